Context: an optimization exercise on an open-source flow, tuned for small area and a short achievable clock period. The choices shown serve that exercise and are no tape-out recipe.
RTL that was checked went through simulation tests only; none was proved equivalent to the original.
Order is by start time. A run may have started before the one above it ended, and the first run may already hold edits.
The series may have gaps, and a smaller design here may also do less where the tests do not look.
Function not checked in runs 1 to 5, 10, 30 and 31: the RTL went through the layout flow alone.
No activity file was given, so power comes from the tool's default toggle rates. The flow treats the clock pin as an ideal source, which a real chip does not have.

==> design.v <==
module memory_in(
    input [7:0] data,
    input [5:0] addr,
    input wr,
    input clk,
    output [7:0] out
);
  (* mem2reg *) reg [7:0] mem [63:0];
  reg [5:0] addr_reg;
  always @ (posedge clk)
    begin
      if (wr) begin
         mem[addr] <= data;  
      end
      addr_reg <= addr;   
    end
  assign out = mem[addr_reg];  
endmodule
module memory_out(
    input [7:0] data,
    input [3:0] addr,
    input wr,
    input clk,
    output [7:0] out
);
  (* mem2reg *) reg [7:0] mem [15:0];
  reg [5:0] addr_reg;
  always @ (posedge clk)
    begin
      if (wr) begin
         mem[addr] <= data;  
      end
      addr_reg <= addr;   
    end
  assign out = mem[addr_reg];  
endmodule
module memory_weight(
    input [7:0] data,
    input [3:0] addr,
    input wr,
    input clk,
    output [7:0] out
);
  (* mem2reg *) reg [7:0] mem [15:0];
  reg [5:0] addr_reg;
  always @ (posedge clk)
    begin
      if (wr) begin
         mem[addr] <= data;  
      end
      addr_reg <= addr;   
    end
  assign out = mem[addr_reg];  
endmodule
module lr_memories(
    input        clk,
    input  [7:0] in_data,
    input  [5:0] in_addr,
    input        in_wr,
    output [7:0] in_q,
    input  [7:0] out_data,
    input  [3:0] out_addr,
    input        out_wr,
    output [7:0] out_q,
    input  [7:0] w_data,
    input  [3:0] w_addr,
    input        w_wr,
    output [7:0] w_q
);
  memory_in u_in (
    .data(in_data), .addr(in_addr), .wr(in_wr), .clk(clk), .out(in_q)
  );
  memory_out u_out (
    .data(out_data), .addr(out_addr), .wr(out_wr), .clk(clk), .out(out_q)
  );
  memory_weight u_w (
    .data(w_data), .addr(w_addr), .wr(w_wr), .clk(clk), .out(w_q)
  );
endmodule
==> run.sh <==
#!/bin/bash
# synth_recipe.tcl (not shown) runs the flow's synth.tcl, then flattens the netlist and writes it again
# the make line also repeats each setting of config.mk as NAME=value (left out here)
make -C /OpenROAD-flow-scripts/flow DESIGN_CONFIG=/design/flow/config.mk WORK_HOME=/design/flow/orfs CLKGATE_MAP_FILE= SYNTH_SCRIPT=/design/flow/synth_recipe.tcl finish
==> config.mk <==
export PLATFORM = sky130hd
export DESIGN_NAME = lr_memories
export DESIGN_NICKNAME = lr_memories
export VERILOG_FILES = /design/flow/design.v
export SDC_FILE = /design/flow/constraint.sdc
export NUM_CORES = 4
export LEC_CHECK = 0
export CAP_MARGIN = 20
export CORE_MARGIN = 2
export CORE_UTILIZATION = 40
export PLACE_DENSITY = 0.6
export SETUP_SLACK_MARGIN = 0.3
export SLEW_MARGIN = 20
==> constraint.sdc <==
create_clock -name core_clock -period 5.0 [get_ports {clk}]
set_input_delay 1.0000 -clock core_clock [delete_from_list [all_inputs] [get_ports {clk}]]
set_output_delay 1.0000 -clock core_clock [all_outputs]
set_load 0.01 [all_outputs]
==> run summary, run 1 <==
- For this run, the leading register cell type out of synthesis is edfxtp_1.
- The startpoint type of the worst setup path is a flop.
- The post-layout utilization of the core is 0.475.
- The design draws 14.0 mW.
- The number of unique standard cell types used by synthesis is 61.
- The final setup violation count is 0.
- The proportion of register bits with asynchronous set or reset after synthesis is 0.
- The type of the worst setup path is reg -> out.
- The accumulated negative setup slack is 0 ns.
- Setup repair after global routing could not meet its margin everywhere.
- The cell with the largest stage delay on the worst path is clkdlybuf4s50_1.
- The arrival time at the worst endpoint is 3.65 ns.
- The filler cells instantiated in the layout total 6545.
- The type of destination of the critical path is a primary output.
- Buffers inserted during clock tree synthesis total 82.
- For this design the static power due to leakage is 11.4 nW.
- The first detailed-routing pass took 5 iterations.
- The register name with the most flops is u_in.mem.
- The initial antenna violation count is 1.
- The DRC violation count after routing is 0.
- The number of sinks driven by the clock tree is 782.
- The maximum vdd ir drop is 0.276 mV.
- The multi-input combinational cell area is 7040 um^2.
- For the pin with the worst max-slew slack, the measured transition is 1.21 ns.
- Counting flops with a built-in enable in the synthesized netlist gives 768.
- From synthesis to final layout, the design area changed by 17.2%.
- The net count reported at finish is 2280.
- Across the run, the number of max-cap violations was 0.
- The count of pins over their slew limit is 0.
- The clock-pin slew on the worst setup and hold paths is 0.06 ns.
- In this design, the stage delay of the slowest critical-path cell is 0.55 ns.
- The initial utilization of the core area, before any placement, comes to 0.405.
- Once detail routing completed, the nets flagged for antenna violations numbered 0.
- The post-route standard cell area excluding fillers is 36100 um^2.
- The register with the most flip-flops in the layout has 512 of them.
- The most frequent cell on the critical path is nand4_1.
- The wire length of the first global-routing pass is 133000 um.
- The largest buffer count on any clock path is 3.
- The cell sitting at the root of the clock tree is a clkbuf_16.
- The largest registers in the layout are u_in.mem: 512 flops, u_out.mem: 128 flops, u_w.mem: 128 flops.
- The via total after detailed routing is 20.3k.
- Of all nets on the critical path, the largest fanout is 99.
- The critical path required time is 4.00 ns.
- In this run the horizontal extent of the chip is 282 um.
- Measured against its own limit, the worst slew margin works out to 0.188.
- The register area is 23300 um^2.
- In this run the number of H-tree levels came out at 3.
- The number of flip-flops and latches in the synthesized netlist is 782.
- Among cell families on the critical path, the largest total delay comes from simple AND/OR/NAND/NOR gates.
- The share of the Yosys chip area taken by registers is 0.757.
- The core region is 76100 um^2.
- The final-layout worst hold slack is 0.778 ns.
- Counting every net in the synthesized netlist gives 2150.
- The number of standard cells in the layout, taps in and fillers out is 3330.
- The count of hold buffers inserted by post-cts repair is 0.
- Each instance of the synthesized netlist takes up on average 14.6 um^2.
- By area the synthesized netlist is led by edfxtp_1 75%, nand3_1 8.1%, nand4_1 2.6%.
- Routability-driven placement finished with a final weighted congestion of 0.937.
- The number of diodes is 0.
- The global-route usage over all layers is 0.230.
- Summing every instance area after synthesis gives 30800 um^2.
- The number of global-route vias before repair is 19.8k.
- After legalization and detailed placement, the total HPWL measured 57000 um.
- In the final layout, the share of cells above drive strength 1 is 0.145.
- The remaining global-route overflow is 0.
- Timing analysis after detailed placement gives a worst setup slack of 0.355 ns.
- Derived from the worst setup path, the maximum achievable clock frequency is 215 MHz.
- The critical path contains buffers and inverters numbering 3 combined.
- Entering global routing, the biggest net connects 100 pins.
- The signal on the critical path passes through nor2b_4, buf_12, buf_4, nand3_1, nand4_1, nor4_2, nand4_1, clkdlybuf4s50_1.
- In this run the cell area measured after placement is 33400 um^2.
- The count of input and output buffers is 65.
- 66 I/O pins were placed.
- The die height is 282 um.
- After detailed routing, the total wire length is 92000 um.
- The count of synthesis-stage warnings from yosys is 3.
- The portion of synthesized cell area occupied by the leading cell type is 0.748.
- TritonCTS built the clock tree.
- edfxtp_1 takes more of the synthesized area than any other cell.
- The site row count is 101.
- The flow ran to the end and the layout has no timing, DRC or antenna violations.
- The first-iteration detailed-routing DRC count is 2915.
- The ratio of final minimum period to clock period is 0.930.
- The setup slack after layout is 0.348 ns.
- Dividing the detail-routed wire length by the instance count gives 27.6 um.
- Counting tap cells, the placed design contains a total of 3179 instances.
- The count of mapped cells out of synthesis is 2108.
- The final critical delay including setup and external delays is 4.65 ns.
- The number of hold-slack violations in the final timing report came to 0.
- Dividing the detail-routed via count by the number of cells gives 6.11.
- Dividing total power by cell area gives a power density of 389 nW/um^2.
- The full die area is 79300 um^2.
- In this run the worst hold path is classified as in -> reg.
-- final cells by class --
cell class	instances	area share
well taps	1030	0.0357
repair buffers	204	0.0497
flip-flops and latches	782	0.647
multi-input cells	1157	0.195
clock buffers	105	0.0618
inverters	11	0.00114
clock inverters	41	0.0103
-- per-layer routing --
| layer | GRT usage | routed length (um) |
|---|---|---|
| met1 | 0.319 | 37100 |
| met2 | 0.358 | 42200 |
| met3 | 0.0458 | 9240 |
| met4 | 0.0922 | 3520 |
| met5 | 0 | 0 |
-- kinds of logic after synthesis --
kind of cell,count (synthesis),share of synthesized area
DFF,782,0.757
AOI/OAI and AO/OA,176,0.0427
buffers and inverters,169,0.0224
muxes,51,0.0198
and+or+nand+nor,930,0.158
-- Yosys cell counts, drive strengths merged, types with 8 or more instances --
| library cell | instances |
|---|---|
| mux2i | 24 |
| clkbuf | 99 |
| nand3 | 496 |
| a22oi | 17 |
| a32o | 10 |
| a32oi | 16 |
| nand4 | 128 |
| a21oi | 27 |
| o21ai | 21 |
| a221oi | 12 |
| and3 | 8 |
| a22o | 9 |
| nand2 | 48 |
| nor3 | 13 |
| o2bb2ai | 8 |
| buf | 59 |
| nor4 | 33 |
| nor2 | 124 |
| dfxtp | 14 |
| nand2b | 9 |
| mux2 | 21 |
| inv | 9 |
| nand3b | 13 |
| a31oi | 9 |
| edfxtp | 768 |
| nor2b | 25 |
-- cell usage in the layout, fill, tap and decap left out, types with 23 or more instances in the layout --
master / synthesis / final
nor2_1: 124 / 112
clkdlybuf4s50_1: 0 / 57
edfxtp_1: 768 / 768
nor4_1: 32 / 23
clkbuf_16: 0 / 85
buf_4: 2 / 127
nand2_1: 48 / 48
mux2i_1: 24 / 24
nand3_1: 496 / 496
nand4_1: 128 / 128
nor2b_1: 25 / 23
a21oi_1: 27 / 27
-- worst paths after layout --
check / cells after the start / slack [ns] / end / start
setup / recovery: 8 / 0.35 / in_q[2] / u_in.addr_reg[4]
hold / removal: 1 / 0.78 / u_in.mem[7][5] / in_data[5]
-- what timing repair did --
item	in CTS	in global routing
pin swaps	1	1
buffers inserted	0	3
endpoints found under the hold margin	0	0
endpoints found under the setup margin	8	8
resized for setup	14	6
-- power by group --
| part | total [mW] | switching [mW] | internal, mW |
|---|---|---|---|
| logic | 0.753 | 0.507 | 0.246 |
| clock network | 5.97 | 2.47 | 3.50 |
| registers | 7.32 | 0.0448 | 7.28 |
| total | 14.0 | 3.02 | 11.0 |
==> inputs of run 2 (changes only) <==
--- a/design.v
+++ b/design.v
@@ -8,3 +8,3 @@
   (* mem2reg *) reg [7:0] mem [63:0];
-  reg [5:0] addr_reg;
+  reg [7:0] q;
   always @ (posedge clk)
@@ -14,5 +14,5 @@
       end
-      addr_reg <= addr;   
+      q <= wr ? data : mem[addr];  
     end
-  assign out = mem[addr_reg];  
+  assign out = q;
 endmodule
@@ -26,3 +26,3 @@
   (* mem2reg *) reg [7:0] mem [15:0];
-  reg [5:0] addr_reg;
+  reg [7:0] q;
   always @ (posedge clk)
@@ -32,5 +32,5 @@
       end
-      addr_reg <= addr;   
+      q <= wr ? data : mem[addr];  
     end
-  assign out = mem[addr_reg];  
+  assign out = q;
 endmodule
@@ -44,3 +44,3 @@
   (* mem2reg *) reg [7:0] mem [15:0];
-  reg [5:0] addr_reg;
+  reg [7:0] q;
   always @ (posedge clk)
@@ -50,5 +50,5 @@
       end
-      addr_reg <= addr;   
+      q <= wr ? data : mem[addr];  
     end
-  assign out = mem[addr_reg];  
+  assign out = q;
 endmodule
==> run summary, run 2 <==
- The die height is 282 um (about the same).
- Leading registers by flop count: u_in.mem: 512 flops, u_out.mem: 128 flops, u_w.mem: 128 flops (unchanged).
- The initial antenna violation count came to 3 (was 1).
- The proportion of layout cells with a drive suffix above 1 is 0.159 (was 0.145).
- For the final database, setup skew stands at 0.0305 ns.
- The number of flip-flops and latches in the synthesized netlist came to 792 (was 782).
- The type of the tightest min-delay check is reg -> reg (was in -> reg).
- The global-route usage over all layers is 0.273 (was 0.230).
- The number of flops mapped to enable cells by yosys came to 768 (unchanged).
- The multi-input combinational cell area is 6730 um^2 (was 7040 um^2).
- The first-iteration detailed-routing DRC count is 3931 (was 2915).
- The most common cell in the synthesized netlist is edfxtp_1 (unchanged).
- The switching power is 3.26 mW (was 3.02 mW).
- The arrival time at the worst endpoint is 4.31 ns (was 3.65 ns).
- The DRC violation count after routing came to 0 (unchanged).
- The top cell type by total area after synthesis is edfxtp_1 (unchanged).
- The ratio of final minimum period to clock period is 0.766 (was 0.930).
- Most frequent cells after synthesis: 768 x edfxtp_1, 170 x nor2_1, 101 x a22oi_1 (was 768 x edfxtp_1, 496 x nand3_1, 128 x nand4_1).
- The register name with the most flops is u_in.mem (unchanged).
- The maximum vdd ir drop was 0.264 mV (was 0.276 mV).
- The TritonCTS clock tree is yes (unchanged).
- The critical path required time was 5.48 ns (was 4.00 ns).
- The proportion of register bits with asynchronous set or reset after synthesis is 0 (unchanged).
- The maximum number of pins on one net before global-route repair came to 45 (was 100).
- The total CTS buffers is 83 (was 82).
- The site row count was 101 (unchanged).
- The slew of the pin with the lowest slew margin came to 1.17 ns (was 1.21 ns).
- The wire length of the first global-routing pass is 152000 um (was 133000 um).
- The final setup violation count was 0 (unchanged).
- The remaining global-route overflow is 0 (unchanged).
- Unrepaired setup endpoints after global routing: no (was yes).
- The cell area after synthesis is 30800 um^2 (about the same).
- The placed wire-length estimate is 71300 um (was 57000 um).
- The floorplan die width is 282 um (about the same).
- Most frequent cells in the layout: 768 x edfxtp_1, 168 x nor2_1, 157 x buf_4, 101 x a22oi_1, 99 x nand3_1 (was 768 x edfxtp_1, 496 x nand3_1, 128 x nand4_1, 127 x buf_4, 112 x nor2_1).
- The end point of the worst hold path is u_w.q[6] (was u_in.mem[7][5]).
- The maximum clock rate is 261 MHz (was 215 MHz).
- The largest driver fanout on the critical path was 25 (was 99).
- The number of setup buffers added after CTS is 0 (unchanged).
- The cell with the largest stage delay on the worst path is nor4_1 (was clkdlybuf4s50_1).
- The portion of synthesized cell area occupied by the leading cell type is 0.748 (about the same).
- The number of standard cells in the layout, taps in and fillers out is 3221 (was 3330).
- The final critical delay including setup and external delays was 3.83 ns (was 4.65 ns).
- The weighted congestion at the end of routability-driven global placement is 1.11 (was 0.937).
- The count of placed standard cells including taps was 3065 (was 3179).
- The startpoint identified for the worst register-to-register timing path is u_in.mem[58][4].
- The cell chosen for the clock root was clkbuf_16 (unchanged).
- The hold path startpoint was u_w.mem[0][6] (was in_data[5]).
- Setup slack on the worst reg-to-reg path comes out at 2.59 ns.
- The number of sinks driven by the clock tree was 792 (was 782).
- The detailed-route wire length is 109000 um (was 92000 um).
- The type of destination of the critical path is a flop (was primary output).
- The commonest register cell after synthesis is edfxtp_1 (unchanged).
- The synthesized net count came to 1979 (was 2150).
- The clock-pin slew on the worst setup and hold paths is 0.06 ns (about the same).
- The net count reported at finish was 2163 (was 2280).
- Chain of cells forming the critical path: clkdlybuf4s50_1, buf_4, buf_4, nor4b_4, buf_4, a22o_1, a221oi_1, o21ai_0, nor4_1, a31oi_1 (was nor2b_4, buf_12, buf_4, nand3_1, nand4_1, nor4_2, nand4_1, clkdlybuf4s50_1).
- Run status: no timing/DRC/antenna violations (unchanged).
- The final antenna-violating net count is 0 (unchanged).
- The sequential fraction of design power came to 0.514 (was 0.521).
- The number of unique standard cell types used by synthesis came to 77 (was 61).
- The count of hold buffers inserted by post-cts repair is 0 (unchanged).
- The leakage power is 11.6 nW (was 11.4 nW).
- The count of mapped cells out of synthesis was 1937 (was 2108).
- The type of the worst setup path is in -> reg (was reg -> out).
- The sequential fraction of the synthesis area came to 0.763 (was 0.757).
- The number of fillers in the final layout is 6552 (was 6545).
- The register area came to 23500 um^2 (was 23300 um^2).
- The most frequent cell on the critical path is buf_4 (was nand4_1).
- The growth of design area from synthesis to finish is 17.1% (was 17.2%).
- The vias per cell is 6.41 (was 6.11).
- The largest buffer count on any clock path was 3 (unchanged).
- The delay of the slowest cell on the worst path came to 0.77 ns (was 0.55 ns).
- The I/O pin count is 66 (unchanged).
- The number of gates resized after CTS is 0 (was 14).
- The count of input and output buffers came to 65 (unchanged).
- The via total after detailed routing was 20.7k (was 20.3k).
- The max-cap violation count is 0 (unchanged).
- Top area cells in the synthesized netlist: edfxtp_1 75%, a22oi_1 2.5%, nor2_1 2.1% (was edfxtp_1 75%, nand3_1 8.1%, nand4_1 2.6%).
- The worst hold path cell count was 2 (was 1).
- The accumulated negative setup slack is 0 ns (unchanged).
- The clock network fraction of total power is 0.430 (was 0.425).
- The count of synthesis-stage warnings from yosys is 3 (unchanged).
- The flip-flop count of the largest register, all copies and words added is 512 (unchanged).
- The number of global-route vias before repair is 19.7k (was 19.8k).
- The effective utilization at floorplan is 0.405 (about the same).
- The iteration count of the initial detailed-routing pass was 7 (was 5).
- The share of total power consumed by net switching is 0.226 (was 0.215).
- The mean post-synth cell area came to 15.9 um^2 (was 14.6 um^2).
- The count of pins over their slew limit came to 0 (unchanged).
- The area of placed instances came to 33400 um^2 (about the same).
- The most common cell after layout, fill and taps aside is edfxtp_1 (unchanged).
- The headroom to the max-slew limit is 0.217 (was 0.188).
- The number of levels in the clock H-tree came to 3 (unchanged).
- The clock insertion delay at the later pin of the skew report is 0.66 ns.
- The share of total power in combinational logic came to 0.056 (was 0.054).
- The routed wire length per instance came to 33.7 um (was 27.6 um).
- The number of hold-slack violations in the final timing report is 0 (unchanged).
- The post-route standard cell area excluding fillers was 36100 um^2 (about the same).
- The power per unit of standard cell area is 399 nW/um^2 (was 389 nW/um^2).
- The final-layout worst hold slack came to 0.535 ns (was 0.778 ns).
- The internal power is 11.2 mW (was 11.0 mW).
- The depth of the worst register-to-register path is 5.
- The full die area is 79300 um^2 (about the same).
- The startpoint type of the worst setup path is an input pin (was flop).
- The area of the core is 76100 um^2 (unchanged).
- The end of the worst register-to-register path is u_in.q[4].
-- run 2: area by class of cell --
cell class,count,area share
Timing Repair Buffer,224,0.0498
Sequential cell,792,0.652
Tap cell,1030,0.0357
Multi-Input combinational cell,1007,0.186
Antenna cell,1,0.0000693
Clock inverter,50,0.0148
Clock buffer,104,0.0603
Inverter,13,0.00135
-- run 2: worst max path at each step --
stage / cells after the start / slack [ns] / start / end
after floorplan: 7 / 1.95 / in_addr[4] / u_in.mem[23][0]
after global placement: 10 / 0.67 / in_addr[0] / u_in.q[4]
after detailed placement: 10 / 0.73 / in_addr[0] / u_in.q[4]
after CTS: 10 / 1.43 / in_addr[0] / u_in.q[4]
after global routing: 10 / 1.27 / in_addr[0] / u_in.q[4]
final: 10 / 1.17 / in_addr[0] / u_in.q[4]
-- run 2: cells by family (layout without fill, tap and decap cells) --
logic type             Yosys count  after routing  synth area share
multiplexers                    63             63            0.0235
other                            0              1                 0
buffers and inverters          138            391            0.0214
AO/OA/AOI/OAI                  424            424             0.104
flip-flops                     792            792             0.763
AND/OR/NAND/NOR                520            520            0.0878
-- run 2: through the flow --
stage                     power (mW)  setup WS, ns   util
after floorplan                 7.88          1.95      -
after global placement          8.32         0.670  0.439
after global routing            14.8          1.27  0.475
after detailed placement        8.32         0.729  0.439
final                           14.4          1.17  0.475
after CTS                       14.4          1.43  0.475
-- run 2: metal layers --
metal	share of wire	GRT usage
met1	0.36	0.358
met2	0.44	0.410
met3	0.13	0.0839
met4	0.063	0.140
met5	0.00025	0
-- run 2: power by group through the flow --
| stage | combinational [mW] | clock (mW) | sequential, mW |
|---|---|---|---|
| 2_1_floorplan | 0.333 | 0 | 7.54 |
| 3_3_place_gp | 0.770 | 0 | 7.55 |
| 3_5_place_dp | 0.774 | 0 | 7.55 |
| 4_1_cts | 0.776 | 6.23 | 7.41 |
| 5_1_grt | 0.827 | 6.51 | 7.41 |
| 6_report | 0.801 | 6.20 | 7.41 |
-- run 2: critical path: cells and delay by family --
| family | cells | cell delay [ns] |
|---|---|---|
| buffers and inverters | 4 | 1.29 |
| AOI/OAI and AO/OA | 4 | 1.15 |
| and+or+nand+nor | 2 | 0.83 |
==> inputs of run 3 (changes only) <==
--- a/config.mk
+++ b/config.mk
@@ -11,3 +11,3 @@
 export PLACE_DENSITY = 0.6
-export SETUP_SLACK_MARGIN = 0.3
+export SETUP_SLACK_MARGIN = 3.3
 export SLEW_MARGIN = 20
==> run summary, run 3 <==
- The cell chosen for the clock root is clkbuf_16 (unchanged).
- The cell area after synthesis is 30800 um^2 (unchanged).
- The type of destination of the critical path was a flop (unchanged).
- The ratio of final minimum period to clock period is 0.494 (was 0.766).
- The power consumption was 14.9 mW (was 14.4 mW).
- The DRC violation count after routing came to 0 (unchanged).
- The detailed-route wire length is 125000 um (was 109000 um).
- The net count reported at finish is 2484 (was 2163).
- The register area was 23600 um^2 (was 23500 um^2).
- The count of pins over their slew limit is 0 (unchanged).
- The post-route standard cell area excluding fillers is 43600 um^2 (was 36100 um^2).
- The worst slack after detailed placement was 0.670 ns (was 0.729 ns).
- The proportion of register bits with asynchronous set or reset after synthesis is 0 (unchanged).
- The mean post-synth cell area came to 15.9 um^2 (unchanged).
- The leakage power came to 14.6 nW (was 11.6 nW).
- The area of the core is 76100 um^2 (unchanged).
- The startpoint type of the worst setup path was an input pin (unchanged).
- The flip-flop count of the largest register, all copies and words added is 512 (unchanged).
- Unrepaired setup endpoints after global routing: yes (was no).
- The setup slack after layout is 2.53 ns (was 1.17 ns).
- The sequential fraction of the synthesis area is 0.763 (unchanged).
- The first-iteration detailed-routing DRC count is 3929 (was 3931).
- The vias per cell was 6.51 (was 6.41).
- Most frequent cells in the layout: 768 x edfxtp_1, 221 x buf_4, 121 x buf_6, 116 x buf_12, 114 x nor2_4 (was 768 x edfxtp_1, 168 x nor2_1, 157 x buf_4, 101 x a22oi_1, 99 x nand3_1).
- The total buffers and inverters traversed by the critical path is 3 (was 4).
- Most frequent cells after synthesis: 768 x edfxtp_1, 170 x nor2_1, 101 x a22oi_1 (unchanged).
- The effective utilization at floorplan is 0.405 (unchanged).
- The area of placed instances is 33900 um^2 (was 33400 um^2).
- The count of input and output buffers is 65 (unchanged).
- The delay of the slowest cell on the worst path came to 0.39 ns (was 0.77 ns).
- The largest driver fanout on the critical path came to 13 (was 25).
- The number of hold-slack violations in the final timing report is 0 (unchanged).
- The critical path required time is 5.52 ns (was 5.48 ns).
- The number of sinks driven by the clock tree is 792 (unchanged).
- The I/O pin count is 66 (unchanged).
- The synthesized net count is 1979 (unchanged).
- The type of the worst setup path is in -> reg (unchanged).
- The global-route usage over all layers is 0.307 (was 0.273).
- The growth of design area from synthesis to finish was 41.5% (was 17.1%).
- The wire length of the first global-routing pass was 169000 um (was 152000 um).
- The final antenna-violating net count is 0 (unchanged).
- The clock insertion delay at the later pin of the skew report is 0.65 ns (was 0.66 ns).
- Leading registers by flop count: u_in.mem: 512 flops, u_out.mem: 128 flops, u_w.mem: 128 flops (unchanged).
- The floorplan die width is 282 um (unchanged).
- The final critical delay including setup and external delays came to 2.47 ns (was 3.83 ns).
- The most common cell after layout, fill and taps aside is edfxtp_1 (unchanged).
- The number of global-route vias before repair is 21.8k (was 19.7k).
- The proportion of layout cells with a drive suffix above 1 came to 0.420 (was 0.159).
- The cell class contributing the biggest share of worst-path delay is compound AO/OA/AOI/OAI gates (was buffers and inverters).
- The clock-pin slew on the worst setup and hold paths is 0.06 ns (about the same).
- The power per unit of standard cell area is 341 nW/um^2 (was 399 nW/um^2).
- The iteration count of the initial detailed-routing pass is 6 (was 7).
- The worst-case clock skew is 0.0335 ns (was 0.0305 ns).
- The initial antenna violation count came to 3 (unchanged).
- The commonest register cell after synthesis is edfxtp_1 (unchanged).
- The remaining global-route overflow was 0 (unchanged).
- The cell with the largest stage delay on the worst path was nor4_4 (was nor4_1).
- The multi-input combinational cell area was 9240 um^2 (was 6730 um^2).
- The maximum clock rate is 405 MHz (was 261 MHz).
- The site row count is 101 (unchanged).
- The type of the tightest min-delay check was reg -> reg (unchanged).
- The number of levels in the clock H-tree was 3 (unchanged).
- The slew of the pin with the lowest slew margin is 0.914 ns (was 1.17 ns).
- The post-layout utilization of the core is 0.574 (was 0.475).
- The weighted congestion at the end of routability-driven global placement is 0.986 (was 1.11).
- The count of mapped cells out of synthesis is 1937 (unchanged).
- The number of flip-flops and latches in the synthesized netlist is 792 (unchanged).
- The register name with the most flops is u_in.mem (unchanged).
- The placed wire-length estimate is 70200 um (was 71300 um).
- The routed wire length per instance is 35.3 um (was 33.7 um).
- The maximum number of pins on one net before global-route repair is 53 (was 45).
- The TritonCTS clock tree is yes (unchanged).
- The accumulated negative setup slack is 0 ns (unchanged).
- The via total after detailed routing came to 23.1k (was 20.7k).
- The arrival time at the worst endpoint is 2.99 ns (was 4.31 ns).
- The die height is 282 um (unchanged).
- The final setup violation count came to 0 (unchanged).
- The top cell type by total area after synthesis is edfxtp_1 (unchanged).
- The maximum vdd ir drop is 0.263 mV (was 0.264 mV).
- Run status: no timing/DRC/antenna violations (unchanged).
- The portion of synthesized cell area occupied by the leading cell type is 0.748 (unchanged).
- Chain of cells forming the critical path: buf_12, buf_4, and4b_4, buf_8, a22o_1, a221oi_2, o22ai_2, nor4_4, a31oi_1 (was clkdlybuf4s50_1, buf_4, buf_4, nor4b_4, buf_4, a22o_1, a221oi_1, o21ai_0, nor4_1, a31oi_1).
- The max-cap violation count is 0 (unchanged).
- The headroom to the max-slew limit came to 0.390 (was 0.217).
- The most common cell in the synthesized netlist is edfxtp_1 (unchanged).
- The number of fillers in the final layout was 5640 (was 6552).
- The number of unique standard cell types used by synthesis is 77 (unchanged).
- The full die area is 79300 um^2 (unchanged).
- The largest buffer count on any clock path came to 3 (unchanged).
- The count of synthesis-stage warnings from yosys came to 3 (unchanged).
- The total CTS buffers is 85 (was 83).
- Top area cells in the synthesized netlist: edfxtp_1 75%, a22oi_1 2.5%, nor2_1 2.1% (unchanged).
- The number of flops mapped to enable cells by yosys came to 768 (unchanged).
run 3: cell counts after synthesis:
No cell type changed its count.
run 3: worst paths after layout:
check | cells after the start | to | startpoint | slack (ns)
setup / recovery | 9 | u_in.q[0] | in_addr[2] | 2.53
hold / removal | 2 | u_w.q[6] | u_w.mem[0][6] | 0.54
setup reg to reg | 5 | u_in.q[1] | u_in.mem[23][1] | 3.14
hold reg to reg | 2 | u_w.q[6] | u_w.mem[0][6] | 0.54
run 3: kinds of logic (layout without fill, tap and decap cells):
kind of cell           Yosys count  after routing  share of synthesized area
DFF                            792            792                      0.763
and+or+nand+nor                520            526                     0.0878
buffers and inverters          138            703                     0.0214
AOI/OAI and AO/OA              424            424                      0.104
other                            0              3                          0
muxes                           63             63                     0.0235
run 3: worst register-to-register path, cell delays in order (launching register included):
cell and delay, ns:
edfxtp_1 0.35, mux2i_1 0.45, o32ai_1 0.15, or3_4 0.42
nor4_4 0.29, a21oi_1 0.11
run 3: cell type report:
cell class                      count  share of cell area
Antenna cell                        3            0.000172
Clock buffer                      114              0.0524
Clock inverter                     39             0.00900
Inverter                           13             0.00175
Multi-Input combinational cell   1013               0.212
Sequential cell                   792               0.540
Tap cell                         1030              0.0295
Timing Repair Buffer              537               0.156
run 3: through the flow:
stage,std cells,hold WS (ns)
2_1_floorplan,1937,0.477
3_3_place_gp,2983,0.527
3_5_place_dp,2983,0.526
4_1_cts,3472,0.535
5_1_grt,3538,0.566
6_report,3541,0.540
run 3: what timing repair did:
item / in CTS / in global routing
buffers inserted: 306 / 63
pin swaps: 196 / 123
cloned: 30 / 3
hold buffers: 0 / 0
endpoints found under the setup margin: 983 / 672
resized for setup: 529 / 147
run 3: where the power goes:
| part | total [mW] | internal (mW) | switching [mW] | leakage, nW |
|---|---|---|---|---|
| registers | 7.41 | 7.38 | 0.0367 | 7.12 |
| clock network | 6.13 | 3.49 | 2.65 | 1.31 |
| logic | 1.35 | 0.562 | 0.785 | 6.19 |
run 3: metal layers:
layer / up-vias / share of wire / GRT usage
met5: - / 0.00018 / 0
met4: 4 / 0.076 / 0.173
met3: 498 / 0.13 / 0.0849
met2: 2022 / 0.45 / 0.469
met1: 11600 / 0.35 / 0.395
li1: 8960 / - / -
==> inputs of run 4 (changes only) <==
--- a/design.v
+++ b/design.v
@@ -7,12 +7,5 @@
 );
-  (* mem2reg *) reg [7:0] mem [63:0];
-  reg [7:0] q;
-  always @ (posedge clk)
-    begin
-      if (wr) begin
-         mem[addr] <= data;  
-      end
-      q <= wr ? data : mem[addr];  
-    end
-  assign out = q;
+  mem_core #(.A(6), .LO(3)) u_core (
+    .data(data), .addr(addr), .wr(wr), .clk(clk), .out(out)
+  );
 endmodule
@@ -25,12 +18,5 @@
 );
-  (* mem2reg *) reg [7:0] mem [15:0];
-  reg [7:0] q;
-  always @ (posedge clk)
-    begin
-      if (wr) begin
-         mem[addr] <= data;  
-      end
-      q <= wr ? data : mem[addr];  
-    end
-  assign out = q;
+  mem_core #(.A(4), .LO(2)) u_core (
+    .data(data), .addr(addr), .wr(wr), .clk(clk), .out(out)
+  );
 endmodule
@@ -43,12 +29,5 @@
 );
-  (* mem2reg *) reg [7:0] mem [15:0];
-  reg [7:0] q;
-  always @ (posedge clk)
-    begin
-      if (wr) begin
-         mem[addr] <= data;  
-      end
-      q <= wr ? data : mem[addr];  
-    end
-  assign out = q;
+  mem_core #(.A(4), .LO(2)) u_core (
+    .data(data), .addr(addr), .wr(wr), .clk(clk), .out(out)
+  );
 endmodule
@@ -79 +58,117 @@
 endmodule
+module mem_core #(
+    parameter A  = 6,
+    parameter LO = 3
+) (
+    input  [7:0]   data,
+    input  [A-1:0] addr,
+    input          wr,
+    input          clk,
+    output [7:0]   out
+);
+  localparam N  = 1 << A;
+  localparam HI = A - LO;
+  localparam NA = 1 << LO;
+  localparam NB = 1 << HI;
+  genvar i, b, m;
+  wire [A-1:0]  addr_n;
+  wire          wr_n;
+  wire [NA-1:0] pa_n;
+  wire [NB-1:0] pb_n;
+  generate
+    for (i = 0; i < A; i = i + 1) begin : g_lit
+      c_inv u_inv (.a(addr[i]), .y(addr_n[i]));
+    end
+    for (i = 0; i < NA; i = i + 1) begin : g_pa
+      if (LO == 3) begin : g3
+        c_nand3 u_pd (.a(i[0] ? addr[0] : addr_n[0]),
+                      .b(i[1] ? addr[1] : addr_n[1]),
+                      .c(i[2] ? addr[2] : addr_n[2]), .y(pa_n[i]));
+      end else begin : g2
+        c_nand2 u_pd (.a(i[0] ? addr[0] : addr_n[0]),
+                      .b(i[1] ? addr[1] : addr_n[1]), .y(pa_n[i]));
+      end
+    end
+    for (i = 0; i < NB; i = i + 1) begin : g_pb
+      if (HI == 3) begin : g3
+        c_nand3 u_pd (.a(i[0] ? addr[LO] : addr_n[LO]),
+                      .b(i[1] ? addr[LO+1] : addr_n[LO+1]),
+                      .c(i[2] ? addr[LO+2] : addr_n[LO+2]), .y(pb_n[i]));
+      end else begin : g2
+        c_nand2 u_pd (.a(i[0] ? addr[LO] : addr_n[LO]),
+                      .b(i[1] ? addr[LO+1] : addr_n[LO+1]), .y(pb_n[i]));
+      end
+    end
+  endgenerate
+  c_inv u_wr_n (.a(wr), .y(wr_n));
+  wire [N-1:0] wl;
+  wire [N-1:0] we;
+  wire [7:0]   word_q [N-1:0];
+  generate
+    for (i = 0; i < N; i = i + 1) begin : g_word
+      reg [7:0] word;
+      c_nor2 u_wl (.a(pa_n[i % NA]), .b(pb_n[i / NA]), .y(wl[i]));
+      c_nor3 u_we (.a(pa_n[i % NA]), .b(pb_n[i / NA]), .c(wr_n), .y(we[i]));
+      always @ (posedge clk)
+        if (we[i])
+          word <= data;  
+      assign word_q[i] = word;
+    end
+  endgenerate
+  wire [7:0] q_d;
+  reg  [7:0] q;
+  generate
+    for (b = 0; b < 8; b = b + 1) begin : g_bit
+      wire [N/8-1:0] p;
+      for (m = 0; m < N/8; m = m + 1) begin : g_grp
+        c_ao8 u_p (.w(wl[8*m+7:8*m]),
+                   .d({word_q[8*m+7][b], word_q[8*m+6][b], word_q[8*m+5][b],
+                       word_q[8*m+4][b], word_q[8*m+3][b], word_q[8*m+2][b],
+                       word_q[8*m+1][b], word_q[8*m][b]}),
+                   .y(p[m]));
+      end
+      if (N == 64) begin : g64
+        wire [3:0] r_n;
+        for (m = 0; m < 4; m = m + 1) begin : g_or
+          c_nor2 u_r (.a(p[2*m]), .b(p[2*m+1]), .y(r_n[m]));
+        end
+        c_wt4 u_wt (.n(r_n), .wr(wr), .d(data[b]), .y(q_d[b]));
+      end else begin : g16
+        c_wt2 u_wt (.p(p), .wr(wr), .d(data[b]), .y(q_d[b]));
+      end
+    end
+  endgenerate
+  always @ (posedge clk)
+    q <= q_d;  
+  assign out = q;
+endmodule
+module c_inv (input a, output y);
+  assign y = ~a;
+endmodule
+module c_nand2 (input a, input b, output y);
+  assign y = ~(a & b);
+endmodule
+module c_nand3 (input a, input b, input c, output y);
+  assign y = ~(a & b & c);
+endmodule
+module c_nand4 (input a, input b, input c, input d, output y);
+  assign y = ~(a & b & c & d);
+endmodule
+module c_nor2 (input a, input b, output y);
+  assign y = ~(a | b);
+endmodule
+module c_nor3 (input a, input b, input c, output y);
+  assign y = ~(a | b | c);
+endmodule
+module c_a22oi (input a1, input a2, input b1, input b2, output y);
+  assign y = ~((a1 & a2) | (b1 & b2));
+endmodule
+module c_wt4 (input [3:0] n, input wr, input d, output y);
+  assign y = wr ? d : ~(&n);
+endmodule
+module c_wt2 (input [1:0] p, input wr, input d, output y);
+  assign y = wr ? d : (|p);
+endmodule
+module c_ao8 (input [7:0] w, input [7:0] d, output y);
+  assign y = |(w & d);
+endmodule
--- a/config.mk
+++ b/config.mk
@@ -11,3 +11,5 @@
 export PLACE_DENSITY = 0.6
-export SETUP_SLACK_MARGIN = 3.3
+export SETUP_SLACK_MARGIN = 3.0
 export SLEW_MARGIN = 20
+export SYNTH_HIERARCHICAL = 1
+export SYNTH_MINIMUM_KEEP_SIZE = 0
==> run summary, run 4 <==
- The area of placed instances was 31300 um^2 (was 33900 um^2).
- The share of total power consumed by net switching came to 0.212 (was 0.233).
- The TritonCTS clock tree was yes (unchanged).
- The count of mapped cells out of synthesis is 1609 (was 1937).
- The number of global-route vias before repair is 17.7k (was 21.8k).
- The leakage power is 12.4 nW (was 14.6 nW).
- The startpoint type of the worst setup path is an input pin (unchanged).
- The launch point of the worst reg-to-reg path was u_in.u_core.g_word[2].word[7] (was u_in.mem[23][1]).
- The number of hold-slack violations in the final timing report came to 0 (unchanged).
- The final antenna-violating net count is 0 (unchanged).
- The total CTS buffers is 82 (was 85).
- The proportion of register bits with asynchronous set or reset after synthesis is 0 (unchanged).
- The commonest register cell after synthesis is edfxtp_1 (unchanged).
- The remaining global-route overflow is 0 (unchanged).
- The cell area after synthesis is 29000 um^2 (was 30800 um^2).
- The delay of the slowest cell on the worst path is 0.29 ns (was 0.39 ns).
- The site row count came to 98 (was 101).
- The post-route standard cell area excluding fillers was 38600 um^2 (was 43600 um^2).
- The final setup violation count is 0 (unchanged).
- The routed wire length per instance came to 25.6 um (was 35.3 um).
- The number of sinks driven by the clock tree came to 792 (unchanged).
- The power per unit of standard cell area came to 371 nW/um^2 (was 341 nW/um^2).
- The headroom to the max-slew limit is 0.319 (was 0.390).
- The die height is 273 um (was 282 um).
- The max-cap violation count was 0 (unchanged).
- The detailed-route wire length is 77600 um (was 125000 um).
- The weighted congestion at the end of routability-driven global placement is 0.850 (was 0.986).
- The largest buffer count on any clock path came to 3 (unchanged).
- The number of diodes came to 0 (was 3).
- The sequential fraction of the synthesis area is 0.811 (was 0.763).
- The net count reported at finish is 2059 (was 2484).
- The type of the tightest min-delay check is reg -> reg (unchanged).
- The first-iteration detailed-routing DRC count came to 2006 (was 3929).
- The portion of synthesized cell area occupied by the leading cell type came to 0.795 (was 0.748).
- The arrival time at the worst endpoint came to 2.87 ns (was 2.99 ns).
- The growth of design area from synthesis to finish is 33.2% (was 41.5%).
- The proportion of layout cells with a drive suffix above 1 is 0.393 (was 0.420).
- The DRC violation count after routing came to 0 (unchanged).
- The iteration count of the initial detailed-routing pass came to 7 (was 6).
- The global-route usage over all layers is 0.204 (was 0.307).
- Leading registers by flop count: u_in.u_core.g_word.word: 512 flops, u_out.u_core.g_word.word: 128 flops, u_w.u_core.g_word.word: 128 flops (was u_in.mem: 512 flops, u_out.mem: 128 flops, u_w.mem: 128 flops).
- The critical path required time is 5.51 ns (was 5.52 ns).
- The wire length of the first global-routing pass is 113000 um (was 169000 um).
- The count of hold buffers inserted by post-cts repair was 0 (unchanged).
- The count of synthesis-stage warnings from yosys is 8 (was 3).
- The full die area was 74700 um^2 (was 79300 um^2).
- The count of input and output buffers is 65 (unchanged).
- The clock insertion delay at the later pin of the skew report is 0.62 ns (was 0.65 ns).
- The end of the worst register-to-register path is u_in.u_core.q[7] (was u_in.q[1]).
- The worst hold path cell count is 4 (was 2).
- The largest driver fanout on the critical path is 8 (was 13).
- The power consumption is 14.3 mW (was 14.9 mW).
- The count of pins over their slew limit is 0 (unchanged).
- The count of placed standard cells including taps is 2635 (was 2983).
- The flip-flop count of the largest register, all copies and words added is 512 (unchanged).
- The maximum vdd ir drop is 0.283 mV (was 0.263 mV).
- The placed wire-length estimate was 43500 um (was 70200 um).
- The final-layout worst hold slack came to 0.649 ns (was 0.540 ns).
- The maximum clock rate is 423 MHz (was 405 MHz).
- The number of unique standard cell types used by synthesis is 11 (was 77).
- The type of destination of the critical path is a flop (unchanged).
- The worst reg-to-reg setup slack is 3.36 ns (was 3.14 ns).
- The I/O pin count is 66 (unchanged).
- The clock-pin slew on the worst setup and hold paths came to 0.06 ns (about the same).
- The via total after detailed routing came to 17.8k (was 23.1k).
- The synthesized net count came to 1651 (was 1979).
- Top area cells in the synthesized netlist: edfxtp_1 79%, a22oi_1 9.9%, nor3_2 3.3% (was edfxtp_1 75%, a22oi_1 2.5%, nor2_1 2.1%).
- The number of standard cells in the layout, taps in and fillers out is 3030 (was 3541).
- Run status: no timing/DRC/antenna violations (unchanged).
- The initial antenna violation count was 0 (was 3).
- The switching power is 3.03 mW (was 3.47 mW).
- The type of the worst setup path is in -> reg (unchanged).
- The accumulated negative setup slack is 0 ns (unchanged).
- The cell with the largest stage delay on the worst path is nand4_1 (was nor4_4).
- The sequential fraction of design power is 0.518 (was 0.498).
- The depth of the worst register-to-register path was 5 (unchanged).
- The cell chosen for the clock root is clkbuf_16 (unchanged).
- The register name with the most flops was u_in.u_core.g_word.word (was u_in.mem).
- The maximum number of pins on one net before global-route repair was 66 (was 53).
- The share of total power in combinational logic was 0.055 (was 0.090).
- The clock network fraction of total power is 0.427 (was 0.412).
- Unrepaired setup endpoints after global routing: yes (unchanged).
- The internal power came to 11.3 mW (was 11.4 mW).
- Most frequent cells in the layout: 768 x edfxtp_1, 275 x a22oi_1, 142 x buf_4, 109 x a22oi_2, 104 x nand4_1 (was 768 x edfxtp_1, 221 x buf_4, 121 x buf_6, 116 x buf_12, 114 x nor2_4).
- The top cell type by total area after synthesis is edfxtp_1 (unchanged).
- The end point of the worst hold path was u_w.u_core.q[0] (was u_w.q[6]).
- The number of fillers in the final layout is 5436 (was 5640).
- The area of the core is 71600 um^2 (was 76100 um^2).
- The floorplan die width was 273 um (was 282 um).
- The vias per cell is 5.87 (was 6.51).
- The number of flip-flops and latches in the synthesized netlist is 792 (unchanged).
- The number of levels in the clock H-tree is 3 (unchanged).
- The hold path startpoint is u_w.u_core.g_word[4].word[0] (was u_w.mem[0][6]).
- The worst setup path startpoint is in_addr[1] (was in_addr[2]).
- The most common cell in the synthesized netlist is edfxtp_1 (unchanged).
- Chain of cells forming the critical path: buf_12, clkinvlp_4, buf_6, nand3_4, buf_8, nor2_2, a22oi_1, nand4_1, nor2_2, nand4_1, mux2_2 (was buf_12, buf_4, and4b_4, buf_8, a22o_1, a221oi_2, o22ai_2, nor4_4, a31oi_1).
- The ratio of final minimum period to clock period is 0.473 (was 0.494).
- The final critical delay including setup and external delays came to 2.36 ns (was 2.47 ns).
- Most frequent cells after synthesis: 768 x edfxtp_1, 384 x a22oi_1, 144 x nor2_1 (was 768 x edfxtp_1, 170 x nor2_1, 101 x a22oi_1).
- The mean post-synth cell area is 18.0 um^2 (was 15.9 um^2).
- The effective utilization at floorplan is 0.405 (about the same).
- The number of flops mapped to enable cells by yosys was 768 (unchanged).
- The worst-case clock skew is 0.0283 ns (was 0.0335 ns).
- The most common cell after layout, fill and taps aside is edfxtp_1 (unchanged).
- The slew of the pin with the lowest slew margin is 1.02 ns (was 0.914 ns).
-- run 4: cell types whose count changed in the layout (fill, tap and decap cells not counted), sizes merged, moves of 34 or more --
cell	previous run	this run
a22oi	101	384
buf	505	293
nand3	100	18
nor3	17	96
nand4	35	104
a32oi	62	0
nand2	74	32
a21oi	38	0
mux2i	34	0
-- run 4: power groups by stage --
stage	registers, mW	logic [mW]	clock network, mW
global placement	7.54	0.549	0
floorplan	7.55	0.222	0
detailed placement	7.54	0.560	0
global route	7.42	0.837	6.46
CTS	7.41	0.744	6.20
finish	7.41	0.794	6.11
-- run 4: through the flow --
stage               worst slack, ns   util
finish                         2.64  0.540
global route                   2.60  0.540
CTS                            2.67  0.531
detailed placement            0.868  0.437
global placement              0.977  0.437
floorplan                      1.97      -
-- run 4: per-layer routing --
metal / global-route usage / share of wire / vias up
li1: - / - / 7692
met3: 0.0417 / 0.082 / 183
met5: 0 / 0 / -
met2: 0.336 / 0.49 / 886
met1: 0.269 / 0.39 / 9011
met4: 0.0741 / 0.036 / 0
-- run 4: worst max path at each step --
stage / to / cells past startpoint
6_report: u_in.u_core.q[7] / 11
5_1_grt: u_in.u_core.q[1] / 12
4_1_cts: u_in.u_core.q[7] / 9
3_5_place_dp: u_in.u_core.q[7] / 9
3_3_place_gp: u_in.u_core.q[7] / 9
2_1_floorplan: u_in.u_core.g_word[0].word[0] / 2
-- run 4: logic make-up after synthesis --
family / after synthesis / synth area share
multiplexers: 8 / 0.00311
AO/OA/AOI/OAI: 400 / 0.102
buffers and inverters: 17 / 0.00220
flip-flops: 792 / 0.811
AND/OR/NAND/NOR: 392 / 0.0811
-- run 4: worst max-delay path: cells and delay by family --
family | cells | cell delay [ns]
compound gates | 1 | 0.23
buf+inv | 4 | 0.58
mux | 1 | 0.27
simple gates | 5 | 0.77
-- run 4: final cells by class --
type / instances / area [um^2] / area share
clock buffer: 101 / 2200 / 0.0568
clock inverter: 46 / 495 / 0.0128
inverter: 17 / 98.8 / 0.00256
multi-input combinational: 802 / 7440 / 0.193
sequential: 792 / 23600 / 0.610
tap: 950 / 1190 / 0.0308
timing repair buffer: 322 / 3660 / 0.0948
-- run 4: repair_timing --
action / 4_1_cts / 5_1_grt
setup buffers: 204 / 37
gates resized for setup: 543 / 68
pin swaps: 188 / 44
cloned: 4 / 2
endpoints found under the setup margin: 816 / 580
-- run 4: Yosys stat by module, one instance, submodules excluded, excerpt --
module	copies in the design	cell area [um^2]	flops+latches
c_ao8	96	36.3	0
c_inv	17	3.75	0
c_nand2	16	3.75	0
c_nand3	16	5.00	0
c_nor2	128	3.75	0
c_nor3	96	10.0	0
c_wt2	16	12.5	0
c_wt4	8	17.5	0
==> inputs of run 5 (changes only) <==
--- a/config.mk
+++ b/config.mk
@@ -9,4 +9,6 @@
 export CORE_MARGIN = 2
-export CORE_UTILIZATION = 40
-export PLACE_DENSITY = 0.6
+export CORE_UTILIZATION = 60
+export CTS_CLUSTER_DIAMETER = 60
+export CTS_CLUSTER_SIZE = 30
+export PLACE_DENSITY = 0.7
 export SETUP_SLACK_MARGIN = 3.0
==> run summary, run 5 <==
- The DRC violation count after routing came to 0 (unchanged).
- The startpoint type of the worst setup path is an input pin (unchanged).
- The most common cell after layout, fill and taps aside is edfxtp_1 (unchanged).
- The number of hold-slack violations in the final timing report is 0 (unchanged).
- The sum of met2 wire segment lengths after detailed routing is 38200 um (was 38000 um).
- The slew of the pin with the lowest slew margin is 0.986 ns (was 1.02 ns).
- The arrival time at the worst endpoint is 2.97 ns (was 2.87 ns).
- The number of flip-flops and latches in the synthesized netlist is 792 (unchanged).
- The accumulated negative setup slack came to 0 ns (unchanged).
- The leakage power is 11.8 nW (was 12.4 nW).
- The most common cell in the synthesized netlist is edfxtp_1 (unchanged).
- The number of unique standard cell types used by synthesis came to 11 (unchanged).
- The via total after detailed routing came to 18.0k (was 17.8k).
- The ratio of final minimum period to clock period is 0.490 (was 0.473).
- The site row count is 80 (was 98).
- The maximum vdd ir drop is 0.367 mV (was 0.283 mV).
- The number of global-route vias before repair came to 17.1k (was 17.7k).
- The critical path required time is 5.52 ns (was 5.51 ns).
- The type of the tightest min-delay check was reg -> reg (unchanged).
- The vias per cell came to 6.79 (was 5.87).
- The effective utilization at floorplan is 0.608 (was 0.405).
- The top layer used by detailed routing is met4 (unchanged).
- The worst-case clock skew is 0.0344 ns (was 0.0283 ns).
- The cell chosen for the clock root is clkbuf_16 (unchanged).
- The number of flops mapped to enable cells by yosys is 768 (unchanged).
- The headroom to the max-slew limit is 0.343 (was 0.319).
- The routed length on met1 is 27400 um (was 30400 um).
- The count of pins over their slew limit is 0 (unchanged).
- The count of placed standard cells including taps is 2303 (was 2635).
- The clock-pin slew on the worst setup and hold paths came to 0.10 ns (was 0.06 ns).
- The maximum number of pins on one net before global-route repair was 66 (unchanged).
- The die height came to 224 um (was 273 um).
- The largest buffer count on any clock path is 3 (unchanged).
- The synthesized net count is 1651 (unchanged).
- The total CTS buffers is 43 (was 82).
- The clock insertion delay at the later pin of the skew report came to 0.62 ns (about the same).
- The proportion of layout cells with a drive suffix above 1 is 0.376 (was 0.393).
- The top cell type by total area after synthesis is edfxtp_1 (unchanged).
- The portion of synthesized cell area occupied by the leading cell type is 0.795 (unchanged).
- The floorplan die width was 224 um (was 273 um).
- The proportion of register bits with asynchronous set or reset after synthesis is 0 (unchanged).
- The net count reported at finish is 2037 (was 2059).
- The post-layout utilization of the core came to 0.774 (was 0.540).
- The type of destination of the critical path is a flop (unchanged).
- The flip-flop count of the largest register, all copies and words added was 512 (unchanged).
- The placed wire-length estimate is 41800 um (was 43500 um).
- The I/O pin count came to 66 (unchanged).
- The worst reg-to-reg setup slack was 3.30 ns (was 3.36 ns).
- The TritonCTS clock tree is yes (unchanged).
- The sequential fraction of the synthesis area was 0.811 (unchanged).
- The global-route usage over all layers came to 0.293 (was 0.204).
- Leading registers by flop count: u_in.u_core.g_word.word: 512 flops, u_out.u_core.g_word.word: 128 flops, u_w.u_core.g_word.word: 128 flops (unchanged).
- The number of levels in the clock H-tree came to 2 (was 3).
- The number of standard cells in the layout, taps in and fillers out is 2644 (was 3030).
- The commonest register cell after synthesis was edfxtp_1 (unchanged).
- The remaining global-route overflow is 0 (unchanged).
- Run status: no timing/DRC/antenna violations (unchanged).
- The cell area after synthesis is 29000 um^2 (unchanged).
- Unrepaired setup endpoints after global routing: yes (unchanged).
- The final antenna-violating net count is 0 (unchanged).
- The count of synthesis-stage warnings from yosys was 8 (unchanged).
- The maximum clock rate is 408 MHz (was 423 MHz).
- The count of mapped cells out of synthesis is 1609 (unchanged).
- Top area cells in the synthesized netlist: edfxtp_1 79%, a22oi_1 9.9%, nor3_2 3.3% (unchanged).
- The area of the core was 47700 um^2 (was 71600 um^2).
- The routed wire length per instance is 28.7 um (was 25.6 um).
- The initial antenna violation count is 0 (unchanged).
- The type of the worst setup path is in -> reg (unchanged).
- The weighted congestion at the end of routability-driven global placement is 0.915 (was 0.850).
- The power per unit of standard cell area is 334 nW/um^2 (was 371 nW/um^2).
- The count of input and output buffers is 65 (unchanged).
- The number of sinks driven by the clock tree came to 792 (unchanged).
- The full die area came to 50100 um^2 (was 74700 um^2).
- The max-cap violation count is 0 (unchanged).
- The number of diodes is 0 (unchanged).
- The wire length of the first global-routing pass is 108000 um (was 113000 um).
- Most frequent cells in the layout: 768 x edfxtp_1, 295 x a22oi_1, 182 x buf_4, 104 x nand4_1, 94 x nor3_4 (was 768 x edfxtp_1, 275 x a22oi_1, 142 x buf_4, 109 x a22oi_2, 104 x nand4_1).
- The first-iteration detailed-routing DRC count is 2442 (was 2006).
- The final critical delay including setup and external delays is 2.45 ns (was 2.36 ns).
- The largest driver fanout on the critical path is 8 (unchanged).
- The iteration count of the initial detailed-routing pass is 6 (was 7).
- The final-layout worst hold slack came to 0.660 ns (was 0.649 ns).
- The detailed-route wire length was 75800 um (was 77600 um).
- The sum of met3 wire segment lengths after detailed routing is 6940 um (was 6400 um).
- The register name with the most flops is u_in.u_core.g_word.word (unchanged).
- Most frequent cells after synthesis: 768 x edfxtp_1, 384 x a22oi_1, 144 x nor2_1 (unchanged).
- The growth of design area from synthesis to finish is 27.3% (was 33.2%).
- The final setup violation count was 0 (unchanged).
- The mean post-synth cell area was 18.0 um^2 (unchanged).
==> run 5: cell count changes in the layout (fill, tap and decap cells not counted), sizes merged <==
cell,previous run,this run
inv,13,27
clkbuf,110,53
clkinv,30,12
clkinvlp,10,11
bufbuf,1,0
dlygate4sd2,0,1
bufinv,10,0
buf,293,309
nand3,18,21
==> run 5: repair_timing <==
action,in CTS,in global routing
pin swaps,139,86
endpoints found under the setup margin,816,512
resized for setup,481,87
setup buffers,177,78
hold buffers,0,0
gates cloned,6,1
==> run 5: cell type report <==
type | count | area (um^2)
Clock buffer | 46 | 1130
Inverter | 17 | 96.3
Timing Repair Buffer | 336 | 3640
Sequential cell | 792 | 23600
Clock inverter | 33 | 417
Fill cell | 2417 | 10800
Multi-Input combinational cell | 805 | 7310
Tap cell | 615 | 769
==> run 5: path summary, 6_finish.rpt <==
kind                                        start                end  depth (start not counted)
hold / removal    u_out.u_core.g_word[14].word[2]  u_out.u_core.q[2]                          4
setup reg to reg   u_in.u_core.g_word[48].word[2]   u_in.u_core.q[2]                          5
setup / recovery                       in_addr[3]   u_in.u_core.q[2]                         10
hold reg to reg   u_out.u_core.g_word[14].word[2]  u_out.u_core.q[2]                          4
==> run 5: critical path: stages <==
cell and delay (ns):
buf_12 0.09, clkinvlp_4 0.21, buf_4 0.22, nand3_2 0.16
nor2_2 0.14, a22oi_2 0.27, nand4_1 0.22, nor2_4 0.23
nand4_1 0.14, mux2_4 0.29
==> run 5: logic make-up after synthesis <==
logic type             after synthesis  share of synthesized area
and+or+nand+nor                    392                     0.0811
DFF                                792                      0.811
AOI/OAI and AO/OA                  400                      0.102
buffers and inverters               17                    0.00220
muxes                                8                    0.00311
==> run 5: per-module statistics from Yosys (local to each module, per instance), excerpt <==
| module | cells inside | times used |
|---|---|---|
| c_wt2 | 3 | 16 |
| c_inv | 1 | 17 |
| c_nor2 | 1 | 128 |
| c_ao8 | 5 | 96 |
| c_nand2 | 1 | 16 |
| c_wt4 | 2 | 8 |
==> run 5: power by group <==
group | switching, mW | internal [mW] | total [mW]
logic | 0.516 | 0.276 | 0.792
clock network | 2.32 | 1.81 | 4.14
registers | 0.0379 | 7.37 | 7.41
total | 2.88 | 9.46 | 12.3
==> run 5: metrics by stage <==
stage,total power [mW],instance area (um^2),worst slack (ns)
finish,12.3,36900,2.55
global route,12.6,36900,2.53
CTS,12.3,35700,2.74
detailed placement,8.10,30900,0.912
global placement,8.09,30900,0.963
floorplan,7.77,29400,1.97
==> run 5: metal layers <==
layer | up-vias | track usage
met2 | 1165 | 0.490
li1 | 7623 | -
met5 | - | 0
met1 | 8963 | 0.394
met3 | 208 | 0.0480
met4 | 0 | 0.105
==> inputs of run 6 (changes only) <==
--- a/design.v
+++ b/design.v
@@ -109,3 +109,3 @@
       reg [7:0] word;
-      c_nor2 u_wl (.a(pa_n[i % NA]), .b(pb_n[i / NA]), .y(wl[i]));
+      c_nor3 u_wl (.a(pa_n[i % NA]), .b(pb_n[i / NA]), .c(wr), .y(wl[i]));
       c_nor3 u_we (.a(pa_n[i % NA]), .b(pb_n[i / NA]), .c(wr_n), .y(we[i]));
@@ -129,10 +129,13 @@
       end
+      wire wd;
+      c_and2 u_wd (.a(wr), .b(data[b]), .y(wd));
       if (N == 64) begin : g64
         wire [3:0] r_n;
-        for (m = 0; m < 4; m = m + 1) begin : g_or
+        for (m = 0; m < 3; m = m + 1) begin : g_or
           c_nor2 u_r (.a(p[2*m]), .b(p[2*m+1]), .y(r_n[m]));
         end
-        c_wt4 u_wt (.n(r_n), .wr(wr), .d(data[b]), .y(q_d[b]));
+        c_nor3 u_r3 (.a(p[6]), .b(p[7]), .c(wd), .y(r_n[3]));
+        c_nand4 u_q (.a(r_n[0]), .b(r_n[1]), .c(r_n[2]), .d(r_n[3]), .y(q_d[b]));
       end else begin : g16
-        c_wt2 u_wt (.p(p), .wr(wr), .d(data[b]), .y(q_d[b]));
+        c_or3 u_q (.a(p[0]), .b(p[1]), .c(wd), .y(q_d[b]));
       end
@@ -162,10 +165,7 @@
 endmodule
-module c_a22oi (input a1, input a2, input b1, input b2, output y);
-  assign y = ~((a1 & a2) | (b1 & b2));
+module c_and2 (input a, input b, output y);
+  assign y = a & b;
 endmodule
-module c_wt4 (input [3:0] n, input wr, input d, output y);
-  assign y = wr ? d : ~(&n);
-endmodule
-module c_wt2 (input [1:0] p, input wr, input d, output y);
-  assign y = wr ? d : (|p);
+module c_or3 (input a, input b, input c, output y);
+  assign y = a | b | c;
 endmodule
==> run summary, run 6 <==
- Run status: no timing/DRC/antenna violations (unchanged).
- The total CTS buffers is 48 (was 43).
- The count of input and output buffers is 65 (unchanged).
- The global-route usage over all layers was 0.302 (was 0.293).
- The area of placed instances is 32200 um^2 (was 30900 um^2).
- The number of hold-slack violations in the final timing report was 0 (unchanged).
- The cell chosen for the clock root is clkbuf_16 (unchanged).
- The ratio of final minimum period to clock period is 0.452 (was 0.490).
- Leading registers by flop count: u_in.u_core.g_word.word: 512 flops, u_out.u_core.g_word.word: 128 flops, u_w.u_core.g_word.word: 128 flops (unchanged).
- The register name with the most flops is u_in.u_core.g_word.word (unchanged).
- The number of diodes was 0 (unchanged).
- The maximum clock rate came to 443 MHz (was 408 MHz).
- The number of levels in the clock H-tree is 2 (unchanged).
- The detailed-route wire length is 76800 um (was 75800 um).
- The register area was 23600 um^2 (about the same).
- The startpoint type of the worst setup path is an input pin (unchanged).
- The number of fillers in the final layout is 2496 (was 2417).
- The clock-pin slew on the worst setup and hold paths is 0.11 ns (was 0.10 ns).
- The wire length of the first global-routing pass is 113000 um (was 108000 um).
- The weighted congestion at the end of routability-driven global placement is 0.896 (was 0.915).
- The vias per cell is 6.70 (was 6.79).
- The largest driver fanout on the critical path is 8 (unchanged).
- The number of flops mapped to enable cells by yosys is 768 (unchanged).
- The most common cell in the synthesized netlist is edfxtp_1 (unchanged).
- The full die area is 51200 um^2 (was 50100 um^2).
- Chain of cells forming the critical path: buf_12, clkinvlp_4, nand3_4, buf_12, buf_12, nor3_4, a22oi_1, nand4_1, nor3_4, nand4_1 (was buf_12, clkinvlp_4, buf_4, nand3_2, nor2_2, a22oi_2, nand4_1, nor2_4, nand4_1, mux2_4).
- The count of synthesis-stage warnings from yosys came to 8 (unchanged).
- The portion of synthesized cell area occupied by the leading cell type is 0.779 (was 0.795).
- The accumulated negative setup slack is 0 ns (unchanged).
- Most frequent cells in the layout: 768 x edfxtp_1, 271 x a22oi_1, 193 x nor3_4, 151 x buf_4, 113 x a22oi_2 (was 768 x edfxtp_1, 295 x a22oi_1, 182 x buf_4, 104 x nand4_1, 94 x nor3_4).
- The type of the tightest min-delay check is reg -> reg (unchanged).
- The top cell type by total area after synthesis is edfxtp_1 (unchanged).
- The die height is 226 um (was 224 um).
- The maximum vdd ir drop is 0.395 mV (was 0.367 mV).
- The site row count came to 81 (was 80).
- The mean post-synth cell area is 18.6 um^2 (was 18.0 um^2).
- The arrival time at the worst endpoint is 2.74 ns (was 2.97 ns).
- The type of the worst setup path is in -> reg (unchanged).
- The routed wire length per instance is 28.7 um (about the same).
- The count of mapped cells out of synthesis is 1593 (was 1609).
- The growth of design area from synthesis to finish is 29.7% (was 27.3%).
- The delay of the slowest cell on the worst path came to 0.38 ns (was 0.29 ns).
- The largest buffer count on any clock path was 3 (unchanged).
- The type of destination of the critical path is a flop (unchanged).
- The power per unit of standard cell area is 333 nW/um^2 (was 334 nW/um^2).
- The DRC violation count after routing was 0 (unchanged).
- The flip-flop count of the largest register, all copies and words added is 512 (unchanged).
- The post-route standard cell area excluding fillers is 38400 um^2 (was 36900 um^2).
- Top area cells in the synthesized netlist: edfxtp_1 78%, a22oi_1 9.7%, nor3_2 6.8% (was edfxtp_1 79%, a22oi_1 9.9%, nor3_2 3.3%).
- The critical path required time was 5.48 ns (was 5.52 ns).
- The floorplan die width came to 226 um (was 224 um).
- The number of sinks driven by the clock tree is 792 (unchanged).
- The worst-case clock skew is 0.0483 ns (was 0.0344 ns).
- The final critical delay including setup and external delays came to 2.26 ns (was 2.45 ns).
- The most common cell after layout, fill and taps aside is edfxtp_1 (unchanged).
- The TritonCTS clock tree is yes (unchanged).
- The clock insertion delay at the later pin of the skew report came to 0.65 ns (was 0.62 ns).
- The leakage power is 12.5 nW (was 11.8 nW).
- The final antenna-violating net count came to 0 (unchanged).
- The number of global-route vias before repair is 17.7k (was 17.1k).
- The via total after detailed routing was 18.0k (about the same).
- The proportion of layout cells with a drive suffix above 1 is 0.396 (was 0.376).
- The iteration count of the initial detailed-routing pass was 6 (unchanged).
- The headroom to the max-slew limit is 0.339 (was 0.343).
- The first-iteration detailed-routing DRC count came to 2248 (was 2442).
- The cell area after synthesis was 29600 um^2 (was 29000 um^2).
- Most frequent cells after synthesis: 768 x edfxtp_1, 384 x a22oi_1, 200 x nor3_2 (was 768 x edfxtp_1, 384 x a22oi_1, 144 x nor2_1).
- The count of hold buffers inserted by post-cts repair is 0 (unchanged).
- The number of flip-flops and latches in the synthesized netlist was 792 (unchanged).
- The number of unique standard cell types used by synthesis is 11 (unchanged).
- The multi-input combinational cell area was 8280 um^2 (was 7310 um^2).
- The placed wire-length estimate is 42800 um (was 41800 um).
- The max-cap violation count was 0 (unchanged).
- The count of pins over their slew limit is 0 (unchanged).
- The proportion of register bits with asynchronous set or reset after synthesis is 0 (unchanged).
- The cell with the largest stage delay on the worst path was nor3_4 (was mux2_4).
- The final setup violation count came to 0 (unchanged).
- The commonest register cell after synthesis is edfxtp_1 (unchanged).
- Unrepaired setup endpoints after global routing: yes (unchanged).
- The area of the core is 48800 um^2 (was 47700 um^2).
- The sequential fraction of the synthesis area is 0.795 (was 0.811).
- The net count reported at finish is 2016 (was 2037).
- The remaining global-route overflow is 0 (unchanged).
- The synthesized net count is 1635 (was 1651).
- The I/O pin count was 66 (unchanged).
- The slew of the pin with the lowest slew margin is 0.992 ns (was 0.986 ns).
- The maximum number of pins on one net before global-route repair is 66 (unchanged).
- The effective utilization at floorplan is 0.606 (was 0.608).
- The initial antenna violation count is 1 (was 0).
- The most frequent cell on the critical path is buf_12 (was nand4_1).
## run 6: cell count changes after synthesis
| cell | delta |
|---|---|
| mux2_2 | -8 |
| nor2_1 | -120 |
| nand2_1 | -16 |
| and2_1 | +24 |
| o21ai_1 | -16 |
| nor3_2 | +104 |
| or3_1 | +16 |
## run 6: routing by layer
metal	wire length, um	GRT usage	share of wire
met5	0	0	0
met1	28200	0.389	0.37
met2	39100	0.511	0.51
met4	4040	0.145	0.053
met3	5500	0.0453	0.072
## run 6: kinds of logic after synthesis
family,share of synthesized area
AO/OA/AOI/OAI,0.0973
flip-flops,0.795
AND/OR/NAND/NOR,0.106
buffers and inverters,0.00215
## run 6: power by group
group	internal (mW)	switching [mW]	total, mW
clock network	2.10	2.48	4.58
registers	7.37	0.0407	7.41
logic	0.284	0.523	0.807
## run 6: modules after synthesis (local to each module, per instance), a selection
module | area (um^2) | flip-flops and latches | times used
c_ao8 | 36.3 | 0 | 96
c_nor3 | 10.0 | 0 | 200
c_and2 | 6.26 | 0 | 24
c_nand4 | 6.26 | 0 | 8
c_or3 | 6.26 | 0 | 16
c_nand3 | 5.00 | 0 | 16
c_inv | 3.75 | 0 | 17
c_nand2 | 3.75 | 0 | 16
c_nor2 | 3.75 | 0 | 24
## run 6: final timing paths
kind / start / to / slack, ns / depth (start not counted)
max: in_addr[2] / u_in.u_core.q[2] / 2.74 / 10
min: u_w.u_core.g_word[12].word[5] / u_w.u_core.q[5] / 0.57 / 3
max reg2reg: u_in.u_core.g_word[53].word[2] / u_in.u_core.q[2] / 3.39 / 4
min reg2reg: u_w.u_core.g_word[12].word[5] / u_w.u_core.q[5] / 0.57 / 3
## run 6: worst max-delay path: cells and delay by family
kind | cells | cell delay [ns]
buf+inv | 4 | 0.53
compound gates | 1 | 0.18
simple gates | 5 | 1.04
## run 6: timing repair
action                                  CTS  global route
resized for setup                       427           103
setup buffers                           210            32
endpoints found under the setup margin  816           166
pin swaps                               164            86
gates cloned                              4             1
## run 6: area by class of cell
cell class | count | share of cell area
Sequential cell | 792 | 0.613
Multi-Input combinational cell | 785 | 0.215
Timing Repair Buffer | 330 | 0.101
Clock buffer | 50 | 0.0320
Tap cell | 664 | 0.0216
Clock inverter | 40 | 0.0144
Inverter | 17 | 0.00254
## run 6: through the flow
stage,hold WS (ns),worst slack (ns),instances,utilization,total power [mW]
finish,0.568,2.74,2678,0.787,12.8
CTS,0.573,2.83,2645,0.770,12.8
global route,0.627,2.77,2678,0.787,13.1
detailed placement,0.561,0.905,2341,0.658,8.12
global placement,0.565,0.978,2341,0.658,8.11
floorplan,0.522,1.97,1593,-,7.77
==> inputs of run 7 (changes only) <==
--- a/config.mk
+++ b/config.mk
@@ -9,6 +9,4 @@
 export CORE_MARGIN = 2
-export CORE_UTILIZATION = 60
-export CTS_CLUSTER_DIAMETER = 60
-export CTS_CLUSTER_SIZE = 30
-export PLACE_DENSITY = 0.7
+export CORE_UTILIZATION = 40
+export PLACE_DENSITY = 0.6
 export SETUP_SLACK_MARGIN = 3.0
==> run summary, run 7 <==
- The initial antenna violation count is 0 (was 1).
- The synthesized net count is 1635 (unchanged).
- The accumulated negative setup slack was 0 ns (unchanged).
- The wire length of the first global-routing pass is 113000 um (about the same).
- The type of destination of the critical path is a flop (unchanged).
- The area of the core is 73100 um^2 (was 48800 um^2).
- The area of placed instances came to 32500 um^2 (was 32200 um^2).
- The headroom to the max-slew limit is 0.292 (was 0.339).
- The register name with the most flops is u_in.u_core.g_word.word (unchanged).
- The met3 demand-to-capacity share in global routing is 0.0352 (was 0.0453).
- The xor-xnor portion of the synthesized cell area is 0 (unchanged).
- The number of diodes is 0 (unchanged).
- The slew of the pin with the lowest slew margin is 1.06 ns (was 0.992 ns).
- The sequential fraction of the synthesis area is 0.795 (unchanged).
- The mux contribution to synthesized area is 0 (unchanged).
- Most frequent cells in the layout: 768 x edfxtp_1, 276 x a22oi_1, 190 x nor3_4, 138 x buf_4, 108 x a22oi_2 (was 768 x edfxtp_1, 271 x a22oi_1, 193 x nor3_4, 151 x buf_4, 113 x a22oi_2).
- The most frequent cell on the critical path is buf_12 (unchanged).
- Unrepaired setup endpoints after global routing: yes (unchanged).
- The max-cap violation count is 0 (unchanged).
- The most common cell after layout, fill and taps aside is edfxtp_1 (unchanged).
- The number of sinks driven by the clock tree was 792 (unchanged).
- The total CTS buffers came to 82 (was 48).
- The maximum number of pins on one net before global-route repair is 48 (was 66).
- The die height is 276 um (was 226 um).
- The arrival time at the worst endpoint is 2.76 ns (was 2.74 ns).
- The simple logic cell fraction of the synthesized area is 0.106 (unchanged).
- The clock-pin slew on the worst setup and hold paths is 0.06 ns (was 0.11 ns).
- The via total after detailed routing was 17.7k (was 18.0k).
- The placed wire-length estimate is 45300 um (was 42800 um).
- Top area cells in the synthesized netlist: edfxtp_1 78%, a22oi_1 9.7%, nor3_2 6.8% (unchanged).
- The iteration count of the initial detailed-routing pass is 6 (unchanged).
- The full die area is 76200 um^2 (was 51200 um^2).
- The TritonCTS clock tree is yes (unchanged).
- The count of hold buffers inserted by post-cts repair is 0 (unchanged).
- The cell class contributing the biggest share of worst-path delay is simple AND/OR/NAND/NOR gates (unchanged).
- The most common cell in the synthesized netlist is edfxtp_1 (unchanged).
- Most frequent cells after synthesis: 768 x edfxtp_1, 384 x a22oi_1, 200 x nor3_2 (unchanged).
- The proportion of register bits with asynchronous set or reset after synthesis is 0 (unchanged).
- The worst-case clock skew was 0.0209 ns (was 0.0483 ns).
- The DRC violation count after routing is 0 (unchanged).
- The met2 track utilization from global routing is 0.327 (was 0.511).
- The site row count is 99 (was 81).
- The met1 usage in global routing is 0.267 (was 0.389).
- The effective utilization at floorplan is 0.405 (was 0.606).
- The count of synthesis-stage warnings from yosys is 8 (unchanged).
- The type of the worst setup path is in -> reg (unchanged).
- The mean post-synth cell area is 18.6 um^2 (unchanged).
- The number of unique standard cell types used by synthesis is 11 (unchanged).
- The proportion of layout cells with a drive suffix above 1 is 0.388 (was 0.396).
- The power consumption came to 14.2 mW (was 12.8 mW).
- The largest driver fanout on the critical path is 7 (was 8).
- The critical path required time was 5.49 ns (was 5.48 ns).
- The fraction of the mapped netlist area in compound gates was 0.0973 (unchanged).
- The count of mapped cells out of synthesis was 1593 (unchanged).
- The count of input and output buffers was 65 (unchanged).
- The floorplan die width is 276 um (was 226 um).
- The type of the tightest min-delay check is reg -> reg (unchanged).
- The delay of the slowest cell on the worst path was 0.24 ns (was 0.38 ns).
- The remaining global-route overflow is 0 (unchanged).
- The cell with the largest stage delay on the worst path is a22oi_2 (was nor3_4).
- The final setup violation count is 0 (unchanged).
- The number of flip-flops and latches in the synthesized netlist was 792 (unchanged).
- The first-iteration detailed-routing DRC count is 2119 (was 2248).
- The post-route standard cell area excluding fillers is 39400 um^2 (was 38400 um^2).
- The net count reported at finish came to 2023 (was 2016).
- The power per unit of standard cell area is 362 nW/um^2 (was 333 nW/um^2).
- The worst slack after detailed placement came to 0.922 ns (was 0.905 ns).
- The number of flops mapped to enable cells by yosys is 768 (unchanged).
- The cell area after synthesis is 29600 um^2 (unchanged).
- The ratio of final minimum period to clock period is 0.453 (was 0.452).
- The detailed-route wire length is 77800 um (was 76800 um).
- The number of global-route vias before repair is 17.3k (was 17.7k).
- The number of hold-slack violations in the final timing report is 0 (unchanged).
- The maximum clock rate is 441 MHz (was 443 MHz).
- The final critical delay including setup and external delays is 2.27 ns (was 2.26 ns).
- The most used routing layer in global routing is met2 (unchanged).
- The portion of synthesized cell area occupied by the leading cell type is 0.779 (unchanged).
- The clock insertion delay at the later pin of the skew report is 0.62 ns (was 0.65 ns).
- The commonest register cell after synthesis is edfxtp_1 (unchanged).
- The vias per cell is 5.89 (was 6.70).
- The number of levels in the clock H-tree is 3 (was 2).
- The flip-flop count of the largest register, all copies and words added is 512 (unchanged).
- The top cell type by total area after synthesis is edfxtp_1 (unchanged).
- The setup slack after layout was 2.73 ns (was 2.74 ns).
- The startpoint type of the worst setup path is an input pin (unchanged).
- The total buffers and inverters traversed by the critical path is 5 (was 4).
- The weighted congestion at the end of routability-driven global placement is 0.853 (was 0.896).
- The I/O pin count is 66 (unchanged).
- The leakage power is 12.8 nW (was 12.5 nW).
- The dominant combinational cell family by area after synthesis was simple AND/OR/NAND/NOR gates (unchanged).
- Run status: no timing/DRC/antenna violations (unchanged).
- Chain of cells forming the critical path: buf_6, buf_12, clkinvlp_4, nand3_4, buf_12, nor3_4, buf_12, a22oi_2, nand4_1, nor2_1, nand4_1 (was buf_12, clkinvlp_4, nand3_4, buf_12, buf_12, nor3_4, a22oi_1, nand4_1, nor3_4, nand4_1).
- The cell chosen for the clock root is clkbuf_16 (unchanged).
- The growth of design area from synthesis to finish is 32.8% (was 29.7%).
- The routed wire length per instance is 25.8 um (was 28.7 um).
- The maximum vdd ir drop is 0.244 mV (was 0.395 mV).
- The area share of fa/ha/maj cells after synthesis came to 0 (unchanged).
- The final antenna-violating net count is 0 (unchanged).
- The largest buffer count on any clock path is 3 (unchanged).
- The global-route usage over all layers is 0.199 (was 0.302).
- Leading registers by flop count: u_in.u_core.g_word.word: 512 flops, u_out.u_core.g_word.word: 128 flops, u_w.u_core.g_word.word: 128 flops (unchanged).
- The count of pins over their slew limit is 0 (unchanged).
run 7: per-layer routing:
| layer | up-vias | part of all wire |
|---|---|---|
| met4 | 0 | 0.033 |
| li1 | 7700 | - |
| met3 | 158 | 0.069 |
| met1 | 9124 | 0.40 |
| met5 | - | 0 |
| met2 | 745 | 0.49 |
run 7: kinds of logic after synthesis:
family / count (synthesis)
buf+inv: 17
compound gates: 384
flops: 792
simple gates: 400
run 7: final cells by class:
cell class / count / area, um^2
inverters: 17 / 103
well taps: 959 / 1200
clock buffers: 110 / 2270
repair buffers: 303 / 3580
fillers: 5611 / 33700
flip-flops and latches: 792 / 23600
multi-input cells: 785 / 8220
clock inverters: 43 / 412
run 7: what timing repair did:
action	in CTS	in global routing
cloned	6	0
endpoints found under the setup margin	816	406
buffers inserted	148	64
resized for setup	411	96
pin swaps	102	99
run 7: worst min-delay path, delay by kind of cell, from the launching register on:
| family | cells | cell delay [ns] |
|---|---|---|
| simple gates | 2 | 0.17 |
| compound gates | 1 | 0.07 |
| flops | 1 | 0.32 |
run 7: per-module statistics from Yosys, one instance, submodules excluded, excerpt:
module / cells / flops+latches
c_and2: 1 / 0
c_ao8: 5 / 0
c_inv: 1 / 0
c_nand2: 1 / 0
c_nand3: 1 / 0
c_nand4: 1 / 0
c_nor2: 1 / 0
c_nor3: 1 / 0
c_or3: 1 / 0
run 7: per-stage QoR:
step / instances / utilization / hold slack, ns
after floorplan: 1593 / - / 0.522
after global placement: 2638 / 0.445 / 0.564
after detailed placement: 2638 / 0.445 / 0.585
after CTS: 2945 / 0.522 / 0.600
after global routing: 3009 / 0.538 / 0.634
final: 3009 / 0.538 / 0.587
run 7: path summary, 6_finish.rpt:
check                                  from                to  slack, ns  depth (start not counted)
max                              in_addr[5]  u_in.u_core.q[1]       2.73                         11
min           u_w.u_core.g_word[14].word[7]   u_w.u_core.q[7]       0.59                          3
max reg2reg  u_in.u_core.g_word[50].word[0]  u_in.u_core.q[0]       3.52                          4
min reg2reg   u_w.u_core.g_word[14].word[7]   u_w.u_core.q[7]       0.59                          3
run 7: power breakdown:
| part | internal (mW) | leakage [nW] | switching (mW) |
|---|---|---|---|
| clock network | 3.52 | 1.30 | 2.50 |
| registers | 7.38 | 7.12 | 0.0385 |
| logic | 0.288 | 4.42 | 0.526 |
| total | 11.2 | 12.8 | 3.06 |
==> inputs of run 8 (changes only) <==
--- a/config.mk
+++ b/config.mk
@@ -9,5 +9,7 @@
 export CORE_MARGIN = 2
-export CORE_UTILIZATION = 40
-export PLACE_DENSITY = 0.6
-export SETUP_SLACK_MARGIN = 3.0
+export CORE_UTILIZATION = 60
+export CTS_CLUSTER_DIAMETER = 60
+export CTS_CLUSTER_SIZE = 30
+export PLACE_DENSITY = 0.7
+export SETUP_SLACK_MARGIN = 2.6
 export SLEW_MARGIN = 20
==> run summary, run 8 <==
- Run status: no timing/DRC/antenna violations (unchanged).
- The number of diodes is 0 (unchanged).
- The total buffers and inverters traversed by the critical path came to 4 (was 5).
- Chain of cells forming the critical path: clkdlybuf4s15_2, inv_2, nand3_2, buf_12, buf_4, nor3_4, a22oi_1, nand4_1, nor2_1, nand4_1 (was buf_6, buf_12, clkinvlp_4, nand3_4, buf_12, nor3_4, buf_12, a22oi_2, nand4_1, nor2_1, nand4_1).
- The top cell type by total area after synthesis is edfxtp_1 (unchanged).
- The most frequent cell on the critical path is nand4_1 (was buf_12).
- The number of fillers in the final layout was 2991 (was 5611).
- The share of total power in combinational logic is 0.053 (was 0.057).
- The I/O pin count is 66 (unchanged).
- The iteration count of the initial detailed-routing pass is 5 (was 6).
- The most used routing layer in global routing is met2 (unchanged).
- The sequential fraction of design power came to 0.600 (was 0.521).
- The type of the worst setup path is in -> reg (unchanged).
- The number of global-route vias before repair is 16.4k (was 17.3k).
- The number of standard cells in the layout, taps in and fillers out is 2521 (was 3009).
- The count of synthesis-stage warnings from yosys is 8 (unchanged).
- The weighted congestion at the end of routability-driven global placement came to 0.880 (was 0.853).
- The routed wire length per instance was 27.0 um (was 25.8 um).
- The count of input and output buffers is 65 (unchanged).
- The clock network fraction of total power came to 0.347 (was 0.422).
- The arrival time at the worst endpoint is 2.96 ns (was 2.76 ns).
- The maximum clock rate was 405 MHz (was 441 MHz).
- The clock insertion delay at the later pin of the skew report is 0.62 ns (about the same).
- The worst-case clock skew is 0.0264 ns (was 0.0209 ns).
- The net count reported at finish was 1865 (was 2023).
- The final antenna-violating net count is 0 (unchanged).
- The critical path required time is 5.49 ns (about the same).
- The fraction of the mapped netlist area in compound gates is 0.0973 (unchanged).
- The maximum vdd ir drop is 0.304 mV (was 0.244 mV).
- The most common cell in the synthesized netlist is edfxtp_1 (unchanged).
- The commonest register cell after synthesis is edfxtp_1 (unchanged).
- The ratio of final minimum period to clock period is 0.493 (was 0.453).
- The type of the tightest min-delay check was reg -> reg (unchanged).
- The largest buffer count on any clock path is 3 (unchanged).
- The cell area after synthesis is 29600 um^2 (unchanged).
- The count of mapped cells out of synthesis came to 1593 (unchanged).
- The floorplan die width is 226 um (was 276 um).
- The area of the core is 48800 um^2 (was 73100 um^2).
- The die height is 226 um (was 276 um).
- The initial antenna violation count was 0 (unchanged).
- The type of destination of the critical path is a flop (unchanged).
- The via total after detailed routing is 16.8k (was 17.7k).
- The count of pins over their slew limit came to 0 (unchanged).
- The delay of the slowest cell on the worst path is 0.33 ns (was 0.24 ns).
- The mux contribution to synthesized area is 0 (unchanged).
- Most frequent cells in the layout: 768 x edfxtp_1, 372 x a22oi_1, 133 x nor3_4, 104 x nand4_1, 87 x buf_4 (was 768 x edfxtp_1, 276 x a22oi_1, 190 x nor3_4, 138 x buf_4, 108 x a22oi_2).
- The sequential fraction of the synthesis area is 0.795 (unchanged).
- The xor-xnor portion of the synthesized cell area came to 0 (unchanged).
- The number of sinks driven by the clock tree came to 792 (unchanged).
- The headroom to the max-slew limit is 0.358 (was 0.292).
- The flip-flop count of the largest register, all copies and words added is 512 (unchanged).
- The most common cell after layout, fill and taps aside is edfxtp_1 (unchanged).
- The share of total power consumed by net switching is 0.228 (was 0.215).
- The max-cap violation count came to 0 (unchanged).
- The proportion of layout cells with a drive suffix above 1 is 0.256 (was 0.388).
- The largest driver fanout on the critical path is 16 (was 7).
- The number of flops mapped to enable cells by yosys came to 768 (unchanged).
- The proportion of register bits with asynchronous set or reset after synthesis was 0 (unchanged).
- The met1 usage in global routing came to 0.377 (was 0.267).
- The synthesized net count is 1635 (unchanged).
- The remaining global-route overflow came to 0 (unchanged).
- The number of unique standard cell types used by synthesis is 11 (unchanged).
- The met3 demand-to-capacity share in global routing is 0.0394 (was 0.0352).
- The startpoint type of the worst setup path is an input pin (unchanged).
- The wire length of the first global-routing pass was 102000 um (was 113000 um).
- The number of flip-flops and latches in the synthesized netlist came to 792 (unchanged).
- The detailed-route wire length came to 68200 um (was 77800 um).
- The area share of fa/ha/maj cells after synthesis is 0 (unchanged).
- The global-route usage over all layers is 0.272 (was 0.199).
- The TritonCTS clock tree is yes (unchanged).
- The count of placed standard cells including taps is 2339 (was 2638).
- The cell class contributing the biggest share of worst-path delay is buffers and inverters (was simple AND/OR/NAND/NOR gates).
- Unrepaired setup endpoints after global routing: yes (unchanged).
- The power per unit of standard cell area is 351 nW/um^2 (was 362 nW/um^2).
- The site row count was 81 (was 99).
- Top area cells in the synthesized netlist: edfxtp_1 78%, a22oi_1 9.7%, nor3_2 6.8% (unchanged).
- The full die area is 51200 um^2 (was 76200 um^2).
- The met2 track utilization from global routing is 0.458 (was 0.327).
- The register name with the most flops is u_in.u_core.g_word.word (unchanged).
- The first-iteration detailed-routing DRC count is 2087 (was 2119).
- Most frequent cells after synthesis: 768 x edfxtp_1, 384 x a22oi_1, 200 x nor3_2 (unchanged).
- The number of levels in the clock H-tree is 2 (was 3).
- The effective utilization at floorplan is 0.606 (was 0.405).
- The placed wire-length estimate is 42600 um (was 45300 um).
- The final critical delay including setup and external delays came to 2.47 ns (was 2.27 ns).
- The total CTS buffers is 43 (was 82).
- The portion of synthesized cell area occupied by the leading cell type was 0.779 (unchanged).
- The mean post-synth cell area was 18.6 um^2 (unchanged).
- The vias per cell is 6.65 (was 5.89).
- The leakage power is 11.2 nW (was 12.8 nW).
- The growth of design area from synthesis to finish is 18.7% (was 32.8%).
- The simple logic cell fraction of the synthesized area is 0.106 (unchanged).
- The accumulated negative setup slack was 0 ns (unchanged).
- The number of hold-slack violations in the final timing report came to 0 (unchanged).
- The switching power is 2.81 mW (was 3.06 mW).
- The DRC violation count after routing came to 0 (unchanged).
- The maximum number of pins on one net before global-route repair is 52 (was 48).
- The clock-pin slew on the worst setup and hold paths came to 0.10 ns (was 0.06 ns).
- The internal power is 9.52 mW (was 11.2 mW).
- The cell chosen for the clock root is clkbuf_16 (unchanged).
- The final setup violation count is 0 (unchanged).
- The dominant combinational cell family by area after synthesis is simple AND/OR/NAND/NOR gates (unchanged).
- The power consumption was 12.3 mW (was 14.2 mW).
- Leading registers by flop count: u_in.u_core.g_word.word: 512 flops, u_out.u_core.g_word.word: 128 flops, u_w.u_core.g_word.word: 128 flops (unchanged).
- The slew of the pin with the lowest slew margin came to 0.963 ns (was 1.06 ns).
- The cell with the largest stage delay on the worst path is clkdlybuf4s15_2 (was a22oi_2).
## run 8: cell count changes in the layout (fill, tap and decap cells not counted), sizes merged
cell,before,now
clkinv,29,7
inv,11,31
dlygate4sd2,0,28
bufbuf,3,0
clkinvlp,14,10
bufinv,6,3
nand3,17,16
dlymetal6s2s,0,3
clkdlybuf4s50,16,17
clkbuf,111,48
buf,281,130
clkdlybuf4s15,2,4
## run 8: power groups by stage
stage	clock (mW)	sequential [mW]	combinational, mW
after floorplan	0	7.55	0.173
after global placement	0	7.54	0.495
after detailed placement	0	7.55	0.506
after CTS	4.32	7.39	0.622
after global routing	4.55	7.40	0.688
final	4.28	7.39	0.653
## run 8: metal layers
metal / routed length [um] / vias up / part of all wire
met5: 0 / - / 0
met4: 1830 / 0 / 0.027
met3: 4710 / 112 / 0.069
met2: 34800 / 717 / 0.51
met1: 26900 / 8588 / 0.39
li1: - / 7347 / -
## run 8: through the flow
stage,hold slack (ns),area [um^2],utilization,setup slack (ns)
after floorplan,0.522,29700,-,1.97
after global routing,0.637,35200,0.720,2.59
after CTS,0.592,34700,0.711,2.46
after detailed placement,0.579,31300,0.640,1.16
final,0.589,35200,0.720,2.53
after global placement,0.578,31300,0.640,1.22
## run 8: per-module statistics from Yosys, one instance, submodules excluded, excerpt
module	flip-flops and latches	copies in the design	cells inside	cell area, um^2
c_nor2	0	24	1	3.75
c_or3	0	16	1	6.26
c_nand2	0	16	1	3.75
c_inv	0	17	1	3.75
c_and2	0	24	1	6.26
c_ao8	0	96	5	36.3
c_nor3	0	200	1	10.0
c_nand4	0	8	1	6.26
c_nand3	0	16	1	5.00
## run 8: worst min-delay path: stages (launching register included)
cell	delay, ns
edfxtp_1	0.33
a22oi_1	0.06
nand4_1	0.07
nor2_1	0.05
nand4_1	0.06
## run 8: what timing repair did
item,in CTS,in global routing
pin swaps,20,16
hold buffers,0,0
resized for setup,249,34
setup buffers,73,30
endpoints found under the setup margin,816,157
## run 8: cell type report
class / count / area (um^2) / area share
Sequential cell: 792 / 23500 / 0.670
Multi-Input combinational cell: 784 / 7210 / 0.205
Timing Repair Buffer: 185 / 1880 / 0.0535
Clock buffer: 45 / 1130 / 0.0320
Tap cell: 664 / 831 / 0.0236
Clock inverter: 34 / 475 / 0.0135
Inverter: 17 / 90.1 / 0.00256
## run 8: cell families after synthesis
logic type | count (synthesis)
buf+inv | 17
simple gates | 400
flops | 792
compound gates | 384
## run 8: final timing paths
kind | from | to | slack, ns | depth (start not counted)
hold reg to reg | u_in.u_core.g_word[22].word[7] | u_in.u_core.q[7] | 0.59 | 4
setup reg to reg | u_in.u_core.g_word[53].word[7] | u_in.u_core.q[7] | 3.53 | 4
hold / removal | u_in.u_core.g_word[22].word[7] | u_in.u_core.q[7] | 0.59 | 4
setup / recovery | in_addr[1] | u_in.u_core.q[1] | 2.53 | 10
==> inputs of run 9 (changes only) <==
--- a/config.mk
+++ b/config.mk
@@ -13,3 +13,3 @@
 export PLACE_DENSITY = 0.7
-export SETUP_SLACK_MARGIN = 2.6
+export SETUP_SLACK_MARGIN = 3.0
 export SLEW_MARGIN = 20
@@ -17 +17,2 @@
 export SYNTH_MINIMUM_KEEP_SIZE = 0
+export TNS_END_PERCENT = 0
==> run summary, run 9 <==
- The placed wire-length estimate is 42700 um (was 42600 um).
- The cell area after synthesis is 29600 um^2 (unchanged).
- The iteration count of the initial detailed-routing pass came to 5 (unchanged).
- The initial antenna violation count is 0 (unchanged).
- The vias per cell came to 6.72 (was 6.65).
- The flip-flop count of the largest register, all copies and words added is 512 (unchanged).
- The critical path required time was 5.49 ns (about the same).
- The final antenna-violating net count came to 0 (unchanged).
- The synthesized net count is 1635 (unchanged).
- The maximum clock rate is 456 MHz (was 405 MHz).
- The accumulated negative setup slack was 0 ns (unchanged).
- The max-cap violation count is 0 (unchanged).
- The number of fillers in the final layout is 2775 (was 2991).
- Run status: no timing/DRC/antenna violations (unchanged).
- The depth of the worst register-to-register path is 4 (unchanged).
- The type of the tightest min-delay check is reg -> reg (unchanged).
- The total CTS buffers is 44 (was 43).
- The net count reported at finish came to 1963 (was 1865).
- The weighted congestion at the end of routability-driven global placement is 0.903 (was 0.880).
- Leading registers by flop count: u_in.u_core.g_word.word: 512 flops, u_out.u_core.g_word.word: 128 flops, u_w.u_core.g_word.word: 128 flops (unchanged).
- The worst reg-to-reg setup slack came to 3.51 ns (was 3.53 ns).
- The post-route standard cell area excluding fillers is 36600 um^2 (was 35200 um^2).
- The end of the worst register-to-register path is u_in.u_core.q[5] (was u_in.u_core.q[7]).
- The count of synthesis-stage warnings from yosys is 8 (unchanged).
- The proportion of layout cells with a drive suffix above 1 is 0.337 (was 0.256).
- The power per unit of standard cell area is 341 nW/um^2 (was 351 nW/um^2).
- The count of mapped cells out of synthesis is 1593 (unchanged).
- The cell with the largest stage delay on the worst path was nor2_4 (was clkdlybuf4s15_2).
- The site row count came to 81 (unchanged).
- The remaining global-route overflow is 0 (unchanged).
- The number of flops mapped to enable cells by yosys is 768 (unchanged).
- The count of placed standard cells including taps is 2353 (was 2339).
- The worst slack after detailed placement was 1.09 ns (was 1.16 ns).
- The number of diodes was 0 (unchanged).
- The maximum vdd ir drop is 0.337 mV (was 0.304 mV).
- The mean post-synth cell area is 18.6 um^2 (unchanged).
- The clock-pin slew on the worst setup and hold paths is 0.10 ns (about the same).
- The wire length of the first global-routing pass is 111000 um (was 102000 um).
- The worst hold path cell count was 4 (unchanged).
- The register name with the most flops is u_in.u_core.g_word.word (unchanged).
- The multi-input combinational cell area is 7630 um^2 (was 7210 um^2).
- The delay of the slowest cell on the worst path was 0.26 ns (was 0.33 ns).
- The type of destination of the critical path is a flop (unchanged).
- Top area cells in the synthesized netlist: edfxtp_1 78%, a22oi_1 9.7%, nor3_2 6.8% (unchanged).
- The area of the core is 48800 um^2 (unchanged).
- The final setup violation count was 0 (unchanged).
- The slew of the pin with the lowest slew margin is 1.05 ns (was 0.963 ns).
- The number of sinks driven by the clock tree came to 792 (unchanged).
- The clock insertion delay at the later pin of the skew report was 0.61 ns (was 0.62 ns).
- The final-layout worst hold slack is 0.598 ns (was 0.589 ns).
- Most frequent cells after synthesis: 768 x edfxtp_1, 384 x a22oi_1, 200 x nor3_2 (unchanged).
- The DRC violation count after routing is 0 (unchanged).
- The count of input and output buffers is 65 (unchanged).
- The proportion of register bits with asynchronous set or reset after synthesis is 0 (unchanged).
- The first-iteration detailed-routing DRC count is 2187 (was 2087).
- The count of pins over their slew limit is 0 (unchanged).
- The most common cell after layout, fill and taps aside is edfxtp_1 (unchanged).
- The detailed-route wire length is 74900 um (was 68200 um).
- The hold path startpoint is u_in.u_core.g_word[38].word[7] (was u_in.u_core.g_word[22].word[7]).
- Unrepaired setup endpoints after global routing: yes (unchanged).
- The startpoint type of the worst setup path is an input pin (unchanged).
- The count of hold buffers inserted by post-cts repair was 0 (unchanged).
- The commonest register cell after synthesis is edfxtp_1 (unchanged).
- The total buffers and inverters traversed by the critical path is 5 (was 4).
- The cell chosen for the clock root was clkbuf_16 (unchanged).
- The top cell type by total area after synthesis is edfxtp_1 (unchanged).
- The end point of the worst hold path is u_in.u_core.q[7] (unchanged).
- The maximum number of pins on one net before global-route repair was 47 (was 52).
- The launch point of the worst reg-to-reg path is u_in.u_core.g_word[51].word[5] (was u_in.u_core.g_word[53].word[7]).
- The die height came to 226 um (unchanged).
- The growth of design area from synthesis to finish was 23.7% (was 18.7%).
- The post-layout utilization of the core was 0.750 (was 0.720).
- The leakage power was 12.0 nW (was 11.2 nW).
- The setup slack after layout came to 2.81 ns (was 2.53 ns).
- The number of standard cells in the layout, taps in and fillers out is 2619 (was 2521).
- The type of the worst setup path is in -> reg (unchanged).
- The sequential fraction of the synthesis area is 0.795 (unchanged).
- The register area is 23600 um^2 (was 23500 um^2).
- The cell class contributing the biggest share of worst-path delay is simple AND/OR/NAND/NOR gates (was buffers and inverters).
- The area of placed instances is 31300 um^2 (about the same).
- The via total after detailed routing was 17.6k (was 16.8k).
- The number of unique standard cell types used by synthesis is 11 (unchanged).
- The I/O pin count is 66 (unchanged).
- The largest buffer count on any clock path is 3 (unchanged).
- The largest driver fanout on the critical path was 8 (was 16).
- The number of levels in the clock H-tree is 2 (unchanged).
- The global-route usage over all layers is 0.298 (was 0.272).
- The final critical delay including setup and external delays is 2.19 ns (was 2.47 ns).
- The full die area is 51200 um^2 (unchanged).
- The TritonCTS clock tree was yes (unchanged).
- The power consumption was 12.5 mW (was 12.3 mW).
- The number of global-route vias before repair is 17.0k (was 16.4k).
- The arrival time at the worst endpoint is 2.68 ns (was 2.96 ns).
- Most frequent cells in the layout: 768 x edfxtp_1, 331 x a22oi_1, 162 x buf_4, 159 x nor3_4, 104 x nand4_1 (was 768 x edfxtp_1, 372 x a22oi_1, 133 x nor3_4, 104 x nand4_1, 87 x buf_4).
- The routed wire length per instance is 28.6 um (was 27.0 um).
- The most common cell in the synthesized netlist is edfxtp_1 (unchanged).
- The effective utilization at floorplan is 0.606 (unchanged).
- The number of hold-slack violations in the final timing report is 0 (unchanged).
- The number of flip-flops and latches in the synthesized netlist is 792 (unchanged).
- The worst-case clock skew is 0.0253 ns (was 0.0264 ns).
- The ratio of final minimum period to clock period is 0.438 (was 0.493).
- The portion of synthesized cell area occupied by the leading cell type was 0.779 (unchanged).
- Chain of cells forming the critical path: buf_6, inv_4, nand3_4, buf_12, buf_4, nor3_4, buf_12, a22oi_1, nand4_1, nor2_4, nand4_1 (was clkdlybuf4s15_2, inv_2, nand3_2, buf_12, buf_4, nor3_4, a22oi_1, nand4_1, nor2_1, nand4_1).
- The floorplan die width came to 226 um (unchanged).
- The headroom to the max-slew limit is 0.298 (was 0.358).
## run 9: per-module statistics from Yosys (local to each module, per instance), a selection
module	area [um^2]	times used	cells inside	flip-flops and latches
c_and2	6.26	24	1	0
c_nor3	10.0	200	1	0
c_or3	6.26	16	1	0
c_nor2	3.75	24	1	0
c_nand4	6.26	8	1	0
c_nand2	3.75	16	1	0
c_ao8	36.3	96	5	0
c_inv	3.75	17	1	0
c_nand3	5.00	16	1	0
## run 9: worst register-to-register path, stage by stage, from the launching register on
cell	delay, ns
edfxtp_1	0.38
a22oi_1	0.30
nand4_1	0.24
nor3_4	0.33
nand4_1	0.11
## run 9: worst max-delay path by stage
stage	startpoint	end	depth (start not counted)	slack, ns
after global placement	in_addr[2]	u_in.u_core.q[1]	9	1.14
final	in_addr[5]	u_in.u_core.q[1]	11	2.81
after global routing	in_addr[0]	u_in.u_core.q[3]	9	2.80
after floorplan	in_wr	u_in.u_core.g_word[0].word[0]	2	1.97
after detailed placement	in_addr[3]	u_in.u_core.q[1]	9	1.09
after CTS	u_in.u_core.q[3]	in_q[3]	1	2.87
## run 9: layout make-up
class	instances	share of cell area
flip-flops and latches	792	0.643
multi-input cells	785	0.208
repair buffers	281	0.0783
clock buffers	45	0.0307
well taps	664	0.0227
clock inverters	35	0.0144
inverters	17	0.00239
## run 9: metal layers
metal  wire length, um  global-route usage
met1             27900               0.398
met2             37400               0.494
met3              5980              0.0440
met4              3620               0.131
met5                 0                   0
## run 9: power by group
group	internal, mW	switching (mW)	total [mW]
Sequential	7.37	0.0346	7.40
Clock	2.06	2.31	4.37
Combinational	0.223	0.490	0.712
Total	9.65	2.83	12.5
## run 9: kinds of logic after synthesis
family / after synthesis / share of synthesized area
DFF: 792 / 0.795
AOI/OAI and AO/OA: 384 / 0.0973
and+or+nand+nor: 400 / 0.106
buffers and inverters: 17 / 0.00215
## run 9: timing repair
item / in CTS / in global routing
gates resized for setup: 480 / 39
endpoints found under the hold margin: 0 / 0
pin swaps: 100 / 25
endpoints found under the setup margin: 816 / 673
setup buffers: 152 / 26
cloned: 8 / 0
==> inputs of run 10 (changes only) <==
--- a/design.v
+++ b/design.v
@@ -75,4 +75,5 @@
   wire          wr_n;
-  wire [NA-1:0] pa_n;
-  wire [NB-1:0] pb_n;
+  wire [NA-1:0] pa_n [1:0];
+  wire [NB-1:0] pb_n [1:0];
+  genvar s;
   generate
@@ -81,20 +82,22 @@
     end
-    for (i = 0; i < NA; i = i + 1) begin : g_pa
-      if (LO == 3) begin : g3
-        c_nand3 u_pd (.a(i[0] ? addr[0] : addr_n[0]),
-                      .b(i[1] ? addr[1] : addr_n[1]),
-                      .c(i[2] ? addr[2] : addr_n[2]), .y(pa_n[i]));
-      end else begin : g2
-        c_nand2 u_pd (.a(i[0] ? addr[0] : addr_n[0]),
-                      .b(i[1] ? addr[1] : addr_n[1]), .y(pa_n[i]));
+    for (s = 0; s < 2; s = s + 1) begin : g_set
+      for (i = 0; i < NA; i = i + 1) begin : g_pa
+        if (LO == 3) begin : g3
+          c_nand3 u_pd (.a(i[0] ? addr[0] : addr_n[0]),
+                        .b(i[1] ? addr[1] : addr_n[1]),
+                        .c(i[2] ? addr[2] : addr_n[2]), .y(pa_n[s][i]));
+        end else begin : g2
+          c_nand2 u_pd (.a(i[0] ? addr[0] : addr_n[0]),
+                        .b(i[1] ? addr[1] : addr_n[1]), .y(pa_n[s][i]));
+        end
       end
-    end
-    for (i = 0; i < NB; i = i + 1) begin : g_pb
-      if (HI == 3) begin : g3
-        c_nand3 u_pd (.a(i[0] ? addr[LO] : addr_n[LO]),
-                      .b(i[1] ? addr[LO+1] : addr_n[LO+1]),
-                      .c(i[2] ? addr[LO+2] : addr_n[LO+2]), .y(pb_n[i]));
-      end else begin : g2
-        c_nand2 u_pd (.a(i[0] ? addr[LO] : addr_n[LO]),
-                      .b(i[1] ? addr[LO+1] : addr_n[LO+1]), .y(pb_n[i]));
+      for (i = 0; i < NB; i = i + 1) begin : g_pb
+        if (HI == 3) begin : g3
+          c_nand3 u_pd (.a(i[0] ? addr[LO] : addr_n[LO]),
+                        .b(i[1] ? addr[LO+1] : addr_n[LO+1]),
+                        .c(i[2] ? addr[LO+2] : addr_n[LO+2]), .y(pb_n[s][i]));
+        end else begin : g2
+          c_nand2 u_pd (.a(i[0] ? addr[LO] : addr_n[LO]),
+                        .b(i[1] ? addr[LO+1] : addr_n[LO+1]), .y(pb_n[s][i]));
+        end
       end
@@ -109,4 +112,4 @@
       reg [7:0] word;
-      c_nor3 u_wl (.a(pa_n[i % NA]), .b(pb_n[i / NA]), .c(wr), .y(wl[i]));
-      c_nor3 u_we (.a(pa_n[i % NA]), .b(pb_n[i / NA]), .c(wr_n), .y(we[i]));
+      c_nor3 u_wl (.a(pa_n[0][i % NA]), .b(pb_n[0][i / NA]), .c(wr), .y(wl[i]));
+      c_nor3 u_we (.a(pa_n[1][i % NA]), .b(pb_n[1][i / NA]), .c(wr_n), .y(we[i]));
       always @ (posedge clk)
==> run summary, run 10 <==
- Run status: no timing/DRC/antenna violations (unchanged).
- The max-cap violation count is 0 (unchanged).
- The count of mapped cells out of synthesis was 1625 (was 1593).
- The area of the core is 49000 um^2 (was 48800 um^2).
- The cell with the largest stage delay on the worst path was a22oi_1 (was nor2_4).
- The delay of the slowest cell on the worst path came to 0.34 ns (was 0.26 ns).
- The number of unique standard cell types used by synthesis was 11 (unchanged).
- The ratio of final minimum period to clock period is 0.490 (was 0.438).
- The cell chosen for the clock root is clkbuf_16 (unchanged).
- The share of total power consumed by net switching is 0.231 (was 0.227).
- The most common cell in the synthesized netlist is edfxtp_1 (unchanged).
- The launch point of the worst reg-to-reg path is u_in.u_core.g_word[48].word[7] (was u_in.u_core.g_word[51].word[5]).
- The area of placed instances is 31300 um^2 (about the same).
- The count of synthesis-stage warnings from yosys was 8 (unchanged).
- The headroom to the max-slew limit was 0.341 (was 0.298).
- The I/O pin count is 66 (unchanged).
- The number of diodes came to 0 (unchanged).
- The DRC violation count after routing is 0 (unchanged).
- The TritonCTS clock tree is yes (unchanged).
- The iteration count of the initial detailed-routing pass is 9 (was 5).
- The mean post-synth cell area is 18.3 um^2 (was 18.6 um^2).
- The cell class contributing the biggest share of worst-path delay is simple AND/OR/NAND/NOR gates (unchanged).
- The die height is 227 um (was 226 um).
- The largest driver fanout on the critical path came to 8 (unchanged).
- The internal power is 9.40 mW (was 9.65 mW).
- The accumulated negative setup slack came to 0 ns (unchanged).
- The post-route standard cell area excluding fillers came to 35800 um^2 (was 36600 um^2).
- The sequential fraction of design power is 0.605 (was 0.593).
- The clock network fraction of total power is 0.340 (was 0.350).
- The number of flops mapped to enable cells by yosys came to 768 (unchanged).
- The worst setup path startpoint is in_addr[3] (was in_addr[5]).
- The count of pins over their slew limit is 0 (unchanged).
- Top area cells in the synthesized netlist: edfxtp_1 77%, a22oi_1 9.7%, nor3_2 6.7% (was edfxtp_1 78%, a22oi_1 9.7%, nor3_2 6.8%).
- The switching power was 2.83 mW (about the same).
- Unrepaired setup endpoints after global routing: yes (unchanged).
- The sequential fraction of the synthesis area is 0.791 (was 0.795).
- The share of total power in combinational logic is 0.056 (was 0.057).
- The maximum number of pins on one net before global-route repair is 52 (was 47).
- The most common cell after layout, fill and taps aside is edfxtp_1 (unchanged).
- The routed wire length per instance is 28.9 um (was 28.6 um).
- The critical path required time is 5.49 ns (about the same).
- The startpoint type of the worst setup path is an input pin (unchanged).
- The leakage power is 11.5 nW (was 12.0 nW).
- The clock insertion delay at the later pin of the skew report is 0.62 ns (was 0.61 ns).
- The type of the worst setup path is in -> reg (unchanged).
- The vias per cell is 6.85 (was 6.72).
- The maximum clock rate came to 408 MHz (was 456 MHz).
- The number of sinks driven by the clock tree was 792 (unchanged).
- The type of destination of the critical path is a flop (unchanged).
- The flip-flop count of the largest register, all copies and words added is 512 (unchanged).
- The number of global-route vias before repair was 17.3k (was 17.0k).
- The commonest register cell after synthesis is edfxtp_1 (unchanged).
- The count of input and output buffers is 65 (unchanged).
- The total buffers and inverters traversed by the critical path is 4 (was 5).
- The register name with the most flops is u_in.u_core.g_word.word (unchanged).
- The proportion of layout cells with a drive suffix above 1 came to 0.288 (was 0.337).
- The number of hold-slack violations in the final timing report came to 0 (unchanged).
- The number of levels in the clock H-tree is 2 (unchanged).
- The arrival time at the worst endpoint was 2.94 ns (was 2.68 ns).
- The largest buffer count on any clock path came to 3 (unchanged).
- The net count reported at finish was 1909 (was 1963).
- Chain of cells forming the critical path: buf_6, buf_8, clkinvlp_4, nand3_4, buf_12, nor3_4, a22oi_1, nand4_1, nor3_4, nand4_1 (was buf_6, inv_4, nand3_4, buf_12, buf_4, nor3_4, buf_12, a22oi_1, nand4_1, nor2_4, nand4_1).
- The final antenna-violating net count is 0 (unchanged).
- The final setup violation count was 0 (unchanged).
- The setup slack after layout is 2.55 ns (was 2.81 ns).
- The final critical delay including setup and external delays came to 2.45 ns (was 2.19 ns).
- The total CTS buffers is 43 (was 44).
- The remaining global-route overflow was 0 (unchanged).
- The maximum vdd ir drop is 0.280 mV (was 0.337 mV).
- The global-route usage over all layers was 0.294 (was 0.298).
- The top cell type by total area after synthesis is edfxtp_1 (unchanged).
- The proportion of register bits with asynchronous set or reset after synthesis was 0 (unchanged).
- The worst-case clock skew is 0.0329 ns (was 0.0253 ns).
- The cell area after synthesis is 29800 um^2 (was 29600 um^2).
- The full die area was 51400 um^2 (was 51200 um^2).
- Most frequent cells after synthesis: 768 x edfxtp_1, 384 x a22oi_1, 200 x nor3_2 (unchanged).
- The site row count is 81 (unchanged).
- The first-iteration detailed-routing DRC count came to 2192 (was 2187).
- The growth of design area from synthesis to finish is 20.4% (was 23.7%).
- The effective utilization at floorplan is 0.608 (was 0.606).
- The number of flip-flops and latches in the synthesized netlist came to 792 (unchanged).
- The floorplan die width is 227 um (was 226 um).
- The wire length of the first global-routing pass was 110000 um (was 111000 um).
- Leading registers by flop count: u_in.u_core.g_word.word: 512 flops, u_out.u_core.g_word.word: 128 flops, u_w.u_core.g_word.word: 128 flops (unchanged).
- The detailed-route wire length is 74100 um (was 74900 um).
- The hold path startpoint is u_w.u_core.g_word[12].word[1] (was u_in.u_core.g_word[38].word[7]).
- The placed wire-length estimate came to 45500 um (was 42700 um).
- The via total after detailed routing is 17.6k (about the same).
- The weighted congestion at the end of routability-driven global placement is 0.845 (was 0.903).
- The slew of the pin with the lowest slew margin is 0.989 ns (was 1.05 ns).
- The synthesized net count is 1667 (was 1635).
- The worst slack after detailed placement was 0.998 ns (was 1.09 ns).
- The initial antenna violation count came to 1 (was 0).
- The type of the tightest min-delay check is reg -> reg (unchanged).
- The power consumption came to 12.2 mW (was 12.5 mW).
- The power per unit of standard cell area is 341 nW/um^2 (about the same).
- The count of hold buffers inserted by post-cts repair is 0 (unchanged).
- The clock-pin slew on the worst setup and hold paths is 0.10 ns (about the same).
- The portion of synthesized cell area occupied by the leading cell type came to 0.775 (was 0.779).
- Most frequent cells in the layout: 768 x edfxtp_1, 346 x a22oi_1, 166 x nor3_4, 104 x nand4_1, 94 x buf_4 (was 768 x edfxtp_1, 331 x a22oi_1, 162 x buf_4, 159 x nor3_4, 104 x nand4_1).
## run 10: modules after synthesis (local to each module, per instance), excerpt
module / cell area, um^2 / copies in the design / flip-flops and latches
c_ao8: 36.3 / 96 / 0
c_nor3: 10.0 / 200 / 0
c_and2: 6.26 / 24 / 0
c_nand4: 6.26 / 8 / 0
c_or3: 6.26 / 16 / 0
c_nand3: 5.00 / 32 / 0
c_inv: 3.75 / 17 / 0
c_nand2: 3.75 / 32 / 0
c_nor2: 3.75 / 24 / 0
## run 10: tightest hold or removal path, stage by stage, from the launching register on
cell	delay (ns)
edfxtp_1	0.34
a22oi_1	0.06
nand4_1	0.08
or3_1	0.10
## run 10: cell families (layout without fill, tap and decap cells)
family                 count (synthesis)  count (layout)  synth area share
buffers and inverters                 17             293           0.00214
flip-flops                           792             792             0.791
AND/OR/NAND/NOR                      432             432             0.110
AO/OA/AOI/OAI                        384             384            0.0969
## run 10: metal layers
layer  share of wire  vias to the layer above  GRT usage
met1            0.37                     8857      0.391
met3           0.086                      240     0.0527
met5               0                        -          0
met4           0.053                        0      0.133
met2            0.49                     1006      0.481
li1                -                     7464          -
## run 10: through the flow
step                cells  utilization  hold slack (ns)
floorplan            1625            -            0.522
global placement     2372        0.640            0.557
detailed placement   2372        0.640            0.573
CTS                  2561        0.730            0.596
global route         2565        0.732            0.622
finish               2565        0.732            0.590
## run 10: area by class of cell
| class | count | area [um^2] |
|---|---|---|
| clock inverters | 33 | 415 |
| repair buffers | 197 | 2050 |
| fillers | 2869 | 13100 |
| well taps | 664 | 831 |
| flip-flops and latches | 792 | 23500 |
| clock buffers | 46 | 1130 |
| inverters | 17 | 97.6 |
| multi-input cells | 816 | 7750 |
## run 10: power groups by stage
stage	logic [mW]	registers (mW)	clock network, mW
4_1_cts	0.656	7.40	4.19
6_report	0.679	7.40	4.15
5_1_grt	0.712	7.41	4.41
2_1_floorplan	0.176	7.55	0
3_3_place_gp	0.506	7.54	0
3_5_place_dp	0.519	7.55	0
## run 10: path summary, 6_finish.rpt
check	to	slack [ns]	cells after the start
setup reg to reg	u_in.u_core.q[7]	3.40	4
setup / recovery	u_in.u_core.q[7]	2.55	10
hold / removal	u_w.u_core.q[1]	0.59	3
hold reg to reg	u_w.u_core.q[1]	0.59	3
## run 10: repair_timing
item | CTS | global route
setup buffers | 109 | 4
cloned | 1 | 0
gates resized for setup | 436 | 16
pin swaps | 90 | 12
setup endpoints to repair | 816 | 750
==> inputs of run 11 (changes only) <==
--- a/design.v
+++ b/design.v
@@ -78,2 +78,3 @@
   genvar s;
+  c_inv u_wr_n (.a(wr), .y(wr_n));
   generate
@@ -85,8 +86,10 @@
         if (LO == 3) begin : g3
+          c_nand4 u_pd (.a(i[0] ? addr[0] : addr_n[0]),
+                        .b(i[1] ? addr[1] : addr_n[1]),
+                        .c(i[2] ? addr[2] : addr_n[2]),
+                        .d(s ? wr : wr_n), .y(pa_n[s][i]));
+        end else begin : g2
           c_nand3 u_pd (.a(i[0] ? addr[0] : addr_n[0]),
                         .b(i[1] ? addr[1] : addr_n[1]),
-                        .c(i[2] ? addr[2] : addr_n[2]), .y(pa_n[s][i]));
-        end else begin : g2
-          c_nand2 u_pd (.a(i[0] ? addr[0] : addr_n[0]),
-                        .b(i[1] ? addr[1] : addr_n[1]), .y(pa_n[s][i]));
+                        .c(s ? wr : wr_n), .y(pa_n[s][i]));
         end
@@ -105,3 +108,2 @@
   endgenerate
-  c_inv u_wr_n (.a(wr), .y(wr_n));
   wire [N-1:0] wl;
@@ -112,4 +114,4 @@
       reg [7:0] word;
-      c_nor3 u_wl (.a(pa_n[0][i % NA]), .b(pb_n[0][i / NA]), .c(wr), .y(wl[i]));
-      c_nor3 u_we (.a(pa_n[1][i % NA]), .b(pb_n[1][i / NA]), .c(wr_n), .y(we[i]));
+      c_nor2 u_wl (.a(pa_n[0][i % NA]), .b(pb_n[0][i / NA]), .y(wl[i]));
+      c_nor2 u_we (.a(pa_n[1][i % NA]), .b(pb_n[1][i / NA]), .y(we[i]));
       always @ (posedge clk)
==> flow/run.sh (new file) <==
#!/bin/bash
# Layout flow: the standard ORFS flow (standard.sh), synthesis unchanged,
# with these changes to the later steps:
#  - the port buffers are plain buffers, not the delay cells buffer_ports
#    otherwise picks;
#  - clock tree synthesis without dummy loads and with larger sink clusters.
# Each step's full log stays under orfs/logs; make's own output goes to
# flow_synth.log and flow_layout.log here.
set -euo pipefail
here=$(pwd)

bash standard.sh synth > "$here/flow_synth.log" 2>&1

cts_args="-sink_clustering_enable -repair_clock_nets -dont_use_dummy_load"
cts_args="$cts_args -sink_clustering_size 30 -sink_clustering_max_diameter 60"

bash standard.sh \
  BUFFER_PORTS_ARGS="-buffer_cell sky130_fd_sc_hd__buf_4" \
  CTS_ARGS="$cts_args" \
  finish > "$here/flow_layout.log" 2>&1
==> standard.sh (new file) <==
#!/bin/bash
# synth_recipe.tcl (not shown) runs the flow's synth.tcl, then flattens the netlist and writes it again
# the make line also repeats each setting of config.mk as NAME=value (left out here)
make -C /OpenROAD-flow-scripts/flow DESIGN_CONFIG=/design/flow/config.mk WORK_HOME=/design/flow/orfs CLKGATE_MAP_FILE= SYNTH_SCRIPT=/design/flow/synth_recipe.tcl "${@:-finish}"
removed: run.sh
==> run summary, run 11 <==
- Most frequent cells in the layout: 768 x edfxtp_1, 320 x a22oi_1, 125 x buf_4, 120 x nand4_1, 82 x nor2_2 (was 768 x edfxtp_1, 346 x a22oi_1, 166 x nor3_4, 104 x nand4_1, 94 x buf_4).
- The share of total power in combinational logic was 0.045 (was 0.056).
- The wire length of the first global-routing pass was 98200 um (was 110000 um).
- Top area cells in the synthesized netlist: edfxtp_1 81%, a22oi_1 10%, nor2_1 2.8% (was edfxtp_1 77%, a22oi_1 9.7%, nor3_2 6.7%).
- The net count reported at finish is 1857 (was 1909).
- The number of sinks driven by the clock tree is 792 (unchanged).
- The arrival time at the worst endpoint is 2.79 ns (was 2.94 ns).
- The most common cell after layout, fill and taps aside was edfxtp_1 (unchanged).
- The growth of design area from synthesis to finish is 15.0% (was 20.4%).
- The sequential fraction of design power came to 0.656 (was 0.605).
- The number of unique standard cell types used by synthesis was 11 (unchanged).
- The most common cell in the synthesized netlist is edfxtp_1 (unchanged).
- The final setup violation count came to 0 (unchanged).
- The DRC violation count after routing is 0 (unchanged).
- Unrepaired setup endpoints after global routing: yes (unchanged).
- The number of hold-slack violations in the final timing report came to 0 (unchanged).
- Leading registers by flop count: u_in.u_core.g_word.word: 512 flops, u_out.u_core.g_word.word: 128 flops, u_w.u_core.g_word.word: 128 flops (unchanged).
- The number of diodes is 0 (unchanged).
- The commonest register cell after synthesis is edfxtp_1 (unchanged).
- The leakage power is 9.74 nW (was 11.5 nW).
- The critical path required time came to 5.48 ns (was 5.49 ns).
- The count of hold buffers inserted by post-cts repair is 0 (unchanged).
- The type of the worst setup path is in -> reg (unchanged).
- The switching power is 2.25 mW (was 2.83 mW).
- The flip-flop count of the largest register, all copies and words added is 512 (unchanged).
- The power per unit of standard cell area came to 343 nW/um^2 (was 341 nW/um^2).
- The synthesized net count is 1667 (unchanged).
- The placed wire-length estimate was 41500 um (was 45500 um).
- The mean post-synth cell area is 17.6 um^2 (was 18.3 um^2).
- The maximum vdd ir drop is 0.357 mV (was 0.280 mV).
- The power consumption was 11.3 mW (was 12.2 mW).
- The detailed-route wire length is 66900 um (was 74100 um).
- The headroom to the max-slew limit is 0.453 (was 0.341).
- The maximum number of pins on one net before global-route repair came to 66 (was 52).
- The ratio of final minimum period to clock period is 0.463 (was 0.490).
- The sequential fraction of the synthesis area was 0.823 (was 0.791).
- The cell chosen for the clock root was clkbuf_16 (unchanged).
- The worst slack after detailed placement is 1.43 ns (was 0.998 ns).
- The largest buffer count on any clock path was 3 (unchanged).
- The site row count is 80 (was 81).
- The number of flops mapped to enable cells by yosys is 768 (unchanged).
- The remaining global-route overflow is 0 (unchanged).
- The number of global-route vias before repair is 16.0k (was 17.3k).
- The setup slack after layout is 2.69 ns (was 2.55 ns).
- The I/O pin count is 66 (unchanged).
- The total CTS buffers is 42 (was 43).
- The global-route usage over all layers came to 0.266 (was 0.294).
- The count of pins over their slew limit is 0 (unchanged).
- The vias per cell is 6.81 (was 6.85).
- The die height is 222 um (was 227 um).
- The final critical delay including setup and external delays is 2.31 ns (was 2.45 ns).
- The count of mapped cells out of synthesis is 1625 (unchanged).
- The full die area came to 49400 um^2 (was 51400 um^2).
- The clock-pin slew on the worst setup and hold paths is 0.11 ns (was 0.10 ns).
- The worst-case clock skew is 0.0613 ns (was 0.0329 ns).
- The max-cap violation count is 0 (unchanged).
- The maximum clock rate came to 432 MHz (was 408 MHz).
- The largest driver fanout on the critical path was 9 (was 8).
- The count of input and output buffers is 65 (unchanged).
- The register name with the most flops is u_in.u_core.g_word.word (unchanged).
- The proportion of layout cells with a drive suffix above 1 was 0.237 (was 0.288).
- The startpoint type of the worst setup path is an input pin (unchanged).
- The portion of synthesized cell area occupied by the leading cell type came to 0.806 (was 0.775).
- Most frequent cells after synthesis: 768 x edfxtp_1, 384 x a22oi_1, 216 x nor2_1 (was 768 x edfxtp_1, 384 x a22oi_1, 200 x nor3_2).
- The final-layout worst hold slack was 0.559 ns (was 0.590 ns).
- The top cell type by total area after synthesis was edfxtp_1 (unchanged).
- The final antenna-violating net count came to 0 (unchanged).
- The internal power is 9.02 mW (was 9.40 mW).
- The slew of the pin with the lowest slew margin is 0.818 ns (was 0.989 ns).
- Run status: no timing/DRC/antenna violations (unchanged).
- The count of synthesis-stage warnings from yosys came to 8 (unchanged).
- The number of levels in the clock H-tree came to 2 (unchanged).
- The type of the tightest min-delay check is reg -> reg (unchanged).
- The area of the core came to 47300 um^2 (was 49000 um^2).
- The effective utilization at floorplan was 0.604 (was 0.608).
- The proportion of register bits with asynchronous set or reset after synthesis is 0 (unchanged).
- The clock insertion delay at the later pin of the skew report came to 0.60 ns (was 0.62 ns).
- The number of flip-flops and latches in the synthesized netlist came to 792 (unchanged).
- The routed wire length per instance came to 27.6 um (was 28.9 um).
- The first-iteration detailed-routing DRC count is 2165 (was 2192).
- The share of total power consumed by net switching is 0.200 (was 0.231).
- The weighted congestion at the end of routability-driven global placement came to 0.893 (was 0.845).
- The floorplan die width is 222 um (was 227 um).
- The iteration count of the initial detailed-routing pass is 6 (was 9).
- The clock network fraction of total power is 0.299 (was 0.340).
- The TritonCTS clock tree is yes (unchanged).
- The initial antenna violation count is 0 (was 1).
- The accumulated negative setup slack is 0 ns (unchanged).
- The type of destination of the critical path is a flop (unchanged).
- The cell area after synthesis was 28600 um^2 (was 29800 um^2).
- The via total after detailed routing is 16.5k (was 17.6k).
==> run 11: cell count changes after synthesis, sizes merged <==
cell / before / now
nand4: 104 / 120
nand2: 32 / 16
nor2: 24 / 216
nor3: 200 / 8
==> run 11: power by group through the flow <==
stage	Clock [mW]	Sequential [mW]	Combinational, mW
after CTS	3.42	7.40	0.462
after global routing	3.65	7.40	0.538
final	3.37	7.40	0.508
after floorplan	0	7.55	0.128
after global placement	0	7.54	0.396
after detailed placement	0	7.55	0.407
==> run 11: path summary, 6_finish.rpt <==
path	startpoint	to	slack, ns	cells after the start
max	in_addr[1]	u_in.u_core.q[3]	2.69	9
max reg2reg	u_in.u_core.g_word[53].word[7]	u_in.u_core.q[7]	3.56	4
min reg2reg	u_out.u_core.g_word[4].word[7]	u_out.u_core.q[7]	0.56	3
min	u_out.u_core.g_word[4].word[7]	u_out.u_core.q[7]	0.56	3
==> run 11: routing by layer <==
layer / part of all wire / global-route usage / vias to the layer above
met5: 0 / 0 / -
met4: 0.045 / 0.103 / 0
met3: 0.077 / 0.0458 / 181
met2: 0.50 / 0.443 / 846
met1: 0.38 / 0.356 / 8377
li1: - / - / 7121
==> run 11: cells by family (layout without fill, tap and decap cells) <==
| group | after synthesis | after routing | synth area share |
|---|---|---|---|
| flops | 792 | 792 | 0.823 |
| simple gates | 432 | 432 | 0.0738 |
| compound gates | 384 | 384 | 0.101 |
| buf+inv | 17 | 205 | 0.00223 |
==> run 11: area by class of cell <==
type | count | area, um^2
Multi-Input combinational cell | 816 | 6140
Inverter | 17 | 90.1
Sequential cell | 792 | 23500
Fill cell | 2927 | 14500
Clock buffer | 42 | 1050
Timing Repair Buffer | 146 | 1290
Tap cell | 615 | 769
==> run 11: critical path, cell delays in order <==
cell and delay, ns:
buf_6 0.13, clkinvlp_4 0.19, nand4_1 0.19, buf_4 0.22, nor2_2 0.12, a22oi_1 0.28, nand4_1 0.20, nor3_2 0.33
nand4_1 0.13
==> run 11: through the flow <==
stage          utilization  std cells  instance area, um^2
6_report             0.695       2428                32900
5_1_grt              0.695       2428                32900
4_1_cts              0.677       2398                32100
3_5_place_dp         0.631       2305                29900
3_3_place_gp         0.631       2305                29900
2_1_floorplan            -       1625                28600
==> run 11: Yosys stat by module, one instance, submodules excluded, a selection <==
module	times used	flip-flops and latches
c_nor2	216	0
c_nand2	16	0
c_nor3	8	0
c_inv	17	0
c_nand4	24	0
c_ao8	96	0
c_nand3	32	0
c_and2	24	0
c_or3	16	0
==> run 11: what timing repair did <==
action / 4_1_cts / 5_1_grt
gates resized for setup: 216 / 116
endpoints found under the setup margin: 545 / 378
setup buffers: 51 / 29
pin swaps: 32 / 47
cloned: 0 / 1
==> inputs of run 12 (changes only) <==
--- a/config.mk
+++ b/config.mk
@@ -17,2 +17,2 @@
 export SYNTH_MINIMUM_KEEP_SIZE = 0
-export TNS_END_PERCENT = 0
+export TNS_END_PERCENT = 5
==> run summary, run 12 <==
- Run status: no timing/DRC/antenna violations (unchanged).
- The number of sinks driven by the clock tree was 792 (unchanged).
- The type of destination of the critical path is a flop (unchanged).
- The via total after detailed routing is 16.3k (was 16.5k).
- The sequential fraction of design power came to 0.652 (was 0.656).
- The number of unique standard cell types used by synthesis is 11 (unchanged).
- The DRC violation count after routing came to 0 (unchanged).
- The top cell type by total area after synthesis is edfxtp_1 (unchanged).
- The setup slack after layout is 2.19 ns (was 2.69 ns).
- The final-layout worst hold slack is 0.580 ns (was 0.559 ns).
- The site row count is 80 (unchanged).
- The number of diodes came to 0 (unchanged).
- The flip-flop count of the largest register, all copies and words added is 512 (unchanged).
- The count of hold buffers inserted by post-cts repair is 0 (unchanged).
- The accumulated negative setup slack is 0 ns (unchanged).
- The floorplan die width was 222 um (unchanged).
- Top area cells in the synthesized netlist: edfxtp_1 81%, a22oi_1 10%, nor2_1 2.8% (unchanged).
- The power per unit of standard cell area was 350 nW/um^2 (was 343 nW/um^2).
- The count of synthesis-stage warnings from yosys is 8 (unchanged).
- The count of mapped cells out of synthesis was 1625 (unchanged).
- The routed wire length per instance came to 27.4 um (was 27.6 um).
- The critical path required time is 5.18 ns (was 5.48 ns).
- The remaining global-route overflow was 0 (unchanged).
- The maximum clock rate is 356 MHz (was 432 MHz).
- Most frequent cells in the layout: 768 x edfxtp_1, 341 x a22oi_1, 120 x nand4_1, 103 x nor2_1, 100 x buf_4 (was 768 x edfxtp_1, 320 x a22oi_1, 125 x buf_4, 120 x nand4_1, 82 x nor2_2).
- The effective utilization at floorplan was 0.604 (unchanged).
- The post-layout utilization of the core is 0.684 (was 0.695).
- The most common cell after layout, fill and taps aside is edfxtp_1 (unchanged).
- The net count reported at finish came to 1836 (was 1857).
- The headroom to the max-slew limit was 0.294 (was 0.453).
- The die height is 222 um (unchanged).
- The full die area is 49400 um^2 (unchanged).
- The arrival time at the worst endpoint is 2.99 ns (was 2.79 ns).
- The cell chosen for the clock root is clkbuf_16 (unchanged).
- The leakage power was 9.65 nW (was 9.74 nW).
- The depth of the worst register-to-register path is 3 (was 4).
- Unrepaired setup endpoints after global routing: yes (unchanged).
- The share of total power consumed by net switching is 0.200 (about the same).
- The placed wire-length estimate is 41100 um (was 41500 um).
- The register name with the most flops is u_in.u_core.g_word.word (unchanged).
- The number of global-route vias before repair came to 16.0k (about the same).
- The count of pins over their slew limit is 0 (unchanged).
- The worst slack after detailed placement is 1.43 ns (about the same).
- The cell area after synthesis is 28600 um^2 (unchanged).
- The largest buffer count on any clock path was 3 (unchanged).
- The switching power is 2.27 mW (was 2.25 mW).
- Leading registers by flop count: u_in.u_core.g_word.word: 512 flops, u_out.u_core.g_word.word: 128 flops, u_w.u_core.g_word.word: 128 flops (unchanged).
- The maximum number of pins on one net before global-route repair is 66 (unchanged).
- The TritonCTS clock tree is yes (unchanged).
- The iteration count of the initial detailed-routing pass is 6 (unchanged).
- The number of flip-flops and latches in the synthesized netlist is 792 (unchanged).
- The post-route standard cell area excluding fillers came to 32400 um^2 (was 32900 um^2).
- The mean post-synth cell area is 17.6 um^2 (unchanged).
- The synthesized net count is 1667 (unchanged).
- The weighted congestion at the end of routability-driven global placement came to 0.885 (was 0.893).
- The final setup violation count is 0 (unchanged).
- The count of input and output buffers is 65 (unchanged).
- The share of total power in combinational logic came to 0.043 (was 0.045).
- The clock insertion delay at the later pin of the skew report was 0.61 ns (was 0.60 ns).
- The largest driver fanout on the critical path was 9 (unchanged).
- The type of the worst setup path is in -> reg (unchanged).
- The ratio of final minimum period to clock period is 0.562 (was 0.463).
- The first-iteration detailed-routing DRC count is 2427 (was 2165).
- The sequential fraction of the synthesis area is 0.823 (unchanged).
- The vias per cell was 6.79 (was 6.81).
- The final critical delay including setup and external delays is 2.81 ns (was 2.31 ns).
- The clock network fraction of total power is 0.306 (was 0.299).
- The proportion of layout cells with a drive suffix above 1 was 0.192 (was 0.237).
- The initial antenna violation count came to 0 (unchanged).
- The growth of design area from synthesis to finish is 13.2% (was 15.0%).
- The power consumption is 11.3 mW (about the same).
- The proportion of register bits with asynchronous set or reset after synthesis is 0 (unchanged).
- The final antenna-violating net count was 0 (unchanged).
- The most common cell in the synthesized netlist is edfxtp_1 (unchanged).
- The global-route usage over all layers is 0.267 (was 0.266).
- The internal power came to 9.08 mW (was 9.02 mW).
- The number of flops mapped to enable cells by yosys is 768 (unchanged).
- The clock-pin slew on the worst setup and hold paths came to 0.09 ns (was 0.11 ns).
- The I/O pin count is 66 (unchanged).
- The worst-case clock skew is 0.0680 ns (was 0.0613 ns).
- Most frequent cells after synthesis: 768 x edfxtp_1, 384 x a22oi_1, 216 x nor2_1 (unchanged).
- The area of the core was 47300 um^2 (unchanged).
- The worst hold path cell count is 3 (unchanged).
- The commonest register cell after synthesis is edfxtp_1 (unchanged).
- The max-cap violation count is 0 (unchanged).
- The area of placed instances is 29900 um^2 (unchanged).
- The portion of synthesized cell area occupied by the leading cell type is 0.806 (unchanged).
- The startpoint type of the worst setup path is an input pin (unchanged).
- The number of hold-slack violations in the final timing report is 0 (unchanged).
- The wire length of the first global-routing pass is 98000 um (was 98200 um).
- The number of levels in the clock H-tree is 2 (unchanged).
- The number of standard cells in the layout, taps in and fillers out came to 2407 (was 2428).
- The slew of the pin with the lowest slew margin is 1.06 ns (was 0.818 ns).
- The count of placed standard cells including taps is 2305 (unchanged).
- The maximum vdd ir drop is 0.265 mV (was 0.357 mV).
- The type of the tightest min-delay check is reg -> reg (unchanged).
- The detailed-route wire length came to 65900 um (was 66900 um).
- The number of fillers in the final layout is 3077 (was 2927).
- The total CTS buffers is 44 (was 42).
## run 12: cell counts after synthesis
Identical to the previous run, type by type.
## run 12: cell families (layout without fill, tap and decap cells)
| group | count (synthesis) | in the layout | synth area share |
|---|---|---|---|
| simple gates | 432 | 432 | 0.0738 |
| compound gates | 384 | 384 | 0.101 |
| buf+inv | 17 | 184 | 0.00223 |
| flops | 792 | 792 | 0.823 |
## run 12: worst max-delay path: stages
cell     delay (ns)
buf_4          0.14
inv_1          0.23
nand4_1        0.88
nor2_2         0.73
## run 12: timing repair
action,CTS,global route
gates resized for setup,221,19
pin swaps,79,1
endpoints found under the hold margin,0,0
setup buffers,57,1
endpoints found under the setup margin,549,447
## run 12: modules after synthesis (local to each module, per instance), excerpt
module | copies in the design | cells inside
c_ao8 | 96 | 5
c_nor3 | 8 | 1
c_and2 | 24 | 1
c_or3 | 16 | 1
c_nand4 | 24 | 1
c_nand3 | 32 | 1
c_inv | 17 | 1
c_nand2 | 16 | 1
## run 12: power groups by stage
stage / clock (mW) / sequential, mW / combinational, mW
2_1_floorplan: 0 / 7.55 / 0.128
3_3_place_gp: 0 / 7.54 / 0.399
3_5_place_dp: 0 / 7.54 / 0.411
4_1_cts: 3.53 / 7.39 / 0.478
5_1_grt: 3.76 / 7.40 / 0.515
6_report: 3.47 / 7.39 / 0.484
## run 12: layout make-up
class,instances,area (um^2),share of cell area
flip-flops and latches,792,23500,0.727
multi-input cells,816,5790,0.179
clock buffers,44,1100,0.0340
repair buffers,123,1100,0.0340
well taps,615,769,0.0238
inverters,17,78.8,0.00243
## run 12: worst paths after layout
check / from / endpoint / slack, ns
setup / recovery: in_addr[0] / u_in.u_core.g_word[46].word[2] / 2.19
hold / removal: u_w.u_core.g_word[4].word[1] / u_w.u_core.q[1] / 0.58
setup reg to reg: u_out.u_core.g_word[10].word[4] / u_out.u_core.q[4] / 3.60
hold reg to reg: u_w.u_core.g_word[4].word[1] / u_w.u_core.q[1] / 0.58
## run 12: routing by layer
| layer | vias up | track usage | part of all wire |
|---|---|---|---|
| met5 | - | 0 | 0 |
| met4 | 0 | 0.105 | 0.043 |
| met3 | 179 | 0.0501 | 0.082 |
| met2 | 876 | 0.436 | 0.49 |
| met1 | 8205 | 0.363 | 0.39 |
| li1 | 7076 | - | - |
==> inputs of run 13 (changes only) <==
--- a/config.mk
+++ b/config.mk
@@ -17,2 +17,2 @@
 export SYNTH_MINIMUM_KEEP_SIZE = 0
-export TNS_END_PERCENT = 5
+export TNS_END_PERCENT = 20
==> run summary, run 13 <==
- The cell with the largest stage delay on the worst path was nor3_2 (was nand4_1).
- The remaining global-route overflow came to 0 (unchanged).
- Unrepaired setup endpoints after global routing: yes (unchanged).
- The synthesized net count is 1667 (unchanged).
- Most frequent cells after synthesis: 768 x edfxtp_1, 384 x a22oi_1, 216 x nor2_1 (unchanged).
- The iteration count of the initial detailed-routing pass came to 7 (was 6).
- The site row count was 80 (unchanged).
- The mean post-synth cell area is 17.6 um^2 (unchanged).
- The DRC violation count after routing was 0 (unchanged).
- The initial antenna violation count is 0 (unchanged).
- The final critical delay including setup and external delays is 2.35 ns (was 2.81 ns).
- The max-cap violation count is 0 (unchanged).
- The power per unit of standard cell area is 346 nW/um^2 (was 350 nW/um^2).
- The largest buffer count on any clock path is 3 (unchanged).
- The maximum number of pins on one net before global-route repair is 66 (unchanged).
- The I/O pin count was 66 (unchanged).
- The setup slack after layout came to 2.65 ns (was 2.19 ns).
- The maximum vdd ir drop is 0.371 mV (was 0.265 mV).
- The full die area is 49400 um^2 (unchanged).
- The global-route usage over all layers is 0.271 (was 0.267).
- The proportion of layout cells with a drive suffix above 1 is 0.223 (was 0.192).
- The ratio of final minimum period to clock period is 0.470 (was 0.562).
- The worst-case clock skew is 0.0562 ns (was 0.0680 ns).
- The number of flops mapped to enable cells by yosys is 768 (unchanged).
- The number of global-route vias before repair is 15.9k (was 16.0k).
- The arrival time at the worst endpoint is 2.82 ns (was 2.99 ns).
- The count of input and output buffers is 65 (unchanged).
- The endpoint of the worst setup timing path was u_in.u_core.q[1] (was u_in.u_core.g_word[46].word[2]).
- The slew of the pin with the lowest slew margin is 0.815 ns (was 1.06 ns).
- The register name with the most flops is u_in.u_core.g_word.word (unchanged).
- The sequential fraction of the synthesis area came to 0.823 (unchanged).
- The commonest register cell after synthesis was edfxtp_1 (unchanged).
- The detailed-route wire length is 67900 um (was 65900 um).
- The mux contribution to synthesized area is 0 (unchanged).
- The number of standard cells in the layout, taps in and fillers out is 2412 (was 2407).
- The fraction of the mapped netlist area in compound gates is 0.101 (unchanged).
- The count of synthesis-stage warnings from yosys came to 8 (unchanged).
- The TritonCTS clock tree is yes (unchanged).
- The number of levels in the clock H-tree is 2 (unchanged).
- The dominant combinational cell family by area after synthesis is compound AO/OA/AOI/OAI gates (unchanged).
- The depth of the worst register-to-register path is 4 (was 3).
- Leading registers by flop count: u_in.u_core.g_word.word: 512 flops, u_out.u_core.g_word.word: 128 flops, u_w.u_core.g_word.word: 128 flops (unchanged).
- The type of destination of the critical path is a flop (unchanged).
- The placed wire-length estimate is 42800 um (was 41100 um).
- The share of total power in combinational logic is 0.043 (about the same).
- The internal power came to 9.04 mW (was 9.08 mW).
- The proportion of register bits with asynchronous set or reset after synthesis came to 0 (unchanged).
- The most common cell in the synthesized netlist is edfxtp_1 (unchanged).
- The xor-xnor portion of the synthesized cell area was 0 (unchanged).
- The share of total power consumed by net switching is 0.200 (about the same).
- The largest driver fanout on the critical path is 9 (unchanged).
- The die height is 222 um (unchanged).
- The top cell type by total area after synthesis is edfxtp_1 (unchanged).
- The final setup violation count is 0 (unchanged).
- The count of mapped cells out of synthesis is 1625 (unchanged).
- The worst slack after detailed placement was 1.58 ns (was 1.43 ns).
- The type of the worst setup path is in -> reg (unchanged).
- The flip-flop count of the largest register, all copies and words added is 512 (unchanged).
- Chain of cells forming the critical path: buf_6, clkinvlp_4, nand4_1, buf_6, nor2_2, a22oi_1, nand4_1, nor3_2, nand4_1 (was buf_4, inv_1, nand4_1, nor2_2).
- The delay of the slowest cell on the worst path is 0.37 ns (was 0.88 ns).
- The cell that appears most often on the critical path is nand4_1.
- The area share of fa/ha/maj cells after synthesis is 0 (unchanged).
- The cell chosen for the clock root was clkbuf_16 (unchanged).
- The end of the worst register-to-register path is u_in.u_core.q[1] (was u_out.u_core.q[4]).
- The startpoint type of the worst setup path is an input pin (unchanged).
- The number of hold-slack violations in the final timing report is 0 (unchanged).
- The area of the core is 47300 um^2 (unchanged).
- The growth of design area from synthesis to finish is 14.3% (was 13.2%).
- The first-iteration detailed-routing DRC count is 2492 (was 2427).
- Run status: no timing/DRC/antenna violations (unchanged).
- The number of sinks driven by the clock tree is 792 (unchanged).
- The count of pins over their slew limit is 0 (unchanged).
- The accumulated negative setup slack was 0 ns (unchanged).
- The total CTS buffers is 43 (was 44).
- The maximum clock rate was 425 MHz (was 356 MHz).
- The post-layout utilization of the core came to 0.690 (was 0.684).
- The vias per cell is 6.89 (was 6.79).
- The area of placed instances is 29900 um^2 (unchanged).
- The simple logic cell fraction of the synthesized area is 0.0738 (unchanged).
- The final antenna-violating net count was 0 (unchanged).
- The net count reported at finish came to 1841 (was 1836).
- Most frequent cells in the layout: 768 x edfxtp_1, 321 x a22oi_1, 120 x nand4_1, 98 x buf_4, 80 x nor2_2 (was 768 x edfxtp_1, 341 x a22oi_1, 120 x nand4_1, 103 x nor2_1, 100 x buf_4).
- The via total after detailed routing is 16.6k (was 16.3k).
- The worst reg-to-reg setup slack is 3.53 ns (was 3.60 ns).
- The most common cell after layout, fill and taps aside is edfxtp_1 (unchanged).
- The number of diodes is 0 (unchanged).
- The cell area after synthesis was 28600 um^2 (unchanged).
- The count of placed standard cells including taps came to 2305 (unchanged).
- The portion of synthesized cell area occupied by the leading cell type is 0.806 (unchanged).
- The post-route standard cell area excluding fillers is 32700 um^2 (was 32400 um^2).
- The launch point of the worst reg-to-reg path is u_in.u_core.g_word[55].word[1] (was u_out.u_core.g_word[10].word[4]).
- The floorplan die width is 222 um (unchanged).
- The clock network fraction of total power is 0.302 (was 0.306).
- The leakage power is 9.67 nW (was 9.65 nW).
- The clock-pin slew on the worst setup and hold paths is 0.10 ns (was 0.09 ns).
- The sequential fraction of design power was 0.655 (was 0.652).
- The wire length of the first global-routing pass came to 99500 um (was 98000 um).
- The worst setup path startpoint is in_addr[2] (was in_addr[0]).
- The number of unique standard cell types used by synthesis was 11 (unchanged).
- The headroom to the max-slew limit is 0.454 (was 0.294).
- The switching power came to 2.26 mW (was 2.27 mW).
- Top area cells in the synthesized netlist: edfxtp_1 81%, a22oi_1 10%, nor2_1 2.8% (unchanged).
- The number of flip-flops and latches in the synthesized netlist is 792 (unchanged).
- The critical path required time is 5.47 ns (was 5.18 ns).
- The routed wire length per instance is 28.1 um (was 27.4 um).
- The type of the tightest min-delay check is reg -> reg (unchanged).
- The weighted congestion at the end of routability-driven global placement was 0.956 (was 0.885).
- The effective utilization at floorplan is 0.604 (unchanged).
- The clock insertion delay at the later pin of the skew report is 0.60 ns (was 0.61 ns).
## run 13: how the worst min path moves through the flow
stage                                        start           endpoint  slack [ns]  cells after the start
floorplan           u_out.u_core.g_word[6].word[0]  u_out.u_core.q[0]        0.52                      3
global placement    u_in.u_core.g_word[22].word[3]   u_in.u_core.q[3]        0.54                      4
detailed placement  u_in.u_core.g_word[22].word[4]   u_in.u_core.q[4]        0.56                      4
CTS                 u_in.u_core.g_word[22].word[3]   u_in.u_core.q[3]        0.58                      4
global route          u_w.u_core.g_word[4].word[3]    u_w.u_core.q[3]        0.61                      3
finish              u_in.u_core.g_word[22].word[3]   u_in.u_core.q[3]        0.58                      4
## run 13: cell type report
cell class | count | area, um^2
Fill cell | 3019 | 14700
Clock buffer | 43 | 1080
Tap cell | 615 | 769
Inverter | 17 | 86.3
Timing Repair Buffer | 129 | 1150
Sequential cell | 792 | 23500
Multi-Input combinational cell | 816 | 6060
## run 13: power groups by stage
stage                     logic, mW  registers, mW  clock network (mW)
after detailed placement      0.400           7.55                   0
after global placement        0.388           7.55                   0
after floorplan               0.128           7.55                   0
final                         0.488           7.40                3.42
after global routing          0.515           7.41                3.68
after CTS                     0.456           7.40                3.47
## run 13: modules after synthesis (local to each module, per instance), a selection
module / cell area [um^2] / times used / cells inside
c_ao8: 36.3 / 96 / 5
c_nor2: 3.75 / 216 / 1
c_inv: 3.75 / 17 / 1
c_nand3: 5.00 / 32 / 1
c_nand2: 3.75 / 16 / 1
c_and2: 6.26 / 24 / 1
c_nor3: 10.0 / 8 / 1
c_nand4: 6.26 / 24 / 1
c_or3: 6.26 / 16 / 1
## run 13: kinds of logic after synthesis
group	after synthesis
compound gates	384
simple gates	432
buf+inv	17
flops	792
## run 13: layer usage
metal,share of wire,GRT usage
met5,0,0
met4,0.043,0.0933
met3,0.095,0.0517
met2,0.47,0.436
met1,0.39,0.379
## run 13: worst max-delay path: cells and delay by family
kind | cells | cell delay [ns]
simple gates | 5 | 1.06
compound gates | 1 | 0.25
buf+inv | 3 | 0.49
## run 13: per-stage QoR
stage / power (mW) / hold WS, ns
global placement: 7.93 / 0.540
CTS: 11.3 / 0.582
global route: 11.6 / 0.608
finish: 11.3 / 0.584
detailed placement: 7.95 / 0.558
floorplan: 7.68 / 0.522
## run 13: repair_timing
| action | CTS | global route |
|---|---|---|
| hold buffers | 0 | 0 |
| setup buffers | 54 | 10 |
| resized for setup | 214 | 108 |
| endpoints found under the setup margin | 545 | 495 |
| pin swaps | 67 | 42 |
==> inputs of run 14 (changes only) <==
--- a/flow/run.sh
+++ b/flow/run.sh
@@ -5,3 +5,5 @@
 #    otherwise picks;
-#  - clock tree synthesis without dummy loads and with larger sink clusters.
+#  - clock tree synthesis without dummy loads and with larger sink clusters;
+#  - the address decoder and read-tree gates start at drive strengths that
+#    fit their fanout (flow/presize.tcl, after floorplanning).
 # Each step's full log stays under orfs/logs; make's own output goes to
@@ -19,2 +21,3 @@
   CTS_ARGS="$cts_args" \
+  POST_FLOORPLAN_TCL="$here/flow/presize.tcl" \
   finish > "$here/flow_layout.log" 2>&1
==> flow/presize.tcl (new file) <==
# Starting drive strengths for the decoder and read-tree gates of mem_core,
# set after floorplanning so that placement and timing repair start from
# gates that can drive their known fanout. Each gate is found by the name of
# the net it drives and keeps its function; only the drive strength changes.
set presize_rules {
  {*.g_lit\[*\].u_inv.y}   4
  {*.addr_n\[*\]}          4
  {*.u_wr_n.y}             4
  {*.u_pd.y}               4
  {*.u_wl.y}               2
  {*.u_we.y}               2
  {*.u_r.y}                2
  {*.u_r3.y}               2
}
set presize_count 0
set presize_db [ord::get_db]
foreach net [[ord::get_db_block] getNets] {
  set name [$net getName]
  set size ""
  foreach {pattern strength} $presize_rules {
    if {[string match $pattern $name]} { set size $strength; break }
  }
  if {$size eq ""} { continue }
  foreach iterm [$net getITerms] {
    if {![$iterm isOutputSignal]} { continue }
    set inst [$iterm getInst]
    set master [[$inst getMaster] getName]
    if {![regexp {^(.*_)[0-9]+$} $master -> stem]} { continue }
    set target [$presize_db findMaster "${stem}${size}"]
    if {$target eq "NULL" || [$target getName] eq $master} { continue }
    replace_cell [$inst getName] [$target getName]
    incr presize_count
  }
}
puts "presize: resized $presize_count gates"
==> run summary, run 14 <==
- The initial antenna violation count is 0 (unchanged).
- The multi-input combinational cell area was 7540 um^2 (was 6060 um^2).
- The die height was 222 um (unchanged).
- The register name with the most flops is u_in.u_core.g_word.word (unchanged).
- The number of global-route vias before repair was 16.2k (was 15.9k).
- The number of hold-slack violations in the final timing report is 0 (unchanged).
- The number of fillers in the final layout came to 2787 (was 3019).
- The clock-pin slew on the worst setup and hold paths is 0.09 ns (was 0.10 ns).
- The slew of the pin with the lowest slew margin is 0.859 ns (was 0.815 ns).
- The floorplan die width came to 222 um (unchanged).
- The maximum clock rate is 465 MHz (was 425 MHz).
- The worst reg-to-reg setup slack came to 3.57 ns (was 3.53 ns).
- The growth of design area from synthesis to finish is 21.0% (was 14.3%).
- The launch point of the worst reg-to-reg path was u_in.u_core.g_word[58].word[5] (was u_in.u_core.g_word[55].word[1]).
- The DRC violation count after routing is 0 (unchanged).
- The depth of the worst register-to-register path is 4 (unchanged).
- The final critical delay including setup and external delays came to 2.15 ns (was 2.35 ns).
- The register area came to 23600 um^2 (was 23500 um^2).
- The net count reported at finish came to 1852 (was 1841).
- Run status: no timing/DRC/antenna violations (unchanged).
- The type of destination of the critical path is a flop (unchanged).
- The number of diodes is 0 (unchanged).
- The number of flip-flops and latches in the synthesized netlist is 792 (unchanged).
- The first-iteration detailed-routing DRC count is 2222 (was 2492).
- The count of mapped cells out of synthesis was 1625 (unchanged).
- The arrival time at the worst endpoint is 2.37 ns (was 2.82 ns).
- The maximum vdd ir drop came to 0.323 mV (was 0.371 mV).
- The end point of the worst hold path was u_out.u_core.q[3] (was u_in.u_core.q[3]).
- The headroom to the max-slew limit is 0.427 (was 0.454).
- The max-cap violation count is 0 (unchanged).
- The most common cell in the synthesized netlist is edfxtp_1 (unchanged).
- The number of unique standard cell types used by synthesis was 11 (unchanged).
- The maximum number of pins on one net before global-route repair is 66 (unchanged).
- Top area cells in the synthesized netlist: edfxtp_1 81%, a22oi_1 10%, nor2_1 2.8% (unchanged).
- The startpoint type of the worst setup path was an input pin (unchanged).
- The flip-flop count of the largest register, all copies and words added came to 512 (unchanged).
- The proportion of register bits with asynchronous set or reset after synthesis was 0 (unchanged).
- The clock insertion delay at the later pin of the skew report came to 0.62 ns (was 0.60 ns).
- The wire length of the first global-routing pass is 104000 um (was 99500 um).
- The full die area is 49400 um^2 (unchanged).
- The hold path startpoint was u_out.u_core.g_word[8].word[3] (was u_in.u_core.g_word[22].word[3]).
- The placed wire-length estimate came to 45000 um (was 42800 um).
- The critical path required time is 5.22 ns (was 5.47 ns).
- The worst-case clock skew came to 0.0532 ns (was 0.0562 ns).
- The area of the core is 47300 um^2 (unchanged).
- The effective utilization at floorplan was 0.604 (unchanged).
- The final setup violation count is 0 (unchanged).
- The remaining global-route overflow came to 0 (unchanged).
- The end of the worst register-to-register path is u_in.u_core.q[5] (was u_in.u_core.q[1]).
- The largest driver fanout on the critical path was 16 (was 9).
- The leakage power is 10.0 nW (was 9.67 nW).
- Most frequent cells in the layout: 768 x edfxtp_1, 235 x a22oi_1, 149 x a22oi_2, 123 x nor2_2, 104 x nand4_1 (was 768 x edfxtp_1, 321 x a22oi_1, 120 x nand4_1, 98 x buf_4, 80 x nor2_2).
- The number of sinks driven by the clock tree is 792 (unchanged).
- The iteration count of the initial detailed-routing pass is 6 (was 7).
- Leading registers by flop count: u_in.u_core.g_word.word: 512 flops, u_out.u_core.g_word.word: 128 flops, u_w.u_core.g_word.word: 128 flops (unchanged).
- The cell area after synthesis is 28600 um^2 (unchanged).
- The global-route usage over all layers is 0.286 (was 0.271).
- The accumulated negative setup slack is 0 ns (unchanged).
- The type of the tightest min-delay check is reg -> reg (unchanged).
- The commonest register cell after synthesis is edfxtp_1 (unchanged).
- The top cell type by total area after synthesis is edfxtp_1 (unchanged).
- The site row count is 80 (unchanged).
- The worst hold path cell count was 3 (was 4).
- The final antenna-violating net count came to 0 (unchanged).
- The routed wire length per instance is 29.4 um (was 28.1 um).
- The weighted congestion at the end of routability-driven global placement is 1.00 (was 0.956).
- The sequential fraction of the synthesis area is 0.823 (unchanged).
- The via total after detailed routing is 16.6k (about the same).
- The ratio of final minimum period to clock period came to 0.430 (was 0.470).
- The cell chosen for the clock root is clkbuf_16 (unchanged).
- Unrepaired setup endpoints after global routing: yes (unchanged).
- The proportion of layout cells with a drive suffix above 1 is 0.359 (was 0.223).
- The number of flops mapped to enable cells by yosys is 768 (unchanged).
- The power consumption is 11.5 mW (was 11.3 mW).
- Most frequent cells after synthesis: 768 x edfxtp_1, 384 x a22oi_1, 216 x nor2_1 (unchanged).
- The number of levels in the clock H-tree is 2 (unchanged).
- The count of pins over their slew limit is 0 (unchanged).
- The I/O pin count is 66 (unchanged).
- The synthesized net count is 1667 (unchanged).
- The TritonCTS clock tree is yes (unchanged).
- The detailed-route wire length is 71100 um (was 67900 um).
- The type of the worst setup path is in -> reg (unchanged).
- The count of synthesis-stage warnings from yosys is 8 (unchanged).
- The vias per cell is 6.85 (was 6.89).
- The total CTS buffers came to 45 (was 43).
- The portion of synthesized cell area occupied by the leading cell type came to 0.806 (unchanged).
- The most common cell after layout, fill and taps aside is edfxtp_1 (unchanged).
- The count of input and output buffers is 65 (unchanged).
- The largest buffer count on any clock path is 3 (unchanged).
- The power per unit of standard cell area is 333 nW/um^2 (was 346 nW/um^2).
- The mean post-synth cell area is 17.6 um^2 (unchanged).
==> run 14: cell count changes in the layout (fill, tap and decap cells not counted), sizes merged <==
cell	previous run	this run
clkinvlp	6	15
inv	11	2
buf	129	138
clkbuf	43	45
==> run 14: what timing repair did <==
| item | in CTS | in global routing |
|---|---|---|
| hold buffers | 0 | 0 |
| gates resized for setup | 194 | 145 |
| setup buffers | 60 | 13 |
| setup endpoints to repair | 552 | 290 |
| pin swaps | 80 | 76 |
==> run 14: area by class of cell <==
type | count | area share
clock buffer | 45 | 0.0325
inverter | 17 | 0.00347
multi-input combinational | 816 | 0.218
sequential | 792 | 0.681
tap | 615 | 0.0222
timing repair buffer | 138 | 0.0427
==> run 14: cells by family after synthesis <==
group / Yosys count / synth area share
compound gates: 384 / 0.101
buf+inv: 17 / 0.00223
flops: 792 / 0.823
simple gates: 432 / 0.0738
==> run 14: worst max-delay path by stage <==
stage          slack (ns)                             end  depth (start not counted)       start
2_1_floorplan        2.81   u_in.u_core.g_word[0].word[0]                          3  in_addr[0]
3_3_place_gp         1.71                u_in.u_core.q[1]                          8       in_wr
3_5_place_dp         1.65                u_in.u_core.q[1]                          8       in_wr
4_1_cts              2.85               u_out.u_core.q[4]                          7      out_wr
5_1_grt              2.84                u_in.u_core.q[7]                          9  in_addr[4]
6_report             2.85  u_in.u_core.g_word[31].word[0]                          4       in_wr
==> run 14: metrics by stage <==
stage / setup WS (ns) / hold WS, ns / utilization / instance area [um^2] / std cells
after floorplan: 2.81 / 0.522 / - / 28600 / 1625
after global placement: 1.71 / 0.554 / 0.658 / 31200 / 2305
after detailed placement: 1.65 / 0.581 / 0.658 / 31200 / 2305
after CTS: 2.85 / 0.565 / 0.714 / 33800 / 2410
after global routing: 2.84 / 0.601 / 0.731 / 34600 / 2423
final: 2.85 / 0.574 / 0.731 / 34600 / 2423
==> run 14: report_power, final <==
part           internal, mW  total [mW]  switching [mW]
Sequential             7.37        7.42          0.0471
Clock                  1.60        3.50            1.90
Combinational         0.199       0.606           0.407
Total                  9.17        11.5            2.36
==> run 14: modules after synthesis, one instance, submodules excluded, excerpt <==
module | flops+latches | times used | cells inside | cell area (um^2)
c_or3 | 0 | 16 | 1 | 6.26
c_nand4 | 0 | 24 | 1 | 6.26
c_nand3 | 0 | 32 | 1 | 5.00
c_and2 | 0 | 24 | 1 | 6.26
c_nor2 | 0 | 216 | 1 | 3.75
c_nor3 | 0 | 8 | 1 | 10.0
c_inv | 0 | 17 | 1 | 3.75
c_ao8 | 0 | 96 | 5 | 36.3
c_nand2 | 0 | 16 | 1 | 3.75
==> run 14: worst max-delay path, stage by stage <==
cell     delay (ns)
buf_16         0.09
buf_4          0.28
nand4_4        0.40
nor2_2         0.60
==> run 14: layer usage <==
metal,wire length (um),GRT usage
met2,34300,0.451
met5,0,0
met4,2950,0.111
met3,5570,0.0554
met1,28300,0.402
==> inputs of run 15 (changes only) <==
--- a/config.mk
+++ b/config.mk
@@ -17,2 +17,2 @@
 export SYNTH_MINIMUM_KEEP_SIZE = 0
-export TNS_END_PERCENT = 20
+export TNS_END_PERCENT = 0
==> run summary, run 15 <==
- The site row count is 80 (unchanged).
- The synthesized net count is 1667 (unchanged).
- The share of total power consumed by net switching is 0.203 (was 0.204).
- The max-cap violation count is 0 (unchanged).
- The critical path required time is 5.45 ns (was 5.22 ns).
- The most common cell after layout, fill and taps aside is edfxtp_1 (unchanged).
- The count of pins over their slew limit is 0 (unchanged).
- Run status: no timing/DRC/antenna violations (unchanged).
- The die height is 222 um (unchanged).
- The sequential fraction of design power is 0.653 (was 0.644).
- The number of levels in the clock H-tree is 2 (unchanged).
- The startpoint type of the worst setup path is an input pin (unchanged).
- The final critical delay including setup and external delays is 2.19 ns (was 2.15 ns).
- Top area cells in the synthesized netlist: edfxtp_1 81%, a22oi_1 10%, nor2_1 2.8% (unchanged).
- The mean post-synth cell area was 17.6 um^2 (unchanged).
- The via total after detailed routing is 16.3k (was 16.6k).
- The largest buffer count on any clock path is 3 (unchanged).
- The register name with the most flops is u_in.u_core.g_word.word (unchanged).
- The count of hold buffers inserted by post-cts repair is 0 (unchanged).
- The ratio of final minimum period to clock period is 0.438 (was 0.430).
- The area of placed instances is 31200 um^2 (unchanged).
- The clock-pin slew on the worst setup and hold paths is 0.09 ns (about the same).
- The power per unit of standard cell area came to 339 nW/um^2 (was 333 nW/um^2).
- The leakage power is 9.85 nW (was 10.0 nW).
- The initial antenna violation count is 0 (unchanged).
- The proportion of layout cells with a drive suffix above 1 is 0.291 (was 0.359).
- The placed wire-length estimate is 43300 um (was 45000 um).
- The top cell type by total area after synthesis was edfxtp_1 (unchanged).
- The largest driver fanout on the critical path is 9 (was 16).
- The floorplan die width is 222 um (unchanged).
- The portion of synthesized cell area occupied by the leading cell type is 0.806 (unchanged).
- Unrepaired setup endpoints after global routing: yes (unchanged).
- The vias per cell came to 6.77 (was 6.85).
- The first-iteration detailed-routing DRC count is 1913 (was 2222).
- Most frequent cells after synthesis: 768 x edfxtp_1, 384 x a22oi_1, 216 x nor2_1 (unchanged).
- The total CTS buffers is 42 (was 45).
- The clock insertion delay at the later pin of the skew report is 0.61 ns (was 0.62 ns).
- The worst-case clock skew is 0.0427 ns (was 0.0532 ns).
- The routed length on met1 is 27000 um (was 28300 um).
- The I/O pin count was 66 (unchanged).
- The type of the tightest min-delay check is reg -> reg (unchanged).
- The net count reported at finish is 1844 (was 1852).
- The flip-flop count of the largest register, all copies and words added is 512 (unchanged).
- The switching power is 2.30 mW (was 2.36 mW).
- The number of diodes is 0 (unchanged).
- The maximum number of pins on one net before global-route repair is 66 (unchanged).
- Leading registers by flop count: u_in.u_core.g_word.word: 512 flops, u_out.u_core.g_word.word: 128 flops, u_w.u_core.g_word.word: 128 flops (unchanged).
- The weighted congestion at the end of routability-driven global placement was 0.869 (was 1.00).
- Most frequent cells in the layout: 768 x edfxtp_1, 340 x a22oi_1, 164 x nor2_2, 111 x buf_4, 104 x nand4_1 (was 768 x edfxtp_1, 235 x a22oi_1, 149 x a22oi_2, 123 x nor2_2, 104 x nand4_1).
- The cell chosen for the clock root is clkbuf_16 (unchanged).
- The growth of design area from synthesis to finish was 17.1% (was 21.0%).
- The arrival time at the worst endpoint is 2.63 ns (was 2.37 ns).
- The remaining global-route overflow is 0 (unchanged).
- The post-route standard cell area excluding fillers is 33500 um^2 (was 34600 um^2).
- The number of flops mapped to enable cells by yosys was 768 (unchanged).
- The count of input and output buffers was 65 (unchanged).
- The commonest register cell after synthesis is edfxtp_1 (unchanged).
- The accumulated negative setup slack came to 0 ns (unchanged).
- The internal power is 9.04 mW (was 9.17 mW).
- The headroom to the max-slew limit is 0.464 (was 0.427).
- The count of mapped cells out of synthesis is 1625 (unchanged).
- The type of the worst setup path is in -> reg (unchanged).
- The detailed-route wire length is 67600 um (was 71100 um).
- The most common cell in the synthesized netlist is edfxtp_1 (unchanged).
- The DRC violation count after routing is 0 (unchanged).
- The final setup violation count is 0 (unchanged).
- The maximum clock rate is 457 MHz (was 465 MHz).
- The count of synthesis-stage warnings from yosys came to 8 (unchanged).
- The number of sinks driven by the clock tree is 792 (unchanged).
- The number of unique standard cell types used by synthesis is 11 (unchanged).
- The number of hold-slack violations in the final timing report is 0 (unchanged).
- The effective utilization at floorplan is 0.604 (unchanged).
- The number of flip-flops and latches in the synthesized netlist came to 792 (unchanged).
- The global-route usage over all layers came to 0.275 (was 0.286).
- The full die area came to 49400 um^2 (unchanged).
- The sequential fraction of the synthesis area is 0.823 (unchanged).
- The slew of the pin with the lowest slew margin is 0.805 ns (was 0.859 ns).
- The share of total power in combinational logic is 0.050 (was 0.053).
- The sum of met2 wire segment lengths after detailed routing is 33400 um (was 34300 um).
- The wire length of the first global-routing pass came to 101000 um (was 104000 um).
- The routed wire length per instance is 28.0 um (was 29.4 um).
- The sum of met3 wire segment lengths after detailed routing is 4790 um (was 5570 um).
- The number of global-route vias before repair came to 15.8k (was 16.2k).
- The TritonCTS clock tree is yes (unchanged).
- The maximum vdd ir drop is 0.353 mV (was 0.323 mV).
- The proportion of register bits with asynchronous set or reset after synthesis was 0 (unchanged).
- The clock network fraction of total power came to 0.297 (was 0.304).
- The top layer used by detailed routing is met4 (unchanged).
- The area of the core came to 47300 um^2 (unchanged).
- The final antenna-violating net count came to 0 (unchanged).
- The iteration count of the initial detailed-routing pass is 5 (was 6).
- The type of destination of the critical path is a flop (unchanged).
- The cell area after synthesis is 28600 um^2 (unchanged).
==> run 15: changes by cell type in the layout (fill, tap and decap cells not counted), sizes merged <==
cell,previous run,this run
buf,138,133
clkbuf,45,42
clkinvlp,15,8
inv,2,9
==> run 15: kinds of logic (layout without fill, tap and decap cells) <==
family / after synthesis / in the layout / synth area share
and+or+nand+nor: 432 / 432 / 0.0738
DFF: 792 / 792 / 0.823
AOI/OAI and AO/OA: 384 / 384 / 0.101
buffers and inverters: 17 / 192 / 0.00223
==> run 15: repair_timing <==
item,in CTS,in global routing
hold endpoints to repair,0,0
resized for setup,141,15
buffers inserted,48,20
pin swaps,37,21
setup endpoints to repair,549,459
==> run 15: final cells by class <==
| type | count | area (um^2) |
|---|---|---|
| flip-flops and latches | 792 | 23600 |
| fillers | 2914 | 13900 |
| multi-input cells | 816 | 6810 |
| repair buffers | 133 | 1200 |
| clock buffers | 42 | 1050 |
| well taps | 615 | 769 |
| inverters | 17 | 93.8 |
==> run 15: critical path: stages <==
cell and delay [ns]:
buf_8 0.16, clkinvlp_4 0.18, buf_4 0.18, nand3_4 0.14, nor2_2 0.15, a22oi_1 0.24
nand4_1 0.23, nor2_4 0.21, nand4_1 0.11
==> run 15: final timing paths <==
check,from,end,slack (ns),depth (start not counted)
worst max-delay path,in_addr[4],u_in.u_core.q[5],2.81,9
worst min-delay path,u_w.u_core.g_word[12].word[6],u_w.u_core.q[6],0.59,3
worst max register to register,u_in.u_core.g_word[56].word[3],u_in.u_core.q[3],3.46,4
worst min register to register,u_w.u_core.g_word[12].word[6],u_w.u_core.q[6],0.59,3
==> run 15: routing by layer <==
layer | vias up | global-route usage
met5 | - | 0
met4 | 0 | 0.0916
met3 | 129 | 0.0424
met2 | 753 | 0.451
met1 | 8353 | 0.385
li1 | 7105 | -
==> run 15: per-stage QoR <==
stage	power, mW	instances	util	setup slack, ns	hold WS [ns]
after detailed placement	8.05	2305	0.658	1.51	0.572
after global placement	8.04	2305	0.658	1.58	0.562
after global routing	11.7	2415	0.707	2.77	0.607
after CTS	11.4	2395	0.703	2.87	0.596
final	11.3	2415	0.707	2.81	0.586
after floorplan	7.68	1625	-	2.81	0.522
==> run 15: modules after synthesis, one instance, submodules excluded, excerpt <==
module	cell area, um^2	cells inside
c_nor2	3.75	1
c_or3	6.26	1
c_and2	6.26	1
c_nand4	6.26	1
c_nand3	5.00	1
c_nand2	3.75	1
c_ao8	36.3	5
c_inv	3.75	1
c_nor3	10.0	1
==> run 15: power by group through the flow <==
stage | sequential, mW | clock (mW) | combinational (mW)
after floorplan | 7.55 | 0 | 0.128
after global placement | 7.55 | 0 | 0.486
after detailed placement | 7.55 | 0 | 0.498
after CTS | 7.41 | 3.42 | 0.556
after global routing | 7.42 | 3.65 | 0.605
final | 7.41 | 3.37 | 0.568
==> inputs of run 16 (changes only) <==
--- a/design.v
+++ b/design.v
@@ -75,4 +75,4 @@
   wire          wr_n;
-  wire [NA-1:0] pa_n [1:0];
-  wire [NB-1:0] pb_n [1:0];
+  wire [NA-1:0] pa [1:0];
+  wire [NB-1:0] pb [1:0];
   genvar s;
@@ -86,10 +86,10 @@
         if (LO == 3) begin : g3
-          c_nand4 u_pd (.a(i[0] ? addr[0] : addr_n[0]),
-                        .b(i[1] ? addr[1] : addr_n[1]),
-                        .c(i[2] ? addr[2] : addr_n[2]),
-                        .d(s ? wr : wr_n), .y(pa_n[s][i]));
+          c_and4 u_pd (.a(i[0] ? addr[0] : addr_n[0]),
+                       .b(i[1] ? addr[1] : addr_n[1]),
+                       .c(i[2] ? addr[2] : addr_n[2]),
+                       .d(s ? wr : wr_n), .y(pa[s][i]));
         end else begin : g2
-          c_nand3 u_pd (.a(i[0] ? addr[0] : addr_n[0]),
-                        .b(i[1] ? addr[1] : addr_n[1]),
-                        .c(s ? wr : wr_n), .y(pa_n[s][i]));
+          c_and3 u_pd (.a(i[0] ? addr[0] : addr_n[0]),
+                       .b(i[1] ? addr[1] : addr_n[1]),
+                       .c(s ? wr : wr_n), .y(pa[s][i]));
         end
@@ -98,8 +98,8 @@
         if (HI == 3) begin : g3
-          c_nand3 u_pd (.a(i[0] ? addr[LO] : addr_n[LO]),
-                        .b(i[1] ? addr[LO+1] : addr_n[LO+1]),
-                        .c(i[2] ? addr[LO+2] : addr_n[LO+2]), .y(pb_n[s][i]));
+          c_and3 u_pd (.a(i[0] ? addr[LO] : addr_n[LO]),
+                       .b(i[1] ? addr[LO+1] : addr_n[LO+1]),
+                       .c(i[2] ? addr[LO+2] : addr_n[LO+2]), .y(pb[s][i]));
         end else begin : g2
-          c_nand2 u_pd (.a(i[0] ? addr[LO] : addr_n[LO]),
-                        .b(i[1] ? addr[LO+1] : addr_n[LO+1]), .y(pb_n[s][i]));
+          c_and2 u_pd (.a(i[0] ? addr[LO] : addr_n[LO]),
+                       .b(i[1] ? addr[LO+1] : addr_n[LO+1]), .y(pb[s][i]));
         end
@@ -114,4 +114,4 @@
       reg [7:0] word;
-      c_nor2 u_wl (.a(pa_n[0][i % NA]), .b(pb_n[0][i / NA]), .y(wl[i]));
-      c_nor2 u_we (.a(pa_n[1][i % NA]), .b(pb_n[1][i / NA]), .y(we[i]));
+      c_and2 u_wl (.a(pa[0][i % NA]), .b(pb[0][i / NA]), .y(wl[i]));
+      c_and2 u_we (.a(pa[1][i % NA]), .b(pb[1][i / NA]), .y(we[i]));
       always @ (posedge clk)
@@ -173,2 +173,8 @@
 endmodule
+module c_and3 (input a, input b, input c, output y);
+  assign y = a & b & c;
+endmodule
+module c_and4 (input a, input b, input c, input d, output y);
+  assign y = a & b & c & d;
+endmodule
 module c_or3 (input a, input b, input c, output y);
--- a/flow/run.sh
+++ b/flow/run.sh
@@ -6,2 +6,4 @@
 #  - clock tree synthesis without dummy loads and with larger sink clusters;
+#  - slow low-power inverters and delay cells are kept out of the layout
+#    steps (the platform's own don't-use list plus these);
 #  - the address decoder and read-tree gates start at drive strengths that
@@ -18,3 +20,13 @@
 
+platform_dont_use=$(make -s -C "$FLOW_HOME" -f - print <<'MK'
+include platforms/sky130hd/config.mk
+print:
+	@echo $(DONT_USE_CELLS)
+MK
+)
+dont_use="$platform_dont_use sky130_fd_sc_hd__clkinvlp_* sky130_fd_sc_hd__dlygate4sd*"
+dont_use="$dont_use sky130_fd_sc_hd__clkdlybuf4s* sky130_fd_sc_hd__dlymetal6s*"
+
 bash standard.sh \
+  DONT_USE_CELLS="$dont_use" \
   BUFFER_PORTS_ARGS="-buffer_cell sky130_fd_sc_hd__buf_4" \
--- a/flow/presize.tcl
+++ b/flow/presize.tcl
@@ -8,3 +8,5 @@
   {*.u_wr_n.y}             4
-  {*.u_pd.y}               4
+  {*.u_pd.y}               2
+  {u_in.*.u_wl.y}          4
+  {u_in.*.u_we.y}          4
   {*.u_wl.y}               2
@@ -13,2 +15,3 @@
   {*.u_r3.y}               2
+  {u_in.*.g64.u_q.y}       2
 }
==> run summary, run 16 <==
- The net count reported at finish is 1779 (was 1844).
- The synthesized net count came to 1667 (unchanged).
- The maximum clock rate is 469 MHz (was 457 MHz).
- The number of levels in the clock H-tree is 2 (unchanged).
- Leading registers by flop count: u_in.u_core.g_word.word: 512 flops, u_out.u_core.g_word.word: 128 flops, u_w.u_core.g_word.word: 128 flops (unchanged).
- The clock-pin slew on the worst setup and hold paths is 0.09 ns (about the same).
- The first-iteration detailed-routing DRC count is 1921 (was 1913).
- The launch point of the worst reg-to-reg path was u_in.u_core.g_word[50].word[3] (was u_in.u_core.g_word[56].word[3]).
- The cell area after synthesis came to 29200 um^2 (was 28600 um^2).
- The count of pins over their slew limit is 0 (unchanged).
- The growth of design area from synthesis to finish was 11.6% (was 17.1%).
- The area of placed instances was 31300 um^2 (was 31200 um^2).
- The delay of the slowest cell on the worst path was 0.30 ns (was 0.24 ns).
- The leakage power is 10.1 nW (was 9.85 nW).
- The number of hold-slack violations in the final timing report is 0 (unchanged).
- The die height is 225 um (was 222 um).
- The via total after detailed routing is 15.8k (was 16.3k).
- The worst setup path startpoint is in_addr[5] (was in_addr[4]).
- The accumulated negative setup slack is 0 ns (unchanged).
- Top area cells in the synthesized netlist: edfxtp_1 79%, a22oi_1 9.9%, and2_1 5.0% (was edfxtp_1 81%, a22oi_1 10%, nor2_1 2.8%).
- The TritonCTS clock tree is yes (unchanged).
- The sequential fraction of the synthesis area is 0.806 (was 0.823).
- The worst slack after detailed placement came to 2.09 ns (was 1.51 ns).
- The power per unit of standard cell area was 347 nW/um^2 (was 339 nW/um^2).
- The number of global-route vias before repair is 15.6k (was 15.8k).
- The number of flip-flops and latches in the synthesized netlist is 792 (unchanged).
- The clock insertion delay at the later pin of the skew report is 0.61 ns (about the same).
- The arrival time at the worst endpoint is 2.62 ns (was 2.63 ns).
- The largest driver fanout on the critical path was 9 (unchanged).
- The floorplan die width is 225 um (was 222 um).
- The startpoint type of the worst setup path is an input pin (unchanged).
- Most frequent cells after synthesis: 768 x edfxtp_1, 384 x a22oi_1, 232 x and2_1 (was 768 x edfxtp_1, 384 x a22oi_1, 216 x nor2_1).
- The number of diodes is 0 (unchanged).
- Run status: no timing/DRC/antenna violations (unchanged).
- The final critical delay including setup and external delays came to 2.13 ns (was 2.19 ns).
- The maximum vdd ir drop is 0.284 mV (was 0.353 mV).
- The weighted congestion at the end of routability-driven global placement was 0.892 (was 0.869).
- The full die area is 50400 um^2 (was 49400 um^2).
- The headroom to the max-slew limit is 0.475 (was 0.464).
- The mean post-synth cell area is 18.0 um^2 (was 17.6 um^2).
- The most common cell in the synthesized netlist is edfxtp_1 (unchanged).
- The worst reg-to-reg setup slack was 3.59 ns (was 3.46 ns).
- The proportion of layout cells with a drive suffix above 1 is 0.281 (was 0.291).
- The detailed-route wire length came to 67400 um (was 67600 um).
- The cell chosen for the clock root is clkbuf_16 (unchanged).
- The area of the core is 47800 um^2 (was 47300 um^2).
- The maximum number of pins on one net before global-route repair is 66 (unchanged).
- The remaining global-route overflow is 0 (unchanged).
- The global-route usage over all layers came to 0.271 (was 0.275).
- The type of destination of the critical path is a flop (unchanged).
- The count of synthesis-stage warnings from yosys was 8 (unchanged).
- The hold path startpoint is u_out.u_core.g_word[1].word[6] (was u_w.u_core.g_word[12].word[6]).
- The max-cap violation count is 0 (unchanged).
- The number of sinks driven by the clock tree was 792 (unchanged).
- The register name with the most flops is u_in.u_core.g_word.word (unchanged).
- The DRC violation count after routing is 0 (unchanged).
- The initial antenna violation count is 2 (was 0).
- The final antenna-violating net count was 0 (unchanged).
- The multi-input combinational cell area is 6540 um^2 (was 6810 um^2).
- Unrepaired setup endpoints after global routing: yes (unchanged).
- The flip-flop count of the largest register, all copies and words added is 512 (unchanged).
- The slew of the pin with the lowest slew margin is 0.788 ns (was 0.805 ns).
- The number of unique standard cell types used by synthesis was 11 (unchanged).
- The post-layout utilization of the core came to 0.681 (was 0.707).
- The most common cell after layout, fill and taps aside is edfxtp_1 (unchanged).
- The commonest register cell after synthesis was edfxtp_1 (unchanged).
- The portion of synthesized cell area occupied by the leading cell type is 0.790 (was 0.806).
- Chain of cells forming the critical path: buf_4, inv_1, and3_2, and2_4, a22oi_1, nand4_1, nor2_2, nand4_2 (was buf_8, clkinvlp_4, buf_4, nand3_4, nor2_2, a22oi_1, nand4_1, nor2_4, nand4_1).
- The largest buffer count on any clock path is 3 (unchanged).
- The count of mapped cells out of synthesis is 1625 (unchanged).
- The effective utilization at floorplan is 0.610 (was 0.604).
- The post-route standard cell area excluding fillers was 32600 um^2 (was 33500 um^2).
- The top cell type by total area after synthesis is edfxtp_1 (unchanged).
- The vias per cell is 6.74 (was 6.77).
- The final setup violation count is 0 (unchanged).
- The iteration count of the initial detailed-routing pass is 7 (was 5).
- The cell with the largest stage delay on the worst path is and3_2 (was a22oi_1).
- The setup slack after layout is 2.87 ns (was 2.81 ns).
- The register area came to 23600 um^2 (about the same).
- The routed wire length per instance was 28.7 um (was 28.0 um).
- The placed wire-length estimate was 43500 um (was 43300 um).
- The count of input and output buffers was 65 (unchanged).
- The worst-case clock skew is 0.0525 ns (was 0.0427 ns).
- The I/O pin count came to 66 (unchanged).
- The number of fillers in the final layout is 3154 (was 2914).
- The site row count was 80 (unchanged).
- The type of the worst setup path is in -> reg (unchanged).
- The type of the tightest min-delay check is reg -> reg (unchanged).
- Most frequent cells in the layout: 768 x edfxtp_1, 322 x a22oi_1, 128 x and2_4, 96 x nand4_1, 80 x and2_2 (was 768 x edfxtp_1, 340 x a22oi_1, 164 x nor2_2, 111 x buf_4, 104 x nand4_1).
- The ratio of final minimum period to clock period came to 0.426 (was 0.438).
- The wire length of the first global-routing pass is 100000 um (was 101000 um).
- The total CTS buffers is 44 (was 42).
- The number of flops mapped to enable cells by yosys is 768 (unchanged).
- The critical path required time is 5.49 ns (was 5.45 ns).
- The proportion of register bits with asynchronous set or reset after synthesis came to 0 (unchanged).
-- run 16: changes by cell type after synthesis, sizes merged --
| cell | delta |
|---|---|
| nand3 | -32 |
| and2 | +208 |
| nand4 | -16 |
| nor2 | -192 |
| and3 | +32 |
| nand2 | -16 |
| and4 | +16 |
-- run 16: per-layer routing --
metal | vias up | routed length (um) | part of all wire | track usage
met1 | 8122 | 28900 | 0.43 | 0.398
met3 | 102 | 4490 | 0.067 | 0.0351
li1 | 6961 | - | - | -
met5 | - | 28 | 0.00042 | 0
met4 | 4 | 1510 | 0.022 | 0.0652
met2 | 659 | 32500 | 0.48 | 0.439
-- run 16: through the flow --
step	total power, mW	hold WS [ns]	std cells
after floorplan	7.70	0.517	1625
after global placement	7.98	0.560	2305
after detailed placement	7.99	0.551	2305
after CTS	11.4	0.565	2349
after global routing	11.6	0.603	2350
final	11.3	0.568	2350
-- run 16: Yosys stat by module (local to each module, per instance), excerpt --
module   copies in the design  flip-flops and latches  cell area [um^2]  cells inside
c_and2                    232                       0              6.26             1
c_and3                     32                       0              6.26             1
c_and4                     16                       0              8.76             1
c_ao8                      96                       0              36.3             5
c_inv                      17                       0              3.75             1
c_nand4                     8                       0              6.26             1
c_nor2                     24                       0              3.75             1
c_nor3                      8                       0              10.0             1
c_or3                      16                       0              6.26             1
-- run 16: worst paths after layout --
path / to / depth (start not counted)
worst max-delay path: u_in.u_core.q[5] / 8
worst max register to register: u_in.u_core.q[3] / 4
worst min-delay path: u_out.u_core.q[6] / 3
worst min register to register: u_out.u_core.q[6] / 3
-- run 16: layout make-up --
cell class                 instances  area share
clock buffer                      44      0.0338
multi-input combinational        816       0.201
inverter                          17     0.00288
tap                              615      0.0236
timing repair buffer              66      0.0157
sequential                       792       0.723
-- run 16: where the power goes --
group / internal [mW] / leakage (nW) / switching [mW] / total (mW)
Combinational: 0.140 / 2.48 / 0.302 / 0.442
Sequential: 7.37 / 7.12 / 0.0391 / 7.41
Clock: 1.57 / 0.542 / 1.89 / 3.45
Total: 9.08 / 10.1 / 2.23 / 11.3
-- run 16: worst max-delay path, delay by kind of cell --
kind | cells | cell delay, ns
buffers and inverters | 2 | 0.26
AOI/OAI and AO/OA | 1 | 0.26
and+or+nand+nor | 5 | 1.08
-- run 16: timing repair --
item                                    4_1_cts  5_1_grt
setup buffers                                 0        1
endpoints found under the setup margin       38       47
hold buffers                                  0        0
pin swaps                                     6       22
gates resized for setup                      24       28
-- run 16: cells by family (layout without fill, tap and decap cells) --
family	Yosys count	after routing	share of synthesized area
and+or+nand+nor	432	432	0.0929
buffers and inverters	17	127	0.00219
AOI/OAI and AO/OA	384	384	0.0987
DFF	792	792	0.806
==> inputs of run 17 (changes only) <==
--- a/design.v
+++ b/design.v
@@ -75,4 +75,4 @@
   wire          wr_n;
-  wire [NA-1:0] pa [1:0];
-  wire [NB-1:0] pb [1:0];
+  wire [NA-1:0] pa_n [1:0];
+  wire [NB-1:0] pb_n [1:0];
   genvar s;
@@ -86,10 +86,10 @@
         if (LO == 3) begin : g3
-          c_and4 u_pd (.a(i[0] ? addr[0] : addr_n[0]),
-                       .b(i[1] ? addr[1] : addr_n[1]),
-                       .c(i[2] ? addr[2] : addr_n[2]),
-                       .d(s ? wr : wr_n), .y(pa[s][i]));
+          c_nand4 u_pd (.a(i[0] ? addr[0] : addr_n[0]),
+                        .b(i[1] ? addr[1] : addr_n[1]),
+                        .c(i[2] ? addr[2] : addr_n[2]),
+                        .d(s ? wr : wr_n), .y(pa_n[s][i]));
         end else begin : g2
-          c_and3 u_pd (.a(i[0] ? addr[0] : addr_n[0]),
-                       .b(i[1] ? addr[1] : addr_n[1]),
-                       .c(s ? wr : wr_n), .y(pa[s][i]));
+          c_nand3 u_pd (.a(i[0] ? addr[0] : addr_n[0]),
+                        .b(i[1] ? addr[1] : addr_n[1]),
+                        .c(s ? wr : wr_n), .y(pa_n[s][i]));
         end
@@ -98,8 +98,8 @@
         if (HI == 3) begin : g3
-          c_and3 u_pd (.a(i[0] ? addr[LO] : addr_n[LO]),
-                       .b(i[1] ? addr[LO+1] : addr_n[LO+1]),
-                       .c(i[2] ? addr[LO+2] : addr_n[LO+2]), .y(pb[s][i]));
+          c_nand3 u_pd (.a(i[0] ? addr[LO] : addr_n[LO]),
+                        .b(i[1] ? addr[LO+1] : addr_n[LO+1]),
+                        .c(i[2] ? addr[LO+2] : addr_n[LO+2]), .y(pb_n[s][i]));
         end else begin : g2
-          c_and2 u_pd (.a(i[0] ? addr[LO] : addr_n[LO]),
-                       .b(i[1] ? addr[LO+1] : addr_n[LO+1]), .y(pb[s][i]));
+          c_nand2 u_pd (.a(i[0] ? addr[LO] : addr_n[LO]),
+                        .b(i[1] ? addr[LO+1] : addr_n[LO+1]), .y(pb_n[s][i]));
         end
@@ -114,4 +114,4 @@
       reg [7:0] word;
-      c_and2 u_wl (.a(pa[0][i % NA]), .b(pb[0][i / NA]), .y(wl[i]));
-      c_and2 u_we (.a(pa[1][i % NA]), .b(pb[1][i / NA]), .y(we[i]));
+      c_nor2 u_wl (.a(pa_n[0][i % NA]), .b(pb_n[0][i / NA]), .y(wl[i]));
+      c_nor2 u_we (.a(pa_n[1][i % NA]), .b(pb_n[1][i / NA]), .y(we[i]));
       always @ (posedge clk)
@@ -173,8 +173,2 @@
 endmodule
-module c_and3 (input a, input b, input c, output y);
-  assign y = a & b & c;
-endmodule
-module c_and4 (input a, input b, input c, input d, output y);
-  assign y = a & b & c & d;
-endmodule
 module c_or3 (input a, input b, input c, output y);
--- a/flow/presize.tcl
+++ b/flow/presize.tcl
@@ -8,5 +8,3 @@
   {*.u_wr_n.y}             4
-  {*.u_pd.y}               2
-  {u_in.*.u_wl.y}          4
-  {u_in.*.u_we.y}          4
+  {*.u_pd.y}               4
   {*.u_wl.y}               2
==> run summary, run 17 <==
- The type of destination of the critical path is a flop (unchanged).
- The clock network fraction of total power is 0.296 (was 0.306).
- The power per unit of standard cell area is 343 nW/um^2 (was 347 nW/um^2).
- The I/O pin count is 66 (unchanged).
- The growth of design area from synthesis to finish is 14.9% (was 11.6%).
- The type of the tightest min-delay check is reg -> reg (unchanged).
- The sequential fraction of design power is 0.657 (was 0.655).
- The TritonCTS clock tree is yes (unchanged).
- The count of hold buffers inserted by post-cts repair is 0 (unchanged).
- Run status: no timing/DRC/antenna violations (unchanged).
- The die height is 222 um (was 225 um).
- The most common cell in the synthesized netlist is edfxtp_1 (unchanged).
- The via total after detailed routing is 16.2k (was 15.8k).
- The commonest register cell after synthesis is edfxtp_1 (unchanged).
- The final critical delay including setup and external delays is 2.14 ns (was 2.13 ns).
- The area of the core is 47300 um^2 (was 47800 um^2).
- The placed wire-length estimate is 44300 um (was 43500 um).
- The top cell type by total area after synthesis is edfxtp_1 (unchanged).
- Most frequent cells after synthesis: 768 x edfxtp_1, 384 x a22oi_1, 216 x nor2_1 (was 768 x edfxtp_1, 384 x a22oi_1, 232 x and2_1).
- The most frequent cell on the critical path is nor2_2.
- The critical path required time was 5.50 ns (was 5.49 ns).
- The switching power came to 2.29 mW (was 2.23 mW).
- The number of diodes is 0 (unchanged).
- The count of synthesis-stage warnings from yosys is 8 (unchanged).
- The number of unique standard cell types used by synthesis is 11 (unchanged).
- The leakage power was 9.57 nW (was 10.1 nW).
- The wire length of the first global-routing pass is 102000 um (was 100000 um).
- The detailed-route wire length is 69000 um (was 67400 um).
- The clock insertion delay at the later pin of the skew report came to 0.61 ns (about the same).
- The cell chosen for the clock root is clkbuf_16 (unchanged).
- The floorplan die width is 222 um (was 225 um).
- The flip-flop count of the largest register, all copies and words added is 512 (unchanged).
- The startpoint type of the worst setup path is an input pin (unchanged).
- The worst slack after detailed placement is 1.71 ns (was 2.09 ns).
- The slew of the pin with the lowest slew margin is 0.826 ns (was 0.788 ns).
- The proportion of layout cells with a drive suffix above 1 is 0.272 (was 0.281).
- The global-route usage over all layers is 0.280 (was 0.271).
- Leading registers by flop count: u_in.u_core.g_word.word: 512 flops, u_out.u_core.g_word.word: 128 flops, u_w.u_core.g_word.word: 128 flops (unchanged).
- The ratio of final minimum period to clock period is 0.428 (was 0.426).
- The arrival time at the worst endpoint came to 2.64 ns (was 2.62 ns).
- The setup slack after layout is 2.86 ns (was 2.87 ns).
- The maximum number of pins on one net before global-route repair came to 66 (unchanged).
- The count of mapped cells out of synthesis is 1625 (unchanged).
- The number of sinks driven by the clock tree is 792 (unchanged).
- The proportion of register bits with asynchronous set or reset after synthesis is 0 (unchanged).
- The maximum clock rate is 468 MHz (was 469 MHz).
- The post-route standard cell area excluding fillers is 32900 um^2 (was 32600 um^2).
- The sequential fraction of the synthesis area is 0.823 (was 0.806).
- The vias per cell is 6.84 (was 6.74).
- The maximum vdd ir drop is 0.281 mV (was 0.284 mV).
- The power consumption was 11.3 mW (about the same).
- The share of total power in combinational logic is 0.047 (was 0.039).
- The number of global-route vias before repair was 15.7k (was 15.6k).
- The number of hold-slack violations in the final timing report is 0 (unchanged).
- The largest buffer count on any clock path is 3 (unchanged).
- The cell with the largest stage delay on the worst path is nor2_2 (was and3_2).
- The count of pins over their slew limit came to 0 (unchanged).
- The area of placed instances is 31200 um^2 (was 31300 um^2).
- The largest driver fanout on the critical path is 9 (unchanged).
- The final setup violation count is 0 (unchanged).
- The remaining global-route overflow was 0 (unchanged).
- The full die area is 49400 um^2 (was 50400 um^2).
- Most frequent cells in the layout: 768 x edfxtp_1, 343 x a22oi_1, 200 x nor2_2, 96 x nand4_1, 55 x buf_4 (was 768 x edfxtp_1, 322 x a22oi_1, 128 x and2_4, 96 x nand4_1, 80 x and2_2).
- The final antenna-violating net count is 0 (unchanged).
- The final-layout worst hold slack is 0.604 ns (was 0.568 ns).
- Chain of cells forming the critical path: buf_6, inv_4, nand4_4, buf_1, nor2_2, a22oi_1, nand4_1, nor2_2, nand4_2 (was buf_4, inv_1, and3_2, and2_4, a22oi_1, nand4_1, nor2_2, nand4_2).
- The DRC violation count after routing is 0 (unchanged).
- The register name with the most flops is u_in.u_core.g_word.word (unchanged).
- The worst-case clock skew is 0.0527 ns (was 0.0525 ns).
- The total CTS buffers was 41 (was 44).
- Unrepaired setup endpoints after global routing: yes (unchanged).
- The headroom to the max-slew limit is 0.450 (was 0.475).
- The number of flip-flops and latches in the synthesized netlist is 792 (unchanged).
- The internal power is 8.98 mW (was 9.08 mW).
- The delay of the slowest cell on the worst path is 0.34 ns (was 0.30 ns).
- The share of total power consumed by net switching was 0.203 (was 0.197).
- The mean post-synth cell area is 17.6 um^2 (was 18.0 um^2).
- The most common cell after layout, fill and taps aside was edfxtp_1 (unchanged).
- The number of levels in the clock H-tree is 2 (unchanged).
- The effective utilization at floorplan is 0.604 (was 0.610).
- The clock-pin slew on the worst setup and hold paths is 0.08 ns (was 0.09 ns).
- The count of input and output buffers is 65 (unchanged).
- The max-cap violation count is 0 (unchanged).
- The number of flops mapped to enable cells by yosys came to 768 (unchanged).
- The cell area after synthesis came to 28600 um^2 (was 29200 um^2).
- The portion of synthesized cell area occupied by the leading cell type came to 0.806 (was 0.790).
- The site row count is 80 (unchanged).
- The routed wire length per instance is 29.1 um (was 28.7 um).
- The net count reported at finish is 1800 (was 1779).
- The weighted congestion at the end of routability-driven global placement was 0.972 (was 0.892).
- Top area cells in the synthesized netlist: edfxtp_1 81%, a22oi_1 10%, nor2_1 2.8% (was edfxtp_1 79%, a22oi_1 9.9%, and2_1 5.0%).
- The initial antenna violation count is 0 (was 2).
- The first-iteration detailed-routing DRC count was 2230 (was 1921).
- The iteration count of the initial detailed-routing pass is 5 (was 7).
- The accumulated negative setup slack is 0 ns (unchanged).
- The synthesized net count came to 1667 (unchanged).
- The type of the worst setup path is in -> reg (unchanged).
[run 17: cell count changes after synthesis]
cell and change:
and2_1 -208, nor2_1 +192, and3_1 -32, nand3_1 +32
and4_1 -16, nand2_1 +16, nand4_1 +16
[run 17: timing repair]
| action | 4_1_cts | 5_1_grt |
|---|---|---|
| pin swaps | 20 | 25 |
| endpoints found under the setup margin | 550 | 324 |
| buffers inserted | 17 | 8 |
| gates resized for setup | 56 | 61 |
[run 17: modules after synthesis, one instance, submodules excluded, excerpt]
module	cell area, um^2	times used
c_or3	6.26	16
c_nor3	10.0	8
c_inv	3.75	17
c_nand4	6.26	24
c_nand3	5.00	32
c_nand2	3.75	16
[run 17: cell type report]
cell class | instances | area (um^2)
sequential | 792 | 23600
fill | 2989 | 14500
multi-input combinational | 816 | 6660
clock buffer | 41 | 1030
tap | 615 | 769
timing repair buffer | 90 | 751
inverter | 17 | 83.8
[run 17: worst max-delay path: cells and delay by family]
| family | cells | cell delay, ns |
|---|---|---|
| and+or+nand+nor | 5 | 0.93 |
| buffers and inverters | 3 | 0.51 |
| AOI/OAI and AO/OA | 1 | 0.19 |
[run 17: metal layers]
layer  vias to the layer above  track usage  routed length (um)
met1                      8276        0.399               27300
met4                         0       0.0821                1960
met3                       110       0.0499                5750
met5                         -            0                   0
li1                       7017            -                   -
met2                       810        0.452               34000
[run 17: cells by family (layout without fill, tap and decap cells)]
| family | Yosys count | after routing | share of synthesized area |
|---|---|---|---|
| AO/OA/AOI/OAI | 384 | 384 | 0.101 |
| buffers and inverters | 17 | 148 | 0.00223 |
| flip-flops | 792 | 792 | 0.823 |
| AND/OR/NAND/NOR | 432 | 432 | 0.0738 |
[run 17: path summary, 6_finish.rpt]
check,startpoint,to,slack (ns),cells past startpoint
setup reg to reg,u_out.u_core.g_word[8].word[4],u_out.u_core.q[4],3.57,3
setup / recovery,in_addr[0],u_in.u_core.q[7],2.86,9
hold reg to reg,u_out.u_core.g_word[6].word[7],u_out.u_core.q[7],0.60,3
hold / removal,u_out.u_core.g_word[6].word[7],u_out.u_core.q[7],0.60,3
[run 17: power by group through the flow]
stage / combinational [mW] / clock (mW) / sequential [mW]
detailed placement: 0.500 / 0 / 7.55
CTS: 0.521 / 3.39 / 7.41
finish: 0.528 / 3.34 / 7.41
global placement: 0.488 / 0 / 7.55
global route: 0.560 / 3.61 / 7.41
floorplan: 0.128 / 0 / 7.55
[run 17: stage by stage]
step	instances	util
3_3_place_gp	2305	0.659
5_1_grt	2371	0.694
2_1_floorplan	1625	-
6_report	2371	0.694
3_5_place_dp	2305	0.659
4_1_cts	2363	0.688
==> inputs of run 18 (changes only) <==
--- a/design.v
+++ b/design.v
@@ -75,4 +75,4 @@
   wire          wr_n;
-  wire [NA-1:0] pa_n [1:0];
-  wire [NB-1:0] pb_n [1:0];
+  wire [NA-1:0] pa [1:0];
+  wire [NB-1:0] pb [1:0];
   genvar s;
@@ -86,10 +86,10 @@
         if (LO == 3) begin : g3
-          c_nand4 u_pd (.a(i[0] ? addr[0] : addr_n[0]),
-                        .b(i[1] ? addr[1] : addr_n[1]),
-                        .c(i[2] ? addr[2] : addr_n[2]),
-                        .d(s ? wr : wr_n), .y(pa_n[s][i]));
+          c_and4 u_pd (.a(i[0] ? addr[0] : addr_n[0]),
+                       .b(i[1] ? addr[1] : addr_n[1]),
+                       .c(i[2] ? addr[2] : addr_n[2]),
+                       .d(s ? wr : wr_n), .y(pa[s][i]));
         end else begin : g2
-          c_nand3 u_pd (.a(i[0] ? addr[0] : addr_n[0]),
-                        .b(i[1] ? addr[1] : addr_n[1]),
-                        .c(s ? wr : wr_n), .y(pa_n[s][i]));
+          c_and3 u_pd (.a(i[0] ? addr[0] : addr_n[0]),
+                       .b(i[1] ? addr[1] : addr_n[1]),
+                       .c(s ? wr : wr_n), .y(pa[s][i]));
         end
@@ -98,8 +98,8 @@
         if (HI == 3) begin : g3
-          c_nand3 u_pd (.a(i[0] ? addr[LO] : addr_n[LO]),
-                        .b(i[1] ? addr[LO+1] : addr_n[LO+1]),
-                        .c(i[2] ? addr[LO+2] : addr_n[LO+2]), .y(pb_n[s][i]));
+          c_and3 u_pd (.a(i[0] ? addr[LO] : addr_n[LO]),
+                       .b(i[1] ? addr[LO+1] : addr_n[LO+1]),
+                       .c(i[2] ? addr[LO+2] : addr_n[LO+2]), .y(pb[s][i]));
         end else begin : g2
-          c_nand2 u_pd (.a(i[0] ? addr[LO] : addr_n[LO]),
-                        .b(i[1] ? addr[LO+1] : addr_n[LO+1]), .y(pb_n[s][i]));
+          c_and2 u_pd (.a(i[0] ? addr[LO] : addr_n[LO]),
+                       .b(i[1] ? addr[LO+1] : addr_n[LO+1]), .y(pb[s][i]));
         end
@@ -114,4 +114,4 @@
       reg [7:0] word;
-      c_nor2 u_wl (.a(pa_n[0][i % NA]), .b(pb_n[0][i / NA]), .y(wl[i]));
-      c_nor2 u_we (.a(pa_n[1][i % NA]), .b(pb_n[1][i / NA]), .y(we[i]));
+      c_and2 u_wl (.a(pa[0][i % NA]), .b(pb[0][i / NA]), .y(wl[i]));
+      c_and2 u_we (.a(pa[1][i % NA]), .b(pb[1][i / NA]), .y(we[i]));
       always @ (posedge clk)
@@ -173,2 +173,8 @@
 endmodule
+module c_and3 (input a, input b, input c, output y);
+  assign y = a & b & c;
+endmodule
+module c_and4 (input a, input b, input c, input d, output y);
+  assign y = a & b & c & d;
+endmodule
 module c_or3 (input a, input b, input c, output y);
--- a/flow/presize.tcl
+++ b/flow/presize.tcl
@@ -5,8 +5,13 @@
 set presize_rules {
-  {*.g_lit\[*\].u_inv.y}   4
-  {*.addr_n\[*\]}          4
-  {*.u_wr_n.y}             4
-  {*.u_pd.y}               4
+  {*.addr_n*}              4
+  {*.wr_n}                 4
+  {*.u_pd.y}               2
+  {u_in.*.u_wl.y}          4
+  {u_in.*.u_we.y}          4
   {*.u_wl.y}               2
   {*.u_we.y}               2
+  {u_in.*.u_r.a}           2
+  {u_in.*.u_r.b}           2
+  {u_in.*.u_r3.a}          2
+  {u_in.*.u_r3.b}          2
   {*.u_r.y}                2
@@ -15,2 +20,4 @@
 }
+# the read-result flip-flops drive the output ports: start them strong
+set presize_flops {*.u_core.q*$_DFF_P_}
 set presize_count 0
@@ -35,2 +42,9 @@
 }
+foreach inst [[ord::get_db_block] getInsts] {
+  if {![string match $presize_flops [$inst getName]]} { continue }
+  set target [$presize_db findMaster sky130_fd_sc_hd__dfxtp_4]
+  if {[[$inst getMaster] getName] eq [$target getName]} { continue }
+  replace_cell [$inst getName] [$target getName]
+  incr presize_count
+}
 puts "presize: resized $presize_count gates"
==> run summary, run 18 <==
- The final critical delay including setup and external delays was 2.14 ns (about the same).
- Leading registers by flop count: u_in.u_core.g_word.word: 512 flops, u_out.u_core.g_word.word: 128 flops, u_w.u_core.g_word.word: 128 flops (unchanged).
- The initial antenna violation count is 1 (was 0).
- The number of flip-flops and latches in the synthesized netlist is 792 (unchanged).
- The number of fillers in the final layout is 3119 (was 2989).
- The wire length of the first global-routing pass came to 97600 um (was 102000 um).
- The count of hold buffers inserted by post-cts repair came to 0 (unchanged).
- The number of global-route vias before repair is 15.3k (was 15.7k).
- The final antenna-violating net count is 0 (unchanged).
- The most frequent cell on the critical path is nand4_2 (was nor2_2).
- The most used routing layer in global routing is met2 (unchanged).
- The number of unique standard cell types used by synthesis was 11 (unchanged).
- The via total after detailed routing was 15.5k (was 16.2k).
- The most common cell after layout, fill and taps aside is edfxtp_1 (unchanged).
- The iteration count of the initial detailed-routing pass is 5 (unchanged).
- The vias per cell is 6.58 (was 6.84).
- The flip-flop count of the largest register, all copies and words added came to 512 (unchanged).
- The accumulated negative setup slack is 0 ns (unchanged).
- The type of destination of the critical path is a flop (unchanged).
- The maximum vdd ir drop came to 0.281 mV (about the same).
- The register name with the most flops was u_in.u_core.g_word.word (unchanged).
- The worst reg-to-reg setup slack was 3.56 ns (was 3.57 ns).
- The area of placed instances is 31800 um^2 (was 31200 um^2).
- The effective utilization at floorplan is 0.610 (was 0.604).
- The type of the tightest min-delay check is reg -> reg (unchanged).
- The maximum clock rate came to 467 MHz (was 468 MHz).
- The detailed-route wire length is 65500 um (was 69000 um).
- The mean post-synth cell area is 18.0 um^2 (was 17.6 um^2).
- The placed wire-length estimate was 42600 um (was 44300 um).
- The clock insertion delay at the later pin of the skew report is 0.61 ns (about the same).
- The number of sinks driven by the clock tree is 792 (unchanged).
- The final-layout worst hold slack is 0.565 ns (was 0.604 ns).
- The number of flops mapped to enable cells by yosys is 768 (unchanged).
- The max-cap violation count was 0 (unchanged).
- The clock-pin slew on the worst setup and hold paths is 0.08 ns (about the same).
- The global-route usage over all layers is 0.265 (was 0.280).
- The floorplan die width is 225 um (was 222 um).
- The maximum number of pins on one net before global-route repair was 66 (unchanged).
- The met3 demand-to-capacity share in global routing is 0.0396 (was 0.0499).
- The DRC violation count after routing is 0 (unchanged).
- The remaining global-route overflow is 0 (unchanged).
- The delay of the slowest cell on the worst path is 0.28 ns (was 0.34 ns).
- The site row count is 80 (unchanged).
- The count of synthesis-stage warnings from yosys is 8 (unchanged).
- The net count reported at finish came to 1779 (was 1800).
- The growth of design area from synthesis to finish came to 13.2% (was 14.9%).
- The depth of the worst register-to-register path came to 4 (was 3).
- The die height is 225 um (was 222 um).
- The proportion of layout cells with a drive suffix above 1 is 0.326 (was 0.272).
- Most frequent cells after synthesis: 768 x edfxtp_1, 384 x a22oi_1, 232 x and2_1 (was 768 x edfxtp_1, 384 x a22oi_1, 216 x nor2_1).
- The count of input and output buffers was 65 (unchanged).
- The arrival time at the worst endpoint is 2.60 ns (was 2.64 ns).
- The leakage power is 10.2 nW (was 9.57 nW).
- The met2 track utilization from global routing is 0.424 (was 0.452).
- The met1 usage in global routing is 0.379 (was 0.399).
- Unrepaired setup endpoints after global routing: yes (unchanged).
- The cell chosen for the clock root is clkbuf_16 (unchanged).
- The full die area is 50400 um^2 (was 49400 um^2).
- The count of mapped cells out of synthesis came to 1625 (unchanged).
- The portion of synthesized cell area occupied by the leading cell type was 0.790 (was 0.806).
- The endpoint of the worst setup timing path is u_in.u_core.q[0] (was u_in.u_core.q[7]).
- The setup slack after layout is 2.86 ns (about the same).
- The largest buffer count on any clock path is 3 (unchanged).
- The ratio of final minimum period to clock period is 0.428 (about the same).
- The cell area after synthesis is 29200 um^2 (was 28600 um^2).
- The startpoint type of the worst setup path is an input pin (unchanged).
- The post-route standard cell area excluding fillers was 33100 um^2 (was 32900 um^2).
- The total buffers and inverters traversed by the critical path was 2 (was 3).
- The I/O pin count is 66 (unchanged).
- The proportion of register bits with asynchronous set or reset after synthesis is 0 (unchanged).
- The cell class contributing the biggest share of worst-path delay was simple AND/OR/NAND/NOR gates (unchanged).
- The top cell type by total area after synthesis was edfxtp_1 (unchanged).
- The most common cell in the synthesized netlist was edfxtp_1 (unchanged).
- The final setup violation count is 0 (unchanged).
- The end of the worst register-to-register path is u_in.u_core.q[1] (was u_out.u_core.q[4]).
- Top area cells in the synthesized netlist: edfxtp_1 79%, a22oi_1 9.9%, and2_1 5.0% (was edfxtp_1 81%, a22oi_1 10%, nor2_1 2.8%).
- The worst setup path startpoint is in_wr (was in_addr[0]).
- The cell with the largest stage delay on the worst path is nor3_4 (was nor2_2).
- The type of the worst setup path was in -> reg (unchanged).
- The critical path required time is 5.46 ns (was 5.50 ns).
- The worst-case clock skew is 0.0877 ns (was 0.0527 ns).
- The first-iteration detailed-routing DRC count was 1506 (was 2230).
- Most frequent cells in the layout: 768 x edfxtp_1, 329 x a22oi_1, 128 x and2_4, 80 x and2_2, 72 x nand4_2 (was 768 x edfxtp_1, 343 x a22oi_1, 200 x nor2_2, 96 x nand4_1, 55 x buf_4).
- Run status: no timing/DRC/antenna violations (unchanged).
- The worst slack after detailed placement is 1.99 ns (was 1.71 ns).
- The weighted congestion at the end of routability-driven global placement is 0.839 (was 0.972).
- The routed wire length per instance came to 27.9 um (was 29.1 um).
- The number of cells on the critical path was 8 (was 9).
- The launch point of the worst reg-to-reg path is u_in.u_core.g_word[50].word[1] (was u_out.u_core.g_word[8].word[4]).
- The sequential fraction of the synthesis area is 0.806 (was 0.823).
- The largest driver fanout on the critical path was 17 (was 9).
- The number of hold-slack violations in the final timing report is 0 (unchanged).
- The commonest register cell after synthesis is edfxtp_1 (unchanged).
- The total CTS buffers came to 45 (was 41).
- The TritonCTS clock tree is yes (unchanged).
- The headroom to the max-slew limit came to 0.475 (was 0.450).
- The synthesized net count came to 1667 (unchanged).
- The worst hold path cell count is 3 (unchanged).
- The number of levels in the clock H-tree is 2 (unchanged).
- The power per unit of standard cell area was 343 nW/um^2 (about the same).
- The slew of the pin with the lowest slew margin was 0.788 ns (was 0.826 ns).
- The area of the core was 47800 um^2 (was 47300 um^2).
- The count of pins over their slew limit is 0 (unchanged).
- Chain of cells forming the critical path: buf_4, inv_2, and4_4, and2_4, a22oi_2, nand4_2, nor3_4, nand4_2 (was buf_6, inv_4, nand4_4, buf_1, nor2_2, a22oi_1, nand4_1, nor2_2, nand4_2).
[run 18: changes by cell type after synthesis, sizes merged]
| cell | previous run | this run |
|---|---|---|
| and2 | 24 | 232 |
| and3 | 0 | 32 |
| and4 | 0 | 16 |
| nand2 | 16 | 0 |
| nand3 | 32 | 0 |
| nand4 | 120 | 104 |
| nor2 | 216 | 24 |
[run 18: what timing repair did]
action	in CTS	in global routing
endpoints found under the setup margin	35	48
setup buffers	0	0
cloned	0	0
pin swaps	7	11
gates resized for setup	26	7
[run 18: per-module statistics from Yosys, one instance, submodules excluded, excerpt]
module	times used	cells inside	cell area [um^2]	flops+latches
c_and2	232	1	6.26	0
c_and3	32	1	6.26	0
c_and4	16	1	8.76	0
c_ao8	96	5	36.3	0
c_inv	17	1	3.75	0
c_nand4	8	1	6.26	0
c_nor2	24	1	3.75	0
c_nor3	8	1	10.0	0
c_or3	16	1	6.26	0
[run 18: worst min-delay path by stage]
stage,from,end
after floorplan,u_out.u_core.g_word[9].word[0],u_out.u_core.q[0]
after global placement,u_out.u_core.g_word[15].word[5],u_out.u_core.q[5]
after detailed placement,u_w.u_core.g_word[1].word[6],u_w.u_core.q[6]
after CTS,u_out.u_core.g_word[15].word[0],u_out.u_core.q[0]
after global routing,u_out.u_core.g_word[15].word[0],u_out.u_core.q[0]
final,u_out.u_core.g_word[15].word[0],u_out.u_core.q[0]
[run 18: cells by family (layout without fill, tap and decap cells)]
logic type	count (synthesis)	count (layout)	synth area share
AOI/OAI and AO/OA	384	384	0.0987
buffers and inverters	17	127	0.00219
DFF	792	792	0.806
other	0	2	0
and+or+nand+nor	432	432	0.0929
[run 18: report_power, final]
part / switching (mW) / internal [mW]
Clock: 1.86 / 1.60
Sequential: 0.0377 / 7.37
Combinational: 0.305 / 0.144
[run 18: routing by layer]
| metal | vias up | share of wire |
|---|---|---|
| met5 | - | 0 |
| li1 | 6961 | - |
| met4 | 0 | 0.032 |
| met3 | 104 | 0.061 |
| met1 | 7874 | 0.43 |
| met2 | 543 | 0.48 |
[run 18: area by class of cell]
| class | instances | area [um^2] | share of cell area |
|---|---|---|---|
| clock buffers | 45 | 1130 | 0.0341 |
| inverters | 17 | 104 | 0.00314 |
| repair buffers | 65 | 492 | 0.0149 |
| multi-input cells | 816 | 6930 | 0.210 |
| diodes | 2 | 5.00 | 0.000151 |
| well taps | 615 | 769 | 0.0233 |
| flip-flops and latches | 792 | 23600 | 0.715 |
[run 18: through the flow]
stage	cells	total power [mW]	util
2_1_floorplan	1625	7.70	-
3_3_place_gp	2305	7.99	0.664
3_5_place_dp	2305	8.00	0.664
4_1_cts	2350	11.4	0.690
5_1_grt	2351	11.6	0.691
6_report	2352	11.3	0.691
[run 18: tightest hold or removal path: cells and delay by family (launching register included)]
kind / cells / cell delay (ns)
flip-flops: 1 / 0.33
AND/OR/NAND/NOR: 2 / 0.17
AO/OA/AOI/OAI: 1 / 0.06
==> inputs of run 19 (changes only) <==
--- a/flow/presize.tcl
+++ b/flow/presize.tcl
@@ -5,4 +5,5 @@
 set presize_rules {
-  {*.addr_n*}              4
-  {*.wr_n}                 4
+  {*.g_lit\[*\].u_inv.y}   4
+  {*.addr_n\[*\]}          4
+  {*.u_wr_n.y}             4
   {*.u_pd.y}               2
@@ -12,6 +13,2 @@
   {*.u_we.y}               2
-  {u_in.*.u_r.a}           2
-  {u_in.*.u_r.b}           2
-  {u_in.*.u_r3.a}          2
-  {u_in.*.u_r3.b}          2
   {*.u_r.y}                2
@@ -20,4 +17,2 @@
 }
-# the read-result flip-flops drive the output ports: start them strong
-set presize_flops {*.u_core.q*$_DFF_P_}
 set presize_count 0
@@ -42,9 +37,2 @@
 }
-foreach inst [[ord::get_db_block] getInsts] {
-  if {![string match $presize_flops [$inst getName]]} { continue }
-  set target [$presize_db findMaster sky130_fd_sc_hd__dfxtp_4]
-  if {[[$inst getMaster] getName] eq [$target getName]} { continue }
-  replace_cell [$inst getName] [$target getName]
-  incr presize_count
-}
 puts "presize: resized $presize_count gates"
--- a/config.mk
+++ b/config.mk
@@ -9,6 +9,6 @@
 export CORE_MARGIN = 2
-export CORE_UTILIZATION = 60
+export CORE_UTILIZATION = 80
 export CTS_CLUSTER_DIAMETER = 60
 export CTS_CLUSTER_SIZE = 30
-export PLACE_DENSITY = 0.7
+export PLACE_DENSITY = 0.9
 export SETUP_SLACK_MARGIN = 3.0
==> run summary, run 19 <==
- The count of mapped cells out of synthesis came to 1625 (unchanged).
- The final-layout worst hold slack is 0.594 ns (was 0.565 ns).
- The final critical delay including setup and external delays is 2.22 ns (was 2.14 ns).
- The commonest register cell after synthesis is edfxtp_1 (unchanged).
- The power consumption came to 11.1 mW (was 11.3 mW).
- The wire length of the first global-routing pass is 111000 um (was 97600 um).
- The effective utilization at floorplan was 0.817 (was 0.610).
- The worst slack after detailed placement is 2.04 ns (was 1.99 ns).
- The cell class contributing the biggest share of worst-path delay was simple AND/OR/NAND/NOR gates (unchanged).
- The count of hold buffers inserted by post-cts repair is 0 (unchanged).
- Top area cells in the synthesized netlist: edfxtp_1 79%, a22oi_1 9.9%, and2_1 5.0% (unchanged).
- The mean post-synth cell area is 18.0 um^2 (unchanged).
- The clock network fraction of total power is 0.287 (was 0.306).
- The largest driver fanout on the critical path is 8 (was 17).
- The portion of synthesized cell area occupied by the leading cell type is 0.790 (unchanged).
- The TritonCTS clock tree is yes (unchanged).
- The vias per cell is 8.09 (was 6.58).
- The DRC violation count after routing is 0 (unchanged).
- The I/O pin count came to 66 (unchanged).
- The startpoint type of the worst setup path was an input pin (unchanged).
- The proportion of layout cells with a drive suffix above 1 came to 0.318 (was 0.326).
- The final setup violation count was 0 (unchanged).
- The die height is 195 um (was 225 um).
- The critical path required time is 5.42 ns (was 5.46 ns).
- The worst-case clock skew is 0.0413 ns (was 0.0877 ns).
- The remaining global-route overflow is 0 (unchanged).
- The post-route standard cell area excluding fillers came to 32800 um^2 (was 33100 um^2).
- The share of total power consumed by net switching is 0.202 (was 0.195).
- The flip-flop count of the largest register, all copies and words added is 512 (unchanged).
- Leading registers by flop count: u_in.u_core.g_word.word: 512 flops, u_out.u_core.g_word.word: 128 flops, u_w.u_core.g_word.word: 128 flops (unchanged).
- The total CTS buffers is 37 (was 45).
- The cell area after synthesis came to 29200 um^2 (unchanged).
- The sequential fraction of design power came to 0.669 (was 0.654).
- The number of unique standard cell types used by synthesis is 11 (unchanged).
- The growth of design area from synthesis to finish is 12.2% (was 13.2%).
- The largest buffer count on any clock path is 3 (unchanged).
- The maximum vdd ir drop came to 0.378 mV (was 0.281 mV).
- The count of synthesis-stage warnings from yosys is 8 (unchanged).
- The weighted congestion at the end of routability-driven global placement is 0.980 (was 0.839).
- The register name with the most flops is u_in.u_core.g_word.word (unchanged).
- The most common cell in the synthesized netlist is edfxtp_1 (unchanged).
- The power per unit of standard cell area is 339 nW/um^2 (was 343 nW/um^2).
- The final antenna-violating net count came to 0 (unchanged).
- The type of the tightest min-delay check is reg -> reg (unchanged).
- The initial antenna violation count is 0 (was 1).
- The global-route usage over all layers was 0.404 (was 0.265).
- The setup slack after layout is 2.78 ns (was 2.86 ns).
- Run status: no timing/DRC/antenna violations (unchanged).
- The internal power is 8.85 mW (was 9.11 mW).
- The delay of the slowest cell on the worst path is 0.29 ns (was 0.28 ns).
- The full die area is 38000 um^2 (was 50400 um^2).
- The maximum clock rate is 451 MHz (was 467 MHz).
- The first-iteration detailed-routing DRC count came to 3000 (was 1506).
- The number of global-route vias before repair is 17.1k (was 15.3k).
- The ratio of final minimum period to clock period was 0.443 (was 0.428).
- The number of flip-flops and latches in the synthesized netlist is 792 (unchanged).
- The proportion of register bits with asynchronous set or reset after synthesis is 0 (unchanged).
- Chain of cells forming the critical path: buf_12, inv_8, and4_4, buf_6, and2_4, a22oi_2, nand4_1, nor2_4, nand4_2 (was buf_4, inv_2, and4_4, and2_4, a22oi_2, nand4_2, nor3_4, nand4_2).
- The leakage power is 10.2 nW (about the same).
- The number of sinks driven by the clock tree is 792 (unchanged).
- The net count reported at finish is 1796 (was 1779).
- The area of the core was 35700 um^2 (was 47800 um^2).
- The clock insertion delay at the later pin of the skew report is 0.60 ns (was 0.61 ns).
- The cell with the largest stage delay on the worst path is nand4_1 (was nor3_4).
- The type of destination of the critical path is a flop (unchanged).
- The number of diodes is 0 (was 2).
- The maximum number of pins on one net before global-route repair is 66 (unchanged).
- The top cell type by total area after synthesis is edfxtp_1 (unchanged).
- The total buffers and inverters traversed by the critical path came to 3 (was 2).
- The switching power is 2.24 mW (was 2.21 mW).
- The count of pins over their slew limit was 0 (unchanged).
- The clock-pin slew on the worst setup and hold paths is 0.11 ns (was 0.08 ns).
- The number of levels in the clock H-tree came to 2 (unchanged).
- The count of input and output buffers is 65 (unchanged).
- The placed wire-length estimate is 44500 um (was 42600 um).
- The iteration count of the initial detailed-routing pass was 6 (was 5).
- The number of fillers in the final layout was 1052 (was 3119).
- The number of hold-slack violations in the final timing report is 0 (unchanged).
- The floorplan die width is 195 um (was 225 um).
- The most common cell after layout, fill and taps aside is edfxtp_1 (unchanged).
- The sequential fraction of the synthesis area is 0.806 (unchanged).
- Unrepaired setup endpoints after global routing: yes (unchanged).
- The site row count came to 69 (was 80).
- The synthesized net count is 1667 (unchanged).
- The via total after detailed routing is 17.9k (was 15.5k).
- Most frequent cells in the layout: 768 x edfxtp_1, 262 x a22oi_1, 131 x and2_4, 122 x a22oi_2, 96 x nand4_1 (was 768 x edfxtp_1, 329 x a22oi_1, 128 x and2_4, 80 x and2_2, 72 x nand4_2).
- The headroom to the max-slew limit is 0.459 (was 0.475).
- The max-cap violation count was 0 (unchanged).
- The cell chosen for the clock root is clkbuf_16 (unchanged).
- The slew of the pin with the lowest slew margin is 0.811 ns (was 0.788 ns).
- The arrival time at the worst endpoint is 2.64 ns (was 2.60 ns).
- The accumulated negative setup slack came to 0 ns (unchanged).
- The routed wire length per instance came to 34.4 um (was 27.9 um).
- The detailed-route wire length was 76100 um (was 65500 um).
- The type of the worst setup path is in -> reg (unchanged).
- The number of flops mapped to enable cells by yosys is 768 (unchanged).
- Most frequent cells after synthesis: 768 x edfxtp_1, 384 x a22oi_1, 232 x and2_1 (unchanged).
- The area of placed instances came to 31100 um^2 (was 31800 um^2).
- The share of total power in combinational logic was 0.044 (was 0.040).
run 19: cell counts after synthesis:
Identical to the previous run, type by type.
run 19: logic make-up (layout without fill, tap and decap cells):
| group | count (synthesis) | in the layout | synth area share |
|---|---|---|---|
| simple gates | 432 | 432 | 0.0929 |
| buf+inv | 17 | 144 | 0.00219 |
| flops | 792 | 792 | 0.806 |
| compound gates | 384 | 384 | 0.0987 |
run 19: stage by stage:
stage / instances / util
final: 2213 / 0.916
after global placement: 2151 / 0.870
after global routing: 2213 / 0.916
after floorplan: 1625 / -
after CTS: 2205 / 0.906
after detailed placement: 2151 / 0.870
run 19: final timing paths:
path         depth (start not counted)  slack (ns)                            from               end
max                                  9        2.78                           in_wr  u_in.u_core.q[2]
min                                  3        0.59    u_w.u_core.g_word[9].word[3]   u_w.u_core.q[3]
max reg2reg                          4        3.42  u_in.u_core.g_word[59].word[2]  u_in.u_core.q[2]
min reg2reg                          3        0.59    u_w.u_core.g_word[9].word[3]   u_w.u_core.q[3]
run 19: cell type report:
class	instances	area (um^2)	area share
flip-flops and latches	792	23600	0.719
inverters	17	109	0.00332
well taps	461	577	0.0176
repair buffers	90	686	0.0209
clock buffers	37	926	0.0283
multi-input cells	816	6900	0.211
run 19: metal layers:
layer | part of all wire | track usage | vias to the layer above
li1 | - | - | 6992
met1 | 0.33 | 0.548 | 8688
met2 | 0.48 | 0.660 | 1888
met3 | 0.13 | 0.0722 | 334
met4 | 0.062 | 0.181 | 0
met5 | 0 | 0 | -
run 19: power groups by stage:
stage / Combinational, mW / Clock [mW] / Sequential [mW]
after global routing: 0.506 / 3.36 / 7.42
after floorplan: 0.146 / 0 / 7.55
after global placement: 0.410 / 0 / 7.55
after detailed placement: 0.435 / 0 / 7.56
final: 0.490 / 3.19 / 7.42
after CTS: 0.462 / 3.17 / 7.41
run 19: what timing repair did:
action / CTS / global route
gates resized for setup: 71 / 80
gates cloned: 0 / 0
setup endpoints to repair: 44 / 48
buffers inserted: 17 / 8
pin swaps: 32 / 53
run 19: tightest hold or removal path, delay by kind of cell (launching register included):
| family | cells | cell delay, ns |
|---|---|---|
| DFF | 1 | 0.33 |
| and+or+nand+nor | 2 | 0.19 |
| AOI/OAI and AO/OA | 1 | 0.08 |
run 19: Yosys stat by module, one instance, submodules excluded, a selection:
module,flip-flops and latches,cells,cell area [um^2],times used
c_nand4,0,1,6.26,8
c_nor3,0,1,10.0,8
c_inv,0,1,3.75,17
c_or3,0,1,6.26,16
c_ao8,0,5,36.3,96
c_and4,0,1,8.76,16
c_nor2,0,1,3.75,24
c_and3,0,1,6.26,32
==> inputs of run 20 (changes only) <==
--- a/config.mk
+++ b/config.mk
@@ -9,6 +9,6 @@
 export CORE_MARGIN = 2
-export CORE_UTILIZATION = 80
+export CORE_UTILIZATION = 70
 export CTS_CLUSTER_DIAMETER = 60
 export CTS_CLUSTER_SIZE = 30
-export PLACE_DENSITY = 0.9
+export PLACE_DENSITY = 0.8
 export SETUP_SLACK_MARGIN = 3.0
==> run summary, run 20 <==
- The type of the tightest min-delay check is reg -> reg (unchanged).
- The sequential fraction of design power is 0.663 (was 0.669).
- The startpoint type of the worst setup path was an input pin (unchanged).
- The wire length of the first global-routing pass is 99700 um (was 111000 um).
- The hold path startpoint is u_w.u_core.g_word[1].word[5] (was u_w.u_core.g_word[9].word[3]).
- The global-route usage over all layers is 0.312 (was 0.404).
- The die height was 208 um (was 195 um).
- The number of hold-slack violations in the final timing report is 0 (unchanged).
- The growth of design area from synthesis to finish is 11.7% (was 12.2%).
- The clock insertion delay at the later pin of the skew report was 0.60 ns (about the same).
- The end point of the worst hold path is u_w.u_core.q[5] (was u_w.u_core.q[3]).
- The full die area is 43400 um^2 (was 38000 um^2).
- The initial antenna violation count is 0 (unchanged).
- The effective utilization at floorplan came to 0.712 (was 0.817).
- The clock-pin slew on the worst setup and hold paths was 0.11 ns (about the same).
- The maximum vdd ir drop is 0.411 mV (was 0.378 mV).
- The maximum number of pins on one net before global-route repair is 66 (unchanged).
- The routed wire length per instance came to 29.3 um (was 34.4 um).
- The floorplan die width was 208 um (was 195 um).
- The iteration count of the initial detailed-routing pass was 6 (unchanged).
- Run status: no timing/DRC/antenna violations (unchanged).
- The final antenna-violating net count is 0 (unchanged).
- The power per unit of standard cell area is 343 nW/um^2 (was 339 nW/um^2).
- The headroom to the max-slew limit is 0.448 (was 0.459).
- The cell chosen for the clock root is clkbuf_16 (unchanged).
- The count of mapped cells out of synthesis is 1625 (unchanged).
- The register name with the most flops was u_in.u_core.g_word.word (unchanged).
- The weighted congestion at the end of routability-driven global placement is 0.965 (was 0.980).
- The accumulated negative setup slack is 0 ns (unchanged).
- The number of flip-flops and latches in the synthesized netlist is 792 (unchanged).
- The remaining global-route overflow is 0 (unchanged).
- The critical path required time came to 5.46 ns (was 5.42 ns).
- The number of levels in the clock H-tree was 2 (unchanged).
- The placed wire-length estimate came to 43000 um (was 44500 um).
- The proportion of register bits with asynchronous set or reset after synthesis is 0 (unchanged).
- The number of sinks driven by the clock tree is 792 (unchanged).
- The final critical delay including setup and external delays is 2.09 ns (was 2.22 ns).
- The delay of the slowest cell on the worst path is 0.35 ns (was 0.29 ns).
- The depth of the worst register-to-register path was 4 (unchanged).
- The maximum clock rate came to 478 MHz (was 451 MHz).
- The final setup violation count is 0 (unchanged).
- The largest buffer count on any clock path was 3 (unchanged).
- The type of the worst setup path is in -> reg (unchanged).
- The worst hold path cell count came to 3 (unchanged).
- The DRC violation count after routing came to 0 (unchanged).
- The net count reported at finish was 1791 (was 1796).
- The top cell type by total area after synthesis is edfxtp_1 (unchanged).
- The site row count is 74 (was 69).
- The portion of synthesized cell area occupied by the leading cell type was 0.790 (unchanged).
- The switching power is 2.20 mW (was 2.24 mW).
- The most common cell after layout, fill and taps aside is edfxtp_1 (unchanged).
- The mean post-synth cell area is 18.0 um^2 (unchanged).
- The most common cell in the synthesized netlist is edfxtp_1 (unchanged).
- The number of diodes is 0 (unchanged).
- The cell with the largest stage delay on the worst path is nor3_4 (was nand4_1).
- Most frequent cells in the layout: 768 x edfxtp_1, 308 x a22oi_1, 130 x and2_4, 96 x nand4_1, 78 x and2_2 (was 768 x edfxtp_1, 262 x a22oi_1, 131 x and2_4, 122 x a22oi_2, 96 x nand4_1).
- The commonest register cell after synthesis is edfxtp_1 (unchanged).
- The worst-case clock skew was 0.0350 ns (was 0.0413 ns).
- The worst reg-to-reg setup slack is 3.50 ns (was 3.42 ns).
- The count of pins over their slew limit was 0 (unchanged).
- The via total after detailed routing is 16.4k (was 17.9k).
- The ratio of final minimum period to clock period was 0.418 (was 0.443).
- The count of synthesis-stage warnings from yosys is 8 (unchanged).
- The leakage power is 10.2 nW (about the same).
- The arrival time at the worst endpoint is 2.55 ns (was 2.64 ns).
- The share of total power consumed by net switching came to 0.197 (was 0.202).
- The count of input and output buffers is 65 (unchanged).
- The vias per cell came to 7.20 (was 8.09).
- The synthesized net count was 1667 (unchanged).
- Unrepaired setup endpoints after global routing: yes (unchanged).
- The worst slack after detailed placement is 2.11 ns (was 2.04 ns).
- The count of hold buffers inserted by post-cts repair is 0 (unchanged).
- The share of total power in combinational logic is 0.041 (was 0.044).
- The internal power is 8.98 mW (was 8.85 mW).
- The flip-flop count of the largest register, all copies and words added is 512 (unchanged).
- The post-layout utilization of the core is 0.795 (was 0.916).
- The number of global-route vias before repair was 15.8k (was 17.1k).
- The TritonCTS clock tree is yes (unchanged).
- The first-iteration detailed-routing DRC count was 2320 (was 3000).
- The cell area after synthesis is 29200 um^2 (unchanged).
- The number of flops mapped to enable cells by yosys came to 768 (unchanged).
- Most frequent cells after synthesis: 768 x edfxtp_1, 384 x a22oi_1, 232 x and2_1 (unchanged).
- The setup slack after layout came to 2.91 ns (was 2.78 ns).
- The slew of the pin with the lowest slew margin came to 0.827 ns (was 0.811 ns).
- The I/O pin count was 66 (unchanged).
- Chain of cells forming the critical path: buf_8, inv_4, and4_4, and2_4, a22oi_2, nand4_1, nor3_4, nand4_2 (was buf_12, inv_8, and4_4, buf_6, and2_4, a22oi_2, nand4_1, nor2_4, nand4_2).
- The total CTS buffers was 41 (was 37).
- Leading registers by flop count: u_in.u_core.g_word.word: 512 flops, u_out.u_core.g_word.word: 128 flops, u_w.u_core.g_word.word: 128 flops (unchanged).
- The clock network fraction of total power is 0.297 (was 0.287).
- The sequential fraction of the synthesis area is 0.806 (unchanged).
- The largest driver fanout on the critical path is 17 (was 8).
- The type of destination of the critical path was a flop (unchanged).
- The detailed-route wire length was 66800 um (was 76100 um).
- The max-cap violation count was 0 (unchanged).
- The area of the core is 41000 um^2 (was 35700 um^2).
- Top area cells in the synthesized netlist: edfxtp_1 79%, a22oi_1 9.9%, and2_1 5.0% (unchanged).
- The end of the worst register-to-register path is u_in.u_core.q[4] (was u_in.u_core.q[2]).
- The launch point of the worst reg-to-reg path is u_in.u_core.g_word[58].word[4] (was u_in.u_core.g_word[59].word[2]).
- The proportion of layout cells with a drive suffix above 1 is 0.290 (was 0.318).
- The number of unique standard cell types used by synthesis is 11 (unchanged).
run 20: cell counts after synthesis:
Identical to the previous run, type by type.
run 20: kinds of logic (layout without fill, tap and decap cells):
logic type | count (synthesis) | count (layout) | share of synthesized area
DFF | 792 | 792 | 0.806
AOI/OAI and AO/OA | 384 | 384 | 0.0987
buffers and inverters | 17 | 139 | 0.00219
and+or+nand+nor | 432 | 432 | 0.0929
run 20: worst max-delay path by stage:
stage,from,depth (start not counted),to
5_1_grt,in_addr[4],8,u_in.u_core.q[1]
3_5_place_dp,in_wr,8,u_in.u_core.q[6]
4_1_cts,u_in.u_core.q[1],1,in_q[1]
3_3_place_gp,in_wr,8,u_in.u_core.q[6]
6_report,in_wr,8,u_in.u_core.q[4]
2_1_floorplan,out_addr[1],6,u_out.u_core.q[0]
run 20: what timing repair did:
item | CTS | global route
resized for setup | 40 | 41
pin swaps | 14 | 36
setup endpoints to repair | 35 | 46
setup buffers | 5 | 11
run 20: cell type report:
class                      instances  area [um^2]
multi-input combinational        816         6650
sequential                       792        23600
fill                            2069         8400
inverter                          17          101
timing repair buffer              81          619
tap                              532          666
clock buffer                      41         1030
run 20: metrics by stage:
step	hold slack, ns	instances	instance area, um^2	power (mW)
floorplan	0.517	1625	29700	7.70
global placement	0.557	2222	31200	7.97
detailed placement	0.560	2222	31200	7.99
CTS	0.569	2268	32400	11.2
global route	0.600	2279	32600	11.5
finish	0.567	2279	32600	11.2
run 20: routing by layer:
metal | GRT usage | wire [um] | up-vias
li1 | - | - | 6980
met1 | 0.458 | 25900 | 8224
met2 | 0.489 | 32000 | 1031
met3 | 0.0500 | 6410 | 177
met4 | 0.106 | 2520 | 0
met5 | 0 | 0 | -
run 20: power groups by stage:
stage / logic [mW] / registers [mW] / clock network, mW
after floorplan: 0.146 / 7.55 / 0
after global placement: 0.418 / 7.55 / 0
after detailed placement: 0.435 / 7.55 / 0
after CTS: 0.447 / 7.41 / 3.35
after global routing: 0.485 / 7.42 / 3.56
final: 0.454 / 7.41 / 3.32
run 20: Yosys stat by module (local to each module, per instance), a selection:
module	flops+latches	area, um^2	cells inside
c_ao8	0	36.3	5
c_or3	0	6.26	1
c_nand4	0	6.26	1
c_and3	0	6.26	1
c_inv	0	3.75	1
c_nor2	0	3.75	1
c_nor3	0	10.0	1
c_and4	0	8.76	1
c_and2	0	6.26	1
run 20: critical path, delay by kind of cell:
family / cells / cell delay [ns]
buffers and inverters: 2 / 0.18
and+or+nand+nor: 5 / 1.16
AOI/OAI and AO/OA: 1 / 0.21
==> inputs of run 21 (changes only) <==
--- a/flow/run.sh
+++ b/flow/run.sh
@@ -9,3 +9,6 @@
 #  - the address decoder and read-tree gates start at drive strengths that
-#    fit their fanout (flow/presize.tcl, after floorplanning).
+#    fit their fanout (flow/presize.tcl, after floorplanning);
+#  - the 64-word memory's flip-flops and first read gates are placed in
+#    compact per-bit blocks before global placement (flow/slice_place.tcl)
+#    and released for the later steps after it (flow/slice_release.tcl).
 # Each step's full log stays under orfs/logs; make's own output goes to
@@ -34,2 +37,4 @@
   POST_FLOORPLAN_TCL="$here/flow/presize.tcl" \
+  PRE_GLOBAL_PLACE_SKIP_IO_TCL="$here/flow/slice_place.tcl" \
+  POST_GLOBAL_PLACE_TCL="$here/flow/slice_release.tcl" \
   finish > "$here/flow_layout.log" 2>&1
==> flow/slice_place.tcl (new file) <==
# Bit-sliced placement of the 64-word input memory: each of its 8 bits gets
# a compact block of its own holding that bit of every word and the first
# level of its read tree, so that the read tree of a bit stays short. The
# word lines and write enables, which are driven by strong gates, run across
# the blocks instead. The cells are fixed here, before global placement
# places everything else around them, and released again after it
# (slice_release.tcl), so that later steps may still move them.
set sp_block [ord::get_db_block]
set sp_db [ord::get_db]
set sp_site_w 460
set sp_row_h 2720
set sp_slice_sites 140
set sp_slice_rows 16

# core rows, bottom to top
set sp_rows [lsort -command {apply {{a b} {expr {[lindex [$a getOrigin] 1] - [lindex [$b getOrigin] 1]}}}} [$sp_block getRows]]
set sp_core [$sp_block getCoreArea]
set sp_cx0 [$sp_core xMin]; set sp_cx1 [$sp_core xMax]
set sp_nrows [llength $sp_rows]

# block of 2 x 4 slices, centred in the core
set sp_bw [expr {2 * $sp_slice_sites * $sp_site_w}]
set sp_bh_rows [expr {4 * $sp_slice_rows}]
set sp_bx0 [expr {$sp_cx0 + (($sp_cx1 - $sp_cx0 - $sp_bw) / 2 / $sp_site_w) * $sp_site_w}]
set sp_r0 [expr {($sp_nrows - $sp_bh_rows) / 2}]

# occupied intervals per row (tap cells and anything already placed)
array set sp_busy {}
foreach inst [$sp_block getInsts] {
  if {![$inst isPlaced]} { continue }
  set bb [$inst getBBox]
  set r [expr {([$bb yMin] - [lindex [[lindex $sp_rows 0] getOrigin] 1]) / $sp_row_h}]
  lappend sp_busy($r) [list [$bb xMin] [$bb xMax]]
}

proc sp_find {name} {
  set inst [$::sp_block findInst $name]
  if {$inst eq "NULL"} { error "slice_place: no instance $name" }
  return $inst
}

# place inst in row r at the first free x at or after x, return the end x
proc sp_put {inst r x} {
  set w [[$inst getMaster] getWidth]
  set row [lindex $::sp_rows $r]
  set y [lindex [$row getOrigin] 1]
  set moved 1
  while {$moved} {
    set moved 0
    if {[info exists ::sp_busy($r)]} {
      foreach iv $::sp_busy($r) {
        lassign $iv a b
        if {$x < $b && $x + $w > $a} {
          set x [expr {$b + (($::sp_site_w - ($b - $::sp_cx0) % $::sp_site_w) % $::sp_site_w)}]
          set moved 1
        }
      }
    }
  }
  set orient [$row getOrient]
  $inst setOrient $orient
  $inst setLocation $x $y
  $inst setPlacementStatus FIRM
  lappend ::sp_busy($r) [list $x [expr {$x + $w}]]
  return [expr {$x + $w}]
}

# instances of a bit's read tree, by the nets they drive
proc sp_driver {netname} {
  set net [$::sp_block findNet $netname]
  if {$net eq "NULL"} { return "" }
  foreach it [$net getITerms] { if {[$it isOutputSignal]} { return [$it getInst] } }
  return ""
}

# the first-level read gate of a word's flop (its only load), and the other
# flop that gate reads
proc sp_pair {f} {
  set q [[$f findITerm Q] getNet]
  foreach it [$q getITerms] {
    if {![$it isInputSignal]} { continue }
    set g [$it getInst]
    foreach git [$g getITerms] {
      if {![$git isInputSignal]} { continue }
      set n [$git getNet]
      if {$n eq "NULL" || $n eq $q} { continue }
      foreach dit [$n getITerms] {
        if {[$dit isOutputSignal]} {
          set d [$dit getInst]
          if {[string match "*DFFE*" [$d getName]]} { return [list $g $d] }
        }
      }
    }
    return [list $g ""]
  }
  return [list "" ""]
}

set sp_count 0
for {set b 0} {$b < 8} {incr b} {
  set col [expr {$b % 2}]
  set rb [expr {$b / 2}]
  set x0 [expr {$sp_bx0 + $col * $sp_slice_sites * $sp_site_w}]
  set units {}
  for {set w 0} {$w < 64} {incr w} {
    set f [sp_find "u_in.u_core.g_word\\\[$w\\\].word\\\[$b\\\]\$_DFFE_PP_"]
    if {[$f getPlacementStatus] eq "FIRM" || [lsearch -exact $units $f] >= 0} { continue }
    lassign [sp_pair $f] g p
    set skip 0
    foreach u $units { if {[lsearch -exact $u $f] >= 0} { set skip 1 } }
    if {$skip} { continue }
    lappend units [list $f $g $p]
  }
  set k 0
  foreach u $units {
    set r [expr {$k / 2}]
    set row [expr {$sp_r0 + $rb * $sp_slice_rows + $r}]
    if {$k % 2 == 0} { set x [expr {$x0 + 8 * $sp_site_w}] } else { set x [expr {$x + 8 * $sp_site_w}] }
    foreach c $u {
      if {$c eq "" || [$c getPlacementStatus] eq "FIRM"} { continue }
      set x [sp_put $c $row $x]
      incr sp_count
    }
    incr k
  }
}
puts "slice_place: fixed $sp_count cells in bit slices"
==> flow/slice_release.tcl (new file) <==
# Release the cells slice_place.tcl fixed, now that global placement is done.
set sr_count 0
foreach inst [[ord::get_db_block] getInsts] {
  if {[$inst getPlacementStatus] eq "FIRM" && [[$inst getMaster] getType] eq "CORE"} {
    $inst setPlacementStatus PLACED
    incr sr_count
  }
}
puts "slice_release: released $sr_count cells"
--- a/config.mk
+++ b/config.mk
@@ -9,6 +9,6 @@
 export CORE_MARGIN = 2
-export CORE_UTILIZATION = 70
+export CORE_UTILIZATION = 60
 export CTS_CLUSTER_DIAMETER = 60
 export CTS_CLUSTER_SIZE = 30
-export PLACE_DENSITY = 0.8
+export PLACE_DENSITY = 0.7
 export SETUP_SLACK_MARGIN = 3.0
==> run summary, run 21 <==
- The mux contribution to synthesized area came to 0 (unchanged).
- The portion of synthesized cell area occupied by the leading cell type came to 0.790 (unchanged).
- The xor-xnor portion of the synthesized cell area came to 0 (unchanged).
- The site row count is 80 (was 74).
- The run ended at 3_1_place_gp_skip_io.
- The synthesized net count came to 1667 (unchanged).
- The mean post-synth cell area is 18.0 um^2 (unchanged).
- The top cell type by total area after synthesis is edfxtp_1 (unchanged).
- The commonest register cell after synthesis is edfxtp_1 (unchanged).
- The area share of fa/ha/maj cells after synthesis was 0 (unchanged).
- The first error in the log reads "Error: global_place_skip_io.tcl, 4 can't read ”::sp_block”: no such variable".
- The proportion of register bits with asynchronous set or reset after synthesis is 0 (unchanged).
- The floorplan die width is 225 um (was 208 um).
- Top area cells in the synthesized netlist: edfxtp_1 79%, a22oi_1 9.9%, and2_1 5.0% (unchanged).
- The sequential fraction of the synthesis area is 0.806 (unchanged).
- The number of flip-flops and latches in the synthesized netlist is 792 (unchanged).
- The effective utilization at floorplan is 0.610 (was 0.712).
- The most common cell in the synthesized netlist is edfxtp_1 (unchanged).
- The count of mapped cells out of synthesis is 1625 (unchanged).
- The fraction of the mapped netlist area in compound gates came to 0.0987 (unchanged).
- Run status: aborted with a tool error (was no timing/DRC/antenna violations).
- The dominant combinational cell family by area after synthesis was compound AO/OA/AOI/OAI gates (unchanged).
- The number of unique standard cell types used by synthesis is 11 (unchanged).
- The die height was 225 um (was 208 um).
- The simple logic cell fraction of the synthesized area is 0.0929 (unchanged).
- The number of flops mapped to enable cells by yosys was 768 (unchanged).
- The count of synthesis-stage warnings from yosys is 8 (unchanged).
- Most frequent cells after synthesis: 768 x edfxtp_1, 384 x a22oi_1, 232 x and2_1 (unchanged).
- The cell area after synthesis is 29200 um^2 (unchanged).
==> run 21: cell counts after synthesis <==
Identical to the previous run, type by type.
==> run 21: per-module statistics from Yosys (local to each module, per instance), excerpt <==
module | cells inside | flops+latches
c_nor2 | 1 | 0
c_and2 | 1 | 0
c_inv | 1 | 0
c_and3 | 1 | 0
c_and4 | 1 | 0
c_nor3 | 1 | 0
c_nand4 | 1 | 0
c_or3 | 1 | 0
==> run 21: cells by family after synthesis <==
kind of cell    after synthesis
simple gates                432
buf+inv                      17
compound gates              384
flops                       792
==> inputs of run 22 (changes only) <==
--- a/flow/run.sh
+++ b/flow/run.sh
@@ -9,6 +9,3 @@
 #  - the address decoder and read-tree gates start at drive strengths that
-#    fit their fanout (flow/presize.tcl, after floorplanning);
-#  - the 64-word memory's flip-flops and first read gates are placed in
-#    compact per-bit blocks before global placement (flow/slice_place.tcl)
-#    and released for the later steps after it (flow/slice_release.tcl).
+#    fit their fanout (flow/presize.tcl, after floorplanning).
 # Each step's full log stays under orfs/logs; make's own output goes to
@@ -34,7 +31,5 @@
   DONT_USE_CELLS="$dont_use" \
-  BUFFER_PORTS_ARGS="-buffer_cell sky130_fd_sc_hd__buf_4" \
+  BUFFER_PORTS_ARGS="-buffer_cell sky130_fd_sc_hd__buf_2" \
   CTS_ARGS="$cts_args" \
   POST_FLOORPLAN_TCL="$here/flow/presize.tcl" \
-  PRE_GLOBAL_PLACE_SKIP_IO_TCL="$here/flow/slice_place.tcl" \
-  POST_GLOBAL_PLACE_TCL="$here/flow/slice_release.tcl" \
   finish > "$here/flow_layout.log" 2>&1
--- a/flow/presize.tcl
+++ b/flow/presize.tcl
@@ -10,3 +10,3 @@
   {u_in.*.u_wl.y}          4
-  {u_in.*.u_we.y}          4
+  {u_in.*.u_we.y}          2
   {*.u_wl.y}               2
--- a/config.mk
+++ b/config.mk
@@ -9,6 +9,6 @@
 export CORE_MARGIN = 2
-export CORE_UTILIZATION = 60
+export CORE_UTILIZATION = 70
 export CTS_CLUSTER_DIAMETER = 60
 export CTS_CLUSTER_SIZE = 30
-export PLACE_DENSITY = 0.7
+export PLACE_DENSITY = 0.8
 export SETUP_SLACK_MARGIN = 3.0
removed: flow/slice_place.tcl
removed: flow/slice_release.tcl
==> run summary, run 22 <==
- The maximum vdd ir drop is 0.402 mV.
- Most frequent cells after synthesis: 768 x edfxtp_1, 384 x a22oi_1, 232 x and2_1 (unchanged).
- The number of unique standard cell types used by synthesis is 11 (unchanged).
- The maximum clock rate is 469 MHz.
- The die height was 208 um (was 225 um).
- The net count reported at finish is 1788.
- The root buffer cell chosen for the clock tree is clkbuf_16.
- The number of flops mapped to enable cells by yosys was 768 (unchanged).
- The sequential cells in the finished layout cover a total of 23600 um^2.
- The total buffers and inverters traversed by the critical path is 2.
- The number of clock buffers added by TritonCTS is 38.
- The finished cells cover 32300 um^2.
- The floorplan die width was 208 um (was 225 um).
- The type of destination of the critical path is a flop.
- The sequential fraction of design power is 0.671.
- On the worst path, the slowest cell contributes a delay of 0.33 ns.
- 66 I/O pins were placed.
- Max-cap violations in this run came to 0.
- The arrival time at the worst endpoint is 2.59 ns.
- The mean post-synth cell area is 18.0 um^2 (unchanged).
- In the layout the commonest cells are 768 x edfxtp_1, 304 x a22oi_1, 144 x and2_2, 96 x nand4_1, 80 x a22oi_2.
- The final antenna-violating net count is 0.
- Along the worst path, the maximum fanout reaches 17.
- The share of total power in combinational logic is 0.038.
- The count of pins over their slew limit is 0.
- In this run the tool buffered the top-level ports with 65 buffer cells.
- The maximum number of pins on one net before global-route repair is 66.
- The final setup violation count is 0.
- Setup repair after global routing could not meet its margin everywhere.
- The endpoint identified for the worst register-to-register timing path is u_in.u_core.q[5].
- The power consumption is 11.0 mW.
- The worst hold path begins at u_w.u_core.g_word[9].word[4].
- The critical path in this run is classified as in -> reg.
- The initial antenna violation count came to 1.
- The detailed-route wire length is 66400 um.
- The number of levels in the clock H-tree is 2.
- The HPWL after detailed placement is 43500 um.
- The cell with the largest stage delay on the worst path is nor3_2.
- In this run the power spent charging and discharging nets is 2.18 mW.
- Clock-pin slew was measured on the worst setup and hold paths at 0.09 ns.
- The site row count came to 74 (was 80).
- The count of placed standard cells including taps is 2229.
- The wire length of the first global-routing pass is 99600 um.
- The area of placed instances is 31000 um^2.
- In this run the power density over the cells is 342 nW/um^2.
- The share of total power consumed by net switching is 0.198.
- At the pin with the least slew margin, the transition time is 0.960 ns.
- The worst reg-to-reg setup slack is 3.54 ns.
- The launch point of the worst reg-to-reg path is u_in.u_core.g_word[53].word[5].
- The TritonCTS clock tree is yes.
- At the end of routability-driven placement, the weighted congestion stood at 0.925.
- Internal power comes to 8.86 mW.
- The count of synthesis-stage warnings from yosys was 8 (unchanged).
- The clock passes through at most 3 buffers.
- The most common cell in the synthesized netlist is edfxtp_1 (unchanged).
- The worst-case clock skew is 0.0426 ns.
- The startpoint type of the worst setup path is an input pin.
- Of the total power, the clock network draws 0.291.
- On the critical path the largest part of the delay comes from simple AND/OR/NAND/NOR gates.
- The die covers 43400 um^2.
- Counting flops per register, the top entry is u_in.u_core.g_word.word.
- The tightest min-delay check is of the reg -> reg type.
- For this run, design rule violations remaining after detail routing come to 0.
- In this run the static leakage power is 10.0 nW.
- The count of mapped cells out of synthesis is 1625 (unchanged).
- The remaining global-route overflow is 0.
- Leaving out fill and tap cells, the most frequent cell in the layout is edfxtp_1.
- Counting instances, the worst hold path has a depth of 3.
- The commonest register cell after synthesis is edfxtp_1 (unchanged).
- The clock drives 792 sinks.
- The proportion of register bits with asynchronous set or reset after synthesis is 0 (unchanged).
- Of the cells placed in the final design, the portion with a size suffix greater than 1 is 0.292.
- The number of cells on the worst reg-to-reg path is 4.
- The number of standard cells in the layout, taps in and fillers out is 2277.
- The headroom to the max-slew limit is 0.360.
- The largest registers in the layout are u_in.u_core.g_word.word: 512 flops, u_out.u_core.g_word.word: 128 flops, u_w.u_core.g_word.word: 128 flops.
- The number of fillers in the final layout is 2133.
- The end point of the worst hold path is u_w.u_core.q[4].
- Compared with the post-synthesis result, the final layout area differs by 10.6%.
- The sequential fraction of the synthesis area came to 0.806 (unchanged).
- The clock insertion delay at the later pin of the skew report is 0.60 ns.
- The vias per cell is 7.17.
- Run status: no timing/DRC/antenna violations (was aborted with a tool error).
- Walking the worst path, the cells encountered are buf_6, inv_2, and4_4, and2_4, a22oi_2, nand4_1, nor3_2, nand4_2.
- The routed wire length per instance is 29.2 um.
- The first-iteration detailed-routing DRC count is 2348.
- The cell area after synthesis is 29200 um^2 (unchanged).
- The number of flip-flops and latches in the synthesized netlist is 792 (unchanged).
- The final critical delay including setup and external delays is 2.13 ns.
- Summed over all failing endpoints, the final setup total negative slack is 0 ns.
- The portion of synthesized cell area occupied by the leading cell type is 0.790 (unchanged).
- For this run, the total global-route usage over all layers was measured as 0.311.
- The critical path required time is 5.46 ns.
- The area of the core is 41000 um^2.
- The effective utilization at floorplan is 0.712 (was 0.610).
- The register with the most flip-flops in the layout has 512 of them.
- Summing all multi-input logic gate instances after layout gives 6560 um^2.
- The iteration count of the initial detailed-routing pass is 6.
- The number of global-route vias before repair came to 16.1k.
- The synthesized net count is 1667 (unchanged).
- Top area cells in the synthesized netlist: edfxtp_1 79%, a22oi_1 9.9%, and2_1 5.0% (unchanged).
- The top cell type by total area after synthesis is edfxtp_1 (unchanged).
- The number of hold-slack violations in the final timing report is 0.
- The ratio of final minimum period to clock period is 0.426.
- The via total after detailed routing is 16.3k.
[run 22: cell counts after synthesis]
Identical to the previous run, type by type.
[run 22: repair_timing]
item,CTS,global route
setup endpoints to repair,39,62
gates resized for setup,47,40
pin swaps,21,31
setup buffers,8,1
hold buffers,0,0
hold endpoints to repair,0,0
[run 22: per-stage QoR]
step                utilization  hold WS [ns]  setup WS (ns)
floorplan                     -         0.517           2.95
detailed placement        0.755         0.574           1.99
global placement          0.755         0.534           2.04
global route              0.788         0.595           2.85
finish                    0.788         0.578           2.87
CTS                       0.783         0.572           2.90
[run 22: layer usage]
metal,up-vias,share of wire,GRT usage,routed length (um)
li1,6986,-,-,-
met1,8176,0.39,0.433,25600
met2,1006,0.49,0.503,32400
met3,153,0.086,0.0540,5690
met4,0,0.040,0.119,2690
met5,-,0,0,0
[run 22: Yosys stat by module (local to each module, per instance), a selection]
module | flip-flops and latches | cells | copies in the design
c_ao8 | 0 | 5 | 96
c_nor3 | 0 | 1 | 8
c_and4 | 0 | 1 | 16
c_and2 | 0 | 1 | 232
c_and3 | 0 | 1 | 32
c_nand4 | 0 | 1 | 8
c_or3 | 0 | 1 | 16
c_inv | 0 | 1 | 17
c_nor2 | 0 | 1 | 24
[run 22: final cells by class]
type	count	share of cell area
Antenna cell	1	0.0000775
Sequential cell	792	0.729
Tap cell	532	0.0206
Inverter	17	0.00290
Multi-Input combinational cell	816	0.203
Timing Repair Buffer	81	0.0148
Clock buffer	38	0.0294
[run 22: cells by family (layout without fill, tap and decap cells)]
kind of cell | Yosys count | count (layout) | synth area share
flip-flops | 792 | 792 | 0.806
other | 0 | 1 | 0
AND/OR/NAND/NOR | 432 | 432 | 0.0929
buffers and inverters | 17 | 136 | 0.00219
AO/OA/AOI/OAI | 384 | 384 | 0.0987
[run 22: how the worst max path moves through the flow]
| stage | depth (start not counted) | start | endpoint |
|---|---|---|---|
| finish | 8 | in_wr | u_in.u_core.q[5] |
| global route | 10 | in_addr[2] | u_in.u_core.q[6] |
| CTS | 1 | u_in.u_core.q[5] | in_q[5] |
| detailed placement | 8 | in_wr | u_in.u_core.q[5] |
| global placement | 8 | in_wr | u_in.u_core.q[5] |
| floorplan | 6 | out_addr[1] | u_out.u_core.q[0] |
[run 22: power groups by stage]
stage               combinational, mW  clock, mW  sequential [mW]
finish                          0.423       3.21             7.41
floorplan                       0.146          0             7.55
global route                    0.453       3.45             7.42
CTS                             0.417       3.24             7.41
detailed placement              0.401          0             7.55
global placement                0.386          0             7.55
[run 22: worst register-to-register path: cells and delay by family, from the launching register on]
family | cells | cell delay (ns)
and+or+nand+nor | 3 | 0.69
DFF | 1 | 0.39
AOI/OAI and AO/OA | 1 | 0.27
==> inputs of run 23 (changes only) <==
--- a/flow/run.sh
+++ b/flow/run.sh
@@ -9,3 +9,6 @@
 #  - the address decoder and read-tree gates start at drive strengths that
-#    fit their fanout (flow/presize.tcl, after floorplanning).
+#    fit their fanout (flow/presize.tcl, after floorplanning);
+#  - each output port's buffer is moved next to the flip-flop that drives it
+#    after global placement (flow/outbuf_place.tcl), so that the buffer
+#    drives the wire to the port.
 # Each step's full log stays under orfs/logs; make's own output goes to
@@ -34,2 +37,3 @@
   POST_FLOORPLAN_TCL="$here/flow/presize.tcl" \
+  POST_GLOBAL_PLACE_TCL="$here/flow/outbuf_place.tcl" \
   finish > "$here/flow_layout.log" 2>&1
==> flow/outbuf_place.tcl (new file) <==
# Move each output port's buffer next to the flip-flop that drives it, after
# global placement: the buffer, not the flip-flop, then drives the long wire
# to the port. The buffer starts as a buf_6 and the flip-flop as a dfxtp_2.
set ob_block [ord::get_db_block]
set ob_count 0
foreach bterm [$ob_block getBTerms] {
  if {[$bterm getIoType] ne "OUTPUT"} { continue }
  set net [$bterm getNet]
  if {$net eq "NULL"} { continue }
  set buf ""
  foreach it [$net getITerms] { if {[$it isOutputSignal]} { set buf [$it getInst] } }
  if {$buf eq ""} { continue }
  set in ""
  foreach it [$buf getITerms] { if {[$it isInputSignal]} { set in [$it getNet] } }
  if {$in eq "" || $in eq "NULL"} { continue }
  set src ""
  foreach it [$in getITerms] { if {[$it isOutputSignal]} { set src [$it getInst] } }
  if {$src eq ""} { continue }
  if {[[$src getMaster] getName] eq "sky130_fd_sc_hd__dfxtp_1"} {
    replace_cell [$src getName] sky130_fd_sc_hd__dfxtp_2
  }
  replace_cell [$buf getName] sky130_fd_sc_hd__buf_6
  set bb [$src getBBox]
  $buf setLocation [$bb xMax] [$bb yMin]
  $buf setPlacementStatus PLACED
  incr ob_count
}
puts "outbuf_place: moved $ob_count output buffers"
==> run summary, run 23 <==
- Run status: no timing/DRC/antenna violations (unchanged).
- The end of the worst register-to-register path is u_in.u_core.q[7] (was u_in.u_core.q[5]).
- The maximum clock rate came to 470 MHz (was 469 MHz).
- The setup slack after layout is 2.87 ns (about the same).
- The clock-pin slew on the worst setup and hold paths is 0.11 ns (was 0.09 ns).
- The effective utilization at floorplan is 0.712 (unchanged).
- The routed wire length per instance is 29.3 um (was 29.2 um).
- The power consumption came to 11.1 mW (was 11.0 mW).
- The I/O pin count came to 66 (unchanged).
- The arrival time at the worst endpoint came to 2.62 ns (was 2.59 ns).
- The clock insertion delay at the later pin of the skew report is 0.61 ns (was 0.60 ns).
- The depth of the worst register-to-register path is 4 (unchanged).
- The sequential fraction of the synthesis area came to 0.806 (unchanged).
- Unrepaired setup endpoints after global routing: yes (unchanged).
- The number of unique standard cell types used by synthesis is 11 (unchanged).
- The flip-flop count of the largest register, all copies and words added was 512 (unchanged).
- The portion of synthesized cell area occupied by the leading cell type is 0.790 (unchanged).
- The initial antenna violation count is 2 (was 1).
- The final critical delay including setup and external delays is 2.13 ns (about the same).
- The cell chosen for the clock root is clkbuf_16 (unchanged).
- The leakage power came to 10.1 nW (was 10.0 nW).
- The first-iteration detailed-routing DRC count was 2445 (was 2348).
- The most common cell in the synthesized netlist is edfxtp_1 (unchanged).
- The maximum number of pins on one net before global-route repair is 66 (unchanged).
- The worst-case clock skew came to 0.0531 ns (was 0.0426 ns).
- The accumulated negative setup slack is 0 ns (unchanged).
- The startpoint type of the worst setup path is an input pin (unchanged).
- The mean post-synth cell area is 18.0 um^2 (unchanged).
- The hold path startpoint is u_out.u_core.g_word[11].word[5] (was u_w.u_core.g_word[9].word[4]).
- The number of standard cells in the layout, taps in and fillers out came to 2280 (was 2277).
- The TritonCTS clock tree is yes (unchanged).
- The via total after detailed routing was 16.4k (was 16.3k).
- The full die area was 43400 um^2 (unchanged).
- The largest driver fanout on the critical path is 9 (was 17).
- Most frequent cells in the layout: 768 x edfxtp_1, 308 x a22oi_1, 144 x and2_2, 96 x nand4_1, 76 x a22oi_2 (was 768 x edfxtp_1, 304 x a22oi_1, 144 x and2_2, 96 x nand4_1, 80 x a22oi_2).
- The proportion of register bits with asynchronous set or reset after synthesis was 0 (unchanged).
- The worst reg-to-reg setup slack is 3.53 ns (was 3.54 ns).
- The count of mapped cells out of synthesis is 1625 (unchanged).
- The most common cell after layout, fill and taps aside is edfxtp_1 (unchanged).
- The largest buffer count on any clock path is 3 (unchanged).
- The total CTS buffers was 39 (was 38).
- Most frequent cells after synthesis: 768 x edfxtp_1, 384 x a22oi_1, 232 x and2_1 (unchanged).
- The count of placed standard cells including taps is 2229 (unchanged).
- The placed wire-length estimate is 44100 um (was 43500 um).
- The detailed-route wire length was 66800 um (was 66400 um).
- The synthesized net count is 1667 (unchanged).
- The number of flip-flops and latches in the synthesized netlist is 792 (unchanged).
- The register name with the most flops is u_in.u_core.g_word.word (unchanged).
- The site row count came to 74 (unchanged).
- The worst slack after detailed placement was 1.97 ns (was 1.99 ns).
- The worst setup path startpoint is in_addr[0] (was in_wr).
- The launch point of the worst reg-to-reg path is u_in.u_core.g_word[48].word[7] (was u_in.u_core.g_word[53].word[5]).
- The count of pins over their slew limit came to 0 (unchanged).
- The max-cap violation count came to 0 (unchanged).
- The count of synthesis-stage warnings from yosys was 8 (unchanged).
- The type of destination of the critical path is a flop (unchanged).
- The number of sinks driven by the clock tree is 792 (unchanged).
- The count of input and output buffers is 65 (unchanged).
- The cell area after synthesis is 29200 um^2 (unchanged).
- The iteration count of the initial detailed-routing pass is 6 (unchanged).
- The type of the tightest min-delay check is reg -> reg (unchanged).
- The maximum vdd ir drop is 0.377 mV (was 0.402 mV).
- The global-route usage over all layers came to 0.311 (about the same).
- Leading registers by flop count: u_in.u_core.g_word.word: 512 flops, u_out.u_core.g_word.word: 128 flops, u_w.u_core.g_word.word: 128 flops (unchanged).
- The remaining global-route overflow was 0 (unchanged).
- The floorplan die width is 208 um (unchanged).
- The commonest register cell after synthesis is edfxtp_1 (unchanged).
- The number of levels in the clock H-tree is 2 (unchanged).
- The net count reported at finish is 1790 (was 1788).
- The proportion of layout cells with a drive suffix above 1 is 0.298 (was 0.292).
- The type of the worst setup path is in -> reg (unchanged).
- The final antenna-violating net count is 0 (unchanged).
- The power per unit of standard cell area is 342 nW/um^2 (about the same).
- The area of the core is 41000 um^2 (unchanged).
- The number of hold-slack violations in the final timing report is 0 (unchanged).
- Top area cells in the synthesized netlist: edfxtp_1 79%, a22oi_1 9.9%, and2_1 5.0% (unchanged).
- The headroom to the max-slew limit came to 0.355 (was 0.360).
- The ratio of final minimum period to clock period is 0.425 (was 0.426).
- The die height was 208 um (unchanged).
- The number of flops mapped to enable cells by yosys is 768 (unchanged).
- The count of hold buffers inserted by post-cts repair is 0 (unchanged).
- The DRC violation count after routing came to 0 (unchanged).
- The worst hold path cell count came to 3 (unchanged).
- The slew of the pin with the lowest slew margin is 0.967 ns (was 0.960 ns).
- The top cell type by total area after synthesis is edfxtp_1 (unchanged).
- The vias per cell came to 7.18 (was 7.17).
- The number of global-route vias before repair is 16.1k (about the same).
- The final setup violation count is 0 (unchanged).
- The end point of the worst hold path is u_out.u_core.q[5] (was u_w.u_core.q[4]).
- The growth of design area from synthesis to finish came to 11.1% (was 10.6%).
- The post-layout utilization of the core is 0.791 (was 0.788).
- The wire length of the first global-routing pass came to 99600 um (about the same).
- The critical path required time is 5.50 ns (was 5.46 ns).
==> run 23: final cells by class <==
cell class / instances / area (um^2)
flip-flops and latches: 792 / 23600
well taps: 532 / 666
repair buffers: 82 / 594
diodes: 2 / 5.00
multi-input cells: 816 / 6530
inverters: 17 / 104
clock buffers: 39 / 976
fillers: 2125 / 8570
==> run 23: metrics by stage <==
| stage | cell area, um^2 | hold WS [ns] |
|---|---|---|
| global route | 32500 | 0.585 |
| finish | 32500 | 0.577 |
| CTS | 32300 | 0.560 |
| floorplan | 29700 | 0.517 |
| global placement | 31000 | 0.534 |
| detailed placement | 31100 | 0.562 |
==> run 23: cell families after synthesis <==
kind of cell,after synthesis,share of synthesized area
buffers and inverters,17,0.00219
DFF,792,0.806
and+or+nand+nor,432,0.0929
AOI/OAI and AO/OA,384,0.0987
==> run 23: repair_timing <==
item                                    in CTS  in global routing
endpoints found under the setup margin      44                 61
buffers inserted                             8                  2
pin swaps                                   25                 27
resized for setup                           35                 35
==> run 23: power by group <==
group          total, mW  switching [mW]  internal [mW]
combinational      0.462           0.312          0.149
clock               3.24            1.84           1.40
sequential          7.41          0.0352           7.37
total               11.1            2.19           8.92
==> run 23: per-layer routing <==
metal,global-route usage,up-vias,part of all wire
met5,0,-,0
li1,-,6981,-
met2,0.513,1060,0.49
met4,0.111,0,0.034
met3,0.0525,141,0.095
met1,0.430,8190,0.38
==> run 23: how the worst max path moves through the flow <==
stage / slack, ns / to / cells after the start
3_5_place_dp: 1.97 / u_in.u_core.q[5] / 8
3_3_place_gp: 2.04 / u_in.u_core.q[5] / 8
2_1_floorplan: 2.95 / u_out.u_core.q[0] / 6
4_1_cts: 2.90 / in_q[4] / 1
5_1_grt: 2.87 / u_w.u_core.q[5] / 7
6_report: 2.87 / u_in.u_core.q[4] / 9
==> run 23: critical path, cell delays in order <==
cell      delay, ns
clkbuf_4       0.17
inv_4          0.07
and4_4         0.23
and2_4         0.19
buf_1          0.11
a22oi_2        0.17
nand4_1        0.22
nor3_4         0.33
nand4_2        0.12
==> run 23: per-module statistics from Yosys, one instance, submodules excluded, a selection <==
module | copies in the design | area, um^2 | cells inside
c_nor3 | 8 | 10.0 | 1
c_nand4 | 8 | 6.26 | 1
c_nor2 | 24 | 3.75 | 1
c_and2 | 232 | 6.26 | 1
c_or3 | 16 | 6.26 | 1
c_and4 | 16 | 8.76 | 1
c_inv | 17 | 3.75 | 1
c_and3 | 32 | 6.26 | 1
c_ao8 | 96 | 36.3 | 5
==> inputs of run 24 (changes only) <==
--- a/flow/outbuf_place.tcl
+++ b/flow/outbuf_place.tcl
@@ -2,3 +2,3 @@
 # global placement: the buffer, not the flip-flop, then drives the long wire
-# to the port. The buffer starts as a buf_6 and the flip-flop as a dfxtp_2.
+# to the port.
 set ob_block [ord::get_db_block]
@@ -18,6 +18,2 @@
   if {$src eq ""} { continue }
-  if {[[$src getMaster] getName] eq "sky130_fd_sc_hd__dfxtp_1"} {
-    replace_cell [$src getName] sky130_fd_sc_hd__dfxtp_2
-  }
-  replace_cell [$buf getName] sky130_fd_sc_hd__buf_6
   set bb [$src getBBox]
==> run summary, run 24 <==
- The maximum vdd ir drop was 0.338 mV (was 0.377 mV).
- The final antenna-violating net count is 0 (unchanged).
- The count of mapped cells out of synthesis is 1625 (unchanged).
- The number of flops mapped to enable cells by yosys is 768 (unchanged).
- The area of the core is 41000 um^2 (unchanged).
- The max-cap violation count was 0 (unchanged).
- The routed wire length per instance came to 29.0 um (was 29.3 um).
- The dominant combinational cell family by area after synthesis is compound AO/OA/AOI/OAI gates (unchanged).
- Leading registers by flop count: u_in.u_core.g_word.word: 512 flops, u_out.u_core.g_word.word: 128 flops, u_w.u_core.g_word.word: 128 flops (unchanged).
- The vias per cell is 7.14 (was 7.18).
- The final setup violation count came to 0 (unchanged).
- The cell area after synthesis came to 29200 um^2 (unchanged).
- The largest buffer count on any clock path is 3 (unchanged).
- The effective utilization at floorplan is 0.712 (unchanged).
- The top cell type by total area after synthesis is edfxtp_1 (unchanged).
- The most common cell in the synthesized netlist is edfxtp_1 (unchanged).
- The number of fillers in the final layout was 2164 (was 2125).
- The first-iteration detailed-routing DRC count was 2114 (was 2445).
- The growth of design area from synthesis to finish was 10.5% (was 11.1%).
- The proportion of register bits with asynchronous set or reset after synthesis is 0 (unchanged).
- The wire length of the first global-routing pass is 99700 um (was 99600 um).
- The startpoint type of the worst setup path is an input pin (unchanged).
- The area share of fa/ha/maj cells after synthesis is 0 (unchanged).
- Run status: no timing/DRC/antenna violations (unchanged).
- The net count reported at finish was 1786 (was 1790).
- The ratio of final minimum period to clock period is 0.418 (was 0.425).
- The number of global-route vias before repair came to 16.1k (about the same).
- The detailed-route wire length is 66100 um (was 66800 um).
- The count of synthesis-stage warnings from yosys is 8 (unchanged).
- The sequential fraction of the synthesis area was 0.806 (unchanged).
- The simple logic cell fraction of the synthesized area is 0.0929 (unchanged).
- The commonest register cell after synthesis is edfxtp_1 (unchanged).
- The number of levels in the clock H-tree is 2 (unchanged).
- The portion of synthesized cell area occupied by the leading cell type is 0.790 (unchanged).
- The cell chosen for the clock root is clkbuf_16 (unchanged).
- The final critical delay including setup and external delays is 2.09 ns (was 2.13 ns).
- The number of flip-flops and latches in the synthesized netlist is 792 (unchanged).
- Unrepaired setup endpoints after global routing: yes (unchanged).
- The type of the tightest min-delay check is reg -> reg (unchanged).
- The total CTS buffers is 39 (unchanged).
- The count of pins over their slew limit is 0 (unchanged).
- The most common cell after layout, fill and taps aside is edfxtp_1 (unchanged).
- The fraction of the mapped netlist area in compound gates came to 0.0987 (unchanged).
- The site row count is 74 (unchanged).
- The mean post-synth cell area came to 18.0 um^2 (unchanged).
- The number of unique standard cell types used by synthesis was 11 (unchanged).
- The type of destination of the critical path is a flop (unchanged).
- The clock-pin slew on the worst setup and hold paths came to 0.10 ns (was 0.11 ns).
- The synthesized net count is 1667 (unchanged).
- The maximum number of pins on one net before global-route repair is 66 (unchanged).
- The worst reg-to-reg setup slack is 3.60 ns (was 3.53 ns).
- The flip-flop count of the largest register, all copies and words added is 512 (unchanged).
- The remaining global-route overflow was 0 (unchanged).
- The die height is 208 um (unchanged).
- The placed wire-length estimate is 43600 um (was 44100 um).
- The iteration count of the initial detailed-routing pass is 6 (unchanged).
- The via total after detailed routing is 16.2k (was 16.4k).
- The clock insertion delay at the later pin of the skew report is 0.60 ns (was 0.61 ns).
- The worst-case clock skew is 0.0595 ns (was 0.0531 ns).
- The critical path required time came to 5.46 ns (was 5.50 ns).
- The I/O pin count was 66 (unchanged).
- The largest driver fanout on the critical path came to 17 (was 9).
- The global-route usage over all layers is 0.309 (was 0.311).
- The type of the worst setup path is in -> reg (unchanged).
- The leakage power is 10.0 nW (was 10.1 nW).
- The power per unit of standard cell area is 343 nW/um^2 (was 342 nW/um^2).
- The DRC violation count after routing is 0 (unchanged).
- The floorplan die width is 208 um (unchanged).
- The TritonCTS clock tree was yes (unchanged).
- The number of hold-slack violations in the final timing report is 0 (unchanged).
- The mux contribution to synthesized area is 0 (unchanged).
- The initial antenna violation count is 1 (was 2).
- The count of input and output buffers was 65 (unchanged).
- The xor-xnor portion of the synthesized cell area is 0 (unchanged).
- The register name with the most flops is u_in.u_core.g_word.word (unchanged).
- The proportion of layout cells with a drive suffix above 1 is 0.285 (was 0.298).
- The number of sinks driven by the clock tree came to 792 (unchanged).
- The maximum clock rate is 478 MHz (was 470 MHz).
- Top area cells in the synthesized netlist: edfxtp_1 79%, a22oi_1 9.9%, and2_1 5.0% (unchanged).
- Most frequent cells in the layout: 768 x edfxtp_1, 311 x a22oi_1, 144 x and2_2, 96 x nand4_1, 73 x a22oi_2 (was 768 x edfxtp_1, 308 x a22oi_1, 144 x and2_2, 96 x nand4_1, 76 x a22oi_2).
- The post-layout utilization of the core came to 0.787 (was 0.791).
- The accumulated negative setup slack is 0 ns (unchanged).
- The slew of the pin with the lowest slew margin is 1.15 ns (was 0.967 ns).
- The headroom to the max-slew limit was 0.232 (was 0.355).
- Most frequent cells after synthesis: 768 x edfxtp_1, 384 x a22oi_1, 232 x and2_1 (unchanged).
- The full die area is 43400 um^2 (unchanged).
- The arrival time at the worst endpoint is 2.55 ns (was 2.62 ns).
[run 24: cell count changes in the layout (fill, tap and decap cells not counted), sizes merged]
cell,change
diode,-1
clkbuf,-2
buf,-2
[run 24: through the flow]
| step | std cells | power [mW] | hold WS, ns | worst slack [ns] | area, um^2 |
|---|---|---|---|---|---|
| 2_1_floorplan | 1625 | 7.70 | 0.517 | 2.95 | 29700 |
| 3_3_place_gp | 2229 | 7.93 | 0.534 | 2.04 | 31000 |
| 3_5_place_dp | 2229 | 7.96 | 0.568 | 1.98 | 31000 |
| 4_1_cts | 2272 | 11.1 | 0.592 | 2.91 | 32100 |
| 5_1_grt | 2275 | 11.3 | 0.623 | 2.88 | 32300 |
| 6_report | 2275 | 11.1 | 0.594 | 2.91 | 32300 |
[run 24: layout make-up]
cell class | instances | area (um^2) | share of cell area
antenna | 1 | 2.50 | 0.0000776
clock buffer | 39 | 976 | 0.0302
inverter | 17 | 98.8 | 0.00306
multi-input combinational | 816 | 6530 | 0.202
sequential | 792 | 23500 | 0.730
tap | 532 | 666 | 0.0206
timing repair buffer | 78 | 445 | 0.0138
[run 24: cells by family after synthesis]
group / after synthesis
DFF: 792
and+or+nand+nor: 432
AOI/OAI and AO/OA: 384
buffers and inverters: 17
[run 24: path summary, 6_finish.rpt]
kind / to / start / cells past startpoint
hold / removal: u_w.u_core.q[4] / u_w.u_core.g_word[9].word[4] / 3
setup / recovery: u_in.u_core.q[7] / in_wr / 9
setup reg to reg: u_in.u_core.q[7] / u_in.u_core.g_word[48].word[7] / 4
hold reg to reg: u_w.u_core.q[4] / u_w.u_core.g_word[9].word[4] / 3
[run 24: power by group]
| group | switching, mW | internal (mW) | total, mW |
|---|---|---|---|
| clock | 1.83 | 1.40 | 3.23 |
| combinational | 0.308 | 0.123 | 0.431 |
| sequential | 0.0296 | 7.37 | 7.40 |
| total | 2.16 | 8.89 | 11.1 |
[run 24: critical path, stage by stage]
cell and delay (ns):
buf_6 0.14, inv_4 0.07, and4_4 0.21, buf_1 0.10
and2_4 0.18, a22oi_1 0.22, nand4_1 0.25, nor2_2 0.26
nand4_2 0.11
[run 24: layer usage]
layer	track usage	wire, um	vias to the layer above
li1	-	-	6974
met1	0.431	25500	8259
met2	0.511	33000	864
met3	0.0539	5610	140
met4	0.0930	1960	0
met5	0	0	-
[run 24: repair_timing]
action	4_1_cts	5_1_grt
gates resized for setup	43	31
hold buffers	0	0
pin swaps	29	29
setup buffers	4	2
endpoints found under the hold margin	0	0
setup endpoints to repair	46	50
[run 24: modules after synthesis, one instance, submodules excluded, excerpt]
module   times used  cell area, um^2
c_and4           16             8.76
c_and2          232             6.26
c_nand4           8             6.26
c_inv            17             3.75
c_nor3            8             10.0
c_ao8            96             36.3
c_and3           32             6.26
c_or3            16             6.26
==> inputs of run 25 (changes only) <==
--- a/flow/run.sh
+++ b/flow/run.sh
@@ -12,3 +12,4 @@
 #    after global placement (flow/outbuf_place.tcl), so that the buffer
-#    drives the wire to the port.
+#    drives the wire to the port;
+#  - timing repair only sizes gates and swaps pins, without inserting buffers.
 # Each step's full log stays under orfs/logs; make's own output goes to
@@ -36,2 +37,3 @@
   CTS_ARGS="$cts_args" \
+  SETUP_MOVE_SEQUENCE="unbuffer,sizeup,swap" \
   POST_FLOORPLAN_TCL="$here/flow/presize.tcl" \
==> run summary, run 25 <==
- The number of fillers in the final layout was 2177 (was 2164).
- The detailed-route wire length came to 65900 um (was 66100 um).
- The total CTS buffers is 39 (unchanged).
- The number of sinks driven by the clock tree is 792 (unchanged).
- The routed wire length per instance came to 29.1 um (was 29.0 um).
- The max-cap violation count was 0 (unchanged).
- The most common cell after layout, fill and taps aside is edfxtp_1 (unchanged).
- The site row count is 74 (unchanged).
- The type of the worst setup path is in -> reg (unchanged).
- The I/O pin count is 66 (unchanged).
- The count of input and output buffers is 65 (unchanged).
- The full die area is 43400 um^2 (unchanged).
- The number of flip-flops and latches in the synthesized netlist was 792 (unchanged).
- The hold path startpoint is u_w.u_core.g_word[9].word[4] (unchanged).
- The type of destination of the critical path is a flop (unchanged).
- Top area cells in the synthesized netlist: edfxtp_1 79%, a22oi_1 9.9%, and2_1 5.0% (unchanged).
- The maximum number of pins on one net before global-route repair is 66 (unchanged).
- The critical path required time is 5.48 ns (was 5.46 ns).
- The placed wire-length estimate was 43600 um (unchanged).
- The TritonCTS clock tree is yes (unchanged).
- The net count reported at finish is 1780 (was 1786).
- The count of synthesis-stage warnings from yosys is 8 (unchanged).
- The clock-pin slew on the worst setup and hold paths is 0.10 ns (about the same).
- The met3 demand-to-capacity share in global routing came to 0.0537 (was 0.0539).
- The clock insertion delay at the later pin of the skew report is 0.60 ns (about the same).
- The proportion of register bits with asynchronous set or reset after synthesis came to 0 (unchanged).
- The sequential fraction of the synthesis area is 0.806 (unchanged).
- The largest driver fanout on the critical path is 17 (unchanged).
- The synthesized net count is 1667 (unchanged).
- The die height is 208 um (unchanged).
- The portion of synthesized cell area occupied by the leading cell type is 0.790 (unchanged).
- The most used routing layer in global routing is met2 (unchanged).
- The maximum vdd ir drop was 0.337 mV (was 0.338 mV).
- The register name with the most flops is u_in.u_core.g_word.word (unchanged).
- The met2 track utilization from global routing is 0.510 (was 0.511).
- The most common cell in the synthesized netlist is edfxtp_1 (unchanged).
- The worst setup path startpoint is in_wr (unchanged).
- The cell with the largest stage delay on the worst path is nor3_4 (was nor2_2).
- Leading registers by flop count: u_in.u_core.g_word.word: 512 flops, u_out.u_core.g_word.word: 128 flops, u_w.u_core.g_word.word: 128 flops (unchanged).
- The final critical delay including setup and external delays is 2.10 ns (was 2.09 ns).
- The flip-flop count of the largest register, all copies and words added came to 512 (unchanged).
- Run status: no timing/DRC/antenna violations (unchanged).
- The launch point of the worst reg-to-reg path is u_in.u_core.g_word[48].word[7] (unchanged).
- The proportion of layout cells with a drive suffix above 1 is 0.283 (was 0.285).
- Unrepaired setup endpoints after global routing: yes (unchanged).
- The met1 usage in global routing is 0.432 (was 0.431).
- The count of pins over their slew limit is 0 (unchanged).
- The worst hold path cell count is 3 (unchanged).
- Chain of cells forming the critical path: buf_6, inv_2, and4_4, and2_4, a22oi_2, nand4_1, nor3_4, nand4_2 (was buf_6, inv_4, and4_4, buf_1, and2_4, a22oi_1, nand4_1, nor2_2, nand4_2).
- The startpoint type of the worst setup path was an input pin (unchanged).
- The area of placed instances came to 31000 um^2 (unchanged).
- The count of mapped cells out of synthesis is 1625 (unchanged).
- The headroom to the max-slew limit is 0.252 (was 0.232).
- The area of the core is 41000 um^2 (unchanged).
- The DRC violation count after routing was 0 (unchanged).
- The number of diodes is 0 (was 1).
- The post-layout utilization of the core is 0.785 (was 0.787).
- The floorplan die width is 208 um (unchanged).
- The number of flops mapped to enable cells by yosys is 768 (unchanged).
- The ratio of final minimum period to clock period is 0.420 (was 0.418).
- The remaining global-route overflow is 0 (unchanged).
- The effective utilization at floorplan is 0.712 (unchanged).
- The final setup violation count is 0 (unchanged).
- The number of global-route vias before repair is 16.1k (about the same).
- The cell area after synthesis is 29200 um^2 (unchanged).
- The mean post-synth cell area is 18.0 um^2 (unchanged).
- The cell chosen for the clock root was clkbuf_16 (unchanged).
- The accumulated negative setup slack is 0 ns (unchanged).
- The post-route standard cell area excluding fillers was 32200 um^2 (was 32300 um^2).
- The number of unique standard cell types used by synthesis came to 11 (unchanged).
- The type of the tightest min-delay check is reg -> reg (unchanged).
- The worst-case clock skew is 0.0619 ns (was 0.0595 ns).
- The initial antenna violation count is 0 (was 1).
- The vias per cell is 7.14 (about the same).
- The global-route usage over all layers is 0.309 (about the same).
- The largest buffer count on any clock path is 3 (unchanged).
- The number of hold-slack violations in the final timing report is 0 (unchanged).
- The commonest register cell after synthesis was edfxtp_1 (unchanged).
- The maximum clock rate is 476 MHz (was 478 MHz).
- The growth of design area from synthesis to finish was 10.3% (was 10.5%).
- The final-layout worst hold slack is 0.599 ns (was 0.594 ns).
- The final antenna-violating net count is 0 (unchanged).
- The power per unit of standard cell area is 343 nW/um^2 (about the same).
- Most frequent cells after synthesis: 768 x edfxtp_1, 384 x a22oi_1, 232 x and2_1 (unchanged).
- The first-iteration detailed-routing DRC count is 2065 (was 2114).
- The iteration count of the initial detailed-routing pass came to 5 (was 6).
- The slew of the pin with the lowest slew margin is 1.12 ns (was 1.15 ns).
- The leakage power is 10.0 nW (about the same).
- The depth of the worst register-to-register path is 4 (unchanged).
- The top cell type by total area after synthesis is edfxtp_1 (unchanged).
- The number of setup buffers added after CTS is 0 (was 4).
- The via total after detailed routing is 16.2k (about the same).
- Most frequent cells in the layout: 768 x edfxtp_1, 314 x a22oi_1, 144 x and2_2, 96 x nand4_1, 70 x a22oi_2 (was 768 x edfxtp_1, 311 x a22oi_1, 144 x and2_2, 96 x nand4_1, 73 x a22oi_2).
- The number of levels in the clock H-tree is 2 (unchanged).
- The arrival time at the worst endpoint was 2.58 ns (was 2.55 ns).
- The count of hold buffers inserted by post-cts repair came to 0 (unchanged).
- The delay of the slowest cell on the worst path is 0.35 ns (was 0.26 ns).
- The wire length of the first global-routing pass is 99700 um (about the same).
==> run 25: changes by cell type in the layout (fill, tap and decap cells not counted), sizes merged <==
cell,delta
clkbuf,+1
buf,-7
diode,-1
==> run 25: final timing paths <==
path | endpoint | slack (ns)
setup / recovery | u_in.u_core.q[4] | 2.90
setup reg to reg | u_in.u_core.q[7] | 3.61
hold reg to reg | u_w.u_core.q[4] | 0.60
hold / removal | u_w.u_core.q[4] | 0.60
==> run 25: final cells by class <==
class	count	area, um^2	share of cell area
Inverter	17	96.3	0.00299
Sequential cell	792	23500	0.731
Tap cell	532	666	0.0207
Clock buffer	39	976	0.0303
Multi-Input combinational cell	816	6510	0.202
Timing Repair Buffer	72	412	0.0128
==> run 25: routing by layer <==
metal	up-vias	wire [um]
met4	0	1980
met3	131	5780
met5	-	0
met2	892	32800
li1	6976	-
met1	8200	25300
==> run 25: critical path: cells and delay by family <==
| kind | cells | cell delay [ns] |
|---|---|---|
| simple gates | 5 | 1.17 |
| buf+inv | 2 | 0.22 |
| compound gates | 1 | 0.18 |
==> run 25: through the flow <==
stage                     instances  worst slack (ns)  total power [mW]
final                          2268              2.90              11.1
after global routing           2268              2.88              11.3
after CTS                      2268              2.91              11.1
after detailed placement       2229              1.98              7.96
after global placement         2229              2.04              7.93
after floorplan                1625              2.95              7.70
==> run 25: modules after synthesis (local to each module, per instance), a selection <==
module / copies in the design / flip-flops and latches
c_ao8: 96 / 0
c_inv: 17 / 0
c_nand4: 8 / 0
c_and4: 16 / 0
c_nor2: 24 / 0
c_or3: 16 / 0
c_nor3: 8 / 0
c_and2: 232 / 0
c_and3: 32 / 0
==> run 25: logic make-up after synthesis <==
group	count (synthesis)	synth area share
AOI/OAI and AO/OA	384	0.0987
and+or+nand+nor	432	0.0929
buffers and inverters	17	0.00219
DFF	792	0.806
==> run 25: power breakdown <==
part	switching, mW	total [mW]	internal, mW
Sequential	0.0294	7.40	7.37
Clock	1.83	3.23	1.40
Combinational	0.307	0.429	0.122
Total	2.17	11.1	8.89
==> run 25: repair_timing <==
item	CTS	global route
resized for setup	43	25
pin swaps	27	18
setup endpoints to repair	46	50
==> inputs of run 26 (changes only) <==
--- a/flow/run.sh
+++ b/flow/run.sh
@@ -12,4 +12,3 @@
 #    after global placement (flow/outbuf_place.tcl), so that the buffer
-#    drives the wire to the port;
-#  - timing repair only sizes gates and swaps pins, without inserting buffers.
+#    drives the wire to the port.
 # Each step's full log stays under orfs/logs; make's own output goes to
@@ -37,3 +36,2 @@
   CTS_ARGS="$cts_args" \
-  SETUP_MOVE_SEQUENCE="unbuffer,sizeup,swap" \
   POST_FLOORPLAN_TCL="$here/flow/presize.tcl" \
--- a/config.mk
+++ b/config.mk
@@ -17,2 +17,2 @@
 export SYNTH_MINIMUM_KEEP_SIZE = 0
-export TNS_END_PERCENT = 0
+export TNS_END_PERCENT = 10
==> run summary, run 26 <==
- Run status: no timing/DRC/antenna violations (unchanged).
- The hold path startpoint is u_w.u_core.g_word[9].word[3] (was u_w.u_core.g_word[9].word[4]).
- The number of levels in the clock H-tree was 2 (unchanged).
- The TritonCTS clock tree is yes (unchanged).
- The top layer used by detailed routing is met4 (unchanged).
- The end point of the worst hold path is u_w.u_core.q[3] (was u_w.u_core.q[4]).
- The worst slack after detailed placement is 1.92 ns (was 1.98 ns).
- The accumulated negative setup slack is 0 ns (unchanged).
- Leading registers by flop count: u_in.u_core.g_word.word: 512 flops, u_out.u_core.g_word.word: 128 flops, u_w.u_core.g_word.word: 128 flops (unchanged).
- The count of mapped cells out of synthesis is 1625 (unchanged).
- The floorplan die width was 208 um (unchanged).
- The count of synthesis-stage warnings from yosys is 8 (unchanged).
- The switching power was 2.22 mW (was 2.17 mW).
- The delay of the slowest cell on the worst path is 0.38 ns (was 0.35 ns).
- The initial antenna violation count came to 0 (unchanged).
- The wire length of the first global-routing pass was 102000 um (was 99700 um).
- The type of destination of the critical path is a flop (unchanged).
- The mean post-synth cell area is 18.0 um^2 (unchanged).
- The via total after detailed routing was 16.5k (was 16.2k).
- The portion of synthesized cell area occupied by the leading cell type came to 0.790 (unchanged).
- The type of the tightest min-delay check is reg -> reg (unchanged).
- The growth of design area from synthesis to finish is 11.2% (was 10.3%).
- The die height is 208 um (unchanged).
- The routed length on met1 was 25800 um (was 25300 um).
- Unrepaired setup endpoints after global routing: yes (unchanged).
- The end of the worst register-to-register path is u_in.u_core.q[6] (was u_in.u_core.q[7]).
- The cell class contributing the biggest share of worst-path delay is simple AND/OR/NAND/NOR gates (unchanged).
- The synthesized net count was 1667 (unchanged).
- The routed wire length per instance is 29.8 um (was 29.1 um).
- The power per unit of standard cell area is 345 nW/um^2 (was 343 nW/um^2).
- The setup slack after layout is 2.83 ns (was 2.90 ns).
- The commonest register cell after synthesis is edfxtp_1 (unchanged).
- The clock-pin slew on the worst setup and hold paths came to 0.09 ns (was 0.10 ns).
- The total CTS buffers was 42 (was 39).
- Most frequent cells in the layout: 768 x edfxtp_1, 324 x a22oi_1, 144 x and2_2, 96 x nand4_1 (was 768 x edfxtp_1, 314 x a22oi_1, 144 x and2_2, 96 x nand4_1, 70 x a22oi_2).
- The largest driver fanout on the critical path is 13 (was 17).
- The clock insertion delay at the later pin of the skew report came to 0.61 ns (was 0.60 ns).
- The multi-input combinational cell area is 6470 um^2 (was 6510 um^2).
- The clock network fraction of total power was 0.300 (was 0.292).
- The number of fillers in the final layout is 2172 (was 2177).
- The net count reported at finish came to 1817 (was 1780).
- The sequential fraction of design power was 0.660 (was 0.669).
- The remaining global-route overflow came to 0 (unchanged).
- The ratio of final minimum period to clock period is 0.435 (was 0.420).
- The maximum clock rate was 460 MHz (was 476 MHz).
- The site row count is 74 (unchanged).
- The share of total power in combinational logic is 0.040 (was 0.039).
- The launch point of the worst reg-to-reg path is u_in.u_core.g_word[61].word[6] (was u_in.u_core.g_word[48].word[7]).
- Chain of cells forming the critical path: buf_2, inv_4, and3_2, and2_2, a22oi_1, nand4_1, or3_1 (was buf_6, inv_2, and4_4, and2_4, a22oi_2, nand4_1, nor3_4, nand4_2).
- The most common cell after layout, fill and taps aside is edfxtp_1 (unchanged).
- The number of sinks driven by the clock tree is 792 (unchanged).
- The worst hold path cell count is 3 (unchanged).
- The count of pins over their slew limit is 0 (unchanged).
- The headroom to the max-slew limit is 0.357 (was 0.252).
- The max-cap violation count is 0 (unchanged).
- The worst-case clock skew is 0.0705 ns (was 0.0619 ns).
- The iteration count of the initial detailed-routing pass came to 6 (was 5).
- The most common cell in the synthesized netlist was edfxtp_1 (unchanged).
- The share of total power consumed by net switching came to 0.198 (was 0.196).
- The arrival time at the worst endpoint came to 2.62 ns (was 2.58 ns).
- The proportion of register bits with asynchronous set or reset after synthesis is 0 (unchanged).
- The final antenna-violating net count is 0 (unchanged).
- The number of hold-slack violations in the final timing report is 0 (unchanged).
- The maximum number of pins on one net before global-route repair is 59 (was 66).
- The number of flops mapped to enable cells by yosys is 768 (unchanged).
- The startpoint type of the worst setup path is an input pin (unchanged).
- The slew of the pin with the lowest slew margin is 0.965 ns (was 1.12 ns).
- The area of the core is 41000 um^2 (unchanged).
- The power consumption is 11.2 mW (was 11.1 mW).
- The detailed-route wire length is 68600 um (was 65900 um).
- The I/O pin count is 66 (unchanged).
- The count of input and output buffers is 65 (unchanged).
- The proportion of layout cells with a drive suffix above 1 is 0.280 (was 0.283).
- The sequential fraction of the synthesis area is 0.806 (unchanged).
- The count of hold buffers inserted by post-cts repair is 0 (unchanged).
- The number of global-route vias before repair is 16.2k (was 16.1k).
- The global-route usage over all layers is 0.321 (was 0.309).
- The DRC violation count after routing is 0 (unchanged).
- The vias per cell came to 7.18 (was 7.14).
- Most frequent cells after synthesis: 768 x edfxtp_1, 384 x a22oi_1, 232 x and2_1 (unchanged).
- The full die area came to 43400 um^2 (unchanged).
- The final setup violation count is 0 (unchanged).
- The placed wire-length estimate is 45000 um (was 43600 um).
- The register area is 23500 um^2 (about the same).
- The depth of the worst register-to-register path is 4 (unchanged).
- The number of unique standard cell types used by synthesis came to 11 (unchanged).
- Top area cells in the synthesized netlist: edfxtp_1 79%, a22oi_1 9.9%, and2_1 5.0% (unchanged).
- The worst reg-to-reg setup slack is 3.47 ns (was 3.61 ns).
- The top cell type by total area after synthesis is edfxtp_1 (unchanged).
- The final critical delay including setup and external delays is 2.17 ns (was 2.10 ns).
- The cell chosen for the clock root is clkbuf_16 (unchanged).
- The effective utilization at floorplan is 0.712 (unchanged).
- The critical path required time is 5.44 ns (was 5.48 ns).
- The first-iteration detailed-routing DRC count is 2194 (was 2065).
- The register name with the most flops is u_in.u_core.g_word.word (unchanged).
- The sum of met2 wire segment lengths after detailed routing was 34300 um (was 32800 um).
- The sum of met3 wire segment lengths after detailed routing is 6130 um (was 5780 um).
- The maximum vdd ir drop was 0.317 mV (was 0.337 mV).
- The cell area after synthesis is 29200 um^2 (unchanged).
- The total buffers and inverters traversed by the critical path is 2 (unchanged).
- The internal power is 8.99 mW (was 8.89 mW).
- The leakage power came to 10.2 nW (was 10.0 nW).
- The number of flip-flops and latches in the synthesized netlist is 792 (unchanged).
- The largest buffer count on any clock path is 3 (unchanged).
- The type of the worst setup path is in -> reg (unchanged).
- The cell with the largest stage delay on the worst path is or3_1 (was nor3_4).
- The flip-flop count of the largest register, all copies and words added is 512 (unchanged).
[run 26: worst max-delay path by stage]
stage,to,depth (start not counted),slack [ns],start
6_report,u_out.u_core.q[3],7,2.83,out_wr
5_1_grt,u_out.u_core.q[2],7,2.79,out_wr
4_1_cts,u_in.u_core.g_word[53].word[4],2,2.86,in_data[4]
3_5_place_dp,u_in.u_core.q[0],8,1.92,in_wr
3_3_place_gp,u_in.u_core.q[6],8,1.96,in_wr
2_1_floorplan,u_out.u_core.q[0],6,2.95,out_addr[1]
[run 26: layout make-up]
cell class | count | area share
antenna | 1 | 0.0000771
clock buffer | 42 | 0.0324
inverter | 17 | 0.00343
multi-input combinational | 816 | 0.199
sequential | 792 | 0.725
tap | 532 | 0.0205
timing repair buffer | 106 | 0.0192
[run 26: power groups by stage]
stage	Clock (mW)	Combinational (mW)	Sequential, mW
floorplan	0	0.149	7.55
global placement	0	0.396	7.55
detailed placement	0	0.425	7.55
CTS	3.40	0.446	7.40
global route	3.59	0.476	7.40
finish	3.36	0.448	7.40
[run 26: cells by family after synthesis]
kind of cell | synth area share
flip-flops | 0.806
buffers and inverters | 0.00219
AO/OA/AOI/OAI | 0.0987
AND/OR/NAND/NOR | 0.0929
[run 26: metal layers]
metal	up-vias	GRT usage
met2	1036	0.535
met3	147	0.0426
met5	-	0
li1	7046	-
met1	8317	0.444
met4	0	0.114
[run 26: repair_timing]
item | 4_1_cts | 5_1_grt
endpoints found under the setup margin | 74 | 104
buffers inserted | 33 | 0
gates resized for setup | 59 | 1
pin swaps | 32 | 0
[run 26: per-stage QoR]
stage	hold WS, ns	area (um^2)	utilization	std cells
after floorplan	0.517	29800	-	1625
after global placement	0.552	31000	0.755	2230
after detailed placement	0.555	31000	0.755	2230
after CTS	0.577	32500	0.791	2305
after global routing	0.590	32500	0.791	2305
final	0.582	32500	0.791	2306
[run 26: worst register-to-register path: cells and delay by family (launching register included)]
| family | cells | cell delay (ns) |
|---|---|---|
| compound gates | 1 | 0.23 |
| simple gates | 3 | 0.79 |
| flops | 1 | 0.40 |
[run 26: per-module statistics from Yosys (local to each module, per instance), excerpt]
module / flops+latches / cells inside
c_ao8: 0 / 5
c_nor3: 0 / 1
c_and4: 0 / 1
c_and2: 0 / 1
c_and3: 0 / 1
c_nand4: 0 / 1
c_or3: 0 / 1
c_inv: 0 / 1
c_nor2: 0 / 1
==> inputs of run 27 (changes only) <==
--- a/flow/presize.tcl
+++ b/flow/presize.tcl
@@ -5,5 +5,4 @@
 set presize_rules {
-  {*.g_lit\[*\].u_inv.y}   4
-  {*.addr_n\[*\]}          4
-  {*.u_wr_n.y}             4
+  {*.addr_n*}              4
+  {*.wr_n}                 4
   {*.u_pd.y}               2
@@ -13,4 +12,8 @@
   {*.u_we.y}               2
+  {u_in.*.u_r.a}           2
+  {u_in.*.u_r.b}           2
+  {u_in.*.u_r3.a}          2
+  {u_in.*.u_r3.b}          2
   {*.u_r.y}                2
-  {*.u_r3.y}               2
+  {*.u_r3.y}               4
   {u_in.*.g64.u_q.y}       2
--- a/config.mk
+++ b/config.mk
@@ -17,2 +17,2 @@
 export SYNTH_MINIMUM_KEEP_SIZE = 0
-export TNS_END_PERCENT = 10
+export TNS_END_PERCENT = 0
==> run summary, run 27 <==
- Run status: no timing/DRC/antenna violations (unchanged).
- The cell chosen for the clock root was clkbuf_16 (unchanged).
- The slew of the pin with the lowest slew margin came to 0.954 ns (was 0.965 ns).
- The number of flops mapped to enable cells by yosys came to 768 (unchanged).
- The wire length of the first global-routing pass is 99400 um (was 102000 um).
- The accumulated negative setup slack is 0 ns (unchanged).
- The initial antenna violation count is 0 (unchanged).
- The headroom to the max-slew limit was 0.364 (was 0.357).
- The synthesized net count was 1667 (unchanged).
- The full die area came to 43400 um^2 (unchanged).
- The number of diodes was 0 (was 1).
- The type of destination of the critical path is a flop (unchanged).
- The count of hold buffers inserted by post-cts repair came to 0 (unchanged).
- The count of pins over their slew limit is 0 (unchanged).
- The proportion of register bits with asynchronous set or reset after synthesis is 0 (unchanged).
- The routed wire length per instance is 29.0 um (was 29.8 um).
- Unrepaired setup endpoints after global routing: yes (unchanged).
- The global-route usage over all layers is 0.310 (was 0.321).
- The detailed-route wire length is 65900 um (was 68600 um).
- The I/O pin count is 66 (unchanged).
- The number of hold-slack violations in the final timing report is 0 (unchanged).
- The met1 usage in global routing was 0.442 (was 0.444).
- The clock insertion delay at the later pin of the skew report came to 0.59 ns (was 0.61 ns).
- The final antenna-violating net count is 0 (unchanged).
- The maximum vdd ir drop was 0.312 mV (was 0.317 mV).
- The largest buffer count on any clock path is 3 (unchanged).
- The effective utilization at floorplan is 0.712 (unchanged).
- The placed wire-length estimate is 43400 um (was 45000 um).
- The iteration count of the initial detailed-routing pass is 8 (was 6).
- The number of unique standard cell types used by synthesis is 11 (unchanged).
- Leading registers by flop count: u_in.u_core.g_word.word: 512 flops, u_out.u_core.g_word.word: 128 flops, u_w.u_core.g_word.word: 128 flops (unchanged).
- The worst-case clock skew is 0.0310 ns (was 0.0705 ns).
- The largest driver fanout on the critical path was 9 (was 13).
- The power consumption is 11.1 mW (was 11.2 mW).
- The clock-pin slew on the worst setup and hold paths is 0.07 ns (was 0.09 ns).
- The proportion of layout cells with a drive suffix above 1 was 0.314 (was 0.280).
- Most frequent cells after synthesis: 768 x edfxtp_1, 384 x a22oi_1, 232 x and2_1 (unchanged).
- The die height is 208 um (unchanged).
- The remaining global-route overflow is 0 (unchanged).
- The flip-flop count of the largest register, all copies and words added is 512 (unchanged).
- The mean post-synth cell area was 18.0 um^2 (unchanged).
- The number of flip-flops and latches in the synthesized netlist is 792 (unchanged).
- The most common cell in the synthesized netlist is edfxtp_1 (unchanged).
- The final critical delay including setup and external delays came to 2.19 ns (was 2.17 ns).
- The growth of design area from synthesis to finish is 11.8% (was 11.2%).
- The worst hold path cell count is 3 (unchanged).
- The sequential fraction of the synthesis area was 0.806 (unchanged).
- The count of synthesis-stage warnings from yosys came to 8 (unchanged).
- The cell area after synthesis came to 29200 um^2 (unchanged).
- The TritonCTS clock tree was yes (unchanged).
- The type of the tightest min-delay check is reg -> reg (unchanged).
- The net count reported at finish came to 1785 (was 1817).
- The depth of the worst register-to-register path is 4 (unchanged).
- The floorplan die width is 208 um (unchanged).
- The final setup violation count was 0 (unchanged).
- The startpoint type of the worst setup path is an input pin (unchanged).
- The post-layout utilization of the core came to 0.796 (was 0.791).
- The portion of synthesized cell area occupied by the leading cell type is 0.790 (unchanged).
- The arrival time at the worst endpoint is 2.64 ns (was 2.62 ns).
- The number of levels in the clock H-tree is 2 (unchanged).
- The ratio of final minimum period to clock period was 0.438 (was 0.435).
- The type of the worst setup path is in -> reg (unchanged).
- The DRC violation count after routing was 0 (unchanged).
- The count of mapped cells out of synthesis is 1625 (unchanged).
- The maximum number of pins on one net before global-route repair is 57 (was 59).
- The vias per cell is 7.13 (was 7.18).
- The power per unit of standard cell area came to 341 nW/um^2 (was 345 nW/um^2).
- The met2 track utilization from global routing is 0.509 (was 0.535).
- The top cell type by total area after synthesis is edfxtp_1 (unchanged).
- The commonest register cell after synthesis is edfxtp_1 (unchanged).
- The via total after detailed routing is 16.2k (was 16.5k).
- The most common cell after layout, fill and taps aside is edfxtp_1 (unchanged).
- The count of input and output buffers is 65 (unchanged).
- The site row count is 74 (unchanged).
- The register name with the most flops is u_in.u_core.g_word.word (unchanged).
- The critical path required time was 5.45 ns (was 5.44 ns).
- The first-iteration detailed-routing DRC count is 1840 (was 2194).
- The area of the core is 41000 um^2 (unchanged).
- The most used routing layer in global routing is met2 (unchanged).
- The number of sinks driven by the clock tree is 792 (unchanged).
- Top area cells in the synthesized netlist: edfxtp_1 79%, a22oi_1 9.9%, and2_1 5.0% (unchanged).
- Most frequent cells in the layout: 768 x edfxtp_1, 325 x a22oi_1, 144 x and2_2, 71 x nand4_2, 64 x and2_4 (was 768 x edfxtp_1, 324 x a22oi_1, 144 x and2_2, 96 x nand4_1).
- The max-cap violation count is 0 (unchanged).
- The total CTS buffers was 41 (was 42).
- The leakage power came to 10.1 nW (was 10.2 nW).
- The maximum clock rate was 457 MHz (was 460 MHz).
- The met3 demand-to-capacity share in global routing came to 0.0568 (was 0.0426).
- The number of global-route vias before repair is 16.0k (was 16.2k).
run 27: cell counts after synthesis:
No cell type changed its count.
run 27: layer usage:
layer,up-vias,share of wire
met5,-,0
met4,0,0.023
met3,95,0.089
met2,811,0.50
met1,8325,0.39
li1,6979,-
run 27: repair_timing:
action                     CTS  global route
pin swaps                    3            14
setup endpoints to repair  114           115
buffers inserted             0             2
resized for setup           24            29
run 27: stage by stage:
stage	hold WS [ns]	instance area, um^2	std cells	setup WS, ns
finish	0.582	32600	2273	2.81
global route	0.630	32600	2273	2.82
CTS	0.590	32500	2271	2.82
detailed placement	0.560	31400	2230	2.02
global placement	0.564	31400	2230	2.06
floorplan	0.517	29700	1625	2.95
run 27: final timing paths:
check / start / to / slack (ns)
min: u_w.u_core.g_word[9].word[5] / u_w.u_core.q[5] / 0.58
min reg2reg: u_w.u_core.g_word[9].word[5] / u_w.u_core.q[5] / 0.58
max: in_addr[5] / u_in.u_core.q[3] / 2.81
max reg2reg: u_in.u_core.g_word[48].word[1] / u_in.u_core.q[1] / 3.61
run 27: critical path, cell delays in order:
cell	delay, ns
buf_2	0.22
inv_4	0.07
and3_2	0.29
and2_4	0.21
a22oi_1	0.31
nand4_2	0.17
nor2_2	0.24
nand4_2	0.10
run 27: report_power, final:
group | switching (mW) | internal (mW) | leakage, nW | total, mW
registers | 0.0264 | 7.37 | 7.12 | 7.39
clock network | 1.84 | 1.47 | 0.505 | 3.31
logic | 0.317 | 0.124 | 2.44 | 0.440
run 27: kinds of logic (layout without fill, tap and decap cells):
| kind of cell | Yosys count | after routing | share of synthesized area |
|---|---|---|---|
| flip-flops | 792 | 792 | 0.806 |
| AND/OR/NAND/NOR | 432 | 432 | 0.0929 |
| AO/OA/AOI/OAI | 384 | 384 | 0.0987 |
| buffers and inverters | 17 | 133 | 0.00219 |
run 27: layout make-up:
class	count	area (um^2)
repair buffers	75	408
fillers	2113	8370
inverters	17	104
flip-flops and latches	792	23500
clock buffers	41	1030
well taps	532	666
multi-input cells	816	6900
run 27: Yosys stat by module (local to each module, per instance), excerpt:
module	flip-flops and latches	cells	cell area, um^2	copies in the design
c_and2	0	1	6.26	232
c_nand4	0	1	6.26	8
c_inv	0	1	3.75	17
c_nor3	0	1	10.0	8
c_ao8	0	5	36.3	96
c_and4	0	1	8.76	16
c_nor2	0	1	3.75	24
c_and3	0	1	6.26	32
c_or3	0	1	6.26	16
==> inputs of run 28 (changes only) <==
--- a/flow/presize.tcl
+++ b/flow/presize.tcl
@@ -5,4 +5,5 @@
 set presize_rules {
-  {*.addr_n*}              4
-  {*.wr_n}                 4
+  {*.g_lit\[*\].u_inv.y}   4
+  {*.addr_n\[*\]}          4
+  {*.u_wr_n.y}             4
   {*.u_pd.y}               2
@@ -12,8 +13,4 @@
   {*.u_we.y}               2
-  {u_in.*.u_r.a}           2
-  {u_in.*.u_r.b}           2
-  {u_in.*.u_r3.a}          2
-  {u_in.*.u_r3.b}          2
   {*.u_r.y}                2
-  {*.u_r3.y}               4
+  {*.u_r3.y}               2
   {u_in.*.g64.u_q.y}       2
--- a/config.mk
+++ b/config.mk
@@ -12,2 +12,3 @@
 export CTS_CLUSTER_SIZE = 30
+export GPL_ROUTABILITY_DRIVEN = 0
 export PLACE_DENSITY = 0.8
==> run summary, run 28 <==
- Most frequent cells after synthesis: 768 x edfxtp_1, 384 x a22oi_1, 232 x and2_1 (unchanged).
- The count of input and output buffers is 65 (unchanged).
- The number of sinks driven by the clock tree is 792 (unchanged).
- The effective utilization at floorplan is 0.712 (unchanged).
- The max-cap violation count is 0 (unchanged).
- The accumulated negative setup slack is 0 ns (unchanged).
- The net count reported at finish is 1792 (was 1785).
- The maximum clock rate is 467 MHz (was 457 MHz).
- The cell chosen for the clock root is clkbuf_16 (unchanged).
- The arrival time at the worst endpoint is 2.60 ns (was 2.64 ns).
- The maximum vdd ir drop is 0.289 mV (was 0.312 mV).
- The number of diodes is 0 (unchanged).
- The area of the core was 41000 um^2 (unchanged).
- The first-iteration detailed-routing DRC count is 2239 (was 1840).
- Run status: no timing/DRC/antenna violations (unchanged).
- The area of placed instances is 31000 um^2 (was 31400 um^2).
- The die height is 208 um (unchanged).
- The flip-flop count of the largest register, all copies and words added is 512 (unchanged).
- The detailed-route wire length is 66600 um (was 65900 um).
- The power consumption is 11.0 mW (was 11.1 mW).
- The routed wire length per instance was 29.2 um (was 29.0 um).
- The I/O pin count came to 66 (unchanged).
- The iteration count of the initial detailed-routing pass came to 6 (was 8).
- The via total after detailed routing is 16.5k (was 16.2k).
- The global-route usage over all layers came to 0.308 (was 0.310).
- The largest driver fanout on the critical path is 9 (unchanged).
- The register name with the most flops is u_in.u_core.g_word.word (unchanged).
- The cell area after synthesis is 29200 um^2 (unchanged).
- Most frequent cells in the layout: 768 x edfxtp_1, 317 x a22oi_1, 143 x and2_2, 96 x nand4_1, 67 x a22oi_2 (was 768 x edfxtp_1, 325 x a22oi_1, 144 x and2_2, 71 x nand4_2, 64 x and2_4).
- The headroom to the max-slew limit is 0.270 (was 0.364).
- The count of hold buffers inserted by post-cts repair is 0 (unchanged).
- The slew of the pin with the lowest slew margin is 1.10 ns (was 0.954 ns).
- The maximum number of pins on one net before global-route repair is 56 (was 57).
- The power per unit of standard cell area was 342 nW/um^2 (was 341 nW/um^2).
- The worst-case clock skew is 0.0656 ns (was 0.0310 ns).
- The final critical delay including setup and external delays came to 2.14 ns (was 2.19 ns).
- The final antenna-violating net count is 0 (unchanged).
- The count of pins over their slew limit is 0 (unchanged).
- The most common cell after layout, fill and taps aside is edfxtp_1 (unchanged).
- The mean post-synth cell area is 18.0 um^2 (unchanged).
- The launch point of the worst reg-to-reg path is u_in.u_core.g_word[50].word[2] (was u_in.u_core.g_word[48].word[1]).
- The TritonCTS clock tree is yes (unchanged).
- The placed wire-length estimate is 44500 um (was 43400 um).
- The DRC violation count after routing was 0 (unchanged).
- The sequential fraction of the synthesis area is 0.806 (unchanged).
- The final setup violation count was 0 (unchanged).
- The floorplan die width is 208 um (unchanged).
- The worst setup path startpoint is in_addr[3] (was in_addr[5]).
- The hold path startpoint is u_w.u_core.g_word[9].word[5] (unchanged).
- The leakage power is 10.1 nW (about the same).
- The count of mapped cells out of synthesis is 1625 (unchanged).
- The final-layout worst hold slack is 0.571 ns (was 0.582 ns).
- The portion of synthesized cell area occupied by the leading cell type came to 0.790 (unchanged).
- The number of flip-flops and latches in the synthesized netlist was 792 (unchanged).
- The vias per cell was 7.22 (was 7.13).
- The clock-pin slew on the worst setup and hold paths came to 0.10 ns (was 0.07 ns).
- The proportion of register bits with asynchronous set or reset after synthesis came to 0 (unchanged).
- The proportion of layout cells with a drive suffix above 1 came to 0.281 (was 0.314).
- The number of flops mapped to enable cells by yosys is 768 (unchanged).
- The type of the worst setup path was in -> reg (unchanged).
- The critical path required time is 5.46 ns (was 5.45 ns).
- The site row count is 74 (unchanged).
- The full die area is 43400 um^2 (unchanged).
- The top cell type by total area after synthesis is edfxtp_1 (unchanged).
- The growth of design area from synthesis to finish came to 10.5% (was 11.8%).
- The number of levels in the clock H-tree is 2 (unchanged).
- The type of the tightest min-delay check was reg -> reg (unchanged).
- Top area cells in the synthesized netlist: edfxtp_1 79%, a22oi_1 9.9%, and2_1 5.0% (unchanged).
- The ratio of final minimum period to clock period is 0.428 (was 0.438).
- The most common cell in the synthesized netlist is edfxtp_1 (unchanged).
- The total CTS buffers came to 39 (was 41).
- The post-route standard cell area excluding fillers is 32300 um^2 (was 32600 um^2).
- The synthesized net count is 1667 (unchanged).
- The commonest register cell after synthesis is edfxtp_1 (unchanged).
- The largest buffer count on any clock path is 3 (unchanged).
- The wire length of the first global-routing pass came to 99100 um (was 99400 um).
- Unrepaired setup endpoints after global routing: yes (unchanged).
- The number of hold-slack violations in the final timing report came to 0 (unchanged).
- Leading registers by flop count: u_in.u_core.g_word.word: 512 flops, u_out.u_core.g_word.word: 128 flops, u_w.u_core.g_word.word: 128 flops (unchanged).
- The startpoint type of the worst setup path is an input pin (unchanged).
- The remaining global-route overflow is 0 (unchanged).
- The clock insertion delay at the later pin of the skew report was 0.61 ns (was 0.59 ns).
- The number of unique standard cell types used by synthesis is 11 (unchanged).
- The type of destination of the critical path is a flop (unchanged).
- The count of synthesis-stage warnings from yosys is 8 (unchanged).
- The initial antenna violation count is 0 (unchanged).
- The number of global-route vias before repair came to 16.0k (about the same).
## run 28: changes by cell type in the layout (fill, tap and decap cells not counted), moves of 3 or more
cell	previous run	this run
buf_4	0	7
a22oi_1	325	317
a22oi_2	59	67
inv_2	1	5
and3_4	0	3
clkbuf_4	11	2
nand4_2	71	8
nand4_1	32	96
inv_4	16	9
nor2_4	8	2
buf_1	6	11
and3_2	32	29
nor2_2	16	22
## run 28: final timing paths
| path | end | depth (start not counted) | slack [ns] |
|---|---|---|---|
| setup / recovery | u_in.u_core.q[4] | 8 | 2.86 |
| hold / removal | u_w.u_core.q[5] | 3 | 0.57 |
| setup reg to reg | u_in.u_core.q[2] | 4 | 3.49 |
| hold reg to reg | u_w.u_core.q[5] | 3 | 0.57 |
## run 28: logic make-up after synthesis
kind of cell / Yosys count / synth area share
AOI/OAI and AO/OA: 384 / 0.0987
buffers and inverters: 17 / 0.00219
DFF: 792 / 0.806
and+or+nand+nor: 432 / 0.0929
## run 28: per-module statistics from Yosys (local to each module, per instance), a selection
module	cells inside	flops+latches
c_and3	1	0
c_and2	1	0
c_and4	1	0
c_ao8	5	0
c_nor3	1	0
c_nor2	1	0
c_nand4	1	0
c_or3	1	0
c_inv	1	0
## run 28: power by group
group	total, mW	switching [mW]	internal (mW)	leakage, nW
Combinational	0.439	0.315	0.124	2.46
Sequential	7.39	0.0285	7.37	7.12
Clock	3.21	1.81	1.40	0.481
Total	11.0	2.15	8.89	10.1
## run 28: critical path, cell delays in order
cell and delay (ns):
buf_4 0.15, inv_4 0.07, and3_4 0.19, and2_4 0.22, a22oi_2 0.26, nand4_1 0.22, nor3_4 0.36, nand4_2 0.13
## run 28: layer usage
layer,track usage,vias to the layer above,wire (um)
met5,0,-,0
li1,-,6989,-
met2,0.504,986,32700
met4,0.139,0,3070
met3,0.0495,173,5500
met1,0.418,8311,25300
## run 28: repair_timing
item                                    in CTS  in global routing
endpoints found under the setup margin      46                109
cloned                                       0                  0
buffers inserted                            11                  0
resized for setup                           60                  4
pin swaps                                   31                  4
## run 28: through the flow
step	cells	setup slack [ns]	utilization
floorplan	1625	2.95	-
global placement	2229	1.95	0.755
detailed placement	2230	1.88	0.755
CTS	2280	2.93	0.786
global route	2280	2.84	0.787
finish	2280	2.86	0.787
## run 28: cell type report
class / instances / area (um^2)
sequential: 792 / 23500
fill: 2152 / 8740
multi-input combinational: 816 / 6500
clock buffer: 39 / 976
tap: 532 / 666
timing repair buffer: 84 / 484
inverter: 17 / 101
==> inputs of run 29 (changes only) <==
--- a/config.mk
+++ b/config.mk
@@ -12,4 +12,3 @@
 export CTS_CLUSTER_SIZE = 30
-export GPL_ROUTABILITY_DRIVEN = 0
-export PLACE_DENSITY = 0.8
+export PLACE_DENSITY = 0.75
 export SETUP_SLACK_MARGIN = 3.0
==> run summary, run 29 <==
- The I/O pin count is 66 (unchanged).
- The clock network fraction of total power was 0.300 (was 0.291).
- The clock-pin slew on the worst setup and hold paths came to 0.08 ns (was 0.10 ns).
- The number of unique standard cell types used by synthesis was 11 (unchanged).
- The iteration count of the initial detailed-routing pass is 6 (unchanged).
- The DRC violation count after routing was 0 (unchanged).
- The register name with the most flops is u_in.u_core.g_word.word (unchanged).
- The floorplan die width is 208 um (unchanged).
- The placed wire-length estimate is 43600 um (was 44500 um).
- The full die area is 43400 um^2 (unchanged).
- The delay of the slowest cell on the worst path is 0.44 ns (was 0.36 ns).
- The proportion of layout cells with a drive suffix above 1 came to 0.309 (was 0.281).
- The final setup violation count came to 0 (unchanged).
- The synthesized net count was 1667 (unchanged).
- Unrepaired setup endpoints after global routing: yes (unchanged).
- The post-route standard cell area excluding fillers is 32700 um^2 (was 32300 um^2).
- The routed wire length per instance is 29.4 um (was 29.2 um).
- The maximum vdd ir drop is 0.501 mV (was 0.289 mV).
- The mean post-synth cell area is 18.0 um^2 (unchanged).
- The count of synthesis-stage warnings from yosys is 8 (unchanged).
- The power consumption is 11.2 mW (was 11.0 mW).
- The type of the worst setup path is in -> reg (unchanged).
- The cell chosen for the clock root is clkbuf_16 (unchanged).
- The critical path required time came to 5.45 ns (was 5.46 ns).
- The number of levels in the clock H-tree is 2 (unchanged).
- The total buffers and inverters traversed by the critical path is 2 (unchanged).
- The die height came to 208 um (unchanged).
- The most common cell after layout, fill and taps aside is edfxtp_1 (unchanged).
- The type of the tightest min-delay check is reg -> reg (unchanged).
- The cell with the largest stage delay on the worst path is or3_4 (was nor3_4).
- The maximum number of pins on one net before global-route repair is 59 (was 56).
- The number of diodes came to 0 (unchanged).
- The flip-flop count of the largest register, all copies and words added is 512 (unchanged).
- The setup slack after layout was 2.91 ns (was 2.86 ns).
- The maximum clock rate was 477 MHz (was 467 MHz).
- The number of standard cells in the layout, taps in and fillers out is 2284 (was 2280).
- The via total after detailed routing was 16.3k (was 16.5k).
- The growth of design area from synthesis to finish is 11.8% (was 10.5%).
- The accumulated negative setup slack is 0 ns (unchanged).
- The remaining global-route overflow is 0 (unchanged).
- The area of placed instances is 31000 um^2 (about the same).
- The commonest register cell after synthesis is edfxtp_1 (unchanged).
- The number of global-route vias before repair is 15.9k (was 16.0k).
- The leakage power was 10.2 nW (was 10.1 nW).
- The cell class contributing the biggest share of worst-path delay is simple AND/OR/NAND/NOR gates (unchanged).
- Run status: no timing/DRC/antenna violations (unchanged).
- The headroom to the max-slew limit is 0.316 (was 0.270).
- The type of destination of the critical path is a flop (unchanged).
- The TritonCTS clock tree is yes (unchanged).
- The global-route usage over all layers is 0.313 (was 0.308).
- The detailed-route wire length is 67100 um (was 66600 um).
- The slew of the pin with the lowest slew margin came to 1.03 ns (was 1.10 ns).
- The cell area after synthesis is 29200 um^2 (unchanged).
- Leading registers by flop count: u_in.u_core.g_word.word: 512 flops, u_out.u_core.g_word.word: 128 flops, u_w.u_core.g_word.word: 128 flops (unchanged).
- The effective utilization at floorplan is 0.712 (unchanged).
- The number of flip-flops and latches in the synthesized netlist was 792 (unchanged).
- Top area cells in the synthesized netlist: edfxtp_1 79%, a22oi_1 9.9%, and2_1 5.0% (unchanged).
- The number of hold-slack violations in the final timing report came to 0 (unchanged).
- The count of input and output buffers is 65 (unchanged).
- The count of placed standard cells including taps is 2230 (unchanged).
- The most common cell in the synthesized netlist is edfxtp_1 (unchanged).
- The share of total power consumed by net switching is 0.198 (was 0.195).
- The count of pins over their slew limit is 0 (unchanged).
- Most frequent cells after synthesis: 768 x edfxtp_1, 384 x a22oi_1, 232 x and2_1 (unchanged).
- The share of total power in combinational logic is 0.041 (was 0.040).
- Chain of cells forming the critical path: buf_2, inv_4, and3_2, and2_2, a22oi_2, nand4_1, or3_4 (was buf_4, inv_4, and3_4, and2_4, a22oi_2, nand4_1, nor3_4, nand4_2).
- The count of mapped cells out of synthesis was 1625 (unchanged).
- The max-cap violation count is 0 (unchanged).
- The sequential fraction of design power is 0.659 (was 0.670).
- The portion of synthesized cell area occupied by the leading cell type is 0.790 (unchanged).
- The top cell type by total area after synthesis is edfxtp_1 (unchanged).
- The largest driver fanout on the critical path is 8 (was 9).
- The initial antenna violation count is 0 (unchanged).
- The worst-case clock skew is 0.0342 ns (was 0.0656 ns).
- The area of the core is 41000 um^2 (unchanged).
- The startpoint type of the worst setup path is an input pin (unchanged).
- The first-iteration detailed-routing DRC count is 2023 (was 2239).
- The internal power was 9.00 mW (was 8.89 mW).
- The arrival time at the worst endpoint is 2.55 ns (was 2.60 ns).
- The number of flops mapped to enable cells by yosys came to 768 (unchanged).
- The wire length of the first global-routing pass is 100000 um (was 99100 um).
- The power per unit of standard cell area is 344 nW/um^2 (was 342 nW/um^2).
- The sequential fraction of the synthesis area came to 0.806 (unchanged).
- The worst slack after detailed placement was 1.98 ns (was 1.88 ns).
- The final critical delay including setup and external delays came to 2.09 ns (was 2.14 ns).
- The site row count is 74 (unchanged).
- The number of sinks driven by the clock tree is 792 (unchanged).
- The switching power is 2.22 mW (was 2.15 mW).
- The net count reported at finish is 1796 (was 1792).
- The clock insertion delay at the later pin of the skew report is 0.59 ns (was 0.61 ns).
- The total CTS buffers was 42 (was 39).
- The vias per cell is 7.11 (was 7.22).
- Most frequent cells in the layout: 768 x edfxtp_1, 278 x a22oi_1, 138 x and2_2, 106 x a22oi_2, 96 x nand4_1 (was 768 x edfxtp_1, 317 x a22oi_1, 143 x and2_2, 96 x nand4_1, 67 x a22oi_2).
- The ratio of final minimum period to clock period came to 0.419 (was 0.428).
- The final antenna-violating net count is 0 (unchanged).
- The largest buffer count on any clock path is 3 (unchanged).
- The proportion of register bits with asynchronous set or reset after synthesis was 0 (unchanged).
==> run 29: cell types whose count changed in the layout (fill, tap and decap cells not counted), moves of 5 or more <==
cell and change:
and2_4 +5, a22oi_2 +39, a22oi_1 -39, buf_2 -5, buf_6 +5, and2_2 -5
==> run 29: metal layers <==
metal / routed length (um) / GRT usage
met2: 32500 / 0.503
met4: 2260 / 0.102
met5: 0 / 0
met1: 26400 / 0.447
met3: 5950 / 0.0565
==> run 29: repair_timing <==
action	in CTS	in global routing
setup endpoints to repair	58	72
setup buffers	9	2
endpoints found under the hold margin	0	0
cloned	0	1
hold buffers	0	0
pin swaps	48	50
resized for setup	95	45
==> run 29: per-stage QoR <==
step	hold WS (ns)	utilization
after floorplan	0.517	-
after global placement	0.553	0.755
after detailed placement	0.572	0.755
after CTS	0.585	0.791
after global routing	0.620	0.796
final	0.591	0.796
==> run 29: cells by family after synthesis <==
| group | after synthesis | synth area share |
|---|---|---|
| flip-flops | 792 | 0.806 |
| AND/OR/NAND/NOR | 432 | 0.0929 |
| AO/OA/AOI/OAI | 384 | 0.0987 |
| buffers and inverters | 17 | 0.00219 |
==> run 29: power by group through the flow <==
stage / Sequential [mW] / Combinational, mW / Clock, mW
2_1_floorplan: 7.55 / 0.146 / 0
3_3_place_gp: 7.55 / 0.393 / 0
3_5_place_dp: 7.54 / 0.420 / 0
4_1_cts: 7.40 / 0.445 / 3.40
5_1_grt: 7.40 / 0.486 / 3.60
6_report: 7.40 / 0.458 / 3.37
==> run 29: worst register-to-register path, delay by kind of cell, from the launching register on <==
family / cells / cell delay, ns
AND/OR/NAND/NOR: 3 / 0.66
flip-flops: 1 / 0.41
AO/OA/AOI/OAI: 1 / 0.26
==> run 29: cell type report <==
class / count / area, um^2
well taps: 532 / 666
fillers: 2162 / 8360
clock buffers: 42 / 1050
multi-input cells: 816 / 6750
repair buffers: 85 / 546
flip-flops and latches: 792 / 23500
inverters: 17 / 101
==> run 29: modules after synthesis (local to each module, per instance), excerpt <==
module | copies in the design | cell area [um^2] | flip-flops and latches
c_nand4 | 8 | 6.26 | 0
c_ao8 | 96 | 36.3 | 0
c_nor2 | 24 | 3.75 | 0
c_and2 | 232 | 6.26 | 0
c_nor3 | 8 | 10.0 | 0
c_and3 | 32 | 6.26 | 0
c_or3 | 16 | 6.26 | 0
c_and4 | 16 | 8.76 | 0
c_inv | 17 | 3.75 | 0
==> run 29: worst paths after layout <==
kind	start	end	slack [ns]	cells after the start
setup / recovery	out_addr[0]	u_out.u_core.q[3]	2.91	7
hold / removal	u_out.u_core.g_word[14].word[4]	u_out.u_core.q[4]	0.59	3
setup reg to reg	u_in.u_core.g_word[59].word[0]	u_in.u_core.q[0]	3.54	4
hold reg to reg	u_out.u_core.g_word[14].word[4]	u_out.u_core.q[4]	0.59	3
==> inputs of run 30 (changes only) <==
--- a/design.v
+++ b/design.v
@@ -127,20 +127,27 @@
       wire [N/8-1:0] p;
-      for (m = 0; m < N/8; m = m + 1) begin : g_grp
-        c_ao8 u_p (.w(wl[8*m+7:8*m]),
-                   .d({word_q[8*m+7][b], word_q[8*m+6][b], word_q[8*m+5][b],
-                       word_q[8*m+4][b], word_q[8*m+3][b], word_q[8*m+2][b],
-                       word_q[8*m+1][b], word_q[8*m][b]}),
-                   .y(p[m]));
-      end
       wire wd;
       c_and2 u_wd (.a(wr), .b(data[b]), .y(wd));
+      for (m = 0; m < N/8; m = m + 1) begin : g_grp
+        if (m == N/8 - 1) begin : g_last
+          c_ao8w u_p (.w(wl[8*m+7:8*m]),
+                      .d({word_q[8*m+7][b], word_q[8*m+6][b], word_q[8*m+5][b],
+                          word_q[8*m+4][b], word_q[8*m+3][b], word_q[8*m+2][b],
+                          word_q[8*m+1][b], word_q[8*m][b]}),
+                      .e(wd), .y(p[m]));
+        end else begin : g_mid
+          c_ao8 u_p (.w(wl[8*m+7:8*m]),
+                     .d({word_q[8*m+7][b], word_q[8*m+6][b], word_q[8*m+5][b],
+                         word_q[8*m+4][b], word_q[8*m+3][b], word_q[8*m+2][b],
+                         word_q[8*m+1][b], word_q[8*m][b]}),
+                     .y(p[m]));
+        end
+      end
       if (N == 64) begin : g64
         wire [3:0] r_n;
-        for (m = 0; m < 3; m = m + 1) begin : g_or
+        for (m = 0; m < 4; m = m + 1) begin : g_or
           c_nor2 u_r (.a(p[2*m]), .b(p[2*m+1]), .y(r_n[m]));
         end
-        c_nor3 u_r3 (.a(p[6]), .b(p[7]), .c(wd), .y(r_n[3]));
         c_nand4 u_q (.a(r_n[0]), .b(r_n[1]), .c(r_n[2]), .d(r_n[3]), .y(q_d[b]));
       end else begin : g16
-        c_or3 u_q (.a(p[0]), .b(p[1]), .c(wd), .y(q_d[b]));
+        c_or2 u_q (.a(p[0]), .b(p[1]), .y(q_d[b]));
       end
@@ -179,4 +186,4 @@
 endmodule
-module c_or3 (input a, input b, input c, output y);
-  assign y = a | b | c;
+module c_or2 (input a, input b, output y);
+  assign y = a | b;
 endmodule
@@ -185 +192,15 @@
 endmodule
+module c_ao8w (input [7:0] w, input [7:0] d, input e, output y);
+  wire [3:0] s;
+  c_a22oi u_s0 (.a1(w[0]), .a2(d[0]), .b1(w[1]), .b2(d[1]), .y(s[0]));
+  c_a22oi u_s1 (.a1(w[2]), .a2(d[2]), .b1(w[3]), .b2(d[3]), .y(s[1]));
+  c_a22oi u_s2 (.a1(w[4]), .a2(d[4]), .b1(w[5]), .b2(d[5]), .y(s[2]));
+  c_a221oi u_s3 (.a1(w[6]), .a2(d[6]), .b1(w[7]), .b2(d[7]), .c(e), .y(s[3]));
+  c_nand4 u_y (.a(s[0]), .b(s[1]), .c(s[2]), .d(s[3]), .y(y));
+endmodule
+module c_a22oi (input a1, input a2, input b1, input b2, output y);
+  assign y = ~((a1 & a2) | (b1 & b2));
+endmodule
+module c_a221oi (input a1, input a2, input b1, input b2, input c, output y);
+  assign y = ~((a1 & a2) | (b1 & b2) | c);
+endmodule
--- a/flow/presize.tcl
+++ b/flow/presize.tcl
@@ -5,2 +5,3 @@
 set presize_rules {
+  {*.g_last.u_p.s*}        1
   {*.g_lit\[*\].u_inv.y}   4
--- a/config.mk
+++ b/config.mk
@@ -12,3 +12,3 @@
 export CTS_CLUSTER_SIZE = 30
-export PLACE_DENSITY = 0.75
+export PLACE_DENSITY = 0.8
 export SETUP_SLACK_MARGIN = 3.0
==> run summary, run 30 <==
- The xor-xnor portion of the synthesized cell area is 0 (unchanged).
- The fraction of the mapped netlist area in compound gates is 0.115 (was 0.0987).
- The most used routing layer in global routing is met2 (unchanged).
- The routed wire length per instance was 29.9 um (was 29.4 um).
- The effective utilization at floorplan was 0.708 (was 0.712).
- The maximum number of pins on one net before global-route repair is 66 (was 59).
- The dominant combinational cell family by area after synthesis is compound AO/OA/AOI/OAI gates (unchanged).
- The register name with the most flops is u_in.u_core.g_word.word (unchanged).
- Leading registers by flop count: u_in.u_core.g_word.word: 512 flops, u_out.u_core.g_word.word: 128 flops, u_w.u_core.g_word.word: 128 flops (unchanged).
- The detailed-route wire length is 67900 um (was 67100 um).
- The final critical delay including setup and external delays is 2.36 ns (was 2.09 ns).
- The final setup violation count came to 0 (unchanged).
- The clock insertion delay at the later pin of the skew report was 0.61 ns (was 0.59 ns).
- Most frequent cells after synthesis: 768 x edfxtp_1, 288 x a22oi_1, 232 x and2_1 (was 768 x edfxtp_1, 384 x a22oi_1, 232 x and2_1).
- The global-route usage over all layers is 0.312 (was 0.313).
- The number of flops mapped to enable cells by yosys was 768 (unchanged).
- The worst reg-to-reg setup slack is 3.49 ns (was 3.54 ns).
- The initial antenna violation count is 1 (was 0).
- The remaining global-route overflow was 0 (unchanged).
- The final antenna-violating net count is 0 (unchanged).
- The number of flip-flops and latches in the synthesized netlist is 792 (unchanged).
- The I/O pin count is 66 (unchanged).
- The number of global-route vias before repair came to 16.0k (was 15.9k).
- The sequential fraction of the synthesis area is 0.793 (was 0.806).
- The number of unique standard cell types used by synthesis was 12 (was 11).
- The number of hold-slack violations in the final timing report is 0 (unchanged).
- The die height is 210 um (was 208 um).
- The site row count was 75 (was 74).
- The launch point of the worst reg-to-reg path is u_out.u_core.g_word[14].word[5] (was u_in.u_core.g_word[59].word[0]).
- The area of the core is 41900 um^2 (was 41000 um^2).
- The largest buffer count on any clock path is 3 (unchanged).
- The most common cell after layout, fill and taps aside is edfxtp_1 (unchanged).
- The proportion of register bits with asynchronous set or reset after synthesis is 0 (unchanged).
- Top area cells in the synthesized netlist: edfxtp_1 78%, a22oi_1 7.3%, and2_1 4.9% (was edfxtp_1 79%, a22oi_1 9.9%, and2_1 5.0%).
- The maximum vdd ir drop was 0.277 mV (was 0.501 mV).
- The simple logic cell fraction of the synthesized area is 0.0897 (was 0.0929).
- The type of destination of the critical path is a flop (unchanged).
- Most frequent cells in the layout: 768 x edfxtp_1, 360 x a22oi_1, 130 x and2_2, 96 x nand4_1, 78 x and2_4 (was 768 x edfxtp_1, 278 x a22oi_1, 138 x and2_2, 106 x a22oi_2, 96 x nand4_1).
- The largest driver fanout on the critical path is 9 (was 8).
- The count of pins over their slew limit was 0 (unchanged).
- The type of the tightest min-delay check is reg -> reg (unchanged).
- The worst hold path cell count is 3 (unchanged).
- The post-layout utilization of the core came to 0.758 (was 0.796).
- The net count reported at finish came to 1778 (was 1796).
- The arrival time at the worst endpoint came to 2.82 ns (was 2.55 ns).
- The slew of the pin with the lowest slew margin was 0.961 ns (was 1.03 ns).
- The count of synthesis-stage warnings from yosys is 8 (unchanged).
- The growth of design area from synthesis to finish is 7.09% (was 11.8%).
- The post-route standard cell area excluding fillers is 31800 um^2 (was 32700 um^2).
- The total CTS buffers is 40 (was 42).
- The synthesized net count was 1667 (unchanged).
- The startpoint type of the worst setup path is an input pin (unchanged).
- The TritonCTS clock tree is yes (unchanged).
- The end point of the worst hold path is u_w.u_core.q[5] (was u_out.u_core.q[4]).
- The floorplan die width is 210 um (was 208 um).
- The vias per cell is 7.13 (was 7.11).
- The type of the worst setup path is in -> reg (unchanged).
- The met1 usage in global routing came to 0.440 (was 0.447).
- The count of input and output buffers was 65 (unchanged).
- The iteration count of the initial detailed-routing pass came to 6 (unchanged).
- The first-iteration detailed-routing DRC count came to 2255 (was 2023).
- The via total after detailed routing was 16.2k (was 16.3k).
- The commonest register cell after synthesis is edfxtp_1 (unchanged).
- The end of the worst register-to-register path is u_out.u_core.q[5] (was u_in.u_core.q[0]).
- The top cell type by total area after synthesis is edfxtp_1 (unchanged).
- The number of sinks driven by the clock tree is 792 (unchanged).
- The placed wire-length estimate is 44300 um (was 43600 um).
- The hold path startpoint was u_w.u_core.g_word[14].word[5] (was u_out.u_core.g_word[14].word[4]).
- The cell area after synthesis was 29700 um^2 (was 29200 um^2).
- The number of levels in the clock H-tree was 2 (unchanged).
- The flip-flop count of the largest register, all copies and words added is 512 (unchanged).
- The full die area came to 44100 um^2 (was 43400 um^2).
- The depth of the worst register-to-register path is 3 (was 4).
- The ratio of final minimum period to clock period is 0.471 (was 0.419).
- The power per unit of standard cell area is 348 nW/um^2 (was 344 nW/um^2).
- The area of placed instances is 30700 um^2 (was 31000 um^2).
- The wire length of the first global-routing pass is 100000 um (about the same).
- Run status: no timing/DRC/antenna violations (unchanged).
- The critical path required time was 5.46 ns (was 5.45 ns).
- The portion of synthesized cell area occupied by the leading cell type is 0.777 (was 0.790).
- The worst-case clock skew came to 0.0431 ns (was 0.0342 ns).
- The clock-pin slew on the worst setup and hold paths is 0.09 ns (was 0.08 ns).
- The proportion of layout cells with a drive suffix above 1 is 0.236 (was 0.309).
- The area share of fa/ha/maj cells after synthesis was 0 (unchanged).
- The DRC violation count after routing is 0 (unchanged).
- The count of hold buffers inserted by post-cts repair is 0 (unchanged).
- Unrepaired setup endpoints after global routing: yes (unchanged).
- The maximum clock rate is 424 MHz (was 477 MHz).
- The accumulated negative setup slack was 0 ns (unchanged).
- The mux contribution to synthesized area was 0 (unchanged).
- The most common cell in the synthesized netlist is edfxtp_1 (unchanged).
- The leakage power is 9.97 nW (was 10.2 nW).
- The headroom to the max-slew limit is 0.359 (was 0.316).
- The met3 demand-to-capacity share in global routing is 0.0381 (was 0.0565).
- The final-layout worst hold slack is 0.555 ns (was 0.591 ns).
- The mean post-synth cell area is 18.3 um^2 (was 18.0 um^2).
- The max-cap violation count came to 0 (unchanged).
- The count of mapped cells out of synthesis is 1625 (unchanged).
- The cell chosen for the clock root is clkbuf_16 (unchanged).
- The met2 track utilization from global routing is 0.513 (was 0.503).
-- run 30: metrics by stage --
step / worst slack [ns] / total power, mW / instances
6_report: 2.64 / 11.1 / 2274
2_1_floorplan: 2.98 / 7.71 / 1625
5_1_grt: 2.69 / 11.4 / 2274
3_5_place_dp: 2.01 / 7.95 / 2233
3_3_place_gp: 2.14 / 7.93 / 2233
4_1_cts: 2.79 / 11.1 / 2273
-- run 30: Yosys stat by module (local to each module, per instance), excerpt --
module    flip-flops and latches  times used
c_nand4                        0          32
c_and4                         0          16
c_nor2                         0          32
c_or2                          0          16
c_and3                         0          32
c_inv                          0          17
c_and2                         0         232
c_a221oi                       0          24
c_ao8                          0          72
c_a22oi                        0          72
-- run 30: final cells by class --
type                       count  area (um^2)
tap                          539          674
fill                        2370        10100
clock buffer                  40         1000
timing repair buffer          69          355
multi-input combinational    816         6160
sequential                   792        23500
antenna                        1         2.50
inverter                      17         63.8
-- run 30: where the power goes --
| part | switching (mW) | internal [mW] |
|---|---|---|
| sequential | 0.0254 | 7.37 |
| combinational | 0.306 | 0.115 |
| clock | 1.83 | 1.43 |
-- run 30: how the worst max path moves through the flow --
stage / from / end / slack [ns] / cells after the start
after global routing: in_addr[2] / u_in.u_core.q[5] / 2.69 / 8
after CTS: in_addr[2] / u_in.u_core.q[2] / 2.79 / 8
final: in_addr[2] / u_in.u_core.q[5] / 2.64 / 8
after detailed placement: in_wr / u_in.u_core.q[5] / 2.01 / 8
after global placement: in_wr / u_in.u_core.q[5] / 2.14 / 8
after floorplan: in_addr[2] / u_in.u_core.g_word[10].word[0] / 2.98 / 3
-- run 30: worst max-delay path, cell delays in order --
cell and delay (ns):
buf_2 0.18, inv_1 0.13, and4_2 0.33, and2_4 0.23, a22oi_1 0.28, nand4_1 0.33
nor2_2 0.20, nand4_2 0.12
-- run 30: what timing repair did --
| item | 4_1_cts | 5_1_grt |
|---|---|---|
| buffers inserted | 0 | 0 |
| setup endpoints to repair | 120 | 107 |
| gates resized for setup | 7 | 3 |
| pin swaps | 4 | 1 |
-- run 30: logic make-up after synthesis --
family,Yosys count
DFF,792
and+or+nand+nor,432
AOI/OAI and AO/OA,384
buffers and inverters,17
-- run 30: per-layer routing --
metal  routed length, um  vias up
met5                   0        -
met3                6200      149
met1               25800     8192
met2               33500      922
li1                    -     6952
met4                2470        0
==> inputs of run 31 (changes only) <==
--- a/flow/presize.tcl
+++ b/flow/presize.tcl
@@ -6,4 +6,4 @@
   {*.g_last.u_p.s*}        1
-  {*.g_lit\[*\].u_inv.y}   4
-  {*.addr_n\[*\]}          4
+  {*.addr_n*}              4
+  {*.wr_n}                 4
   {*.u_wr_n.y}             4
==> run summary, run 31 <==
- The largest buffer count on any clock path was 3 (unchanged).
- The first-iteration detailed-routing DRC count is 1813 (was 2255).
- The most common cell in the synthesized netlist is edfxtp_1 (unchanged).
- The depth of the worst register-to-register path was 3 (unchanged).
- The worst hold path cell count came to 3 (unchanged).
- The count of pins over their slew limit is 0 (unchanged).
- The type of destination of the critical path is a flop (unchanged).
- The iteration count of the initial detailed-routing pass was 6 (unchanged).
- The total buffers and inverters traversed by the critical path is 2 (unchanged).
- The most common cell after layout, fill and taps aside is edfxtp_1 (unchanged).
- The detailed-route wire length is 63900 um (was 67900 um).
- The proportion of register bits with asynchronous set or reset after synthesis was 0 (unchanged).
- The final antenna-violating net count is 0 (unchanged).
- The cell area after synthesis is 29700 um^2 (unchanged).
- The worst-case clock skew is 0.0389 ns (was 0.0431 ns).
- The post-route standard cell area excluding fillers is 31900 um^2 (was 31800 um^2).
- The global-route usage over all layers is 0.295 (was 0.312).
- The cell with the largest stage delay on the worst path is and4_2 (unchanged).
- The full die area is 44100 um^2 (unchanged).
- The fraction of the mapped netlist area in compound gates was 0.115 (unchanged).
- The dominant combinational cell family by area after synthesis is compound AO/OA/AOI/OAI gates (unchanged).
- The mean post-synth cell area is 18.3 um^2 (unchanged).
- The effective utilization at floorplan came to 0.708 (unchanged).
- The portion of synthesized cell area occupied by the leading cell type was 0.777 (unchanged).
- The hold path startpoint is u_out.u_core.g_word[4].word[0] (was u_w.u_core.g_word[14].word[5]).
- The total CTS buffers came to 41 (was 40).
- The final-layout worst hold slack is 0.564 ns (was 0.555 ns).
- The final critical delay including setup and external delays is 2.28 ns (was 2.36 ns).
- The placed wire-length estimate came to 42400 um (was 44300 um).
- The arrival time at the worst endpoint came to 2.74 ns (was 2.82 ns).
- The number of hold-slack violations in the final timing report is 0 (unchanged).
- The sequential fraction of the synthesis area is 0.793 (unchanged).
- The ratio of final minimum period to clock period is 0.456 (was 0.471).
- The number of unique standard cell types used by synthesis is 12 (unchanged).
- The routed wire length per instance is 28.0 um (was 29.9 um).
- Most frequent cells after synthesis: 768 x edfxtp_1, 288 x a22oi_1, 232 x and2_1 (unchanged).
- The initial antenna violation count came to 1 (unchanged).
- The count of synthesis-stage warnings from yosys is 8 (unchanged).
- The number of cells on the critical path is 8 (unchanged).
- The number of sinks driven by the clock tree is 792 (unchanged).
- The accumulated negative setup slack was 0 ns (unchanged).
- Top area cells in the synthesized netlist: edfxtp_1 78%, a22oi_1 7.3%, and2_1 4.9% (unchanged).
- The multi-input combinational cell area came to 6130 um^2 (was 6160 um^2).
- The critical path required time is 5.46 ns (about the same).
- The vias per cell is 7.02 (was 7.13).
- Chain of cells forming the critical path: clkbuf_4, inv_2, and4_2, and2_4, a22oi_1, nand4_1, nor2_4, nand4_2 (was buf_2, inv_1, and4_2, and2_4, a22oi_1, nand4_1, nor2_2, nand4_2).
- The floorplan die width was 210 um (unchanged).
- The cell chosen for the clock root is clkbuf_16 (unchanged).
- The growth of design area from synthesis to finish is 7.27% (was 7.09%).
- The register name with the most flops is u_in.u_core.g_word.word (unchanged).
- The max-cap violation count was 0 (unchanged).
- The xor-xnor portion of the synthesized cell area is 0 (unchanged).
- The clock insertion delay at the later pin of the skew report came to 0.60 ns (was 0.61 ns).
- The top cell type by total area after synthesis is edfxtp_1 (unchanged).
- The die height was 210 um (unchanged).
- The TritonCTS clock tree is yes (unchanged).
- The area of placed instances is 30800 um^2 (was 30700 um^2).
- The maximum clock rate is 438 MHz (was 424 MHz).
- The post-layout utilization of the core is 0.759 (was 0.758).
- The area share of fa/ha/maj cells after synthesis is 0 (unchanged).
- The leakage power was 9.97 nW (about the same).
- The delay of the slowest cell on the worst path was 0.34 ns (was 0.33 ns).
- The count of hold buffers inserted by post-cts repair is 0 (unchanged).
- The startpoint type of the worst setup path is an input pin (unchanged).
- The via total after detailed routing is 16.0k (was 16.2k).
- The launch point of the worst reg-to-reg path is u_w.u_core.g_word[14].word[5] (was u_out.u_core.g_word[14].word[5]).
- The number of flip-flops and latches in the synthesized netlist is 792 (unchanged).
- The commonest register cell after synthesis is edfxtp_1 (unchanged).
- The I/O pin count is 66 (unchanged).
- The number of flops mapped to enable cells by yosys is 768 (unchanged).
- The largest driver fanout on the critical path is 17 (was 9).
- The maximum number of pins on one net before global-route repair came to 66 (unchanged).
- The slew of the pin with the lowest slew margin was 0.806 ns (was 0.961 ns).
- The number of global-route vias before repair was 15.9k (was 16.0k).
- The mux contribution to synthesized area is 0 (unchanged).
- The flip-flop count of the largest register, all copies and words added is 512 (unchanged).
- The wire length of the first global-routing pass was 96200 um (was 100000 um).
- Unrepaired setup endpoints after global routing: yes (unchanged).
- The site row count is 75 (unchanged).
- The area of the core is 41900 um^2 (unchanged).
- Most frequent cells in the layout: 768 x edfxtp_1, 360 x a22oi_1, 130 x and2_2, 96 x nand4_1, 78 x and2_4 (unchanged).
- The final setup violation count is 0 (unchanged).
- Leading registers by flop count: u_in.u_core.g_word.word: 512 flops, u_out.u_core.g_word.word: 128 flops, u_w.u_core.g_word.word: 128 flops (unchanged).
- The number of fillers in the final layout came to 2339 (was 2370).
- The synthesized net count is 1667 (unchanged).
- The type of the worst setup path is in -> reg (unchanged).
- The proportion of layout cells with a drive suffix above 1 was 0.245 (was 0.236).
- The count of input and output buffers is 65 (unchanged).
- The number of levels in the clock H-tree is 2 (unchanged).
- The power per unit of standard cell area is 349 nW/um^2 (was 348 nW/um^2).
- The DRC violation count after routing is 0 (unchanged).
- The net count reported at finish came to 1782 (was 1778).
- The simple logic cell fraction of the synthesized area came to 0.0897 (unchanged).
- The worst setup path startpoint is in_wr (was in_addr[2]).
- Run status: no timing/DRC/antenna violations (unchanged).
- The cell class contributing the biggest share of worst-path delay is simple AND/OR/NAND/NOR gates (unchanged).
- The clock-pin slew on the worst setup and hold paths was 0.11 ns (was 0.09 ns).
- The headroom to the max-slew limit was 0.463 (was 0.359).
- The count of mapped cells out of synthesis is 1625 (unchanged).
- The maximum vdd ir drop is 0.417 mV (was 0.277 mV).
- The register area is 23500 um^2 (unchanged).
- The type of the tightest min-delay check was reg -> reg (unchanged).
- The remaining global-route overflow came to 0 (unchanged).
-- run 31: cell counts after synthesis --
No cell type changed its count.
-- run 31: where the power goes --
group,internal [mW],switching [mW]
Combinational,0.116,0.301
Sequential,7.37,0.0250
Clock,1.46,1.83
-- run 31: logic make-up after synthesis --
kind of cell           after synthesis
AO/OA/AOI/OAI                      384
flip-flops                         792
AND/OR/NAND/NOR                    432
buffers and inverters               17
-- run 31: path summary, 6_finish.rpt --
kind                            end  slack [ns]
setup / recovery   u_in.u_core.q[2]        2.72
setup reg to reg    u_w.u_core.q[5]        3.50
hold / removal    u_out.u_core.q[0]        0.56
hold reg to reg   u_out.u_core.q[0]        0.56
-- run 31: what timing repair did --
action,CTS,global route
endpoints found under the setup margin,183,75
buffers inserted,0,0
hold endpoints to repair,0,0
pin swaps,0,1
gates resized for setup,1,4
-- run 31: area by class of cell --
class / count / share of cell area
Antenna cell: 2 / 0.000157
Clock buffer: 41 / 0.0322
Inverter: 17 / 0.00310
Multi-Input combinational cell: 816 / 0.193
Sequential cell: 792 / 0.739
Tap cell: 539 / 0.0212
Timing Repair Buffer: 72 / 0.0117
-- run 31: modules after synthesis (local to each module, per instance), excerpt --
module	area [um^2]	times used	flops+latches
c_a22oi	12.5	72	0
c_or2	6.26	16	0
c_and3	6.26	32	0
c_a221oi	15.0	24	0
c_inv	3.75	17	0
c_and4	8.76	16	0
c_and2	6.26	232	0
c_nor2	3.75	32	0
-- run 31: metrics by stage --
stage                     setup slack [ns]  cells  power, mW
after global routing                  2.70   2278       11.4
final                                 2.72   2279       11.1
after detailed placement              2.07   2236       7.96
after floorplan                       2.98   1625       7.71
after CTS                             2.72   2277       11.2
after global placement                2.12   2236       7.94
-- run 31: worst min-delay path: stages, from the launching register on --
cell and delay, ns:
edfxtp_1 0.33, a22oi_1 0.06, nand4_1 0.08, or2_1 0.10
-- run 31: per-layer routing --
metal / vias up / part of all wire / global-route usage
met5: - / 0 / 0
li1: 6963 / - / -
met4: 0 / 0.038 / 0.117
met2: 800 / 0.50 / 0.487
met1: 8110 / 0.39 / 0.410
met3: 129 / 0.074 / 0.0369
==> inputs of run 32 (changes only) <==
==> design.v: back to that of run 16 <==
--- a/flow/presize.tcl
+++ b/flow/presize.tcl
@@ -5,3 +5,2 @@
 set presize_rules {
-  {*.g_last.u_p.s*}        1
   {*.addr_n*}              4
==> run summary, run 32 <==
- The commonest register cell after synthesis is edfxtp_1 (unchanged).
- The via total after detailed routing was 16.4k (was 16.0k).
- The effective utilization at floorplan is 0.712 (was 0.708).
- The count of mapped cells out of synthesis was 1625 (unchanged).
- The flip-flop count of the largest register, all copies and words added came to 512 (unchanged).
- The largest buffer count on any clock path was 3 (unchanged).
- The initial antenna violation count was 0 (was 1).
- The type of the worst setup path is in -> reg (unchanged).
- The synthesized net count is 1667 (unchanged).
- The maximum number of pins on one net before global-route repair was 56 (was 66).
- The post-layout utilization of the core came to 0.792 (was 0.759).
- The critical path required time is 5.43 ns (was 5.46 ns).
- The type of the tightest min-delay check is reg -> reg (unchanged).
- The proportion of register bits with asynchronous set or reset after synthesis came to 0 (unchanged).
- The max-cap violation count is 0 (unchanged).
- The type of destination of the critical path is a flop (unchanged).
- The global-route usage over all layers is 0.306 (was 0.295).
- The largest driver fanout on the critical path was 9 (was 17).
- The growth of design area from synthesis to finish was 11.3% (was 7.27%).
- The DRC violation count after routing is 0 (unchanged).
- Most frequent cells after synthesis: 768 x edfxtp_1, 384 x a22oi_1, 232 x and2_1 (was 768 x edfxtp_1, 288 x a22oi_1, 232 x and2_1).
- The first-iteration detailed-routing DRC count came to 1912 (was 1813).
- The multi-input combinational cell area is 6530 um^2 (was 6130 um^2).
- The site row count was 74 (was 75).
- The cell chosen for the clock root is clkbuf_16 (unchanged).
- The delay of the slowest cell on the worst path is 0.27 ns (was 0.34 ns).
- The proportion of layout cells with a drive suffix above 1 is 0.284 (was 0.245).
- The TritonCTS clock tree is yes (unchanged).
- The power per unit of standard cell area came to 342 nW/um^2 (was 349 nW/um^2).
- The count of input and output buffers was 65 (unchanged).
- The number of sinks driven by the clock tree was 792 (unchanged).
- The area of the core is 41000 um^2 (was 41900 um^2).
- The detailed-route wire length came to 65300 um (was 63900 um).
- The maximum clock rate is 474 MHz (was 438 MHz).
- The wire length of the first global-routing pass is 98100 um (was 96200 um).
- The placed wire-length estimate is 43200 um (was 42400 um).
- The top cell type by total area after synthesis is edfxtp_1 (unchanged).
- The die height was 208 um (was 210 um).
- The number of unique standard cell types used by synthesis is 11 (was 12).
- Most frequent cells in the layout: 768 x edfxtp_1, 315 x a22oi_1, 144 x and2_2, 96 x nand4_1, 69 x a22oi_2 (was 768 x edfxtp_1, 360 x a22oi_1, 130 x and2_2, 96 x nand4_1, 78 x and2_4).
- The leakage power is 10.2 nW (was 9.97 nW).
- The number of levels in the clock H-tree was 2 (unchanged).
- Top area cells in the synthesized netlist: edfxtp_1 79%, a22oi_1 9.9%, and2_1 5.0% (was edfxtp_1 78%, a22oi_1 7.3%, and2_1 4.9%).
- The mean post-synth cell area is 18.0 um^2 (was 18.3 um^2).
- The full die area came to 43400 um^2 (was 44100 um^2).
- The worst-case clock skew is 0.0454 ns (was 0.0389 ns).
- The register area is 23500 um^2 (about the same).
- The cell area after synthesis is 29200 um^2 (was 29700 um^2).
- The clock-pin slew on the worst setup and hold paths is 0.07 ns (was 0.11 ns).
- Run status: no timing/DRC/antenna violations (unchanged).
- The count of pins over their slew limit was 0 (unchanged).
- The routed wire length per instance is 28.3 um (was 28.0 um).
- The startpoint type of the worst setup path is an input pin (unchanged).
- The total buffers and inverters traversed by the critical path is 3 (was 2).
- The iteration count of the initial detailed-routing pass is 6 (unchanged).
- Chain of cells forming the critical path: buf_8, inv_4, and4_4, buf_1, and2_4, a22oi_1, nand4_1, nor2_4, nand4_2 (was clkbuf_4, inv_2, and4_2, and2_4, a22oi_1, nand4_1, nor2_4, nand4_2).
- Unrepaired setup endpoints after global routing: yes (unchanged).
- The most common cell in the synthesized netlist was edfxtp_1 (unchanged).
- The total CTS buffers is 40 (was 41).
- The final setup violation count is 0 (unchanged).
- The number of global-route vias before repair came to 15.9k (about the same).
- The number of flip-flops and latches in the synthesized netlist came to 792 (unchanged).
- The remaining global-route overflow came to 0 (unchanged).
- The ratio of final minimum period to clock period is 0.422 (was 0.456).
- The final antenna-violating net count was 0 (unchanged).
- The arrival time at the worst endpoint is 2.54 ns (was 2.74 ns).
- The most common cell after layout, fill and taps aside is edfxtp_1 (unchanged).
- The maximum vdd ir drop was 0.420 mV (was 0.417 mV).
- The slew of the pin with the lowest slew margin is 1.06 ns (was 0.806 ns).
- The headroom to the max-slew limit was 0.292 (was 0.463).
- The I/O pin count is 66 (unchanged).
- The accumulated negative setup slack is 0 ns (unchanged).
- The sequential fraction of the synthesis area is 0.806 (was 0.793).
- The count of synthesis-stage warnings from yosys is 8 (unchanged).
- The floorplan die width is 208 um (was 210 um).
- Leading registers by flop count: u_in.u_core.g_word.word: 512 flops, u_out.u_core.g_word.word: 128 flops, u_w.u_core.g_word.word: 128 flops (unchanged).
- The vias per cell came to 7.09 (was 7.02).
- The portion of synthesized cell area occupied by the leading cell type is 0.790 (was 0.777).
- The number of diodes is 0 (was 2).
- The cell class contributing the biggest share of worst-path delay is simple AND/OR/NAND/NOR gates (unchanged).
- The number of flops mapped to enable cells by yosys was 768 (unchanged).
- The number of fillers in the final layout was 2158 (was 2339).
- The net count reported at finish was 1820 (was 1782).
- The register name with the most flops is u_in.u_core.g_word.word (unchanged).
- The final critical delay including setup and external delays is 2.11 ns (was 2.28 ns).
- The clock insertion delay at the later pin of the skew report is 0.61 ns (was 0.60 ns).
- The number of hold-slack violations in the final timing report came to 0 (unchanged).
- The cell with the largest stage delay on the worst path is nand4_1 (was and4_2).
[run 32: cell types whose count changed after synthesis, sizes merged]
cell,delta
nor3,+8
or3,+16
a221oi,-24
or2,-16
a22oi,+24
nor2,-8
[run 32: worst reg2reg max path, delay by kind of cell, from the launching register on]
kind               cells  cell delay [ns]
AOI/OAI and AO/OA      1             0.21
DFF                    1             0.39
and+or+nand+nor        3             0.74
[run 32: where the power goes]
group	leakage, nW	internal, mW	switching, mW
sequential	7.12	7.37	0.0290
clock	0.493	1.43	1.85
combinational	2.54	0.135	0.312
total	10.2	8.93	2.19
[run 32: Yosys stat by module (local to each module, per instance), a selection]
module | flip-flops and latches | copies in the design
c_and2 | 0 | 232
c_and3 | 0 | 32
c_and4 | 0 | 16
c_ao8 | 0 | 96
c_inv | 0 | 17
c_nand4 | 0 | 8
c_nor2 | 0 | 24
c_nor3 | 0 | 8
c_or3 | 0 | 16
[run 32: cell type report]
cell class                      instances  share of cell area
Tap cell                              532              0.0205
Sequential cell                       792               0.725
Multi-Input combinational cell        816               0.201
Timing Repair Buffer                  111              0.0201
Clock buffer                           40              0.0308
Inverter                               17             0.00327
[run 32: kinds of logic after synthesis]
family | synth area share
compound gates | 0.0987
simple gates | 0.0929
flops | 0.806
buf+inv | 0.00219
[run 32: what timing repair did]
| item | CTS | global route |
|---|---|---|
| endpoints found under the setup margin | 45 | 116 |
| pin swaps | 24 | 24 |
| resized for setup | 49 | 41 |
| hold buffers | 0 | 0 |
| buffers inserted | 27 | 10 |
[run 32: worst paths after layout]
| kind | start | end | slack [ns] | cells past startpoint |
|---|---|---|---|---|
| worst max-delay path | in_addr[2] | u_in.u_core.q[3] | 2.89 | 9 |
| worst min-delay path | u_w.u_core.g_word[1].word[0] | u_w.u_core.q[0] | 0.58 | 3 |
| worst max register to register | u_in.u_core.g_word[51].word[3] | u_in.u_core.q[3] | 3.49 | 4 |
| worst min register to register | u_w.u_core.g_word[1].word[0] | u_w.u_core.q[0] | 0.58 | 3 |
[run 32: layer usage]
layer / GRT usage / part of all wire / vias up
met3: 0.0370 / 0.081 / 140
met4: 0.123 / 0.040 / 0
met1: 0.438 / 0.40 / 8279
li1: - / - / 7035
met2: 0.492 / 0.48 / 911
met5: 0 / 0 / -
[run 32: through the flow]
stage / instance area [um^2] / total power, mW / hold slack (ns) / setup WS (ns) / std cells
after global routing: 32500 / 11.4 / 0.607 / 2.89 / 2308
after detailed placement: 31000 / 7.96 / 0.560 / 1.95 / 2231
final: 32500 / 11.1 / 0.578 / 2.89 / 2308
after CTS: 32300 / 11.1 / 0.580 / 2.92 / 2298
after global placement: 31000 / 7.94 / 0.549 / 1.96 / 2230
after floorplan: 29700 / 7.70 / 0.517 / 2.95 / 1625
==> inputs of run 33 (changes only) <==
--- a/flow/presize.tcl
+++ b/flow/presize.tcl
@@ -5,4 +5,4 @@
 set presize_rules {
-  {*.addr_n*}              4
-  {*.wr_n}                 4
+  {*.g_lit\[*\].u_inv.y}   4
+  {*.addr_n\[*\]}          4
   {*.u_wr_n.y}             4
@@ -12,3 +12,3 @@
   {*.u_wl.y}               2
-  {*.u_we.y}               2
+  {*.u_we.y}               1
   {*.u_r.y}                2
==> run summary, run 33 <==
- The maximum number of pins on one net before global-route repair is 58 (was 56).
- The sum of met3 wire segment lengths after detailed routing is 5930 um (was 5300 um).
- The maximum vdd ir drop was 0.417 mV (was 0.420 mV).
- The site row count came to 74 (unchanged).
- The number of levels in the clock H-tree is 2 (unchanged).
- The global-route usage over all layers was 0.304 (was 0.306).
- The growth of design area from synthesis to finish is 10.4% (was 11.3%).
- The TritonCTS clock tree is yes (unchanged).
- Most frequent cells in the layout: 768 x edfxtp_1, 318 x a22oi_1, 112 x and2_2, 96 x nand4_1, 66 x a22oi_2 (was 768 x edfxtp_1, 315 x a22oi_1, 144 x and2_2, 96 x nand4_1, 69 x a22oi_2).
- The flip-flop count of the largest register, all copies and words added came to 512 (unchanged).
- The placed wire-length estimate came to 43200 um (about the same).
- The mean post-synth cell area is 18.0 um^2 (unchanged).
- The worst-case clock skew is 0.0459 ns (was 0.0454 ns).
- The detailed-route wire length is 65300 um (about the same).
- The top cell type by total area after synthesis is edfxtp_1 (unchanged).
- The clock insertion delay at the later pin of the skew report is 0.59 ns (was 0.61 ns).
- The cell chosen for the clock root is clkbuf_16 (unchanged).
- The number of global-route vias before repair is 15.6k (was 15.9k).
- The internal power is 8.89 mW (was 8.93 mW).
- The wire length of the first global-routing pass is 96700 um (was 98100 um).
- The share of total power in combinational logic was 0.040 (about the same).
- The clock network fraction of total power is 0.291 (was 0.295).
- The slew of the pin with the lowest slew margin is 0.983 ns (was 1.06 ns).
- The cell area after synthesis is 29200 um^2 (unchanged).
- The register name with the most flops is u_in.u_core.g_word.word (unchanged).
- The max-cap violation count came to 0 (unchanged).
- The top layer used by detailed routing is met5 (was met4).
- The total CTS buffers was 39 (was 40).
- The share of total power consumed by net switching is 0.195 (was 0.197).
- The largest buffer count on any clock path is 3 (unchanged).
- The critical path required time was 5.47 ns (was 5.43 ns).
- The routed length on met1 is 24600 um (was 25800 um).
- The clock-pin slew on the worst setup and hold paths is 0.10 ns (was 0.07 ns).
- The remaining global-route overflow is 0 (unchanged).
- The proportion of layout cells with a drive suffix above 1 is 0.268 (was 0.284).
- The synthesized net count was 1667 (unchanged).
- The type of the worst setup path is in -> reg (unchanged).
- The count of synthesis-stage warnings from yosys came to 8 (unchanged).
- The count of input and output buffers came to 65 (unchanged).
- The number of flops mapped to enable cells by yosys is 768 (unchanged).
- The accumulated negative setup slack is 0 ns (unchanged).
- Run status: no timing/DRC/antenna violations (unchanged).
- The count of mapped cells out of synthesis is 1625 (unchanged).
- The floorplan die width is 208 um (unchanged).
- The via total after detailed routing came to 16.3k (was 16.4k).
- The most common cell after layout, fill and taps aside is edfxtp_1 (unchanged).
- The routed wire length per instance came to 28.7 um (was 28.3 um).
- The effective utilization at floorplan is 0.712 (unchanged).
- The number of flip-flops and latches in the synthesized netlist is 792 (unchanged).
- The vias per cell is 7.16 (was 7.09).
- The leakage power is 10.0 nW (was 10.2 nW).
- The iteration count of the initial detailed-routing pass is 7 (was 6).
- The first-iteration detailed-routing DRC count is 2232 (was 1912).
- The initial antenna violation count was 1 (was 0).
- The post-route standard cell area excluding fillers was 32200 um^2 (was 32500 um^2).
- The most common cell in the synthesized netlist is edfxtp_1 (unchanged).
- The type of the tightest min-delay check is reg -> reg (unchanged).
- The number of fillers in the final layout is 2191 (was 2158).
- The proportion of register bits with asynchronous set or reset after synthesis is 0 (unchanged).
- The final setup violation count is 0 (unchanged).
- The number of unique standard cell types used by synthesis is 11 (unchanged).
- Most frequent cells after synthesis: 768 x edfxtp_1, 384 x a22oi_1, 232 x and2_1 (unchanged).
- The ratio of final minimum period to clock period was 0.436 (was 0.422).
- The count of pins over their slew limit came to 0 (unchanged).
- The number of sinks driven by the clock tree was 792 (unchanged).
- The headroom to the max-slew limit is 0.345 (was 0.292).
- The number of hold-slack violations in the final timing report came to 0 (unchanged).
- The die height was 208 um (unchanged).
- Chain of cells forming the critical path: buf_2, and3_2, and2_4, a22oi_1, nand4_1, nor3_4, nand4_2 (was buf_8, inv_4, and4_4, buf_1, and2_4, a22oi_1, nand4_1, nor2_4, nand4_2).
- The cell with the largest stage delay on the worst path is nor3_4 (was nand4_1).
- The net count reported at finish is 1789 (was 1820).
- Leading registers by flop count: u_in.u_core.g_word.word: 512 flops, u_out.u_core.g_word.word: 128 flops, u_w.u_core.g_word.word: 128 flops (unchanged).
- The power per unit of standard cell area was 342 nW/um^2 (about the same).
- The area of placed instances was 30900 um^2 (was 31000 um^2).
- Unrepaired setup endpoints after global routing: yes (unchanged).
- The area of the core is 41000 um^2 (unchanged).
- The sum of met2 wire segment lengths after detailed routing came to 32600 um (was 31600 um).
- The sequential fraction of design power is 0.670 (was 0.665).
- The DRC violation count after routing is 0 (unchanged).
- The delay of the slowest cell on the worst path is 0.35 ns (was 0.27 ns).
- The count of hold buffers inserted by post-cts repair is 0 (unchanged).
- The final critical delay including setup and external delays is 2.18 ns (was 2.11 ns).
- The final antenna-violating net count is 0 (unchanged).
- The type of destination of the critical path is a flop (unchanged).
- The power consumption is 11.0 mW (was 11.1 mW).
- The full die area is 43400 um^2 (unchanged).
- The number of diodes is 0 (unchanged).
- The switching power is 2.15 mW (was 2.19 mW).
- The arrival time at the worst endpoint is 2.65 ns (was 2.54 ns).
- The portion of synthesized cell area occupied by the leading cell type is 0.790 (unchanged).
- The maximum clock rate is 459 MHz (was 474 MHz).
- The largest driver fanout on the critical path is 9 (unchanged).
- The startpoint type of the worst setup path is an input pin (unchanged).
- Top area cells in the synthesized netlist: edfxtp_1 79%, a22oi_1 9.9%, and2_1 5.0% (unchanged).
- The commonest register cell after synthesis is edfxtp_1 (unchanged).
- The I/O pin count is 66 (unchanged).
- The sequential fraction of the synthesis area came to 0.806 (unchanged).
- The worst reg-to-reg setup slack was 3.54 ns (was 3.49 ns).
-- run 33: cell counts after synthesis --
No cell type changed its count.
-- run 33: cells by family (layout without fill, tap and decap cells) --
logic type      after synthesis  count (layout)  synth area share
flops                       792             792             0.806
buf+inv                      17             137           0.00219
simple gates                432             432            0.0929
compound gates              384             384            0.0987
-- run 33: repair_timing --
item,in CTS,in global routing
resized for setup,64,8
hold endpoints to repair,0,0
endpoints found under the setup margin,52,85
buffers inserted,8,0
pin swaps,37,4
-- run 33: cell type report --
class / instances / area [um^2] / area share
clock buffers: 39 / 976 / 0.0303
flip-flops and latches: 792 / 23500 / 0.730
multi-input cells: 816 / 6480 / 0.201
well taps: 532 / 666 / 0.0206
repair buffers: 81 / 483 / 0.0150
inverters: 17 / 93.8 / 0.00291
-- run 33: critical path, delay by kind of cell --
kind | cells | cell delay, ns
buf+inv | 1 | 0.16
simple gates | 5 | 1.24
compound gates | 1 | 0.24
-- run 33: layer usage --
layer	vias to the layer above	track usage
met3	137	0.0510
met5	-	0
met2	996	0.502
met1	8199	0.421
li1	6974	-
met4	2	0.102
-- run 33: per-stage QoR --
step                hold WS [ns]  std cells  setup WS, ns   util
floorplan                  0.517       1625          2.95      -
global placement           0.536       2230          2.07  0.754
detailed placement         0.575       2230          2.02  0.754
CTS                        0.578       2277          2.93  0.785
global route               0.620       2277          2.83  0.786
finish                     0.580       2277          2.82  0.786
-- run 33: per-module statistics from Yosys (local to each module, per instance), excerpt --
module | cells | flip-flops and latches | area [um^2] | times used
c_and3 | 1 | 0 | 6.26 | 32
c_nor2 | 1 | 0 | 3.75 | 24
c_and2 | 1 | 0 | 6.26 | 232
c_or3 | 1 | 0 | 6.26 | 16
c_ao8 | 5 | 0 | 36.3 | 96
c_inv | 1 | 0 | 3.75 | 17
c_nor3 | 1 | 0 | 10.0 | 8
-- run 33: worst paths after layout --
path	from	endpoint	cells after the start
hold reg to reg	u_w.u_core.g_word[12].word[2]	u_w.u_core.q[2]	3
setup / recovery	in_addr[5]	u_in.u_core.q[1]	7
setup reg to reg	u_in.u_core.g_word[51].word[3]	u_in.u_core.q[3]	4
hold / removal	u_w.u_core.g_word[12].word[2]	u_w.u_core.q[2]	3
-- run 33: power groups by stage --
stage                     clock [mW]  combinational [mW]  sequential, mW
after floorplan                    0               0.146            7.55
after global placement             0               0.388            7.55
after detailed placement           0               0.413            7.54
after CTS                       3.25               0.434            7.40
after global routing            3.47               0.465            7.40
final                           3.21               0.437            7.39
==> inputs of run 34 (changes only) <==
--- a/flow/outbuf_place.tcl
+++ b/flow/outbuf_place.tcl
@@ -2,3 +2,3 @@
 # global placement: the buffer, not the flip-flop, then drives the long wire
-# to the port.
+# to the port. The buffer starts as a buf_4.
 set ob_block [ord::get_db_block]
@@ -18,2 +18,3 @@
   if {$src eq ""} { continue }
+  replace_cell [$buf getName] sky130_fd_sc_hd__buf_4
   set bb [$src getBBox]
--- a/flow/presize.tcl
+++ b/flow/presize.tcl
@@ -12,3 +12,3 @@
   {*.u_wl.y}               2
-  {*.u_we.y}               1
+  {*.u_we.y}               2
   {*.u_r.y}                2
==> run summary, run 34 <==
- The effective utilization at floorplan came to 0.712 (unchanged).
- The number of flops mapped to enable cells by yosys was 768 (unchanged).
- The number of flip-flops and latches in the synthesized netlist is 792 (unchanged).
- The routed wire length per instance came to 29.1 um (was 28.7 um).
- Leading registers by flop count: u_in.u_core.g_word.word: 512 flops, u_out.u_core.g_word.word: 128 flops, u_w.u_core.g_word.word: 128 flops (unchanged).
- The detailed-route wire length is 66500 um (was 65300 um).
- The maximum clock rate is 473 MHz (was 459 MHz).
- The top layer used by detailed routing is met4 (was met5).
- The largest buffer count on any clock path is 3 (unchanged).
- The leakage power came to 10.1 nW (was 10.0 nW).
- The sum of met2 wire segment lengths after detailed routing came to 32600 um (about the same).
- The clock insertion delay at the later pin of the skew report is 0.60 ns (was 0.59 ns).
- The wire length of the first global-routing pass is 100000 um (was 96700 um).
- The first-iteration detailed-routing DRC count is 2129 (was 2232).
- The most common cell after layout, fill and taps aside is edfxtp_1 (unchanged).
- The via total after detailed routing is 16.3k (about the same).
- The type of the worst setup path is in -> reg (unchanged).
- The vias per cell came to 7.14 (was 7.16).
- The floorplan die width was 208 um (unchanged).
- The accumulated negative setup slack was 0 ns (unchanged).
- The number of hold-slack violations in the final timing report is 0 (unchanged).
- The net count reported at finish is 1794 (was 1789).
- The dominant combinational cell family by area after synthesis was compound AO/OA/AOI/OAI gates (unchanged).
- The area share of fa/ha/maj cells after synthesis is 0 (unchanged).
- The total CTS buffers is 41 (was 39).
- The number of sinks driven by the clock tree is 792 (unchanged).
- The max-cap violation count is 0 (unchanged).
- The I/O pin count is 66 (unchanged).
- The final critical delay including setup and external delays was 2.11 ns (was 2.18 ns).
- The initial antenna violation count is 0 (was 1).
- The number of unique standard cell types used by synthesis is 11 (unchanged).
- The mean post-synth cell area is 18.0 um^2 (unchanged).
- The site row count is 74 (unchanged).
- The proportion of layout cells with a drive suffix above 1 was 0.295 (was 0.268).
- The worst setup path startpoint is in_addr[1] (was in_addr[5]).
- The final antenna-violating net count is 0 (unchanged).
- The full die area is 43400 um^2 (unchanged).
- The largest driver fanout on the critical path is 9 (unchanged).
- The worst reg-to-reg setup slack was 3.55 ns (was 3.54 ns).
- The routed length on met1 was 25400 um (was 24600 um).
- The ratio of final minimum period to clock period is 0.423 (was 0.436).
- The type of destination of the critical path is a flop (unchanged).
- The number of diodes is 0 (unchanged).
- The placed wire-length estimate was 43900 um (was 43200 um).
- The count of pins over their slew limit was 0 (unchanged).
- The slew of the pin with the lowest slew margin came to 0.903 ns (was 0.983 ns).
- The die height is 208 um (unchanged).
- The portion of synthesized cell area occupied by the leading cell type is 0.790 (unchanged).
- The final setup violation count is 0 (unchanged).
- The headroom to the max-slew limit is 0.398 (was 0.345).
- The type of the tightest min-delay check was reg -> reg (unchanged).
- The cell chosen for the clock root is clkbuf_16 (unchanged).
- The cell area after synthesis was 29200 um^2 (unchanged).
- The flip-flop count of the largest register, all copies and words added is 512 (unchanged).
- The mux contribution to synthesized area was 0 (unchanged).
- The count of synthesis-stage warnings from yosys came to 8 (unchanged).
- The register name with the most flops is u_in.u_core.g_word.word (unchanged).
- The global-route usage over all layers is 0.312 (was 0.304).
- The critical path required time came to 5.45 ns (was 5.47 ns).
- The count of input and output buffers is 65 (unchanged).
- The TritonCTS clock tree is yes (unchanged).
- The maximum number of pins on one net before global-route repair is 66 (was 58).
- The most common cell in the synthesized netlist is edfxtp_1 (unchanged).
- The area of the core is 41000 um^2 (unchanged).
- The post-route standard cell area excluding fillers is 32500 um^2 (was 32200 um^2).
- The commonest register cell after synthesis is edfxtp_1 (unchanged).
- The count of mapped cells out of synthesis was 1625 (unchanged).
- Unrepaired setup endpoints after global routing: yes (unchanged).
- The launch point of the worst reg-to-reg path was u_in.u_core.g_word[48].word[7] (was u_in.u_core.g_word[51].word[3]).
- The top cell type by total area after synthesis is edfxtp_1 (unchanged).
- Most frequent cells after synthesis: 768 x edfxtp_1, 384 x a22oi_1, 232 x and2_1 (unchanged).
- The sum of met3 wire segment lengths after detailed routing is 5910 um (was 5930 um).
- The hold path startpoint is u_w.u_core.g_word[9].word[4] (was u_w.u_core.g_word[12].word[2]).
- The clock-pin slew on the worst setup and hold paths is 0.09 ns (was 0.10 ns).
- The power per unit of standard cell area is 343 nW/um^2 (was 342 nW/um^2).
- The worst-case clock skew is 0.0441 ns (was 0.0459 ns).
- The iteration count of the initial detailed-routing pass is 6 (was 7).
- The simple logic cell fraction of the synthesized area came to 0.0929 (unchanged).
- Run status: no timing/DRC/antenna violations (unchanged).
- The fraction of the mapped netlist area in compound gates is 0.0987 (unchanged).
- Top area cells in the synthesized netlist: edfxtp_1 79%, a22oi_1 9.9%, and2_1 5.0% (unchanged).
- The DRC violation count after routing is 0 (unchanged).
- The sequential fraction of the synthesis area is 0.806 (unchanged).
- The startpoint type of the worst setup path is an input pin (unchanged).
- The number of global-route vias before repair came to 16.1k (was 15.6k).
- The maximum vdd ir drop is 0.327 mV (was 0.417 mV).
- The growth of design area from synthesis to finish is 11.3% (was 10.4%).
- The remaining global-route overflow is 0 (unchanged).
- The proportion of register bits with asynchronous set or reset after synthesis is 0 (unchanged).
- The area of placed instances is 31000 um^2 (was 30900 um^2).
- The number of levels in the clock H-tree is 2 (unchanged).
- The synthesized net count is 1667 (unchanged).
- Most frequent cells in the layout: 768 x edfxtp_1, 296 x a22oi_1, 144 x and2_2, 96 x nand4_1, 88 x a22oi_2 (was 768 x edfxtp_1, 318 x a22oi_1, 112 x and2_2, 96 x nand4_1, 66 x a22oi_2).
- The arrival time at the worst endpoint is 2.57 ns (was 2.65 ns).
- The xor-xnor portion of the synthesized cell area is 0 (unchanged).
-- run 34: cell counts after synthesis --
Identical to the previous run, type by type.
-- run 34: per-stage QoR --
stage | power, mW | hold slack (ns) | util | instances | worst slack [ns]
after detailed placement | 7.97 | 0.565 | 0.756 | 2229 | 1.98
after CTS | 11.2 | 0.561 | 0.787 | 2278 | 2.92
final | 11.2 | 0.567 | 0.792 | 2282 | 2.89
after floorplan | 7.70 | 0.517 | - | 1625 | 2.95
after global placement | 7.93 | 0.534 | 0.755 | 2229 | 2.04
after global routing | 11.4 | 0.619 | 0.792 | 2282 | 2.89
-- run 34: modules after synthesis, one instance, submodules excluded, excerpt --
module	times used	flip-flops and latches	area (um^2)	cells inside
c_nand4	8	0	6.26	1
c_inv	17	0	3.75	1
c_nor2	24	0	3.75	1
c_ao8	96	0	36.3	5
c_or3	16	0	6.26	1
c_nor3	8	0	10.0	1
c_and2	232	0	6.26	1
c_and3	32	0	6.26	1
c_and4	16	0	8.76	1
-- run 34: timing repair --
action / CTS / global route
pin swaps: 38 / 36
hold buffers: 0 / 0
setup buffers: 8 / 3
endpoints found under the setup margin: 48 / 48
resized for setup: 55 / 32
-- run 34: cells by family (layout without fill, tap and decap cells) --
kind of cell,count (synthesis),after routing
flops,792,792
simple gates,432,432
compound gates,384,384
buf+inv,17,142
-- run 34: worst paths after layout --
| kind | to | cells after the start |
|---|---|---|
| worst max-delay path | u_in.u_core.q[7] | 10 |
| worst min-delay path | u_w.u_core.q[4] | 3 |
| worst max register to register | u_in.u_core.q[7] | 4 |
| worst min register to register | u_w.u_core.q[4] | 3 |
-- run 34: worst max-delay path, cell delays in order --
cell	delay, ns
buf_4	0.13
inv_2	0.07
and4_4	0.17
buf_6	0.14
buf_1	0.09
and2_4	0.20
a22oi_1	0.26
nand4_1	0.22
nor2_2	0.17
nand4_2	0.10
-- run 34: power by group --
| group | switching, mW | leakage [nW] | total (mW) | internal (mW) |
|---|---|---|---|---|
| clock | 1.84 | 0.505 | 3.31 | 1.47 |
| sequential | 0.0318 | 7.12 | 7.40 | 7.37 |
| combinational | 0.311 | 2.47 | 0.450 | 0.139 |
-- run 34: layout make-up --
type | count | area (um^2)
flip-flops and latches | 792 | 23500
multi-input cells | 816 | 6610
clock buffers | 41 | 1030
repair buffers | 84 | 553
well taps | 532 | 666
inverters | 17 | 98.8
fillers | 2117 | 8520
-- run 34: routing by layer --
| layer | GRT usage | up-vias |
|---|---|---|
| met5 | 0 | - |
| met4 | 0.110 | 0 |
| met3 | 0.0555 | 156 |
| met2 | 0.508 | 952 |
| met1 | 0.434 | 8198 |
| li1 | - | 6991 |
==> inputs of run 35 (changes only) <==
--- a/flow/run.sh
+++ b/flow/run.sh
@@ -21,3 +21,3 @@
 cts_args="-sink_clustering_enable -repair_clock_nets -dont_use_dummy_load"
-cts_args="$cts_args -sink_clustering_size 30 -sink_clustering_max_diameter 60"
+cts_args="$cts_args -sink_clustering_size 30 -sink_clustering_max_diameter 90"
 
--- a/flow/outbuf_place.tcl
+++ b/flow/outbuf_place.tcl
@@ -2,3 +2,3 @@
 # global placement: the buffer, not the flip-flop, then drives the long wire
-# to the port. The buffer starts as a buf_4.
+# to the port.
 set ob_block [ord::get_db_block]
@@ -18,3 +18,2 @@
   if {$src eq ""} { continue }
-  replace_cell [$buf getName] sky130_fd_sc_hd__buf_4
   set bb [$src getBBox]
==> run summary, run 35 <==
- Run status: no timing/DRC/antenna violations (unchanged).
- The ratio of final minimum period to clock period came to 0.435 (was 0.423).
- The accumulated negative setup slack came to 0 ns (unchanged).
- The type of the tightest min-delay check is reg -> reg (unchanged).
- The number of diodes came to 0 (unchanged).
- The first-iteration detailed-routing DRC count is 2073 (was 2129).
- The clock insertion delay at the later pin of the skew report is 0.63 ns (was 0.60 ns).
- Leading registers by flop count: u_in.u_core.g_word.word: 512 flops, u_out.u_core.g_word.word: 128 flops, u_w.u_core.g_word.word: 128 flops (unchanged).
- The detailed-route wire length is 65500 um (was 66500 um).
- The type of destination of the critical path is a flop (unchanged).
- The wire length of the first global-routing pass was 98300 um (was 100000 um).
- Most frequent cells after synthesis: 768 x edfxtp_1, 384 x a22oi_1, 232 x and2_1 (unchanged).
- The effective utilization at floorplan came to 0.712 (unchanged).
- The count of mapped cells out of synthesis came to 1625 (unchanged).
- The maximum number of pins on one net before global-route repair came to 66 (unchanged).
- The number of unique standard cell types used by synthesis is 11 (unchanged).
- The count of pins over their slew limit is 0 (unchanged).
- The area of the core was 41000 um^2 (unchanged).
- Unrepaired setup endpoints after global routing: yes (unchanged).
- The remaining global-route overflow came to 0 (unchanged).
- Most frequent cells in the layout: 768 x edfxtp_1, 327 x a22oi_1, 144 x and2_2, 96 x nand4_1, 64 x and2_4 (was 768 x edfxtp_1, 296 x a22oi_1, 144 x and2_2, 96 x nand4_1, 88 x a22oi_2).
- The worst-case clock skew is 0.0597 ns (was 0.0441 ns).
- The simple logic cell fraction of the synthesized area is 0.0929 (unchanged).
- The clock-pin slew on the worst setup and hold paths came to 0.12 ns (was 0.09 ns).
- The mean post-synth cell area is 18.0 um^2 (unchanged).
- The leakage power is 9.89 nW (was 10.1 nW).
- The routed wire length per instance is 29.0 um (was 29.1 um).
- The number of standard cells in the layout, taps in and fillers out came to 2259 (was 2282).
- The cell chosen for the clock root was clkbuf_16 (unchanged).
- The largest buffer count on any clock path is 3 (unchanged).
- The vias per cell came to 7.19 (was 7.14).
- The sequential fraction of the synthesis area is 0.806 (unchanged).
- The final antenna-violating net count was 0 (unchanged).
- The count of synthesis-stage warnings from yosys came to 8 (unchanged).
- The final critical delay including setup and external delays is 2.17 ns (was 2.11 ns).
- The number of global-route vias before repair was 16.0k (was 16.1k).
- The maximum vdd ir drop is 0.381 mV (was 0.327 mV).
- The number of fillers in the final layout is 2227 (was 2117).
- The max-cap violation count is 0 (unchanged).
- The dominant combinational cell family by area after synthesis is compound AO/OA/AOI/OAI gates (unchanged).
- The via total after detailed routing came to 16.2k (was 16.3k).
- Top area cells in the synthesized netlist: edfxtp_1 79%, a22oi_1 9.9%, and2_1 5.0% (unchanged).
- The initial antenna violation count came to 0 (unchanged).
- The site row count is 74 (unchanged).
- The count of input and output buffers is 65 (unchanged).
- The total CTS buffers is 30 (was 41).
- The largest driver fanout on the critical path was 9 (unchanged).
- The number of hold-slack violations in the final timing report was 0 (unchanged).
- The growth of design area from synthesis to finish is 9.26% (was 11.3%).
- The arrival time at the worst endpoint is 2.70 ns (was 2.57 ns).
- The area share of fa/ha/maj cells after synthesis came to 0 (unchanged).
- The slew of the pin with the lowest slew margin is 1.15 ns (was 0.903 ns).
- The number of levels in the clock H-tree is 1 (was 2).
- The count of placed standard cells including taps was 2229 (unchanged).
- The commonest register cell after synthesis is edfxtp_1 (unchanged).
- The maximum clock rate is 460 MHz (was 473 MHz).
- The startpoint type of the worst setup path is an input pin (unchanged).
- The floorplan die width was 208 um (unchanged).
- The cell area after synthesis is 29200 um^2 (unchanged).
- The most common cell after layout, fill and taps aside is edfxtp_1 (unchanged).
- The power per unit of standard cell area was 334 nW/um^2 (was 343 nW/um^2).
- The register name with the most flops is u_in.u_core.g_word.word (unchanged).
- The I/O pin count is 66 (unchanged).
- The TritonCTS clock tree is yes (unchanged).
- The synthesized net count was 1667 (unchanged).
- The portion of synthesized cell area occupied by the leading cell type is 0.790 (unchanged).
- The mux contribution to synthesized area is 0 (unchanged).
- The proportion of layout cells with a drive suffix above 1 is 0.273 (was 0.295).
- The headroom to the max-slew limit came to 0.236 (was 0.398).
- The die height is 208 um (unchanged).
- The top cell type by total area after synthesis was edfxtp_1 (unchanged).
- The iteration count of the initial detailed-routing pass is 6 (unchanged).
- The type of the worst setup path was in -> reg (unchanged).
- The final setup violation count is 0 (unchanged).
- The number of sinks driven by the clock tree is 792 (unchanged).
- The full die area came to 43400 um^2 (unchanged).
- The number of flops mapped to enable cells by yosys is 768 (unchanged).
- The number of flip-flops and latches in the synthesized netlist is 792 (unchanged).
- The placed wire-length estimate is 43600 um (was 43900 um).
- The xor-xnor portion of the synthesized cell area is 0 (unchanged).
- The critical path required time is 5.52 ns (was 5.45 ns).
- The fraction of the mapped netlist area in compound gates is 0.0987 (unchanged).
- The most common cell in the synthesized netlist was edfxtp_1 (unchanged).
- The DRC violation count after routing is 0 (unchanged).
- The flip-flop count of the largest register, all copies and words added is 512 (unchanged).
- The global-route usage over all layers is 0.303 (was 0.312).
- The net count reported at finish is 1771 (was 1794).
- The proportion of register bits with asynchronous set or reset after synthesis is 0 (unchanged).
-- run 35: cell counts after synthesis --
No cell type changed its count.
-- run 35: final timing paths --
check / slack, ns / cells after the start / endpoint / startpoint
setup / recovery: 2.83 / 8 / u_in.u_core.q[7] / in_addr[4]
hold / removal: 0.60 / 3 / u_w.u_core.q[4] / u_w.u_core.g_word[9].word[4]
setup reg to reg: 3.59 / 4 / u_in.u_core.q[4] / u_in.u_core.g_word[51].word[4]
hold reg to reg: 0.60 / 3 / u_w.u_core.q[4] / u_w.u_core.g_word[9].word[4]
-- run 35: logic make-up (layout without fill, tap and decap cells) --
group | Yosys count | in the layout
AO/OA/AOI/OAI | 384 | 384
buffers and inverters | 17 | 119
flip-flops | 792 | 792
AND/OR/NAND/NOR | 432 | 432
-- run 35: metal layers --
metal	wire, um	track usage	vias up
li1	-	-	6949
met1	25300	0.427	8188
met2	32500	0.504	972
met3	5690	0.0426	127
met4	2040	0.0910	0
met5	0	0	-
-- run 35: layout make-up --
class | instances | area [um^2] | area share
repair buffers | 72 | 419 | 0.0131
inverters | 17 | 93.8 | 0.00294
flip-flops and latches | 792 | 23600 | 0.738
multi-input cells | 816 | 6430 | 0.201
well taps | 532 | 666 | 0.0209
clock buffers | 30 | 751 | 0.0235
-- run 35: through the flow --
stage	setup slack, ns	instance area, um^2	total power [mW]	hold WS, ns	utilization
detailed placement	1.98	31000	7.96	0.568	0.755
global placement	2.04	31000	7.93	0.534	0.755
global route	2.85	31900	10.9	0.635	0.778
CTS	2.88	31800	10.7	0.594	0.775
floorplan	2.95	29700	7.70	0.517	-
finish	2.83	31900	10.7	0.599	0.778
-- run 35: what timing repair did --
item                       in CTS  in global routing
resized for setup              32                 22
setup buffers                   0                  0
setup endpoints to repair      36                 48
pin swaps                       7                 16
hold buffers                    0                  0
-- run 35: worst max-delay path: stages --
cell and delay [ns]:
buf_2 0.18, inv_1 0.14, and3_2 0.27, and2_4 0.19, a22oi_1 0.26, nand4_1 0.26
nor2_2 0.27, nand4_2 0.11
-- run 35: modules after synthesis (local to each module, per instance), excerpt --
module,flops+latches,area [um^2],cells inside
c_nor3,0,10.0,1
c_nand4,0,6.26,1
c_inv,0,3.75,1
c_and4,0,8.76,1
c_nor2,0,3.75,1
c_or3,0,6.26,1
c_and3,0,6.26,1
c_and2,0,6.26,1
c_ao8,0,36.3,5
-- run 35: report_power, final --
group / internal (mW) / switching, mW
combinational: 0.125 / 0.306
sequential: 7.37 / 0.0298
clock: 1.08 / 1.76

[re-timing with driven ports]
How much do the figures lean on ideal ports? The routed layouts below were timed once more, with nothing changed but the port constraints.
Step 1: set_driving_cell puts a clkbuf_16 on clk and a buf_2 on each other input, an assumption about the parent block.
Step 2 moves the port delays by t, midway between the first and last clock arrival at a register: inputs arrive t later, outputs are due t later. That takes back most of the time a late clock gives input paths.
a / b / c = ideal ports / drivers / drivers and shift; a / b = the first two.
| run | t, ns | setup slack, ns | slew at the worst register clock pin (ns) | worst slew at a driven data input, ns | cell pins on the clock port's net |
|---|---|---|---|---|---|
| run 1 | 0.673 | 0.348 / 0.288 / 0.961 | 0.07 / 0.07 | 0.05 | 1 |
| run 2 | 0.714 | 1.169 / 1.214 / 0.500 | 0.07 / 0.07 | 0.05 | 1 |
| run 3 | 0.712 | 2.532 / 2.452 / 1.740 | 0.07 / 0.07 | 0.27 | 1 |
| run 4 | 0.669 | 2.635 / 2.621 / 1.951 | 0.07 / 0.07 | 0.07 | 1 |
| run 5 | 0.663 | 2.550 / 2.528 / 1.864 | 0.12 / 0.12 | 0.08 | 1 |
| run 6 | 0.684 | 2.742 / 2.734 / 2.050 | 0.11 / 0.11 | 0.16 | 1 |
| run 7 | 0.673 | 2.733 / 2.711 / 2.037 | 0.07 / 0.07 | 0.16 | 1 |
| run 8 | 0.665 | 2.533 / 2.571 / 1.906 | 0.11 / 0.11 | 0.08 | 1 |
| run 9 | 0.657 | 2.809 / 2.724 / 2.067 | 0.10 / 0.10 | 0.23 | 1 |
| run 10 | 0.665 | 2.550 / 2.565 / 1.900 | 0.11 / 0.11 | 0.19 | 1 |
| run 11 | 0.629 | 2.687 / 2.644 / 2.015 | 0.11 / 0.11 | 0.13 | 1 |
| run 12 | 0.639 | 2.190 / 2.211 / 1.572 | 0.10 / 0.10 | 0.06 | 1 |
| run 13 | 0.636 | 2.648 / 2.648 / 2.012 | 0.10 / 0.10 | 0.07 | 1 |
| run 14 | 0.648 | 2.850 / 2.809 / 2.161 | 0.10 / 0.10 | 0.10 | 1 |
| run 15 | 0.647 | 2.812 / 2.769 / 2.123 | 0.10 / 0.10 | 0.11 | 1 |
| run 16 | 0.637 | 2.870 / 2.838 / 2.241 | 0.10 / 0.10 | 0.07 | 1 |
| run 17 | 0.636 | 2.862 / 2.860 / 2.224 | 0.11 / 0.11 | 0.08 | 1 |
| run 18 | 0.627 | 2.860 / 2.823 / 2.226 | 0.10 / 0.10 | 0.10 | 1 |
| run 19 | 0.635 | 2.785 / 2.767 / 2.132 | 0.11 / 0.11 | 0.07 | 1 |
| run 20 | 0.631 | 2.910 / 2.859 / 2.255 | 0.11 / 0.11 | 0.07 | 1 |
| run 22 | 0.635 | 2.869 / 2.842 / 2.221 | 0.11 / 0.11 | 0.08 | 1 |
| run 23 | 0.639 | 2.874 / 2.853 / 2.214 | 0.11 / 0.11 | 0.08 | 1 |
| run 24 | 0.623 | 2.908 / 2.870 / 2.283 | 0.11 / 0.11 | 0.08 | 1 |
| run 25 | 0.623 | 2.900 / 2.870 / 2.277 | 0.11 / 0.11 | 0.07 | 1 |
| run 26 | 0.640 | 2.825 / 2.831 / 2.204 | 0.10 / 0.10 | 0.11 | 1 |
| run 27 | 0.635 | 2.810 / 2.828 / 2.194 | 0.10 / 0.10 | 0.04 | 1 |
| run 28 | 0.630 | 2.860 / 2.828 / 2.198 | 0.11 / 0.11 | 0.09 | 1 |
| run 29 | 0.635 | 2.905 / 2.832 / 2.196 | 0.10 / 0.10 | 0.17 | 1 |
| run 30 | 0.639 | 2.643 / 2.660 / 2.021 | 0.11 / 0.11 | 0.07 | 1 |
| run 31 | 0.643 | 2.718 / 2.753 / 2.109 | 0.11 / 0.11 | 0.08 | 1 |
| run 32 | 0.643 | 2.890 / 2.859 / 2.217 | 0.11 / 0.11 | 0.08 | 1 |
| run 33 | 0.625 | 2.819 / 2.828 / 2.204 | 0.10 / 0.10 | 0.08 | 1 |
| run 34 | 0.633 | 2.887 / 2.862 / 2.229 | 0.11 / 0.11 | 0.08 | 1 |
| run 35 | 0.658 | 2.826 / 2.834 / 2.196 | 0.12 / 0.12 | 0.08 | 1 |
After both steps setup and hold are still met in every run listed. The setup slack of run 3, which loses most, moves by -0.080 ns with the drivers and by -0.792 ns with both steps.
